Context: an optimization exercise on an open-source flow, tuned for small area, a short achievable clock period and few clock cycles. The choices shown serve that exercise and are no tape-out recipe. At most, simulation tests tie the RTL to the original design; equivalence was not proved. The runs stand in the order in which they began. Some may have run side by side, so a run need not build on the results above it, and the first need not be the original design. Some runs may be left out. An edit can pass the tests and still lose a function that they never use. No functional check of the RTL was part of runs 4 to 13, 16 to 21, 32, 41, 45, 50, 51, 57 and 58.

==> design.v <==
module LCD_CTRL(
    input clk, cmd_valid, reset,
    input [3:0] cmd,
    input [7:0] IROM_Q,
    output IRAM_valid, IROM_rd, busy, done,
    output [5:0] IROM_A,
    output [5:0] IRAM_A,
    output [7:0] IRAM_D
);
    reg [3:0] status;
    reg [6:0] datAddr;
    reg [6:0] wrAddr;
    reg [7:0] dat [63:0];
    reg _ramVaild, _romRD, _busy, _done;
    reg [2:0] _x, _y;
    assign IRAM_valid = _ramVaild;
    assign IROM_rd = _romRD;
    assign busy = _busy;
    assign done = _done;
    assign IROM_A = datAddr[5:0];
    assign IRAM_A = wrAddr[5:0];
    assign IRAM_D = dat[0];
    integer idx;
    parameter WR = 4'h0, UP = 4'h1, DOWN = 4'h2, LEFT = 4'h3, RIGHT = 4'h4,
        MAX = 4'h5, MIN = 4'h6, AVG = 4'h7, CCWR = 4'h8, CWR = 4'h9, 
        MX = 4'hA, MY = 4'hB, RD = 4'hC, RCMD = 4'hD, TRANS = 4'hE;
    wire [7:0] max, min;
    wire [7:0] dat1, dat2, dat3, dat4;
    wire [9:0] total;
    wire [7:0] average;
    reg [63:0] rowA, rowB;
    integer r, c;
    always @(*) begin
        rowA = 64'd0;
        rowB = 64'd0;
        for (r = 0; r < 7; r = r + 1)
            if (_y == r)
                for (c = 0; c < 8; c = c + 1) begin
                    rowA[c * 8 +: 8] = dat[r * 8 + c];
                    rowB[c * 8 +: 8] = dat[r * 8 + 8 + c];
                end
    end
    assign dat1 = rowA[{_x, 3'b000} +: 8];
    assign dat2 = rowA[{_x + 3'd1, 3'b000} +: 8];
    assign dat3 = rowB[{_x, 3'b000} +: 8];
    assign dat4 = rowB[{_x + 3'd1, 3'b000} +: 8];
    reg [7:0] new1, new2, new3, new4;
    always @(*) begin
        new1 = dat1; new2 = dat2; new3 = dat3; new4 = dat4;
        case (status)
            MAX: begin new1 = max; new2 = max; new3 = max; new4 = max; end
            MIN: begin new1 = min; new2 = min; new3 = min; new4 = min; end
            AVG: begin new1 = average; new2 = average; new3 = average; new4 = average; end
            CCWR: begin new1 = dat2; new2 = dat4; new3 = dat1; new4 = dat3; end
            CWR: begin new1 = dat3; new2 = dat1; new3 = dat4; new4 = dat2; end
            MX: begin new1 = dat3; new2 = dat4; new3 = dat1; new4 = dat2; end
            MY: begin new1 = dat2; new2 = dat1; new3 = dat4; new4 = dat3; end
            default: ;
        endcase
    end
    assign max = (dat1 > dat2) ? ((dat1 > dat3) ? (dat1 > dat4 ? dat1 : dat4) : (dat3 > dat4 ? dat3 : dat4)) : (dat2 > dat3 ? (dat2 > dat4 ? dat2 : dat4) : (dat3 > dat4 ? dat3 : dat4));
    assign min = (dat1 < dat2) ? ((dat1 < dat3) ? (dat1 < dat4 ? dat1 : dat4) : (dat3 < dat4 ? dat3 : dat4)) : (dat2 < dat3 ? (dat2 < dat4 ? dat2 : dat4) : (dat3 < dat4 ? dat3 : dat4));
    assign total = dat1 + dat2 + dat3 + dat4;
    assign average = total >> 2;
    always @(posedge clk, posedge reset) begin
        if (reset) begin
            datAddr <= 7'd0;
            status <= 4'hC;
            _romRD <= 1'b1;
            _busy <= 1'b1;
            _y <= 3'd3;
            _x <= 3'd3;
        end else begin
            case(status)
                WR: begin
                    _busy <= (wrAddr[6] & !wrAddr[0]) ? 1'b0 : 1'b1;
                end
                UP: begin
                    if (_y == 3'd0) begin
                        _y <= 3'd0;
                    end else begin
                        _y <= _y - 1;
                    end
                    status <= TRANS;
                end
                DOWN: begin
                    if (_y == 3'd6) begin
                        _y <= 3'd6;
                    end else begin
                        _y <= _y + 1;
                    end
                    status <= TRANS;
                end
                LEFT: begin
                    if (_x == 3'd0) begin
                        _x <= 3'd0;
                    end else begin
                        _x <= _x - 1;
                    end
                    status <= TRANS;
                end
                RIGHT: begin
                    if (_x == 3'd6) begin
                        _x <= 3'd6;
                    end else begin
                        _x <= _x + 1;
                    end
                    status <= TRANS;
                end
                RD: begin
                    if (datAddr == 7'd63) begin
                        status <= RCMD;
                        _busy <= 1'b0;
                        _romRD <= 1'b0;
                    end else begin
                        datAddr <= datAddr + 1;
                    end
                end
                RCMD: begin
                    status <= (cmd_valid) ? cmd : status;
                    _busy <= cmd_valid;
                end
                TRANS: begin
                    status <= RCMD;
                    _busy <= 1'b0;
                end
                default: status <= TRANS;
            endcase
        end
    end
    always @(posedge clk, posedge reset) begin
        if (reset) begin
            for (idx = 63; idx >= 0; idx = idx - 1) begin
                dat[idx] <= 0;
            end
            wrAddr <= 7'd65;
            _done <= 1'b0;
            _ramVaild <= 1'b0;
        end else begin
            case(status)
                WR: begin
                    if (wrAddr[6] & wrAddr[0]) begin
                        wrAddr <= 7'd0;
                        _ramVaild <= 1'b1;
                    end else if (wrAddr[6]) begin
                        _done <= 1'b1;
                        _ramVaild <= 1'b0;
                    end else begin
                        dat[63] <= dat[0];
                        for (idx = 63; idx > 0; idx = idx - 1) begin
                            dat[idx - 1] <= dat[idx];
                        end
                        wrAddr <= wrAddr + 1;
                    end
                end
                MAX, MIN, AVG, CCWR, CWR, MX, MY: begin
                    for (idx = 0; idx < 64; idx = idx + 1) begin
                        if (idx[5:3] == _y && idx[2:0] == _x) dat[idx] <= new1;
                        if (idx[5:3] == _y && idx[2:0] == _x + 3'd1) dat[idx] <= new2;
                        if (idx[5:3] == _y + 3'd1 && idx[2:0] == _x) dat[idx] <= new3;
                        if (idx[5:3] == _y + 3'd1 && idx[2:0] == _x + 3'd1) dat[idx] <= new4;
                    end
                end
                RD: begin
                    for (idx = 63; idx > 0; idx = idx - 1) begin
                        dat[idx - 1] <= dat[idx];
                    end
                    dat[63] <= IROM_Q;
                end
            endcase
        end
    end
endmodule
==> run.sh <==
#!/bin/bash
# synth_recipe.tcl (not shown) runs the flow's synth.tcl, then flattens the netlist and writes it again
# the make line also repeats each setting of config.mk as NAME=value (left out here)
make -C /OpenROAD-flow-scripts/flow DESIGN_CONFIG=/design/flow/config.mk WORK_HOME=/design/flow/orfs CLKGATE_MAP_FILE= SYNTH_SCRIPT=/design/flow/synth_recipe.tcl finish
==> config.mk <==
export PLATFORM = sky130hd
export DESIGN_NAME = LCD_CTRL
export DESIGN_NICKNAME = LCD_CTRL
export VERILOG_FILES = /design/flow/design.v
export SDC_FILE = /design/flow/constraint.sdc
export NUM_CORES = 8
export LEC_CHECK = 0
export CAP_MARGIN = 20
export CORE_MARGIN = 2
export CORE_UTILIZATION = 30
export SLEW_MARGIN = 20
==> constraint.sdc <==
create_clock -name core_clock -period 10.0 [get_ports {clk}]
set_input_delay 2.0000 -clock core_clock [delete_from_list [all_inputs] [get_ports {clk}]]
set_output_delay 2.0000 -clock core_clock [all_outputs]
set_load 0.01 [all_outputs]
==> results of run 1 <==
[layout make-up]
class	count	area, sq um
Multi-Input combinational cell	6864	40800
Timing Repair Buffer	433	4360
Clock inverter	30	510
Sequential cell	540	13500
Clock buffer	114	2300
Inverter	121	462
Tap cell	2526	3160
Antenna cell	62	155
Fill cell	20599	127000
[stage by stage]
step / setup WS [ps] / std cells
3_5_place_dp: 1040 / 10480
5_1_grt: 431 / 10631
4_1_cts: 980 / 10624
3_3_place_gp: 895 / 10478
2_1_floorplan: 664 / 8361
6_report: 432 / 10690
[worst paths after layout]
kind / from / to / slack, ps / depth (start not counted)
setup / recovery: _y[0] / dat[35][5] / 430 / 25
hold reg to reg: _romRD / _romRD / 460 / 1
setup reg to reg: _y[0] / dat[35][5] / 430 / 25
hold / removal: _romRD / _romRD / 460 / 1
min in group asynchronous: reset / wrAddr[1] / 1560 / 2
max in group asynchronous: reset / dat[0][3] / 5900 / 5
[flip-flops by register name, indices dropped and copies added (netlist names)]
| signal | cells |
|---|---|
| _done | 1 |
| _romRD | 1 |
| wrAddr | 7 |
| _y | 3 |
| dat | 512 |
| _x | 3 |
| _ramVaild | 1 |
| status | 4 |
| datAddr | 7 |
| _busy | 1 |
[cells in the final DEF (no fill, tap or decap), drive strengths merged, types with 26 or more instances in the layout]
master and n:
mux2 26, a22oi 49, a21oi 1058, a211oi 112, and3 53, mux2i 289
nor2b 77, nand3b 76, a311oi 186, clkdlybuf4s50 38, a21o 34, inv 119
o31ai 58, a22o 36, clkbuf 115, o22ai 112, nand4 31, diode 62
o221ai 51, ha 80, a221oi 133, dfrtp 530, nor3 107, nand2b 53
and2 75, or3 41, o211ai 187, nor2 921, nand2 1091, nand3 233
buf 394, a31oi 142, o21ai 1089, mux4 43, a221o 59
[cell usage after synthesis, drive strengths merged, types with 107 or more instances]
cell type | number | area [sq um]
nand2 | 1091 | 4100
buf | 261 | 1520
a31oi | 142 | 901
nand3 | 233 | 1180
a221oi | 133 | 1170
a311oi | 186 | 1640
a21oi | 1058 | 5300
nor3 | 107 | 546
o211ai | 187 | 1410
a211oi | 112 | 846
o21ai | 1089 | 5460
nor2 | 921 | 3460
mux2i | 289 | 2900
clkbuf | 575 | 2160
inv | 116 | 435
o22ai | 112 | 721
dfrtp | 530 | 13300
[cell families (layout without fill, tap and decap cells)]
| group | Yosys count | in the layout | share of synthesized area |
|---|---|---|---|
| compound gates | 3570 | 3570 | 0.384 |
| xor+xnor | 19 | 19 | 0.00288 |
| fa+ha+maj | 93 | 93 | 0.0216 |
| buf+inv | 957 | 698 | 0.0714 |
| flops | 540 | 540 | 0.234 |
| mux | 358 | 358 | 0.0718 |
| other cells | 0 | 62 | 0 |
| simple gates | 2824 | 2824 | 0.214 |
[worst register-to-register path, stage by stage (launching register included)]
cell and delay, ps:
dfstp_2 590, inv_1 170, ha_4 360, inv_4 600, buf_4 520, nor2_1 70
o21ai_0 580, o21ai_0 380, mux4_2 520, mux2i_1 690, inv_1 420, ha_1 420
nor2b_1 130, o21ai_0 140, nand2b_1 90, a21oi_1 300, o31ai_1 190, a31oi_2 400
mux2i_1 240, a211o_1 170, nand4_1 340, o22ai_4 960, buf_12 390, mux2i_1 470
a21oi_1 190, a311oi_1 60
[metal layers]
metal	vias up	GRT usage
met1	37855	0.553
li1	30653	-
met5	-	0.00733
met4	38	0.372
met2	7842	0.618
met3	2247	0.186
==> results.cfg, run 1 <==
[floorplanning]
ios = 39
rows = 161
die_height_um = 443
die_w_um = 443
start_util = 0.301
core_sq_um = 192000
die-area_sq_um = 196000

[setup_path]
slowest_delay_ps = 960
critPathCaptureType = register
crit_path_max_fanout = 47
critPathRequiredTime_ps = 10570
arrival_ps = 10140
path_buf_inv = 5
crit_family = compound AO/OA/AOI/OAI gates
crit_path_start_kind = register
critPathKind = reg2reg
critPathSlowestCell = o22ai_4

[cts]
clkLatencyLatePin_ps = 810
holdBufCountCts = 0
clockBufferDepth = 3
htree_levels = 3
cts_tree = yes
cts.repair.resized = 0
post_cts_buffers = 0
numCtsBuffers = 79
cts_root_buf = clkbuf_16
cts_num_sinks = 540
clk_pin_slew_worst_paths_ps = 60

[place]
portBuffers = 38
dp_hpwl_mm = 323
gp_congestion = 1.09
postPlaceCellArea_sq_um = 62200

[sta]
maxSlewViolCount = 0
tightest_slew_ps = 1210
setup_viol = 0
period_share = 0.957
whs_ps = 458
max_freq_mhz = 105
slew_headroom = 0.196
grt_setup_unrepaired = false
fin_setup_tns_ps = 0
hold_violations = 0
finClkSkew_ps = 84.2
layout_min_cycle_time_ps = 9570

[logic_synthesis]
synthCells = 8361
avgSynthCellArea_sq_um = 6.92
ys_ff_latch = 540
syn_area_sq_um = 57900
synth_seq_area_share = 0.234
synth_flop_cell = dfrtp_1
synth-edff-count = 0
async_reset_ff_frac = 1.00
synth_fp_nets = 8468
yosysWarnings = 2
ys_types = 104

[grt]
antenna_found_initial = 64
grt_util_all_layers = 0.454
grt_start_max_net_pins = 163
grt_overflow = 0
grt_pass1_wl_mm = 622
grt_pass1_vias = 69526

[route]
wl_per_cell_um = 43.6
top_layer_used = met5
firstDrtPassIters = 10
drc_errors = 0
route.detailed.vias_per_inst = 7.36
drt-met1-wl_mm = 168
wl_met2_mm = 180
ant_nets = 0
vias = 78635
dr_wl_met3_mm = 69.9
drt_wl_total_mm = 466
drtIter0Drc = 15539

[layout]
final_util = 0.340
drive_gt1_frac = 0.0900
area_growth_pct = 12.8
design_area_sq_um = 65300
final_nets = 8146

[hold_path]
hp-class = reg2reg

[run]
drv_cap = 0

[run_status]
outcome = finished clean
Testbench counts, summed over its fixed seeds: cycles 24,921.
Power of run 1 is not shown: default switching activity piles up to over one toggle a cycle in this logic, so the estimate is an artifact.
==> run 2: changes to the inputs <==
==> design.v (replaced) <==
module LCD_CTRL(
    input clk, cmd_valid, reset,
    input [3:0] cmd,
    input [7:0] IROM_Q,
    output IRAM_valid, IROM_rd, busy, done,
    output [5:0] IROM_A,
    output [5:0] IRAM_A,
    output [7:0] IRAM_D
);
    reg [2:0] r, c;           
    reg       busy_r, pend, wph, done_r, rom_rd, ram_v;
    reg [3:0] pcmd;           
    reg [5:0] rom_a, ram_a;
    reg [7:0] ram_d;
    reg [63:0] ld;            
    reg [7:0] pix [0:63];     
    assign busy = busy_r;
    assign done = done_r;
    assign IROM_rd = rom_rd;
    assign IROM_A = rom_a;
    assign IRAM_valid = ram_v;
    assign IRAM_A = ram_a;
    assign IRAM_D = ram_d;
    wire [1:0] ri1 = r[2:1];                  
    wire [1:0] ri0 = r[2:1] + {1'b0, r[0]};    
    wire [1:0] ci1 = c[2:1];
    wire [1:0] ci0 = c[2:1] + {1'b0, c[0]};
    wire [5:0] wa0 = {ri0, 1'b0, ci0, 1'b0};   
    wire [5:0] wa1 = {ri0, 1'b0, ci1, 1'b1};   
    wire [5:0] wa2 = {ri1, 1'b1, ci0, 1'b0};   
    wire [5:0] wa3 = {ri1, 1'b1, ci1, 1'b1};   
    wire [7:0] x0 = pix[wa0];
    wire [7:0] x1 = pix[wa1];
    wire [7:0] x2 = pix[wa2];
    wire [7:0] x3 = pix[wa3];
    wire l0 = ld[wa0], l1 = ld[wa1], l2 = ld[wa2], l3 = ld[wa3];
    wire wc = l0 & l1 & l2 & l3;              
    wire g01 = x0 >= x1, g02 = x0 >= x2, g03 = x0 >= x3;
    wire g12 = x1 >= x2, g13 = x1 >= x3, g23 = x2 >= x3;
    wire [7:0] vmax = ({8{ g01 &  g02 &  g03}} & x0) | ({8{~g01 &  g12 &  g13}} & x1) |
                      ({8{~g02 & ~g12 &  g23}} & x2) | ({8{~g03 & ~g13 & ~g23}} & x3);
    wire [7:0] vmin = ({8{~g01 & ~g02 & ~g03}} & x0) | ({8{ g01 & ~g12 & ~g13}} & x1) |
                      ({8{ g02 &  g12 & ~g23}} & x2) | ({8{ g03 &  g13 &  g23}} & x3);
    wire [9:0] sum = x0 + x1 + x2 + x3;
    wire [7:0] vavg = sum[9:2];
    wire       take = cmd_valid & ~busy_r;
    wire [3:0] opc = pend ? pcmd : cmd;
    wire       is_op = (cmd >= 4'd5);
    wire       opx = (pend | (take & is_op)) & wc;
    wire d = r[0] ^ c[0];
    function [7:0] newv;
        input [3:0] op;
        input       dd;
        input [7:0] rown, coln, mx, mn, av;
        begin
            case (op)
                4'd5: newv = mx;
                4'd6: newv = mn;
                4'd7: newv = av;
                4'd8: newv = dd ? rown : coln;    
                4'd9: newv = dd ? coln : rown;    
                4'd10: newv = rown;               
                default: newv = coln;             
            endcase
        end
    endfunction
    wire [7:0] n0 = newv(opc, d,  x2, x1, vmax, vmin, vavg);
    wire [7:0] n1 = newv(opc, ~d, x3, x0, vmax, vmin, vavg);
    wire [7:0] n2 = newv(opc, ~d, x0, x3, vmax, vmin, vavg);
    wire [7:0] n3 = newv(opc, d,  x1, x2, vmax, vmin, vavg);
    wire       land = rom_rd & ~wph;         
    integer k;
    always @(posedge clk) begin
        for (k = 0; k < 64; k = k + 1) begin
            if (opx && k == wa0) pix[k] <= n0;
            if (opx && k == wa1) pix[k] <= n1;
            if (opx && k == wa2) pix[k] <= n2;
            if (opx && k == wa3) pix[k] <= n3;
            if (land && k == rom_a) pix[k] <= IROM_Q;
        end
    end
    reg [2:0] rn, cn;
    always @(*) begin
        rn = r; cn = c;
        if (take) case (cmd)
            4'd1: if (r != 3'd0) rn = r - 3'd1;
            4'd2: if (r != 3'd6) rn = r + 3'd1;
            4'd3: if (c != 3'd0) cn = c - 3'd1;
            4'd4: if (c != 3'd6) cn = c + 3'd1;
            default: ;
        endcase
    end
    wire [63:0] ldn = ld | ({63'd0, land} << rom_a);
    wire [1:0] nri1 = rn[2:1], nri0 = rn[2:1] + {1'b0, rn[0]};
    wire [1:0] nci1 = cn[2:1], nci0 = cn[2:1] + {1'b0, cn[0]};
    wire [5:0] na0 = {nri0, 1'b0, nci0, 1'b0};
    wire [5:0] na1 = {nri0, 1'b0, nci1, 1'b1};
    wire [5:0] na2 = {nri1, 1'b1, nci0, 1'b0};
    wire [5:0] na3 = {nri1, 1'b1, nci1, 1'b1};
    wire m0 = ~ldn[na0], m1 = ~ldn[na1], m2 = ~ldn[na2], m3 = ~ldn[na3];
    wire [5:0] fa = m0 ? na0 : m1 ? na1 : m2 ? na2 : na3;
    wire [5:0] w = {r, c};
    wire       wlast = ram_v & (ram_a == 6'd63);
    wire       wgo = wph & ~done_r & ~wlast;
    reg  [7:0] wsel;
    reg        lsel;
    always @(*) begin
        case ({r[0], c[0]})
            2'b00: begin wsel = x0; lsel = l0; end
            2'b01: begin wsel = x1; lsel = l1; end
            2'b10: begin wsel = x2; lsel = l2; end
            default: begin wsel = x3; lsel = l3; end
        endcase
    end
    always @(posedge clk) begin
        if (wgo) begin
            ram_a <= w;
            ram_d <= lsel ? wsel : IROM_Q;
        end
    end
    always @(posedge clk, posedge reset) begin
        if (reset) begin
            r <= 3'd3;
            c <= 3'd3;
            busy_r <= 1'b0;
            pend <= 1'b0;
            pcmd <= 4'd0;
            wph <= 1'b0;
            done_r <= 1'b0;
            rom_rd <= 1'b0;
            rom_a <= 6'd0;
            ram_v <= 1'b0;
            ld <= 64'd0;
        end else begin
            ld <= ldn;
            if (wph) begin
                ram_v <= wgo;
                if (wlast) done_r <= 1'b1;
                if (wgo) begin
                    {r, c} <= w + 6'd1;
                    rom_a <= w + 6'd1;
                end
                rom_rd <= wgo;
            end else if (take && cmd == 4'd0) begin
                wph <= 1'b1;
                busy_r <= 1'b1;
                {r, c} <= 6'd0;
                rom_a <= 6'd0;
                rom_rd <= 1'b1;
            end else begin
                r <= rn;
                c <= cn;
                rom_rd <= m0 | m1 | m2 | m3;
                rom_a <= fa;
                if (pend) begin
                    if (wc) begin
                        pend <= 1'b0;
                        busy_r <= 1'b0;
                    end
                end else if (take && is_op && !wc) begin
                    pend <= 1'b1;
                    pcmd <= cmd;
                    busy_r <= 1'b1;
                end
            end
        end
    end
endmodule
==> results.cfg, run 2 <==
[route]
drtIter0Drc = 4503
dr_wl_met3_mm = 14.7
ant_nets = 0
drt-met1-wl_mm = 57.3
drt_wl_total_mm = 142
wl_met2_mm = 63.3
route.detailed.vias_per_inst = 5.88
firstDrtPassIters = 6
top_layer_used = met4
wl_per_cell_um = 27.8
vias = 30037
drc_errors = 0

[cts]
cts.repair.resized = 0
clk_pin_slew_worst_paths_ps = 60
cts_num_sinks = 612
htree_levels = 3
holdBufCountCts = 0
post_cts_buffers = 0
clkLatencyLatePin_ps = 650
numCtsBuffers = 70
clockBufferDepth = 3
cts_root_buf = clkbuf_16
cts_tree = yes

[logic_synthesis]
syn_area_sq_um = 36300
ys_ff_latch = 612
synth_top_area_share = 0.435
synth.area.top_cells = edfxtp_1, mux2_2, o21ai_0
synthTopCellsByCount = edfxtp_1, nand2_1, o21ai_0, mux2_2, clkbuf_1
synth_most_common_cell = edfxtp_1
synth_flop_cell = edfxtp_1
yosysWarnings = 2
synth_fp_nets = 3579
synth_seq_area_share = 0.494
ys_types = 98
async_reset_ff_frac = 0.141
synth_top_cell_by_area = edfxtp_1
synth-edff-count = 526
synthCells = 3471
avgSynthCellArea_sq_um = 10.5

[layout]
largest_reg_flops = 512
drive_gt1_frac = 0.194
largest_register = pix
final_common_cell = edfxtp_1
final_nets = 3551
final_util = 0.341
design_area_sq_um = 40900
area_growth_pct = 12.5
diodes = 0
mostFrequentLayoutCells = edfxtp_1, nand2_1, o21ai_0
fin_cells = 5110
reg_top3 = pix: 512 flops, ld: 64 flops, ram_d: 8 flops

[floorplanning]
die-area_sq_um = 124000
start_util = 0.303
core_sq_um = 120000
rows = 127
die_height_um = 352
die_w_um = 352
ios = 39

[sta]
finClkSkew_ps = 32.5
hold_violations = 0
tightest_slew_ps = 1240
grt_setup_unrepaired = false
slew_headroom = 0.175
maxSlewViolCount = 0
layout_min_cycle_time_ps = 8410
period_share = 0.841
max_freq_mhz = 119
whs_ps = 475
setup_viol = 0
setup_slack_ps = 1590
fin_setup_tns_ps = 0

[setup_path]
path_buf_inv = 5
crit_path_max_fanout = 41
crit_path_start_kind = register
slowest_delay_ps = 930
critPathKind = reg2reg
arrival_ps = 8740
crit_family = compound AO/OA/AOI/OAI gates
crit_chain = inv_1, ha_4, buf_4, mux2_2, a22oi_1, nor3_1, a2111oi_1, a21oi_1, buf_4, fa_1, inv_1, fa_1, inv_1, fa_1, a21oi_1, o21bai_1, a211oi_1, nor2_1, o21a_1, o21ai_0, o2111ai_1, nor2_1, a22o_1, o21ai_0
critPathRequiredTime_ps = 10330
critPathSlowestCell = dfstp_4
critPathCaptureType = register

[grt]
grt_util_all_layers = 0.222
grt_pass1_wl_mm = 205
use_met1 = 0.302
antenna_found_initial = 0
grt_start_max_net_pins = 70
grt_most_used_layer = met2
use_met2 = 0.342
grt_overflow = 0
grt_pass1_vias = 28536
met3_usage = 0.0447

[place]
portBuffers = 38
dp_cells = 4980
dp_slack_ps = 1810
postPlaceCellArea_sq_um = 38700
gp_congestion = 0.985
dp_hpwl_mm = 93.5

[hold_path]
hp-class = reg2reg

[run]
drv_cap = 0

[run_status]
outcome = finished clean
-- run 2: cell types whose count changed in the layout (fill, tap and decap cells not counted), moves of 123 or more --
cell | previous run | this run
mux2_2 | 26 | 220
nor2_1 | 908 | 129
edfxtp_1 | 0 | 526
mux2i_1 | 288 | 78
dfrtp_1 | 529 | 80
o21ai_0 | 1078 | 449
a21oi_1 | 1054 | 118
a311oi_1 | 185 | 6
nand3_1 | 231 | 108
buf_4 | 314 | 173
o211ai_1 | 186 | 26
nand2_1 | 1090 | 499
-- run 2: cell type report --
| type | instances | area, sq um |
|---|---|---|
| clock buffers | 105 | 1940 |
| inverters | 64 | 243 |
| clock inverters | 22 | 158 |
| fillers | 11965 | 79100 |
| flip-flops and latches | 612 | 18000 |
| multi-input cells | 2480 | 16900 |
| well taps | 1612 | 2020 |
| repair buffers | 215 | 1690 |
-- run 2: worst reg2reg max path: stages, from the launching register on --
cell	delay, ps
dfstp_4	930
inv_1	190
ha_4	660
buf_4	420
mux2_2	370
a22oi_1	140
nor3_1	70
a2111oi_1	840
a21oi_1	160
buf_4	230
fa_1	490
inv_1	50
fa_1	470
inv_1	60
fa_1	410
a21oi_1	210
o21bai_1	140
a211oi_1	260
nor2_1	90
o21a_1	170
o21ai_0	250
o2111ai_1	220
nor2_1	260
a22o_1	810
o21ai_0	220
-- run 2: path summary, 6_finish.rpt --
check                       start          to  slack, ps  cells past startpoint
setup / recovery             c[1]  pix[54][7]       1590                     24
hold / removal             ld[23]      ld[23]        480                      1
setup reg to reg             c[1]  pix[54][7]       1590                     24
hold reg to reg            ld[23]      ld[23]        480                      1
max in group asynchronous   reset        c[2]       7060                      3
min in group asynchronous   reset      ld[30]       1780                      2
-- run 2: logic make-up (layout without fill, tap and decap cells) --
group,Yosys count,after routing,synth area share
adder cells (fa/ha/maj),93,93,0.0353
AND/OR/NAND/NOR,1037,1037,0.133
buffers and inverters,379,406,0.0467
flip-flops,612,612,0.494
AO/OA/AOI/OAI,999,999,0.173
XOR/XNOR,15,15,0.00475
multiplexers,336,336,0.113
Testbench counts for the RTL of run 2, summed over its fixed seeds: cycles 11,473.
Power of run 2 is not shown: the default activity estimate is doubtful for this run.
==> run 3: changes to the inputs <==
==> design.v (replaced) <==
module LCD_CTRL(
    input clk, cmd_valid, reset,
    input [3:0] cmd,
    input [7:0] IROM_Q,
    output IRAM_valid, IROM_rd, busy, done,
    output [5:0] IROM_A,
    output [5:0] IRAM_A,
    output [7:0] IRAM_D
);
    reg [2:0] r, c;           
    reg [1:0] ri0, ri1, ci0, ci1;
    reg       busy_r, cv, cw, wph, done_r, rom_rd, ram_v;
    reg       smax, smin, savg;
    reg [3:0] srow, scol;     
    reg [5:0] rom_a, ram_a, wend;
    reg [7:0] ram_d;
    reg [63:0] ld;            
    reg [7:0] b0 [0:15];      
    reg [7:0] b1 [0:15];      
    reg [7:0] b2 [0:15];      
    reg [7:0] b3 [0:15];      
    reg [7:0] x0, x1, x2, x3;  
    reg       l0, l1, l2, l3;  
    assign busy = busy_r;
    assign done = done_r;
    assign IROM_rd = rom_rd;
    assign IROM_A = rom_a;
    assign IRAM_valid = ram_v;
    assign IRAM_A = ram_a;
    assign IRAM_D = ram_d;
    wire wc = l0 & l1 & l2 & l3;              
    wire opx = cv & wc;                       
    wire g01 = x0 >= x1, g02 = x0 >= x2, g03 = x0 >= x3;
    wire g12 = x1 >= x2, g13 = x1 >= x3, g23 = x2 >= x3;
    wire [7:0] vmax = ({8{ g01 &  g02 &  g03}} & x0) | ({8{~g01 &  g12 &  g13}} & x1) |
                      ({8{~g02 & ~g12 &  g23}} & x2) | ({8{~g03 & ~g13 & ~g23}} & x3);
    wire [7:0] vmin = ({8{~g01 & ~g02 & ~g03}} & x0) | ({8{ g01 & ~g12 & ~g13}} & x1) |
                      ({8{ g02 &  g12 & ~g23}} & x2) | ({8{ g03 &  g13 &  g23}} & x3);
    wire [9:0] sum = x0 + x1 + x2 + x3;
    wire [7:0] vavg = sum[9:2];
    wire [7:0] vsym = ({8{smax}} & vmax) | ({8{smin}} & vmin) | ({8{savg}} & vavg);
    wire [7:0] nv0 = vsym | ({8{srow[0]}} & x2) | ({8{scol[0]}} & x1);
    wire [7:0] nv1 = vsym | ({8{srow[1]}} & x3) | ({8{scol[1]}} & x0);
    wire [7:0] nv2 = vsym | ({8{srow[2]}} & x0) | ({8{scol[2]}} & x3);
    wire [7:0] nv3 = vsym | ({8{srow[3]}} & x1) | ({8{scol[3]}} & x2);
    wire       land = rom_rd & ~wph;           
    wire [3:0] lidx = {rom_a[5:4], rom_a[2:1]};
    wire [3:0] wi0 = {ri0, ci0}, wi1 = {ri0, ci1}, wi2 = {ri1, ci0}, wi3 = {ri1, ci1};
    wire lb0 = land & ~rom_a[3] & ~rom_a[0];
    wire lb1 = land & ~rom_a[3] &  rom_a[0];
    wire lb2 = land &  rom_a[3] & ~rom_a[0];
    wire lb3 = land &  rom_a[3] &  rom_a[0];
    wire [7:0] wd0 = land ? IROM_Q : nv0;
    wire [7:0] wd1 = land ? IROM_Q : nv1;
    wire [7:0] wd2 = land ? IROM_Q : nv2;
    wire [7:0] wd3 = land ? IROM_Q : nv3;
    integer k;
    always @(posedge clk) begin
        for (k = 0; k < 16; k = k + 1) begin
            if ((opx && wi0 == k) || (lb0 && lidx == k)) b0[k] <= wd0;
            if ((opx && wi1 == k) || (lb1 && lidx == k)) b1[k] <= wd1;
            if ((opx && wi2 == k) || (lb2 && lidx == k)) b2[k] <= wd2;
            if ((opx && wi3 == k) || (lb3 && lidx == k)) b3[k] <= wd3;
        end
    end
    wire [5:0] a0 = {ri0, 1'b0, ci0, 1'b0};    
    wire [5:0] a1 = {ri0, 1'b0, ci1, 1'b1};
    wire [5:0] a2 = {ri1, 1'b1, ci0, 1'b0};
    wire [5:0] a3 = {ri1, 1'b1, ci1, 1'b1};
    wire h0 = lb0 & (lidx == wi0), h1 = lb1 & (lidx == wi1);
    wire h2 = lb2 & (lidx == wi2), h3 = lb3 & (lidx == wi3);
    wire [7:0] y0 = h0 ? IROM_Q : b0[wi0];
    wire [7:0] y1 = h1 ? IROM_Q : b1[wi1];
    wire [7:0] y2 = h2 ? IROM_Q : b2[wi2];
    wire [7:0] y3 = h3 ? IROM_Q : b3[wi3];
    wire nl0 = ld[a0] | h0, nl1 = ld[a1] | h1, nl2 = ld[a2] | h2, nl3 = ld[a3] | h3;
    wire miss = ~(nl0 & nl1 & nl2 & nl3);
    wire [5:0] fa = ~nl0 ? a0 : ~nl1 ? a1 : ~nl2 ? a2 : a3;
    always @(posedge clk) begin
        x0 <= opx ? nv0 : y0;
        x1 <= opx ? nv1 : y1;
        x2 <= opx ? nv2 : y2;
        x3 <= opx ? nv3 : y3;
    end
    wire take = cmd_valid & ~busy_r;
    wire mu = take & (cmd == 4'd1) & (r != 3'd0);
    wire md = take & (cmd == 4'd2) & (r != 3'd6);
    wire ml = take & (cmd == 4'd3) & (c != 3'd0);
    wire mr = take & (cmd == 4'd4) & (c != 3'd6);
    wire is_op = cmd >= 4'd5;
    wire [2:0] ru = r - 3'd1, rd = r + 3'd1, cl = c - 3'd1, cr = c + 3'd1;
    wire [1:0] ru0 = ru[2:1] + {1'b0, ru[0]}, rd0 = rd[2:1] + {1'b0, rd[0]};
    wire [1:0] cl0 = cl[2:1] + {1'b0, cl[0]}, cr0 = cr[2:1] + {1'b0, cr[0]};
    wire [5:0] w = {r, c};
    wire       wstart = cw & ~wph;
    wire [5:0] wfirst = wc ? w : rom_a;
    wire [5:0] wnext = (wstart ? wfirst : w) + 6'd1;
    wire [2:0] wr = wnext[5:3], wcl = wnext[2:0];
    wire       wlast = ram_v & (w == wend);     
    wire       wgo = wph & ~done_r & ~wlast;
    reg  [7:0] xs, ys;
    reg        ls, nls;
    always @(*) begin
        case ({r[0], c[0]})
            2'b00: begin xs = x0; ls = l0; ys = y0; nls = nl0; end
            2'b01: begin xs = x1; ls = l1; ys = y1; nls = nl1; end
            2'b10: begin xs = x2; ls = l2; ys = y2; nls = nl2; end
            default: begin xs = x3; ls = l3; ys = y3; nls = nl3; end
        endcase
    end
    always @(posedge clk) begin
        if (wstart) begin
            ram_a <= wfirst;
            ram_d <= wc ? xs : IROM_Q;
            wend <= wfirst;
        end else if (wgo) begin
            ram_a <= w;
            ram_d <= nls ? ys : IROM_Q;
        end
    end
    wire cvn = (take & is_op) | (cv & ~wc);
    wire dd = r[0] ^ c[0];                    
    always @(posedge clk, posedge reset) begin
        if (reset) begin
            r <= 3'd3; c <= 3'd3;
            ri0 <= 2'd2; ri1 <= 2'd1; ci0 <= 2'd2; ci1 <= 2'd1;
            busy_r <= 1'b0;
            cv <= 1'b0;
            cw <= 1'b0;
            wph <= 1'b0;
            done_r <= 1'b0;
            rom_rd <= 1'b0;
            rom_a <= 6'd0;
            ram_v <= 1'b0;
            ld <= 64'd0;
            l0 <= 1'b0; l1 <= 1'b0; l2 <= 1'b0; l3 <= 1'b0;
        end else begin
            ld <= ld | ({63'd0, land} << rom_a);
            l0 <= nl0; l1 <= nl1; l2 <= nl2; l3 <= nl3;
            if (wph | wstart) begin
                wph <= 1'b1;
                cv <= 1'b0;
                ram_v <= wstart | wgo;
                if (wlast) done_r <= 1'b1;
                if (wstart | wgo) begin
                    r <= wr; c <= wcl;
                    ri1 <= wr[2:1]; ri0 <= wr[2:1] + {1'b0, wr[0]};
                    ci1 <= wcl[2:1]; ci0 <= wcl[2:1] + {1'b0, wcl[0]};
                    rom_a <= wnext;
                end
                rom_rd <= wstart | wgo;
            end else begin
                if (mu) begin r <= ru; ri1 <= ru[2:1]; ri0 <= ru0; end
                if (md) begin r <= rd; ri1 <= rd[2:1]; ri0 <= rd0; end
                if (ml) begin c <= cl; ci1 <= cl[2:1]; ci0 <= cl0; end
                if (mr) begin c <= cr; ci1 <= cr[2:1]; ci0 <= cr0; end
                rom_rd <= miss;
                rom_a <= fa;
                cv <= cvn;
                if (take & (cmd == 4'd0)) cw <= 1'b1;
                busy_r <= (take & (cmd == 4'd0)) | (cvn & miss);
            end
        end
    end
    always @(posedge clk) begin
        if (take) begin
            smax <= cmd == 4'd5;
            smin <= cmd == 4'd6;
            savg <= cmd == 4'd7;
            srow[0] <= (cmd == 4'd10) | (cmd == 4'd8 &  dd) | (cmd == 4'd9 & ~dd);
            srow[1] <= (cmd == 4'd10) | (cmd == 4'd8 & ~dd) | (cmd == 4'd9 &  dd);
            srow[2] <= (cmd == 4'd10) | (cmd == 4'd8 & ~dd) | (cmd == 4'd9 &  dd);
            srow[3] <= (cmd == 4'd10) | (cmd == 4'd8 &  dd) | (cmd == 4'd9 & ~dd);
            scol[0] <= (cmd == 4'd11) | (cmd == 4'd8 & ~dd) | (cmd == 4'd9 &  dd);
            scol[1] <= (cmd == 4'd11) | (cmd == 4'd8 &  dd) | (cmd == 4'd9 & ~dd);
            scol[2] <= (cmd == 4'd11) | (cmd == 4'd8 &  dd) | (cmd == 4'd9 & ~dd);
            scol[3] <= (cmd == 4'd11) | (cmd == 4'd8 & ~dd) | (cmd == 4'd9 &  dd);
        end
    end
endmodule
==> results.cfg, run 3 <==
[setup_path]
arrival_ps = 5390
critPathKind = reg2reg
critPathRequiredTime_ps = 10240
critPathCaptureType = register
crit_path_max_fanout = 16
crit_path_start_kind = register

[hold_path]
hp-class = reg2reg

[sta]
maxSlewViolCount = 0
hold_violations = 0
max_freq_mhz = 194
tightest_slew_ps = 1080
layout_min_cycle_time_ps = 5150
finClkSkew_ps = 31.1
fin_setup_tns_ps = 0
setup_viol = 0
grt_setup_unrepaired = false
period_share = 0.515
slew_headroom = 0.272

[run_status]
outcome = finished clean

[cts]
clk_pin_slew_worst_paths_ps = 60
clkLatencyLatePin_ps = 650
holdBufCountCts = 0
cts_num_sinks = 662
cts_root_buf = clkbuf_16
cts_tree = yes
cts.repair.resized = 0
clockBufferDepth = 3
post_cts_buffers = 0
numCtsBuffers = 71
htree_levels = 3

[logic_synthesis]
synth_top_cell_by_area = edfxtp_1
synth-edff-count = 539
ys_ff_latch = 662
async_reset_ff_frac = 0.137
synth_fp_nets = 2521
yosysWarnings = 5
avgSynthCellArea_sq_um = 12.8
synth_seq_area_share = 0.617
yosys.area_share.xor_xnor = 0.0104
synth_most_common_cell = edfxtp_1
ys_types = 97
synth.area.top_cells = edfxtp_1, dfrtp_1, ha_1
synth_flop_cell = edfxtp_1
synth-compound-area-share = 0.156
synthCells = 2415
synthTopCellsByCount = edfxtp_1, nand2_1, nor2_1, o21ai_0, a22oi_1
synth_top_family_by_area = compound AO/OA/AOI/OAI gates
synth-simple-area-share = 0.0998
syn_area_sq_um = 31000
synth_top_area_share = 0.522
synthAdderAreaFrac = 0.0406
yosys-mux-area-fraction = 0.0455

[layout]
diodes = 0
mostFrequentLayoutCells = edfxtp_1, nand2_1, buf_4
fin_cells = 3926
area_growth_pct = 15.6
final_nets = 2606
ff_latch_area_sq_um = 19100
drive_gt1_frac = 0.139
nFillCells = 10003
final_common_cell = edfxtp_1
multiInputGateArea_sq_um = 11000

[grt]
grt_pass1_vias = 21181
grt_util_all_layers = 0.188
grt_start_max_net_pins = 57
grt_overflow = 0
antenna_found_initial = 1
grt_pass1_wl_mm = 148

[place]
dp_hpwl_mm = 69.0
gp_congestion = 0.926
dp_cells = 3793
portBuffers = 38

[floorplanning]
ios = 39
rows = 117
core_sq_um = 102000
start_util = 0.303
die_w_um = 325
die-area_sq_um = 106000
die_height_um = 325

[run]
drv_cap = 0

[route]
route.detailed.vias_per_inst = 5.65
vias = 22171
drtIter0Drc = 3338
drt_wl_total_mm = 102
ant_nets = 0
drc_errors = 0
firstDrtPassIters = 10
wl_per_cell_um = 26.1
[run 3: changes by cell type in the layout (fill, tap and decap cells not counted), sizes merged, moves of 54 or more]
cell    before  now
a22oi       39  113
a31oi       21   75
buf        184  122
mux2       220   33
nand2      499  194
nand2b      31   85
o21ai      472  120
o22ai       79   18
or2         72    9
[run 3: layout make-up]
type | count | share of cell area
clock inverter | 43 | 0.0145
timing repair buffer | 162 | 0.0367
inverter | 75 | 0.00793
tap | 1368 | 0.0478
multi-input combinational | 1528 | 0.307
clock buffer | 88 | 0.0522
sequential | 662 | 0.534
[run 3: path summary, 6_finish.rpt]
path,end,depth (start not counted),slack [ps],from
setup / recovery,b1[6][5],13,4850,x0[1]
hold / removal,ld[63],1,450,ld[63]
setup reg to reg,b1[6][5],13,4850,x0[1]
hold reg to reg,ld[63],1,450,ld[63]
max in group asynchronous,r[2],3,6870,reset
min in group asynchronous,ld[38],2,1930,reset
[run 3: critical path: stages (launching register included)]
cell,delay (ps)
dfxtp_1,530
inv_1,120
fa_1,560
fa_1,410
nor3b_1,370
fa_1,320
a21o_1,140
a21oi_1,100
o21ai_0,440
xor2_1,120
and2_1,180
a221o_1,310
nor4_2,640
a21oi_1,520
[run 3: stage by stage]
step | hold slack (ps) | setup slack [ps] | area [sq um] | utilization
floorplan | 423 | 5650 | 31000 | -
global placement | 435 | 4860 | 33400 | 0.327
detailed placement | 444 | 4810 | 33400 | 0.327
CTS | 458 | 4770 | 35800 | 0.350
global route | 469 | 4710 | 35800 | 0.350
finish | 454 | 4850 | 35800 | 0.350
[run 3: layer usage]
layer | GRT usage | vias up | share of wire
li1 | - | 9578 | -
met1 | 0.266 | 11209 | 0.43
met2 | 0.294 | 1207 | 0.46
met3 | 0.0276 | 177 | 0.086
met4 | 0.0645 | 0 | 0.030
met5 | 0 | - | 0
Testbench counts for the RTL of run 3, summed over its fixed seeds: cycles 11,404.
Power of run 3 is left out: the tool's default activity adds up to more than one toggle a clock period on the data nets, which glitch-free logic cannot reach.
==> run 4: changes to the inputs <==
--- a/design.v
+++ b/design.v
@@ -11,2 +11,3 @@
     reg [1:0] ri0, ri1, ci0, ci1;
+    reg [1:0] pri0, pri1, pci0, pci1;   
     reg       busy_r, cv, cw, wph, done_r, rom_rd, ram_v;
@@ -45,5 +46,6 @@
     wire [7:0] nv3 = vsym | ({8{srow[3]}} & x1) | ({8{scol[3]}} & x2);
-    wire       land = rom_rd & ~wph;           
-    wire [3:0] lidx = {rom_a[5:4], rom_a[2:1]};
     wire [3:0] wi0 = {ri0, ci0}, wi1 = {ri0, ci1}, wi2 = {ri1, ci0}, wi3 = {ri1, ci1};
+    wire [3:0] pi0 = {pri0, pci0}, pi1 = {pri0, pci1}, pi2 = {pri1, pci0}, pi3 = {pri1, pci1};
+    wire chg0 = wi0 != pi0, chg1 = wi1 != pi1, chg2 = wi2 != pi2, chg3 = wi3 != pi3;
+    wire land = rom_rd & ~wph;                 
     wire lb0 = land & ~rom_a[3] & ~rom_a[0];
@@ -52,6 +54,11 @@
     wire lb3 = land &  rom_a[3] &  rom_a[0];
-    wire [7:0] wd0 = land ? IROM_Q : nv0;
-    wire [7:0] wd1 = land ? IROM_Q : nv1;
-    wire [7:0] wd2 = land ? IROM_Q : nv2;
-    wire [7:0] wd3 = land ? IROM_Q : nv3;
+    wire wstart = cw & ~wph;
+    wire ev0 = lb0 | wstart | (chg0 & ~wph);
+    wire ev1 = lb1 | wstart | (chg1 & ~wph);
+    wire ev2 = lb2 | wstart | (chg2 & ~wph);
+    wire ev3 = lb3 | wstart | (chg3 & ~wph);
+    wire [7:0] wd0 = lb0 ? IROM_Q : x0;
+    wire [7:0] wd1 = lb1 ? IROM_Q : x1;
+    wire [7:0] wd2 = lb2 ? IROM_Q : x2;
+    wire [7:0] wd3 = lb3 ? IROM_Q : x3;
     integer k;
@@ -59,6 +66,6 @@
         for (k = 0; k < 16; k = k + 1) begin
-            if ((opx && wi0 == k) || (lb0 && lidx == k)) b0[k] <= wd0;
-            if ((opx && wi1 == k) || (lb1 && lidx == k)) b1[k] <= wd1;
-            if ((opx && wi2 == k) || (lb2 && lidx == k)) b2[k] <= wd2;
-            if ((opx && wi3 == k) || (lb3 && lidx == k)) b3[k] <= wd3;
+            if (ev0 && pi0 == k) b0[k] <= wd0;
+            if (ev1 && pi1 == k) b1[k] <= wd1;
+            if (ev2 && pi2 == k) b2[k] <= wd2;
+            if (ev3 && pi3 == k) b3[k] <= wd3;
         end
@@ -69,9 +76,7 @@
     wire [5:0] a3 = {ri1, 1'b1, ci1, 1'b1};
-    wire h0 = lb0 & (lidx == wi0), h1 = lb1 & (lidx == wi1);
-    wire h2 = lb2 & (lidx == wi2), h3 = lb3 & (lidx == wi3);
-    wire [7:0] y0 = h0 ? IROM_Q : b0[wi0];
-    wire [7:0] y1 = h1 ? IROM_Q : b1[wi1];
-    wire [7:0] y2 = h2 ? IROM_Q : b2[wi2];
-    wire [7:0] y3 = h3 ? IROM_Q : b3[wi3];
-    wire nl0 = ld[a0] | h0, nl1 = ld[a1] | h1, nl2 = ld[a2] | h2, nl3 = ld[a3] | h3;
+    wire [7:0] y0 = b0[wi0], y1 = b1[wi1], y2 = b2[wi2], y3 = b3[wi3];
+    wire nl0 = chg0 ? ld[a0] : (l0 | lb0);
+    wire nl1 = chg1 ? ld[a1] : (l1 | lb1);
+    wire nl2 = chg2 ? ld[a2] : (l2 | lb2);
+    wire nl3 = chg3 ? ld[a3] : (l3 | lb3);
     wire miss = ~(nl0 & nl1 & nl2 & nl3);
@@ -79,6 +84,6 @@
     always @(posedge clk) begin
-        x0 <= opx ? nv0 : y0;
-        x1 <= opx ? nv1 : y1;
-        x2 <= opx ? nv2 : y2;
-        x3 <= opx ? nv3 : y3;
+        x0 <= opx ? nv0 : chg0 ? y0 : lb0 ? IROM_Q : x0;
+        x1 <= opx ? nv1 : chg1 ? y1 : lb1 ? IROM_Q : x1;
+        x2 <= opx ? nv2 : chg2 ? y2 : lb2 ? IROM_Q : x2;
+        x3 <= opx ? nv3 : chg3 ? y3 : lb3 ? IROM_Q : x3;
     end
@@ -94,3 +99,2 @@
     wire [5:0] w = {r, c};
-    wire       wstart = cw & ~wph;
     wire [5:0] wfirst = wc ? w : rom_a;
@@ -101,9 +105,9 @@
     reg  [7:0] xs, ys;
-    reg        ls, nls;
+    reg        nls;
     always @(*) begin
         case ({r[0], c[0]})
-            2'b00: begin xs = x0; ls = l0; ys = y0; nls = nl0; end
-            2'b01: begin xs = x1; ls = l1; ys = y1; nls = nl1; end
-            2'b10: begin xs = x2; ls = l2; ys = y2; nls = nl2; end
-            default: begin xs = x3; ls = l3; ys = y3; nls = nl3; end
+            2'b00: begin xs = x0; ys = y0; nls = ld[a0]; end
+            2'b01: begin xs = x1; ys = y1; nls = ld[a1]; end
+            2'b10: begin xs = x2; ys = y2; nls = ld[a2]; end
+            default: begin xs = x3; ys = y3; nls = ld[a3]; end
         endcase
@@ -126,2 +130,3 @@
             ri0 <= 2'd2; ri1 <= 2'd1; ci0 <= 2'd2; ci1 <= 2'd1;
+            pri0 <= 2'd2; pri1 <= 2'd1; pci0 <= 2'd2; pci1 <= 2'd1;
             busy_r <= 1'b0;
@@ -137,2 +142,3 @@
         end else begin
+            pri0 <= ri0; pri1 <= ri1; pci0 <= ci0; pci1 <= ci1;
             ld <= ld | ({63'd0, land} << rom_a);
--- a/config.mk
+++ b/config.mk
@@ -10,2 +10,3 @@
 export CORE_UTILIZATION = 30
+export SETUP_SLACK_MARGIN = 5
 export SLEW_MARGIN = 20
==> results.cfg, run 4 <==
[hold_path]
min_to = ld[42]
hold_path_depth = 1
hp-class = reg2reg
hold_start = ld[42]

[setup_path]
path_buf_inv = 1
arrival_ps = 4640
r2r_slack_ps = 5610
crit_family = simple AND/OR/NAND/NOR gates
worst_r2r_path_depth = 7
crit_chain = buf_4, xor2_1, or4_1, nor2_1, o21ai_0, nand2_1, nor2_1
rr_startpoint = ci0[1]
critPathSlowestCell = dfstp_4
critPathRequiredTime_ps = 10250
path_depth = 7
crit_path_max_fanout = 47
critPathKind = reg2reg
slowest_delay_ps = 880
critPathCaptureType = register
crit_path_start_kind = register
cp_common_cell = nor2_1
regToRegEndpoint = b2[12][0]

[logic_synthesis]
synthAdderAreaFrac = 0.0429
yosys.area_share.xor_xnor = 0.00897
synth_top_family_by_area = compound AO/OA/AOI/OAI gates
ys_types = 89
synth_top_area_share = 0.525
synth-edff-count = 539
async_reset_ff_frac = 0.148
synthTopCellsByCount = edfxtp_1, nand2_1, nor2_1, a22oi_1, clkbuf_1
synth.area.top_cells = edfxtp_1, dfrtp_1, ha_1
synth_top_cell_by_area = edfxtp_1
synthCells = 2344
syn_area_sq_um = 30800
synth_most_common_cell = edfxtp_1
synth-compound-area-share = 0.167
synth_fp_nets = 2455
synth_flop_cell = edfxtp_1
yosysWarnings = 5
ys_ff_latch = 670
avgSynthCellArea_sq_um = 13.1
synth_seq_area_share = 0.627
yosys-mux-area-fraction = 0.0406
synth-simple-area-share = 0.0831

[cts]
cts_num_sinks = 670
holdBufCountCts = 0
cts_root_buf = clkbuf_16
clockBufferDepth = 3
post_cts_buffers = 0
cts.repair.resized = 0
numCtsBuffers = 71
clk_pin_slew_worst_paths_ps = 60
cts_tree = yes
clkLatencyLatePin_ps = 630
htree_levels = 3

[floorplanning]
ios = 39
start_util = 0.302
core_sq_um = 102000
die_height_um = 324
die-area_sq_um = 105000
rows = 117
die_w_um = 324

[layout]
area_growth_pct = 13.9
mostFrequentLayoutCells = edfxtp_1, nand2_1, nor2_1
final_nets = 2465
diodes = 0
final_common_cell = edfxtp_1
drive_gt1_frac = 0.108
nFillCells = 9963

[place]
dp_hpwl_mm = 64.2
gp_congestion = 0.959
dp_slack_ps = 5540
portBuffers = 38

[grt]
antenna_found_initial = 1
grt_start_max_net_pins = 68
grt_overflow = 0
grt_pass1_wl_mm = 141
grt_pass1_vias = 20347
grt_util_all_layers = 0.177

[sta]
setup_slack_ps = 5610
slew_headroom = 0.248
finClkSkew_ps = 31.2
maxSlewViolCount = 0
period_share = 0.439
fin_setup_tns_ps = 0
tightest_slew_ps = 1120
setup_viol = 0
layout_min_cycle_time_ps = 4390
hold_violations = 0
grt_setup_unrepaired = false
max_freq_mhz = 228

[route]
drt_wl_total_mm = 96.0
vias = 21356
route.detailed.vias_per_inst = 5.65
drc_errors = 0
ant_nets = 0
drtIter0Drc = 3139
firstDrtPassIters = 8
wl_per_cell_um = 25.4

[run]
drv_cap = 0

[run_status]
outcome = finished clean
==> run 4: cell types whose count changed after synthesis, sizes merged, moves of 16 or more <==
cell	before	now
nand2	194	148
mux2	33	17
nand2b	85	29
a21oi	99	83
a31oi	75	30
nand3	62	43
o21bai	1	23
a21o	16	56
nor2	120	139
clkbuf	81	104
o21ai	120	101
==> run 4: layout make-up <==
class / count / area (sq um) / area share
sequential: 670 / 19300 / 0.551
multi-input combinational: 1439 / 10700 / 0.304
clock buffer: 83 / 1880 / 0.0537
tap: 1368 / 1710 / 0.0488
timing repair buffer: 95 / 808 / 0.0230
clock inverter: 45 / 399 / 0.0114
inverter: 77 / 292 / 0.00831
==> run 4: layer usage <==
metal / up-vias / GRT usage / share of wire
li1: 9246 / - / -
met1: 10772 / 0.248 / 0.42
met2: 1130 / 0.269 / 0.45
met3: 208 / 0.0412 / 0.10
met4: 0 / 0.0582 / 0.034
met5: - / 0 / 0
==> run 4: cells by family after synthesis <==
logic type      after synthesis
simple gates                521
buf+inv                     235
xor+xnor                     30
mux                          93
compound gates              699
fa+ha+maj                    96
flops                       670
==> run 4: worst max path at each step <==
stage                     startpoint   endpoint  slack, ps
after floorplan                reset     busy_r       5430
after global placement        cmd[2]     ri0[0]       5580
after detailed placement      cmd[2]     ri0[0]       5540
after CTS                     ci0[1]  b2[11][0]       5740
after global routing          ci0[1]  b2[11][0]       5440
final                         ci0[1]  b2[12][0]       5610
==> run 4: stage by stage <==
step                      instance area [sq um]  std cells   util  hold slack, ps
after detailed placement                  32800       3649  0.322             435
after global placement                    32800       3649  0.322             431
final                                     35100       3777  0.344             445
after global routing                      35100       3777  0.344             463
after floorplan                           30800       2344      -             352
after CTS                                 35100       3777  0.344             449
==> run 4: worst register-to-register path: stages (launching register included) <==
cell,delay [ps]
dfstp_4,880
buf_4,640
xor2_1,280
or4_1,620
nor2_1,80
o21ai_0,510
nand2_1,230
nor2_1,790
Power of run 4 is not shown: the default activity estimate is doubtful for this run.
==> run 5: changes to the inputs <==
--- a/design.v
+++ b/design.v
@@ -39,3 +39,26 @@
                       ({8{ g02 &  g12 & ~g23}} & x2) | ({8{ g03 &  g13 &  g23}} & x3);
-    wire [9:0] sum = x0 + x1 + x2 + x3;
+    function [8:0] add8;
+        input [7:0] a, b;
+        reg [7:0] g0, p0, g1, p1, g2, p2, g3;
+        begin
+            g0 = a & b; p0 = a ^ b;
+            g1 = g0 | (p0 & {g0[6:0], 1'b0}); p1 = p0 & {p0[6:0], 1'b0};
+            g2 = g1 | (p1 & {g1[5:0], 2'b0}); p2 = p1 & {p1[5:0], 2'b0};
+            g3 = g2 | (p2 & {g2[3:0], 4'b0});
+            add8 = {g3[7], p0 ^ {g3[6:0], 1'b0}};
+        end
+    endfunction
+    function [9:0] add9;
+        input [8:0] a, b;
+        reg [8:0] g0, p0, g1, p1, g2, p2, g3, p3, g4;
+        begin
+            g0 = a & b; p0 = a ^ b;
+            g1 = g0 | (p0 & {g0[7:0], 1'b0}); p1 = p0 & {p0[7:0], 1'b0};
+            g2 = g1 | (p1 & {g1[6:0], 2'b0}); p2 = p1 & {p1[6:0], 2'b0};
+            g3 = g2 | (p2 & {g2[4:0], 4'b0}); p3 = p2 & {p2[4:0], 4'b0};
+            g4 = g3 | (p3 & {g3[0], 8'b0});
+            add9 = {g4[8], p0 ^ {g4[7:0], 1'b0}};
+        end
+    endfunction
+    wire [9:0] sum = add9(add8(x0, x1), add8(x2, x3));
     wire [7:0] vavg = sum[9:2];
==> flow/run.sh (new file) <==
#!/bin/bash
# The standard layout, with timing repair aiming for a setup slack of 7 ns at the 10 ns clock.
set -euo pipefail
bash standard.sh SETUP_SLACK_MARGIN=7 finish > standard.log 2>&1
==> standard.sh (new file) <==
#!/bin/bash
# synth_recipe.tcl (not shown) runs the flow's synth.tcl, then flattens the netlist and writes it again
# the make line also repeats each setting of config.mk as NAME=value (left out here)
make -C /OpenROAD-flow-scripts/flow DESIGN_CONFIG=/design/flow/config.mk WORK_HOME=/design/flow/orfs CLKGATE_MAP_FILE= SYNTH_SCRIPT=/design/flow/synth_recipe.tcl "${@:-finish}"
--- a/config.mk
+++ b/config.mk
@@ -10,3 +10,2 @@
 export CORE_UTILIZATION = 30
-export SETUP_SLACK_MARGIN = 5
 export SLEW_MARGIN = 20
removed: run.sh
==> results.cfg, run 5 <==
[run_status]
outcome = finished clean

[logic_synthesis]
yosys-mux-area-fraction = 0.0612
synth-compound-area-share = 0.151
synth-edff-count = 539
synth-simple-area-share = 0.0931
ys_types = 95
synth_top_cell_by_area = edfxtp_1
async_reset_ff_frac = 0.148
yosys.area_share.xor_xnor = 0.0128
synth_top_area_share = 0.513
synthTopCellsByCount = edfxtp_1, nor2_1, nand2_1, o21ai_0, a21oi_1
synthCells = 2450
synthAdderAreaFrac = 0.0366
synth_fp_nets = 2556
synth_flop_cell = edfxtp_1
synth_seq_area_share = 0.613
syn_area_sq_um = 31500
synth_top_family_by_area = compound AO/OA/AOI/OAI gates
avgSynthCellArea_sq_um = 12.9
ys_ff_latch = 670
yosysWarnings = 5
synth.area.top_cells = edfxtp_1, dfrtp_1, ha_1
synth_most_common_cell = edfxtp_1

[grt]
grt_pass1_wl_mm = 159
grt_start_max_net_pins = 55
use_met1 = 0.265
use_met2 = 0.306
grt_most_used_layer = met2
antenna_found_initial = 3
grt_util_all_layers = 0.199
met3_usage = 0.0495
grt_pass1_vias = 22795
grt_overflow = 0

[sta]
tightest_slew_ps = 1020
max_freq_mhz = 295
setup_viol = 0
finClkSkew_ps = 36.8
maxSlewViolCount = 0
grt_setup_unrepaired = true
fin_setup_tns_ps = 0
slew_headroom = 0.320
period_share = 0.339
hold_violations = 0
layout_min_cycle_time_ps = 3390

[floorplanning]
die-area_sq_um = 108000
die_height_um = 328
start_util = 0.303
rows = 118
ios = 39
core_sq_um = 104000
die_w_um = 328

[layout]
mostFrequentLayoutCells = edfxtp_1, buf_4, nand2_1
final_common_cell = edfxtp_1
drive_gt1_frac = 0.306
final_nets = 2785
area_growth_pct = 27.4

[run]
drv_cap = 0

[cts]
numCtsBuffers = 72
htree_levels = 3
holdBufCountCts = 0
post_cts_buffers = 148
cts_tree = yes
clk_pin_slew_worst_paths_ps = 60
cts_num_sinks = 670
cts.repair.resized = 449
clkLatencyLatePin_ps = 650
cts_root_buf = clkbuf_16
clockBufferDepth = 3

[setup_path]
arrival_ps = 1390
critPathSlowestCell = edfxtp_1
critPathKind = reg2out
critPathRequiredTime_ps = 8000
critPathCaptureType = output pin
slowest_delay_ps = 540
crit_path_start_kind = register
crit_chain = buf_2
crit_path_max_fanout = 2
path_buf_inv = 1
crit_family = flip-flops

[route]
route.detailed.vias_per_inst = 5.77
wl_per_cell_um = 27.1
drt_wl_total_mm = 112
ant_nets = 0
vias = 23744
firstDrtPassIters = 8
drtIter0Drc = 2953
drc_errors = 0

[place]
gp_congestion = 0.962
dp_hpwl_mm = 68.9
portBuffers = 38

[hold_path]
hp-class = reg2reg
[run 5: cell count changes after synthesis, moves of 20 or more]
cell,delta
nand3_1,+26
nor2_1,+20
a222oi_1,-32
a22oi_1,-20
mux2_2,+24
o21ai_0,+20
clkbuf_1,-36
a21oi_1,+20
mux2i_1,+22
[run 5: logic make-up after synthesis]
group / after synthesis
compound gates: 673
xor+xnor: 46
fa+ha+maj: 91
buf+inv: 222
flops: 670
mux: 148
simple gates: 600
[run 5: area by class of cell]
class | instances | area (sq um)
timing repair inverter | 1 | 7.51
clock buffer | 93 | 1910
clock inverter | 37 | 492
inverter | 66 | 288
timing repair buffer | 310 | 3340
sequential | 670 | 19400
fill | 9752 | 63800
antenna | 1 | 2.50
multi-input combinational | 1558 | 13000
tap | 1380 | 1730
[run 5: final timing paths]
| check | startpoint | end | slack, ps | cells after the start |
|---|---|---|---|---|
| hold / removal | ld[37] | ld[37] | 450 | 1 |
| max in group asynchronous | reset | pci0[1] | 7250 | 3 |
| setup / recovery | ram_d[7] | IRAM_D[7] | 6610 | 1 |
| min in group asynchronous | reset | ld[17] | 1880 | 2 |
| setup reg to reg | x2[1] | x3[6] | 6720 | 18 |
| hold reg to reg | ld[37] | ld[37] | 450 | 1 |
[run 5: per-layer routing]
layer | up-vias | share of wire | wire [um]
li1 | 9940 | - | -
met1 | 11878 | 0.38 | 42700
met2 | 1567 | 0.45 | 49800
met3 | 357 | 0.12 | 13100
met4 | 2 | 0.055 | 6110
met5 | - | 0.000081 | 9
[run 5: stage by stage]
stage	worst slack (ps)	instances	util	cell area [sq um]	hold slack, ps
finish	6610	4116	0.386	40200	452
global route	6610	4115	0.386	40200	463
floorplan	6670	2450	-	31700	352
CTS	6630	4063	0.375	39000	454
detailed placement	5650	3779	0.323	33600	440
global placement	5510	3777	0.323	33500	432
Power of run 5 is not shown: the default activity estimate is doubtful for this run.
==> run 6: changes to the inputs <==
==> flow/run.sh (replaced) <==
#!/bin/bash
# The standard layout, with timing repair aiming for a setup slack of 6.5 ns at the 10 ns clock.
set -euo pipefail
bash standard.sh SETUP_SLACK_MARGIN=6.5 finish > standard.log 2>&1
==> results.cfg, run 6 <==
[logic_synthesis]
synth.area.top_cells = edfxtp_1, dfrtp_1, ha_1
synth_fp_nets = 2556
ys_ff_latch = 670
yosysWarnings = 5
synth_top_area_share = 0.513
synth_flop_cell = edfxtp_1
async_reset_ff_frac = 0.148
synthCells = 2450
synth_seq_area_share = 0.613
syn_area_sq_um = 31500
synthTopCellsByCount = edfxtp_1, nor2_1, nand2_1, o21ai_0, a21oi_1
synth-edff-count = 539
ys_types = 95
synth_top_cell_by_area = edfxtp_1
synth_most_common_cell = edfxtp_1
avgSynthCellArea_sq_um = 12.9

[grt]
grt_util_all_layers = 0.188
antenna_found_initial = 7
grt_pass1_vias = 21539
grt_most_used_layer = met2
use_met2 = 0.286
use_met1 = 0.267
grt_pass1_wl_mm = 150
met3_usage = 0.0397
grt_start_max_net_pins = 69
grt_overflow = 0

[setup_path]
rr_startpoint = ci0[0]
path_buf_inv = 1
crit_chain = dlygate4sd2_1
crit_family = flip-flops
crit_path_max_fanout = 1
crit_path_start_kind = register
critPathKind = reg2out
critPathSlowestCell = edfxtp_1
critPathCaptureType = output pin
r2r_slack_ps = 6500
critPathRequiredTime_ps = 8000
worst_r2r_path_depth = 8
arrival_ps = 1500
slowest_delay_ps = 520
regToRegEndpoint = ram_d[2]

[layout]
nFillCells = 10138
mostFrequentLayoutCells = edfxtp_1, nand2_1, nor2_1
drive_gt1_frac = 0.190
area_growth_pct = 17.4
final_nets = 2629
final_common_cell = edfxtp_1

[run_status]
outcome = finished clean

[cts]
cts_num_sinks = 670
holdBufCountCts = 0
clk_pin_slew_worst_paths_ps = 60
clockBufferDepth = 3
numCtsBuffers = 72
clkLatencyLatePin_ps = 640
cts_root_buf = clkbuf_16
cts_tree = yes
htree_levels = 3

[place]
portBuffers = 38
dp_hpwl_mm = 66.9
gp_congestion = 0.934

[floorplanning]
core_sq_um = 104000
die_height_um = 328
start_util = 0.303
ios = 39
rows = 118
die_w_um = 328
die-area_sq_um = 108000

[sta]
setup_viol = 0
maxSlewViolCount = 0
grt_setup_unrepaired = true
layout_min_cycle_time_ps = 3500
fin_setup_tns_ps = 0
slew_headroom = 0.266
tightest_slew_ps = 1100
max_freq_mhz = 286
finClkSkew_ps = 32.0
hold_violations = 0
period_share = 0.350

[route]
drt_wl_total_mm = 104
vias = 22400
top_layer_used = met5
route.detailed.vias_per_inst = 5.66
drc_errors = 0
firstDrtPassIters = 6
drt-met1-wl_mm = 44.3
wl_per_cell_um = 26.3
dr_wl_met3_mm = 10.5
ant_nets = 0
wl_met2_mm = 45.8
drtIter0Drc = 3308

[run]
drv_cap = 0

[hold_path]
min_to = ld[48]
hold_path_depth = 1
hold_start = ld[48]
hp-class = reg2reg
run 6: changes by cell type in the layout (fill, tap and decap cells not counted), moves of 15 or more:
cell / delta
nor2_4: -38
buf_6: -24
buf_4: -96
buf_2: -15
buf_12: -34
nand2_1: +20
nor2_2: +27
a22oi_2: -23
dlygate4sd2_1: +21
nand2_2: -19
a22oi_1: +23
a21oi_1: +17
run 6: kinds of logic after synthesis:
logic type                 share of synthesized area
buffers and inverters                         0.0330
AOI/OAI and AO/OA                              0.151
xor gates and xnor gates                      0.0128
DFF                                            0.613
adders and majority gates                     0.0366
muxes                                         0.0612
and+or+nand+nor                               0.0931
run 6: metrics by stage:
stage           util  instance area, sq um  setup slack (ps)  instances  hold slack (ps)
4_1_cts        0.349                 36300              6410       3928              450
3_3_place_gp   0.321                 33300              5740       3767              434
6_report       0.356                 37000              6500       3961              448
5_1_grt        0.356                 37000              6330       3959              466
2_1_floorplan      -                 31500              6570       2450              352
3_5_place_dp   0.321                 33400              5740       3770              438
run 6: repair_timing:
item | 4_1_cts | 5_1_grt
gates resized for setup | 142 | 85
endpoints found under the setup margin | 539 | 386
pin swaps | 15 | 28
buffers inserted | 27 | 29
gates cloned | 1 | 1
hold endpoints to repair | 0 | 0
run 6: worst max-delay path by stage:
stage | start | end | slack (ps) | cells past startpoint
final | ram_d[0] | IRAM_D[0] | 6500 | 1
after detailed placement | cmd_valid | ri0[0] | 5740 | 9
after CTS | cmd_valid | ri0[0] | 6410 | 9
after floorplan | cmd_valid | ri0[0] | 6570 | 8
after global routing | r[1] | b3[1][2] | 6330 | 7
after global placement | cmd_valid | ri0[0] | 5740 | 9
run 6: layout make-up:
cell class	instances	area [sq um]	area share
antenna	2	5.00	0.000135
clock buffer	92	1910	0.0515
clock inverter	38	398	0.0108
inverter	66	270	0.00730
multi-input combinational	1558	11800	0.319
sequential	670	19400	0.524
tap	1380	1730	0.0467
timing repair buffer	154	1480	0.0399
timing repair inverter	1	7.51	0.000203
Power of run 6 is not shown: the default activity estimate is doubtful for this run.
==> run 7: changes to the inputs <==
==> flow/run.sh (replaced) <==
#!/bin/bash
# The standard layout, with timing repair aiming for a setup slack of 7 ns at the 10 ns clock.
set -euo pipefail
bash standard.sh SETUP_SLACK_MARGIN=7 finish > standard.log 2>&1
--- a/config.mk
+++ b/config.mk
@@ -7,2 +7,3 @@
 export LEC_CHECK = 0
+export ABC_AREA = 1
 export CAP_MARGIN = 20
==> results.cfg, run 7 <==
[floorplanning]
die-area_sq_um = 106000
core_sq_um = 103000
ios = 39
die_w_um = 326
die_height_um = 326
rows = 118
start_util = 0.302

[hold_path]
hold_path_depth = 2
hp-class = reg2reg

[route]
drc_errors = 0
firstDrtPassIters = 7
route.detailed.vias_per_inst = 5.09
vias = 23855
drtIter0Drc = 2523
drt_wl_total_mm = 95.3
wl_per_cell_um = 20.4
ant_nets = 0

[logic_synthesis]
synth_top_area_share = 0.519
ys_ff_latch = 670
synth_seq_area_share = 0.620
syn_area_sq_um = 31200
synth_top_cell_by_area = edfxtp_1
synth-edff-count = 539
synthCells = 3105
synth_flop_cell = edfxtp_1
synth_most_common_cell = nand2_1
synth_fp_nets = 3211
async_reset_ff_frac = 0.148
ys_types = 51
synth.area.top_cells = edfxtp_1, nand2_1, dfrtp_1
synthTopCellsByCount = nand2_1, edfxtp_1, nor2_1, inv_1, nand3_1
yosysWarnings = 5
avgSynthCellArea_sq_um = 10.0

[setup_path]
critPathSlowestCell = edfxtp_1
crit_family = flip-flops
crit_path_max_fanout = 1
worst_r2r_path_depth = 21
crit_path_start_kind = register
arrival_ps = 1310
crit_chain = buf_6
critPathRequiredTime_ps = 8000
path_buf_inv = 1
path_depth = 1
critPathKind = reg2out
slowest_delay_ps = 510
critPathCaptureType = output pin

[cts]
cts_num_sinks = 670
cts_root_buf = clkbuf_16
clkLatencyLatePin_ps = 630
clockBufferDepth = 3
numCtsBuffers = 73
htree_levels = 3
cts_tree = yes
clk_pin_slew_worst_paths_ps = 60
holdBufCountCts = 0

[sta]
max_freq_mhz = 302
maxSlewViolCount = 0
period_share = 0.331
grt_setup_unrepaired = true
whs_ps = 454
tightest_slew_ps = 854
layout_min_cycle_time_ps = 3310
hold_violations = 0
setup_slack_ps = 6690
finClkSkew_ps = 35.1
slew_headroom = 0.429
setup_viol = 0
fin_setup_tns_ps = 0

[layout]
mostFrequentLayoutCells = nand2_1, edfxtp_1, nor2_1
final_common_cell = nand2_1
final_nets = 3350
drive_gt1_frac = 0.178
area_growth_pct = 20.9
final_util = 0.365

[place]
gp_congestion = 0.946
dp_slack_ps = 5980
portBuffers = 38
dp_hpwl_mm = 65.6

[grt]
grt_util_all_layers = 0.175
grt_pass1_wl_mm = 142
antenna_found_initial = 2
grt_pass1_vias = 22852
grt_start_max_net_pins = 66
grt_overflow = 0

[run]
drv_cap = 0

[run_status]
outcome = finished clean
run 7: worst paths after layout:
check	endpoint	start	slack [ps]
worst min register to register	ld[59]	ld[59]	450
worst max register to register	x3[7]	x3[1]	6720
min in group asynchronous	ld[40]	reset	1830
worst max-delay path	IRAM_D[4]	ram_d[4]	6690
max in group asynchronous	r[2]	reset	7340
worst min-delay path	ld[59]	ld[59]	450
run 7: through the flow:
step,area (sq um),cells
floorplan,31200,3105
detailed placement,33200,4478
global route,37700,4682
CTS,36800,4664
finish,37700,4684
global placement,33200,4478
run 7: cells by family (layout without fill, tap and decap cells):
family | Yosys count | after routing | synth area share
simple gates | 1644 | 1644 | 0.223
flops | 670 | 670 | 0.620
compound gates | 374 | 375 | 0.0735
buf+inv | 299 | 495 | 0.0386
fa+ha+maj | 91 | 91 | 0.0370
xor+xnor | 27 | 27 | 0.00759
other cells | 0 | 2 | 0
run 7: layer usage:
metal | GRT usage | routed length, um | vias to the layer above
li1 | - | - | 11094
met1 | 0.236 | 39600 | 11433
met2 | 0.282 | 44100 | 1107
met3 | 0.0304 | 8000 | 219
met4 | 0.0672 | 3650 | 2
met5 | 0 | 16 | -
run 7: final cells by class:
type / count / area (sq um)
multi-input combinational: 2137 / 12200
timing repair inverter: 2 / 10.0
sequential: 670 / 19400
timing repair buffer: 131 / 1200
clock buffer: 92 / 1940
tap: 1380 / 1730
clock inverter: 41 / 299
inverter: 229 / 947
fill: 10142 / 65500
antenna: 2 / 5.00
run 7: timing repair:
item,in CTS,in global routing
cloned,3,1
setup buffers,50,17
pin swaps,29,28
resized for setup,420,160
endpoints found under the setup margin,1011,547
Power of run 7 is not shown: the default activity estimate is doubtful for this run.
==> run 8: changes to the inputs <==
--- a/design.v
+++ b/design.v
@@ -78,6 +78,2 @@
     wire wstart = cw & ~wph;
-    wire ev0 = lb0 | wstart | (chg0 & ~wph);
-    wire ev1 = lb1 | wstart | (chg1 & ~wph);
-    wire ev2 = lb2 | wstart | (chg2 & ~wph);
-    wire ev3 = lb3 | wstart | (chg3 & ~wph);
     wire [7:0] wd0 = lb0 ? IROM_Q : x0;
@@ -89,6 +85,6 @@
         for (k = 0; k < 16; k = k + 1) begin
-            if (ev0 && pi0 == k) b0[k] <= wd0;
-            if (ev1 && pi1 == k) b1[k] <= wd1;
-            if (ev2 && pi2 == k) b2[k] <= wd2;
-            if (ev3 && pi3 == k) b3[k] <= wd3;
+            if (pi0 == k) b0[k] <= wd0;
+            if (pi1 == k) b1[k] <= wd1;
+            if (pi2 == k) b2[k] <= wd2;
+            if (pi3 == k) b3[k] <= wd3;
         end
@@ -138,10 +134,5 @@
     always @(posedge clk) begin
-        if (wstart) begin
-            ram_a <= wfirst;
-            ram_d <= wc ? xs : IROM_Q;
-            wend <= wfirst;
-        end else if (wgo) begin
-            ram_a <= w;
-            ram_d <= nls ? ys : IROM_Q;
-        end
+        ram_a <= wstart ? wfirst : w;
+        ram_d <= wstart ? (wc ? xs : IROM_Q) : (nls ? ys : IROM_Q);
+        if (wstart) wend <= wfirst;
     end
@@ -160,5 +151,3 @@
             rom_rd <= 1'b0;
-            rom_a <= 6'd0;
             ram_v <= 1'b0;
-            ld <= 64'd0;
             l0 <= 1'b0; l1 <= 1'b0; l2 <= 1'b0; l3 <= 1'b0;
@@ -166,3 +155,2 @@
             pri0 <= ri0; pri1 <= ri1; pci0 <= ci0; pci1 <= ci1;
-            ld <= ld | ({63'd0, land} << rom_a);
             l0 <= nl0; l1 <= nl1; l2 <= nl2; l3 <= nl3;
@@ -177,3 +165,2 @@
                     ci1 <= wcl[2:1]; ci0 <= wcl[2:1] + {1'b0, wcl[0]};
-                    rom_a <= wnext;
                 end
@@ -186,3 +173,2 @@
                 rom_rd <= miss;
-                rom_a <= fa;
                 cv <= cvn;
@@ -192,2 +178,8 @@
         end
+    end
+    always @(posedge clk) rom_a <= (wph | wstart) ? wnext : fa;
+    integer q;
+    always @(posedge clk, posedge reset) begin
+        if (reset) ld <= 64'd0;
+        else for (q = 0; q < 64; q = q + 1) if (land && rom_a == q) ld[q] <= 1'b1;
     end
--- a/config.mk
+++ b/config.mk
@@ -11,2 +11,3 @@
 export CORE_UTILIZATION = 30
+export CTS_BUF_LIST = sky130_fd_sc_hd__clkbuf_8
 export SLEW_MARGIN = 20
==> results.cfg, run 8 <==
[setup_path]
crit_path_max_fanout = 2
critPathRequiredTime_ps = 8000
slowest_delay_ps = 470
crit_chain = buf_6
critPathKind = reg2out
crit_family = flip-flops
crit_path_start_kind = register
arrival_ps = 1380
path_buf_inv = 1
critPathCaptureType = output pin
critPathSlowestCell = dfrtp_2

[logic_synthesis]
synth_seq_area_share = 0.620
ys_ff_latch = 670
async_reset_ff_frac = 0.139
ys_types = 55
synth_fp_nets = 3174
synth_flop_cell = edfxtp_1
synth_top_area_share = 0.511
avgSynthCellArea_sq_um = 10.1
syn_area_sq_um = 30900
synthTopCellsByCount = nand2_1, edfxtp_1, nor2_1, inv_1, nand3_1
synth-edff-count = 525
synthCells = 3068
synth_most_common_cell = nand2_1
yosysWarnings = 5
synth_top_cell_by_area = edfxtp_1
synth.area.top_cells = edfxtp_1, nand2_1, dfrtp_1

[route]
vias = 24092
drtIter0Drc = 2852
wl_per_cell_um = 20.9
firstDrtPassIters = 6
drt_wl_total_mm = 98.5
drc_errors = 0
route.detailed.vias_per_inst = 5.10
ant_nets = 0

[grt]
grt_pass1_vias = 23277
grt_util_all_layers = 0.182
antenna_found_initial = 4
grt_start_max_net_pins = 57
grt_pass1_wl_mm = 146
grt_overflow = 0

[cts]
clockBufferDepth = 3
post_cts_buffers = 43
htree_levels = 3
cts_root_buf = clkbuf_8
clk_pin_slew_worst_paths_ps = 60
cts_num_sinks = 670
numCtsBuffers = 108
cts_tree = yes
holdBufCountCts = 0
cts.repair.resized = 313
clkLatencyLatePin_ps = 760

[floorplanning]
die_height_um = 325
rows = 117
die-area_sq_um = 106000
start_util = 0.303
die_w_um = 325
ios = 39
core_sq_um = 102000

[place]
dp_hpwl_mm = 67.9
gp_congestion = 0.922
portBuffers = 38

[sta]
hold_violations = 0
maxSlewViolCount = 0
max_freq_mhz = 296
tightest_slew_ps = 1080
period_share = 0.338
finClkSkew_ps = 74.1
layout_min_cycle_time_ps = 3380
grt_setup_unrepaired = true
slew_headroom = 0.274
setup_viol = 0
fin_setup_tns_ps = 0

[layout]
final_common_cell = nand2_1
final_nets = 3366
area_growth_pct = 19.4
drive_gt1_frac = 0.183
mostFrequentLayoutCells = nand2_1, edfxtp_1, nor2_1
final_util = 0.362

[hold_path]
hp-class = reg2reg

[run_status]
outcome = finished clean

[run]
drv_cap = 0
==> run 8: changes by cell type after synthesis, moves of 6 or more <==
cell / change
dfrtp_1: -6
nor2_1: +6
nand2_1: -18
a21oi_1: -11
o21bai_1: -6
o21ai_0: -19
nand3_1: -19
edfxtp_1: -14
a21o_1: +7
dfxtp_1: +20
inv_1: +23
==> run 8: stage by stage <==
step | cells | cell area [sq um] | worst slack (ps) | hold WS, ps
floorplan | 3068 | 31000 | 6920 | 352
global placement | 4431 | 32900 | 6100 | 432
detailed placement | 4431 | 32900 | 6100 | 435
CTS | 4674 | 36000 | 6560 | 458
global route | 4720 | 36900 | 6560 | 476
finish | 4720 | 36900 | 6620 | 457
==> run 8: logic make-up after synthesis <==
kind of cell / after synthesis / synth area share
fa+ha+maj: 91 / 0.0374
flops: 670 / 0.620
simple gates: 1623 / 0.224
xor+xnor: 29 / 0.00822
compound gates: 346 / 0.0696
buf+inv: 309 / 0.0410
==> run 8: routing by layer <==
layer / wire length, um / global-route usage
met2: 45200 / 0.293
met3: 8680 / 0.0356
met4: 4200 / 0.0741
met5: 0 / 0
met1: 40400 / 0.239
==> run 8: worst paths after layout <==
| kind | start | endpoint | slack, ps | cells past startpoint |
|---|---|---|---|---|
| worst max-delay path | ram_v | IRAM_valid | 6620 | 1 |
| worst max register to register | x1[4] | x0[6] | 6740 | 16 |
| min in group asynchronous | reset | cw | 1760 | 2 |
| worst min-delay path | ld[12] | ld[12] | 460 | 1 |
| worst min register to register | ld[12] | ld[12] | 460 | 1 |
| max in group asynchronous | reset | ld[43] | 7250 | 3 |
==> run 8: area by class of cell <==
| cell class | count | area (sq um) |
|---|---|---|
| diodes | 2 | 5.00 |
| clock inverters | 84 | 478 |
| flip-flops and latches | 670 | 19300 |
| fillers | 10198 | 65000 |
| well taps | 1368 | 1710 |
| multi-input cells | 2090 | 11600 |
| inverters | 245 | 1020 |
| clock buffers | 116 | 1600 |
| repair buffers | 145 | 1240 |
Power of run 8 is not shown: the default activity estimate is doubtful for this run.
==> run 9: changes to the inputs <==
--- a/config.mk
+++ b/config.mk
@@ -11,3 +11,2 @@
 export CORE_UTILIZATION = 30
-export CTS_BUF_LIST = sky130_fd_sc_hd__clkbuf_8
 export SLEW_MARGIN = 20
==> results.cfg, run 9 <==
[hold_path]
hp-class = reg2reg
hold_path_depth = 1
hold_start = ld[12]
min_to = ld[12]

[floorplanning]
die_w_um = 325
rows = 117
start_util = 0.303
die-area_sq_um = 106000
die_height_um = 325
ios = 39
core_sq_um = 102000

[layout]
drive_gt1_frac = 0.166
diodes = 0
final_common_cell = nand2_1
final_util = 0.361
area_growth_pct = 19.0
final_nets = 3317
fin_cells = 4630
mostFrequentLayoutCells = nand2_1, edfxtp_1, nor2_1

[sta]
setup_slack_ps = 6700
setup_viol = 0
hold_violations = 0
fin_setup_tns_ps = 0
max_freq_mhz = 303
maxSlewViolCount = 0
slew_headroom = 0.278
grt_setup_unrepaired = true
period_share = 0.330
layout_min_cycle_time_ps = 3300
finClkSkew_ps = 35.9
tightest_slew_ps = 1080

[route]
route.detailed.vias_per_inst = 5.17
wl_per_cell_um = 21.3
vias = 23938
drtIter0Drc = 2883
drc_errors = 0
ant_nets = 0
drt_wl_total_mm = 98.7
firstDrtPassIters = 6

[logic_synthesis]
synthTopCellsByCount = nand2_1, edfxtp_1, nor2_1, inv_1, nand3_1
synth_flop_cell = edfxtp_1
ys_ff_latch = 670
synth_seq_area_share = 0.620
avgSynthCellArea_sq_um = 10.1
synth-edff-count = 525
async_reset_ff_frac = 0.139
syn_area_sq_um = 30900
synth_fp_nets = 3174
synth_top_cell_by_area = edfxtp_1
synth_most_common_cell = nand2_1
ys_types = 55
synthCells = 3068
synth.area.top_cells = edfxtp_1, nand2_1, dfrtp_1
yosysWarnings = 5
synth_top_area_share = 0.511

[setup_path]
rr_startpoint = x0[0]
arrival_ps = 3800
worst_r2r_path_depth = 18
critPathKind = reg2reg
critPathRequiredTime_ps = 10500
critPathCaptureType = register
crit_path_max_fanout = 5
r2r_slack_ps = 6700
regToRegEndpoint = x1[6]
crit_path_start_kind = register

[place]
gp_congestion = 0.922
dp_slack_ps = 6100
dp_hpwl_mm = 67.9
portBuffers = 38
dp_cells = 4431

[cts]
clk_pin_slew_worst_paths_ps = 60
numCtsBuffers = 72
clkLatencyLatePin_ps = 620
cts_tree = yes
htree_levels = 3
cts_num_sinks = 670
clockBufferDepth = 3
cts_root_buf = clkbuf_16
holdBufCountCts = 0

[grt]
grt_start_max_net_pins = 57
grt_overflow = 0
grt_pass1_vias = 22921
grt_pass1_wl_mm = 145
antenna_found_initial = 4
grt_util_all_layers = 0.181

[run]
drv_cap = 0

[run_status]
outcome = finished clean
run 9: cell counts after synthesis:
Identical to the previous run, type by type.
run 9: metrics by stage:
stage	area, sq um	hold slack (ps)
after detailed placement	32900	435
after global placement	32900	432
after CTS	36100	458
final	36800	455
after floorplan	31000	352
after global routing	36800	475
run 9: cell type report:
cell class,count,area [sq um]
clock buffer,94,1920
tap,1368,1710
inverter,245,1020
multi-input combinational,2089,11400
sequential,670,19200
clock inverter,31,280
timing repair buffer,132,1120
timing repair inverter,1,5.00
fill,10109,65100
run 9: logic make-up (layout without fill, tap and decap cells):
kind of cell / Yosys count / count (layout) / share of synthesized area
buf+inv: 309 / 503 / 0.0410
flops: 670 / 670 / 0.620
fa+ha+maj: 91 / 91 / 0.0374
simple gates: 1623 / 1623 / 0.224
compound gates: 346 / 346 / 0.0696
xor+xnor: 29 / 29 / 0.00822
run 9: worst max-delay path: stages, from the launching register on:
cell and delay, ps:
dfxtp_1 370, ha_1 250, fa_2 370, a21oi_2 240, o21bai_2 130, a21oi_2 160, o21bai_1 100, xor2_1 150
inv_1 90, ha_4 260, nand2_2 70, inv_2 40, a221oi_2 200, nand2_1 140, or2_4 260, nand3_4 80
nand3_4 140, nor2_1 120, nor2_1 50
run 9: worst max path at each step:
stage	from	to	slack [ps]	cells after the start
finish	x0[0]	x1[6]	6700	18
global route	x0[0]	x0[6]	6560	18
CTS	ram_v	IRAM_valid	6710	1
detailed placement	IROM_Q[0]	x0[0]	6100	7
global placement	IROM_Q[3]	x1[3]	6100	8
floorplan	reset	busy_r	6920	1
run 9: repair_timing:
item,CTS,global route
pin swaps,24,25
gates cloned,0,1
resized for setup,324,93
setup endpoints to repair,402,164
buffers inserted,42,29
run 9: per-layer routing:
layer / up-vias / track usage / share of wire
li1: 10906 / - / -
met2: 1199 / 0.293 / 0.47
met3: 277 / 0.0359 / 0.090
met4: 2 / 0.0747 / 0.039
met5: - / 0 / 0.00011
met1: 11554 / 0.237 / 0.41
Power of run 9 is not shown: the default activity estimate is doubtful for this run.
==> run 10: changes to the inputs <==
--- a/design.v
+++ b/design.v
@@ -14,2 +14,4 @@
     reg       smax, smin, savg;
+    reg [9:0] ssum;           
+    reg       sv;             
     reg [3:0] srow, scol;     
@@ -32,3 +34,3 @@
     wire wc = l0 & l1 & l2 & l3;              
-    wire opx = cv & wc;                       
+    wire opx = cv & wc & (~savg | sv);
     wire g01 = x0 >= x1, g02 = x0 >= x2, g03 = x0 >= x3;
@@ -63,3 +65,3 @@
     wire [9:0] sum = add9(add8(x0, x1), add8(x2, x3));
-    wire [7:0] vavg = sum[9:2];
+    wire [7:0] vavg = ssum[9:2];
     wire [7:0] vsym = ({8{smax}} & vmax) | ({8{smin}} & vmin) | ({8{savg}} & vavg);
@@ -102,2 +104,9 @@
     wire [5:0] fa = ~nl0 ? a0 : ~nl1 ? a1 : ~nl2 ? a2 : a3;
+    wire sym = smax | smin | savg;            
+    wire xch = chg0 | chg1 | chg2 | chg3 | land;
+    always @(posedge clk) ssum <= opx ? (sym ? {vsym, 2'b00} : ssum) : sum;
+    always @(posedge clk, posedge reset) begin
+        if (reset) sv <= 1'b0;
+        else sv <= opx ? (sym | sv) : ~xch;
+    end
     always @(posedge clk) begin
@@ -138,3 +147,5 @@
     end
-    wire cvn = (take & is_op) | (cv & ~wc);
+    wire cvn = (take & is_op) | (cv & ~opx);
+    wire avgn = take ? (cmd == 4'd7) : savg;   
+    wire svn = opx ? (sym | sv) : ~xch;
     wire dd = r[0] ^ c[0];                    
@@ -175,3 +186,3 @@
                 if (take & (cmd == 4'd0)) cw <= 1'b1;
-                busy_r <= (take & (cmd == 4'd0)) | (cvn & miss);
+                busy_r <= (take & (cmd == 4'd0)) | (cvn & (miss | (avgn & ~svn)));
             end
--- a/config.mk
+++ b/config.mk
@@ -11,2 +11,3 @@
 export CORE_UTILIZATION = 30
+export CTS_BUF_LIST = sky130_fd_sc_hd__clkbuf_8
 export SLEW_MARGIN = 20
==> results.cfg, run 10 <==
[hold_path]
hp-class = reg2reg
min_to = ld[16]
hold_start = ld[16]
hold_path_depth = 2

[layout]
final_common_cell = nand2_1
drive_gt1_frac = 0.178
mostFrequentLayoutCells = nand2_1, edfxtp_1, nor2_1
nFillCells = 10247
final_nets = 3464
area_growth_pct = 21.0

[setup_path]
crit_path_start_kind = register
crit_chain = buf_2
arrival_ps = 1370
critPathSlowestCell = dfrtp_1
critPathKind = reg2out
path_buf_inv = 1
rr_startpoint = x0[0]
worst_r2r_path_depth = 16
r2r_slack_ps = 6920
critPathRequiredTime_ps = 8000
critPathCaptureType = output pin
slowest_delay_ps = 440
regToRegEndpoint = ssum[8]
path_depth = 1
crit_family = flip-flops
crit_path_max_fanout = 2

[cts]
clkLatencyLatePin_ps = 770
clockBufferDepth = 3
cts_num_sinks = 679
htree_levels = 3
clk_pin_slew_worst_paths_ps = 60
post_cts_buffers = 66
cts_root_buf = clkbuf_8
cts.repair.resized = 339
numCtsBuffers = 113
holdBufCountCts = 0
cts_tree = yes

[sta]
fin_setup_tns_ps = 0
setup_viol = 0
period_share = 0.337
slew_headroom = 0.233
max_freq_mhz = 296
maxSlewViolCount = 0
layout_min_cycle_time_ps = 3370
whs_ps = 449
grt_setup_unrepaired = true
finClkSkew_ps = 55.5
setup_slack_ps = 6630
hold_violations = 0
tightest_slew_ps = 1150

[logic_synthesis]
synth-edff-count = 532
avgSynthCellArea_sq_um = 9.93
synthCells = 3138
synth_top_cell_by_area = edfxtp_1
syn_area_sq_um = 31200
ys_types = 50
synth_flop_cell = edfxtp_1
synth_seq_area_share = 0.623
synth_fp_nets = 3249
async_reset_ff_frac = 0.138
yosysWarnings = 5
synth_top_area_share = 0.513
synthTopCellsByCount = nand2_1, edfxtp_1, nor2_1, inv_1, o21ai_0
ys_ff_latch = 679
synth_most_common_cell = nand2_1
synth.area.top_cells = edfxtp_1, nand2_1, dfrtp_1

[floorplanning]
core_sq_um = 103000
die_w_um = 326
die-area_sq_um = 106000
ios = 39
rows = 118
die_height_um = 326
start_util = 0.302

[grt]
grt_overflow = 0
grt_util_all_layers = 0.189
grt_start_max_net_pins = 68
grt_pass1_wl_mm = 152
antenna_found_initial = 8
grt_pass1_vias = 23514

[route]
route.detailed.vias_per_inst = 5.10
drt_wl_total_mm = 103
vias = 24662
drc_errors = 0
wl_per_cell_um = 21.3
drtIter0Drc = 3199
ant_nets = 0
firstDrtPassIters = 8

[run_status]
outcome = finished clean

[place]
dp_hpwl_mm = 67.7
gp_congestion = 0.937
dp_slack_ps = 5930
portBuffers = 38

[run]
drv_cap = 0
-- run 10: changes by cell type after synthesis, moves of 26 or more --
cell,before,now
o221ai_1,40,8
o21ai_0,97,137
o22ai_1,11,37
nand3_1,167,124
nor2_1,366,334
nand2_1,856,959
-- run 10: area by class of cell --
| class | count | area [sq um] | share of cell area |
|---|---|---|---|
| multi-input cells | 2149 | 11700 | 0.311 |
| flip-flops and latches | 679 | 19500 | 0.518 |
| clock buffers | 121 | 1670 | 0.0442 |
| repair buffers | 162 | 1520 | 0.0404 |
| well taps | 1380 | 1730 | 0.0458 |
| clock inverters | 90 | 533 | 0.0141 |
| inverters | 248 | 1010 | 0.0267 |
| diodes | 4 | 10.0 | 0.000265 |
-- run 10: per-stage QoR --
| step | utilization | std cells | instance area (sq um) |
|---|---|---|---|
| global route | 0.365 | 4831 | 37700 |
| detailed placement | 0.322 | 4515 | 33200 |
| floorplan | - | 3138 | 31200 |
| finish | 0.365 | 4833 | 37700 |
| global placement | 0.321 | 4514 | 33200 |
| CTS | 0.355 | 4793 | 36700 |
-- run 10: how the worst max path moves through the flow --
stage              start  slack, ps      to
2_1_floorplan  cmd_valid       6850  ri0[0]
3_3_place_gp   IROM_Q[0]       5880   x2[0]
3_5_place_dp   IROM_Q[1]       5930   x2[1]
4_1_cts           done_r       6590    done
5_1_grt           done_r       6610    done
6_report          done_r       6630    done
-- run 10: metal layers --
metal	track usage	wire [um]	vias to the layer above
li1	-	-	11226
met1	0.255	42700	11893
met2	0.296	46700	1279
met3	0.0378	9480	256
met4	0.0785	4080	8
met5	0	54	-
-- run 10: logic make-up after synthesis --
kind of cell	after synthesis	share of synthesized area
AND/OR/NAND/NOR	1636	0.220
flip-flops	679	0.623
AO/OA/AOI/OAI	390	0.0724
buffers and inverters	311	0.0391
adder cells (fa/ha/maj)	96	0.0390
XOR/XNOR	26	0.00731
Power of run 10 is not shown: the default activity estimate is doubtful for this run.
==> run 11: changes to the inputs <==
--- a/design.v
+++ b/design.v
@@ -14,4 +14,2 @@
     reg       smax, smin, savg;
-    reg [9:0] ssum;           
-    reg       sv;             
     reg [3:0] srow, scol;     
@@ -34,3 +32,3 @@
     wire wc = l0 & l1 & l2 & l3;              
-    wire opx = cv & wc & (~savg | sv);
+    wire opx = cv & wc;                       
     wire g01 = x0 >= x1, g02 = x0 >= x2, g03 = x0 >= x3;
@@ -65,3 +63,3 @@
     wire [9:0] sum = add9(add8(x0, x1), add8(x2, x3));
-    wire [7:0] vavg = ssum[9:2];
+    wire [7:0] vavg = sum[9:2];
     wire [7:0] vsym = ({8{smax}} & vmax) | ({8{smin}} & vmin) | ({8{savg}} & vavg);
@@ -104,9 +102,2 @@
     wire [5:0] fa = ~nl0 ? a0 : ~nl1 ? a1 : ~nl2 ? a2 : a3;
-    wire sym = smax | smin | savg;            
-    wire xch = chg0 | chg1 | chg2 | chg3 | land;
-    always @(posedge clk) ssum <= opx ? (sym ? {vsym, 2'b00} : ssum) : sum;
-    always @(posedge clk, posedge reset) begin
-        if (reset) sv <= 1'b0;
-        else sv <= opx ? (sym | sv) : ~xch;
-    end
     always @(posedge clk) begin
@@ -147,5 +138,3 @@
     end
-    wire cvn = (take & is_op) | (cv & ~opx);
-    wire avgn = take ? (cmd == 4'd7) : savg;   
-    wire svn = opx ? (sym | sv) : ~xch;
+    wire cvn = (take & is_op) | (cv & ~wc);
     wire dd = r[0] ^ c[0];                    
@@ -186,3 +175,3 @@
                 if (take & (cmd == 4'd0)) cw <= 1'b1;
-                busy_r <= (take & (cmd == 4'd0)) | (cvn & (miss | (avgn & ~svn)));
+                busy_r <= (take & (cmd == 4'd0)) | (cvn & miss);
             end
==> flow/run.sh (replaced) <==
#!/bin/bash
# The standard layout, with timing repair aiming for a setup slack of 7.5 ns at the 10 ns clock.
set -euo pipefail
bash standard.sh SETUP_SLACK_MARGIN=7.5 finish > standard.log 2>&1
==> results.cfg, run 11 <==
[logic_synthesis]
synth_seq_area_share = 0.620
ys_ff_latch = 670
synth_top_area_share = 0.511
synth_fp_nets = 3174
synth_top_cell_by_area = edfxtp_1
synthCells = 3068
synth-edff-count = 525
synth_flop_cell = edfxtp_1
avgSynthCellArea_sq_um = 10.1
yosysWarnings = 5
ys_types = 55
syn_area_sq_um = 30900
synth_most_common_cell = nand2_1
synth.area.top_cells = edfxtp_1, nand2_1, dfrtp_1
async_reset_ff_frac = 0.139
synthTopCellsByCount = nand2_1, edfxtp_1, nor2_1, inv_1, nand3_1

[route]
drc_errors = 0
drt_wl_total_mm = 99.8
route.detailed.vias_per_inst = 5.08
vias = 24482
drtIter0Drc = 2308
ant_nets = 0
firstDrtPassIters = 5
wl_per_cell_um = 20.7

[cts]
clkLatencyLatePin_ps = 760
cts_root_buf = clkbuf_8
cts_tree = yes
htree_levels = 3
clk_pin_slew_worst_paths_ps = 60
clockBufferDepth = 3
cts_num_sinks = 670
numCtsBuffers = 110
holdBufCountCts = 0

[setup_path]
crit_chain = buf_6
crit_family = flip-flops
rr_startpoint = x2[1]
critPathKind = reg2out
path_buf_inv = 1
arrival_ps = 1380
r2r_slack_ps = 6780
crit_end = busy
critPathSlowestCell = dfrtp_2
crit_path_max_fanout = 2
worst_r2r_path_depth = 19
cp-startpoint = busy_r
slowest_delay_ps = 480
critPathRequiredTime_ps = 8000
regToRegEndpoint = x3[6]
critPathCaptureType = output pin
crit_path_start_kind = register
path_depth = 1

[hold_path]
hp-class = reg2reg
hold_start = ld[0]

[run]
drv_cap = 0

[layout]
final_common_cell = nand2_1
final_util = 0.389
final_nets = 3468
area_growth_pct = 28.5
design_area_sq_um = 39700
drive_gt1_frac = 0.268
mostFrequentLayoutCells = nand2_1, edfxtp_1, nor2_1

[floorplanning]
die-area_sq_um = 106000
die_height_um = 325
start_util = 0.303
core_sq_um = 102000
die_w_um = 325
rows = 117
ios = 39

[sta]
whs_ps = 453
slew_headroom = 0.299
setup_viol = 0
tightest_slew_ps = 1050
grt_setup_unrepaired = true
fin_setup_tns_ps = 0
hold_violations = 0
period_share = 0.338
maxSlewViolCount = 0
layout_min_cycle_time_ps = 3380
max_freq_mhz = 295
finClkSkew_ps = 70.6

[place]
postPlaceCellArea_sq_um = 33600
gp_congestion = 0.933
portBuffers = 38
dp_hpwl_mm = 66.9

[run_status]
outcome = finished clean

[grt]
grt_start_max_net_pins = 58
grt_util_all_layers = 0.182
antenna_found_initial = 2
grt_pass1_wl_mm = 146
grt_overflow = 0
grt_pass1_vias = 23034
-- run 11: cell count changes in the layout (fill, tap and decap cells not counted), moves of 26 or more --
cell      previous run  this run
o22ai_1             37        11
nand2_4              9        35
inv_1              245       211
o221ai_1             6        40
buf_4              104       163
o21ai_0            107        57
buf_6               22        49
nand2_1            931       767
nor2_1             279       253
nor2_4              53        89
nand2_2             20        46
-- run 11: final cells by class --
cell class,instances,area [sq um]
antenna,1,2.50
fill,9777,62200
multi-input combinational,2093,13200
clock buffer,124,1710
timing repair inverter,1,7.51
tap,1368,1710
inverter,245,1090
timing repair buffer,241,2240
clock inverter,80,480
sequential,670,19300
-- run 11: kinds of logic after synthesis --
logic type | count (synthesis) | share of synthesized area
compound gates | 346 | 0.0696
xor+xnor | 29 | 0.00822
fa+ha+maj | 91 | 0.0374
buf+inv | 309 | 0.0410
flops | 670 | 0.620
simple gates | 1623 | 0.224
-- run 11: what timing repair did --
item	4_1_cts	5_1_grt
pin swaps	78	152
resized for setup	557	215
cloned	1	5
setup buffers	114	76
endpoints found under the setup margin	666	168
-- run 11: worst min-delay path by stage --
stage	endpoint	slack, ps	depth (start not counted)
after CTS	ld[0]	450	2
after global routing	ld[47]	470	2
final	ld[0]	450	2
after detailed placement	pri0[1]	410	0
after floorplan	pri0[1]	350	0
after global placement	pri0[1]	400	0
-- run 11: metrics by stage --
step / setup WS [ps] / cells
after CTS: 6590 / 4741
after detailed placement: 6040 / 4422
final: 6620 / 4823
after global placement: 6080 / 4422
after global routing: 6570 / 4823
after floorplan: 6920 / 3068
-- run 11: tightest hold or removal path, stage by stage (launching register included) --
cell	delay, ps
dfrtp_1	320
inv_1	50
nand2_1	50
-- run 11: metal layers --
layer,track usage,vias up,part of all wire
li1,-,11266,-
met2,0.284,1175,0.45
met4,0.0691,0,0.037
met1,0.251,11841,0.43
met3,0.0349,200,0.080
met5,0,-,0
Power of run 11 is not shown: the default activity estimate is doubtful for this run.
==> run 12: changes to the inputs <==
==> flow/run.sh (replaced) <==
#!/bin/bash
# The standard layout, with timing repair aiming for a setup slack of 7 ns at the 10 ns clock.
set -euo pipefail
bash standard.sh SETUP_SLACK_MARGIN=7 finish > standard.log 2>&1
--- a/config.mk
+++ b/config.mk
@@ -10,4 +10,3 @@
 export CORE_MARGIN = 2
-export CORE_UTILIZATION = 30
-export CTS_BUF_LIST = sky130_fd_sc_hd__clkbuf_8
+export CORE_UTILIZATION = 55
 export SLEW_MARGIN = 20
==> results.cfg, run 12 <==
[run_status]
outcome = finished clean

[floorplanning]
start_util = 0.558
die_height_um = 241
rows = 86
die_w_um = 241
die-area_sq_um = 58100
core_sq_um = 55300
ios = 39

[logic_synthesis]
synth_top_cell_by_area = edfxtp_1
synth.area.top_cells = edfxtp_1, nand2_1, dfrtp_1
ys_ff_latch = 670
ys_types = 55
syn_area_sq_um = 30900
synth_top_area_share = 0.511
synth_flop_cell = edfxtp_1
synth-edff-count = 525
synth_most_common_cell = nand2_1
yosysWarnings = 5
avgSynthCellArea_sq_um = 10.1
synthTopCellsByCount = nand2_1, edfxtp_1, nor2_1, inv_1, nand3_1
synthCells = 3068
synth_seq_area_share = 0.620
synth_fp_nets = 3174
async_reset_ff_frac = 0.139

[setup_path]
slowest_delay_ps = 430
critPathKind = reg2reg
regToRegEndpoint = x0[6]
crit_path_max_fanout = 5
critPathSlowestCell = dfxtp_2
crit_chain = ha_2, fa_2, a21oi_2, o21bai_1, a21oi_1, o21bai_1, xor2_1, inv_1, ha_4, nand2_2, inv_2, a221oi_2, nand2_1, or2_4, nand3_4, nand3_4, nor2_2, nor2_1
critPathCaptureType = register
path_depth = 18
critPathRequiredTime_ps = 10510
rr_startpoint = x1[0]
crit_family = simple AND/OR/NAND/NOR gates
arrival_ps = 3820
worst_r2r_path_depth = 18
path_buf_inv = 2
crit_path_start_kind = register
r2r_slack_ps = 6690

[grt]
grt_pass1_vias = 22649
grt_start_max_net_pins = 80
antenna_found_initial = 1
grt_util_all_layers = 0.354
grt_pass1_wl_mm = 148
grt_overflow = 0

[layout]
final_common_cell = nand2_1
diodes = 0
multiInputGateArea_sq_um = 11700
ff_latch_area_sq_um = 19300
area_growth_pct = 18.1
drive_gt1_frac = 0.180
nFillCells = 4458
mostFrequentLayoutCells = nand2_1, edfxtp_1, nor2_1
final_nets = 3329

[cts]
numCtsBuffers = 71
htree_levels = 3
holdBufCountCts = 0
cts_tree = yes
clk_pin_slew_worst_paths_ps = 60
clkLatencyLatePin_ps = 630
cts_root_buf = clkbuf_16
clockBufferDepth = 3
cts_num_sinks = 670

[route]
route.detailed.vias_per_inst = 6.11
ant_nets = 0
drtIter0Drc = 3461
drt_wl_total_mm = 102
drc_errors = 0
vias = 24603
wl_per_cell_um = 25.4
firstDrtPassIters = 8

[sta]
layout_min_cycle_time_ps = 3310
period_share = 0.331
max_freq_mhz = 302
tightest_slew_ps = 1160
fin_setup_tns_ps = 0
maxSlewViolCount = 0
grt_setup_unrepaired = true
hold_violations = 0
setup_viol = 0
finClkSkew_ps = 32.2
slew_headroom = 0.225

[run]
drv_cap = 0

[hold_path]
hp-class = reg2reg
hold_start = ld[0]
min_to = ld[0]
hold_path_depth = 2

[place]
gp_congestion = 1.02
portBuffers = 38
dp_hpwl_mm = 68.5
## run 12: routing by layer
metal	GRT usage	up-vias	share of wire
li1	-	10918	-
met1	0.488	11923	0.40
met2	0.535	1443	0.45
met3	0.0856	317	0.11
met4	0.160	2	0.048
met5	0	-	0.00040
## run 12: logic make-up after synthesis
group	count (synthesis)	share of synthesized area
xor+xnor	29	0.00822
fa+ha+maj	91	0.0374
buf+inv	309	0.0410
compound gates	346	0.0696
flops	670	0.620
simple gates	1623	0.224
## run 12: final cells by class
class | count | area share
clock buffers | 91 | 0.0522
clock inverters | 40 | 0.00991
inverters | 245 | 0.0283
multi-input cells | 2090 | 0.322
flip-flops and latches | 670 | 0.528
well taps | 748 | 0.0257
repair buffers | 145 | 0.0339
## run 12: worst max path at each step
stage | from | end | slack [ps]
finish | x1[0] | x0[6] | 6690
global route | x1[0] | x0[6] | 6540
CTS | x1[2] | x3[6] | 6790
detailed placement | IROM_Q[2] | x3[2] | 5790
global placement | IROM_Q[2] | x3[2] | 5740
floorplan | reset | busy_r | 6920
## run 12: metrics by stage
| stage | hold slack (ps) | setup slack (ps) | util | area [sq um] | std cells |
|---|---|---|---|---|---|
| floorplan | 352 | 6920 | - | 31000 | 3068 |
| global placement | 435 | 5740 | 0.581 | 32100 | 3808 |
| detailed placement | 434 | 5790 | 0.581 | 32200 | 3809 |
| CTS | 455 | 6790 | 0.643 | 35600 | 3991 |
| global route | 470 | 6540 | 0.659 | 36500 | 4029 |
| finish | 458 | 6690 | 0.659 | 36500 | 4029 |
## run 12: repair_timing
action                     CTS  global route
cloned                       1             0
buffers inserted            50            38
pin swaps                   34            49
setup endpoints to repair  484            76
gates resized for setup    349           149
## run 12: worst reg2reg max path: stages, from the launching register on
cell	delay, ps
dfxtp_2	430
ha_2	250
fa_2	230
a21oi_2	70
o21bai_1	200
a21oi_1	110
o21bai_1	210
xor2_1	170
inv_1	90
ha_4	260
nand2_2	70
inv_2	40
a221oi_2	210
nand2_1	170
or2_4	280
nand3_4	70
nand3_4	160
nor2_2	140
nor2_1	40
Power of run 12 is not shown: the default activity estimate is doubtful for this run.
==> run 13: changes to the inputs <==
--- a/design.v
+++ b/design.v
@@ -14,2 +14,4 @@
     reg       smax, smin, savg;
+    reg [9:0] ssum;           
+    reg       sv;             
     reg [3:0] srow, scol;     
@@ -32,3 +34,3 @@
     wire wc = l0 & l1 & l2 & l3;              
-    wire opx = cv & wc;                       
+    wire opx = cv & wc & (~savg | sv);
     wire g01 = x0 >= x1, g02 = x0 >= x2, g03 = x0 >= x3;
@@ -63,3 +65,3 @@
     wire [9:0] sum = add9(add8(x0, x1), add8(x2, x3));
-    wire [7:0] vavg = sum[9:2];
+    wire [7:0] vavg = ssum[9:2];
     wire [7:0] vsym = ({8{smax}} & vmax) | ({8{smin}} & vmin) | ({8{savg}} & vavg);
@@ -102,2 +104,9 @@
     wire [5:0] fa = ~nl0 ? a0 : ~nl1 ? a1 : ~nl2 ? a2 : a3;
+    wire sym = smax | smin | savg;            
+    wire xch = chg0 | chg1 | chg2 | chg3 | land;
+    always @(posedge clk) ssum <= opx ? (sym ? {vsym, 2'b00} : ssum) : sum;
+    always @(posedge clk, posedge reset) begin
+        if (reset) sv <= 1'b0;
+        else sv <= opx ? (sym | sv) : ~xch;
+    end
     always @(posedge clk) begin
@@ -138,3 +147,5 @@
     end
-    wire cvn = (take & is_op) | (cv & ~wc);
+    wire cvn = (take & is_op) | (cv & ~opx);
+    wire avgn = take ? (cmd == 4'd7) : savg;   
+    wire svn = opx ? (sym | sv) : ~xch;
     wire dd = r[0] ^ c[0];                    
@@ -175,3 +186,3 @@
                 if (take & (cmd == 4'd0)) cw <= 1'b1;
-                busy_r <= (take & (cmd == 4'd0)) | (cvn & miss);
+                busy_r <= (take & (cmd == 4'd0)) | (cvn & (miss | (avgn & ~svn)));
             end
==> results.cfg, run 13 <==
[run_status]
outcome = finished clean

[logic_synthesis]
synth_top_cell_by_area = edfxtp_1
synth_seq_area_share = 0.623
synth-simple-area-share = 0.220
synth-edff-count = 532
synthTopCellsByCount = nand2_1, edfxtp_1, nor2_1, inv_1, o21ai_0
yosys.area_share.xor_xnor = 0.00731
synthAdderAreaFrac = 0.0390
synth.area.top_cells = edfxtp_1, nand2_1, dfrtp_1
synth_flop_cell = edfxtp_1
synth-compound-area-share = 0.0724
synth_fp_nets = 3249
ys_ff_latch = 679
synthCells = 3138
avgSynthCellArea_sq_um = 9.93
yosys-mux-area-fraction = 0
yosysWarnings = 5
synth_top_area_share = 0.513
synth_most_common_cell = nand2_1
async_reset_ff_frac = 0.138
syn_area_sq_um = 31200
ys_types = 50
synth_top_family_by_area = simple AND/OR/NAND/NOR gates

[sta]
layout_min_cycle_time_ps = 3210
max_freq_mhz = 312
slew_headroom = 0.195
setup_viol = 0
hold_violations = 0
maxSlewViolCount = 0
tightest_slew_ps = 1200
finClkSkew_ps = 22.8
grt_setup_unrepaired = true
period_share = 0.321
fin_setup_tns_ps = 0

[place]
portBuffers = 38
gp_congestion = 0.939
dp_hpwl_mm = 68.3

[setup_path]
critPathCaptureType = output pin
critPathSlowestCell = dfrtp_1
path_buf_inv = 1
rr_startpoint = x0[0]
crit_path_max_fanout = 2
critPathRequiredTime_ps = 8000
crit_family = flip-flops
arrival_ps = 1210
slowest_delay_ps = 430
crit_chain = buf_2
crit_path_start_kind = register
critPathKind = reg2out
cp-startpoint = rom_rd

[floorplanning]
die_height_um = 242
rows = 87
die-area_sq_um = 58600
die_w_um = 242
ios = 39
start_util = 0.555
core_sq_um = 56200

[route]
firstDrtPassIters = 6
drt_wl_total_mm = 101
wl_per_cell_um = 24.7
vias = 24536
drtIter0Drc = 2883
ant_nets = 0
drc_errors = 0
route.detailed.vias_per_inst = 5.96

[cts]
clockBufferDepth = 3
cts_root_buf = clkbuf_16
htree_levels = 3
cts_tree = yes
numCtsBuffers = 73
clkLatencyLatePin_ps = 620
cts_num_sinks = 679
holdBufCountCts = 0
clk_pin_slew_worst_paths_ps = 70

[run]
drv_cap = 0

[hold_path]
hp-class = reg2reg
hold_start = ri0[1]

[grt]
grt_util_all_layers = 0.345
grt_overflow = 0
antenna_found_initial = 1
grt_most_used_layer = met2
grt_pass1_wl_mm = 150
use_met1 = 0.466
grt_start_max_net_pins = 52
met3_usage = 0.0582
grt_pass1_vias = 23571
use_met2 = 0.557

[layout]
drive_gt1_frac = 0.163
mostFrequentLayoutCells = nand2_1, edfxtp_1, nor2_1
final_common_cell = nand2_1
area_growth_pct = 17.5
diodes = 0
final_nets = 3415
-- run 13: cell count changes after synthesis, sizes merged, moves of 8 or more --
cell	delta
a211oi	-9
a21oi	+10
a221oi	-9
buf	-17
clkbuf	+16
nand2	+93
nand3	-43
nand4	-8
nor2	-26
o211ai	+9
o21ai	+43
o21bai	+13
o221ai	-32
o22ai	+26
-- run 13: timing repair --
| action | 4_1_cts | 5_1_grt |
|---|---|---|
| gates cloned | 2 | 0 |
| setup endpoints to repair | 406 | 127 |
| pin swaps | 29 | 35 |
| resized for setup | 346 | 99 |
| buffers inserted | 58 | 29 |
-- run 13: layout make-up --
cell class	count	area, sq um
clock buffer	88	1970
multi-input combinational	2149	11500
inverter	248	992
tap	756	946
sequential	679	19500
timing repair buffer	152	1340
clock inverter	42	349
timing repair inverter	1	7.51
fill	4490	19500
-- run 13: worst paths after layout --
kind | endpoint | slack (ps) | cells past startpoint
min in group asynchronous | ld[22] | 1920 | 2
min reg2reg | pri0[1] | 450 | 0
min | pri0[1] | 450 | 0
max reg2reg | ssum[8] | 6880 | 16
max in group asynchronous | ci1[1] | 7180 | 3
max | IROM_rd | 6790 | 1
-- run 13: cell families (layout without fill, tap and decap cells) --
group	count (synthesis)	count (layout)
AND/OR/NAND/NOR	1636	1637
flip-flops	679	679
AO/OA/AOI/OAI	390	390
buffers and inverters	311	531
adder cells (fa/ha/maj)	96	96
XOR/XNOR	26	26
-- run 13: per-stage QoR --
stage               worst slack, ps  hold slack [ps]  utilization  area, sq um  cells
floorplan                      6850              349            -        31200   3138
global placement               5760              429        0.578        32400   3892
detailed placement             5740              434        0.578        32500   3893
CTS                            6770              451        0.642        36100   4083
global route                   6760              460        0.652        36600   4115
finish                         6790              447        0.652        36600   4115
-- run 13: routing by layer --
metal	share of wire	vias up
met2	0.47	1380
met1	0.39	11788
met3	0.10	268
li1	-	11098
met4	0.042	2
met5	0.00013	-
Power of run 13 is not shown: the default activity estimate is doubtful for this run.
==> run 14: changes to the inputs <==
--- a/design.v
+++ b/design.v
@@ -13,2 +13,3 @@
     reg       busy_r, cv, cw, wph, done_r, rom_rd, ram_v;
+    reg       rsp;            
     reg       smax, smin, savg;
@@ -75,6 +76,10 @@
     wire land = rom_rd & ~wph;                 
-    wire lb0 = land & ~rom_a[3] & ~rom_a[0];
-    wire lb1 = land & ~rom_a[3] &  rom_a[0];
-    wire lb2 = land &  rom_a[3] & ~rom_a[0];
-    wire lb3 = land &  rom_a[3] &  rom_a[0];
+    wire lb0 = land & ~rsp & ~rom_a[3] & ~rom_a[0];
+    wire lb1 = land & ~rsp & ~rom_a[3] &  rom_a[0];
+    wire lb2 = land & ~rsp &  rom_a[3] & ~rom_a[0];
+    wire lb3 = land & ~rsp &  rom_a[3] &  rom_a[0];
+    wire sh0 = land & rsp & ~rom_a[3] & ~rom_a[0];
+    wire sh1 = land & rsp & ~rom_a[3] &  rom_a[0];
+    wire sh2 = land & rsp &  rom_a[3] & ~rom_a[0];
+    wire sh3 = land & rsp &  rom_a[3] &  rom_a[0];
     wire wstart = cw & ~wph;
@@ -98,6 +103,7 @@
     wire [7:0] y0 = b0[wi0], y1 = b1[wi1], y2 = b2[wi2], y3 = b3[wi3];
-    wire nl0 = chg0 ? ld[a0] : (l0 | lb0);
-    wire nl1 = chg1 ? ld[a1] : (l1 | lb1);
-    wire nl2 = chg2 ? ld[a2] : (l2 | lb2);
-    wire nl3 = chg3 ? ld[a3] : (l3 | lb3);
+    wire ld0 = ld[a0], ld1 = ld[a1], ld2 = ld[a2], ld3 = ld[a3];
+    wire nl0 = chg0 ? (ld0 | sh0) : (l0 | lb0);
+    wire nl1 = chg1 ? (ld1 | sh1) : (l1 | lb1);
+    wire nl2 = chg2 ? (ld2 | sh2) : (l2 | lb2);
+    wire nl3 = chg3 ? (ld3 | sh3) : (l3 | lb3);
     wire miss = ~(nl0 & nl1 & nl2 & nl3);
@@ -112,6 +118,6 @@
     always @(posedge clk) begin
-        x0 <= opx ? nv0 : chg0 ? y0 : lb0 ? IROM_Q : x0;
-        x1 <= opx ? nv1 : chg1 ? y1 : lb1 ? IROM_Q : x1;
-        x2 <= opx ? nv2 : chg2 ? y2 : lb2 ? IROM_Q : x2;
-        x3 <= opx ? nv3 : chg3 ? y3 : lb3 ? IROM_Q : x3;
+        x0 <= opx ? nv0 : chg0 ? ((sh0 & ~ld0) ? IROM_Q : y0) : lb0 ? IROM_Q : x0;
+        x1 <= opx ? nv1 : chg1 ? ((sh1 & ~ld1) ? IROM_Q : y1) : lb1 ? IROM_Q : x1;
+        x2 <= opx ? nv2 : chg2 ? ((sh2 & ~ld2) ? IROM_Q : y2) : lb2 ? IROM_Q : x2;
+        x3 <= opx ? nv3 : chg3 ? ((sh3 & ~ld3) ? IROM_Q : y3) : lb3 ? IROM_Q : x3;
     end
@@ -162,2 +168,3 @@
             rom_rd <= 1'b0;
+            rsp <= 1'b0;
             ram_v <= 1'b0;
@@ -178,2 +185,3 @@
                 rom_rd <= wstart | wgo;
+                rsp <= 1'b0;
             end else begin
@@ -183,3 +191,4 @@
                 if (mr) begin c <= cr; ci1 <= cr[2:1]; ci0 <= cr0; end
-                rom_rd <= miss;
+                rom_rd <= miss | mv_any;
+                rsp <= mv_any;
                 cv <= cvn;
@@ -190,3 +199,5 @@
     end
-    always @(posedge clk) rom_a <= (wph | wstart) ? wnext : fa;
+    wire mv_any = mu | md | ml | mr;
+    wire [5:0] fmv = mu ? {ru, c} : md ? {r + 3'd2, c} : ml ? {r, cl} : {r, c + 3'd2};
+    always @(posedge clk) rom_a <= (wph | wstart) ? wnext : mv_any ? fmv : fa;
     integer q;
==> results.cfg, run 14 <==
[sta]
slew_headroom = 0.238
hold_violations = 0
setup_viol = 0
max_freq_mhz = 312
layout_min_cycle_time_ps = 3200
period_share = 0.320
tightest_slew_ps = 1140
grt_setup_unrepaired = true
fin_setup_tns_ps = 0
finClkSkew_ps = 38.4
maxSlewViolCount = 0

[run]
drv_cap = 0

[grt]
grt_util_all_layers = 0.353
grt_pass1_wl_mm = 156
antenna_found_initial = 2
grt_start_max_net_pins = 67
grt_pass1_vias = 24401
grt_overflow = 0

[logic_synthesis]
synth_top_area_share = 0.499
synth_most_common_cell = nand2_1
avgSynthCellArea_sq_um = 9.66
synth-edff-count = 532
synth_flop_cell = edfxtp_1
ys_types = 55
synth_seq_area_share = 0.607
synthCells = 3315
yosysWarnings = 5
syn_area_sq_um = 32000
ys_ff_latch = 680
synthTopCellsByCount = nand2_1, edfxtp_1, nor2_1, inv_1, nand3_1
async_reset_ff_frac = 0.140
synth_fp_nets = 3429
synth_top_cell_by_area = edfxtp_1
synth.area.top_cells = edfxtp_1, nand2_1, dfrtp_1

[route]
vias = 25727
wl_per_cell_um = 24.6
drt_wl_total_mm = 106
route.detailed.vias_per_inst = 5.97
ant_nets = 0
drtIter0Drc = 2867
firstDrtPassIters = 6
drc_errors = 0

[layout]
final_common_cell = nand2_1
final_nets = 3601
area_growth_pct = 17.2
ff_latch_area_sq_um = 19600
diodes = 0
drive_gt1_frac = 0.166
nFillCells = 4704
mostFrequentLayoutCells = nand2_1, edfxtp_1, nor2_1
multiInputGateArea_sq_um = 12100

[cts]
cts_num_sinks = 680
htree_levels = 3
cts_root_buf = clkbuf_16
numCtsBuffers = 71
clk_pin_slew_worst_paths_ps = 60
cts_tree = yes
clkLatencyLatePin_ps = 640
clockBufferDepth = 3

[floorplanning]
ios = 39
core_sq_um = 57600
die-area_sq_um = 60200
start_util = 0.556
die_w_um = 245
die_height_um = 245
rows = 88

[setup_path]
r2r_slack_ps = 6960
crit_family = flip-flops
crit_path_start_kind = register
critPathSlowestCell = dfrtp_2
critPathCaptureType = output pin
path_buf_inv = 1
critPathRequiredTime_ps = 8000
crit_path_max_fanout = 2
critPathKind = reg2out
slowest_delay_ps = 440
crit_chain = buf_6
arrival_ps = 1200

[place]
gp_congestion = 1.02
portBuffers = 38
dp_hpwl_mm = 72.5

[run_status]
outcome = finished clean

[hold_path]
hp-class = reg2reg
run 14: changes by cell type in the layout (fill, tap and decap cells not counted), sizes merged, moves of 8 or more:
cell	previous run	this run
clkinvlp	20	28
o22ai	37	18
o21bai	44	26
nand3	126	162
nor2	362	343
nand2	965	1049
inv	239	266
buf	138	151
a21oi	96	139
or2	22	14
nand4	135	143
run 14: worst paths after layout:
check,start,end,cells past startpoint
max in group asynchronous,reset,ci0[0],3
worst min register to register,ld[46],ld[46],2
worst max register to register,x3[3],ssum[8],16
worst max-delay path,busy_r,busy,1
min in group asynchronous,reset,ld[19],2
worst min-delay path,ld[46],ld[46],2
run 14: routing by layer:
metal	part of all wire	wire [um]	track usage
met1	0.40	42100	0.483
met2	0.46	48400	0.552
met3	0.10	10600	0.0688
met4	0.047	4980	0.155
met5	0.00025	27	0
run 14: metrics by stage:
stage | setup WS, ps | hold slack, ps | instances | area, sq um | utilization
2_1_floorplan | 6780 | 354 | 3315 | 32100 | -
3_3_place_gp | 5730 | 431 | 4073 | 33300 | 0.578
3_5_place_dp | 5640 | 434 | 4073 | 33300 | 0.578
4_1_cts | 6770 | 445 | 4268 | 36800 | 0.639
5_1_grt | 6780 | 467 | 4307 | 37500 | 0.652
6_report | 6800 | 450 | 4307 | 37500 | 0.652
run 14: repair_timing:
action,in CTS,in global routing
hold buffers,0,0
setup endpoints to repair,613,330
pin swaps,30,23
gates resized for setup,354,128
setup buffers,67,37
cloned,0,1
run 14: cell type report:
type                    instances  area share
well taps                     765      0.0255
repair buffers                164      0.0395
clock inverters                37     0.00780
inverters                     294      0.0331
flip-flops and latches        680       0.521
multi-input cells            2276       0.322
clock buffers                  91      0.0513
run 14: kinds of logic after synthesis:
family / count (synthesis) / synth area share
adder cells (fa/ha/maj): 99 / 0.0392
AND/OR/NAND/NOR: 1749 / 0.230
XOR/XNOR: 26 / 0.00711
flip-flops: 680 / 0.607
AO/OA/AOI/OAI: 401 / 0.0717
buffers and inverters: 360 / 0.0451
Testbench counts for the RTL of run 14, summed over its fixed seeds: cycles 11,240.
Power of run 14 is not shown: the default activity estimate is doubtful for this run.
==> run 15: changes to the inputs <==
--- a/config.mk
+++ b/config.mk
@@ -10,3 +10,3 @@
 export CORE_MARGIN = 2
-export CORE_UTILIZATION = 55
+export CORE_UTILIZATION = 70
 export SLEW_MARGIN = 20
==> results.cfg, run 15 <==
[route]
drt_wl_total_mm = 112
dr_wl_met3_mm = 17.0
top_layer_used = met4
wl_per_cell_um = 27.2
firstDrtPassIters = 12
vias = 28309
drtIter0Drc = 5658
drc_errors = 0
drt-met1-wl_mm = 35.9
wl_met2_mm = 49.7
route.detailed.vias_per_inst = 6.87
ant_nets = 0

[floorplanning]
core_sq_um = 45300
start_util = 0.707
ios = 39
die-area_sq_um = 47500
die_w_um = 218
die_height_um = 218
rows = 78

[place]
gp_congestion = 1.02
dp_slack_ps = 5780
dp_hpwl_mm = 70.2
portBuffers = 38

[grt]
use_met1 = 0.575
grt_start_max_net_pins = 60
grt_pass1_vias = 27281
grt_util_all_layers = 0.467
use_met2 = 0.718
grt_pass1_wl_mm = 163
met3_usage = 0.147
grt_most_used_layer = met2
antenna_found_initial = 0
grt_overflow = 0

[sta]
hold_violations = 0
tightest_slew_ps = 1690
setup_slack_ps = 6780
max_freq_mhz = 311
finClkSkew_ps = 37.2
layout_min_cycle_time_ps = 3220
slew_headroom = -0.133
setup_viol = 0
maxSlewViolCount = 9
period_share = 0.322
grt_setup_unrepaired = true
fin_setup_tns_ps = 0

[layout]
final_common_cell = nand2_1
mostFrequentLayoutCells = nand2_1, edfxtp_1, nor2_1
nFillCells = 2448
drive_gt1_frac = 0.154
final_nets = 3583
final_util = 0.823
area_growth_pct = 16.4

[setup_path]
crit_chain = clkinvlp_4, ha_1, o21bai_1, a21oi_1, o21bai_2, xor2_1, inv_1, ha_1, inv_2, nor3_2, nand2_1, o311ai_4, a21oi_2, o21ai_1, nand2_1
arrival_ps = 3600
critPathKind = reg2reg
critPathCaptureType = register
crit_path_start_kind = register
critPathSlowestCell = dfxtp_4
crit_path_max_fanout = 6
slowest_delay_ps = 430
critPathRequiredTime_ps = 10380
path_buf_inv = 3
r2r_slack_ps = 6780
crit_family = compound AO/OA/AOI/OAI gates

[logic_synthesis]
synth_flop_cell = edfxtp_1
async_reset_ff_frac = 0.140
ys_ff_latch = 680
avgSynthCellArea_sq_um = 9.66
synthTopCellsByCount = nand2_1, edfxtp_1, nor2_1, inv_1, nand3_1
syn_area_sq_um = 32000
synthCells = 3315
synth_most_common_cell = nand2_1
synth-edff-count = 532
ys_types = 55
yosysWarnings = 5
synth_top_cell_by_area = edfxtp_1
synth.area.top_cells = edfxtp_1, nand2_1, dfrtp_1
synth_seq_area_share = 0.607
synth_fp_nets = 3429
synth_top_area_share = 0.499

[cts]
cts_root_buf = clkbuf_16
htree_levels = 3
holdBufCountCts = 0
clockBufferDepth = 3
clk_pin_slew_worst_paths_ps = 60
cts_num_sinks = 680
numCtsBuffers = 70
clkLatencyLatePin_ps = 660
cts_tree = yes

[run_status]
check-failures = capacitance limit, slew limit
outcome = complete, but fails checks

[hold_path]
hp-class = reg2reg

[run]
drv_cap = 1
run 15: cell counts after synthesis:
Identical to the previous run, type by type.
run 15: repair_timing:
item | CTS | global route
resized for setup | 335 | 131
endpoints found under the setup margin | 624 | 434
cloned | 2 | 1
buffers inserted | 59 | 39
pin swaps | 22 | 30
run 15: worst reg2reg max path, cell delays in order, from the launching register on:
cell,delay (ps)
dfxtp_4,430
clkinvlp_4,140
ha_1,370
o21bai_1,280
a21oi_1,130
o21bai_2,210
xor2_1,210
inv_1,70
ha_1,310
inv_2,70
nor3_2,200
nand2_1,120
o311ai_4,110
a21oi_2,110
o21ai_1,110
nand2_1,70
run 15: cell type report:
type	count	area [sq um]	share of cell area
timing repair buffer	145	1310	0.0350
clock inverter	33	433	0.0116
antenna	1	2.50	0.0000671
inverter	294	1220	0.0327
tap	600	751	0.0201
timing repair inverter	1	5.00	0.000134
multi-input combinational	2277	12100	0.325
clock buffer	91	1910	0.0514
sequential	680	19500	0.524
run 15: through the flow:
| step | instances | hold slack (ps) | instance area [sq um] |
|---|---|---|---|
| floorplan | 3315 | 354 | 32100 |
| global placement | 3896 | 431 | 33000 |
| detailed placement | 3896 | 437 | 33000 |
| CTS | 4081 | 442 | 36500 |
| global route | 4121 | 451 | 37300 |
| finish | 4122 | 451 | 37300 |
run 15: cells by family (layout without fill, tap and decap cells):
logic type      count (synthesis)  count (layout)  share of synthesized area
other cells                     0               1                          0
simple gates                 1749            1751                      0.230
fa+ha+maj                      99              99                     0.0392
buf+inv                       360             564                     0.0451
flops                         680             680                      0.607
xor+xnor                       26              26                    0.00711
compound gates                401             401                     0.0717
run 15: path summary, 6_finish.rpt:
path | startpoint | end | cells past startpoint
max | x3[3] | ssum[8] | 15
min | ld[7] | ld[7] | 2
max reg2reg | x3[3] | ssum[8] | 15
min reg2reg | ld[7] | ld[7] | 2
max in group asynchronous | reset | ri1[1] | 3
min in group asynchronous | reset | pri0[0] | 2
Power of run 15 is not shown: the default activity estimate is doubtful for this run.
==> run 16: changes to the inputs <==
--- a/design.v
+++ b/design.v
@@ -14,2 +14,3 @@
     reg       rsp;            
+    reg       idl;            
     reg       smax, smin, savg;
@@ -75,3 +76,3 @@
     wire chg0 = wi0 != pi0, chg1 = wi1 != pi1, chg2 = wi2 != pi2, chg3 = wi3 != pi3;
-    wire land = rom_rd & ~wph;                 
+    wire land = rom_rd & ~wph & ~idl;          
     wire lb0 = land & ~rsp & ~rom_a[3] & ~rom_a[0];
@@ -84,3 +85,4 @@
     wire sh3 = land & rsp &  rom_a[3] &  rom_a[0];
-    wire wstart = cw & ~wph;
+    wire fast = take & (cmd == 4'd0) & idl & ~ld[0] & ~(opx & (r == 3'd0));
+    wire wstart = (cw & ~wph) | fast;
     wire [7:0] wd0 = lb0 ? IROM_Q : x0;
@@ -133,3 +135,3 @@
     wire [5:0] w = {r, c};
-    wire [5:0] wfirst = wc ? w : rom_a;
+    wire [5:0] wfirst = fast ? 6'd0 : wc ? w : rom_a;
     wire [5:0] wnext = (wstart ? wfirst : w) + 6'd1;
@@ -150,3 +152,3 @@
         ram_a <= wstart ? wfirst : w;
-        ram_d <= wstart ? (wc ? xs : IROM_Q) : (nls ? ys : IROM_Q);
+        ram_d <= wstart ? ((wc & ~fast) ? xs : IROM_Q) : (nls ? ys : IROM_Q);
         if (wstart) wend <= wfirst;
@@ -169,2 +171,3 @@
             rsp <= 1'b0;
+            idl <= 1'b0;
             ram_v <= 1'b0;
@@ -176,2 +179,3 @@
                 wph <= 1'b1;
+                busy_r <= 1'b1;
                 cv <= 1'b0;
@@ -186,2 +190,3 @@
                 rsp <= 1'b0;
+                idl <= 1'b0;
             end else begin
@@ -191,4 +196,5 @@
                 if (mr) begin c <= cr; ci1 <= cr[2:1]; ci0 <= cr0; end
-                rom_rd <= miss | mv_any;
+                rom_rd <= 1'b1;
                 rsp <= mv_any;
+                idl <= ~miss & ~mv_any;
                 cv <= cvn;
@@ -201,3 +207,3 @@
     wire [5:0] fmv = mu ? {ru, c} : md ? {r + 3'd2, c} : ml ? {r, cl} : {r, c + 3'd2};
-    always @(posedge clk) rom_a <= (wph | wstart) ? wnext : mv_any ? fmv : fa;
+    always @(posedge clk) rom_a <= (wph | wstart) ? wnext : mv_any ? fmv : miss ? fa : 6'd0;
     integer q;
==> flow/run.sh (replaced) <==
#!/bin/bash
# The standard layout, with plain buffers on the ports and timing repair aiming for a setup
# slack of 7 ns at the 10 ns clock.
set -euo pipefail
export BUFFER_PORTS_ARGS="-buffer_cell sky130_fd_sc_hd__buf_4"
bash standard.sh SETUP_SLACK_MARGIN=7 finish > standard.log 2>&1
--- a/config.mk
+++ b/config.mk
@@ -10,3 +10,5 @@
 export CORE_MARGIN = 2
-export CORE_UTILIZATION = 70
+export CORE_UTILIZATION = 55
+export CTS_CLUSTER_DIAMETER = 100
+export CTS_CLUSTER_SIZE = 24
 export SLEW_MARGIN = 20
==> results.cfg, run 16 <==
[run_status]
outcome = finished clean

[logic_synthesis]
synth-edff-count = 532
synth_top_area_share = 0.493
synth.area.top_cells = edfxtp_1, nand2_1, dfrtp_1
ys_types = 51
synthTopCellsByCount = nand2_1, edfxtp_1, nor2_1, inv_1, nand3_1
ys_ff_latch = 681
synth_top_cell_by_area = edfxtp_1
yosysWarnings = 5
synth_flop_cell = edfxtp_1
avgSynthCellArea_sq_um = 9.70
syn_area_sq_um = 32400
synthCells = 3339
synth_seq_area_share = 0.600
async_reset_ff_frac = 0.141
synth_fp_nets = 3454
synth_most_common_cell = nand2_1

[grt]
grt_most_used_layer = met2
use_met1 = 0.482
grt_overflow = 0
grt_pass1_vias = 24686
use_met2 = 0.541
met3_usage = 0.0672
grt_pass1_wl_mm = 154
grt_util_all_layers = 0.344
grt_start_max_net_pins = 56
antenna_found_initial = 1

[sta]
slew_headroom = 0.336
period_share = 0.329
grt_setup_unrepaired = true
layout_min_cycle_time_ps = 3290
setup_viol = 0
fin_setup_tns_ps = 0
maxSlewViolCount = 0
whs_ps = 464
tightest_slew_ps = 992
hold_violations = 0
max_freq_mhz = 304
finClkSkew_ps = 31.2

[setup_path]
crit_chain = buf_8, inv_12, nand2_4, nor2_4, nand2_2, nor2_4, nand2_4, nand2_8, nand2_4, o21ai_4, ha_4, nand3_4, xnor2_4, ha_4, o21ai_1, o22ai_1
slowest_delay_ps = 220
arrival_ps = 3760
critPathRequiredTime_ps = 10470
rr_startpoint = ri0[1]
critPathKind = in2reg
r2r_slack_ps = 6960
critPathCaptureType = register
regToRegEndpoint = ram_d[7]
critPathSlowestCell = ha_4
crit_path_max_fanout = 5
cp_common_cell = nand2_4
worst_r2r_path_depth = 12
crit_path_start_kind = input port

[route]
drtIter0Drc = 3182
wl_per_cell_um = 24.6
drt_wl_total_mm = 105
vias = 25492
route.detailed.vias_per_inst = 6.00
ant_nets = 0
drc_errors = 0
firstDrtPassIters = 7

[layout]
final_common_cell = nand2_1
ff_latch_area_sq_um = 19600
nFillCells = 4777
design_area_sq_um = 36700
area_growth_pct = 13.4
mostFrequentLayoutCells = nand2_1, edfxtp_1, nor2_1
multiInputGateArea_sq_um = 12600
diodes = 0
final_nets = 3578
drive_gt1_frac = 0.155

[cts]
cts_root_buf = clkbuf_16
clockBufferDepth = 3
clkLatencyLatePin_ps = 600
cts_num_sinks = 681
clk_pin_slew_worst_paths_ps = 90
holdBufCountCts = 0
cts_tree = yes
numCtsBuffers = 35
htree_levels = 2

[run]
drv_cap = 0

[hold_path]
hold_start = ld[38]
min_to = ld[38]
hold_path_depth = 2
hp-class = reg2reg

[floorplanning]
die_w_um = 247
die_height_um = 247
core_sq_um = 57900
ios = 39
start_util = 0.559
rows = 88
die-area_sq_um = 60900

[place]
gp_congestion = 0.959
dp_hpwl_mm = 71.6
postPlaceCellArea_sq_um = 33600
portBuffers = 38
[run 16: changes by cell type after synthesis, moves of 13 or more]
cell      previous run  this run
nand4_1            143       156
o21a_1               2        16
nor2_1             328       306
a21oi_1            135       104
inv_1              281       265
o21bai_1            26        44
[run 16: layout make-up]
type	count	area share
clock buffers	50	0.0260
clock inverters	8	0.00211
inverters	291	0.0326
multi-input cells	2297	0.343
flip-flops and latches	681	0.533
well taps	765	0.0261
repair buffers	157	0.0378
[run 16: logic make-up after synthesis]
family	after synthesis	synth area share
simple gates	1757	0.232
flops	681	0.600
compound gates	409	0.0740
buf+inv	363	0.0471
fa+ha+maj	100	0.0391
xor+xnor	29	0.00784
[run 16: repair_timing]
item / CTS / global route
setup buffers: 40 / 50
setup endpoints to repair: 164 / 155
cloned: 2 / 0
pin swaps: 33 / 53
gates resized for setup: 221 / 129
[run 16: how the worst max path moves through the flow]
stage	startpoint	to	slack [ps]	depth (start not counted)
6_report	cmd[3]	ri0[0]	6710	16
5_1_grt	cmd[3]	ri0[0]	6600	17
4_1_cts	cmd[3]	ri0[0]	6700	16
3_5_place_dp	cmd[1]	ri0[0]	5710	14
3_3_place_gp	cmd[2]	ri0[1]	5740	19
2_1_floorplan	cmd[2]	ri0[0]	6170	15
[run 16: critical path, delay by kind of cell]
family                   cells  cell delay [ps]
XOR/XNOR                     1              190
AO/OA/AOI/OAI                3              280
AND/OR/NAND/NOR              8              710
buffers and inverters        2              150
adder cells (fa/ha/maj)      2              410
[run 16: stage by stage]
stage	utilization	cells	setup slack, ps
final	0.634	4249	6710
after global routing	0.634	4249	6600
after CTS	0.618	4199	6700
after detailed placement	0.581	4099	5710
after global placement	0.580	4097	5740
after floorplan	-	3339	6170
[run 16: metal layers]
metal  routed length [um]  part of all wire
met4                 3620             0.035
met5                   13           0.00012
met1                43000              0.41
met3                10300             0.099
met2                47700              0.46
Power of run 16 is not shown: the default activity estimate is doubtful for this run.
==> run 17: changes to the inputs <==
--- a/config.mk
+++ b/config.mk
@@ -11,4 +11,4 @@
 export CORE_UTILIZATION = 55
-export CTS_CLUSTER_DIAMETER = 100
-export CTS_CLUSTER_SIZE = 24
+export CTS_CLUSTER_DIAMETER = 80
+export CTS_CLUSTER_SIZE = 20
 export SLEW_MARGIN = 20
==> results.cfg, run 17 <==
[grt]
grt_overflow = 0
grt_start_max_net_pins = 56
grt_pass1_wl_mm = 154
grt_util_all_layers = 0.344
grt_pass1_vias = 24682
antenna_found_initial = 0

[hold_path]
hold_start = ri0[1]
hp-class = reg2reg
hold_path_depth = 0
min_to = pri0[1]

[cts]
cts_root_buf = clkbuf_16
cts_num_sinks = 681
clockBufferDepth = 3
cts_tree = yes
numCtsBuffers = 42
htree_levels = 2
clk_pin_slew_worst_paths_ps = 80
clkLatencyLatePin_ps = 620
holdBufCountCts = 0

[route]
drt-met1-wl_mm = 42.9
dr_wl_met3_mm = 10.2
wl_met2_mm = 47.5
drtIter0Drc = 3121
top_layer_used = met4
ant_nets = 0
route.detailed.vias_per_inst = 6.01
drt_wl_total_mm = 105
vias = 25675
wl_per_cell_um = 24.5
firstDrtPassIters = 6
drc_errors = 0

[sta]
finClkSkew_ps = 41.3
maxSlewViolCount = 0
tightest_slew_ps = 995
max_freq_mhz = 305
setup_viol = 0
fin_setup_tns_ps = 0
grt_setup_unrepaired = true
period_share = 0.328
hold_violations = 0
layout_min_cycle_time_ps = 3280
slew_headroom = 0.334

[logic_synthesis]
yosysWarnings = 5
syn_area_sq_um = 32400
synth_flop_cell = edfxtp_1
synthAdderAreaFrac = 0.0391
synth_top_area_share = 0.493
synthTopCellsByCount = nand2_1, edfxtp_1, nor2_1, inv_1, nand3_1
synth_top_cell_by_area = edfxtp_1
synth-compound-area-share = 0.0740
async_reset_ff_frac = 0.141
synth.area.top_cells = edfxtp_1, nand2_1, dfrtp_1
synth_most_common_cell = nand2_1
ys_ff_latch = 681
ys_types = 51
synthCells = 3339
synth-simple-area-share = 0.232
synth_fp_nets = 3454
avgSynthCellArea_sq_um = 9.70
synth_seq_area_share = 0.600
synth_top_family_by_area = simple AND/OR/NAND/NOR gates
yosys.area_share.xor_xnor = 0.00784
yosys-mux-area-fraction = 0
synth-edff-count = 532

[layout]
drive_gt1_frac = 0.157
diodes = 0
area_growth_pct = 14.1
nFillCells = 4737
mostFrequentLayoutCells = nand2_1, edfxtp_1, nor2_1
final_nets = 3586
final_common_cell = nand2_1

[setup_path]
rr_startpoint = ri0[0]
critPathRequiredTime_ps = 10480
critPathCaptureType = register
critPathKind = in2reg
worst_r2r_path_depth = 11
arrival_ps = 3750
crit_path_max_fanout = 5
r2r_slack_ps = 6940
crit_path_start_kind = input port
regToRegEndpoint = ram_d[4]
cp-startpoint = cmd[3]

[floorplanning]
die-area_sq_um = 60900
start_util = 0.559
ios = 39
rows = 88
die_w_um = 247
core_sq_um = 57900
die_height_um = 247

[place]
dp_hpwl_mm = 71.6
portBuffers = 38
gp_congestion = 0.959

[run_status]
outcome = finished clean

[run]
drv_cap = 0
run 17: cell counts after synthesis:
Identical to the previous run, type by type.
run 17: kinds of logic after synthesis:
logic type,after synthesis
buf+inv,363
xor+xnor,29
flops,681
compound gates,409
fa+ha+maj,100
simple gates,1757
run 17: worst max-delay path, cell delays in order:
cell     delay (ps)
buf_8           110
inv_12           40
nand2_4          50
nor2_4          110
nand2_4          70
nor2_4          120
nand2_4         110
nand2_8          90
nand2_4          60
o21ai_4         100
ha_4            200
nand3_4          90
xnor2_4         190
ha_4            220
o21ai_1         110
o22ai_1          70
run 17: per-layer routing:
layer / track usage / vias to the layer above
li1: - / 11648
met1: 0.483 / 12449
met2: 0.538 / 1334
met3: 0.0641 / 244
met4: 0.121 / 0
met5: 0 / -
run 17: worst max path at each step:
stage	to	slack (ps)	cells after the start
floorplan	ri0[0]	6170	15
global placement	ri0[1]	5740	19
detailed placement	ri0[0]	5710	14
CTS	ri0[0]	6710	16
global route	ri0[0]	6600	17
finish	ri0[0]	6720	16
run 17: through the flow:
step	setup slack (ps)	hold WS [ps]	util	std cells	instance area [sq um]
after CTS	6710	447	0.621	4218	36000
final	6720	454	0.638	4269	37000
after detailed placement	5710	444	0.581	4099	33600
after global routing	6600	460	0.638	4269	37000
after floorplan	6170	352	-	3339	32600
after global placement	5740	435	0.580	4097	33600
run 17: final cells by class:
cell class | instances | area, sq um | share of cell area
clock inverters | 9 | 109 | 0.00294
well taps | 765 | 957 | 0.0259
multi-input cells | 2298 | 12600 | 0.341
repair buffers | 157 | 1390 | 0.0376
flip-flops and latches | 681 | 19600 | 0.529
clock buffers | 68 | 1150 | 0.0311
inverters | 291 | 1200 | 0.0325
run 17: what timing repair did:
action,in CTS,in global routing
cloned,2,1
setup endpoints to repair,156,155
pin swaps,32,48
setup buffers,40,50
resized for setup,223,128
Power of run 17 is not shown: the default activity estimate is doubtful for this run.
==> run 18: changes to the inputs <==
--- a/design.v
+++ b/design.v
@@ -86,3 +86,4 @@
     wire fast = take & (cmd == 4'd0) & idl & ~ld[0] & ~(opx & (r == 3'd0));
-    wire wstart = (cw & ~wph) | fast;
+    wire ws = cw & ~wph;                      
+    wire wstart = ws | fast;
     wire [7:0] wd0 = lb0 ? IROM_Q : x0;
@@ -135,5 +136,6 @@
     wire [5:0] w = {r, c};
-    wire [5:0] wfirst = fast ? 6'd0 : wc ? w : rom_a;
-    wire [5:0] wnext = (wstart ? wfirst : w) + 6'd1;
+    wire [5:0] wfirst = wc ? w : rom_a;
+    wire [5:0] wnext = (ws ? wfirst : w) + 6'd1;
     wire [2:0] wr = wnext[5:3], wcl = wnext[2:0];
+    wire [1:0] wri0 = wr[2:1] + {1'b0, wr[0]}, wci0 = wcl[2:1] + {1'b0, wcl[0]};
     wire       wlast = ram_v & (w == wend);     
@@ -151,5 +153,5 @@
     always @(posedge clk) begin
-        ram_a <= wstart ? wfirst : w;
-        ram_d <= wstart ? ((wc & ~fast) ? xs : IROM_Q) : (nls ? ys : IROM_Q);
-        if (wstart) wend <= wfirst;
+        ram_a <= fast ? 6'd0 : ws ? wfirst : w;
+        ram_d <= fast ? IROM_Q : ws ? (wc ? xs : IROM_Q) : (nls ? ys : IROM_Q);
+        if (wstart) wend <= fast ? 6'd0 : wfirst;
     end
@@ -183,6 +185,9 @@
                 if (wlast) done_r <= 1'b1;
-                if (wstart | wgo) begin
+                if (fast) begin                   
+                    r <= 3'd0; c <= 3'd1;
+                    ri1 <= 2'd0; ri0 <= 2'd0; ci1 <= 2'd0; ci0 <= 2'd1;
+                end else if (ws | wgo) begin
                     r <= wr; c <= wcl;
-                    ri1 <= wr[2:1]; ri0 <= wr[2:1] + {1'b0, wr[0]};
-                    ci1 <= wcl[2:1]; ci0 <= wcl[2:1] + {1'b0, wcl[0]};
+                    ri1 <= wr[2:1]; ri0 <= wri0;
+                    ci1 <= wcl[2:1]; ci0 <= wci0;
                 end
@@ -207,3 +212,4 @@
     wire [5:0] fmv = mu ? {ru, c} : md ? {r + 3'd2, c} : ml ? {r, cl} : {r, c + 3'd2};
-    always @(posedge clk) rom_a <= (wph | wstart) ? wnext : mv_any ? fmv : miss ? fa : 6'd0;
+    always @(posedge clk)
+        rom_a <= (wph | ws) ? wnext : fast ? 6'd1 : mv_any ? fmv : miss ? fa : 6'd0;
     integer q;
--- a/config.mk
+++ b/config.mk
@@ -11,4 +11,2 @@
 export CORE_UTILIZATION = 55
-export CTS_CLUSTER_DIAMETER = 80
-export CTS_CLUSTER_SIZE = 20
 export SLEW_MARGIN = 20
==> results.cfg, run 18 <==
[sta]
maxSlewViolCount = 0
setup_slack_ps = 6800
finClkSkew_ps = 34.6
layout_min_cycle_time_ps = 3200
hold_violations = 0
max_freq_mhz = 312
tightest_slew_ps = 1090
slew_headroom = 0.269
setup_viol = 0
fin_setup_tns_ps = 0
period_share = 0.320
grt_setup_unrepaired = true
whs_ps = 454

[logic_synthesis]
synth-edff-count = 532
syn_area_sq_um = 34000
synth_most_common_cell = nand2_1
ys_types = 64
synth_flop_cell = edfxtp_1
synth_seq_area_share = 0.572
avgSynthCellArea_sq_um = 9.21
yosysWarnings = 5
async_reset_ff_frac = 0.141
synth_fp_nets = 3808
synthTopCellsByCount = nand2_1, edfxtp_1, nor2_1, inv_1, nand3_1
synth_top_cell_by_area = edfxtp_1
synth_top_area_share = 0.469
ys_ff_latch = 681
synth.area.top_cells = edfxtp_1, nand2_1, dfrtp_1
synthCells = 3694

[cts]
htree_levels = 3
cts_root_buf = clkbuf_16
post_cts_buffers = 51
clkLatencyLatePin_ps = 630
cts.repair.resized = 197
holdBufCountCts = 0
cts_num_sinks = 681
cts_tree = yes
numCtsBuffers = 73
clk_pin_slew_worst_paths_ps = 60
clockBufferDepth = 3

[setup_path]
slowest_delay_ps = 440
arrival_ps = 1200
worst_r2r_path_depth = 19
critPathRequiredTime_ps = 8000
critPathKind = reg2out
crit_family = flip-flops
crit_path_max_fanout = 2
crit_chain = buf_6
path_buf_inv = 1
crit_path_start_kind = register
critPathCaptureType = output pin
path_depth = 1
critPathSlowestCell = dfrtp_1

[place]
gp_congestion = 0.987
dp_cells = 4430
portBuffers = 38
postPlaceCellArea_sq_um = 35000
dp_hpwl_mm = 76.3
dp_slack_ps = 6060

[grt]
grt_pass1_wl_mm = 170
grt_pass1_vias = 26624
antenna_found_initial = 2
grt_util_all_layers = 0.361
grt_start_max_net_pins = 72
grt_overflow = 0

[run]
drv_cap = 0

[run_status]
outcome = finished clean

[layout]
fin_cells = 4670
final_util = 0.638
mostFrequentLayoutCells = nand2_1, edfxtp_1, nor2_1
final_common_cell = nand2_1
area_growth_pct = 15.3
final_nets = 3934
nFillCells = 5184
design_area_sq_um = 39200
drive_gt1_frac = 0.150

[floorplanning]
die_w_um = 253
die_height_um = 253
start_util = 0.553
die-area_sq_um = 63900
rows = 91
core_sq_um = 61500
ios = 39

[hold_path]
hold_path_depth = 2
hp-class = reg2reg

[route]
ant_nets = 0
drc_errors = 0
drt_wl_total_mm = 116
firstDrtPassIters = 6
route.detailed.vias_per_inst = 6.00
drtIter0Drc = 3474
vias = 28000
wl_per_cell_um = 24.7
-- run 18: cell types whose count changed after synthesis, sizes merged, moves of 13 or more --
cell / previous run / this run
nor2: 331 / 428
nand3: 167 / 344
inv: 286 / 414
o211ai: 17 / 32
o21a: 16 / 3
nand4: 156 / 131
buf: 46 / 96
clkbuf: 26 / 41
nand2: 1060 / 942
-- run 18: worst paths after layout --
path	from	slack, ps	endpoint
max reg2reg	x3[2]	6920	ssum[8]
max	busy_r	6800	busy
max in group asynchronous	reset	7440	ri1[1]
min in group asynchronous	reset	1430	ld[17]
min reg2reg	ld[61]	450	ld[61]
min	ld[61]	450	ld[61]
-- run 18: area by class of cell --
cell class	instances	area, sq um	area share
clock inverters	43	428	0.0109
inverters	421	1680	0.0429
well taps	790	988	0.0252
repair buffers	179	1600	0.0407
diodes	1	2.50	0.0000638
repair inverters	2	13.8	0.000351
clock buffers	91	1920	0.0489
flip-flops and latches	681	19600	0.499
multi-input cells	2462	13000	0.332
-- run 18: cells by family after synthesis --
family / count (synthesis) / share of synthesized area
AO/OA/AOI/OAI: 427 / 0.0729
XOR/XNOR: 28 / 0.00721
adder cells (fa/ha/maj): 99 / 0.0368
buffers and inverters: 558 / 0.0685
flip-flops: 681 / 0.572
AND/OR/NAND/NOR: 1901 / 0.243
-- run 18: routing by layer --
metal  part of all wire  global-route usage  vias to the layer above  wire length [um]
met5           0.000087                   0                        -                10
met4              0.046               0.168                        2              5330
met3              0.094              0.0735                      326             10800
met2               0.46               0.570                     1429             53200
met1               0.40               0.481                    13526             46200
li1                   -                   -                    12717                 -
-- run 18: worst reg2reg max path, cell delays in order (launching register included) --
cell and delay [ps]:
dfxtp_4 390, inv_8 50, ha_4 240, buf_4 130, nor2_1 110, nand2_1 70
nand2_2 80, a21oi_2 70, o21bai_2 140, a21oi_1 80, nor2_1 100, nor2_1 60
xor2_1 140, ha_1 360, inv_2 60, buf_4 140, o311ai_4 290, a21oi_2 110
o21ai_1 110, nand2_1 70
Power of run 18 is not shown: the default activity estimate is doubtful for this run.
==> run 19: changes to the inputs <==
==> flow/run.sh (replaced) <==
#!/bin/bash
# The standard layout, with plain buffers on the ports and timing repair aiming for a setup
# slack of 6.85 ns at the 10 ns clock.
set -euo pipefail
export BUFFER_PORTS_ARGS="-buffer_cell sky130_fd_sc_hd__buf_4"
bash standard.sh SETUP_SLACK_MARGIN=6.85 finish > standard.log 2>&1
==> results.cfg, run 19 <==
[setup_path]
path_buf_inv = 1
critPathCaptureType = output pin
crit_family = flip-flops
crit_path_max_fanout = 2
crit_path_start_kind = register
slowest_delay_ps = 420
critPathKind = reg2out
critPathRequiredTime_ps = 8000
crit_chain = buf_6
arrival_ps = 1170
critPathSlowestCell = dfrtp_1

[route]
drc_errors = 0
drt-met1-wl_mm = 45.3
drt_wl_total_mm = 112
top_layer_used = met5
vias = 27642
wl_met2_mm = 52.1
route.detailed.vias_per_inst = 5.98
dr_wl_met3_mm = 9.87
wl_per_cell_um = 24.3
firstDrtPassIters = 6
ant_nets = 0
drtIter0Drc = 3161

[place]
portBuffers = 38
dp_hpwl_mm = 75.0
gp_congestion = 0.979

[logic_synthesis]
async_reset_ff_frac = 0.141
yosysWarnings = 5
ys_ff_latch = 681
synth.area.top_cells = edfxtp_1, nand2_1, dfrtp_1
avgSynthCellArea_sq_um = 9.21
synthTopCellsByCount = nand2_1, edfxtp_1, nor2_1, inv_1, nand3_1
synth-edff-count = 532
synth_seq_area_share = 0.572
syn_area_sq_um = 34000
synth_fp_nets = 3808
synth_most_common_cell = nand2_1
synth_flop_cell = edfxtp_1
synth_top_cell_by_area = edfxtp_1
synth_top_area_share = 0.469
ys_types = 64
synthCells = 3694

[floorplanning]
ios = 39
start_util = 0.553
die_w_um = 253
core_sq_um = 61500
rows = 91
die-area_sq_um = 63900
die_height_um = 253

[grt]
antenna_found_initial = 2
grt_start_max_net_pins = 81
grt_util_all_layers = 0.349
grt_pass1_vias = 26052
grt_overflow = 0
grt_pass1_wl_mm = 164

[sta]
setup_viol = 0
max_freq_mhz = 315
maxSlewViolCount = 0
slew_headroom = 0.208
tightest_slew_ps = 1180
hold_violations = 0
grt_setup_unrepaired = true
fin_setup_tns_ps = 0
period_share = 0.317
finClkSkew_ps = 34.8
layout_min_cycle_time_ps = 3170

[cts]
cts_tree = yes
clk_pin_slew_worst_paths_ps = 60
numCtsBuffers = 74
cts_num_sinks = 681
clkLatencyLatePin_ps = 640
cts_root_buf = clkbuf_16
htree_levels = 3
clockBufferDepth = 3

[layout]
drive_gt1_frac = 0.129
final_common_cell = nand2_1
mostFrequentLayoutCells = nand2_1, edfxtp_1, nor2_1
area_growth_pct = 13.7
diodes = 0
final_nets = 3890

[run_status]
outcome = finished clean

[run]
drv_cap = 0

[hold_path]
hp-class = reg2reg
run 19: cell counts after synthesis:
No cell type changed its count.
run 19: final cells by class:
cell class | count | area [sq um]
Multi-Input combinational cell | 2457 | 12700
Timing Repair inverter | 1 | 6.26
Sequential cell | 681 | 19600
Tap cell | 790 | 988
Inverter | 421 | 1670
Clock buffer | 94 | 2000
Fill cell | 5148 | 22800
Clock inverter | 41 | 522
Timing Repair Buffer | 140 | 1190
run 19: cells by family (layout without fill, tap and decap cells):
group / after synthesis / count (layout) / share of synthesized area
and+or+nand+nor: 1901 / 1903 / 0.243
DFF: 681 / 681 / 0.572
buffers and inverters: 558 / 697 / 0.0685
AOI/OAI and AO/OA: 427 / 427 / 0.0729
adders and majority gates: 99 / 99 / 0.0368
xor gates and xnor gates: 28 / 28 / 0.00721
run 19: final timing paths:
path	start	end	slack, ps	depth (start not counted)
max in group asynchronous	reset	c[2]	7540	3
min in group asynchronous	reset	ld[33]	1350	2
min reg2reg	ld[29]	ld[29]	460	2
max reg2reg	x1[4]	ssum[4]	6860	15
min	ld[29]	ld[29]	460	2
max	rom_rd	IROM_rd	6830	1
run 19: stage by stage:
step	hold WS [ps]	worst slack [ps]	instance area (sq um)	utilization	instances
after global routing	470	6790	38700	0.629	4625
after floorplan	352	6610	34100	-	3694
after global placement	439	6050	35000	0.569	4426
final	458	6830	38700	0.629	4625
after detailed placement	446	5990	35000	0.569	4426
after CTS	459	6810	38000	0.618	4585
run 19: per-layer routing:
metal	GRT usage	up-vias
li1	-	12610
met1	0.471	13250
met2	0.560	1460
met3	0.0568	320
met4	0.153	2
met5	0	-
run 19: repair_timing:
item | in CTS | in global routing
resized for setup | 124 | 93
pin swaps | 7 | 34
setup endpoints to repair | 79 | 61
endpoints found under the hold margin | 0 | 0
setup buffers | 22 | 38
cloned | 2 | 1
hold buffers | 0 | 0
Power of run 19 is not shown: the default activity estimate is doubtful for this run.
==> run 20: changes to the inputs <==
==> flow/run.sh (replaced) <==
#!/bin/bash
# The standard layout, with plain buffers on the ports and timing repair aiming for a setup
# slack of 7 ns at the 10 ns clock.
set -euo pipefail
export BUFFER_PORTS_ARGS="-buffer_cell sky130_fd_sc_hd__buf_4"
bash standard.sh SETUP_SLACK_MARGIN=7 finish > standard.log 2>&1
--- a/config.mk
+++ b/config.mk
@@ -7,3 +7,3 @@
 export LEC_CHECK = 0
-export ABC_AREA = 1
+export ABC_AREA = 0
 export CAP_MARGIN = 20
==> results.cfg, run 20 <==
[sta]
max_freq_mhz = 313
hold_violations = 0
layout_min_cycle_time_ps = 3190
setup_slack_ps = 6810
slew_headroom = 0.225
whs_ps = 451
tightest_slew_ps = 1160
grt_setup_unrepaired = true
period_share = 0.319
fin_setup_tns_ps = 0
setup_viol = 0
finClkSkew_ps = 44.4
maxSlewViolCount = 0

[logic_synthesis]
synthCells = 2581
syn_area_sq_um = 32600
avgSynthCellArea_sq_um = 12.6
synth_seq_area_share = 0.598
yosysWarnings = 5
async_reset_ff_frac = 0.141
synth.area.top_cells = edfxtp_1, dfrtp_1, ha_1
synth_flop_cell = edfxtp_1
synthTopCellsByCount = edfxtp_1, nand2_1, nor2_1, a21oi_1, a22oi_1
synth_most_common_cell = edfxtp_1
synth_fp_nets = 2695
ys_types = 118
synth-edff-count = 532
ys_ff_latch = 681
synth_top_cell_by_area = edfxtp_1
synth_top_area_share = 0.491

[layout]
area_growth_pct = 21.2
drive_gt1_frac = 0.271
nFillCells = 4316
final_common_cell = edfxtp_1
final_nets = 2848
mostFrequentLayoutCells = edfxtp_1, buf_4, nand2_1
final_util = 0.671

[floorplanning]
die-area_sq_um = 61100
ios = 39
rows = 89
die_height_um = 247
core_sq_um = 58800
start_util = 0.554
die_w_um = 247

[cts]
clk_pin_slew_worst_paths_ps = 60
cts_num_sinks = 681
cts_root_buf = clkbuf_16
htree_levels = 3
numCtsBuffers = 71
cts.repair.resized = 284
post_cts_buffers = 81
clkLatencyLatePin_ps = 650
cts_tree = yes
clockBufferDepth = 3
holdBufCountCts = 0

[grt]
grt_pass1_wl_mm = 160
antenna_found_initial = 1
grt_util_all_layers = 0.360
grt_start_max_net_pins = 72
grt_pass1_vias = 23079
grt_overflow = 0

[setup_path]
crit_path_max_fanout = 6
worst_r2r_path_depth = 10
critPathRequiredTime_ps = 10490
regToRegEndpoint = ram_d[5]
critPathKind = reg2reg
crit_end = ram_d[5]
critPathCaptureType = register
arrival_ps = 3680
r2r_slack_ps = 6810
rr_startpoint = c[1]
cp-startpoint = c[1]
crit_path_start_kind = register

[route]
wl_per_cell_um = 31.5
drc_errors = 0
drtIter0Drc = 3486
vias = 24680
firstDrtPassIters = 7
route.detailed.vias_per_inst = 6.92
ant_nets = 0
drt_wl_total_mm = 112

[hold_path]
hp-class = reg2reg
hold_start = ld[33]

[run]
drv_cap = 0

[place]
portBuffers = 38
gp_congestion = 0.988
dp_slack_ps = 5910
dp_hpwl_mm = 69.7

[run_status]
outcome = finished clean
-- run 20: changes by cell type after synthesis, moves of 38 or more --
cell / previous run / this run
a22oi_1: 5 / 117
nand2_1: 931 / 176
a21o_1: 4 / 58
nor2_1: 404 / 150
nand3_1: 336 / 61
nand2b_1: 1 / 43
a221oi_1: 0 / 38
a222oi_1: 0 / 43
o21ai_0: 159 / 72
clkbuf_1: 39 / 99
inv_1: 396 / 67
mux2i_1: 0 / 64
nand4_1: 131 / 18
-- run 20: worst max-delay path: stages (launching register included) --
cell        delay, ps
dfstp_2           580
clkinvlp_4        200
ha_4              270
buf_16            160
a222oi_1          350
a221oi_1          150
a21oi_2           250
o211ai_1          250
a222oi_1          430
a211oi_1          130
a221o_1           270
-- run 20: cells by family after synthesis --
logic type | synth area share
multiplexers | 0.0349
buffers and inverters | 0.0344
AO/OA/AOI/OAI | 0.178
XOR/XNOR | 0.0145
flip-flops | 0.598
adder cells (fa/ha/maj) | 0.0385
AND/OR/NAND/NOR | 0.102
-- run 20: worst min-delay path by stage --
stage	cells after the start	slack, ps	endpoint
after CTS	1	460	ld[33]
after global routing	1	470	ld[2]
after detailed placement	1	440	ld[33]
final	1	450	ld[33]
after floorplan	0	350	pri0[0]
after global placement	1	440	ld[37]
-- run 20: cell type report --
class | count | area [sq um] | share of cell area
Tap cell | 773 | 967 | 0.0245
Inverter | 73 | 317 | 0.00802
Clock buffer | 89 | 1870 | 0.0475
Antenna cell | 1 | 2.50 | 0.0000634
Clock inverter | 40 | 363 | 0.00919
Multi-Input combinational cell | 1652 | 13600 | 0.344
Sequential cell | 681 | 19600 | 0.497
Timing Repair Buffer | 255 | 2720 | 0.0690
-- run 20: metal layers --
metal  GRT usage  share of wire
met5           0              0
met4       0.153          0.049
met3      0.0776           0.11
met2       0.544           0.45
met1       0.506           0.40
-- run 20: per-stage QoR --
step,cells,cell area (sq um)
2_1_floorplan,2581,32700
3_3_place_gp,3257,33400
3_5_place_dp,3257,33400
4_1_cts,3480,37700
5_1_grt,3563,39500
6_report,3564,39500
Power of run 20 is not shown: the default activity estimate is doubtful for this run.
==> run 21: changes to the inputs <==
--- a/design.v
+++ b/design.v
@@ -86,4 +86,3 @@
     wire fast = take & (cmd == 4'd0) & idl & ~ld[0] & ~(opx & (r == 3'd0));
-    wire ws = cw & ~wph;                      
-    wire wstart = ws | fast;
+    wire wstart = (cw & ~wph) | fast;
     wire [7:0] wd0 = lb0 ? IROM_Q : x0;
@@ -136,6 +135,5 @@
     wire [5:0] w = {r, c};
-    wire [5:0] wfirst = wc ? w : rom_a;
-    wire [5:0] wnext = (ws ? wfirst : w) + 6'd1;
+    wire [5:0] wfirst = fast ? 6'd0 : wc ? w : rom_a;
+    wire [5:0] wnext = (wstart ? wfirst : w) + 6'd1;
     wire [2:0] wr = wnext[5:3], wcl = wnext[2:0];
-    wire [1:0] wri0 = wr[2:1] + {1'b0, wr[0]}, wci0 = wcl[2:1] + {1'b0, wcl[0]};
     wire       wlast = ram_v & (w == wend);     
@@ -153,5 +151,5 @@
     always @(posedge clk) begin
-        ram_a <= fast ? 6'd0 : ws ? wfirst : w;
-        ram_d <= fast ? IROM_Q : ws ? (wc ? xs : IROM_Q) : (nls ? ys : IROM_Q);
-        if (wstart) wend <= fast ? 6'd0 : wfirst;
+        ram_a <= wstart ? wfirst : w;
+        ram_d <= wstart ? ((wc & ~fast) ? xs : IROM_Q) : (nls ? ys : IROM_Q);
+        if (wstart) wend <= wfirst;
     end
@@ -185,9 +183,6 @@
                 if (wlast) done_r <= 1'b1;
-                if (fast) begin                   
-                    r <= 3'd0; c <= 3'd1;
-                    ri1 <= 2'd0; ri0 <= 2'd0; ci1 <= 2'd0; ci0 <= 2'd1;
-                end else if (ws | wgo) begin
+                if (wstart | wgo) begin
                     r <= wr; c <= wcl;
-                    ri1 <= wr[2:1]; ri0 <= wri0;
-                    ci1 <= wcl[2:1]; ci0 <= wci0;
+                    ri1 <= wr[2:1]; ri0 <= wr[2:1] + {1'b0, wr[0]};
+                    ci1 <= wcl[2:1]; ci0 <= wcl[2:1] + {1'b0, wcl[0]};
                 end
@@ -212,4 +207,3 @@
     wire [5:0] fmv = mu ? {ru, c} : md ? {r + 3'd2, c} : ml ? {r, cl} : {r, c + 3'd2};
-    always @(posedge clk)
-        rom_a <= (wph | ws) ? wnext : fast ? 6'd1 : mv_any ? fmv : miss ? fa : 6'd0;
+    always @(posedge clk) rom_a <= (wph | wstart) ? wnext : mv_any ? fmv : miss ? fa : 6'd0;
     integer q;
--- a/config.mk
+++ b/config.mk
@@ -7,3 +7,3 @@
 export LEC_CHECK = 0
-export ABC_AREA = 0
+export ABC_AREA = 1
 export CAP_MARGIN = 20
==> results.cfg, run 21 <==
[run_status]
outcome = finished clean

[layout]
final_common_cell = nand2_1
area_growth_pct = 16.8
design_area_sq_um = 37800
fin_cells = 4314
drive_gt1_frac = 0.165
final_util = 0.653
nFillCells = 4624
diodes = 0
mostFrequentLayoutCells = nand2_1, edfxtp_1, nor2_1
final_nets = 3606

[floorplanning]
ios = 39
rows = 88
die-area_sq_um = 60900
die_height_um = 247
start_util = 0.559
core_sq_um = 57900
die_w_um = 247

[logic_synthesis]
synthCells = 3339
ys_types = 51
synth_top_area_share = 0.493
synth_flop_cell = edfxtp_1
syn_area_sq_um = 32400
ys_ff_latch = 681
synth_top_cell_by_area = edfxtp_1
synth.area.top_cells = edfxtp_1, nand2_1, dfrtp_1
synthTopCellsByCount = nand2_1, edfxtp_1, nor2_1, inv_1, nand3_1
yosysWarnings = 5
synth_seq_area_share = 0.600
async_reset_ff_frac = 0.141
synth_most_common_cell = nand2_1
synth-edff-count = 532
avgSynthCellArea_sq_um = 9.70
synth_fp_nets = 3454

[sta]
grt_setup_unrepaired = true
setup_slack_ps = 6700
hold_violations = 0
setup_viol = 0
fin_setup_tns_ps = 0
maxSlewViolCount = 0
max_freq_mhz = 303
tightest_slew_ps = 980
finClkSkew_ps = 26.3
period_share = 0.330
layout_min_cycle_time_ps = 3300
whs_ps = 456
slew_headroom = 0.344

[route]
wl_met2_mm = 47.5
drt_wl_total_mm = 105
vias = 25820
wl_per_cell_um = 24.4
route.detailed.vias_per_inst = 5.99
drt-met1-wl_mm = 42.8
drc_errors = 0
top_layer_used = met4
ant_nets = 0
dr_wl_met3_mm = 10.7
firstDrtPassIters = 6
drtIter0Drc = 3038

[setup_path]
critPathCaptureType = register
crit_path_start_kind = input port
critPathSlowestCell = or2_4
arrival_ps = 3810
path_buf_inv = 5
crit_family = simple AND/OR/NAND/NOR gates
cp_common_cell = nand2_4
slowest_delay_ps = 260
crit_chain = buf_8, inv_12, nand2_4, nor2_4, nand2_4, nor2_4, nand2_4, clkinv_4, nor2_4, nand2_4, o21ai_4, buf_4, inv_2, ha_4, or2_4, o211ai_1, o21ai_1
critPathRequiredTime_ps = 10510
critPathKind = in2reg
crit_path_max_fanout = 5

[grt]
grt_pass1_vias = 25176
grt_start_max_net_pins = 56
antenna_found_initial = 0
grt_util_all_layers = 0.349
grt_overflow = 0
grt_pass1_wl_mm = 156

[place]
gp_congestion = 0.959
portBuffers = 38
dp_cells = 4099
postPlaceCellArea_sq_um = 33600
dp_slack_ps = 5710
dp_hpwl_mm = 71.6

[cts]
clk_pin_slew_worst_paths_ps = 60
numCtsBuffers = 72
htree_levels = 3
cts_tree = yes
cts_root_buf = clkbuf_16
holdBufCountCts = 0
clockBufferDepth = 3
cts_num_sinks = 681
clkLatencyLatePin_ps = 640

[run]
drv_cap = 0

[hold_path]
hp-class = reg2reg
[run 21: cell count changes after synthesis, sizes merged, moves of 34 or more]
cell / previous run / this run
a21o: 58 / 0
clkbuf: 99 / 26
mux2i: 67 / 0
a22oi: 118 / 5
nand2: 179 / 1060
inv: 70 / 286
nand4: 18 / 156
nand2b: 43 / 0
nor2: 153 / 331
a221oi: 39 / 0
o21ai: 79 / 169
buf: 80 / 46
nand3: 61 / 167
a222oi: 43 / 0
[run 21: tightest hold or removal path, cell delays in order, from the launching register on]
cell	delay (ps)
dfrtp_1	320
inv_1	50
o21ai_0	60
[run 21: logic make-up (layout without fill, tap and decap cells)]
logic type | after synthesis | in the layout | synth area share
simple gates | 1757 | 1759 | 0.232
flops | 681 | 681 | 0.600
compound gates | 409 | 409 | 0.0740
buf+inv | 363 | 571 | 0.0471
fa+ha+maj | 100 | 100 | 0.0391
xor+xnor | 29 | 29 | 0.00784
[run 21: worst paths after layout]
kind                             start       end  slack [ps]  cells past startpoint
worst max-delay path            cmd[3]    ci0[0]        6700                     17
max in group asynchronous        reset   pri0[1]        7430                      3
worst min register to register  ld[62]    ld[62]         460                      2
min in group asynchronous        reset    ld[29]        1560                      2
worst min-delay path            ld[62]    ld[62]         460                      2
worst max register to register  ri0[1]  ram_d[7]        6910                     12
[run 21: area by class of cell]
cell class | count | area (sq um) | share of cell area
repair buffers | 148 | 1320 | 0.0350
clock buffers | 95 | 1910 | 0.0504
flip-flops and latches | 681 | 19600 | 0.517
well taps | 765 | 957 | 0.0253
inverters | 291 | 1210 | 0.0320
clock inverters | 37 | 324 | 0.00856
multi-input cells | 2297 | 12500 | 0.332
[run 21: what timing repair did]
| item | in CTS | in global routing |
|---|---|---|
| pin swaps | 32 | 33 |
| setup buffers | 38 | 42 |
| cloned | 2 | 1 |
| setup endpoints to repair | 164 | 153 |
| resized for setup | 221 | 126 |
[run 21: per-layer routing]
layer  up-vias  GRT usage
met4         0      0.125
li1      11737          -
met2      1329      0.545
met1     12502      0.482
met3       252     0.0762
met5         -          0
Power of run 21 is not shown: the default activity estimate is doubtful for this run.
==> run 22: changes to the inputs <==
--- a/design.v
+++ b/design.v
@@ -14,3 +14,2 @@
     reg       rsp;            
-    reg       idl;            
     reg       smax, smin, savg;
@@ -76,3 +75,3 @@
     wire chg0 = wi0 != pi0, chg1 = wi1 != pi1, chg2 = wi2 != pi2, chg3 = wi3 != pi3;
-    wire land = rom_rd & ~wph & ~idl;          
+    wire land = rom_rd & ~wph;                 
     wire lb0 = land & ~rsp & ~rom_a[3] & ~rom_a[0];
@@ -85,4 +84,3 @@
     wire sh3 = land & rsp &  rom_a[3] &  rom_a[0];
-    wire fast = take & (cmd == 4'd0) & idl & ~ld[0] & ~(opx & (r == 3'd0));
-    wire wstart = (cw & ~wph) | fast;
+    wire wstart = cw & ~wph;
     wire [7:0] wd0 = lb0 ? IROM_Q : x0;
@@ -135,3 +133,3 @@
     wire [5:0] w = {r, c};
-    wire [5:0] wfirst = fast ? 6'd0 : wc ? w : rom_a;
+    wire [5:0] wfirst = wc ? w : rom_a;
     wire [5:0] wnext = (wstart ? wfirst : w) + 6'd1;
@@ -152,3 +150,3 @@
         ram_a <= wstart ? wfirst : w;
-        ram_d <= wstart ? ((wc & ~fast) ? xs : IROM_Q) : (nls ? ys : IROM_Q);
+        ram_d <= wstart ? (wc ? xs : IROM_Q) : (nls ? ys : IROM_Q);
         if (wstart) wend <= wfirst;
@@ -171,3 +169,2 @@
             rsp <= 1'b0;
-            idl <= 1'b0;
             ram_v <= 1'b0;
@@ -179,3 +176,2 @@
                 wph <= 1'b1;
-                busy_r <= 1'b1;
                 cv <= 1'b0;
@@ -190,3 +186,2 @@
                 rsp <= 1'b0;
-                idl <= 1'b0;
             end else begin
@@ -196,5 +191,4 @@
                 if (mr) begin c <= cr; ci1 <= cr[2:1]; ci0 <= cr0; end
-                rom_rd <= 1'b1;
+                rom_rd <= miss | mv_any;
                 rsp <= mv_any;
-                idl <= ~miss & ~mv_any;
                 cv <= cvn;
@@ -207,3 +201,3 @@
     wire [5:0] fmv = mu ? {ru, c} : md ? {r + 3'd2, c} : ml ? {r, cl} : {r, c + 3'd2};
-    always @(posedge clk) rom_a <= (wph | wstart) ? wnext : mv_any ? fmv : miss ? fa : 6'd0;
+    always @(posedge clk) rom_a <= (wph | wstart) ? wnext : mv_any ? fmv : fa;
     integer q;
==> flow/run.sh (replaced) <==
#!/bin/bash
# The standard layout with three changes: plain buffers on the ports, an area-oriented ABC
# mapping script (flow/area.script) in the otherwise standard synthesis, and timing repair
# aiming for a setup slack of 7 ns at the 10 ns clock.
set -euo pipefail
here=$(pwd)
cat > own_synth.tcl <<EOF2
proc abc {args} {
  set i [lsearch -exact \$args -script]
  if {\$i >= 0} { lset args [expr {\$i + 1}] $here/flow/area.script }
  yosys abc {*}\$args
}
EOF2
cat synth_recipe.tcl >> own_synth.tcl
export BUFFER_PORTS_ARGS="-buffer_cell sky130_fd_sc_hd__buf_4"
bash standard.sh SYNTH_SCRIPT=$here/own_synth.tcl SETUP_SLACK_MARGIN=7 finish > standard.log 2>&1
==> flow/area.script (new file) <==
strash
dch
amap
topo
stime -c
==> results.cfg, run 22 <==
[logic_synthesis]
synth_seq_area_share = 0.657
synth-edff-count = 532
synth_flop_cell = edfxtp_1
synth_most_common_cell = edfxtp_1
synth_top_cell_by_area = edfxtp_1
synth_top_area_share = 0.540
yosysWarnings = 5
synthCells = 2290
synth_fp_nets = 2404
synth.area.top_cells = edfxtp_1, dfrtp_1, ha_1
syn_area_sq_um = 29600
async_reset_ff_frac = 0.140
ys_types = 46
ys_ff_latch = 680
avgSynthCellArea_sq_um = 12.9
synthTopCellsByCount = edfxtp_1, nor2_1, clkinv_1, o22ai_1, a22oi_1

[place]
dp_hpwl_mm = 65.8
portBuffers = 38
gp_congestion = 1.01
dp_slack_ps = 5090

[setup_path]
crit_path_start_kind = register
r2r_slack_ps = 6700
critPathCaptureType = register
arrival_ps = 3790
crit_path_max_fanout = 14
critPathKind = reg2reg
critPathRequiredTime_ps = 10480

[layout]
final_nets = 2812
multiInputGateArea_sq_um = 12500
diodes = 0
nFillCells = 3343
mostFrequentLayoutCells = edfxtp_1, buf_4, nor2_1
area_growth_pct = 33.6
final_common_cell = edfxtp_1
drive_gt1_frac = 0.350
ff_latch_area_sq_um = 19600
final_util = 0.747

[sta]
fin_setup_tns_ps = 0
finClkSkew_ps = 19.2
hold_violations = 0
max_freq_mhz = 303
setup_slack_ps = 6700
layout_min_cycle_time_ps = 3300
setup_viol = 0
maxSlewViolCount = 0
grt_setup_unrepaired = true
tightest_slew_ps = 1020
slew_headroom = 0.318
period_share = 0.330

[floorplanning]
die_w_um = 236
die_height_um = 236
start_util = 0.560
core_sq_um = 52900
ios = 39
rows = 84
die-area_sq_um = 55700

[route]
ant_nets = 0
route.detailed.vias_per_inst = 6.99
drc_errors = 0
firstDrtPassIters = 7
vias = 24088
drtIter0Drc = 3622
drt_wl_total_mm = 106
wl_per_cell_um = 30.7

[grt]
grt_overflow = 0
grt_pass1_wl_mm = 151
grt_util_all_layers = 0.368
grt_start_max_net_pins = 96
grt_pass1_vias = 23276
antenna_found_initial = 1

[hold_path]
hp-class = reg2reg

[run]
drv_cap = 0

[cts]
cts_num_sinks = 680
clk_pin_slew_worst_paths_ps = 70
htree_levels = 3
clkLatencyLatePin_ps = 620
clockBufferDepth = 3
cts_root_buf = clkbuf_16
cts_tree = yes
numCtsBuffers = 72

[run_status]
outcome = finished clean
==> run 22: metal layers <==
layer	global-route usage	routed length [um]
met4	0.168	5740
met5	0	13
met3	0.0862	11400
met1	0.495	40200
met2	0.572	48200
==> run 22: critical path, stage by stage (launching register included) <==
cell,delay [ps]
dfstp_4,690
clkinv_8,120
ha_4,230
clkinv_4,110
nor3_1,50
buf_4,190
and2_0,210
a2111oi_4,290
nand4_1,280
o22ai_2,200
o21ai_1,140
o22ai_1,170
nor2_1,90
o32a_1,390
==> run 22: what timing repair did <==
action	4_1_cts	5_1_grt
hold buffers	0	0
gates resized for setup	582	215
buffers inserted	208	61
pin swaps	174	151
setup endpoints to repair	528	221
cloned	2	3
==> run 22: kinds of logic after synthesis <==
logic type | count (synthesis) | share of synthesized area
flip-flops | 680 | 0.657
AND/OR/NAND/NOR | 520 | 0.0812
adder cells (fa/ha/maj) | 99 | 0.0424
buffers and inverters | 177 | 0.0225
AO/OA/AOI/OAI | 814 | 0.197
==> run 22: worst paths after layout <==
kind,startpoint,end,cells after the start
max,ri1[0],ram_d[4],13
min,ld[32],ld[32],1
max reg2reg,ri1[0],ram_d[4],13
min reg2reg,ld[32],ld[32],1
max in group asynchronous,reset,ri0[0],2
min in group asynchronous,reset,ld[13],2
==> run 22: stage by stage <==
| stage | hold WS, ps | cell area, sq um | instances |
|---|---|---|---|
| 6_report | 481 | 39500 | 3444 |
| 5_1_grt | 497 | 39500 | 3444 |
| 4_1_cts | 478 | 38000 | 3380 |
| 3_5_place_dp | 461 | 31500 | 3038 |
| 3_3_place_gp | 458 | 31500 | 3037 |
| 2_1_floorplan | 423 | 30100 | 2290 |
==> run 22: final cells by class <==
class                      instances  area share
multi-input combinational       1434       0.317
clock buffer                      87      0.0486
inverter                         177      0.0261
sequential                       680       0.496
timing repair buffer             330      0.0779
tap                              688      0.0218
clock inverter                    45      0.0125
timing repair inverter             3    0.000665
Testbench counts for the RTL of run 22, summed over its fixed seeds: cycles 11,240.
Power of run 22 is not shown: the default activity estimate is doubtful for this run.
==> run 23: changes to the inputs <==
==> flow/area.script (replaced) <==
strash
ifraig
dc2
dch -f
amap
topo
stime -c
==> results.cfg, run 23 <==
[grt]
grt_pass1_vias = 23232
grt_pass1_wl_mm = 151
grt_overflow = 0
grt_util_all_layers = 0.370
grt_start_max_net_pins = 74
antenna_found_initial = 2

[layout]
mostFrequentLayoutCells = edfxtp_1, buf_4, nor2_1
ff_latch_area_sq_um = 19500
multiInputGateArea_sq_um = 12200
final_nets = 2805
nFillCells = 3448
final_common_cell = edfxtp_1
area_growth_pct = 31.8
fin_cells = 3436
drive_gt1_frac = 0.328
diodes = 0

[logic_synthesis]
yosysWarnings = 5
synthCells = 2308
avgSynthCellArea_sq_um = 12.8
synth_fp_nets = 2422
synth_seq_area_share = 0.659
synth_top_area_share = 0.542
ys_types = 52
synthTopCellsByCount = edfxtp_1, nor2_1, clkinv_1, o22ai_1, nand2_1
synth_flop_cell = edfxtp_1
synth-edff-count = 532
async_reset_ff_frac = 0.140
synth_top_cell_by_area = edfxtp_1
ys_ff_latch = 680
synth_most_common_cell = edfxtp_1
synth.area.top_cells = edfxtp_1, dfrtp_1, ha_1
syn_area_sq_um = 29500

[cts]
cts_num_sinks = 680
clk_pin_slew_worst_paths_ps = 70
clkLatencyLatePin_ps = 640
htree_levels = 3
numCtsBuffers = 70
cts_root_buf = clkbuf_16
cts_tree = yes
clockBufferDepth = 3

[sta]
maxSlewViolCount = 0
finClkSkew_ps = 33.1
max_freq_mhz = 274
fin_setup_tns_ps = 0
setup_viol = 0
layout_min_cycle_time_ps = 3650
grt_setup_unrepaired = true
hold_violations = 0
period_share = 0.365
tightest_slew_ps = 1110
slew_headroom = 0.258

[setup_path]
crit_path_max_fanout = 6
critPathKind = reg2reg
crit_path_start_kind = register
slowest_delay_ps = 440
critPathSlowestCell = or3_4
path_buf_inv = 5
arrival_ps = 4140
crit_chain = buf_6, buf_6, clkinv_4, ha_4, inv_4, nand2_2, a21oi_2, nor2_1, o21a_1, o21a_1, nor2_2, o21bai_2, a31oi_4, buf_4, nand3_4, nor2_4, o41ai_4, o21ai_1, or3_4, a221oi_2, a21oi_1
critPathRequiredTime_ps = 10490
crit_family = compound AO/OA/AOI/OAI gates
critPathCaptureType = register

[place]
gp_congestion = 0.972
dp_cells = 3044
dp_hpwl_mm = 67.5
portBuffers = 38

[floorplanning]
start_util = 0.559
core_sq_um = 52800
rows = 84
die_height_um = 236
die-area_sq_um = 55500
ios = 39
die_w_um = 236

[route]
firstDrtPassIters = 8
drc_errors = 0
vias = 23954
ant_nets = 0
wl_per_cell_um = 30.6
drt_wl_total_mm = 105
drtIter0Drc = 3563
route.detailed.vias_per_inst = 6.97

[run_status]
outcome = finished clean

[run]
drv_cap = 0

[hold_path]
hp-class = reg2reg
==> run 23: cell families after synthesis <==
| group | Yosys count | synth area share |
|---|---|---|
| adder cells (fa/ha/maj) | 99 | 0.0425 |
| AO/OA/AOI/OAI | 767 | 0.189 |
| flip-flops | 680 | 0.659 |
| AND/OR/NAND/NOR | 549 | 0.0825 |
| buffers and inverters | 213 | 0.0271 |
==> run 23: final timing paths <==
path / startpoint / endpoint / slack [ps] / cells past startpoint
worst max-delay path: x2[0] / x2[7] / 6350 / 21
worst max register to register: x2[0] / x2[7] / 6350 / 21
max in group asynchronous: reset / ci0[0] / 7300 / 3
worst min-delay path: ri0[1] / pri0[1] / 450 / 0
worst min register to register: ri0[1] / pri0[1] / 450 / 0
min in group asynchronous: reset / ld[13] / 1330 / 2
==> run 23: what timing repair did <==
| action | CTS | global route |
|---|---|---|
| endpoints found under the hold margin | 0 | 0 |
| pin swaps | 124 | 177 |
| cloned | 3 | 0 |
| setup endpoints to repair | 607 | 197 |
| hold buffers | 0 | 0 |
| gates resized for setup | 503 | 217 |
| buffers inserted | 179 | 81 |
==> run 23: final cells by class <==
type                       instances  share of cell area
clock inverter                    39              0.0102
clock buffer                      90              0.0499
sequential                       680               0.503
timing repair inverter             2            0.000515
timing repair buffer             309              0.0723
multi-input combinational       1415               0.313
tap                              688              0.0222
inverter                         213              0.0289
==> run 23: through the flow <==
step | hold WS (ps) | util | cell area [sq um] | setup WS (ps)
floorplan | 376 | - | 30000 | 6350
global placement | 380 | 0.592 | 31200 | 5240
detailed placement | 388 | 0.592 | 31200 | 5210
CTS | 447 | 0.705 | 37200 | 6430
global route | 450 | 0.736 | 38800 | 6250
finish | 448 | 0.736 | 38800 | 6350
==> run 23: routing by layer <==
metal / global-route usage / vias up / wire (um) / part of all wire
li1: - / 10043 / - / -
met1: 0.498 / 11875 / 39000 / 0.37
met2: 0.581 / 1677 / 48900 / 0.46
met3: 0.0794 / 359 / 12300 / 0.12
met4: 0.171 / 0 / 5180 / 0.049
met5: 0 / - / 0 / 0
Power of run 23 is not shown: the default activity estimate is doubtful for this run.
==> run 24: changes to the inputs <==
==> flow/area.script (replaced) <==
strash
dch -f
map -B 0.9
topo
stime -c
buffer -c
upsize -c
dnsize -c
==> results.cfg, run 24 <==
[logic_synthesis]
synth-simple-area-share = 0.228
synth_top_family_by_area = simple AND/OR/NAND/NOR gates
synth_top_cell_by_area = edfxtp_1
syn_area_sq_um = 32100
synth_seq_area_share = 0.605
synthCells = 3257
synthAdderAreaFrac = 0.0391
synth_top_area_share = 0.498
synth_fp_nets = 3371
synth_most_common_cell = nand2_1
async_reset_ff_frac = 0.140
synth-edff-count = 532
yosysWarnings = 5
yosys-mux-area-fraction = 0
ys_ff_latch = 680
synth-compound-area-share = 0.0773
synth_flop_cell = edfxtp_1
synthTopCellsByCount = nand2_1, edfxtp_1, nor2_1, inv_1, nand4_1
yosys.area_share.xor_xnor = 0.00791
synth.area.top_cells = edfxtp_1, nand2_1, dfrtp_1
avgSynthCellArea_sq_um = 9.85
ys_types = 61

[sta]
period_share = 0.320
setup_viol = 0
layout_min_cycle_time_ps = 3200
finClkSkew_ps = 39.0
tightest_slew_ps = 1130
whs_ps = 437
slew_headroom = 0.241
grt_setup_unrepaired = true
maxSlewViolCount = 0
max_freq_mhz = 313
hold_violations = 0
fin_setup_tns_ps = 0

[route]
drc_errors = 0
drt_wl_total_mm = 106
drtIter0Drc = 2866
vias = 25671
ant_nets = 0
route.detailed.vias_per_inst = 6.08
firstDrtPassIters = 9
wl_per_cell_um = 25.1

[setup_path]
crit_family = flip-flops
rr_startpoint = x1[6]
cp-startpoint = busy_r
crit_path_max_fanout = 3
critPathKind = reg2out
r2r_slack_ps = 7060
crit_chain = buf_6
regToRegEndpoint = ssum[3]
arrival_ps = 1200
path_buf_inv = 1
worst_r2r_path_depth = 17
critPathCaptureType = output pin
slowest_delay_ps = 440
critPathRequiredTime_ps = 8000
critPathSlowestCell = dfrtp_2
crit_path_start_kind = register

[cts]
cts_num_sinks = 680
cts_root_buf = clkbuf_16
cts_tree = yes
numCtsBuffers = 73
htree_levels = 3
clk_pin_slew_worst_paths_ps = 60
clockBufferDepth = 3
clkLatencyLatePin_ps = 640

[layout]
nFillCells = 4696
design_area_sq_um = 37200
diodes = 0
ff_latch_area_sq_um = 19600
drive_gt1_frac = 0.160
final_common_cell = nand2_1
fin_cells = 4222
area_growth_pct = 15.8
final_nets = 3518
multiInputGateArea_sq_um = 12000
mostFrequentLayoutCells = nand2_1, edfxtp_1, nor2_1

[floorplanning]
die_w_um = 246
core_sq_um = 57700
rows = 88
ios = 39
die-area_sq_um = 60300
start_util = 0.556
die_height_um = 246

[hold_path]
hp-class = reg2reg
hold_path_depth = 0
hold_start = ri0[1]
min_to = pri0[1]

[place]
gp_congestion = 1.04
dp_hpwl_mm = 72.5
dp_cells = 4020
portBuffers = 38
postPlaceCellArea_sq_um = 33300

[grt]
grt_pass1_wl_mm = 154
grt_util_all_layers = 0.351
grt_pass1_vias = 24192
grt_start_max_net_pins = 61
antenna_found_initial = 0
grt_overflow = 0

[run_status]
outcome = finished clean

[run]
drv_cap = 0
[run 24: through the flow]
step	setup WS, ps	util
after floorplan	6670	-
after global placement	6020	0.576
after detailed placement	5950	0.577
after CTS	6760	0.631
after global routing	6780	0.644
final	6800	0.644
[run 24: layout make-up]
| class | instances | area share |
|---|---|---|
| clock inverters | 34 | 0.0119 |
| flip-flops and latches | 680 | 0.527 |
| repair buffers | 136 | 0.0316 |
| multi-input cells | 2243 | 0.323 |
| clock buffers | 94 | 0.0521 |
| well taps | 765 | 0.0257 |
| inverters | 270 | 0.0291 |
[run 24: layer usage]
layer / global-route usage / part of all wire / vias up
li1: - / - / 11506
met1: 0.493 / 0.41 / 12478
met2: 0.538 / 0.45 / 1427
met3: 0.0777 / 0.10 / 260
met4: 0.130 / 0.039 / 0
met5: 0 / 0 / -
[run 24: cells by family after synthesis]
group,count (synthesis)
adder cells (fa/ha/maj),99
buffers and inverters,335
AO/OA/AOI/OAI,408
XOR/XNOR,29
flip-flops,680
AND/OR/NAND/NOR,1706
[run 24: repair_timing]
action                     in CTS  in global routing
setup endpoints to repair     155                 87
cloned                          1                  0
hold buffers                    0                  0
pin swaps                       6                 37
gates resized for setup       173                114
buffers inserted               34                 38
[run 24: worst max path at each step]
stage | slack [ps] | cells after the start | endpoint
after floorplan | 6670 | 11 | ri0[0]
after global placement | 6020 | 13 | ram_d[5]
after detailed placement | 5950 | 13 | ram_d[5]
after CTS | 6760 | 1 | IROM_rd
after global routing | 6780 | 1 | busy
final | 6800 | 1 | busy
Power of run 24 is not shown: the default activity estimate is doubtful for this run.
==> run 25: changes to the inputs <==
==> flow/area.script (replaced) <==
strash
dc2
dch -f
map
topo
stime -c
buffer -c
upsize -c
dnsize -c
==> results.cfg, run 25 <==
[run_status]
outcome = finished clean

[setup_path]
crit_end = busy
crit_path_start_kind = register
rr_startpoint = ri1[0]
path_depth = 1
worst_r2r_path_depth = 15
slowest_delay_ps = 460
path_buf_inv = 1
r2r_slack_ps = 6890
critPathSlowestCell = dfrtp_2
critPathRequiredTime_ps = 8000
crit_family = flip-flops
crit_path_max_fanout = 2
arrival_ps = 1230
cp-startpoint = busy_r
crit_chain = buf_6
regToRegEndpoint = x2[3]
critPathCaptureType = output pin
critPathKind = reg2out

[layout]
final_nets = 3069
area_growth_pct = 23.5
mostFrequentLayoutCells = edfxtp_1, nand2_1, inv_1
final_util = 0.685
drive_gt1_frac = 0.265
final_common_cell = edfxtp_1
diodes = 0
nFillCells = 4125

[route]
firstDrtPassIters = 8
drt-met1-wl_mm = 43.3
dr_wl_met3_mm = 9.86
wl_met2_mm = 49.9
wl_per_cell_um = 28.5
vias = 24648
drtIter0Drc = 3066
route.detailed.vias_per_inst = 6.54
drc_errors = 0
ant_nets = 0
drt_wl_total_mm = 107
top_layer_used = met4

[logic_synthesis]
synth_fp_nets = 2853
synth_top_cell_by_area = edfxtp_1
async_reset_ff_frac = 0.140
synth_seq_area_share = 0.624
synth_most_common_cell = edfxtp_1
synth-edff-count = 532
avgSynthCellArea_sq_um = 11.4
synth_top_area_share = 0.513
synthCells = 2739
syn_area_sq_um = 31100
yosysWarnings = 5
ys_ff_latch = 680
synth.area.top_cells = edfxtp_1, dfrtp_1, nand2_1
ys_types = 75
synth_flop_cell = edfxtp_1
synthTopCellsByCount = edfxtp_1, nand2_1, inv_1, o21ai_0, nor2_1

[run]
drv_cap = 0

[sta]
setup_viol = 0
grt_setup_unrepaired = true
finClkSkew_ps = 35.1
max_freq_mhz = 309
maxSlewViolCount = 0
hold_violations = 0
period_share = 0.323
slew_headroom = 0.269
tightest_slew_ps = 1100
layout_min_cycle_time_ps = 3230
fin_setup_tns_ps = 0

[grt]
use_met2 = 0.566
met3_usage = 0.0544
antenna_found_initial = 1
use_met1 = 0.511
grt_util_all_layers = 0.359
grt_pass1_vias = 23311
grt_pass1_wl_mm = 156
grt_start_max_net_pins = 85
grt_most_used_layer = met2
grt_overflow = 0

[cts]
holdBufCountCts = 0
numCtsBuffers = 71
clk_pin_slew_worst_paths_ps = 60
cts_tree = yes
cts_root_buf = clkbuf_16
clockBufferDepth = 3
cts_num_sinks = 680
clkLatencyLatePin_ps = 650
htree_levels = 3

[floorplanning]
die_w_um = 242
core_sq_um = 56200
die_height_um = 242
die-area_sq_um = 58600
rows = 87
ios = 39
start_util = 0.555

[place]
dp_hpwl_mm = 73.0
portBuffers = 38
gp_congestion = 0.952

[hold_path]
hold_start = ld[43]
hp-class = reg2reg
==> run 25: cell count changes in the layout (fill, tap and decap cells not counted), sizes merged, moves of 70 or more <==
cell / delta
a22oi: +106
buf: +88
nand2: -654
nand3: -70
nor2: -124
o21ai: +96
==> run 25: kinds of logic after synthesis <==
kind of cell,Yosys count,share of synthesized area
AO/OA/AOI/OAI,818,0.175
AND/OR/NAND/NOR,783,0.112
flip-flops,680,0.624
buffers and inverters,334,0.0422
adder cells (fa/ha/maj),99,0.0403
XOR/XNOR,24,0.00675
multiplexers,1,0.000321
==> run 25: worst min-delay path by stage <==
stage / endpoint / slack (ps) / cells past startpoint
3_3_place_gp: pri0[1] / 410 / 0
4_1_cts: pri0[1] / 410 / 0
5_1_grt: ld[41] / 480 / 1
6_report: ld[43] / 460 / 2
2_1_floorplan: pci0[0] / 350 / 0
3_5_place_dp: pri0[1] / 410 / 0
==> run 25: area by class of cell <==
type | count | area, sq um | share of cell area
sequential | 680 | 19500 | 0.508
clock inverter | 40 | 435 | 0.0113
multi-input combinational | 1730 | 12400 | 0.322
clock buffer | 91 | 1950 | 0.0508
timing repair inverter | 1 | 7.51 | 0.000195
timing repair buffer | 225 | 2130 | 0.0555
inverter | 246 | 1080 | 0.0281
tap | 756 | 946 | 0.0246
==> run 25: per-stage QoR <==
stage | hold slack [ps] | area, sq um | setup slack (ps) | instances
CTS | 407 | 36800 | 6740 | 3694
floorplan | 355 | 31400 | 6750 | 2739
detailed placement | 410 | 32400 | 5470 | 3461
global placement | 409 | 32400 | 5500 | 3460
global route | 479 | 38500 | 6730 | 3769
finish | 458 | 38500 | 6770 | 3769
==> run 25: what timing repair did <==
action / CTS / global route
pin swaps: 50 / 88
resized for setup: 314 / 226
setup endpoints to repair: 116 / 80
setup buffers: 98 / 72
gates cloned: 4 / 3
Power of run 25 is not shown: the default activity estimate is doubtful for this run.
==> run 26: changes to the inputs <==
--- a/design.v
+++ b/design.v
@@ -21,6 +21,2 @@
     reg [63:0] ld;            
-    reg [7:0] b0 [0:15];      
-    reg [7:0] b1 [0:15];      
-    reg [7:0] b2 [0:15];      
-    reg [7:0] b3 [0:15];      
     reg [7:0] x0, x1, x2, x3;  
@@ -89,11 +85,7 @@
     wire [7:0] wd3 = lb3 ? IROM_Q : x3;
-    integer k;
-    always @(posedge clk) begin
-        for (k = 0; k < 16; k = k + 1) begin
-            if (pi0 == k) b0[k] <= wd0;
-            if (pi1 == k) b1[k] <= wd1;
-            if (pi2 == k) b2[k] <= wd2;
-            if (pi3 == k) b3[k] <= wd3;
-        end
-    end
+    wire [7:0] y0, y1, y2, y3;
+    lcd_bank b0 (.clk(clk), .wa(pi0), .wd(wd0), .ra(wi0), .rd(y0));
+    lcd_bank b1 (.clk(clk), .wa(pi1), .wd(wd1), .ra(wi1), .rd(y1));
+    lcd_bank b2 (.clk(clk), .wa(pi2), .wd(wd2), .ra(wi2), .rd(y2));
+    lcd_bank b3 (.clk(clk), .wa(pi3), .wd(wd3), .ra(wi3), .rd(y3));
     wire [5:0] a0 = {ri0, 1'b0, ci0, 1'b0};    
@@ -102,3 +94,2 @@
     wire [5:0] a3 = {ri1, 1'b1, ci1, 1'b1};
-    wire [7:0] y0 = b0[wi0], y1 = b1[wi1], y2 = b2[wi2], y3 = b3[wi3];
     wire ld0 = ld[a0], ld1 = ld[a1], ld2 = ld[a2], ld3 = ld[a3];
@@ -223 +214,14 @@
 endmodule
+module lcd_bank(
+    input clk,
+    input [3:0] wa, ra,
+    input [7:0] wd,
+    output [7:0] rd
+);
+    reg [7:0] m [0:15];
+    integer k;
+    always @(posedge clk)
+        for (k = 0; k < 16; k = k + 1)
+            if (wa == k) m[k] <= wd;
+    assign rd = m[ra];
+endmodule
==> flow/run.sh (replaced) <==
#!/bin/bash
# The standard layout with three changes: plain buffers on the ports; in the otherwise standard
# (hierarchical) synthesis, the pixel banks (module lcd_bank) are mapped by an area-oriented ABC
# script (flow/bank.script) and the rest by the standard one; timing repair aiming for a setup
# slack of 7 ns at the 10 ns clock.
set -euo pipefail
here=$(pwd)
cat > own_synth.tcl <<EOF2
proc abc {args} {
  set i [lsearch -exact \$args -script]
  set a2 \$args
  lset a2 [expr {\$i + 1}] $here/flow/bank.script
  yosys abc {*}\$a2 lcd_bank
  yosys abc {*}\$args LCD_CTRL
}
EOF2
cat synth_recipe.tcl >> own_synth.tcl
export BUFFER_PORTS_ARGS="-buffer_cell sky130_fd_sc_hd__buf_4"
bash standard.sh SYNTH_SCRIPT=$here/own_synth.tcl SETUP_SLACK_MARGIN=7 finish > standard.log 2>&1
==> flow/bank.script (new file) <==
strash
dch
amap
topo
stime -c
--- a/config.mk
+++ b/config.mk
@@ -12 +12,2 @@
 export SLEW_MARGIN = 20
+export SYNTH_HIERARCHICAL = 1
removed: flow/area.script
==> results.cfg, run 26 <==
[run_status]
outcome = finished clean

[layout]
mostFrequentLayoutCells = edfxtp_1, nand2_1, nor2_1
area_growth_pct = 17.4
final_common_cell = edfxtp_1
diodes = 0
design_area_sq_um = 37100
drive_gt1_frac = 0.184
final_nets = 3150
final_util = 0.655
fin_cells = 3855

[route]
vias = 24354
wl_per_cell_um = 25.7
top_layer_used = met5
drt-met1-wl_mm = 41.1
dr_wl_met3_mm = 9.99
drt_wl_total_mm = 99.1
drc_errors = 0
route.detailed.vias_per_inst = 6.32
ant_nets = 0
firstDrtPassIters = 6
drtIter0Drc = 2966
wl_met2_mm = 43.8

[place]
portBuffers = 38
gp_congestion = 0.956
dp_cells = 3647
postPlaceCellArea_sq_um = 33100
dp_hpwl_mm = 67.7
dp_slack_ps = 6180

[logic_synthesis]
synth_top_cell_by_area = edfxtp_1
syn_area_sq_um = 31600
synth_seq_area_share = 0.615
synth_fp_nets = 2961
async_reset_ff_frac = 0.140
synth_top_area_share = 0.506
ys_ff_latch = 680
yosysWarnings = 9
synth_flop_cell = edfxtp_1
synthTopCellsByCount = edfxtp_1, nand2_1, nor2_1, inv_1, a22oi_1
avgSynthCellArea_sq_um = 11.1
synth_most_common_cell = edfxtp_1
synth-edff-count = 532
synth.area.top_cells = edfxtp_1, dfrtp_1, nand2_1
ys_types = 64
synthCells = 2855

[setup_path]
slowest_delay_ps = 420
cp-startpoint = rom_rd
rr_startpoint = x1[3]
critPathCaptureType = output pin
crit_end = IROM_rd
arrival_ps = 1160
crit_path_max_fanout = 2
regToRegEndpoint = ssum[9]
critPathKind = reg2out
critPathRequiredTime_ps = 8000
worst_r2r_path_depth = 18
crit_path_start_kind = register
critPathSlowestCell = dfrtp_1
crit_family = flip-flops
r2r_slack_ps = 6880
path_depth = 1
path_buf_inv = 1
crit_chain = buf_6

[sta]
hold_violations = 0
fin_setup_tns_ps = 0
slew_headroom = 0.356
period_share = 0.316
tightest_slew_ps = 958
layout_min_cycle_time_ps = 3160
setup_viol = 0
finClkSkew_ps = 24.7
whs_ps = 458
setup_slack_ps = 6840
maxSlewViolCount = 0
max_freq_mhz = 316
grt_setup_unrepaired = true

[run]
drv_cap = 0

[grt]
grt_overflow = 0
grt_pass1_vias = 23189
antenna_found_initial = 1
grt_pass1_wl_mm = 146
grt_start_max_net_pins = 57
grt_util_all_layers = 0.328

[cts]
clk_pin_slew_worst_paths_ps = 60
holdBufCountCts = 0
cts_num_sinks = 680
clockBufferDepth = 3
numCtsBuffers = 71
cts_tree = yes
cts_root_buf = clkbuf_16
htree_levels = 3
clkLatencyLatePin_ps = 610

[hold_path]
hp-class = reg2reg
hold_start = ld[42]

[floorplanning]
ios = 39
die_w_um = 244
start_util = 0.558
core_sq_um = 56600
rows = 87
die-area_sq_um = 59400
die_height_um = 244
-- run 26: cell count changes in the layout (fill, tap and decap cells not counted), sizes merged, moves of 53 or more --
cell / previous run / this run
nor4: 3 / 63
nand2: 356 / 507
a221oi: 58 / 0
o21bai: 80 / 27
o21ai: 224 / 167
nand3: 68 / 138
-- run 26: modules after synthesis (local to each module, per instance) --
module,flip-flops and latches,copies in the design
LCD_CTRL,168,1
lcd_bank,128,4
-- run 26: final cells by class --
cell class                 count  area [sq um]
timing repair inverter         1          7.51
clock inverter                31           253
fill                        4387         19500
tap                          756           946
multi-input combinational   1829         11500
clock buffer                  97          1980
timing repair buffer         178          1670
inverter                     283          1140
sequential                   680         19600
-- run 26: worst min-delay path by stage --
stage               cells after the start      to  slack, ps
finish                                  2  ld[42]        460
global route                            1  ld[37]        470
CTS                                     2   ld[2]        450
detailed placement                      2   ld[2]        440
global placement                        2   ld[2]        430
floorplan                               2  ld[45]        420
-- run 26: worst min-delay path: cells and delay by family (launching register included) --
family,cells,cell delay [ps]
flip-flops,1,320
AO/OA/AOI/OAI,1,60
buffers and inverters,1,40
-- run 26: per-layer routing --
metal / GRT usage / up-vias
met4: 0.130 / 2
met3: 0.0627 / 238
met5: 0 / -
met1: 0.476 / 11894
met2: 0.491 / 1370
li1: - / 10850
-- run 26: repair_timing --
action	4_1_cts	5_1_grt
endpoints found under the setup margin	130	160
gates resized for setup	181	97
gates cloned	0	3
pin swaps	22	60
setup buffers	34	43
-- run 26: logic make-up (layout without fill, tap and decap cells) --
| family | after synthesis | in the layout | share of synthesized area |
|---|---|---|---|
| AO/OA/AOI/OAI | 676 | 676 | 0.143 |
| AND/OR/NAND/NOR | 1033 | 1034 | 0.151 |
| adder cells (fa/ha/maj) | 91 | 91 | 0.0365 |
| flip-flops | 680 | 680 | 0.615 |
| buffers and inverters | 347 | 590 | 0.0462 |
| XOR/XNOR | 28 | 28 | 0.00800 |
Testbench counts for the RTL of run 26, summed over its fixed seeds: cycles 11,240.
Power of run 26 is not shown: the default activity estimate is doubtful for this run.
==> run 27: changes to the inputs <==
--- a/design.v
+++ b/design.v
@@ -21,2 +21,6 @@
     reg [63:0] ld;            
+    reg [7:0] b0 [0:15];      
+    reg [7:0] b1 [0:15];      
+    reg [7:0] b2 [0:15];      
+    reg [7:0] b3 [0:15];      
     reg [7:0] x0, x1, x2, x3;  
@@ -85,7 +89,11 @@
     wire [7:0] wd3 = lb3 ? IROM_Q : x3;
-    wire [7:0] y0, y1, y2, y3;
-    lcd_bank b0 (.clk(clk), .wa(pi0), .wd(wd0), .ra(wi0), .rd(y0));
-    lcd_bank b1 (.clk(clk), .wa(pi1), .wd(wd1), .ra(wi1), .rd(y1));
-    lcd_bank b2 (.clk(clk), .wa(pi2), .wd(wd2), .ra(wi2), .rd(y2));
-    lcd_bank b3 (.clk(clk), .wa(pi3), .wd(wd3), .ra(wi3), .rd(y3));
+    integer k;
+    always @(posedge clk) begin
+        for (k = 0; k < 16; k = k + 1) begin
+            if (pi0 == k) b0[k] <= wd0;
+            if (pi1 == k) b1[k] <= wd1;
+            if (pi2 == k) b2[k] <= wd2;
+            if (pi3 == k) b3[k] <= wd3;
+        end
+    end
     wire [5:0] a0 = {ri0, 1'b0, ci0, 1'b0};    
@@ -94,2 +102,3 @@
     wire [5:0] a3 = {ri1, 1'b1, ci1, 1'b1};
+    wire [7:0] y0 = b0[wi0], y1 = b1[wi1], y2 = b2[wi2], y3 = b3[wi3];
     wire ld0 = ld[a0], ld1 = ld[a1], ld2 = ld[a2], ld3 = ld[a3];
@@ -214,14 +223 @@
 endmodule
-module lcd_bank(
-    input clk,
-    input [3:0] wa, ra,
-    input [7:0] wd,
-    output [7:0] rd
-);
-    reg [7:0] m [0:15];
-    integer k;
-    always @(posedge clk)
-        for (k = 0; k < 16; k = k + 1)
-            if (wa == k) m[k] <= wd;
-    assign rd = m[ra];
-endmodule
==> flow/run.sh (replaced) <==
#!/bin/bash
# The standard layout, with plain buffers on the ports and timing repair aiming for a setup
# slack of 7 ns at the 10 ns clock.
set -euo pipefail
export BUFFER_PORTS_ARGS="-buffer_cell sky130_fd_sc_hd__buf_4"
bash standard.sh SETUP_SLACK_MARGIN=7 finish > standard.log 2>&1
--- a/config.mk
+++ b/config.mk
@@ -12,2 +12 @@
 export SLEW_MARGIN = 20
-export SYNTH_HIERARCHICAL = 1
removed: flow/bank.script
==> results.cfg, run 27 <==
[sta]
period_share = 0.317
maxSlewViolCount = 0
hold_violations = 0
fin_setup_tns_ps = 0
setup_viol = 0
grt_setup_unrepaired = true
finClkSkew_ps = 43.2
tightest_slew_ps = 1120
max_freq_mhz = 315
layout_min_cycle_time_ps = 3170
slew_headroom = 0.254

[grt]
antenna_found_initial = 1
grt_start_max_net_pins = 71
grt_pass1_wl_mm = 154
grt_pass1_vias = 24383
grt_util_all_layers = 0.347
grt_overflow = 0

[setup_path]
path_buf_inv = 1
arrival_ps = 1170
crit_path_max_fanout = 2
crit_family = flip-flops
critPathKind = reg2out
critPathRequiredTime_ps = 8000
r2r_slack_ps = 6880
critPathSlowestCell = dfrtp_1
slowest_delay_ps = 410
crit_path_start_kind = register
critPathCaptureType = output pin
crit_chain = buf_6

[place]
dp_hpwl_mm = 72.4
portBuffers = 38
gp_congestion = 0.985

[cts]
clkLatencyLatePin_ps = 640
cts_tree = yes
numCtsBuffers = 74
clockBufferDepth = 3
cts_root_buf = clkbuf_16
clk_pin_slew_worst_paths_ps = 60
cts_num_sinks = 680
htree_levels = 3

[floorplanning]
core_sq_um = 57600
die-area_sq_um = 60200
rows = 88
ios = 39
die_w_um = 245
start_util = 0.556
die_height_um = 245

[route]
drt_wl_total_mm = 105
firstDrtPassIters = 6
drtIter0Drc = 2791
wl_per_cell_um = 24.4
route.detailed.vias_per_inst = 6.01
vias = 25835
drc_errors = 0
ant_nets = 0

[logic_synthesis]
synth_seq_area_share = 0.607
synth_flop_cell = edfxtp_1
syn_area_sq_um = 32000
async_reset_ff_frac = 0.140
ys_types = 55
synth_top_area_share = 0.499
synth_most_common_cell = nand2_1
synth_top_cell_by_area = edfxtp_1
synthTopCellsByCount = nand2_1, edfxtp_1, nor2_1, inv_1, nand3_1
synth_fp_nets = 3429
avgSynthCellArea_sq_um = 9.66
synth.area.top_cells = edfxtp_1, nand2_1, dfrtp_1
synth-edff-count = 532
yosysWarnings = 5
ys_ff_latch = 680
synthCells = 3315

[layout]
drive_gt1_frac = 0.159
final_common_cell = nand2_1
diodes = 0
area_growth_pct = 16.9
final_nets = 3586
mostFrequentLayoutCells = nand2_1, edfxtp_1, nor2_1

[run]
drv_cap = 0

[hold_path]
hp-class = reg2reg

[run_status]
outcome = finished clean
[run 27: stage by stage]
step / cells / hold WS (ps) / util / area, sq um / setup slack, ps
floorplan: 3315 / 354 / - / 32100 / 6780
global placement: 4071 / 427 / 0.576 / 33100 / 6230
detailed placement: 4071 / 426 / 0.576 / 33200 / 6150
CTS: 4244 / 433 / 0.634 / 36500 / 6810
global route: 4298 / 442 / 0.650 / 37400 / 6720
finish: 4298 / 439 / 0.650 / 37400 / 6830
[run 27: final cells by class]
class / count / area [sq um]
Clock inverter: 49 / 588
Timing Repair Buffer: 145 / 1200
Tap cell: 765 / 957
Sequential cell: 680 / 19600
Inverter: 294 / 1210
Clock buffer: 88 / 1980
Multi-Input combinational cell: 2277 / 12000
Fill cell: 4603 / 20100
[run 27: kinds of logic (layout without fill, tap and decap cells)]
logic type / count (synthesis) / after routing / share of synthesized area
AOI/OAI and AO/OA: 401 / 401 / 0.0717
DFF: 680 / 680 / 0.607
xor gates and xnor gates: 26 / 26 / 0.00711
buffers and inverters: 360 / 576 / 0.0451
adders and majority gates: 99 / 99 / 0.0392
and+or+nand+nor: 1749 / 1751 / 0.230
[run 27: per-layer routing]
layer	up-vias	wire (um)	global-route usage
li1	11620	-	-
met1	12326	42000	0.478
met2	1562	47300	0.539
met3	325	10800	0.0677
met4	2	4990	0.153
met5	-	13	0
[run 27: timing repair]
item / 4_1_cts / 5_1_grt
hold buffers: 0 / 0
buffers inserted: 36 / 51
pin swaps: 9 / 30
cloned: 0 / 2
resized for setup: 190 / 145
endpoints found under the setup margin: 327 / 477
[run 27: worst paths after layout]
check / from / end / depth (start not counted)
min in group asynchronous: reset / ld[51] / 2
setup / recovery: busy_r / busy / 1
max in group asynchronous: reset / ci0[0] / 3
hold reg to reg: ri0[1] / pri0[1] / 0
setup reg to reg: x3[1] / ssum[9] / 17
hold / removal: ri0[1] / pri0[1] / 0
Testbench counts for the RTL of run 27, summed over its fixed seeds: cycles 11,240.
Power of run 27 is not shown: the default activity estimate is doubtful for this run.
==> run 28: changes to the inputs <==
--- a/design.v
+++ b/design.v
@@ -21,6 +21,2 @@
     reg [63:0] ld;            
-    reg [7:0] b0 [0:15];      
-    reg [7:0] b1 [0:15];      
-    reg [7:0] b2 [0:15];      
-    reg [7:0] b3 [0:15];      
     reg [7:0] x0, x1, x2, x3;  
@@ -89,11 +85,7 @@
     wire [7:0] wd3 = lb3 ? IROM_Q : x3;
-    integer k;
-    always @(posedge clk) begin
-        for (k = 0; k < 16; k = k + 1) begin
-            if (pi0 == k) b0[k] <= wd0;
-            if (pi1 == k) b1[k] <= wd1;
-            if (pi2 == k) b2[k] <= wd2;
-            if (pi3 == k) b3[k] <= wd3;
-        end
-    end
+    wire [7:0] y0, y1, y2, y3;
+    lcd_bank b0 (.clk(clk), .wa(pi0), .wd(wd0), .ra(wi0), .rd(y0));
+    lcd_bank b1 (.clk(clk), .wa(pi1), .wd(wd1), .ra(wi1), .rd(y1));
+    lcd_bank b2 (.clk(clk), .wa(pi2), .wd(wd2), .ra(wi2), .rd(y2));
+    lcd_bank b3 (.clk(clk), .wa(pi3), .wd(wd3), .ra(wi3), .rd(y3));
     wire [5:0] a0 = {ri0, 1'b0, ci0, 1'b0};    
@@ -102,3 +94,2 @@
     wire [5:0] a3 = {ri1, 1'b1, ci1, 1'b1};
-    wire [7:0] y0 = b0[wi0], y1 = b1[wi1], y2 = b2[wi2], y3 = b3[wi3];
     wire ld0 = ld[a0], ld1 = ld[a1], ld2 = ld[a2], ld3 = ld[a3];
@@ -223 +214,14 @@
 endmodule
+module lcd_bank(
+    input clk,
+    input [3:0] wa, ra,
+    input [7:0] wd,
+    output [7:0] rd
+);
+    reg [7:0] m [0:15];
+    integer k;
+    always @(posedge clk)
+        for (k = 0; k < 16; k = k + 1)
+            if (wa == k) m[k] <= wd;
+    assign rd = m[ra];
+endmodule
==> flow/run.sh (replaced) <==
#!/bin/bash
# The standard layout with three changes: plain buffers on the ports; in the otherwise standard
# (hierarchical) synthesis, the pixel banks (module lcd_bank) are mapped by an area-oriented ABC
# script (flow/bank.script) and the rest by flow/top.script; timing repair aiming for a setup
# slack of 7 ns at the 10 ns clock.
set -euo pipefail
here=$(pwd)
cat > own_synth.tcl <<EOF2
proc abc {args} {
  set i [lsearch -exact \$args -script]
  set a2 \$args
  lset a2 [expr {\$i + 1}] $here/flow/bank.script
  yosys abc {*}\$a2 lcd_bank
  lset a2 [expr {\$i + 1}] $here/flow/top.script
  yosys abc {*}\$a2 LCD_CTRL
}
EOF2
cat synth_recipe.tcl >> own_synth.tcl
export BUFFER_PORTS_ARGS="-buffer_cell sky130_fd_sc_hd__buf_4"
bash standard.sh SYNTH_SCRIPT=$here/own_synth.tcl SETUP_SLACK_MARGIN=7 finish > standard.log 2>&1
==> flow/bank.script (new file) <==
strash
dch
amap
topo
stime -c
==> flow/top.script (new file) <==
strash
dch -f
map -B 0.9
topo
stime -c
buffer -c
upsize -c
dnsize -c
--- a/config.mk
+++ b/config.mk
@@ -12 +12,2 @@
 export SLEW_MARGIN = 20
+export SYNTH_HIERARCHICAL = 1
==> results.cfg, run 28 <==
[run_status]
outcome = finished clean

[setup_path]
critPathCaptureType = register
crit_path_start_kind = register
cp_common_cell = nand2_2
crit_family = adder cells
critPathKind = reg2reg
arrival_ps = 3520
critPathRequiredTime_ps = 10340
r2r_slack_ps = 6820
regToRegEndpoint = ssum[6]
critPathSlowestCell = o21ai_0
path_depth = 15
crit_chain = ha_4, fa_2, xnor2_2, ha_1, a21oi_2, nand2_2, nand2_1, nand2_2, nand2_1, nand2_2, nand2_2, nand2_2, buf_4, o21ai_0, nand2_1
rr_startpoint = x0[0]
worst_r2r_path_depth = 15
crit_path_max_fanout = 5
path_buf_inv = 1
crit_end = ssum[6]
slowest_delay_ps = 460
cp-startpoint = x0[0]

[grt]
grt_pass1_vias = 23434
grt_start_max_net_pins = 55
antenna_found_initial = 1
grt_util_all_layers = 0.327
grt_pass1_wl_mm = 146
grt_overflow = 0

[layout]
final_nets = 3130
fin_cells = 3834
diodes = 0
design_area_sq_um = 37400
final_common_cell = edfxtp_1
final_util = 0.663
nFillCells = 4384
mostFrequentLayoutCells = edfxtp_1, nand2_1, nor2_1
area_growth_pct = 19.1
drive_gt1_frac = 0.192

[cts]
clkLatencyLatePin_ps = 630
cts_tree = yes
numCtsBuffers = 71
cts_num_sinks = 680
holdBufCountCts = 0
cts_root_buf = clkbuf_16
clockBufferDepth = 3
htree_levels = 3
clk_pin_slew_worst_paths_ps = 60

[route]
vias = 24419
firstDrtPassIters = 7
ant_nets = 0
drt_wl_total_mm = 97.7
drtIter0Drc = 3243
route.detailed.vias_per_inst = 6.37
wl_per_cell_um = 25.5
drc_errors = 0

[place]
dp_hpwl_mm = 65.6
postPlaceCellArea_sq_um = 33000
dp_slack_ps = 6150
dp_cells = 3605
portBuffers = 38
gp_congestion = 1.06

[sta]
layout_min_cycle_time_ps = 3180
setup_slack_ps = 6820
grt_setup_unrepaired = true
finClkSkew_ps = 26.1
fin_setup_tns_ps = 0
whs_ps = 455
period_share = 0.318
hold_violations = 0
max_freq_mhz = 315
tightest_slew_ps = 1080
setup_viol = 0
maxSlewViolCount = 0
slew_headroom = 0.274

[floorplanning]
ios = 39
die_height_um = 243
rows = 87
core_sq_um = 56400
die-area_sq_um = 59000
die_w_um = 243
start_util = 0.557

[run]
drv_cap = 0

[logic_synthesis]
syn_area_sq_um = 31400
synthTopCellsByCount = edfxtp_1, nand2_1, nor2_1, inv_1, a22oi_1
synth_most_common_cell = edfxtp_1
synth_fp_nets = 2939
ys_types = 63
async_reset_ff_frac = 0.140
synth-edff-count = 532
synth_seq_area_share = 0.619
synthCells = 2833
synth_flop_cell = edfxtp_1
synth_top_cell_by_area = edfxtp_1
yosysWarnings = 9
ys_ff_latch = 680
synth_top_area_share = 0.509
synth.area.top_cells = edfxtp_1, dfrtp_1, nand2_1
avgSynthCellArea_sq_um = 11.1

[hold_path]
hp-class = reg2reg
run 28: cell types whose count changed in the layout (fill, tap and decap cells not counted), sizes merged, moves of 22 or more:
| cell | previous run | this run |
|---|---|---|
| a211o | 0 | 32 |
| a222oi | 0 | 32 |
| a22oi | 8 | 160 |
| buf | 145 | 183 |
| clkinv | 38 | 72 |
| inv | 279 | 205 |
| nand2 | 1049 | 530 |
| nand3 | 163 | 93 |
| nand4 | 143 | 93 |
| nor2 | 343 | 210 |
| nor4 | 3 | 63 |
| o2111ai | 2 | 24 |
| o211ai | 16 | 41 |
run 28: repair_timing:
item / 4_1_cts / 5_1_grt
setup buffers: 66 / 35
pin swaps: 41 / 51
gates resized for setup: 188 / 111
gates cloned: 0 / 1
endpoints found under the setup margin: 248 / 299
run 28: worst min path at each step:
stage | from | endpoint | slack [ps] | cells after the start
finish | ld[21] | ld[21] | 460 | 2
global route | ld[18] | ld[18] | 470 | 2
CTS | ld[0] | ld[0] | 450 | 1
detailed placement | ld[0] | ld[0] | 440 | 1
global placement | ld[61] | ld[61] | 430 | 2
floorplan | ld[61] | ld[61] | 420 | 2
run 28: cell families (layout without fill, tap and decap cells):
logic type,Yosys count,in the layout,share of synthesized area
adders and majority gates,91,91,0.0367
xor gates and xnor gates,29,29,0.00853
AOI/OAI and AO/OA,674,674,0.143
DFF,680,680,0.619
buffers and inverters,328,572,0.0433
and+or+nand+nor,1031,1032,0.150
run 28: per-layer routing:
layer | vias up | global-route usage | wire length [um]
met3 | 281 | 0.0564 | 8900
met4 | 2 | 0.126 | 3980
met5 | - | 0 | 11
li1 | 10835 | - | -
met1 | 12043 | 0.466 | 40400
met2 | 1258 | 0.504 | 44400
run 28: area by class of cell:
class / instances / area, sq um / area share
flip-flops and latches: 680 / 19600 / 0.524
multi-input cells: 1826 / 11900 / 0.317
clock buffers: 94 / 1980 / 0.0529
repair buffers: 183 / 1580 / 0.0423
inverters: 262 / 1070 / 0.0287
well taps: 756 / 946 / 0.0253
clock inverters: 33 / 374 / 0.0100
Testbench counts for the RTL of run 28, summed over its fixed seeds: cycles 11,240.
Power of run 28 is not shown: the default activity estimate is doubtful for this run.
==> run 29: changes to the inputs <==
==> flow/run.sh (replaced) <==
#!/bin/bash
# The standard layout with three changes: plain buffers on the ports; in the otherwise standard
# (hierarchical) synthesis, the pixel banks (module lcd_bank) are mapped by an area-oriented ABC
# script (flow/bank.script) and the rest by the standard one; timing repair aiming for a setup
# slack of 6.85 ns at the 10 ns clock.
set -euo pipefail
here=$(pwd)
cat > own_synth.tcl <<EOF2
proc abc {args} {
  set i [lsearch -exact \$args -script]
  set a2 \$args
  lset a2 [expr {\$i + 1}] $here/flow/bank.script
  yosys abc {*}\$a2 lcd_bank
  yosys abc {*}\$args LCD_CTRL
}
EOF2
cat synth_recipe.tcl >> own_synth.tcl
export BUFFER_PORTS_ARGS="-buffer_cell sky130_fd_sc_hd__buf_4"
bash standard.sh SYNTH_SCRIPT=$here/own_synth.tcl SETUP_SLACK_MARGIN=6.85 finish > standard.log 2>&1
removed: flow/top.script
==> results.cfg, run 29 <==
[logic_synthesis]
synth_top_cell_by_area = edfxtp_1
synthTopCellsByCount = edfxtp_1, nand2_1, nor2_1, inv_1, a22oi_1
ys_types = 64
synthCells = 2855
synth_top_area_share = 0.506
avgSynthCellArea_sq_um = 11.1
yosysWarnings = 9
synth_seq_area_share = 0.615
synth-edff-count = 532
synth.area.top_cells = edfxtp_1, dfrtp_1, nand2_1
async_reset_ff_frac = 0.140
synth_flop_cell = edfxtp_1
syn_area_sq_um = 31600
synth_fp_nets = 2961
ys_ff_latch = 680
synth_most_common_cell = edfxtp_1

[cts]
cts_root_buf = clkbuf_16
htree_levels = 3
holdBufCountCts = 0
clockBufferDepth = 3
numCtsBuffers = 70
clk_pin_slew_worst_paths_ps = 60
cts_num_sinks = 680
cts.repair.resized = 100
cts_tree = yes
clkLatencyLatePin_ps = 620
post_cts_buffers = 32

[hold_path]
min_to = ld[2]
hold_path_depth = 2
hp-class = reg2reg
hold_start = ld[2]

[setup_path]
worst_r2r_path_depth = 20
cp-startpoint = IROM_Q[5]
crit_path_max_fanout = 17
arrival_ps = 3810
r2r_slack_ps = 6870
rr_startpoint = x3[2]
crit_path_start_kind = input port
critPathRequiredTime_ps = 10550
critPathKind = in2reg
regToRegEndpoint = ssum[9]
crit_end = x2[5]
critPathCaptureType = register

[place]
gp_congestion = 0.963
dp_hpwl_mm = 66.8
postPlaceCellArea_sq_um = 33000
portBuffers = 38

[run]
drv_cap = 0

[grt]
grt_pass1_wl_mm = 143
grt_start_max_net_pins = 54
antenna_found_initial = 0
grt_pass1_vias = 23173
grt_overflow = 0
grt_util_all_layers = 0.322

[layout]
area_growth_pct = 16.3
final_nets = 3139
nFillCells = 4434
diodes = 0
design_area_sq_um = 36700
drive_gt1_frac = 0.174
mostFrequentLayoutCells = edfxtp_1, nand2_1, nor2_1
final_common_cell = edfxtp_1

[route]
firstDrtPassIters = 7
route.detailed.vias_per_inst = 6.34
drtIter0Drc = 2840
drc_errors = 0
drt_wl_total_mm = 96.4
vias = 24392
ant_nets = 0
wl_per_cell_um = 25.1

[sta]
fin_setup_tns_ps = 0
period_share = 0.327
max_freq_mhz = 306
finClkSkew_ps = 31.5
hold_violations = 0
tightest_slew_ps = 1100
slew_headroom = 0.269
layout_min_cycle_time_ps = 3270
setup_viol = 0
maxSlewViolCount = 0
grt_setup_unrepaired = true

[run_status]
outcome = finished clean

[floorplanning]
rows = 87
core_sq_um = 56600
ios = 39
die_height_um = 244
start_util = 0.558
die_w_um = 244
die-area_sq_um = 59400
==> run 29: cell count changes after synthesis, sizes merged, moves of 7 or more <==
cell    change
o21bai     -12
a21o        -7
inv        +18
a31o        +8
nand4      -31
nand3      +45
nor2       +14
o21ai      +15
nand2      -23
==> run 29: through the flow <==
step / hold WS, ps / util / std cells / setup slack [ps]
2_1_floorplan: 422 / - / 2855 / 6710
3_3_place_gp: 433 / 0.582 / 3640 / 6050
3_5_place_dp: 438 / 0.583 / 3644 / 6030
4_1_cts: 454 / 0.634 / 3805 / 6700
5_1_grt: 475 / 0.649 / 3846 / 6650
6_report: 451 / 0.649 / 3846 / 6730
==> run 29: kinds of logic after synthesis <==
| logic type | count (synthesis) | synth area share |
|---|---|---|
| xor gates and xnor gates | 28 | 0.00800 |
| AOI/OAI and AO/OA | 676 | 0.143 |
| DFF | 680 | 0.615 |
| and+or+nand+nor | 1033 | 0.151 |
| buffers and inverters | 347 | 0.0462 |
| adders and majority gates | 91 | 0.0365 |
==> run 29: area by class of cell <==
cell class / count / area [sq um] / area share
sequential: 680 / 19500 / 0.532
multi-input combinational: 1829 / 11500 / 0.313
clock buffer: 93 / 1900 / 0.0517
timing repair buffer: 169 / 1360 / 0.0371
inverter: 283 / 1110 / 0.0303
tap: 756 / 946 / 0.0258
clock inverter: 36 / 379 / 0.0103
==> run 29: Yosys stat by module (local to each module, per instance) <==
module	flip-flops and latches	cells inside
LCD_CTRL	168	1791
lcd_bank	128	266
==> run 29: worst max-delay path: stages <==
cell	delay, ps
buf_4	80
clkinv_1	570
o21ai_2	800
nor2_1	90
nor2_1	110
a21oi_1	80
nand2_1	70
==> run 29: layer usage <==
| metal | vias up | global-route usage | share of wire |
|---|---|---|---|
| met5 | - | 0 | 0 |
| met4 | 0 | 0.139 | 0.045 |
| met3 | 230 | 0.0481 | 0.094 |
| met2 | 1303 | 0.486 | 0.44 |
| met1 | 12027 | 0.468 | 0.42 |
| li1 | 10832 | - | - |
Power of run 29 is not shown: the default activity estimate is doubtful for this run.
==> run 30: changes to the inputs <==
--- a/flow/run.sh
+++ b/flow/run.sh
@@ -4,3 +4,3 @@
 # script (flow/bank.script) and the rest by the standard one; timing repair aiming for a setup
-# slack of 6.85 ns at the 10 ns clock.
+# slack of 7 ns at the 10 ns clock.
 set -euo pipefail
@@ -18,2 +18,2 @@
 export BUFFER_PORTS_ARGS="-buffer_cell sky130_fd_sc_hd__buf_4"
-bash standard.sh SYNTH_SCRIPT=$here/own_synth.tcl SETUP_SLACK_MARGIN=6.85 finish > standard.log 2>&1
+bash standard.sh SYNTH_SCRIPT=$here/own_synth.tcl SETUP_SLACK_MARGIN=7 finish > standard.log 2>&1
--- a/config.mk
+++ b/config.mk
@@ -11,2 +11,4 @@
 export CORE_UTILIZATION = 55
+export CTS_CLUSTER_DIAMETER = 100
+export CTS_CLUSTER_SIZE = 24
 export SLEW_MARGIN = 20
==> results.cfg, run 30 <==
[run_status]
outcome = finished clean

[logic_synthesis]
synth_most_common_cell = edfxtp_1
ys_ff_latch = 680
synth_top_cell_by_area = edfxtp_1
synth_seq_area_share = 0.615
yosysWarnings = 9
synth_fp_nets = 2961
synth_flop_cell = edfxtp_1
synthCells = 2855
synthTopCellsByCount = edfxtp_1, nand2_1, nor2_1, inv_1, a22oi_1
syn_area_sq_um = 31600
synth-edff-count = 532
avgSynthCellArea_sq_um = 11.1
synth_top_area_share = 0.506
synth.area.top_cells = edfxtp_1, dfrtp_1, nand2_1
ys_types = 64
async_reset_ff_frac = 0.140

[grt]
grt_pass1_wl_mm = 146
grt_util_all_layers = 0.327
grt_overflow = 0
grt_pass1_vias = 22811
antenna_found_initial = 0
grt_start_max_net_pins = 57

[route]
ant_nets = 0
route.detailed.vias_per_inst = 6.41
drtIter0Drc = 3146
wl_per_cell_um = 26.2
drt_wl_total_mm = 99.7
firstDrtPassIters = 8
vias = 24421
drc_errors = 0

[place]
portBuffers = 38
postPlaceCellArea_sq_um = 33100
dp_cells = 3647
dp_hpwl_mm = 67.7
gp_congestion = 0.956

[setup_path]
rr_startpoint = x1[2]
cp-startpoint = rom_rd
arrival_ps = 1170
critPathSlowestCell = dfrtp_1
critPathKind = reg2out
path_buf_inv = 1
worst_r2r_path_depth = 20
regToRegEndpoint = ssum[9]
path_depth = 1
slowest_delay_ps = 440
crit_family = flip-flops
critPathRequiredTime_ps = 8000
r2r_slack_ps = 6860
crit_end = IROM_rd
crit_chain = buf_6
crit_path_max_fanout = 2
critPathCaptureType = output pin
crit_path_start_kind = register

[cts]
holdBufCountCts = 0
cts_tree = yes
cts_num_sinks = 680
clkLatencyLatePin_ps = 600
clockBufferDepth = 3
clk_pin_slew_worst_paths_ps = 100
numCtsBuffers = 35
htree_levels = 2
cts_root_buf = clkbuf_16

[layout]
drive_gt1_frac = 0.175
diodes = 0
design_area_sq_um = 36100
final_common_cell = edfxtp_1
fin_cells = 3807
mostFrequentLayoutCells = edfxtp_1, nand2_1, nor2_1
area_growth_pct = 14.3
final_nets = 3131

[sta]
max_freq_mhz = 315
fin_setup_tns_ps = 0
grt_setup_unrepaired = true
layout_min_cycle_time_ps = 3170
period_share = 0.317
maxSlewViolCount = 0
finClkSkew_ps = 28.3
tightest_slew_ps = 1000
slew_headroom = 0.328
hold_violations = 0
setup_viol = 0

[floorplanning]
start_util = 0.558
die_w_um = 244
die-area_sq_um = 59400
ios = 39
rows = 87
die_height_um = 244
core_sq_um = 56600

[run]
drv_cap = 0

[hold_path]
hp-class = reg2reg
-- run 30: cell count changes in the layout (fill, tap and decap cells not counted), moves of 8 or more --
cell	change
buf_12	+9
buf_6	+23
clkbuf_16	-33
clkinv_1	-13
dfxtp_1	-10
dfxtp_4	+9
nor4_4	-8
o21ai_4	+8
-- run 30: what timing repair did --
item / in CTS / in global routing
pin swaps: 21 / 60
setup endpoints to repair: 177 / 180
resized for setup: 181 / 101
hold endpoints to repair: 0 / 0
buffers inserted: 39 / 54
gates cloned: 0 / 4
-- run 30: cell type report --
class,instances,area (sq um)
Tap cell,756,946
Inverter,283,1140
Timing Repair Buffer,195,1810
Multi-Input combinational cell,1830,11600
Clock inverter,4,45.0
Clock buffer,59,1030
Fill cell,4482,20500
Sequential cell,680,19600
-- run 30: how the worst min path moves through the flow --
stage	startpoint	end	slack (ps)	cells after the start
3_5_place_dp	ld[2]	ld[2]	440	2
4_1_cts	ld[2]	ld[2]	460	2
5_1_grt	ld[37]	ld[37]	490	1
6_report	ld[2]	ld[2]	460	2
3_3_place_gp	ld[2]	ld[2]	430	2
2_1_floorplan	ld[45]	ld[45]	420	2
-- run 30: per-module statistics from Yosys (local to each module, per instance) --
module    copies in the design  cell area [sq um]
lcd_bank                     4               4700
LCD_CTRL                     1              12800
-- run 30: layer usage --
layer,GRT usage,wire length (um)
met1,0.480,40900
met2,0.497,45000
met3,0.0577,10100
met4,0.104,3570
met5,0,0
-- run 30: stage by stage --
step	utilization	setup slack [ps]	hold slack (ps)
floorplan	-	6720	422
global placement	0.582	5930	434
detailed placement	0.584	6180	439
CTS	0.621	6830	461
global route	0.638	6720	485
finish	0.638	6830	460
-- run 30: cell families (layout without fill, tap and decap cells) --
group | after synthesis | after routing | synth area share
AOI/OAI and AO/OA | 676 | 676 | 0.143
xor gates and xnor gates | 28 | 28 | 0.00800
adders and majority gates | 91 | 91 | 0.0365
buffers and inverters | 347 | 541 | 0.0462
DFF | 680 | 680 | 0.615
and+or+nand+nor | 1033 | 1035 | 0.151
Power of run 30 is not shown: the default activity estimate is doubtful for this run.
==> run 31: changes to the inputs <==
--- a/config.mk
+++ b/config.mk
@@ -10,3 +10,3 @@
 export CORE_MARGIN = 2
-export CORE_UTILIZATION = 55
+export CORE_UTILIZATION = 62
 export CTS_CLUSTER_DIAMETER = 100
==> results.cfg, run 31 <==
[grt]
grt_overflow = 0
grt_util_all_layers = 0.354
grt_start_max_net_pins = 56
grt_pass1_vias = 23046
grt_pass1_wl_mm = 141
antenna_found_initial = 1

[logic_synthesis]
synth_flop_cell = edfxtp_1
synth_seq_area_share = 0.615
ys_ff_latch = 680
yosysWarnings = 9
async_reset_ff_frac = 0.140
synth_top_cell_by_area = edfxtp_1
synthTopCellsByCount = edfxtp_1, nand2_1, nor2_1, inv_1, a22oi_1
synthCells = 2855
synth_most_common_cell = edfxtp_1
synth.area.top_cells = edfxtp_1, dfrtp_1, nand2_1
ys_types = 64
synth-edff-count = 532
synth_fp_nets = 2961
avgSynthCellArea_sq_um = 11.1
syn_area_sq_um = 31600
synth_top_area_share = 0.506

[route]
drtIter0Drc = 3456
route.detailed.vias_per_inst = 6.59
firstDrtPassIters = 6
vias = 24587
wl_per_cell_um = 25.6
drt_wl_total_mm = 95.4
drc_errors = 0
ant_nets = 0

[floorplanning]
die-area_sq_um = 52800
rows = 82
die_w_um = 230
die_height_um = 230
ios = 39
core_sq_um = 50300
start_util = 0.628

[sta]
slew_headroom = 0.336
hold_violations = 0
max_freq_mhz = 319
fin_setup_tns_ps = 0
setup_viol = 0
layout_min_cycle_time_ps = 3140
finClkSkew_ps = 30.4
grt_setup_unrepaired = true
maxSlewViolCount = 0
period_share = 0.314
tightest_slew_ps = 993

[cts]
cts_num_sinks = 680
htree_levels = 2
clkLatencyLatePin_ps = 600
clk_pin_slew_worst_paths_ps = 90
holdBufCountCts = 0
cts_tree = yes
cts_root_buf = clkbuf_16
numCtsBuffers = 35
clockBufferDepth = 3

[setup_path]
slowest_delay_ps = 420
critPathKind = reg2out
worst_r2r_path_depth = 16
arrival_ps = 1140
critPathCaptureType = output pin
path_depth = 1
regToRegEndpoint = ssum[9]
path_buf_inv = 1
crit_path_max_fanout = 2
critPathSlowestCell = dfrtp_1
crit_chain = buf_6
crit_path_start_kind = register
r2r_slack_ps = 6880
rr_startpoint = x3[4]
crit_family = flip-flops
cp-startpoint = rom_rd
critPathRequiredTime_ps = 8000

[run_status]
outcome = finished clean

[place]
dp_cells = 3549
dp_hpwl_mm = 63.9
gp_congestion = 0.983
portBuffers = 38

[layout]
drive_gt1_frac = 0.185
fin_cells = 3730
final_nets = 3136
area_growth_pct = 14.9
final_common_cell = edfxtp_1
ff_latch_area_sq_um = 19600
nFillCells = 3566
mostFrequentLayoutCells = edfxtp_1, nand2_1, nor2_1
multiInputGateArea_sq_um = 11900

[hold_path]
min_to = ld[45]
hp-class = reg2reg
hold_path_depth = 2
hold_start = ld[45]

[run]
drv_cap = 0
run 31: cell counts after synthesis:
No cell type changed its count.
run 31: worst max path at each step:
stage,end,slack [ps]
finish,IROM_rd,6860
global route,ssum[9],6740
CTS,x1[7],6830
detailed placement,ram_d[6],6180
global placement,ram_d[5],5910
floorplan,rom_a[5],6720
run 31: cells by family (layout without fill, tap and decap cells):
group,after synthesis,in the layout,share of synthesized area
simple gates,1033,1034,0.151
flops,680,680,0.615
compound gates,676,676,0.143
buf+inv,347,548,0.0462
fa+ha+maj,91,91,0.0365
xor+xnor,28,28,0.00800
other cells,0,1,0
run 31: cell type report:
type | count | share of cell area
inverter | 283 | 0.0310
timing repair buffer | 201 | 0.0517
clock buffer | 58 | 0.0265
multi-input combinational | 1829 | 0.327
tap | 672 | 0.0232
clock inverter | 6 | 0.00196
sequential | 680 | 0.539
antenna | 1 | 0.0000689
run 31: timing repair:
action	4_1_cts	5_1_grt
gates cloned	0	2
gates resized for setup	197	119
endpoints found under the setup margin	228	262
pin swaps	47	84
buffers inserted	54	60
run 31: per-stage QoR:
step / area [sq um] / setup WS, ps / hold WS, ps / utilization
after CTS: 35100 / 6830 / 460 / 0.699
after floorplan: 31700 / 6720 / 422 / -
after global placement: 32700 / 5910 / 434 / 0.651
after global routing: 36300 / 6740 / 476 / 0.722
after detailed placement: 32900 / 6180 / 438 / 0.654
final: 36300 / 6860 / 459 / 0.722
run 31: metal layers:
metal,GRT usage,wire length [um]
met3,0.0608,10500
met4,0.134,4630
met2,0.540,42700
met1,0.516,37600
met5,0,0
run 31: per-module statistics from Yosys, one instance, submodules excluded:
module    flops+latches  cell area [sq um]  cells  times used
lcd_bank            128               4700    266           4
LCD_CTRL            168              12800   1791           1
Power of run 31 is not shown: the default activity estimate is doubtful for this run.
==> run 32: changes to the inputs <==
--- a/design.v
+++ b/design.v
@@ -81,11 +81,7 @@
     wire wstart = cw & ~wph;
-    wire [7:0] wd0 = lb0 ? IROM_Q : x0;
-    wire [7:0] wd1 = lb1 ? IROM_Q : x1;
-    wire [7:0] wd2 = lb2 ? IROM_Q : x2;
-    wire [7:0] wd3 = lb3 ? IROM_Q : x3;
     wire [7:0] y0, y1, y2, y3;
-    lcd_bank b0 (.clk(clk), .wa(pi0), .wd(wd0), .ra(wi0), .rd(y0));
-    lcd_bank b1 (.clk(clk), .wa(pi1), .wd(wd1), .ra(wi1), .rd(y1));
-    lcd_bank b2 (.clk(clk), .wa(pi2), .wd(wd2), .ra(wi2), .rd(y2));
-    lcd_bank b3 (.clk(clk), .wa(pi3), .wd(wd3), .ra(wi3), .rd(y3));
+    lcd_bank b0 (.clk(clk), .wa(pi0), .wd(x0), .ra(wi0), .rd(y0));
+    lcd_bank b1 (.clk(clk), .wa(pi1), .wd(x1), .ra(wi1), .rd(y1));
+    lcd_bank b2 (.clk(clk), .wa(pi2), .wd(x2), .ra(wi2), .rd(y2));
+    lcd_bank b3 (.clk(clk), .wa(pi3), .wd(x3), .ra(wi3), .rd(y3));
     wire [5:0] a0 = {ri0, 1'b0, ci0, 1'b0};    
--- a/config.mk
+++ b/config.mk
@@ -10,3 +10,3 @@
 export CORE_MARGIN = 2
-export CORE_UTILIZATION = 62
+export CORE_UTILIZATION = 55
 export CTS_CLUSTER_DIAMETER = 100
==> results.cfg, run 32 <==
[logic_synthesis]
synth.area.top_cells = edfxtp_1, dfrtp_1, nand2_1
synth-compound-area-share = 0.140
yosys.area_share.xor_xnor = 0.00964
avgSynthCellArea_sq_um = 11.5
synth_fp_nets = 2785
ys_ff_latch = 680
ys_types = 55
yosys-mux-area-fraction = 0
synth_top_family_by_area = compound AO/OA/AOI/OAI gates
syn_area_sq_um = 30900
async_reset_ff_frac = 0.140
synth_seq_area_share = 0.639
synth-simple-area-share = 0.129
yosysWarnings = 9
synth_top_cell_by_area = edfxtp_1
synth-edff-count = 564
synth_most_common_cell = edfxtp_1
synthCells = 2679
synth_top_area_share = 0.548
synthTopCellsByCount = edfxtp_1, nand2_1, inv_1, nor2_1, o21ai_0
synthAdderAreaFrac = 0.0374
synth_flop_cell = edfxtp_1

[setup_path]
r2r_slack_ps = 6680
cp-startpoint = x1[2]
critPathRequiredTime_ps = 10360
regToRegEndpoint = ssum[9]
critPathCaptureType = register
crit_end = ssum[9]
crit_path_max_fanout = 3
worst_r2r_path_depth = 19
critPathKind = reg2reg
rr_startpoint = x1[2]
arrival_ps = 3680
crit_path_start_kind = register

[route]
wl_per_cell_um = 26.5
ant_nets = 0
drtIter0Drc = 2999
firstDrtPassIters = 8
vias = 23460
route.detailed.vias_per_inst = 6.40
drt_wl_total_mm = 97.3
drc_errors = 0

[cts]
holdBufCountCts = 0
numCtsBuffers = 34
cts_num_sinks = 680
htree_levels = 2
clockBufferDepth = 3
cts_root_buf = clkbuf_16
clkLatencyLatePin_ps = 590
cts_tree = yes
clk_pin_slew_worst_paths_ps = 100

[sta]
tightest_slew_ps = 1010
layout_min_cycle_time_ps = 3320
maxSlewViolCount = 0
fin_setup_tns_ps = 0
whs_ps = 459
setup_slack_ps = 6680
hold_violations = 0
grt_setup_unrepaired = true
setup_viol = 0
period_share = 0.332
finClkSkew_ps = 16.9
max_freq_mhz = 301
slew_headroom = 0.324

[layout]
area_growth_pct = 15.3
final_nets = 3009
diodes = 0
fin_cells = 3665
design_area_sq_um = 35600
final_common_cell = edfxtp_1
mostFrequentLayoutCells = edfxtp_1, nand2_1, inv_1
final_util = 0.644
drive_gt1_frac = 0.168

[grt]
grt_most_used_layer = met2
use_met2 = 0.526
use_met1 = 0.468
grt_start_max_net_pins = 63
grt_pass1_wl_mm = 140
grt_overflow = 0
antenna_found_initial = 0
grt_util_all_layers = 0.329
grt_pass1_vias = 21826
met3_usage = 0.0467

[place]
dp_cells = 3487
dp_hpwl_mm = 63.1
postPlaceCellArea_sq_um = 32600
dp_slack_ps = 5940
gp_congestion = 0.969
portBuffers = 38

[floorplanning]
rows = 86
die_w_um = 241
die-area_sq_um = 58100
ios = 39
start_util = 0.558
core_sq_um = 55300
die_height_um = 241

[hold_path]
hp-class = reg2reg

[run]
drv_cap = 0

[run_status]
outcome = finished clean
-- run 32: metal layers --
metal / share of wire / up-vias
met5: 0 / -
met4: 0.041 / 0
met3: 0.089 / 245
met2: 0.46 / 1239
met1: 0.41 / 11622
li1: - / 10354
-- run 32: logic make-up after synthesis --
kind of cell	after synthesis
compound gates	645
fa+ha+maj	91
xor+xnor	34
buf+inv	339
flops	680
simple gates	890
-- run 32: worst min path at each step --
stage          slack (ps)    from     end  depth (start not counted)
2_1_floorplan         420  ld[44]  ld[44]                          2
3_3_place_gp          430  ld[44]  ld[44]                          2
3_5_place_dp          440  ld[44]  ld[44]                          2
4_1_cts               460  ld[44]  ld[44]                          2
5_1_grt               480  ld[13]  ld[13]                          1
6_report              460  ld[58]  ld[58]                          2
-- run 32: area by class of cell --
| class | count | area [sq um] |
|---|---|---|
| flip-flops and latches | 680 | 19800 |
| fillers | 4415 | 19700 |
| multi-input cells | 1662 | 10500 |
| repair buffers | 243 | 2220 |
| inverters | 282 | 1120 |
| clock buffers | 47 | 963 |
| well taps | 748 | 936 |
| clock inverters | 3 | 22.5 |
-- run 32: Yosys stat by module, one instance, submodules excluded --
| module | cell area (sq um) | cells inside | times used |
|---|---|---|---|
| lcd_bank | 4700 | 266 | 4 |
| LCD_CTRL | 12100 | 1615 | 1 |
-- run 32: repair_timing --
action                     in CTS  in global routing
setup endpoints to repair     101                134
buffers inserted               77                 46
resized for setup             146                104
cloned                          2                  3
pin swaps                      31                 53
hold endpoints to repair        0                  0
-- run 32: critical path, cell delays in order (launching register included) --
cell	delay [ps]
edfxtp_1	500
buf_6	190
ha_1	260
a21oi_2	210
nand2_2	120
a21oi_4	170
o21bai_1	100
a21oi_1	130
nor2_1	60
nor2_1	110
xor2_1	170
ha_1	290
inv_2	120
nor3_2	40
nand2_1	100
o311ai_4	110
a21oi_2	200
nand2_2	100
nand2_1	70
inv_1	40
Power of run 32 is not shown: the default activity estimate is doubtful for this run.
==> run 33: changes to the inputs <==
--- a/design.v
+++ b/design.v
@@ -81,7 +81,11 @@
     wire wstart = cw & ~wph;
+    wire [7:0] wd0 = lb0 ? IROM_Q : x0;
+    wire [7:0] wd1 = lb1 ? IROM_Q : x1;
+    wire [7:0] wd2 = lb2 ? IROM_Q : x2;
+    wire [7:0] wd3 = lb3 ? IROM_Q : x3;
     wire [7:0] y0, y1, y2, y3;
-    lcd_bank b0 (.clk(clk), .wa(pi0), .wd(x0), .ra(wi0), .rd(y0));
-    lcd_bank b1 (.clk(clk), .wa(pi1), .wd(x1), .ra(wi1), .rd(y1));
-    lcd_bank b2 (.clk(clk), .wa(pi2), .wd(x2), .ra(wi2), .rd(y2));
-    lcd_bank b3 (.clk(clk), .wa(pi3), .wd(x3), .ra(wi3), .rd(y3));
+    lcd_bank b0 (.clk(clk), .wa(pi0), .wd(wd0), .ra(wi0), .rd(y0));
+    lcd_bank b1 (.clk(clk), .wa(pi1), .wd(wd1), .ra(wi1), .rd(y1));
+    lcd_bank b2 (.clk(clk), .wa(pi2), .wd(wd2), .ra(wi2), .rd(y2));
+    lcd_bank b3 (.clk(clk), .wa(pi3), .wd(wd3), .ra(wi3), .rd(y3));
     wire [5:0] a0 = {ri0, 1'b0, ci0, 1'b0};    
@@ -99,6 +103,6 @@
     wire xch = chg0 | chg1 | chg2 | chg3 | land;
-    always @(posedge clk) ssum <= opx ? (sym ? {vsym, 2'b00} : ssum) : sum;
+    always @(posedge clk) ssum <= (opx & sym) ? {vsym, 2'b00} : sum;
     always @(posedge clk, posedge reset) begin
         if (reset) sv <= 1'b0;
-        else sv <= opx ? (sym | sv) : ~xch;
+        else sv <= opx | ~xch;
     end
@@ -142,3 +146,3 @@
     wire avgn = take ? (cmd == 4'd7) : savg;   
-    wire svn = opx ? (sym | sv) : ~xch;
+    wire svn = opx | ~xch;
     wire dd = r[0] ^ c[0];                    
==> results.cfg, run 33 <==
[run_status]
outcome = finished clean

[logic_synthesis]
syn_area_sq_um = 31300
avgSynthCellArea_sq_um = 11.0
synthCells = 2833
synthTopCellsByCount = edfxtp_1, nand2_1, inv_1, nor2_1, o21ai_0
async_reset_ff_frac = 0.140
synth_fp_nets = 2939
ys_ff_latch = 680
synth_top_area_share = 0.503
synth_most_common_cell = edfxtp_1
yosysWarnings = 9
synth_flop_cell = edfxtp_1
synth-edff-count = 524
synth_top_cell_by_area = edfxtp_1
synth.area.top_cells = edfxtp_1, dfrtp_1, nand2_1
ys_types = 59
synth_seq_area_share = 0.619

[cts]
cts_root_buf = clkbuf_16
htree_levels = 2
numCtsBuffers = 35
clockBufferDepth = 3
clkLatencyLatePin_ps = 600
holdBufCountCts = 0
cts_tree = yes
cts_num_sinks = 680
clk_pin_slew_worst_paths_ps = 110

[route]
route.detailed.vias_per_inst = 6.36
ant_nets = 0
wl_per_cell_um = 25.3
firstDrtPassIters = 8
drtIter0Drc = 2956
drc_errors = 0
drt_wl_total_mm = 96.1
vias = 24131

[setup_path]
critPathRequiredTime_ps = 8000
critPathKind = reg2out
critPathCaptureType = output pin
crit_family = flip-flops
path_buf_inv = 1
crit_path_max_fanout = 1
crit_chain = buf_6
critPathSlowestCell = dfxtp_4
crit_path_start_kind = register
slowest_delay_ps = 430
arrival_ps = 1150

[sta]
fin_setup_tns_ps = 0
whs_ps = 466
slew_headroom = 0.243
max_freq_mhz = 317
maxSlewViolCount = 0
setup_viol = 0
grt_setup_unrepaired = true
period_share = 0.315
layout_min_cycle_time_ps = 3150
setup_slack_ps = 6850
tightest_slew_ps = 1130
hold_violations = 0
finClkSkew_ps = 34.9

[layout]
final_nets = 3118
diodes = 0
design_area_sq_um = 36500
mostFrequentLayoutCells = edfxtp_1, nand2_1, inv_1
final_util = 0.648
final_common_cell = edfxtp_1
area_growth_pct = 16.7
drive_gt1_frac = 0.181
fin_cells = 3794
nFillCells = 4396

[place]
gp_congestion = 0.980
portBuffers = 38
postPlaceCellArea_sq_um = 32800
dp_hpwl_mm = 64.5
dp_slack_ps = 6050
dp_cells = 3610

[floorplanning]
die_height_um = 242
start_util = 0.556
ios = 39
die-area_sq_um = 58800
core_sq_um = 56300
rows = 87
die_w_um = 242

[run]
drv_cap = 0

[hold_path]
hp-class = reg2reg

[grt]
grt_pass1_vias = 23034
grt_pass1_wl_mm = 143
grt_start_max_net_pins = 66
grt_util_all_layers = 0.320
grt_overflow = 0
antenna_found_initial = 2
## run 33: cell types whose count changed in the layout (fill, tap and decap cells not counted), sizes merged, moves of 31 or more
| cell | change |
|---|---|
| a21oi | +33 |
| o21ai | +32 |
| o221ai | +31 |
| dfxtp | +40 |
| nor2 | +40 |
| buf | -32 |
| o22ai | -34 |
| edfxtp | -40 |
| nand4 | +42 |
## run 33: metal layers
| layer | up-vias | share of wire | GRT usage |
|---|---|---|---|
| met5 | - | 0.0019 | 0.0180 |
| li1 | 10794 | - | - |
| met1 | 11933 | 0.41 | 0.448 |
| met3 | 250 | 0.087 | 0.0513 |
| met2 | 1148 | 0.46 | 0.506 |
| met4 | 6 | 0.041 | 0.119 |
## run 33: cell type report
type	instances	area (sq um)	share of cell area
Clock buffer	59	1020	0.0279
Clock inverter	4	50.0	0.00137
Inverter	308	1240	0.0340
Multi-Input combinational cell	1776	11700	0.320
Sequential cell	680	19500	0.534
Tap cell	756	946	0.0259
Timing Repair Buffer	210	2070	0.0567
Timing Repair inverter	1	5.00	0.000137
## run 33: modules after synthesis, one instance, submodules excluded
module    cells  times used
LCD_CTRL   1769           1
lcd_bank    266           4
## run 33: worst paths after layout
kind,start,end,slack (ps),cells past startpoint
max in group asynchronous,reset,c[2],7400,3
min in group asynchronous,reset,ld[59],1570,2
max,ram_d[7],IRAM_D[7],6850,1
min,ld[26],ld[26],470,2
max reg2reg,x2[7],x0[1],6990,13
min reg2reg,ld[26],ld[26],470,2
## run 33: cell families (layout without fill, tap and decap cells)
group                    after synthesis  after routing  synth area share
AND/OR/NAND/NOR                      976            976             0.144
AO/OA/AOI/OAI                        680            680             0.144
flip-flops                           680            680             0.619
buffers and inverters                377            582            0.0485
adder cells (fa/ha/maj)               91             91            0.0369
XOR/XNOR                              29             29           0.00812
## run 33: timing repair
action,CTS,global route
setup endpoints to repair,403,172
setup buffers,75,42
gates cloned,1,3
pin swaps,44,50
resized for setup,206,114
Testbench counts for the RTL of run 33, summed over its fixed seeds: cycles 11,201.
Power of run 33 is not shown: the default activity estimate is doubtful for this run.
==> run 34: changes to the inputs <==
--- a/config.mk
+++ b/config.mk
@@ -11,4 +11,4 @@
 export CORE_UTILIZATION = 55
-export CTS_CLUSTER_DIAMETER = 100
-export CTS_CLUSTER_SIZE = 24
+export CTS_CLUSTER_DIAMETER = 110
+export CTS_CLUSTER_SIZE = 27
 export SLEW_MARGIN = 20
==> results.cfg, run 34 <==
[run_status]
outcome = finished clean

[sta]
setup_viol = 0
tightest_slew_ps = 1080
max_freq_mhz = 312
finClkSkew_ps = 38.1
grt_setup_unrepaired = true
slew_headroom = 0.278
hold_violations = 0
period_share = 0.321
fin_setup_tns_ps = 0
maxSlewViolCount = 0
layout_min_cycle_time_ps = 3210

[layout]
final_nets = 3121
area_growth_pct = 15.5
mostFrequentLayoutCells = edfxtp_1, nand2_1, inv_1
diodes = 0
drive_gt1_frac = 0.175
final_common_cell = edfxtp_1

[logic_synthesis]
ys_types = 59
yosys.area_share.xor_xnor = 0.00812
synth_most_common_cell = edfxtp_1
synth_flop_cell = edfxtp_1
synthCells = 2833
syn_area_sq_um = 31300
avgSynthCellArea_sq_um = 11.0
synth_top_cell_by_area = edfxtp_1
synth.area.top_cells = edfxtp_1, dfrtp_1, nand2_1
async_reset_ff_frac = 0.140
synthTopCellsByCount = edfxtp_1, nand2_1, inv_1, nor2_1, o21ai_0
synth_fp_nets = 2939
synth-edff-count = 524
yosysWarnings = 9
synth_seq_area_share = 0.619
synth_top_area_share = 0.503
synth-compound-area-share = 0.144
yosys-mux-area-fraction = 0
synth_top_family_by_area = compound AO/OA/AOI/OAI gates
synthAdderAreaFrac = 0.0369
synth-simple-area-share = 0.144
ys_ff_latch = 680

[cts]
cts_root_buf = clkbuf_16
clkLatencyLatePin_ps = 660
clockBufferDepth = 3
cts_num_sinks = 680
clk_pin_slew_worst_paths_ps = 120
htree_levels = 1
cts_tree = yes
numCtsBuffers = 29
holdBufCountCts = 0

[floorplanning]
die-area_sq_um = 58800
core_sq_um = 56300
ios = 39
die_w_um = 242
start_util = 0.556
die_height_um = 242
rows = 87

[setup_path]
crit_chain = buf_6
crit_path_max_fanout = 2
path_buf_inv = 1
critPathRequiredTime_ps = 8000
crit_family = flip-flops
crit_path_start_kind = register
slowest_delay_ps = 420
critPathCaptureType = output pin
critPathKind = reg2out
arrival_ps = 1210
critPathSlowestCell = dfrtp_1

[route]
top_layer_used = met5
drt-met1-wl_mm = 39.1
drt_wl_total_mm = 96.4
drtIter0Drc = 2682
wl_per_cell_um = 25.4
route.detailed.vias_per_inst = 6.38
dr_wl_met3_mm = 8.45
ant_nets = 0
drc_errors = 0
firstDrtPassIters = 8
wl_met2_mm = 44.8
vias = 24196

[grt]
grt_util_all_layers = 0.318
grt_pass1_wl_mm = 142
antenna_found_initial = 1
grt_overflow = 0
grt_start_max_net_pins = 66
grt_pass1_vias = 22795

[run]
drv_cap = 0

[place]
dp_hpwl_mm = 64.5
portBuffers = 38
gp_congestion = 0.980

[hold_path]
hp-class = reg2reg
## run 34: stage by stage
step                hold slack, ps  area, sq um  instances  worst slack, ps  utilization
global route                   496        36100       3794             6770        0.642
detailed placement             441        32800       3610             6050        0.584
CTS                            465        35100       3718             6780        0.624
floorplan                      422        31400       2833             6730            -
global placement               436        32800       3608             6160        0.583
finish                         467        36100       3794             6790        0.642
## run 34: per-layer routing
metal  global-route usage  vias to the layer above
li1                     -                    10799
met1                0.446                    11947
met2                0.511                     1208
met3               0.0454                      240
met4                0.110                        2
met5                    0                        -
## run 34: cells by family (layout without fill, tap and decap cells)
kind of cell             after synthesis  count (layout)
AND/OR/NAND/NOR                      976             976
buffers and inverters                377             582
XOR/XNOR                              29              29
flip-flops                           680             680
adder cells (fa/ha/maj)               91              91
AO/OA/AOI/OAI                        680             680
## run 34: layout make-up
| cell class | count | area (sq um) |
|---|---|---|
| Clock buffer | 51 | 808 |
| Clock inverter | 3 | 58.8 |
| Fill cell | 4423 | 20100 |
| Inverter | 308 | 1230 |
| Multi-Input combinational cell | 1776 | 11600 |
| Sequential cell | 680 | 19500 |
| Tap cell | 756 | 946 |
| Timing Repair Buffer | 219 | 2000 |
| Timing Repair inverter | 1 | 5.00 |
## run 34: repair_timing
item | 4_1_cts | 5_1_grt
gates resized for setup | 201 | 100
endpoints found under the setup margin | 244 | 291
cloned | 1 | 3
pin swaps | 27 | 55
buffers inserted | 53 | 73
## run 34: worst paths after layout
check / startpoint / end / slack [ps] / cells after the start
worst min register to register: ld[22] / ld[22] / 470 / 2
max in group asynchronous: reset / c[2] / 7480 / 3
min in group asynchronous: reset / rom_rd / 1500 / 2
worst max register to register: x3[5] / x0[7] / 7050 / 15
worst min-delay path: ld[22] / ld[22] / 470 / 2
worst max-delay path: rom_rd / IROM_rd / 6790 / 1
## run 34: modules after synthesis, one instance, submodules excluded
module	cells	times used	flops+latches
LCD_CTRL	1769	1	168
lcd_bank	266	4	128
Power of run 34 is not shown: the default activity estimate is doubtful for this run.
==> run 35: changes to the inputs <==
--- a/flow/run.sh
+++ b/flow/run.sh
@@ -4,3 +4,3 @@
 # script (flow/bank.script) and the rest by the standard one; timing repair aiming for a setup
-# slack of 7 ns at the 10 ns clock.
+# slack of 7.2 ns at the 10 ns clock.
 set -euo pipefail
@@ -18,2 +18,2 @@
 export BUFFER_PORTS_ARGS="-buffer_cell sky130_fd_sc_hd__buf_4"
-bash standard.sh SYNTH_SCRIPT=$here/own_synth.tcl SETUP_SLACK_MARGIN=7 finish > standard.log 2>&1
+bash standard.sh SYNTH_SCRIPT=$here/own_synth.tcl SETUP_SLACK_MARGIN=7.2 finish > standard.log 2>&1
--- a/config.mk
+++ b/config.mk
@@ -11,4 +11,4 @@
 export CORE_UTILIZATION = 55
-export CTS_CLUSTER_DIAMETER = 110
-export CTS_CLUSTER_SIZE = 27
+export CTS_CLUSTER_DIAMETER = 100
+export CTS_CLUSTER_SIZE = 24
 export SLEW_MARGIN = 20
==> results.cfg, run 35 <==
[logic_synthesis]
synth_top_cell_by_area = edfxtp_1
avgSynthCellArea_sq_um = 11.0
synth_fp_nets = 2939
async_reset_ff_frac = 0.140
synth_top_area_share = 0.503
synth_most_common_cell = edfxtp_1
synth_seq_area_share = 0.619
yosysWarnings = 9
synthCells = 2833
synthAdderAreaFrac = 0.0369
yosys.area_share.xor_xnor = 0.00812
synth_flop_cell = edfxtp_1
synth-compound-area-share = 0.144
synth-edff-count = 524
synth.area.top_cells = edfxtp_1, dfrtp_1, nand2_1
ys_types = 59
synth_top_family_by_area = compound AO/OA/AOI/OAI gates
yosys-mux-area-fraction = 0
synthTopCellsByCount = edfxtp_1, nand2_1, inv_1, nor2_1, o21ai_0
synth-simple-area-share = 0.144
syn_area_sq_um = 31300
ys_ff_latch = 680

[route]
wl_per_cell_um = 25.4
top_layer_used = met5
drc_errors = 0
firstDrtPassIters = 6
drt-met1-wl_mm = 38.7
drtIter0Drc = 2857
drt_wl_total_mm = 97.2
ant_nets = 0
dr_wl_met3_mm = 7.22
wl_met2_mm = 46.8
vias = 24268
route.detailed.vias_per_inst = 6.33

[sta]
hold_violations = 0
fin_setup_tns_ps = 0
grt_setup_unrepaired = true
period_share = 0.320
maxSlewViolCount = 0
slew_headroom = 0.240
tightest_slew_ps = 1130
layout_min_cycle_time_ps = 3200
finClkSkew_ps = 21.5
max_freq_mhz = 313
setup_viol = 0
setup_slack_ps = 6800

[cts]
cts_num_sinks = 680
clockBufferDepth = 3
clkLatencyLatePin_ps = 600
cts_tree = yes
numCtsBuffers = 35
clk_pin_slew_worst_paths_ps = 110
cts_root_buf = clkbuf_16
htree_levels = 2
holdBufCountCts = 0

[layout]
drive_gt1_frac = 0.222
final_common_cell = edfxtp_1
fin_cells = 3834
area_growth_pct = 19.6
mostFrequentLayoutCells = edfxtp_1, nand2_1, inv_1
final_nets = 3169
multiInputGateArea_sq_um = 12200
diodes = 0
ff_latch_area_sq_um = 19500
nFillCells = 4380

[hold_path]
hp-class = reg2reg
hold_start = ld[45]

[setup_path]
critPathCaptureType = output pin
rr_startpoint = x1[2]
crit_path_start_kind = register
crit_path_max_fanout = 2
crit_family = flip-flops
slowest_delay_ps = 460
arrival_ps = 1200
crit_chain = buf_6
critPathKind = reg2out
critPathSlowestCell = dfrtp_2
critPathRequiredTime_ps = 8000
cp-startpoint = rom_rd
path_buf_inv = 1

[grt]
met3_usage = 0.0378
grt_start_max_net_pins = 70
use_met2 = 0.539
antenna_found_initial = 1
grt_overflow = 0
grt_pass1_wl_mm = 144
grt_util_all_layers = 0.324
grt_pass1_vias = 23148
grt_most_used_layer = met2
use_met1 = 0.438

[place]
dp_hpwl_mm = 65.4
gp_congestion = 0.940
dp_cells = 3612
portBuffers = 38
dp_slack_ps = 6240

[floorplanning]
ios = 39
start_util = 0.556
die_height_um = 242
core_sq_um = 56300
die_w_um = 242
rows = 87
die-area_sq_um = 58800

[run_status]
outcome = finished clean

[run]
drv_cap = 0
-- run 35: through the flow --
| stage | utilization | instance area [sq um] | hold slack [ps] |
|---|---|---|---|
| after floorplan | - | 31700 | 422 |
| after global placement | 0.586 | 33000 | 437 |
| after detailed placement | 0.587 | 33000 | 442 |
| after CTS | 0.635 | 35700 | 469 |
| after global routing | 0.665 | 37400 | 487 |
| final | 0.665 | 37400 | 464 |
-- run 35: worst reg2reg max path, delay by kind of cell, from the launching register on --
kind | cells | cell delay (ps)
buffers and inverters | 4 | 320
adders and majority gates | 2 | 530
and+or+nand+nor | 4 | 320
AOI/OAI and AO/OA | 7 | 1100
DFF | 1 | 380
xor gates and xnor gates | 1 | 240
-- run 35: modules after synthesis, one instance, submodules excluded --
module / cell area [sq um] / copies in the design / cells
lcd_bank: 4700 / 4 / 266
LCD_CTRL: 12500 / 1 / 1769
-- run 35: path summary, 6_finish.rpt --
check	cells after the start	slack (ps)	endpoint
max	1	6800	IROM_rd
min	2	460	ld[45]
max reg2reg	18	7030	ssum[8]
min reg2reg	2	460	ld[45]
max in group asynchronous	3	7500	c[2]
min in group asynchronous	2	1470	ld[18]
-- run 35: layout make-up --
cell class / instances / share of cell area
Clock inverter: 8 / 0.00231
Multi-Input combinational cell: 1778 / 0.325
Sequential cell: 680 / 0.521
Clock buffer: 44 / 0.0243
Tap cell: 756 / 0.0253
Inverter: 308 / 0.0342
Timing Repair Buffer: 260 / 0.0682
-- run 35: cell families (layout without fill, tap and decap cells) --
kind of cell               Yosys count  in the layout
and+or+nand+nor                    976            978
AOI/OAI and AO/OA                  680            680
buffers and inverters              377            620
xor gates and xnor gates            29             29
DFF                                680            680
adders and majority gates           91             91
-- run 35: repair_timing --
action	4_1_cts	5_1_grt
setup endpoints to repair	108	89
setup buffers	83	83
gates cloned	1	3
resized for setup	252	187
pin swaps	72	134
Power of run 35 is not shown: the default activity estimate is doubtful for this run.
==> run 36: changes to the inputs <==
--- a/flow/run.sh
+++ b/flow/run.sh
@@ -4,3 +4,3 @@
 # script (flow/bank.script) and the rest by the standard one; timing repair aiming for a setup
-# slack of 7.2 ns at the 10 ns clock.
+# slack of 6.9 ns at the 10 ns clock.
 set -euo pipefail
@@ -18,2 +18,2 @@
 export BUFFER_PORTS_ARGS="-buffer_cell sky130_fd_sc_hd__buf_4"
-bash standard.sh SYNTH_SCRIPT=$here/own_synth.tcl SETUP_SLACK_MARGIN=7.2 finish > standard.log 2>&1
+bash standard.sh SYNTH_SCRIPT=$here/own_synth.tcl SETUP_SLACK_MARGIN=6.9 finish > standard.log 2>&1
==> results.cfg, run 36 <==
[setup_path]
path_depth = 1
r2r_slack_ps = 6910
critPathCaptureType = output pin
critPathSlowestCell = dfrtp_1
regToRegEndpoint = ssum[9]
arrival_ps = 1150
rr_startpoint = x1[2]
critPathRequiredTime_ps = 8000
slowest_delay_ps = 420
critPathKind = reg2out
path_buf_inv = 1
crit_end = IROM_rd
cp-startpoint = rom_rd
worst_r2r_path_depth = 16
crit_path_max_fanout = 2
crit_path_start_kind = register
crit_family = flip-flops
crit_chain = buf_6

[cts]
numCtsBuffers = 35
cts_root_buf = clkbuf_16
htree_levels = 2
cts_num_sinks = 680
cts_tree = yes
clkLatencyLatePin_ps = 600
clockBufferDepth = 3
clk_pin_slew_worst_paths_ps = 100
holdBufCountCts = 0

[sta]
tightest_slew_ps = 1170
fin_setup_tns_ps = 0
setup_viol = 0
finClkSkew_ps = 32.9
slew_headroom = 0.213
max_freq_mhz = 318
layout_min_cycle_time_ps = 3150
period_share = 0.315
grt_setup_unrepaired = true
maxSlewViolCount = 0
hold_violations = 0

[grt]
use_met2 = 0.505
grt_util_all_layers = 0.326
grt_start_max_net_pins = 73
antenna_found_initial = 1
met3_usage = 0.0497
grt_most_used_layer = met2
grt_pass1_wl_mm = 144
grt_overflow = 0
use_met1 = 0.474
grt_pass1_vias = 22781

[route]
wl_per_cell_um = 25.9
drc_errors = 0
ant_nets = 0
firstDrtPassIters = 7
vias = 24303
drtIter0Drc = 2941
route.detailed.vias_per_inst = 6.41
drt_wl_total_mm = 98.1

[hold_path]
hold_start = ld[27]
min_to = ld[27]
hp-class = reg2reg
hold_path_depth = 2

[logic_synthesis]
syn_area_sq_um = 31300
synth_fp_nets = 2939
synthTopCellsByCount = edfxtp_1, nand2_1, inv_1, nor2_1, o21ai_0
ys_ff_latch = 680
ys_types = 59
async_reset_ff_frac = 0.140
synth_flop_cell = edfxtp_1
synthCells = 2833
synth.area.top_cells = edfxtp_1, dfrtp_1, nand2_1
synth-edff-count = 524
synth_most_common_cell = edfxtp_1
synth_top_cell_by_area = edfxtp_1
yosysWarnings = 9
avgSynthCellArea_sq_um = 11.0
synth_top_area_share = 0.503
synth_seq_area_share = 0.619

[place]
portBuffers = 38
dp_hpwl_mm = 67.0
gp_congestion = 0.945

[floorplanning]
start_util = 0.556
die_w_um = 242
die_height_um = 242
die-area_sq_um = 58800
ios = 39
rows = 87
core_sq_um = 56300

[layout]
drive_gt1_frac = 0.173
nFillCells = 4428
final_common_cell = edfxtp_1
multiInputGateArea_sq_um = 11600
area_growth_pct = 15.2
final_nets = 3117
ff_latch_area_sq_um = 19500
diodes = 0
mostFrequentLayoutCells = edfxtp_1, nand2_1, inv_1

[run]
drv_cap = 0

[run_status]
outcome = finished clean
-- run 36: cell counts after synthesis --
Identical to the previous run, type by type.
-- run 36: timing repair --
action,in CTS,in global routing
resized for setup,133,119
pin swaps,27,34
buffers inserted,63,48
endpoints found under the hold margin,0,0
cloned,0,2
setup endpoints to repair,362,146
-- run 36: layout make-up --
| class | instances | share of cell area |
|---|---|---|
| inverter | 308 | 0.0341 |
| sequential | 680 | 0.541 |
| timing repair buffer | 210 | 0.0490 |
| tap | 756 | 0.0263 |
| multi-input combinational | 1776 | 0.321 |
| clock buffer | 58 | 0.0273 |
| clock inverter | 6 | 0.00194 |
-- run 36: per-module statistics from Yosys, one instance, submodules excluded --
module    flip-flops and latches  cells
LCD_CTRL                     168   1769
lcd_bank                     128    266
-- run 36: logic make-up after synthesis --
group,after synthesis,share of synthesized area
AND/OR/NAND/NOR,976,0.144
AO/OA/AOI/OAI,680,0.144
flip-flops,680,0.619
buffers and inverters,377,0.0485
adder cells (fa/ha/maj),91,0.0369
XOR/XNOR,29,0.00812
-- run 36: routing by layer --
layer	share of wire	wire length, um	vias to the layer above
li1	-	-	10799
met1	0.41	40700	11957
met2	0.45	44000	1322
met3	0.095	9350	225
met4	0.041	4050	0
met5	0	0	-
-- run 36: metrics by stage --
stage / area (sq um) / hold WS (ps) / worst slack (ps) / util / cells
after floorplan: 31400 / 422 / 6630 / - / 2833
after global placement: 32900 / 435 / 5970 / 0.585 / 3615
after detailed placement: 32900 / 443 / 6000 / 0.585 / 3616
after CTS: 35000 / 466 / 6680 / 0.622 / 3743
after global routing: 36000 / 479 / 6770 / 0.640 / 3794
final: 36000 / 464 / 6850 / 0.640 / 3794
-- run 36: worst register-to-register path, delay by kind of cell (launching register included) --
kind                     cells  cell delay [ps]
AND/OR/NAND/NOR              4              320
adder cells (fa/ha/maj)      2              650
flip-flops                   1              390
XOR/XNOR                     1              290
AO/OA/AOI/OAI                7             1150
buffers and inverters        2              160
Power of run 36 is not shown: the default activity estimate is doubtful for this run.
==> run 37: changes to the inputs <==
--- a/flow/run.sh
+++ b/flow/run.sh
@@ -4,3 +4,3 @@
 # script (flow/bank.script) and the rest by the standard one; timing repair aiming for a setup
-# slack of 6.9 ns at the 10 ns clock.
+# slack of 7 ns at the 10 ns clock.
 set -euo pipefail
@@ -18,2 +18,2 @@
 export BUFFER_PORTS_ARGS="-buffer_cell sky130_fd_sc_hd__buf_4"
-bash standard.sh SYNTH_SCRIPT=$here/own_synth.tcl SETUP_SLACK_MARGIN=6.9 finish > standard.log 2>&1
+bash standard.sh SYNTH_SCRIPT=$here/own_synth.tcl SETUP_SLACK_MARGIN=7 finish > standard.log 2>&1
--- a/config.mk
+++ b/config.mk
@@ -15 +15,2 @@
 export SYNTH_HIERARCHICAL = 1
+export TNS_END_PERCENT = 10
==> results.cfg, run 37 <==
[grt]
grt_overflow = 0
antenna_found_initial = 0
grt_util_all_layers = 0.328
grt_pass1_vias = 23178
grt_pass1_wl_mm = 145
grt_start_max_net_pins = 80

[logic_synthesis]
synthCells = 2833
synth_top_area_share = 0.503
synth_seq_area_share = 0.619
synth-edff-count = 524
synthTopCellsByCount = edfxtp_1, nand2_1, inv_1, nor2_1, o21ai_0
syn_area_sq_um = 31300
synth_fp_nets = 2939
async_reset_ff_frac = 0.140
yosysWarnings = 9
synth_most_common_cell = edfxtp_1
avgSynthCellArea_sq_um = 11.0
ys_ff_latch = 680
synth_top_cell_by_area = edfxtp_1
ys_types = 59
synth.area.top_cells = edfxtp_1, dfrtp_1, nand2_1
synth_flop_cell = edfxtp_1

[layout]
design_area_sq_um = 36300
final_util = 0.646
mostFrequentLayoutCells = edfxtp_1, nand2_1, inv_1
multiInputGateArea_sq_um = 11800
final_nets = 3130
final_common_cell = edfxtp_1
nFillCells = 4409
diodes = 0
area_growth_pct = 16.2
ff_latch_area_sq_um = 19500
drive_gt1_frac = 0.178

[cts]
clockBufferDepth = 3
numCtsBuffers = 35
cts_num_sinks = 680
cts_root_buf = clkbuf_16
cts_tree = yes
htree_levels = 2
holdBufCountCts = 0
clkLatencyLatePin_ps = 600
clk_pin_slew_worst_paths_ps = 100

[sta]
finClkSkew_ps = 31.8
slew_headroom = 0.221
grt_setup_unrepaired = true
tightest_slew_ps = 1160
fin_setup_tns_ps = 0
maxSlewViolCount = 0
period_share = 0.316
max_freq_mhz = 316
setup_viol = 0
layout_min_cycle_time_ps = 3160
setup_slack_ps = 6840
hold_violations = 0

[run_status]
outcome = finished clean

[route]
drt-met1-wl_mm = 40.4
ant_nets = 0
firstDrtPassIters = 7
top_layer_used = met4
drtIter0Drc = 3228
drc_errors = 0
wl_met2_mm = 44.9
drt_wl_total_mm = 97.5
route.detailed.vias_per_inst = 6.37
vias = 24232
wl_per_cell_um = 25.6
dr_wl_met3_mm = 8.63

[setup_path]
crit_path_max_fanout = 4
regToRegEndpoint = ssum[9]
crit_end = ssum[9]
arrival_ps = 3630
crit_path_start_kind = register
critPathRequiredTime_ps = 10470
critPathKind = reg2reg
r2r_slack_ps = 6840
rr_startpoint = x1[2]
critPathCaptureType = register
worst_r2r_path_depth = 18
cp-startpoint = x1[2]

[run]
drv_cap = 0

[hold_path]
min_to = ld[58]
hp-class = reg2reg
hold_path_depth = 2
hold_start = ld[58]

[place]
postPlaceCellArea_sq_um = 32900
dp_slack_ps = 5920
dp_hpwl_mm = 65.5
portBuffers = 38
gp_congestion = 0.967

[floorplanning]
die_w_um = 242
rows = 87
die_height_um = 242
start_util = 0.556
core_sq_um = 56300
ios = 39
die-area_sq_um = 58800
==> run 37: cell counts after synthesis <==
Identical to the previous run, type by type.
==> run 37: cells by family after synthesis <==
| group | share of synthesized area |
|---|---|
| compound gates | 0.144 |
| xor+xnor | 0.00812 |
| fa+ha+maj | 0.0369 |
| simple gates | 0.144 |
| flops | 0.619 |
| buf+inv | 0.0485 |
==> run 37: cell type report <==
cell class                      instances  area share
Clock buffer                           59      0.0283
Clock inverter                          4     0.00117
Inverter                              308      0.0345
Multi-Input combinational cell       1776       0.324
Sequential cell                       680       0.535
Tap cell                              756      0.0260
Timing Repair Buffer                  223      0.0502
==> run 37: worst max-delay path: stages, from the launching register on <==
cell,delay [ps]
dfxtp_4,420
clkinvlp_4,120
ha_4,290
inv_2,40
a21oi_2,150
nand2_2,80
a21oi_2,170
o21bai_2,100
a21oi_1,170
nor2_1,60
nor2_1,120
xor2_1,260
ha_1,330
inv_2,120
nor3_2,50
nand2_1,100
o311ai_4,120
a211oi_2,260
nor2_1,60
==> run 37: metal layers <==
layer | up-vias | track usage
met4 | 0 | 0.109
li1 | 10817 | -
met2 | 1310 | 0.526
met1 | 11859 | 0.460
met5 | - | 0
met3 | 246 | 0.0508
==> run 37: what timing repair did <==
action	4_1_cts	5_1_grt
cloned	0	0
setup buffers	93	40
gates resized for setup	224	69
pin swaps	43	33
endpoints found under the setup margin	559	199
==> run 37: stage by stage <==
step / cells / hold slack (ps)
5_1_grt: 3806 / 487
4_1_cts: 3765 / 460
6_report: 3806 / 459
2_1_floorplan: 2833 / 422
3_3_place_gp: 3608 / 436
3_5_place_dp: 3609 / 438
==> run 37: per-module statistics from Yosys (local to each module, per instance) <==
module    cell area (sq um)  cells
lcd_bank               4700    266
LCD_CTRL              12500   1769
Power of run 37 is not shown: the default activity estimate is doubtful for this run.
==> run 38: changes to the inputs <==
--- a/design.v
+++ b/design.v
@@ -194,3 +194,3 @@
     integer q;
-    always @(posedge clk, posedge reset) begin
+    always @(posedge clk) begin
         if (reset) ld <= 64'd0;
--- a/config.mk
+++ b/config.mk
@@ -15,2 +15 @@
 export SYNTH_HIERARCHICAL = 1
-export TNS_END_PERCENT = 10
==> results.cfg, run 38 <==
[run_status]
outcome = finished clean

[setup_path]
r2r_slack_ps = 6980
critPathSlowestCell = dfrtp_2
critPathCaptureType = output pin
worst_r2r_path_depth = 18
crit_path_max_fanout = 2
critPathKind = reg2out
rr_startpoint = x3[2]
crit_path_start_kind = register
critPathRequiredTime_ps = 8000
arrival_ps = 1170
crit_family = flip-flops
path_buf_inv = 1
slowest_delay_ps = 450
regToRegEndpoint = ssum[9]
crit_chain = buf_6

[cts]
numCtsBuffers = 34
clockBufferDepth = 3
cts_num_sinks = 680
cts_tree = yes
htree_levels = 2
holdBufCountCts = 0
clk_pin_slew_worst_paths_ps = 100
cts_root_buf = clkbuf_16
clkLatencyLatePin_ps = 590

[logic_synthesis]
synth.area.top_cells = edfxtp_1, dfxtp_1, nand2_1
synth_flop_cell = edfxtp_1
avgSynthCellArea_sq_um = 10.9
ys_ff_latch = 680
synth_fp_nets = 2974
synth_top_cell_by_area = edfxtp_1
synth-edff-count = 524
ys_types = 60
syn_area_sq_um = 31100
synth_seq_area_share = 0.611
async_reset_ff_frac = 0.0456
synth_most_common_cell = edfxtp_1
yosysWarnings = 9
synth_top_area_share = 0.506
synthTopCellsByCount = edfxtp_1, nand2_1, nor2_1, inv_1, a21oi_1
synthCells = 2868

[sta]
maxSlewViolCount = 0
finClkSkew_ps = 33.4
grt_setup_unrepaired = true
fin_setup_tns_ps = 0
period_share = 0.317
layout_min_cycle_time_ps = 3170
setup_viol = 0
slew_headroom = 0.260
hold_violations = 0
tightest_slew_ps = 1110
setup_slack_ps = 6830
max_freq_mhz = 316

[layout]
mostFrequentLayoutCells = edfxtp_1, nand2_1, nor2_1
fin_cells = 3809
final_nets = 3134
diodes = 0
nFillCells = 4510
area_growth_pct = 15.0
drive_gt1_frac = 0.165
final_common_cell = edfxtp_1
final_util = 0.637

[grt]
antenna_found_initial = 0
grt_pass1_vias = 22650
grt_pass1_wl_mm = 142
grt_start_max_net_pins = 66
grt_overflow = 0
grt_util_all_layers = 0.322

[place]
dp_cells = 3644
dp_slack_ps = 6110
dp_hpwl_mm = 65.3
portBuffers = 38
gp_congestion = 0.949

[floorplanning]
die-area_sq_um = 58500
core_sq_um = 56200
rows = 87
start_util = 0.554
die_w_um = 242
die_height_um = 242
ios = 39

[route]
drc_errors = 0
drt_wl_total_mm = 96.5
drtIter0Drc = 2838
firstDrtPassIters = 6
vias = 24247
route.detailed.vias_per_inst = 6.37
wl_per_cell_um = 25.3
ant_nets = 0

[hold_path]
hold_start = ld[10]
hold_path_depth = 2
min_to = ld[10]
hp-class = reg2reg

[run]
drv_cap = 0
## run 38: layout make-up
cell class	instances	area (sq um)	share of cell area
clock inverters	2	25.0	0.000699
multi-input cells	1824	11700	0.327
repair buffers	198	1840	0.0515
inverters	290	1150	0.0322
well taps	756	946	0.0264
flip-flops and latches	680	19100	0.535
clock buffers	59	976	0.0273
## run 38: worst max-delay path by stage
| stage | from | cells past startpoint | end | slack, ps |
|---|---|---|---|---|
| floorplan | cmd_valid | 10 | rom_a[2] | 6760 |
| global placement | IROM_Q[3] | 7 | x3[3] | 6140 |
| detailed placement | IROM_Q[6] | 7 | x3[6] | 6110 |
| CTS | busy_r | 1 | busy | 6820 |
| global route | busy_r | 1 | busy | 6810 |
| finish | busy_r | 1 | busy | 6830 |
## run 38: routing by layer
metal  track usage  up-vias  part of all wire
met5             0        -                 0
met4         0.118        0             0.039
met3        0.0482      219             0.081
met2         0.522     1097              0.47
met1         0.443    12041              0.41
li1              -    10890                 -
## run 38: per-module statistics from Yosys (local to each module, per instance)
module | cell area, sq um | copies in the design
LCD_CTRL | 12300 | 1
lcd_bank | 4700 | 4
## run 38: cells by family after synthesis
| logic type | synth area share |
|---|---|
| xor gates and xnor gates | 0.00901 |
| AOI/OAI and AO/OA | 0.146 |
| DFF | 0.611 |
| adders and majority gates | 0.0371 |
| and+or+nand+nor | 0.149 |
| buffers and inverters | 0.0485 |
## run 38: through the flow
stage / hold WS [ps] / instance area (sq um)
2_1_floorplan: 430 / 31300
3_3_place_gp: 438 / 32700
3_5_place_dp: 444 / 32800
4_1_cts: 459 / 35100
5_1_grt: 482 / 35800
6_report: 460 / 35800
## run 38: repair_timing
action | 4_1_cts | 5_1_grt
pin swaps | 33 | 34
gates cloned | 0 | 2
buffers inserted | 58 | 43
endpoints found under the setup margin | 376 | 177
gates resized for setup | 183 | 68
Testbench counts for the RTL of run 38, summed over its fixed seeds: cycles 11,201.
Power of run 38 is not shown: the default activity estimate is doubtful for this run.
==> run 39: changes to the inputs <==
--- a/flow/run.sh
+++ b/flow/run.sh
@@ -4,3 +4,3 @@
 # script (flow/bank.script) and the rest by the standard one; timing repair aiming for a setup
-# slack of 7 ns at the 10 ns clock.
+# slack of 7 ns at the 10 ns clock; clock tree options in CTS_ARGS.
 set -euo pipefail
@@ -17,2 +17,3 @@
 cat synth_recipe.tcl >> own_synth.tcl
+export CTS_ARGS="-sink_clustering_enable -repair_clock_nets -sink_clustering_size 24 -sink_clustering_max_diameter 100 -sink_clustering_levels 1"
 export BUFFER_PORTS_ARGS="-buffer_cell sky130_fd_sc_hd__buf_4"
==> results.cfg, run 39 <==
[logic_synthesis]
synth.area.top_cells = edfxtp_1, dfxtp_1, nand2_1
async_reset_ff_frac = 0.0456
synth_seq_area_share = 0.611
synth_top_cell_by_area = edfxtp_1
synth-edff-count = 524
synth_flop_cell = edfxtp_1
yosysWarnings = 9
ys_ff_latch = 680
synth_most_common_cell = edfxtp_1
synthTopCellsByCount = edfxtp_1, nand2_1, nor2_1, inv_1, a21oi_1
avgSynthCellArea_sq_um = 10.9
syn_area_sq_um = 31100
synthCells = 2868
synth_fp_nets = 2974
ys_types = 60
synth_top_area_share = 0.506

[sta]
maxSlewViolCount = 0
whs_ps = 460
layout_min_cycle_time_ps = 3170
finClkSkew_ps = 33.4
setup_viol = 0
grt_setup_unrepaired = true
period_share = 0.317
tightest_slew_ps = 1110
slew_headroom = 0.260
hold_violations = 0
fin_setup_tns_ps = 0
max_freq_mhz = 316

[route]
drtIter0Drc = 2838
drc_errors = 0
wl_per_cell_um = 25.3
drt_wl_total_mm = 96.5
firstDrtPassIters = 6
route.detailed.vias_per_inst = 6.37
ant_nets = 0
vias = 24247

[layout]
multiInputGateArea_sq_um = 11700
design_area_sq_um = 35800
nFillCells = 4510
diodes = 0
final_util = 0.637
drive_gt1_frac = 0.165
area_growth_pct = 15.0
ff_latch_area_sq_um = 19100
mostFrequentLayoutCells = edfxtp_1, nand2_1, nor2_1
final_nets = 3134
final_common_cell = edfxtp_1

[cts]
clockBufferDepth = 3
cts_num_sinks = 680
cts_root_buf = clkbuf_16
clkLatencyLatePin_ps = 590
cts_tree = yes
holdBufCountCts = 0
numCtsBuffers = 34
htree_levels = 2
clk_pin_slew_worst_paths_ps = 100

[grt]
grt_util_all_layers = 0.322
grt_overflow = 0
antenna_found_initial = 0
grt_pass1_vias = 22650
grt_pass1_wl_mm = 142
grt_start_max_net_pins = 66

[setup_path]
critPathCaptureType = output pin
arrival_ps = 1170
path_buf_inv = 1
critPathSlowestCell = dfrtp_2
crit_path_max_fanout = 2
crit_path_start_kind = register
slowest_delay_ps = 450
crit_chain = buf_6
critPathKind = reg2out
critPathRequiredTime_ps = 8000
crit_family = flip-flops

[place]
portBuffers = 38
dp_hpwl_mm = 65.3
postPlaceCellArea_sq_um = 32800
gp_congestion = 0.949

[floorplanning]
ios = 39
die_w_um = 242
die_height_um = 242
die-area_sq_um = 58500
rows = 87
start_util = 0.554
core_sq_um = 56200

[hold_path]
hp-class = reg2reg

[run_status]
outcome = finished clean

[run]
drv_cap = 0
-- run 39: cell counts after synthesis --
Identical to the previous run, type by type.
-- run 39: logic make-up after synthesis --
group           Yosys count  synth area share
simple gates           1009             0.149
flops                   680             0.611
compound gates          691             0.146
fa+ha+maj                91            0.0371
buf+inv                 365            0.0485
xor+xnor                 32           0.00901
-- run 39: per-stage QoR --
stage	setup slack (ps)	cells
after CTS	6820	3763
after global routing	6810	3809
final	6830	3809
after detailed placement	6110	3644
after global placement	6140	3642
after floorplan	6760	2868
-- run 39: modules after synthesis (local to each module, per instance) --
module    cells inside  copies in the design
LCD_CTRL          1804                     1
lcd_bank           266                     4
-- run 39: path summary, 6_finish.rpt --
kind	start	endpoint	slack [ps]	cells past startpoint
worst min register to register	ld[10]	ld[10]	460	2
worst max-delay path	busy_r	busy	6830	1
max in group asynchronous	reset	c[2]	7570	2
worst min-delay path	ld[10]	ld[10]	460	2
min in group asynchronous	reset	l0	1890	2
worst max register to register	x3[2]	ssum[9]	6980	18
-- run 39: layer usage --
metal	part of all wire	vias up	global-route usage
met5	0	-	0
met2	0.47	1097	0.522
met3	0.081	219	0.0482
met1	0.41	12041	0.443
li1	-	10890	-
met4	0.039	0	0.118
-- run 39: final cells by class --
cell class / instances / share of cell area
Sequential cell: 680 / 0.535
Clock buffer: 59 / 0.0273
Inverter: 290 / 0.0322
Multi-Input combinational cell: 1824 / 0.327
Tap cell: 756 / 0.0264
Clock inverter: 2 / 0.000699
Timing Repair Buffer: 198 / 0.0515
-- run 39: repair_timing --
item / 4_1_cts / 5_1_grt
gates cloned: 0 / 2
pin swaps: 33 / 34
hold endpoints to repair: 0 / 0
resized for setup: 183 / 68
endpoints found under the setup margin: 376 / 177
buffers inserted: 58 / 43
Power of run 39 is not shown: the default activity estimate is doubtful for this run.
==> run 40: changes to the inputs <==
--- a/flow/run.sh
+++ b/flow/run.sh
@@ -17,3 +17,3 @@
 cat synth_recipe.tcl >> own_synth.tcl
-export CTS_ARGS="-sink_clustering_enable -repair_clock_nets -sink_clustering_size 24 -sink_clustering_max_diameter 100 -sink_clustering_levels 1"
+export CTS_ARGS="-sink_clustering_enable -repair_clock_nets -sink_clustering_size 24 -sink_clustering_max_diameter 100 -dont_use_dummy_load"
 export BUFFER_PORTS_ARGS="-buffer_cell sky130_fd_sc_hd__buf_4"
==> results.cfg, run 40 <==
[place]
dp_slack_ps = 6110
dp_hpwl_mm = 65.3
gp_congestion = 0.949
portBuffers = 38

[floorplanning]
rows = 87
die_height_um = 242
die-area_sq_um = 58500
ios = 39
die_w_um = 242
core_sq_um = 56200
start_util = 0.554

[logic_synthesis]
synthAdderAreaFrac = 0.0371
synth.area.top_cells = edfxtp_1, dfxtp_1, nand2_1
syn_area_sq_um = 31100
yosys.area_share.xor_xnor = 0.00901
synth_fp_nets = 2974
synth-edff-count = 524
synth_seq_area_share = 0.611
synth_top_area_share = 0.506
synth_top_cell_by_area = edfxtp_1
synthCells = 2868
synth-compound-area-share = 0.146
async_reset_ff_frac = 0.0456
ys_types = 60
synth_flop_cell = edfxtp_1
avgSynthCellArea_sq_um = 10.9
synth_most_common_cell = edfxtp_1
yosys-mux-area-fraction = 0
ys_ff_latch = 680
synth-simple-area-share = 0.149
synth_top_family_by_area = simple AND/OR/NAND/NOR gates
yosysWarnings = 9
synthTopCellsByCount = edfxtp_1, nand2_1, nor2_1, inv_1, a21oi_1

[route]
firstDrtPassIters = 8
vias = 24117
drtIter0Drc = 2922
drt_wl_total_mm = 97.0
route.detailed.vias_per_inst = 6.35
drc_errors = 0
wl_per_cell_um = 25.5
ant_nets = 0

[layout]
drive_gt1_frac = 0.170
area_growth_pct = 14.8
final_nets = 3148
mostFrequentLayoutCells = edfxtp_1, nand2_1, nor2_1
final_common_cell = edfxtp_1
nFillCells = 4511

[setup_path]
path_buf_inv = 1
crit_chain = buf_6
critPathCaptureType = output pin
critPathRequiredTime_ps = 8000
critPathSlowestCell = dfrtp_2
worst_r2r_path_depth = 18
crit_path_start_kind = register
slowest_delay_ps = 450
crit_family = flip-flops
arrival_ps = 1160
path_depth = 1
critPathKind = reg2out
crit_path_max_fanout = 2

[sta]
slew_headroom = 0.236
max_freq_mhz = 316
setup_slack_ps = 6840
grt_setup_unrepaired = true
tightest_slew_ps = 1140
setup_viol = 0
whs_ps = 458
maxSlewViolCount = 0
fin_setup_tns_ps = 0
finClkSkew_ps = 51.8
hold_violations = 0
period_share = 0.316
layout_min_cycle_time_ps = 3160

[cts]
cts_num_sinks = 680
cts_root_buf = clkbuf_16
numCtsBuffers = 34
clk_pin_slew_worst_paths_ps = 100
htree_levels = 2
cts_tree = yes
clkLatencyLatePin_ps = 590
clockBufferDepth = 3

[grt]
antenna_found_initial = 1
grt_overflow = 0
grt_pass1_wl_mm = 142
grt_pass1_vias = 22630
grt_start_max_net_pins = 66
grt_util_all_layers = 0.322

[hold_path]
hold_path_depth = 2
hp-class = reg2reg

[run]
drv_cap = 0

[run_status]
outcome = finished clean
run 40: Yosys stat by module, one instance, submodules excluded:
module    copies in the design  area [sq um]  flip-flops and latches
LCD_CTRL                     1         12300                     168
lcd_bank                     4          4700                     128
run 40: final cells by class:
cell class	count	area (sq um)	share of cell area
repair buffers	212	1930	0.0541
flip-flops and latches	680	19100	0.536
well taps	756	946	0.0265
inverters	290	1160	0.0324
multi-input cells	1824	11700	0.327
diodes	1	2.50	0.0000700
clock buffers	34	851	0.0238
run 40: kinds of logic (layout without fill, tap and decap cells):
logic type                 count (synthesis)  count (layout)
and+or+nand+nor                         1009            1010
AOI/OAI and AO/OA                        691             691
DFF                                      680             680
buffers and inverters                    365             536
adders and majority gates                 91              91
xor gates and xnor gates                  32              32
other                                      0               1
run 40: final timing paths:
kind                             start      end  slack, ps
worst max-delay path            busy_r     busy       6840
worst min-delay path            ld[47]   ld[47]        460
worst max register to register   x3[2]  ssum[9]       6890
worst min register to register  ld[47]   ld[47]        460
max in group asynchronous        reset     c[2]       7570
min in group asynchronous        reset       l1       1890
run 40: timing repair:
item                       4_1_cts  5_1_grt
setup endpoints to repair      394      193
pin swaps                       36       37
hold buffers                     0        0
resized for setup              188       69
gates cloned                     0        3
setup buffers                   62       53
run 40: metrics by stage:
stage / cell area (sq um) / std cells / util
global placement: 32700 / 3642 / 0.583
floorplan: 31300 / 2868 / -
detailed placement: 32800 / 3644 / 0.583
global route: 35700 / 3796 / 0.636
finish: 35700 / 3797 / 0.636
CTS: 35000 / 3740 / 0.623
run 40: metal layers:
| metal | global-route usage | vias up | routed length [um] |
|---|---|---|---|
| li1 | - | 10895 | - |
| met5 | 0 | - | 0 |
| met3 | 0.0512 | 233 | 8930 |
| met4 | 0.118 | 0 | 4040 |
| met2 | 0.523 | 1157 | 45600 |
| met1 | 0.440 | 11832 | 38500 |
Power of run 40 is not shown: the default activity estimate is doubtful for this run.
==> run 41: changes to the inputs <==
--- a/design.v
+++ b/design.v
@@ -20,3 +20,2 @@
     reg [7:0] ram_d;
-    reg [63:0] ld;            
     reg [7:0] x0, x1, x2, x3;  
@@ -86,6 +85,12 @@
     wire [7:0] y0, y1, y2, y3;
-    lcd_bank b0 (.clk(clk), .wa(pi0), .wd(wd0), .ra(wi0), .rd(y0));
-    lcd_bank b1 (.clk(clk), .wa(pi1), .wd(wd1), .ra(wi1), .rd(y1));
-    lcd_bank b2 (.clk(clk), .wa(pi2), .wd(wd2), .ra(wi2), .rd(y2));
-    lcd_bank b3 (.clk(clk), .wa(pi3), .wd(wd3), .ra(wi3), .rd(y3));
+    wire       ld0, ld1, ld2, ld3;         
+    wire [3:0] lidx = {rom_a[5:4], rom_a[2:1]};
+    lcd_bank b0 (.clk(clk), .clr(reset), .wa(pi0), .wd(wd0), .ra(wi0), .rd(y0), .rl(ld0),
+                 .set(land & ~rom_a[3] & ~rom_a[0]), .sa(lidx));
+    lcd_bank b1 (.clk(clk), .clr(reset), .wa(pi1), .wd(wd1), .ra(wi1), .rd(y1), .rl(ld1),
+                 .set(land & ~rom_a[3] &  rom_a[0]), .sa(lidx));
+    lcd_bank b2 (.clk(clk), .clr(reset), .wa(pi2), .wd(wd2), .ra(wi2), .rd(y2), .rl(ld2),
+                 .set(land &  rom_a[3] & ~rom_a[0]), .sa(lidx));
+    lcd_bank b3 (.clk(clk), .clr(reset), .wa(pi3), .wd(wd3), .ra(wi3), .rd(y3), .rl(ld3),
+                 .set(land &  rom_a[3] &  rom_a[0]), .sa(lidx));
     wire [5:0] a0 = {ri0, 1'b0, ci0, 1'b0};    
@@ -94,3 +99,2 @@
     wire [5:0] a3 = {ri1, 1'b1, ci1, 1'b1};
-    wire ld0 = ld[a0], ld1 = ld[a1], ld2 = ld[a2], ld3 = ld[a3];
     wire nl0 = chg0 ? (ld0 | sh0) : (l0 | lb0);
@@ -133,6 +137,6 @@
         case ({r[0], c[0]})
-            2'b00: begin xs = x0; ys = y0; nls = ld[a0]; end
-            2'b01: begin xs = x1; ys = y1; nls = ld[a1]; end
-            2'b10: begin xs = x2; ys = y2; nls = ld[a2]; end
-            default: begin xs = x3; ys = y3; nls = ld[a3]; end
+            2'b00: begin xs = x0; ys = y0; nls = ld0; end
+            2'b01: begin xs = x1; ys = y1; nls = ld1; end
+            2'b10: begin xs = x2; ys = y2; nls = ld2; end
+            default: begin xs = x3; ys = y3; nls = ld3; end
         endcase
@@ -193,7 +197,2 @@
     always @(posedge clk) rom_a <= (wph | wstart) ? wnext : mv_any ? fmv : fa;
-    integer q;
-    always @(posedge clk) begin
-        if (reset) ld <= 64'd0;
-        else for (q = 0; q < 64; q = q + 1) if (land && rom_a == q) ld[q] <= 1'b1;
-    end
     always @(posedge clk) begin
@@ -215,13 +214,19 @@
 module lcd_bank(
-    input clk,
-    input [3:0] wa, ra,
+    input clk, clr, set,
+    input [3:0] wa, ra, sa,
     input [7:0] wd,
-    output [7:0] rd
+    output [7:0] rd,
+    output rl
 );
     reg [7:0] m [0:15];
+    reg [15:0] ld;
     integer k;
     always @(posedge clk)
-        for (k = 0; k < 16; k = k + 1)
+        for (k = 0; k < 16; k = k + 1) begin
             if (wa == k) m[k] <= wd;
+            if (clr) ld[k] <= 1'b0;
+            else if (set && sa == k) ld[k] <= 1'b1;
+        end
     assign rd = m[ra];
+    assign rl = ld[ra];
 endmodule
--- a/flow/run.sh
+++ b/flow/run.sh
@@ -4,3 +4,3 @@
 # script (flow/bank.script) and the rest by the standard one; timing repair aiming for a setup
-# slack of 7 ns at the 10 ns clock; clock tree options in CTS_ARGS.
+# slack of 7 ns at the 10 ns clock.
 set -euo pipefail
@@ -17,3 +17,2 @@
 cat synth_recipe.tcl >> own_synth.tcl
-export CTS_ARGS="-sink_clustering_enable -repair_clock_nets -sink_clustering_size 24 -sink_clustering_max_diameter 100 -dont_use_dummy_load"
 export BUFFER_PORTS_ARGS="-buffer_cell sky130_fd_sc_hd__buf_4"
==> results.cfg, run 41 <==
[run_status]
outcome = finished clean

[cts]
cts_root_buf = clkbuf_16
holdBufCountCts = 0
cts_tree = yes
htree_levels = 2
clk_pin_slew_worst_paths_ps = 100
cts_num_sinks = 680
clockBufferDepth = 3
numCtsBuffers = 36
clkLatencyLatePin_ps = 590

[route]
firstDrtPassIters = 6
route.detailed.vias_per_inst = 6.21
dr_wl_met3_mm = 8.23
drt-met1-wl_mm = 41.2
top_layer_used = met4
drc_errors = 0
vias = 24501
wl_per_cell_um = 24.8
ant_nets = 0
drt_wl_total_mm = 97.7
drtIter0Drc = 2817
wl_met2_mm = 43.9

[logic_synthesis]
synthTopCellsByCount = edfxtp_1, nor2_1, nand2_1, clkinv_1, inv_1
synth_top_area_share = 0.498
synth.area.top_cells = edfxtp_1, dfxtp_1, nor2_1
synthCells = 3027
async_reset_ff_frac = 0.0456
avgSynthCellArea_sq_um = 10.4
yosysWarnings = 9
synth_flop_cell = edfxtp_1
synth_most_common_cell = edfxtp_1
ys_types = 68
synth_fp_nets = 3132
syn_area_sq_um = 31600
ys_ff_latch = 680
synth_top_cell_by_area = edfxtp_1
synth-edff-count = 524
synth_seq_area_share = 0.603

[sta]
maxSlewViolCount = 0
period_share = 0.318
layout_min_cycle_time_ps = 3180
fin_setup_tns_ps = 0
max_freq_mhz = 314
setup_viol = 0
slew_headroom = 0.175
tightest_slew_ps = 1230
setup_slack_ps = 6820
grt_setup_unrepaired = true
finClkSkew_ps = 26.7
hold_violations = 0

[grt]
antenna_found_initial = 3
grt_util_all_layers = 0.325
grt_start_max_net_pins = 66
grt_overflow = 0
grt_pass1_wl_mm = 145
grt_pass1_vias = 23200

[floorplanning]
die_height_um = 244
die_w_um = 244
rows = 87
core_sq_um = 56600
start_util = 0.558
ios = 39
die-area_sq_um = 59300

[layout]
fin_cells = 3948
area_growth_pct = 16.1
final_common_cell = edfxtp_1
mostFrequentLayoutCells = edfxtp_1, nor2_1, nand2_1
drive_gt1_frac = 0.184
final_nets = 3268
nFillCells = 4510

[hold_path]
hp-class = reg2reg

[setup_path]
crit_path_start_kind = register
critPathKind = reg2out
critPathRequiredTime_ps = 8000
crit_path_max_fanout = 2
crit_family = flip-flops
slowest_delay_ps = 460
crit_chain = buf_6
critPathCaptureType = output pin
path_buf_inv = 1
arrival_ps = 1180
critPathSlowestCell = dfrtp_2
r2r_slack_ps = 6880

[place]
dp_cells = 3779
dp_hpwl_mm = 68.0
gp_congestion = 0.981
portBuffers = 38
dp_slack_ps = 6040

[run]
drv_cap = 0
[run 41: cell count changes after synthesis, sizes merged, moves of 61 or more]
cell	change
a21oi	-62
nor2	+202
nor4	-61
o22ai	+75
a22oi	-116
clkinv	+153
[run 41: cell type report]
cell class              count  area, sq um  area share
flip-flops and latches    680        19100       0.522
clock inverters             5         75.1     0.00205
clock buffers              59         1010      0.0275
diodes                      3         7.51    0.000205
repair inverters            1         5.00    0.000137
multi-input cells        1893        12500       0.341
inverters                 402         1620      0.0441
well taps                 756          946      0.0258
repair buffers            149         1350      0.0367
[run 41: logic make-up (layout without fill, tap and decap cells)]
kind of cell | Yosys count | count (layout) | share of synthesized area
AO/OA/AOI/OAI | 640 | 640 | 0.139
XOR/XNOR | 30 | 30 | 0.00856
adder cells (fa/ha/maj) | 90 | 90 | 0.0361
buffers and inverters | 455 | 616 | 0.0558
flip-flops | 680 | 680 | 0.603
other | 0 | 3 | 0
AND/OR/NAND/NOR | 1132 | 1133 | 0.158
[run 41: final timing paths]
path                       startpoint       end  cells past startpoint
hold reg to reg              b3.ld[7]  b3.ld[7]                      2
max in group asynchronous       reset      r[0]                      3
setup reg to reg                 c[1]  ram_d[3]                     13
min in group asynchronous       reset   pci0[0]                      2
setup / recovery               busy_r      busy                      1
hold / removal               b3.ld[7]  b3.ld[7]                      2
[run 41: repair_timing]
action                                  4_1_cts  5_1_grt
buffers inserted                             42       58
pin swaps                                    24       81
resized for setup                           286      207
endpoints found under the setup margin       77       81
cloned                                        0        2
[run 41: metal layers]
| layer | vias to the layer above | GRT usage |
|---|---|---|
| li1 | 11107 | - |
| met1 | 11972 | 0.463 |
| met2 | 1174 | 0.496 |
| met3 | 248 | 0.0540 |
| met4 | 0 | 0.138 |
| met5 | - | 0 |
[run 41: metrics by stage]
step	hold slack, ps	utilization	area (sq um)
6_report	482	0.647	36600
5_1_grt	514	0.647	36600
4_1_cts	461	0.621	35200
3_5_place_dp	421	0.579	32700
3_3_place_gp	419	0.579	32700
2_1_floorplan	387	-	31700
Power of run 41 is not shown: the default activity estimate is doubtful for this run.
==> run 42: changes to the inputs <==
==> design.v: back to that of run 38 <==
--- a/config.mk
+++ b/config.mk
@@ -13,2 +13,3 @@
 export CTS_CLUSTER_SIZE = 24
+export GPL_ROUTABILITY_DRIVEN = 0
 export SLEW_MARGIN = 20
==> results.cfg, run 42 <==
[logic_synthesis]
yosys.area_share.xor_xnor = 0.00901
synth-edff-count = 524
ys_ff_latch = 680
synth_fp_nets = 2974
synth_top_area_share = 0.506
async_reset_ff_frac = 0.0456
yosys-mux-area-fraction = 0
synth-simple-area-share = 0.149
synthTopCellsByCount = edfxtp_1, nand2_1, nor2_1, inv_1, a21oi_1
synth_top_family_by_area = simple AND/OR/NAND/NOR gates
syn_area_sq_um = 31100
ys_types = 60
synth_most_common_cell = edfxtp_1
synth-compound-area-share = 0.146
avgSynthCellArea_sq_um = 10.9
synth_flop_cell = edfxtp_1
synth_top_cell_by_area = edfxtp_1
synth_seq_area_share = 0.611
yosysWarnings = 9
synth.area.top_cells = edfxtp_1, dfxtp_1, nand2_1
synthCells = 2868
synthAdderAreaFrac = 0.0371

[place]
dp_cells = 3639
dp_hpwl_mm = 63.5
dp_slack_ps = 6090
postPlaceCellArea_sq_um = 32700
portBuffers = 38

[route]
ant_nets = 0
drc_errors = 0
route.detailed.vias_per_inst = 6.29
drtIter0Drc = 2544
vias = 23986
firstDrtPassIters = 10
wl_per_cell_um = 24.5
drt_wl_total_mm = 93.6

[setup_path]
critPathRequiredTime_ps = 8000
crit_family = flip-flops
slowest_delay_ps = 450
critPathKind = reg2out
crit_path_start_kind = register
critPathCaptureType = output pin
crit_path_max_fanout = 2
arrival_ps = 1170
critPathSlowestCell = dfrtp_2
path_buf_inv = 1
crit_chain = buf_6

[grt]
grt_util_all_layers = 0.312
antenna_found_initial = 0
grt_pass1_wl_mm = 139
grt_overflow = 0
grt_start_max_net_pins = 67
grt_pass1_vias = 23046

[layout]
fin_cells = 3814
drive_gt1_frac = 0.166
area_growth_pct = 15.6
diodes = 0
final_util = 0.640
final_common_cell = edfxtp_1
design_area_sq_um = 36000
final_nets = 3141
mostFrequentLayoutCells = edfxtp_1, nand2_1, nor2_1

[sta]
maxSlewViolCount = 0
period_share = 0.317
fin_setup_tns_ps = 0
layout_min_cycle_time_ps = 3170
whs_ps = 461
grt_setup_unrepaired = true
hold_violations = 0
setup_slack_ps = 6830
setup_viol = 0
tightest_slew_ps = 1070
max_freq_mhz = 315
finClkSkew_ps = 33.0
slew_headroom = 0.284

[hold_path]
hp-class = reg2reg

[run]
drv_cap = 0

[floorplanning]
start_util = 0.554
rows = 87
die_w_um = 242
die-area_sq_um = 58500
core_sq_um = 56200
ios = 39
die_height_um = 242

[cts]
htree_levels = 2
cts_tree = yes
cts_num_sinks = 680
numCtsBuffers = 35
clk_pin_slew_worst_paths_ps = 100
clkLatencyLatePin_ps = 590
clockBufferDepth = 3
cts_root_buf = clkbuf_16

[run_status]
outcome = finished clean
==> run 42: worst register-to-register path, cell delays in order, from the launching register on <==
cell and delay [ps]:
dfxtp_4 390, clkinvlp_4 150, ha_4 330, inv_2 40, a21oi_2 130, nand2_2 80
a21oi_2 120, o21bai_1 100, a21oi_1 150, nor2_1 50, nor2_1 130, xor2_1 240
ha_1 320, buf_6 140, a211oi_2 220, nand2_2 110, a211oi_2 170, nor2_1 70
==> run 42: layout make-up <==
type | instances | area [sq um]
timing repair buffer | 204 | 1970
tap | 756 | 946
inverter | 290 | 1150
clock inverter | 4 | 65.1
multi-input combinational | 1824 | 11600
sequential | 680 | 19200
fill | 4498 | 20200
clock buffer | 56 | 1030
==> run 42: layer usage <==
| metal | routed length [um] | vias to the layer above | track usage |
|---|---|---|---|
| met2 | 43700 | 1124 | 0.504 |
| met3 | 8400 | 252 | 0.0531 |
| met4 | 3710 | 0 | 0.117 |
| met1 | 37800 | 11716 | 0.427 |
| li1 | - | 10894 | - |
| met5 | 0 | - | 0 |
==> run 42: what timing repair did <==
action | 4_1_cts | 5_1_grt
hold buffers | 0 | 0
buffers inserted | 79 | 32
endpoints found under the setup margin | 341 | 115
gates resized for setup | 181 | 76
pin swaps | 44 | 42
cloned | 1 | 3
==> run 42: final timing paths <==
kind	start	end	slack, ps	depth (start not counted)
hold reg to reg	ld[2]	ld[2]	460	2
hold / removal	ld[2]	ld[2]	460	2
setup reg to reg	x3[2]	ssum[9]	6960	17
min in group asynchronous	reset	l1	1890	2
max in group asynchronous	reset	c[2]	7580	2
setup / recovery	busy_r	busy	6830	1
==> run 42: Yosys stat by module, one instance, submodules excluded <==
| module | area (sq um) | cells | times used | flip-flops and latches |
|---|---|---|---|---|
| lcd_bank | 4700 | 266 | 4 | 128 |
| LCD_CTRL | 12300 | 1804 | 1 | 168 |
==> run 42: cells by family after synthesis <==
kind of cell,count (synthesis)
adder cells (fa/ha/maj),91
XOR/XNOR,32
AND/OR/NAND/NOR,1009
flip-flops,680
AO/OA/AOI/OAI,691
buffers and inverters,365
Testbench counts for the RTL of run 42, summed over its fixed seeds: cycles 11,201.
Power of run 42 is not shown: the default activity estimate is doubtful for this run.
==> run 43: changes to the inputs <==
--- a/config.mk
+++ b/config.mk
@@ -13,3 +13,3 @@
 export CTS_CLUSTER_SIZE = 24
-export GPL_ROUTABILITY_DRIVEN = 0
+export GPL_TIMING_DRIVEN = 0
 export SLEW_MARGIN = 20
==> results.cfg, run 43 <==
[route]
firstDrtPassIters = 8
drt_wl_total_mm = 102
wl_per_cell_um = 26.0
drc_errors = 0
vias = 24884
ant_nets = 0
route.detailed.vias_per_inst = 6.36
drtIter0Drc = 2880

[grt]
grt_util_all_layers = 0.339
grt_start_max_net_pins = 32
grt_overflow = 0
antenna_found_initial = 0
grt_pass1_wl_mm = 149
grt_pass1_vias = 24028

[logic_synthesis]
yosysWarnings = 9
synth_top_area_share = 0.506
ys_types = 60
synth_most_common_cell = edfxtp_1
synth_top_cell_by_area = edfxtp_1
synth_fp_nets = 2974
syn_area_sq_um = 31100
avgSynthCellArea_sq_um = 10.9
synth_flop_cell = edfxtp_1
synthTopCellsByCount = edfxtp_1, nand2_1, nor2_1, inv_1, a21oi_1
synth-edff-count = 524
ys_ff_latch = 680
synthCells = 2868
synth.area.top_cells = edfxtp_1, dfxtp_1, nand2_1
async_reset_ff_frac = 0.0456
synth_seq_area_share = 0.611

[floorplanning]
die_height_um = 242
rows = 87
core_sq_um = 56200
die_w_um = 242
ios = 39
start_util = 0.554
die-area_sq_um = 58500

[place]
gp_congestion = 1.00
dp_hpwl_mm = 68.5
portBuffers = 37

[sta]
slew_headroom = 0.201
whs_ps = 462
tightest_slew_ps = 1190
max_freq_mhz = 319
layout_min_cycle_time_ps = 3140
hold_violations = 0
fin_setup_tns_ps = 0
maxSlewViolCount = 0
grt_setup_unrepaired = true
finClkSkew_ps = 34.4
period_share = 0.314
setup_viol = 0

[cts]
clkLatencyLatePin_ps = 600
numCtsBuffers = 35
clk_pin_slew_worst_paths_ps = 100
cts_num_sinks = 680
cts_tree = yes
clockBufferDepth = 3
cts_root_buf = clkbuf_16
htree_levels = 2

[setup_path]
r2r_slack_ps = 6940
crit_chain = buf_6
crit_family = flip-flops
critPathKind = reg2out
crit_path_start_kind = register
arrival_ps = 1140
critPathRequiredTime_ps = 8000
critPathCaptureType = output pin
path_buf_inv = 1
critPathSlowestCell = dfrtp_1
crit_path_max_fanout = 2
slowest_delay_ps = 410

[layout]
diodes = 0
mostFrequentLayoutCells = edfxtp_1, nand2_1, nor2_1
final_util = 0.663
area_growth_pct = 19.6
drive_gt1_frac = 0.203
final_nets = 3237
final_common_cell = edfxtp_1

[hold_path]
hp-class = reg2reg

[run_status]
outcome = finished clean

[run]
drv_cap = 0
-- run 43: cell counts after synthesis --
No cell type changed its count.
-- run 43: logic make-up after synthesis --
kind of cell | share of synthesized area
flops | 0.611
compound gates | 0.146
xor+xnor | 0.00901
buf+inv | 0.0485
fa+ha+maj | 0.0371
simple gates | 0.149
-- run 43: Yosys stat by module, one instance, submodules excluded --
module    cells inside  times used
LCD_CTRL          1804           1
lcd_bank           266           4
-- run 43: what timing repair did --
| action | CTS | global route |
|---|---|---|
| pin swaps | 53 | 86 |
| resized for setup | 224 | 115 |
| endpoints found under the setup margin | 461 | 126 |
| setup buffers | 113 | 73 |
| hold buffers | 0 | 0 |
| endpoints found under the hold margin | 0 | 0 |
-- run 43: stage by stage --
step                      setup slack, ps  instances  cell area, sq um
after floorplan                      6760       2868             31300
after global placement               5510       3661             32600
after detailed placement             5880       3664             32900
after CTS                            6830       3840             36200
after global routing                 6820       3913             37200
final                                6860       3913             37200
-- run 43: area by class of cell --
| cell class | instances | area (sq um) |
|---|---|---|
| sequential | 680 | 19200 |
| buffer | 75 | 425 |
| multi-input combinational | 1823 | 12200 |
| timing repair buffer | 226 | 2200 |
| fill | 4311 | 18900 |
| tap | 756 | 946 |
| clock inverter | 6 | 70.1 |
| inverter | 290 | 1170 |
| clock buffer | 57 | 1000 |
-- run 43: per-layer routing --
layer | vias up | part of all wire | GRT usage
li1 | 11092 | - | -
met1 | 12232 | 0.39 | 0.449
met2 | 1271 | 0.47 | 0.544
met3 | 287 | 0.088 | 0.0619
met4 | 2 | 0.050 | 0.163
met5 | - | 0.0015 | 0
-- run 43: final timing paths --
check / cells past startpoint / endpoint / start
setup / recovery: 1 / busy / busy_r
hold / removal: 2 / ld[30] / ld[30]
setup reg to reg: 14 / ram_d[7] / ci0[1]
hold reg to reg: 2 / ld[30] / ld[30]
max in group asynchronous: 3 / c[2] / reset
min in group asynchronous: 3 / pci1[1] / reset
Power of run 43 is not shown: the default activity estimate is doubtful for this run.
==> run 44: changes to the inputs <==
--- a/config.mk
+++ b/config.mk
@@ -7,3 +7,3 @@
 export LEC_CHECK = 0
-export ABC_AREA = 1
+export ABC_AREA = 0
 export CAP_MARGIN = 20
@@ -13,3 +13,2 @@
 export CTS_CLUSTER_SIZE = 24
-export GPL_TIMING_DRIVEN = 0
 export SLEW_MARGIN = 20
==> results.cfg, run 44 <==
[run_status]
outcome = finished clean

[setup_path]
critPathKind = reg2out
path_buf_inv = 1
rr_startpoint = x0[0]
critPathCaptureType = output pin
arrival_ps = 1180
crit_chain = buf_6
crit_path_start_kind = register
regToRegEndpoint = x3[2]
worst_r2r_path_depth = 14
r2r_slack_ps = 6880
crit_family = flip-flops
slowest_delay_ps = 460
critPathRequiredTime_ps = 8000
critPathSlowestCell = dfrtp_2
crit_path_max_fanout = 2

[logic_synthesis]
synthCells = 2389
syn_area_sq_um = 30200
synthTopCellsByCount = edfxtp_1, nor2_1, a22oi_1, nand2_1, a21oi_1
synth.area.top_cells = edfxtp_1, dfxtp_1, a22oi_1
avgSynthCellArea_sq_um = 12.6
synth_top_area_share = 0.521
synth_fp_nets = 2495
synth_top_cell_by_area = edfxtp_1
synth_most_common_cell = edfxtp_1
synth_seq_area_share = 0.630
ys_types = 80
ys_ff_latch = 680
synth-edff-count = 524
async_reset_ff_frac = 0.0456
yosysWarnings = 9
synth_flop_cell = edfxtp_1

[sta]
max_freq_mhz = 314
layout_min_cycle_time_ps = 3180
period_share = 0.318
grt_setup_unrepaired = true
setup_viol = 0
tightest_slew_ps = 1120
slew_headroom = 0.250
hold_violations = 0
maxSlewViolCount = 0
fin_setup_tns_ps = 0
setup_slack_ps = 6820
whs_ps = 470
finClkSkew_ps = 33.7

[place]
dp_hpwl_mm = 59.3
portBuffers = 38
gp_congestion = 0.936
dp_slack_ps = 6160

[route]
drt_wl_total_mm = 93.3
dr_wl_met3_mm = 7.34
drtIter0Drc = 2888
drc_errors = 0
firstDrtPassIters = 9
wl_met2_mm = 42.9
vias = 22090
ant_nets = 0
route.detailed.vias_per_inst = 6.68
drt-met1-wl_mm = 38.8
wl_per_cell_um = 28.2
top_layer_used = met4

[run]
drv_cap = 0

[cts]
cts.repair.resized = 211
holdBufCountCts = 0
post_cts_buffers = 52
htree_levels = 2
cts_root_buf = clkbuf_16
clockBufferDepth = 3
cts_num_sinks = 680
cts_tree = yes
clkLatencyLatePin_ps = 600
clk_pin_slew_worst_paths_ps = 100
numCtsBuffers = 35

[layout]
nFillCells = 3985
area_growth_pct = 18.1
final_nets = 2690
diodes = 0
mostFrequentLayoutCells = edfxtp_1, nor2_1, a22oi_1
drive_gt1_frac = 0.234
final_common_cell = edfxtp_1

[grt]
grt_overflow = 0
met3_usage = 0.0539
grt_util_all_layers = 0.318
grt_most_used_layer = met2
antenna_found_initial = 1
grt_pass1_vias = 21051
grt_pass1_wl_mm = 135
use_met1 = 0.446
use_met2 = 0.505
grt_start_max_net_pins = 66

[floorplanning]
core_sq_um = 54000
die_w_um = 238
rows = 85
die_height_um = 238
die-area_sq_um = 56800
ios = 39
start_util = 0.559

[hold_path]
hp-class = reg2reg
min_to = ld[34]
hold_start = ld[34]
hold_path_depth = 2
[run 44: cell count changes after synthesis, sizes merged, moves of 32 or more]
cell,previous run,this run
nand2,428,170
inv,225,52
o21ai,172,64
nand3,124,27
nand4,104,50
a22oi,153,206
mux2,0,44
a21oi,185,148
clkbuf,34,70
nor2,251,219
[run 44: area by class of cell]
class	count	area [sq um]	area share
Clock inverter	5	70.1	0.00196
Sequential cell	680	19200	0.538
Timing Repair Buffer	243	2230	0.0624
Clock buffer	58	983	0.0276
Inverter	110	478	0.0134
Multi-Input combinational cell	1514	11900	0.333
Tap cell	696	871	0.0244
[run 44: logic make-up after synthesis]
logic type	count (synthesis)	synth area share
XOR/XNOR	49	0.0142
multiplexers	90	0.0400
AND/OR/NAND/NOR	648	0.102
flip-flops	680	0.630
buffers and inverters	198	0.0256
adder cells (fa/ha/maj)	91	0.0382
AO/OA/AOI/OAI	633	0.150
[run 44: worst max path at each step]
stage	slack, ps	endpoint	start	cells after the start
3_5_place_dp	6160	ram_d[7]	r[1]	9
3_3_place_gp	5840	ram_d[0]	c[1]	10
6_report	6820	IROM_rd	rom_rd	1
4_1_cts	6800	IROM_rd	rom_rd	1
5_1_grt	6760	ssum[9]	x1[1]	15
2_1_floorplan	6690	ci0[0]	cmd[2]	5
[run 44: modules after synthesis (local to each module, per instance)]
module	flops+latches	area (sq um)
LCD_CTRL	168	11400
lcd_bank	128	4700
[run 44: worst reg2reg max path, stage by stage (launching register included)]
cell	delay, ps
dfxtp_4	410
clkinvlp_4	200
ha_1	350
nand2b_4	130
a2111oi_4	70
o31a_1	330
buf_4	140
buf_6	100
buf_6	110
and4_4	170
o41ai_4	330
nand4_1	170
buf_6	170
nor2_4	240
a22oi_2	80
[run 44: through the flow]
step,utilization,instance area (sq um),instances
finish,0.660,35700,3306
global placement,0.585,31600,3096
floorplan,-,30300,2389
global route,0.660,35700,3306
detailed placement,0.588,31800,3099
CTS,0.633,34200,3219
Power of run 44 is not shown: the default activity estimate is doubtful for this run.
==> run 45: changes to the inputs <==
--- a/design.v
+++ b/design.v
@@ -14,2 +14,3 @@
     reg       rsp;            
+    reg       idl;            
     reg       smax, smin, savg;
@@ -71,3 +72,3 @@
     wire chg0 = wi0 != pi0, chg1 = wi1 != pi1, chg2 = wi2 != pi2, chg3 = wi3 != pi3;
-    wire land = rom_rd & ~wph;                 
+    wire land = rom_rd & ~wph & ~idl;          
     wire lb0 = land & ~rsp & ~rom_a[3] & ~rom_a[0];
@@ -80,3 +81,3 @@
     wire sh3 = land & rsp &  rom_a[3] &  rom_a[0];
-    wire wstart = cw & ~wph;
+    wire wstart = cw & ~wph;                  
     wire [7:0] wd0 = lb0 ? IROM_Q : x0;
@@ -127,2 +128,9 @@
     wire [2:0] wr = wnext[5:3], wcl = wnext[2:0];
+    wire ldq = rom_a[3] ? (rom_a[0] ? ld3 : ld2) : (rom_a[0] ? ld1 : ld0);
+    wire fok = (idl & ~ld[0] & ~(opx & (r == 3'd0) & ~c[2] & ~c[1])) |
+               (land & ~rsp) | (land & rsp & ~ldq);
+    wire fast = take & (cmd == 4'd0) & fok;
+    wire [5:0] fnext = rom_a + 6'd1;          
+    wire [2:0] fr = fnext[5:3], fcl = fnext[2:0];
+    wire [1:0] fri0 = fr[2:1] + {1'b0, fr[0]}, fci0 = fcl[2:1] + {1'b0, fcl[0]};
     wire       wlast = ram_v & (w == wend);     
@@ -140,5 +148,6 @@
     always @(posedge clk) begin
-        ram_a <= wstart ? wfirst : w;
-        ram_d <= wstart ? (wc ? xs : IROM_Q) : (nls ? ys : IROM_Q);
-        if (wstart) wend <= wfirst;
+        ram_a <= fast ? rom_a : wstart ? wfirst : w;
+        ram_d <= fast ? IROM_Q : wstart ? (wc ? xs : IROM_Q) : (nls ? ys : IROM_Q);
+        if (fast) wend <= rom_a;
+        else if (wstart) wend <= wfirst;
     end
@@ -160,2 +169,3 @@
             rsp <= 1'b0;
+            idl <= 1'b0;
             ram_v <= 1'b0;
@@ -165,3 +175,14 @@
             l0 <= nl0; l1 <= nl1; l2 <= nl2; l3 <= nl3;
-            if (wph | wstart) begin
+            if (fast) begin
+                wph <= 1'b1;
+                busy_r <= 1'b1;
+                cv <= 1'b0;
+                ram_v <= 1'b1;
+                r <= fr; c <= fcl;
+                ri1 <= fr[2:1]; ri0 <= fri0;
+                ci1 <= fcl[2:1]; ci0 <= fci0;
+                rom_rd <= 1'b1;
+                rsp <= 1'b0;
+                idl <= 1'b0;
+            end else if (wph | wstart) begin
                 wph <= 1'b1;
@@ -177,2 +198,3 @@
                 rsp <= 1'b0;
+                idl <= 1'b0;
             end else begin
@@ -182,4 +204,5 @@
                 if (mr) begin c <= cr; ci1 <= cr[2:1]; ci0 <= cr0; end
-                rom_rd <= miss | mv_any;
+                rom_rd <= 1'b1;
                 rsp <= mv_any;
+                idl <= ~miss & ~mv_any;
                 cv <= cvn;
@@ -192,3 +215,4 @@
     wire [5:0] fmv = mu ? {ru, c} : md ? {r + 3'd2, c} : ml ? {r, cl} : {r, c + 3'd2};
-    always @(posedge clk) rom_a <= (wph | wstart) ? wnext : mv_any ? fmv : fa;
+    always @(posedge clk)
+        rom_a <= fast ? fnext : (wph | wstart) ? wnext : mv_any ? fmv : miss ? fa : 6'd0;
     integer q;
--- a/config.mk
+++ b/config.mk
@@ -7,3 +7,3 @@
 export LEC_CHECK = 0
-export ABC_AREA = 0
+export ABC_AREA = 1
 export CAP_MARGIN = 20
==> results.cfg, run 45 <==
[run_status]
outcome = finished clean

[place]
dp_cells = 3832
dp_hpwl_mm = 69.0
gp_congestion = 0.984
portBuffers = 38
postPlaceCellArea_sq_um = 33300
dp_slack_ps = 6090

[layout]
design_area_sq_um = 37100
fin_cells = 4007
drive_gt1_frac = 0.181
nFillCells = 4443
diodes = 0
final_common_cell = nand2_1
ff_latch_area_sq_um = 19200
final_nets = 3335
area_growth_pct = 17.5
mostFrequentLayoutCells = nand2_1, edfxtp_1, inv_1
multiInputGateArea_sq_um = 12400

[sta]
slew_headroom = 0.414
grt_setup_unrepaired = true
fin_setup_tns_ps = 0
tightest_slew_ps = 879
setup_viol = 0
maxSlewViolCount = 0
setup_slack_ps = 6760
finClkSkew_ps = 23.9
max_freq_mhz = 309
layout_min_cycle_time_ps = 3240
hold_violations = 0
period_share = 0.324

[hold_path]
min_to = ld[8]
hold_path_depth = 2
hp-class = reg2reg
hold_start = ld[8]

[grt]
grt_overflow = 0
grt_pass1_wl_mm = 148
grt_start_max_net_pins = 66
grt_pass1_vias = 23756
antenna_found_initial = 0
grt_util_all_layers = 0.333

[logic_synthesis]
synth_top_family_by_area = simple AND/OR/NAND/NOR gates
synth_fp_nets = 3149
synthCells = 3037
async_reset_ff_frac = 0.0470
synth-simple-area-share = 0.168
synthAdderAreaFrac = 0.0389
synth_seq_area_share = 0.603
ys_ff_latch = 681
yosysWarnings = 9
syn_area_sq_um = 31600
synth-compound-area-share = 0.131
synth_top_area_share = 0.498
yosys.area_share.xor_xnor = 0.00998
synth.area.top_cells = edfxtp_1, dfxtp_1, nand2_1
yosys-mux-area-fraction = 0
synth_most_common_cell = nand2_1
synth_flop_cell = edfxtp_1
ys_types = 52
synth_top_cell_by_area = edfxtp_1
avgSynthCellArea_sq_um = 10.4
synth-edff-count = 524
synthTopCellsByCount = nand2_1, edfxtp_1, inv_1, nor2_1, nand3_1

[floorplanning]
die_height_um = 244
rows = 87
die_w_um = 244
ios = 39
core_sq_um = 56600
die-area_sq_um = 59400
start_util = 0.558

[setup_path]
critPathSlowestCell = dfrtp_2
cp-startpoint = rom_rd
rr_startpoint = ri0[1]
path_buf_inv = 1
crit_family = flip-flops
critPathCaptureType = output pin
regToRegEndpoint = ram_d[0]
crit_path_start_kind = register
critPathRequiredTime_ps = 8000
arrival_ps = 1240
slowest_delay_ps = 500
crit_path_max_fanout = 2
critPathKind = reg2out
crit_chain = buf_6
worst_r2r_path_depth = 14
path_depth = 1
r2r_slack_ps = 6980

[route]
drtIter0Drc = 3082
firstDrtPassIters = 6
drc_errors = 0
wl_per_cell_um = 25.5
ant_nets = 0
vias = 25315
route.detailed.vias_per_inst = 6.32
drt_wl_total_mm = 102

[cts]
clk_pin_slew_worst_paths_ps = 90
holdBufCountCts = 0
cts_root_buf = clkbuf_16
cts_num_sinks = 681
htree_levels = 2
numCtsBuffers = 36
clockBufferDepth = 3
clkLatencyLatePin_ps = 590
cts_tree = yes

[run]
drv_cap = 0
-- run 45: kinds of logic (layout without fill, tap and decap cells) --
logic type | after synthesis | count (layout)
AND/OR/NAND/NOR | 1221 | 1221
flip-flops | 681 | 681
AO/OA/AOI/OAI | 599 | 600
buffers and inverters | 403 | 616
adder cells (fa/ha/maj) | 97 | 97
XOR/XNOR | 36 | 36
-- run 45: through the flow --
step	util	hold slack [ps]
finish	0.656	460
global route	0.656	471
CTS	0.629	461
detailed placement	0.588	447
global placement	0.586	443
floorplan	-	435
-- run 45: worst max-delay path by stage --
| stage | slack [ps] | end |
|---|---|---|
| after detailed placement | 6090 | ram_d[7] |
| final | 6760 | IROM_rd |
| after floorplan | 6710 | wend[0] |
| after CTS | 6750 | IROM_rd |
| after global placement | 5800 | ram_d[6] |
| after global routing | 6760 | IROM_rd |
-- run 45: worst reg2reg max path: stages, from the launching register on --
cell and delay (ps):
dfstp_4 670, buf_12 150, nor4_2 70, buf_4 180, a222oi_1 500, o2111ai_2 290
a211o_1 350, nand2_1 90, nand3_2 120, nand2_1 80, o211ai_1 100, o21ai_1 160
nand2_1 60, nand2_1 70, inv_1 40
-- run 45: repair_timing --
item                                    4_1_cts  5_1_grt
resized for setup                           211      220
endpoints found under the setup margin      191      190
pin swaps                                    27      100
cloned                                        3        6
buffers inserted                             33       67
-- run 45: metal layers --
layer / vias up / wire length (um) / GRT usage
met3: 273 / 9510 / 0.0467
met2: 1309 / 46900 / 0.527
met4: 0 / 4510 / 0.132
met1: 12332 / 41200 / 0.468
met5: - / 0 / 0
li1: 11401 / - / -
-- run 45: area by class of cell --
type                            count  share of cell area
Tap cell                          756              0.0255
Clock inverter                      8             0.00249
Timing Repair Buffer              224              0.0580
Clock buffer                       58              0.0276
Inverter                          326              0.0355
Sequential cell                   681               0.517
Multi-Input combinational cell   1954               0.334
-- run 45: Yosys stat by module (local to each module, per instance) --
module	flip-flops and latches	cells	area [sq um]
lcd_bank	128	266	4700
LCD_CTRL	169	1973	12800
Power of run 45 is not shown: the default activity estimate is doubtful for this run.
==> run 46: changes to the inputs <==
--- a/design.v
+++ b/design.v
@@ -14,3 +14,2 @@
     reg       rsp;            
-    reg       idl;            
     reg       smax, smin, savg;
@@ -72,3 +71,3 @@
     wire chg0 = wi0 != pi0, chg1 = wi1 != pi1, chg2 = wi2 != pi2, chg3 = wi3 != pi3;
-    wire land = rom_rd & ~wph & ~idl;          
+    wire land = rom_rd & ~wph;                 
     wire lb0 = land & ~rsp & ~rom_a[3] & ~rom_a[0];
@@ -81,3 +80,3 @@
     wire sh3 = land & rsp &  rom_a[3] &  rom_a[0];
-    wire wstart = cw & ~wph;                  
+    wire wstart = cw & ~wph;
     wire [7:0] wd0 = lb0 ? IROM_Q : x0;
@@ -105,3 +104,3 @@
     always @(posedge clk) ssum <= (opx & sym) ? {vsym, 2'b00} : sum;
-    always @(posedge clk, posedge reset) begin
+    always @(posedge clk) begin
         if (reset) sv <= 1'b0;
@@ -128,9 +127,2 @@
     wire [2:0] wr = wnext[5:3], wcl = wnext[2:0];
-    wire ldq = rom_a[3] ? (rom_a[0] ? ld3 : ld2) : (rom_a[0] ? ld1 : ld0);
-    wire fok = (idl & ~ld[0] & ~(opx & (r == 3'd0) & ~c[2] & ~c[1])) |
-               (land & ~rsp) | (land & rsp & ~ldq);
-    wire fast = take & (cmd == 4'd0) & fok;
-    wire [5:0] fnext = rom_a + 6'd1;          
-    wire [2:0] fr = fnext[5:3], fcl = fnext[2:0];
-    wire [1:0] fri0 = fr[2:1] + {1'b0, fr[0]}, fci0 = fcl[2:1] + {1'b0, fcl[0]};
     wire       wlast = ram_v & (w == wend);     
@@ -148,6 +140,5 @@
     always @(posedge clk) begin
-        ram_a <= fast ? rom_a : wstart ? wfirst : w;
-        ram_d <= fast ? IROM_Q : wstart ? (wc ? xs : IROM_Q) : (nls ? ys : IROM_Q);
-        if (fast) wend <= rom_a;
-        else if (wstart) wend <= wfirst;
+        ram_a <= wstart ? wfirst : w;
+        ram_d <= wstart ? (wc ? xs : IROM_Q) : (nls ? ys : IROM_Q);
+        if (wstart) wend <= wfirst;
     end
@@ -159,2 +150,20 @@
         if (reset) begin
+            busy_r <= 1'b0;
+            done_r <= 1'b0;
+            rom_rd <= 1'b0;
+            ram_v <= 1'b0;
+        end else begin
+            if (wph | wstart) begin
+                busy_r <= 1'b1;
+                ram_v <= wstart | wgo;
+                if (wlast) done_r <= 1'b1;
+                rom_rd <= wstart | wgo;
+            end else begin
+                rom_rd <= miss | mv_any;
+                busy_r <= (take & (cmd == 4'd0)) | (cvn & (miss | (avgn & ~svn)));
+            end
+        end
+    end
+    always @(posedge clk) begin
+        if (reset) begin
             r <= 3'd3; c <= 3'd3;
@@ -162,3 +171,2 @@
             pri0 <= 2'd2; pri1 <= 2'd1; pci0 <= 2'd2; pci1 <= 2'd1;
-            busy_r <= 1'b0;
             cv <= 1'b0;
@@ -166,7 +174,3 @@
             wph <= 1'b0;
-            done_r <= 1'b0;
-            rom_rd <= 1'b0;
             rsp <= 1'b0;
-            idl <= 1'b0;
-            ram_v <= 1'b0;
             l0 <= 1'b0; l1 <= 1'b0; l2 <= 1'b0; l3 <= 1'b0;
@@ -175,18 +179,5 @@
             l0 <= nl0; l1 <= nl1; l2 <= nl2; l3 <= nl3;
-            if (fast) begin
-                wph <= 1'b1;
-                busy_r <= 1'b1;
-                cv <= 1'b0;
-                ram_v <= 1'b1;
-                r <= fr; c <= fcl;
-                ri1 <= fr[2:1]; ri0 <= fri0;
-                ci1 <= fcl[2:1]; ci0 <= fci0;
-                rom_rd <= 1'b1;
-                rsp <= 1'b0;
-                idl <= 1'b0;
-            end else if (wph | wstart) begin
+            if (wph | wstart) begin
                 wph <= 1'b1;
                 cv <= 1'b0;
-                ram_v <= wstart | wgo;
-                if (wlast) done_r <= 1'b1;
                 if (wstart | wgo) begin
@@ -196,5 +187,3 @@
                 end
-                rom_rd <= wstart | wgo;
                 rsp <= 1'b0;
-                idl <= 1'b0;
             end else begin
@@ -204,8 +193,5 @@
                 if (mr) begin c <= cr; ci1 <= cr[2:1]; ci0 <= cr0; end
-                rom_rd <= 1'b1;
                 rsp <= mv_any;
-                idl <= ~miss & ~mv_any;
                 cv <= cvn;
                 if (take & (cmd == 4'd0)) cw <= 1'b1;
-                busy_r <= (take & (cmd == 4'd0)) | (cvn & (miss | (avgn & ~svn)));
             end
@@ -215,4 +201,3 @@
     wire [5:0] fmv = mu ? {ru, c} : md ? {r + 3'd2, c} : ml ? {r, cl} : {r, c + 3'd2};
-    always @(posedge clk)
-        rom_a <= fast ? fnext : (wph | wstart) ? wnext : mv_any ? fmv : miss ? fa : 6'd0;
+    always @(posedge clk) rom_a <= (wph | wstart) ? wnext : mv_any ? fmv : fa;
     integer q;
==> results.cfg, run 46 <==
[grt]
grt_pass1_wl_mm = 139
grt_start_max_net_pins = 85
grt_overflow = 0
antenna_found_initial = 5
grt_pass1_vias = 22597
grt_util_all_layers = 0.319

[setup_path]
critPathKind = reg2out
rr_startpoint = x1[0]
crit_path_max_fanout = 2
crit_chain = buf_6
crit_family = flip-flops
critPathCaptureType = output pin
critPathSlowestCell = dfrtp_2
path_buf_inv = 1
worst_r2r_path_depth = 16
r2r_slack_ps = 7000
slowest_delay_ps = 450
regToRegEndpoint = ssum[7]
arrival_ps = 1170
critPathRequiredTime_ps = 8000
crit_path_start_kind = register

[logic_synthesis]
syn_area_sq_um = 30900
synth_flop_cell = edfxtp_1
async_reset_ff_frac = 0.00588
synth_top_area_share = 0.509
yosysWarnings = 9
synth_top_cell_by_area = edfxtp_1
ys_ff_latch = 680
synthCells = 2896
synth-edff-count = 524
ys_types = 55
synthTopCellsByCount = edfxtp_1, nand2_1, nor2_1, inv_1, a21oi_1
synth_fp_nets = 3001
avgSynthCellArea_sq_um = 10.7
synth_most_common_cell = edfxtp_1
synth_seq_area_share = 0.610
synth.area.top_cells = edfxtp_1, dfxtp_1, nand2_1

[cts]
cts.repair.resized = 190
holdBufCountCts = 0
numCtsBuffers = 36
clockBufferDepth = 3
clk_pin_slew_worst_paths_ps = 90
cts_num_sinks = 680
htree_levels = 2
cts_root_buf = clkbuf_16
clkLatencyLatePin_ps = 600
post_cts_buffers = 52
cts_tree = yes

[route]
drc_errors = 0
route.detailed.vias_per_inst = 6.29
drtIter0Drc = 2663
drt_wl_total_mm = 93.5
firstDrtPassIters = 6
wl_per_cell_um = 24.5
ant_nets = 0
vias = 24022

[hold_path]
hold_path_depth = 2
hold_start = ld[34]
min_to = ld[34]
hp-class = reg2reg

[layout]
final_nets = 3149
final_common_cell = edfxtp_1
ff_latch_area_sq_um = 19000
drive_gt1_frac = 0.157
area_growth_pct = 14.6
mostFrequentLayoutCells = edfxtp_1, nand2_1, nor2_1
nFillCells = 4454
multiInputGateArea_sq_um = 11600

[floorplanning]
ios = 39
die_w_um = 241
die-area_sq_um = 58200
start_util = 0.559
die_height_um = 241
rows = 86
core_sq_um = 55300

[sta]
tightest_slew_ps = 1040
maxSlewViolCount = 0
hold_violations = 0
setup_viol = 0
layout_min_cycle_time_ps = 3170
max_freq_mhz = 316
period_share = 0.317
slew_headroom = 0.303
grt_setup_unrepaired = true
fin_setup_tns_ps = 0
finClkSkew_ps = 40.8

[run_status]
outcome = finished clean

[place]
gp_congestion = 0.976
portBuffers = 38
dp_hpwl_mm = 63.8

[run]
drv_cap = 0
## run 46: cell count changes in the layout (fill, tap and decap cells not counted), sizes merged, moves of 12 or more
cell | before | now
a21oi | 131 | 208
dfxtp | 125 | 152
dfrtp | 22 | 4
nor2 | 232 | 260
clkinv | 62 | 50
inv | 260 | 237
o21ai | 101 | 144
nand2 | 611 | 454
o211ai | 45 | 24
buf | 218 | 185
nand3 | 176 | 117
## run 46: final cells by class
class,instances,area share
tap,748,0.0264
inverter,288,0.0327
clock inverter,7,0.00226
timing repair buffer,187,0.0461
clock buffer,54,0.0279
antenna,3,0.000212
multi-input combinational,1851,0.328
sequential,680,0.536
## run 46: cell families (layout without fill, tap and decap cells)
family	count (synthesis)	count (layout)	share of synthesized area
adders and majority gates	90	90	0.0369
and+or+nand+nor	1050	1052	0.153
xor gates and xnor gates	25	25	0.00708
DFF	680	680	0.610
AOI/OAI and AO/OA	684	684	0.145
buffers and inverters	367	536	0.0482
other	0	3	0
## run 46: per-stage QoR
step	cell area [sq um]	worst slack, ps	cells	utilization	hold WS, ps
2_1_floorplan	31000	6750	2896	-	431
3_3_place_gp	32500	6070	3660	0.587	444
3_5_place_dp	32500	6090	3661	0.588	448
4_1_cts	34700	6800	3774	0.627	461
5_1_grt	35400	6800	3815	0.641	476
6_report	35500	6830	3818	0.641	462
## run 46: how the worst max path moves through the flow
stage / end / cells after the start / start
after floorplan: x1[0] / 6 / IROM_Q[0]
after global placement: ri0[1] / 5 / reset
after detailed placement: ri0[1] / 5 / reset
after CTS: busy / 1 / busy_r
after global routing: ssum[7] / 16 / x1[0]
final: IROM_rd / 1 / rom_rd
## run 46: layer usage
layer / track usage / vias up / wire, um / part of all wire
li1: - / 10953 / - / -
met1: 0.450 / 11748 / 39400 / 0.42
met2: 0.498 / 1116 / 42200 / 0.45
met3: 0.0602 / 201 / 8320 / 0.089
met4: 0.111 / 4 / 3620 / 0.039
met5: 0 / - / 25 / 0.00027
Testbench counts for the RTL of run 46, summed over its fixed seeds: cycles 11,201.
Power of run 46 is not shown: the default activity estimate is doubtful for this run.
==> run 47: changes to the inputs <==
--- a/design.v
+++ b/design.v
@@ -15,2 +15,3 @@
     reg       smax, smin, savg;
+    reg       sperm;          
     reg [9:0] ssum;           
@@ -31,3 +32,6 @@
     wire wc = l0 & l1 & l2 & l3;              
-    wire opx = cv & wc & (~savg | sv);
+    wire [7:0] wd0, wd1, wd2, wd3;
+    wire lb0, lb1, lb2, lb3;
+    wire wcf = (l0 | lb0) & (l1 | lb1) & (l2 | lb2) & (l3 | lb3);
+    wire opx = cv & (sperm ? wcf : (wc & (~savg | sv)));
     wire g01 = x0 >= x1, g02 = x0 >= x2, g03 = x0 >= x3;
@@ -64,6 +68,6 @@
     wire [7:0] vsym = ({8{smax}} & vmax) | ({8{smin}} & vmin) | ({8{savg}} & vavg);
-    wire [7:0] nv0 = vsym | ({8{srow[0]}} & x2) | ({8{scol[0]}} & x1);
-    wire [7:0] nv1 = vsym | ({8{srow[1]}} & x3) | ({8{scol[1]}} & x0);
-    wire [7:0] nv2 = vsym | ({8{srow[2]}} & x0) | ({8{scol[2]}} & x3);
-    wire [7:0] nv3 = vsym | ({8{srow[3]}} & x1) | ({8{scol[3]}} & x2);
+    wire [7:0] nv0 = vsym | ({8{srow[0]}} & wd2) | ({8{scol[0]}} & wd1);
+    wire [7:0] nv1 = vsym | ({8{srow[1]}} & wd3) | ({8{scol[1]}} & wd0);
+    wire [7:0] nv2 = vsym | ({8{srow[2]}} & wd0) | ({8{scol[2]}} & wd3);
+    wire [7:0] nv3 = vsym | ({8{srow[3]}} & wd1) | ({8{scol[3]}} & wd2);
     wire [3:0] wi0 = {ri0, ci0}, wi1 = {ri0, ci1}, wi2 = {ri1, ci0}, wi3 = {ri1, ci1};
@@ -72,6 +76,6 @@
     wire land = rom_rd & ~wph;                 
-    wire lb0 = land & ~rsp & ~rom_a[3] & ~rom_a[0];
-    wire lb1 = land & ~rsp & ~rom_a[3] &  rom_a[0];
-    wire lb2 = land & ~rsp &  rom_a[3] & ~rom_a[0];
-    wire lb3 = land & ~rsp &  rom_a[3] &  rom_a[0];
+    assign lb0 = land & ~rsp & ~rom_a[3] & ~rom_a[0];
+    assign lb1 = land & ~rsp & ~rom_a[3] &  rom_a[0];
+    assign lb2 = land & ~rsp &  rom_a[3] & ~rom_a[0];
+    assign lb3 = land & ~rsp &  rom_a[3] &  rom_a[0];
     wire sh0 = land & rsp & ~rom_a[3] & ~rom_a[0];
@@ -81,6 +85,6 @@
     wire wstart = cw & ~wph;
-    wire [7:0] wd0 = lb0 ? IROM_Q : x0;
-    wire [7:0] wd1 = lb1 ? IROM_Q : x1;
-    wire [7:0] wd2 = lb2 ? IROM_Q : x2;
-    wire [7:0] wd3 = lb3 ? IROM_Q : x3;
+    assign wd0 = lb0 ? IROM_Q : x0;
+    assign wd1 = lb1 ? IROM_Q : x1;
+    assign wd2 = lb2 ? IROM_Q : x2;
+    assign wd3 = lb3 ? IROM_Q : x3;
     wire [7:0] y0, y1, y2, y3;
@@ -106,3 +110,3 @@
         if (reset) sv <= 1'b0;
-        else sv <= opx | ~xch;
+        else sv <= (opx & ~land) | ~xch;
     end
@@ -146,3 +150,6 @@
     wire avgn = take ? (cmd == 4'd7) : savg;   
-    wire svn = opx | ~xch;
+    wire svn = (opx & ~land) | ~xch;
+    wire miss2 = (~nl0 & ~nl1) | (~nl0 & ~nl2) | (~nl0 & ~nl3) | (~nl1 & ~nl2) | (~nl1 & ~nl3) |
+                 (~nl2 & ~nl3);
+    wire permn = take ? ((cmd >= 4'd8) & (cmd <= 4'd11)) : sperm;
     wire dd = r[0] ^ c[0];                    
@@ -162,3 +169,4 @@
                 rom_rd <= miss | mv_any;
-                busy_r <= (take & (cmd == 4'd0)) | (cvn & (miss | (avgn & ~svn)));
+                busy_r <= (take & (cmd == 4'd0)) |
+                          (cvn & (permn ? miss2 : (miss | (avgn & ~svn))));
             end
@@ -210,2 +218,3 @@
             smax <= cmd == 4'd5;
+            sperm <= (cmd >= 4'd8) & (cmd <= 4'd11);
             smin <= cmd == 4'd6;
==> results.cfg, run 47 <==
[setup_path]
crit_chain = buf_6
crit_path_start_kind = register
cp-startpoint = ram_v
path_buf_inv = 1
critPathRequiredTime_ps = 8000
critPathKind = reg2out
critPathSlowestCell = dfrtp_2
rr_startpoint = x3[7]
slowest_delay_ps = 460
arrival_ps = 1190
critPathCaptureType = output pin
crit_path_max_fanout = 3
crit_family = flip-flops

[floorplanning]
die_w_um = 242
die_height_um = 242
ios = 39
die-area_sq_um = 58600
rows = 87
core_sq_um = 56200
start_util = 0.555

[logic_synthesis]
avgSynthCellArea_sq_um = 10.5
synth_most_common_cell = nand2_1
ys_types = 54
syn_area_sq_um = 31200
ys_ff_latch = 681
async_reset_ff_frac = 0.00587
synth.area.top_cells = edfxtp_1, dfxtp_1, nand2_1
synth_seq_area_share = 0.606
synthTopCellsByCount = nand2_1, edfxtp_1, nor2_1, inv_1, a21oi_1
synth_top_cell_by_area = edfxtp_1
synth-edff-count = 524
synthCells = 2978
synth_top_area_share = 0.505
synth_fp_nets = 3084
yosysWarnings = 9
synth_flop_cell = edfxtp_1

[layout]
design_area_sq_um = 35000
drive_gt1_frac = 0.136
diodes = 0
area_growth_pct = 12.3
nFillCells = 4641
mostFrequentLayoutCells = edfxtp_1, nand2_1, nor2_1
final_common_cell = edfxtp_1
final_nets = 3203

[sta]
slew_headroom = 0.298
period_share = 0.319
maxSlewViolCount = 0
hold_violations = 0
setup_viol = 0
tightest_slew_ps = 1050
grt_setup_unrepaired = true
max_freq_mhz = 313
setup_slack_ps = 6810
layout_min_cycle_time_ps = 3190
finClkSkew_ps = 38.2
fin_setup_tns_ps = 0

[route]
wl_per_cell_um = 24.9
firstDrtPassIters = 7
vias = 24397
drc_errors = 0
drt_wl_total_mm = 96.2
drtIter0Drc = 2691
route.detailed.vias_per_inst = 6.31
ant_nets = 0

[place]
dp_slack_ps = 6260
gp_congestion = 0.988
postPlaceCellArea_sq_um = 32700
portBuffers = 38
dp_hpwl_mm = 67.8

[cts]
clkLatencyLatePin_ps = 600
numCtsBuffers = 35
cts_num_sinks = 681
htree_levels = 2
clockBufferDepth = 3
holdBufCountCts = 0
cts_tree = yes
clk_pin_slew_worst_paths_ps = 100
cts_root_buf = clkbuf_16

[grt]
grt_pass1_wl_mm = 143
grt_overflow = 0
antenna_found_initial = 0
grt_pass1_vias = 22847
grt_util_all_layers = 0.322
grt_start_max_net_pins = 81

[run]
drv_cap = 0

[hold_path]
hold_start = ld[49]
hp-class = reg2reg

[run_status]
outcome = finished clean
## run 47: stage by stage
| step | hold slack, ps | instances | util |
|---|---|---|---|
| after global placement | 442 | 3759 | 0.580 |
| after global routing | 485 | 3866 | 0.623 |
| after detailed placement | 449 | 3764 | 0.582 |
| after floorplan | 431 | 2978 | - |
| after CTS | 465 | 3840 | 0.612 |
| final | 463 | 3866 | 0.623 |
## run 47: path summary, 6_finish.rpt
| check | end | slack (ps) | cells past startpoint |
|---|---|---|---|
| hold reg to reg | ld[49] | 460 | 2 |
| max in group asynchronous | ram_v | 7860 | 2 |
| hold / removal | ld[49] | 460 | 2 |
| setup / recovery | IRAM_valid | 6810 | 1 |
| setup reg to reg | x1[7] | 7020 | 12 |
| min in group asynchronous | done_r | 1740 | 2 |
## run 47: per-module statistics from Yosys, one instance, submodules excluded
module | cell area [sq um] | cells inside
LCD_CTRL | 12400 | 1914
lcd_bank | 4700 | 266
## run 47: repair_timing
item / 4_1_cts / 5_1_grt
gates resized for setup: 147 / 100
buffers inserted: 26 / 26
pin swaps: 22 / 37
setup endpoints to repair: 83 / 105
## run 47: cell families after synthesis
group,share of synthesized area
AND/OR/NAND/NOR,0.170
XOR/XNOR,0.00815
flip-flops,0.606
buffers and inverters,0.0455
AO/OA/AOI/OAI,0.132
adder cells (fa/ha/maj),0.0370
## run 47: final cells by class
type | count | area, sq um | share of cell area
Clock inverter | 6 | 71.3 | 0.00204
Sequential cell | 681 | 19000 | 0.544
Timing Repair Buffer | 162 | 1400 | 0.0400
Multi-Input combinational cell | 1944 | 11500 | 0.329
Tap cell | 756 | 946 | 0.0270
Clock buffer | 44 | 931 | 0.0266
Inverter | 273 | 1090 | 0.0312
## run 47: per-layer routing
layer	track usage	vias to the layer above	part of all wire
li1	-	11065	-
met1	0.452	11943	0.42
met4	0.0986	0	0.032
met3	0.0589	176	0.091
met2	0.511	1213	0.46
met5	0.00245	-	0
Testbench counts for the RTL of run 47, summed over its fixed seeds: cycles 11,002.
Power of run 47 is not shown: the default activity estimate is doubtful for this run.
==> run 48: changes to the inputs <==
--- a/flow/run.sh
+++ b/flow/run.sh
@@ -4,3 +4,3 @@
 # script (flow/bank.script) and the rest by the standard one; timing repair aiming for a setup
-# slack of 7 ns at the 10 ns clock.
+# slack of 6.9 ns at the 10 ns clock.
 set -euo pipefail
@@ -18,2 +18,2 @@
 export BUFFER_PORTS_ARGS="-buffer_cell sky130_fd_sc_hd__buf_4"
-bash standard.sh SYNTH_SCRIPT=$here/own_synth.tcl SETUP_SLACK_MARGIN=7 finish > standard.log 2>&1
+bash standard.sh SYNTH_SCRIPT=$here/own_synth.tcl SETUP_SLACK_MARGIN=6.9 finish > standard.log 2>&1
==> results.cfg, run 48 <==
[run_status]
outcome = finished clean

[floorplanning]
die_height_um = 242
start_util = 0.555
die_w_um = 242
core_sq_um = 56200
die-area_sq_um = 58600
rows = 87
ios = 39

[layout]
drive_gt1_frac = 0.129
diodes = 0
ff_latch_area_sq_um = 19000
mostFrequentLayoutCells = edfxtp_1, nand2_1, nor2_1
nFillCells = 4669
design_area_sq_um = 34900
final_common_cell = edfxtp_1
final_nets = 3194
area_growth_pct = 11.9
multiInputGateArea_sq_um = 11500

[sta]
fin_setup_tns_ps = 0
hold_violations = 0
tightest_slew_ps = 967
finClkSkew_ps = 40.4
period_share = 0.319
maxSlewViolCount = 0
max_freq_mhz = 313
grt_setup_unrepaired = true
setup_slack_ps = 6810
layout_min_cycle_time_ps = 3190
slew_headroom = 0.353
setup_viol = 0

[route]
dr_wl_met3_mm = 8.60
wl_met2_mm = 44.7
firstDrtPassIters = 8
vias = 24382
drc_errors = 0
drt-met1-wl_mm = 39.5
route.detailed.vias_per_inst = 6.31
top_layer_used = met5
drtIter0Drc = 2715
wl_per_cell_um = 24.9
drt_wl_total_mm = 96.1
ant_nets = 0

[hold_path]
hp-class = reg2reg

[place]
portBuffers = 38
dp_hpwl_mm = 67.0
gp_congestion = 0.950
postPlaceCellArea_sq_um = 32700
dp_slack_ps = 6290

[setup_path]
critPathKind = reg2out
critPathRequiredTime_ps = 8000
crit_path_start_kind = register
r2r_slack_ps = 6930
crit_family = flip-flops
crit_chain = buf_6
critPathCaptureType = output pin
critPathSlowestCell = dfrtp_2
path_buf_inv = 1
arrival_ps = 1190
crit_path_max_fanout = 2
slowest_delay_ps = 450

[logic_synthesis]
synth_flop_cell = edfxtp_1
avgSynthCellArea_sq_um = 10.5
synth_fp_nets = 3084
synth_top_area_share = 0.505
ys_types = 54
synthCells = 2978
synth_most_common_cell = nand2_1
syn_area_sq_um = 31200
synth-edff-count = 524
synth_seq_area_share = 0.606
async_reset_ff_frac = 0.00587
ys_ff_latch = 681
synth.area.top_cells = edfxtp_1, dfxtp_1, nand2_1
synth_top_cell_by_area = edfxtp_1
synthTopCellsByCount = nand2_1, edfxtp_1, nor2_1, inv_1, a21oi_1
yosysWarnings = 9

[cts]
clk_pin_slew_worst_paths_ps = 110
numCtsBuffers = 35
cts_root_buf = clkbuf_16
clkLatencyLatePin_ps = 610
cts_num_sinks = 681
clockBufferDepth = 3
htree_levels = 2
holdBufCountCts = 0
cts_tree = yes

[grt]
grt_overflow = 0
met3_usage = 0.0496
grt_start_max_net_pins = 81
use_met1 = 0.451
grt_most_used_layer = met2
grt_pass1_vias = 22924
grt_pass1_wl_mm = 143
antenna_found_initial = 2
grt_util_all_layers = 0.320
use_met2 = 0.515

[run]
drv_cap = 0
==> run 48: changes by cell type in the layout (fill, tap and decap cells not counted), moves of 6 or more <==
cell	change
nor4_4	+13
buf_6	-13
nor4_2	-8
buf_4	+7
ha_1	+6
dfxtp_4	-10
dfxtp_1	+11
==> run 48: cells by family after synthesis <==
kind of cell | count (synthesis) | synth area share
xor gates and xnor gates | 29 | 0.00815
buffers and inverters | 353 | 0.0455
DFF | 681 | 0.606
adders and majority gates | 91 | 0.0370
AOI/OAI and AO/OA | 636 | 0.132
and+or+nand+nor | 1188 | 0.170
==> run 48: final timing paths <==
| kind | start | to | cells after the start |
|---|---|---|---|
| worst min register to register | ld[20] | ld[20] | 2 |
| worst max register to register | c[2] | ram_d[2] | 13 |
| worst min-delay path | ld[20] | ld[20] | 2 |
| min in group asynchronous | reset | done_r | 2 |
| max in group asynchronous | reset | rom_rd | 2 |
| worst max-delay path | busy_r | busy | 1 |
==> run 48: cell type report <==
type	count	share of cell area
sequential	681	0.544
multi-input combinational	1944	0.331
timing repair buffer	153	0.0364
inverter	273	0.0317
clock buffer	49	0.0272
tap	756	0.0271
clock inverter	7	0.00215
==> run 48: through the flow <==
stage | hold WS, ps | std cells | util
3_3_place_gp | 442 | 3752 | 0.580
5_1_grt | 475 | 3863 | 0.621
3_5_place_dp | 447 | 3755 | 0.582
6_report | 459 | 3863 | 0.621
4_1_cts | 461 | 3826 | 0.610
2_1_floorplan | 431 | 2978 | -
==> run 48: per-module statistics from Yosys, one instance, submodules excluded <==
module | flip-flops and latches | copies in the design | cells
LCD_CTRL | 169 | 1 | 1914
lcd_bank | 128 | 4 | 266
==> run 48: repair_timing <==
item / in CTS / in global routing
pin swaps: 9 / 37
setup endpoints to repair: 68 / 75
buffers inserted: 15 / 36
gates cloned: 0 / 1
gates resized for setup: 113 / 91
Power of run 48 is not shown: the default activity estimate is doubtful for this run.
==> run 49: changes to the inputs <==
--- a/flow/run.sh
+++ b/flow/run.sh
@@ -4,3 +4,3 @@
 # script (flow/bank.script) and the rest by the standard one; timing repair aiming for a setup
-# slack of 6.9 ns at the 10 ns clock.
+# slack of 7 ns at the 10 ns clock.
 set -euo pipefail
@@ -18,2 +18,2 @@
 export BUFFER_PORTS_ARGS="-buffer_cell sky130_fd_sc_hd__buf_4"
-bash standard.sh SYNTH_SCRIPT=$here/own_synth.tcl SETUP_SLACK_MARGIN=6.9 finish > standard.log 2>&1
+bash standard.sh SYNTH_SCRIPT=$here/own_synth.tcl SETUP_SLACK_MARGIN=7 finish > standard.log 2>&1
--- a/config.mk
+++ b/config.mk
@@ -7,3 +7,3 @@
 export LEC_CHECK = 0
-export ABC_AREA = 1
+export ABC_AREA = 0
 export CAP_MARGIN = 20
==> results.cfg, run 49 <==
[route]
route.detailed.vias_per_inst = 6.65
firstDrtPassIters = 8
ant_nets = 0
drtIter0Drc = 2530
vias = 21698
wl_per_cell_um = 27.9
drt_wl_total_mm = 90.9
drc_errors = 0

[logic_synthesis]
yosys-mux-area-fraction = 0.0478
ys_ff_latch = 681
synth-simple-area-share = 0.0970
synth.area.top_cells = edfxtp_1, dfxtp_1, a22oi_1
yosys.area_share.xor_xnor = 0.0136
synth_top_area_share = 0.521
synth_seq_area_share = 0.625
syn_area_sq_um = 30200
synth_top_cell_by_area = edfxtp_1
avgSynthCellArea_sq_um = 12.7
yosysWarnings = 9
async_reset_ff_frac = 0.00587
synthCells = 2376
synthTopCellsByCount = edfxtp_1, nor2_1, a22oi_1, dfxtp_1, nand2_1
synth_fp_nets = 2482
synth-compound-area-share = 0.153
synth-edff-count = 524
synth_top_family_by_area = compound AO/OA/AOI/OAI gates
synth_most_common_cell = edfxtp_1
synth_flop_cell = edfxtp_1
ys_types = 72
synthAdderAreaFrac = 0.0382

[sta]
slew_headroom = 0.276
period_share = 0.320
setup_slack_ps = 6800
setup_viol = 0
max_freq_mhz = 313
layout_min_cycle_time_ps = 3200
maxSlewViolCount = 0
finClkSkew_ps = 47.7
tightest_slew_ps = 1090
whs_ps = 471
fin_setup_tns_ps = 0
grt_setup_unrepaired = true
hold_violations = 0

[floorplanning]
core_sq_um = 54000
die_w_um = 238
start_util = 0.559
die-area_sq_um = 56900
ios = 39
die_height_um = 238
rows = 85

[setup_path]
critPathSlowestCell = dfxtp_4
crit_family = flip-flops
path_depth = 2
arrival_ps = 1200
critPathRequiredTime_ps = 8000
rr_startpoint = x3[1]
critPathKind = reg2out
crit_chain = buf_12, buf_6
path_buf_inv = 2
worst_r2r_path_depth = 14
critPathCaptureType = output pin
cp-startpoint = rom_a[3]
r2r_slack_ps = 6930
crit_path_start_kind = register
regToRegEndpoint = x1[3]
crit_path_max_fanout = 2
crit_end = IROM_A[3]
slowest_delay_ps = 370

[cts]
clockBufferDepth = 3
clkLatencyLatePin_ps = 590
clk_pin_slew_worst_paths_ps = 100
htree_levels = 2
holdBufCountCts = 0
cts_tree = yes
cts_root_buf = clkbuf_16
cts_num_sinks = 681
numCtsBuffers = 35

[place]
portBuffers = 38
dp_slack_ps = 6310
dp_hpwl_mm = 59.9
postPlaceCellArea_sq_um = 31800
gp_congestion = 0.953
dp_cells = 3089

[layout]
final_nets = 2646
area_growth_pct = 15.5
nFillCells = 4028
final_util = 0.646
design_area_sq_um = 34900
drive_gt1_frac = 0.213
final_common_cell = edfxtp_1
fin_cells = 3261
mostFrequentLayoutCells = edfxtp_1, nor2_1, a22oi_1

[hold_path]
min_to = ld[23]
hold_start = ld[23]
hp-class = reg2reg
hold_path_depth = 2

[grt]
antenna_found_initial = 2
grt_util_all_layers = 0.310
grt_overflow = 0
grt_pass1_vias = 20697
grt_pass1_wl_mm = 131
grt_start_max_net_pins = 86

[run_status]
outcome = finished clean

[run]
drv_cap = 0
-- run 49: cell count changes after synthesis, sizes merged, moves of 24 or more --
cell    before  now
a21oi      179  138
a22oi      152  188
inv        215   54
mux2         0   51
mux2i        0   51
nand2      536  139
nand3      181   31
nand4      105   52
nor2       250  223
o211ai      35    4
o21ai      154   47
xnor2        7   31
-- run 49: area by class of cell --
| type | count | area (sq um) | area share |
|---|---|---|---|
| Multi-Input combinational cell | 1498 | 11500 | 0.330 |
| Sequential cell | 681 | 19000 | 0.545 |
| Tap cell | 696 | 871 | 0.0249 |
| Timing Repair Buffer | 211 | 2000 | 0.0573 |
| Clock inverter | 4 | 53.8 | 0.00154 |
| Antenna cell | 1 | 2.50 | 0.0000717 |
| Clock buffer | 57 | 968 | 0.0277 |
| Inverter | 113 | 478 | 0.0137 |
-- run 49: logic make-up (layout without fill, tap and decap cells) --
kind of cell | Yosys count | in the layout
compound gates | 626 | 626
xor+xnor | 47 | 47
fa+ha+maj | 91 | 91
buf+inv | 197 | 385
flops | 681 | 681
mux | 118 | 118
other cells | 0 | 1
simple gates | 616 | 616
-- run 49: Yosys stat by module (local to each module, per instance) --
module	cell area (sq um)	flip-flops and latches
LCD_CTRL	11400	169
lcd_bank	4700	128
-- run 49: tightest hold or removal path, delay by kind of cell (launching register included) --
kind	cells	cell delay [ps]
flip-flops	1	330
AO/OA/AOI/OAI	1	40
AND/OR/NAND/NOR	1	70
-- run 49: what timing repair did --
action	CTS	global route
gates cloned	1	5
setup buffers	55	49
setup endpoints to repair	84	84
pin swaps	38	83
gates resized for setup	168	124
-- run 49: per-layer routing --
layer,vias up,global-route usage,part of all wire
met5,-,0,0.00014
met4,2,0.127,0.043
met3,238,0.0451,0.080
met2,1072,0.493,0.47
met1,10751,0.429,0.41
li1,9635,-,-
Power of run 49 is not shown: the default activity estimate is doubtful for this run.
==> run 50: changes to the inputs <==
--- a/design.v
+++ b/design.v
@@ -84,3 +84,3 @@
     wire sh3 = land & rsp &  rom_a[3] &  rom_a[0];
-    wire wstart = cw & ~wph;
+    wire ws = cw & ~wph;                      
     assign wd0 = lb0 ? IROM_Q : x0;
@@ -112,7 +112,11 @@
     end
-    always @(posedge clk) begin
-        x0 <= opx ? nv0 : chg0 ? ((sh0 & ~ld0) ? IROM_Q : y0) : lb0 ? IROM_Q : x0;
-        x1 <= opx ? nv1 : chg1 ? ((sh1 & ~ld1) ? IROM_Q : y1) : lb1 ? IROM_Q : x1;
-        x2 <= opx ? nv2 : chg2 ? ((sh2 & ~ld2) ? IROM_Q : y2) : lb2 ? IROM_Q : x2;
-        x3 <= opx ? nv3 : chg3 ? ((sh3 & ~ld3) ? IROM_Q : y3) : lb3 ? IROM_Q : x3;
+    wire [7:0] xn0 = opx ? nv0 : chg0 ? ((sh0 & ~ld0) ? IROM_Q : y0) : lb0 ? IROM_Q : x0;
+    wire [7:0] xn1 = opx ? nv1 : chg1 ? ((sh1 & ~ld1) ? IROM_Q : y1) : lb1 ? IROM_Q : x1;
+    wire [7:0] xn2 = opx ? nv2 : chg2 ? ((sh2 & ~ld2) ? IROM_Q : y2) : lb2 ? IROM_Q : x2;
+    wire [7:0] xn3 = opx ? nv3 : chg3 ? ((sh3 & ~ld3) ? IROM_Q : y3) : lb3 ? IROM_Q : x3;
+    always @(posedge clk) begin
+        x0 <= xn0;
+        x1 <= xn1;
+        x2 <= xn2;
+        x3 <= xn3;
     end
@@ -128,4 +132,16 @@
     wire [5:0] w = {r, c};
-    wire [5:0] wfirst = wc ? w : rom_a;
-    wire [5:0] wnext = (wstart ? wfirst : w) + 6'd1;
+    reg  [7:0] xns;
+    reg        nlp;
+    always @(*) begin
+        case ({r[0], c[0]})
+            2'b00: begin xns = xn0; nlp = nl0; end
+            2'b01: begin xns = xn1; nlp = nl1; end
+            2'b10: begin xns = xn2; nlp = nl2; end
+            default: begin xns = xn3; nlp = nl3; end
+        endcase
+    end
+    wire fast = take & (cmd == 4'd0) & nlp;
+    wire wstart = ws | fast;
+    wire [5:0] wfirst = (fast | wc) ? w : rom_a;
+    wire [5:0] wnext = (wstart ? wfirst : w) - 6'd1;
     wire [2:0] wr = wnext[5:3], wcl = wnext[2:0];
@@ -145,3 +161,3 @@
         ram_a <= wstart ? wfirst : w;
-        ram_d <= wstart ? (wc ? xs : IROM_Q) : (nls ? ys : IROM_Q);
+        ram_d <= fast ? xns : ws ? (wc ? xs : IROM_Q) : (nls ? ys : IROM_Q);
         if (wstart) wend <= wfirst;
--- a/config.mk
+++ b/config.mk
@@ -7,3 +7,3 @@
 export LEC_CHECK = 0
-export ABC_AREA = 0
+export ABC_AREA = 1
 export CAP_MARGIN = 20
==> results.cfg, run 50 <==
[floorplanning]
start_util = 0.557
die-area_sq_um = 59100
rows = 87
die_height_um = 243
core_sq_um = 56400
ios = 39
die_w_um = 243

[grt]
use_met1 = 0.422
grt_pass1_wl_mm = 143
grt_start_max_net_pins = 79
use_met2 = 0.524
met3_usage = 0.0536
grt_util_all_layers = 0.319
grt_pass1_vias = 23782
antenna_found_initial = 3
grt_most_used_layer = met2
grt_overflow = 0

[route]
wl_per_cell_um = 24.6
drtIter0Drc = 2856
wl_met2_mm = 46.6
firstDrtPassIters = 7
ant_nets = 0
dr_wl_met3_mm = 8.37
drt_wl_total_mm = 98.8
vias = 25134
drc_errors = 0
route.detailed.vias_per_inst = 6.27
top_layer_used = met5
drt-met1-wl_mm = 39.2

[sta]
hold_violations = 0
grt_setup_unrepaired = true
layout_min_cycle_time_ps = 3870
fin_setup_tns_ps = 0
maxSlewViolCount = 0
setup_slack_ps = 6130
max_freq_mhz = 259
setup_viol = 0
finClkSkew_ps = 44.5
tightest_slew_ps = 877
slew_headroom = 0.411
period_share = 0.387

[logic_synthesis]
synth-edff-count = 524
synth_flop_cell = edfxtp_1
ys_ff_latch = 681
async_reset_ff_frac = 0.00587
syn_area_sq_um = 31400
synth_top_cell_by_area = edfxtp_1
synth_fp_nets = 3065
synthTopCellsByCount = edfxtp_1, nand2_1, inv_1, a21oi_1, nor2_1
synth_top_area_share = 0.501
synth_seq_area_share = 0.601
avgSynthCellArea_sq_um = 10.6
synth.area.top_cells = edfxtp_1, dfxtp_1, nand2_1
ys_types = 69
yosysWarnings = 9
synth_most_common_cell = edfxtp_1
synthCells = 2960

[layout]
ff_latch_area_sq_um = 19000
multiInputGateArea_sq_um = 12400
design_area_sq_um = 37700
final_nets = 3330
mostFrequentLayoutCells = edfxtp_1, nand2_1, buf_4
final_common_cell = edfxtp_1
final_util = 0.669
diodes = 0
drive_gt1_frac = 0.229
nFillCells = 4352
area_growth_pct = 20.1

[place]
dp_slack_ps = 4960
dp_hpwl_mm = 65.9
gp_congestion = 0.993
portBuffers = 38
postPlaceCellArea_sq_um = 33100

[setup_path]
critPathKind = in2reg
rr_startpoint = r[0]
arrival_ps = 4370
worst_r2r_path_depth = 19
cp_common_cell = nand2_1
critPathSlowestCell = xor2_4
regToRegEndpoint = ri0[0]
crit_family = simple AND/OR/NAND/NOR gates
critPathRequiredTime_ps = 10510
crit_path_start_kind = input port
crit_path_max_fanout = 7
crit_chain = buf_8, inv_8, nor2_4, inv_2, nor2_4, nand2_4, a21oi_4, o21ai_4, buf_8, nand2_8, nand2_4, nand3_4, nand2_4, ha_4, nand3_4, xor2_4, ha_4, inv_2, nand3_2, nand2_1, nand2_1, nand2_1, nand2_1, nand2_1
slowest_delay_ps = 200
path_buf_inv = 5
r2r_slack_ps = 6250
critPathCaptureType = register

[run_status]
outcome = finished clean

[hold_path]
hp-class = reg2reg
hold_path_depth = 2
min_to = ld[6]
hold_start = ld[6]

[cts]
clockBufferDepth = 3
clk_pin_slew_worst_paths_ps = 90
holdBufCountCts = 0
cts_tree = yes
clkLatencyLatePin_ps = 620
numCtsBuffers = 38
htree_levels = 2
cts_root_buf = clkbuf_16
cts_num_sinks = 681

[run]
drv_cap = 0
-- run 50: cell count changes after synthesis, sizes merged, moves of 36 or more --
cell	change
mux2	-51
a21oi	+80
a22oi	-36
mux2i	-51
o21ai	+131
nand3	+81
nand2	+351
inv	+219
-- run 50: layout make-up --
class                           count  share of cell area
Multi-Input combinational cell   1870               0.330
Sequential cell                   681               0.504
Clock inverter                      9             0.00401
Tap cell                          756              0.0251
Clock buffer                       61              0.0289
Inverter                          331              0.0367
Timing Repair Buffer              302              0.0713
Timing Repair inverter              1            0.000133
-- run 50: how the worst max path moves through the flow --
stage | startpoint | endpoint | slack (ps) | cells past startpoint
3_5_place_dp | cmd_valid | ri0[0] | 4960 | 20
5_1_grt | cmd_valid | ri0[1] | 6060 | 24
4_1_cts | cmd[3] | ri0[0] | 6270 | 20
2_1_floorplan | cmd_valid | ri0[0] | 5730 | 19
3_3_place_gp | cmd_valid | ri0[1] | 5030 | 23
6_report | cmd_valid | ri0[1] | 6130 | 24
-- run 50: metrics by stage --
step	hold WS (ps)	instances
finish	461	4011
global route	478	4011
CTS	462	3914
detailed placement	448	3740
global placement	442	3739
floorplan	435	2960
-- run 50: worst min-delay path: cells and delay by family, from the launching register on --
kind	cells	cell delay (ps)
AOI/OAI and AO/OA	1	60
buffers and inverters	1	60
DFF	1	310
-- run 50: modules after synthesis (local to each module, per instance) --
module / cells / flip-flops and latches / copies in the design
LCD_CTRL: 1896 / 169 / 1
lcd_bank: 266 / 128 / 4
-- run 50: cell families (layout without fill, tap and decap cells) --
logic type	Yosys count	after routing	synth area share
compound gates	798	799	0.165
buf+inv	410	704	0.0511
xor+xnor	30	30	0.00836
flops	681	681	0.601
simple gates	951	951	0.138
fa+ha+maj	90	90	0.0363
-- run 50: timing repair --
action,CTS,global route
setup endpoints to repair,118,116
pin swaps,46,103
cloned,1,5
resized for setup,243,269
setup buffers,103,92
hold endpoints to repair,0,0
Power of run 50 is not shown: the default activity estimate is doubtful for this run.
==> run 51: changes to the inputs <==
--- a/design.v
+++ b/design.v
@@ -144,5 +144,9 @@
     wire wstart = ws | fast;
-    wire [5:0] wfirst = (fast | wc) ? w : rom_a;
-    wire [5:0] wnext = (wstart ? wfirst : w) - 6'd1;
+    wire [5:0] wfirst = wc ? w : rom_a;
+    wire [5:0] wnext = (ws ? wfirst : w) - 6'd1;
     wire [2:0] wr = wnext[5:3], wcl = wnext[2:0];
+    wire [1:0] wri0 = wr[2:1] + {1'b0, wr[0]}, wci0 = wcl[2:1] + {1'b0, wcl[0]};
+    wire [5:0] fnext = w - 6'd1;
+    wire [2:0] fr = fnext[5:3], fcl = fnext[2:0];
+    wire [1:0] fri0 = fr[2:1] + {1'b0, fr[0]}, fci0 = fcl[2:1] + {1'b0, fcl[0]};
     wire       wlast = ram_v & (w == wend);     
@@ -160,5 +164,6 @@
     always @(posedge clk) begin
-        ram_a <= wstart ? wfirst : w;
+        ram_a <= (ws & ~wc) ? rom_a : w;
         ram_d <= fast ? xns : ws ? (wc ? xs : IROM_Q) : (nls ? ys : IROM_Q);
-        if (wstart) wend <= wfirst;
+        if (fast) wend <= w;
+        else if (ws) wend <= wfirst;
     end
@@ -206,6 +211,10 @@
                 cv <= 1'b0;
-                if (wstart | wgo) begin
+                if (fast) begin
+                    r <= fr; c <= fcl;
+                    ri1 <= fr[2:1]; ri0 <= fri0;
+                    ci1 <= fcl[2:1]; ci0 <= fci0;
+                end else if (ws | wgo) begin
                     r <= wr; c <= wcl;
-                    ri1 <= wr[2:1]; ri0 <= wr[2:1] + {1'b0, wr[0]};
-                    ci1 <= wcl[2:1]; ci0 <= wcl[2:1] + {1'b0, wcl[0]};
+                    ri1 <= wr[2:1]; ri0 <= wri0;
+                    ci1 <= wcl[2:1]; ci0 <= wci0;
                 end
@@ -225,3 +234,3 @@
     wire [5:0] fmv = mu ? {ru, c} : md ? {r + 3'd2, c} : ml ? {r, cl} : {r, c + 3'd2};
-    always @(posedge clk) rom_a <= (wph | wstart) ? wnext : mv_any ? fmv : fa;
+    always @(posedge clk) rom_a <= fast ? fnext : (wph | ws) ? wnext : mv_any ? fmv : fa;
     integer q;
==> results.cfg, run 51 <==
[floorplanning]
rows = 88
ios = 39
core_sq_um = 57600
start_util = 0.554
die_height_um = 245
die_w_um = 245
die-area_sq_um = 60000

[run_status]
outcome = finished clean

[layout]
final_common_cell = edfxtp_1
design_area_sq_um = 37400
fin_cells = 4068
drive_gt1_frac = 0.199
area_growth_pct = 17.2
diodes = 0
final_nets = 3383
mostFrequentLayoutCells = edfxtp_1, nand2_1, buf_4

[cts]
clockBufferDepth = 3
clk_pin_slew_worst_paths_ps = 100
cts_num_sinks = 681
holdBufCountCts = 0
htree_levels = 2
clkLatencyLatePin_ps = 610
cts_tree = yes
numCtsBuffers = 36
cts_root_buf = clkbuf_16

[logic_synthesis]
synth_top_cell_by_area = edfxtp_1
ys_types = 69
synth_seq_area_share = 0.592
yosysWarnings = 9
synthTopCellsByCount = edfxtp_1, nand2_1, inv_1, nor2_1, a21oi_1
synth.area.top_cells = edfxtp_1, dfxtp_1, nand2_1
async_reset_ff_frac = 0.00587
syn_area_sq_um = 31900
synth_fp_nets = 3141
ys_ff_latch = 681
avgSynthCellArea_sq_um = 10.5
synth_top_area_share = 0.493
synth_flop_cell = edfxtp_1
synthCells = 3035
synth-edff-count = 524
synth_most_common_cell = edfxtp_1

[grt]
antenna_found_initial = 1
grt_pass1_vias = 24293
grt_start_max_net_pins = 79
grt_util_all_layers = 0.332
grt_pass1_wl_mm = 149
grt_overflow = 0

[place]
postPlaceCellArea_sq_um = 33400
portBuffers = 38
dp_hpwl_mm = 67.2
gp_congestion = 0.959
dp_cells = 3816

[run]
drv_cap = 0

[sta]
hold_violations = 0
period_share = 0.318
whs_ps = 453
fin_setup_tns_ps = 0
grt_setup_unrepaired = true
max_freq_mhz = 314
slew_headroom = 0.331
maxSlewViolCount = 0
layout_min_cycle_time_ps = 3180
setup_viol = 0
finClkSkew_ps = 27.7
tightest_slew_ps = 998

[route]
drt_wl_total_mm = 101
vias = 25694
wl_per_cell_um = 24.9
route.detailed.vias_per_inst = 6.32
drtIter0Drc = 3100
firstDrtPassIters = 8
ant_nets = 0
drc_errors = 0

[setup_path]
critPathKind = reg2out
worst_r2r_path_depth = 18
path_depth = 1
crit_chain = buf_6
slowest_delay_ps = 440
r2r_slack_ps = 7010
critPathCaptureType = output pin
crit_path_max_fanout = 2
crit_path_start_kind = register
crit_family = flip-flops
critPathRequiredTime_ps = 8000
critPathSlowestCell = dfrtp_1
arrival_ps = 1180
path_buf_inv = 1

[hold_path]
hp-class = reg2reg
hold_path_depth = 2
## run 51: cell count changes in the layout (fill, tap and decap cells not counted), moves of 19 or more
cell / change
a22o_1: +26
a31oi_1: -19
and2_1: +24
nand3_1: +41
o21a_1: -20
inv_2: -33
nand4_1: +77
a21oi_1: -41
nor2_1: +43
o22ai_1: -19
## run 51: layer usage
metal,vias up,global-route usage,part of all wire
li1,11625,-,-
met1,12497,0.468,0.41
met2,1301,0.511,0.45
met3,269,0.0590,0.097
met4,2,0.133,0.043
met5,-,0,0.000089
## run 51: area by class of cell
type	count	area (sq um)
inverters	303	1330
repair inverters	1	7.51
multi-input cells	1971	12500
flip-flops and latches	681	19000
well taps	765	957
repair buffers	283	2430
clock buffers	56	997
fillers	4640	20200
clock inverters	8	111
## run 51: metrics by stage
step,utilization,setup slack (ps)
after CTS,0.626,6800
after detailed placement,0.579,5750
after global placement,0.579,5770
after floorplan,-,6450
final,0.650,6820
after global routing,0.650,6800
## run 51: cell families (layout without fill, tap and decap cells)
group                      Yosys count  count (layout)  synth area share
and+or+nand+nor                   1132            1138             0.164
AOI/OAI and AO/OA                  703             703             0.147
DFF                                681             681             0.592
buffers and inverters              389             651            0.0508
adders and majority gates           91              91            0.0361
xor gates and xnor gates            39              39            0.0107
## run 51: path summary, 6_finish.rpt
path                               to   start
min                            ld[31]  ld[31]
min reg2reg                    ld[31]  ld[31]
max                        IRAM_valid   ram_v
min in group asynchronous      done_r   reset
max reg2reg                   ssum[3]   x3[2]
max in group asynchronous      busy_r   reset
## run 51: timing repair
item,CTS,global route
cloned,4,3
pin swaps,36,78
resized for setup,217,173
setup buffers,92,89
setup endpoints to repair,109,93
endpoints found under the hold margin,0,0
## run 51: worst reg2reg max path: stages, from the launching register on
cell     delay, ps
dfxtp_4        390
inv_4           50
ha_4           290
inv_4           40
a221o_1        350
xor2_1         200
inv_1          110
ha_4           290
nand2_4         60
buf_6          120
buf_4          120
buf_4          120
buf_4          120
buf_4          120
buf_4          120
buf_4          120
buf_6          110
nand3_2         70
o21ai_2         60
Power of run 51 is not shown: the default activity estimate is doubtful for this run.
==> run 52: changes to the inputs <==
--- a/design.v
+++ b/design.v
@@ -42,26 +42,3 @@
                       ({8{ g02 &  g12 & ~g23}} & x2) | ({8{ g03 &  g13 &  g23}} & x3);
-    function [8:0] add8;
-        input [7:0] a, b;
-        reg [7:0] g0, p0, g1, p1, g2, p2, g3;
-        begin
-            g0 = a & b; p0 = a ^ b;
-            g1 = g0 | (p0 & {g0[6:0], 1'b0}); p1 = p0 & {p0[6:0], 1'b0};
-            g2 = g1 | (p1 & {g1[5:0], 2'b0}); p2 = p1 & {p1[5:0], 2'b0};
-            g3 = g2 | (p2 & {g2[3:0], 4'b0});
-            add8 = {g3[7], p0 ^ {g3[6:0], 1'b0}};
-        end
-    endfunction
-    function [9:0] add9;
-        input [8:0] a, b;
-        reg [8:0] g0, p0, g1, p1, g2, p2, g3, p3, g4;
-        begin
-            g0 = a & b; p0 = a ^ b;
-            g1 = g0 | (p0 & {g0[7:0], 1'b0}); p1 = p0 & {p0[7:0], 1'b0};
-            g2 = g1 | (p1 & {g1[6:0], 2'b0}); p2 = p1 & {p1[6:0], 2'b0};
-            g3 = g2 | (p2 & {g2[4:0], 4'b0}); p3 = p2 & {p2[4:0], 4'b0};
-            g4 = g3 | (p3 & {g3[0], 8'b0});
-            add9 = {g4[8], p0 ^ {g4[7:0], 1'b0}};
-        end
-    endfunction
-    wire [9:0] sum = add9(add8(x0, x1), add8(x2, x3));
+    wire [9:0] sum = x0 + x1 + x2 + x3;
     wire [7:0] vavg = ssum[9:2];
@@ -84,3 +61,3 @@
     wire sh3 = land & rsp &  rom_a[3] &  rom_a[0];
-    wire ws = cw & ~wph;                      
+    wire wstart = cw & ~wph;
     assign wd0 = lb0 ? IROM_Q : x0;
@@ -112,11 +89,7 @@
     end
-    wire [7:0] xn0 = opx ? nv0 : chg0 ? ((sh0 & ~ld0) ? IROM_Q : y0) : lb0 ? IROM_Q : x0;
-    wire [7:0] xn1 = opx ? nv1 : chg1 ? ((sh1 & ~ld1) ? IROM_Q : y1) : lb1 ? IROM_Q : x1;
-    wire [7:0] xn2 = opx ? nv2 : chg2 ? ((sh2 & ~ld2) ? IROM_Q : y2) : lb2 ? IROM_Q : x2;
-    wire [7:0] xn3 = opx ? nv3 : chg3 ? ((sh3 & ~ld3) ? IROM_Q : y3) : lb3 ? IROM_Q : x3;
-    always @(posedge clk) begin
-        x0 <= xn0;
-        x1 <= xn1;
-        x2 <= xn2;
-        x3 <= xn3;
+    always @(posedge clk) begin
+        x0 <= opx ? nv0 : chg0 ? ((sh0 & ~ld0) ? IROM_Q : y0) : lb0 ? IROM_Q : x0;
+        x1 <= opx ? nv1 : chg1 ? ((sh1 & ~ld1) ? IROM_Q : y1) : lb1 ? IROM_Q : x1;
+        x2 <= opx ? nv2 : chg2 ? ((sh2 & ~ld2) ? IROM_Q : y2) : lb2 ? IROM_Q : x2;
+        x3 <= opx ? nv3 : chg3 ? ((sh3 & ~ld3) ? IROM_Q : y3) : lb3 ? IROM_Q : x3;
     end
@@ -132,21 +105,5 @@
     wire [5:0] w = {r, c};
-    reg  [7:0] xns;
-    reg        nlp;
-    always @(*) begin
-        case ({r[0], c[0]})
-            2'b00: begin xns = xn0; nlp = nl0; end
-            2'b01: begin xns = xn1; nlp = nl1; end
-            2'b10: begin xns = xn2; nlp = nl2; end
-            default: begin xns = xn3; nlp = nl3; end
-        endcase
-    end
-    wire fast = take & (cmd == 4'd0) & nlp;
-    wire wstart = ws | fast;
     wire [5:0] wfirst = wc ? w : rom_a;
-    wire [5:0] wnext = (ws ? wfirst : w) - 6'd1;
+    wire [5:0] wnext = (wstart ? wfirst : w) + 6'd1;
     wire [2:0] wr = wnext[5:3], wcl = wnext[2:0];
-    wire [1:0] wri0 = wr[2:1] + {1'b0, wr[0]}, wci0 = wcl[2:1] + {1'b0, wcl[0]};
-    wire [5:0] fnext = w - 6'd1;
-    wire [2:0] fr = fnext[5:3], fcl = fnext[2:0];
-    wire [1:0] fri0 = fr[2:1] + {1'b0, fr[0]}, fci0 = fcl[2:1] + {1'b0, fcl[0]};
     wire       wlast = ram_v & (w == wend);     
@@ -164,6 +121,5 @@
     always @(posedge clk) begin
-        ram_a <= (ws & ~wc) ? rom_a : w;
-        ram_d <= fast ? xns : ws ? (wc ? xs : IROM_Q) : (nls ? ys : IROM_Q);
-        if (fast) wend <= w;
-        else if (ws) wend <= wfirst;
+        ram_a <= wstart ? wfirst : w;
+        ram_d <= wstart ? (wc ? xs : IROM_Q) : (nls ? ys : IROM_Q);
+        if (wstart) wend <= wfirst;
     end
@@ -211,10 +167,6 @@
                 cv <= 1'b0;
-                if (fast) begin
-                    r <= fr; c <= fcl;
-                    ri1 <= fr[2:1]; ri0 <= fri0;
-                    ci1 <= fcl[2:1]; ci0 <= fci0;
-                end else if (ws | wgo) begin
+                if (wstart | wgo) begin
                     r <= wr; c <= wcl;
-                    ri1 <= wr[2:1]; ri0 <= wri0;
-                    ci1 <= wcl[2:1]; ci0 <= wci0;
+                    ri1 <= wr[2:1]; ri0 <= wr[2:1] + {1'b0, wr[0]};
+                    ci1 <= wcl[2:1]; ci0 <= wcl[2:1] + {1'b0, wcl[0]};
                 end
@@ -234,3 +186,3 @@
     wire [5:0] fmv = mu ? {ru, c} : md ? {r + 3'd2, c} : ml ? {r, cl} : {r, c + 3'd2};
-    always @(posedge clk) rom_a <= fast ? fnext : (wph | ws) ? wnext : mv_any ? fmv : fa;
+    always @(posedge clk) rom_a <= (wph | wstart) ? wnext : mv_any ? fmv : fa;
     integer q;
--- a/flow/run.sh
+++ b/flow/run.sh
@@ -4,3 +4,3 @@
 # script (flow/bank.script) and the rest by the standard one; timing repair aiming for a setup
-# slack of 7 ns at the 10 ns clock.
+# slack of 6.9 ns at the 10 ns clock.
 set -euo pipefail
@@ -18,2 +18,2 @@
 export BUFFER_PORTS_ARGS="-buffer_cell sky130_fd_sc_hd__buf_4"
-bash standard.sh SYNTH_SCRIPT=$here/own_synth.tcl SETUP_SLACK_MARGIN=7 finish > standard.log 2>&1
+bash standard.sh SYNTH_SCRIPT=$here/own_synth.tcl SETUP_SLACK_MARGIN=6.9 finish > standard.log 2>&1
==> results.cfg, run 52 <==
[setup_path]
crit_path_start_kind = register
arrival_ps = 3650
cp-startpoint = ri0[1]
worst_r2r_path_depth = 12
critPathRequiredTime_ps = 10490
rr_startpoint = ri0[1]
critPathCaptureType = register
regToRegEndpoint = ram_d[7]
critPathKind = reg2reg
r2r_slack_ps = 6840
crit_path_max_fanout = 20

[sta]
setup_slack_ps = 6840
tightest_slew_ps = 1120
slew_headroom = 0.252
max_freq_mhz = 317
maxSlewViolCount = 0
finClkSkew_ps = 29.9
hold_violations = 0
whs_ps = 458
period_share = 0.316
setup_viol = 0
grt_setup_unrepaired = true
layout_min_cycle_time_ps = 3160
fin_setup_tns_ps = 0

[grt]
grt_overflow = 0
grt_pass1_wl_mm = 138
met3_usage = 0.0464
grt_pass1_vias = 22266
use_met1 = 0.450
antenna_found_initial = 2
use_met2 = 0.514
grt_util_all_layers = 0.320
grt_start_max_net_pins = 81
grt_most_used_layer = met2

[route]
route.detailed.vias_per_inst = 6.27
ant_nets = 0
wl_per_cell_um = 24.6
firstDrtPassIters = 8
drc_errors = 0
drt_wl_total_mm = 93.4
vias = 23793
drtIter0Drc = 2862

[cts]
cts_tree = yes
clkLatencyLatePin_ps = 590
holdBufCountCts = 0
cts_num_sinks = 681
clk_pin_slew_worst_paths_ps = 110
numCtsBuffers = 35
cts_root_buf = clkbuf_16
htree_levels = 2
clockBufferDepth = 3

[layout]
fin_cells = 3795
design_area_sq_um = 34200
final_util = 0.619
drive_gt1_frac = 0.108
area_growth_pct = 11.0
mostFrequentLayoutCells = nand2_1, edfxtp_1, nor2_1
final_nets = 3123
final_common_cell = nand2_1

[logic_synthesis]
synth_flop_cell = edfxtp_1
ys_types = 48
synthCells = 2932
synth_seq_area_share = 0.613
yosysWarnings = 9
synthTopCellsByCount = nand2_1, edfxtp_1, nor2_1, inv_1, a21oi_1
syn_area_sq_um = 30800
synth.area.top_cells = edfxtp_1, dfxtp_1, nand2_1
async_reset_ff_frac = 0.00587
synth_top_cell_by_area = edfxtp_1
synth-edff-count = 524
ys_ff_latch = 681
synth_fp_nets = 3035
synth_top_area_share = 0.510
avgSynthCellArea_sq_um = 10.5
synth_most_common_cell = nand2_1

[place]
portBuffers = 38
postPlaceCellArea_sq_um = 32400
dp_slack_ps = 6320
dp_cells = 3697
gp_congestion = 1.00
dp_hpwl_mm = 65.4

[run]
drv_cap = 0

[floorplanning]
die_w_um = 241
die-area_sq_um = 58000
ios = 39
start_util = 0.558
core_sq_um = 55300
rows = 86
die_height_um = 241

[hold_path]
min_to = ld[55]
hp-class = reg2reg
hold_start = ld[55]
hold_path_depth = 2

[run_status]
outcome = finished clean
[run 52: cell count changes after synthesis, sizes merged, moves of 15 or more]
| cell | previous run | this run |
|---|---|---|
| nand2 | 497 | 550 |
| a22o | 36 | 0 |
| inv | 243 | 212 |
| and2 | 32 | 9 |
| nand3 | 144 | 166 |
| buf | 46 | 29 |
| ha | 89 | 72 |
| xor2 | 26 | 11 |
[run 52: metal layers]
| layer | vias to the layer above | part of all wire |
|---|---|---|
| li1 | 10816 | - |
| met1 | 11582 | 0.41 |
| met2 | 1183 | 0.46 |
| met3 | 212 | 0.089 |
| met4 | 0 | 0.037 |
| met5 | - | 0 |
[run 52: timing repair]
item | in CTS | in global routing
setup endpoints to repair | 62 | 75
cloned | 0 | 1
resized for setup | 85 | 67
pin swaps | 7 | 23
buffers inserted | 13 | 20
[run 52: critical path, cell delays in order (launching register included)]
cell	delay, ps
dfxtp_1	320
buf_4	330
nor4_1	130
buf_4	190
a222oi_1	520
o2111ai_2	250
a211o_1	370
nand2_1	90
nand4_1	330
o21ai_0	230
nand2_1	100
nand3_1	90
nand2_1	60
[run 52: cells by family (layout without fill, tap and decap cells)]
| family | Yosys count | count (layout) | share of synthesized area |
|---|---|---|---|
| AO/OA/AOI/OAI | 619 | 619 | 0.128 |
| flip-flops | 681 | 681 | 0.613 |
| adder cells (fa/ha/maj) | 88 | 88 | 0.0396 |
| XOR/XNOR | 17 | 17 | 0.00483 |
| other | 0 | 1 | 0 |
| buffers and inverters | 349 | 462 | 0.0450 |
| AND/OR/NAND/NOR | 1178 | 1179 | 0.170 |
[run 52: layout make-up]
type,instances,area (sq um)
diodes,1,2.50
clock buffers,59,1010
clock inverters,4,47.5
fillers,4553,21100
inverters,268,1040
multi-input cells,1903,11100
flip-flops and latches,681,19000
well taps,748,936
repair buffers,131,1090
[run 52: worst max path at each step]
stage                     to  slack, ps
finish              ram_d[7]       6840
global route            busy       6810
global placement    ram_d[7]       5970
detailed placement  rom_a[4]       6320
floorplan           rom_a[4]       6730
CTS                     busy       6820
Testbench counts for the RTL of run 52, summed over its fixed seeds: cycles 11,002.
Power of run 52 is not shown: the default activity estimate is doubtful for this run.
==> run 53: changes to the inputs <==
--- a/flow/run.sh
+++ b/flow/run.sh
@@ -4,3 +4,3 @@
 # script (flow/bank.script) and the rest by the standard one; timing repair aiming for a setup
-# slack of 6.9 ns at the 10 ns clock.
+# slack of 7 ns at the 10 ns clock.
 set -euo pipefail
@@ -18,2 +18,2 @@
 export BUFFER_PORTS_ARGS="-buffer_cell sky130_fd_sc_hd__buf_4"
-bash standard.sh SYNTH_SCRIPT=$here/own_synth.tcl SETUP_SLACK_MARGIN=6.9 finish > standard.log 2>&1
+bash standard.sh SYNTH_SCRIPT=$here/own_synth.tcl SETUP_SLACK_MARGIN=7 finish > standard.log 2>&1
==> results.cfg, run 53 <==
[sta]
hold_violations = 0
setup_viol = 0
slew_headroom = 0.415
maxSlewViolCount = 0
max_freq_mhz = 317
whs_ps = 463
fin_setup_tns_ps = 0
grt_setup_unrepaired = true
setup_slack_ps = 6850
period_share = 0.315
finClkSkew_ps = 23.4
layout_min_cycle_time_ps = 3150
tightest_slew_ps = 878

[grt]
grt_pass1_vias = 22460
grt_overflow = 0
antenna_found_initial = 1
grt_util_all_layers = 0.326
grt_start_max_net_pins = 81
grt_pass1_wl_mm = 140

[floorplanning]
die_height_um = 241
core_sq_um = 55300
start_util = 0.558
die-area_sq_um = 58000
rows = 86
die_w_um = 241
ios = 39

[setup_path]
critPathRequiredTime_ps = 8000
critPathSlowestCell = dfrtp_2
crit_path_start_kind = register
crit_chain = buf_6
path_buf_inv = 1
arrival_ps = 1150
slowest_delay_ps = 440
crit_path_max_fanout = 2
crit_family = flip-flops
critPathCaptureType = output pin
critPathKind = reg2out

[route]
ant_nets = 0
drt_wl_total_mm = 93.9
drc_errors = 0
firstDrtPassIters = 8
vias = 23797
route.detailed.vias_per_inst = 6.27
drtIter0Drc = 3006
wl_per_cell_um = 24.8

[place]
dp_hpwl_mm = 64.8
postPlaceCellArea_sq_um = 32300
portBuffers = 38
dp_slack_ps = 6300
dp_cells = 3674
gp_congestion = 0.973

[cts]
cts_root_buf = clkbuf_16
clkLatencyLatePin_ps = 600
post_cts_buffers = 17
holdBufCountCts = 0
cts_tree = yes
clk_pin_slew_worst_paths_ps = 100
cts_num_sinks = 681
numCtsBuffers = 35
cts.repair.resized = 172
htree_levels = 2
clockBufferDepth = 3

[logic_synthesis]
synthTopCellsByCount = nand2_1, edfxtp_1, nor2_1, inv_1, a21oi_1
ys_ff_latch = 681
yosysWarnings = 9
async_reset_ff_frac = 0.00587
synthCells = 2932
synth.area.top_cells = edfxtp_1, dfxtp_1, nand2_1
synth_top_cell_by_area = edfxtp_1
syn_area_sq_um = 30800
avgSynthCellArea_sq_um = 10.5
synth_seq_area_share = 0.613
synth_flop_cell = edfxtp_1
synth-edff-count = 524
ys_types = 48
synth_top_area_share = 0.510
synth_fp_nets = 3035
synth_most_common_cell = nand2_1

[layout]
mostFrequentLayoutCells = nand2_1, edfxtp_1, nor2_1
final_util = 0.628
diodes = 0
fin_cells = 3793
final_nets = 3122
final_common_cell = nand2_1
area_growth_pct = 12.6
drive_gt1_frac = 0.124
design_area_sq_um = 34700

[hold_path]
hp-class = reg2reg

[run]
drv_cap = 0

[run_status]
outcome = finished clean
## run 53: cell count changes in the layout (fill, tap and decap cells not counted), moves of 7 or more
cell and delta:
nor4_4 +19, buf_4 -17, clkinv_1 -9, dfxtp_1 -11
nor4_1 -17, o21ai_1 -12, dfxtp_4 +11, o21ai_4 +7
buf_6 +14
## run 53: metal layers
| metal | global-route usage | vias to the layer above | share of wire |
|---|---|---|---|
| met5 | 0 | - | 0.00014 |
| met1 | 0.466 | 11599 | 0.42 |
| met2 | 0.507 | 1160 | 0.46 |
| li1 | - | 10826 | - |
| met3 | 0.0491 | 210 | 0.084 |
| met4 | 0.125 | 2 | 0.039 |
## run 53: modules after synthesis (local to each module, per instance)
module	copies in the design	flip-flops and latches
LCD_CTRL	1	169
lcd_bank	4	128
## run 53: final cells by class
| cell class | count | area [sq um] |
|---|---|---|
| timing repair buffer | 131 | 1150 |
| tap | 748 | 936 |
| clock buffer | 55 | 951 |
| clock inverter | 8 | 73.8 |
| sequential | 681 | 19000 |
| multi-input combinational | 1902 | 11500 |
| fill | 4553 | 20600 |
| inverter | 268 | 1110 |
## run 53: final timing paths
path | start | to | slack (ps) | depth (start not counted)
hold / removal | ld[34] | ld[34] | 460 | 2
min in group asynchronous | reset | done_r | 1720 | 2
max in group asynchronous | reset | busy_r | 7860 | 2
setup reg to reg | ri0[1] | x0[0] | 7030 | 10
hold reg to reg | ld[34] | ld[34] | 460 | 2
setup / recovery | busy_r | busy | 6850 | 1
## run 53: cell families (layout without fill, tap and decap cells)
family          count (synthesis)  in the layout  share of synthesized area
buf+inv                       349            462                     0.0450
simple gates                 1178           1178                      0.170
xor+xnor                       17             17                    0.00483
fa+ha+maj                      88             88                     0.0396
flops                         681            681                      0.613
compound gates                619            619                      0.128
## run 53: tightest hold or removal path, stage by stage (launching register included)
cell	delay (ps)
dfxtp_1	310
inv_1	60
a21oi_1	60
Power of run 53 is not shown: the default activity estimate is doubtful for this run.
==> run 54: changes to the inputs <==
--- a/config.mk
+++ b/config.mk
@@ -11,4 +11,4 @@
 export CORE_UTILIZATION = 55
-export CTS_CLUSTER_DIAMETER = 100
-export CTS_CLUSTER_SIZE = 24
+export CTS_CLUSTER_DIAMETER = 110
+export CTS_CLUSTER_SIZE = 27
 export SLEW_MARGIN = 20
==> results.cfg, run 54 <==
[run_status]
outcome = finished clean

[sta]
whs_ps = 464
slew_headroom = 0.395
max_freq_mhz = 313
hold_violations = 0
maxSlewViolCount = 0
tightest_slew_ps = 907
setup_viol = 0
period_share = 0.319
layout_min_cycle_time_ps = 3190
grt_setup_unrepaired = true
fin_setup_tns_ps = 0
finClkSkew_ps = 27.7

[logic_synthesis]
synth_most_common_cell = nand2_1
synth-compound-area-share = 0.128
avgSynthCellArea_sq_um = 10.5
syn_area_sq_um = 30800
synthTopCellsByCount = nand2_1, edfxtp_1, nor2_1, inv_1, a21oi_1
synth_top_family_by_area = simple AND/OR/NAND/NOR gates
synth_top_area_share = 0.510
async_reset_ff_frac = 0.00587
ys_types = 48
ys_ff_latch = 681
synth-simple-area-share = 0.170
yosys.area_share.xor_xnor = 0.00483
synthAdderAreaFrac = 0.0396
synth.area.top_cells = edfxtp_1, dfxtp_1, nand2_1
synth-edff-count = 524
synthCells = 2932
synth_seq_area_share = 0.613
synth_flop_cell = edfxtp_1
yosys-mux-area-fraction = 0
yosysWarnings = 9
synth_top_cell_by_area = edfxtp_1
synth_fp_nets = 3035

[layout]
fin_cells = 3791
final_common_cell = nand2_1
drive_gt1_frac = 0.124
mostFrequentLayoutCells = nand2_1, edfxtp_1, nor2_1
final_nets = 3124
nFillCells = 4577
area_growth_pct = 12.2

[floorplanning]
die_w_um = 241
ios = 39
die_height_um = 241
core_sq_um = 55300
start_util = 0.558
die-area_sq_um = 58000
rows = 86

[setup_path]
crit_family = flip-flops
slowest_delay_ps = 440
critPathRequiredTime_ps = 8000
critPathSlowestCell = dfrtp_2
arrival_ps = 1190
crit_path_start_kind = register
critPathCaptureType = output pin
crit_path_max_fanout = 2
critPathKind = reg2out
r2r_slack_ps = 7030
crit_chain = buf_6
path_buf_inv = 1

[route]
drtIter0Drc = 2743
wl_per_cell_um = 24.7
ant_nets = 0
route.detailed.vias_per_inst = 6.30
vias = 23869
drc_errors = 0
firstDrtPassIters = 6
drt_wl_total_mm = 93.7

[hold_path]
hp-class = reg2reg

[place]
dp_hpwl_mm = 64.8
dp_cells = 3674
gp_congestion = 0.973
portBuffers = 38

[grt]
grt_overflow = 0
antenna_found_initial = 0
grt_util_all_layers = 0.324
grt_start_max_net_pins = 81
grt_pass1_vias = 22463
grt_pass1_wl_mm = 140

[cts]
numCtsBuffers = 29
cts.repair.resized = 166
holdBufCountCts = 0
clkLatencyLatePin_ps = 630
htree_levels = 1
clk_pin_slew_worst_paths_ps = 120
cts_root_buf = clkbuf_16
post_cts_buffers = 19
cts_tree = yes
cts_num_sinks = 681
clockBufferDepth = 3

[run]
drv_cap = 0
[run 54: cell types whose count changed in the layout (fill, tap and decap cells not counted), sizes merged]
cell | previous run | this run
buf | 131 | 139
clkbuf | 55 | 50
clkinvlp | 10 | 8
diode | 0 | 1
inv | 216 | 212
[run 54: per-module statistics from Yosys (local to each module, per instance)]
module,copies in the design,flip-flops and latches,area [sq um],cells inside
LCD_CTRL,1,169,12000,1868
lcd_bank,4,128,4700,266
[run 54: cell families (layout without fill, tap and decap cells)]
group,after synthesis,in the layout
buffers and inverters,349,459
DFF,681,681
AOI/OAI and AO/OA,619,619
adders and majority gates,88,88
and+or+nand+nor,1178,1178
xor gates and xnor gates,17,17
other,0,1
[run 54: layout make-up]
| class | instances | area [sq um] | share of cell area |
|---|---|---|---|
| timing repair buffer | 139 | 1220 | 0.0353 |
| clock inverter | 2 | 25.0 | 0.000723 |
| multi-input combinational | 1902 | 11500 | 0.332 |
| clock buffer | 50 | 805 | 0.0232 |
| sequential | 681 | 19000 | 0.550 |
| antenna | 1 | 2.50 | 0.0000723 |
| inverter | 268 | 1090 | 0.0315 |
| tap | 748 | 936 | 0.0270 |
[run 54: per-stage QoR]
step | utilization | setup slack (ps) | instance area [sq um]
3_3_place_gp | 0.580 | 6020 | 32100
6_report | 0.626 | 6810 | 34600
2_1_floorplan | - | 6750 | 30900
3_5_place_dp | 0.584 | 6300 | 32300
4_1_cts | 0.613 | 6770 | 33900
5_1_grt | 0.626 | 6780 | 34600
[run 54: layer usage]
layer / part of all wire / track usage / up-vias
li1: - / - / 10814
met1: 0.42 / 0.462 / 11696
met2: 0.45 / 0.503 / 1147
met3: 0.086 / 0.0482 / 212
met4: 0.044 / 0.124 / 0
met5: 0 / 0 / -
[run 54: final timing paths]
check,from,endpoint,cells past startpoint
worst max register to register,x1[6],x0[2],13
worst min-delay path,ld[34],ld[34],2
worst max-delay path,rom_rd,IROM_rd,1
max in group asynchronous,reset,busy_r,2
min in group asynchronous,reset,ram_v,2
worst min register to register,ld[34],ld[34],2
Power of run 54 is not shown: the default activity estimate is doubtful for this run.
==> run 55: changes to the inputs <==
--- a/config.mk
+++ b/config.mk
@@ -10,5 +10,5 @@
 export CORE_MARGIN = 2
-export CORE_UTILIZATION = 55
-export CTS_CLUSTER_DIAMETER = 110
-export CTS_CLUSTER_SIZE = 27
+export CORE_UTILIZATION = 58
+export CTS_CLUSTER_DIAMETER = 100
+export CTS_CLUSTER_SIZE = 24
 export SLEW_MARGIN = 20
==> results.cfg, run 55 <==
[run_status]
outcome = finished clean

[logic_synthesis]
synth_top_cell_by_area = edfxtp_1
synth_flop_cell = edfxtp_1
synth_top_area_share = 0.510
syn_area_sq_um = 30800
ys_types = 48
synthTopCellsByCount = nand2_1, edfxtp_1, nor2_1, inv_1, a21oi_1
synth_most_common_cell = nand2_1
yosysWarnings = 9
synth_seq_area_share = 0.613
synth-edff-count = 524
synth.area.top_cells = edfxtp_1, dfxtp_1, nand2_1
async_reset_ff_frac = 0.00587
avgSynthCellArea_sq_um = 10.5
ys_ff_latch = 681
synth_fp_nets = 3035
synthCells = 2932

[layout]
final_common_cell = nand2_1
area_growth_pct = 12.2
final_nets = 3125
design_area_sq_um = 34600
drive_gt1_frac = 0.124
ff_latch_area_sq_um = 19000
nFillCells = 4090
multiInputGateArea_sq_um = 11400
fin_cells = 3737
mostFrequentLayoutCells = nand2_1, edfxtp_1, nor2_1

[route]
drtIter0Drc = 3323
firstDrtPassIters = 7
ant_nets = 0
route.detailed.vias_per_inst = 6.44
wl_per_cell_um = 25.3
drt_wl_total_mm = 94.6
drc_errors = 0
vias = 24079

[sta]
period_share = 0.317
setup_viol = 0
fin_setup_tns_ps = 0
hold_violations = 0
whs_ps = 460
maxSlewViolCount = 0
max_freq_mhz = 316
grt_setup_unrepaired = true
slew_headroom = 0.355
tightest_slew_ps = 967
finClkSkew_ps = 37.4
layout_min_cycle_time_ps = 3170

[place]
gp_congestion = 0.981
dp_cells = 3619
postPlaceCellArea_sq_um = 32200
dp_hpwl_mm = 64.8
portBuffers = 38

[setup_path]
crit_end = IROM_rd
rr_startpoint = ci0[1]
crit_chain = buf_6
path_buf_inv = 1
crit_path_max_fanout = 2
critPathKind = reg2out
critPathRequiredTime_ps = 8000
critPathCaptureType = output pin
arrival_ps = 1170
r2r_slack_ps = 7070
worst_r2r_path_depth = 13
crit_path_start_kind = register
cp-startpoint = rom_rd
regToRegEndpoint = ram_d[7]
crit_family = flip-flops
critPathSlowestCell = dfrtp_2
slowest_delay_ps = 440
path_depth = 1

[grt]
grt_overflow = 0
grt_start_max_net_pins = 81
grt_pass1_wl_mm = 140
grt_pass1_vias = 22745
antenna_found_initial = 0
grt_util_all_layers = 0.335

[cts]
clockBufferDepth = 3
cts_root_buf = clkbuf_16
numCtsBuffers = 34
cts_num_sinks = 681
clkLatencyLatePin_ps = 600
htree_levels = 2
cts_tree = yes
clk_pin_slew_worst_paths_ps = 110

[hold_path]
hold_start = ld[39]
hp-class = reg2reg
min_to = ld[39]
hold_path_depth = 2

[floorplanning]
die-area_sq_um = 55000
core_sq_um = 52600
ios = 39
die_w_um = 235
start_util = 0.587
die_height_um = 235
rows = 84

[run]
drv_cap = 0
-- run 55: cell counts after synthesis --
No cell type changed its count.
-- run 55: repair_timing --
action	CTS	global route
pin swaps	12	40
hold buffers	0	0
setup endpoints to repair	79	81
gates cloned	0	1
setup buffers	21	33
endpoints found under the hold margin	0	0
resized for setup	149	80
-- run 55: logic make-up (layout without fill, tap and decap cells) --
logic type / Yosys count / count (layout) / share of synthesized area
other cells: 0 / 1 / 0
simple gates: 1178 / 1179 / 0.170
buf+inv: 349 / 464 / 0.0450
xor+xnor: 17 / 17 / 0.00483
compound gates: 619 / 619 / 0.128
fa+ha+maj: 88 / 88 / 0.0396
flops: 681 / 681 / 0.613
-- run 55: routing by layer --
layer | vias up | GRT usage | part of all wire | routed length, um
li1 | 10839 | - | - | -
met1 | 11612 | 0.456 | 0.39 | 37300
met2 | 1371 | 0.535 | 0.46 | 43800
met3 | 257 | 0.0647 | 0.10 | 9500
met4 | 0 | 0.127 | 0.042 | 3980
met5 | - | 0 | 0 | 0
-- run 55: metrics by stage --
stage / setup WS (ps) / util
2_1_floorplan: 6750 / -
3_3_place_gp: 6000 / 0.609
3_5_place_dp: 6320 / 0.613
4_1_cts: 6780 / 0.647
5_1_grt: 6800 / 0.658
6_report: 6830 / 0.658
-- run 55: Yosys stat by module, one instance, submodules excluded --
module    cells inside  flops+latches  cell area, sq um  times used
LCD_CTRL          1868            169             12000           1
lcd_bank           266            128              4700           4
-- run 55: cell type report --
class,instances,area share
Clock inverter,4,0.00228
Inverter,268,0.0311
Multi-Input combinational cell,1903,0.330
Timing Repair Buffer,134,0.0337
Tap cell,688,0.0249
Clock buffer,58,0.0278
Sequential cell,681,0.550
Antenna cell,1,0.0000723
Power of run 55 is not shown: the default activity estimate is doubtful for this run.
==> run 56: changes to the inputs <==
--- a/design.v
+++ b/design.v
@@ -104,2 +104,4 @@
     wire [1:0] cl0 = cl[2:1] + {1'b0, cl[0]}, cr0 = cr[2:1] + {1'b0, cr[0]};
+    wire mv_any = mu | md | ml | mr;
+    wire [5:0] fmv = mu ? {ru, c} : md ? {r + 3'd2, c} : ml ? {r, cl} : {r, c + 3'd2};
     wire [5:0] w = {r, c};
@@ -184,4 +186,2 @@
     end
-    wire mv_any = mu | md | ml | mr;
-    wire [5:0] fmv = mu ? {ru, c} : md ? {r + 3'd2, c} : ml ? {r, cl} : {r, c + 3'd2};
     always @(posedge clk) rom_a <= (wph | wstart) ? wnext : mv_any ? fmv : fa;
--- a/config.mk
+++ b/config.mk
@@ -10,3 +10,3 @@
 export CORE_MARGIN = 2
-export CORE_UTILIZATION = 58
+export CORE_UTILIZATION = 55
 export CTS_CLUSTER_DIAMETER = 100
==> results.cfg, run 56 <==
[run_status]
outcome = finished clean

[logic_synthesis]
synth_top_area_share = 0.510
synth_most_common_cell = nand2_1
synth_flop_cell = edfxtp_1
avgSynthCellArea_sq_um = 10.5
syn_area_sq_um = 30800
synth-edff-count = 524
synth_seq_area_share = 0.613
synthCells = 2925
async_reset_ff_frac = 0.00587
synth_fp_nets = 3028
synth_top_cell_by_area = edfxtp_1
ys_ff_latch = 681
synthTopCellsByCount = nand2_1, edfxtp_1, nor2_1, inv_1, nand3_1
synth.area.top_cells = edfxtp_1, dfxtp_1, nand2_1
ys_types = 51
yosysWarnings = 9

[floorplanning]
ios = 39
die_height_um = 241
core_sq_um = 55300
die-area_sq_um = 58000
start_util = 0.558
rows = 86
die_w_um = 241

[setup_path]
critPathKind = reg2out
critPathRequiredTime_ps = 8000
cp-startpoint = rom_rd
crit_chain = buf_6
slowest_delay_ps = 450
crit_path_max_fanout = 2
critPathSlowestCell = dfrtp_2
crit_family = flip-flops
critPathCaptureType = output pin
rr_startpoint = ri0[0]
arrival_ps = 1180
crit_path_start_kind = register
path_buf_inv = 1

[hold_path]
hp-class = reg2reg
hold_start = ld[19]

[grt]
grt_start_max_net_pins = 61
grt_util_all_layers = 0.319
grt_pass1_vias = 22243
antenna_found_initial = 2
grt_overflow = 0
grt_pass1_wl_mm = 138

[sta]
slew_headroom = 0.257
fin_setup_tns_ps = 0
whs_ps = 459
tightest_slew_ps = 1110
finClkSkew_ps = 27.7
setup_viol = 0
max_freq_mhz = 315
hold_violations = 0
layout_min_cycle_time_ps = 3180
period_share = 0.318
grt_setup_unrepaired = true
maxSlewViolCount = 0

[route]
vias = 23884
wl_per_cell_um = 24.6
drtIter0Drc = 2771
drc_errors = 0
route.detailed.vias_per_inst = 6.31
firstDrtPassIters = 6
drt_wl_total_mm = 93.0
ant_nets = 0

[layout]
multiInputGateArea_sq_um = 11400
final_common_cell = nand2_1
final_nets = 3112
diodes = 0
drive_gt1_frac = 0.120
ff_latch_area_sq_um = 19000
design_area_sq_um = 34600
nFillCells = 4564
mostFrequentLayoutCells = nand2_1, edfxtp_1, nor2_1
area_growth_pct = 12.2
fin_cells = 3784

[cts]
cts_root_buf = clkbuf_16
clkLatencyLatePin_ps = 600
holdBufCountCts = 0
clk_pin_slew_worst_paths_ps = 100
htree_levels = 2
cts_tree = yes
numCtsBuffers = 35
cts_num_sinks = 681
clockBufferDepth = 3

[place]
portBuffers = 38
dp_hpwl_mm = 65.0
dp_cells = 3683
postPlaceCellArea_sq_um = 32400
gp_congestion = 0.991

[run]
drv_cap = 0
==> run 56: cell types whose count changed in the layout (fill, tap and decap cells not counted), sizes merged, moves of 5 or more <==
cell | before | now
inv | 214 | 200
nand2 | 550 | 544
nand3 | 166 | 176
or2 | 9 | 15
clkinv | 52 | 57
o211ai | 24 | 36
o21ai | 168 | 154
a21oi | 175 | 163
buf | 133 | 127
xor2 | 11 | 6
==> run 56: path summary, 6_finish.rpt <==
path / endpoint / slack (ps) / cells after the start
setup / recovery: IROM_rd / 6820 / 1
hold / removal: ld[19] / 460 / 2
setup reg to reg: ram_d[6] / 7050 / 12
hold reg to reg: ld[19] / 460 / 2
max in group asynchronous: rom_rd / 7980 / 2
min in group asynchronous: ram_v / 1570 / 2
==> run 56: layer usage <==
metal / share of wire / global-route usage / routed length [um]
met1: 0.41 / 0.442 / 37900
met5: 0.00016 / 0 / 15
met4: 0.041 / 0.109 / 3850
met3: 0.084 / 0.0413 / 7770
met2: 0.47 / 0.523 / 43500
==> run 56: Yosys stat by module (local to each module, per instance) <==
module    cells  flops+latches  cell area (sq um)  copies in the design
LCD_CTRL   1861            169              12000                     1
lcd_bank    266            128               4700                     4
==> run 56: layout make-up <==
cell class                 count  area share
clock buffer                  57      0.0277
tap                          748      0.0270
inverter                     258      0.0302
sequential                   681       0.549
timing repair buffer         129      0.0347
clock inverter                 7     0.00206
multi-input combinational   1904       0.329
==> run 56: timing repair <==
item | CTS | global route
gates cloned | 0 | 3
gates resized for setup | 141 | 60
setup endpoints to repair | 84 | 87
setup buffers | 13 | 21
pin swaps | 6 | 22
==> run 56: stage by stage <==
stage | util | worst slack [ps]
6_report | 0.626 | 6820
5_1_grt | 0.626 | 6800
4_1_cts | 0.617 | 6800
3_5_place_dp | 0.587 | 6230
3_3_place_gp | 0.584 | 6070
2_1_floorplan | - | 6710
==> run 56: logic make-up after synthesis <==
group,synth area share
buffers and inverters,0.0431
adders and majority gates,0.0396
xor gates and xnor gates,0.00426
and+or+nand+nor,0.172
AOI/OAI and AO/OA,0.129
DFF,0.613
Testbench counts for the RTL of run 56, summed over its fixed seeds: cycles 11,002.
Power of run 56 is not shown: the default activity estimate is doubtful for this run.
==> run 57: changes to the inputs <==
--- a/design.v
+++ b/design.v
@@ -138,3 +138,3 @@
             done_r <= 1'b0;
-            rom_rd <= 1'b0;
+            rom_rd <= 1'b1;                   
             ram_v <= 1'b0;
@@ -186,3 +186,6 @@
     end
-    always @(posedge clk) rom_a <= (wph | wstart) ? wnext : mv_any ? fmv : fa;
+    always @(posedge clk, posedge reset) begin
+        if (reset) rom_a <= 6'd36;
+        else rom_a <= (wph | wstart) ? wnext : mv_any ? fmv : fa;
+    end
     integer q;
==> results.cfg, run 57 <==
[run_status]
outcome = finished clean

[grt]
antenna_found_initial = 0
use_met2 = 0.503
met3_usage = 0.0540
grt_most_used_layer = met2
grt_pass1_vias = 22661
use_met1 = 0.454
grt_pass1_wl_mm = 140
grt_overflow = 0
grt_util_all_layers = 0.322
grt_start_max_net_pins = 83

[sta]
layout_min_cycle_time_ps = 3280
hold_violations = 0
tightest_slew_ps = 1030
setup_viol = 0
finClkSkew_ps = 29.0
slew_headroom = 0.315
grt_setup_unrepaired = true
max_freq_mhz = 305
maxSlewViolCount = 0
fin_setup_tns_ps = 0
period_share = 0.328

[layout]
final_util = 0.628
area_growth_pct = 12.4
diodes = 0
drive_gt1_frac = 0.132
design_area_sq_um = 34800
final_common_cell = edfxtp_1
mostFrequentLayoutCells = edfxtp_1, nand2_1, nor2_1
final_nets = 3137

[setup_path]
arrival_ps = 1280
crit_family = flip-flops
crit_path_start_kind = register
path_buf_inv = 1
critPathCaptureType = output pin
slowest_delay_ps = 580
critPathKind = reg2out
critPathSlowestCell = dfstp_2
crit_path_max_fanout = 2
crit_chain = buf_6
critPathRequiredTime_ps = 8000

[route]
firstDrtPassIters = 6
drt_wl_total_mm = 94.2
drtIter0Drc = 3119
vias = 24088
ant_nets = 0
route.detailed.vias_per_inst = 6.33
wl_per_cell_um = 24.7
drc_errors = 0

[cts]
clk_pin_slew_worst_paths_ps = 100
numCtsBuffers = 35
cts_root_buf = clkbuf_16
clockBufferDepth = 3
clkLatencyLatePin_ps = 590
htree_levels = 2
cts_tree = yes
holdBufCountCts = 0
cts_num_sinks = 681

[logic_synthesis]
synth-edff-count = 524
synth_top_cell_by_area = edfxtp_1
synth_top_area_share = 0.508
avgSynthCellArea_sq_um = 10.6
synthTopCellsByCount = edfxtp_1, nand2_1, nor2_1, inv_1, nand3_1
yosysWarnings = 9
ys_types = 56
synthCells = 2924
synth_most_common_cell = edfxtp_1
synth.area.top_cells = edfxtp_1, dfxtp_1, nand2_1
ys_ff_latch = 681
synth_flop_cell = edfxtp_1
syn_area_sq_um = 31000
synth_seq_area_share = 0.611
synth_fp_nets = 3027
async_reset_ff_frac = 0.0147

[hold_path]
hp-class = reg2reg

[place]
portBuffers = 38
dp_hpwl_mm = 66.0
postPlaceCellArea_sq_um = 32500
gp_congestion = 0.968

[floorplanning]
die-area_sq_um = 58200
die_w_um = 241
rows = 86
ios = 39
start_util = 0.559
core_sq_um = 55400
die_height_um = 241

[run]
drv_cap = 0
-- run 57: area by class of cell --
cell class                 count  area, sq um
fill                        4514        20600
sequential                   681        19000
multi-input combinational   1904        11400
timing repair buffer         152         1330
inverter                     259         1030
clock buffer                  57         1000
tap                          748          936
clock inverter                 6         48.8
timing repair inverter         1         5.00
-- run 57: path summary, 6_finish.rpt --
check | from | end | slack [ps] | depth (start not counted)
max | rom_a[2] | IROM_A[2] | 6720 | 1
min | ld[47] | ld[47] | 450 | 2
max reg2reg | c[0] | ram_d[1] | 7000 | 8
min reg2reg | ld[47] | ld[47] | 450 | 2
max in group asynchronous | reset | rom_a[0] | 7890 | 2
min in group asynchronous | reset | rom_a[4] | 1750 | 2
-- run 57: what timing repair did --
item,in CTS,in global routing
gates cloned,2,0
gates resized for setup,138,79
endpoints found under the setup margin,87,86
setup buffers,19,36
pin swaps,5,32
-- run 57: kinds of logic after synthesis --
family,count (synthesis),synth area share
AOI/OAI and AO/OA,620,0.130
xor gates and xnor gates,17,0.00481
and+or+nand+nor,1178,0.170
buffers and inverters,340,0.0441
adders and majority gates,88,0.0394
DFF,681,0.611
-- run 57: routing by layer --
layer | routed length (um) | share of wire
met3 | 8280 | 0.088
met2 | 43000 | 0.46
met5 | 0 | 0
met1 | 39000 | 0.41
met4 | 3940 | 0.042
-- run 57: per-module statistics from Yosys (local to each module, per instance) --
| module | flops+latches | copies in the design | area (sq um) |
|---|---|---|---|
| LCD_CTRL | 169 | 1 | 12200 |
| lcd_bank | 128 | 4 | 4700 |
-- run 57: stage by stage --
| step | std cells | setup WS (ps) | hold WS (ps) |
|---|---|---|---|
| finish | 3808 | 6720 | 453 |
| global placement | 3683 | 5990 | 438 |
| detailed placement | 3688 | 6210 | 439 |
| CTS | 3772 | 6690 | 453 |
| global route | 3808 | 6690 | 467 |
| floorplan | 2924 | 6730 | 427 |
Power of run 57 is not shown: the default activity estimate is doubtful for this run.
==> run 58: changes to the inputs <==
--- a/design.v
+++ b/design.v
@@ -12,3 +12,4 @@
     reg [1:0] pri0, pri1, pci0, pci1;   
-    reg       busy_r, cv, cw, wph, done_r, rom_rd, ram_v;
+    reg       busy_r, cv, cw, wph, done_r, rom_rdn, ram_v;
+    wire      rom_rd = ~rom_rdn;   
     reg       rsp;            
@@ -19,3 +20,5 @@
     reg [3:0] srow, scol;     
-    reg [5:0] rom_a, ram_a, wend;
+    reg [5:0] ram_a, wend;
+    reg [5:0] rom_ax;         
+    wire [5:0] rom_a = rom_ax ^ 6'd36;
     reg [7:0] ram_d;
@@ -138,3 +141,3 @@
             done_r <= 1'b0;
-            rom_rd <= 1'b1;                   
+            rom_rdn <= 1'b0;                  
             ram_v <= 1'b0;
@@ -145,5 +148,5 @@
                 if (wlast) done_r <= 1'b1;
-                rom_rd <= wstart | wgo;
+                rom_rdn <= ~(wstart | wgo);
             end else begin
-                rom_rd <= miss | mv_any;
+                rom_rdn <= ~(miss | mv_any);
                 busy_r <= (take & (cmd == 4'd0)) |
@@ -187,4 +190,4 @@
     always @(posedge clk, posedge reset) begin
-        if (reset) rom_a <= 6'd36;
-        else rom_a <= (wph | wstart) ? wnext : mv_any ? fmv : fa;
+        if (reset) rom_ax <= 6'd0;
+        else rom_ax <= ((wph | wstart) ? wnext : mv_any ? fmv : fa) ^ 6'd36;
     end
==> results.cfg, run 58 <==
[layout]
final_util = 0.629
design_area_sq_um = 35400
final_nets = 3196
diodes = 0
drive_gt1_frac = 0.147
fin_cells = 3876
final_common_cell = nand2_1
area_growth_pct = 13.4
mostFrequentLayoutCells = nand2_1, edfxtp_1, nor2_1
nFillCells = 4603

[run_status]
outcome = finished clean

[cts]
numCtsBuffers = 34
clkLatencyLatePin_ps = 600
htree_levels = 2
clk_pin_slew_worst_paths_ps = 100
cts_tree = yes
cts_root_buf = clkbuf_16
cts_num_sinks = 681
clockBufferDepth = 3

[logic_synthesis]
synth_top_family_by_area = simple AND/OR/NAND/NOR gates
synth_top_area_share = 0.504
yosys.area_share.xor_xnor = 0.00589
synth_most_common_cell = nand2_1
synth_seq_area_share = 0.606
synth_fp_nets = 3071
avgSynthCellArea_sq_um = 10.5
synth_top_cell_by_area = edfxtp_1
yosysWarnings = 9
synthAdderAreaFrac = 0.0387
synthTopCellsByCount = nand2_1, edfxtp_1, nor2_1, inv_1, a21oi_1
syn_area_sq_um = 31200
synth-simple-area-share = 0.172
synth-compound-area-share = 0.127
ys_types = 61
synth_flop_cell = edfxtp_1
yosys-mux-area-fraction = 0
synthCells = 2969
synth-edff-count = 524
ys_ff_latch = 681
async_reset_ff_frac = 0.0147
synth.area.top_cells = edfxtp_1, dfxtp_1, nand2_1

[route]
wl_per_cell_um = 24.2
drtIter0Drc = 3024
ant_nets = 0
route.detailed.vias_per_inst = 6.16
drt_wl_total_mm = 93.9
firstDrtPassIters = 8
vias = 23877
drc_errors = 0

[sta]
finClkSkew_ps = 32.8
whs_ps = 461
fin_setup_tns_ps = 0
hold_violations = 0
setup_slack_ps = 6790
max_freq_mhz = 311
tightest_slew_ps = 1040
layout_min_cycle_time_ps = 3210
grt_setup_unrepaired = true
slew_headroom = 0.305
period_share = 0.321
setup_viol = 0
maxSlewViolCount = 0

[setup_path]
critPathSlowestCell = dfrtp_2
critPathRequiredTime_ps = 8000
critPathKind = reg2out
worst_r2r_path_depth = 13
arrival_ps = 1210
critPathCaptureType = output pin
crit_chain = inv_2, buf_6
path_depth = 2
crit_family = flip-flops
slowest_delay_ps = 430
path_buf_inv = 2
crit_path_max_fanout = 2
crit_path_start_kind = register

[floorplanning]
rows = 87
ios = 39
die_height_um = 242
die_w_um = 242
start_util = 0.555
core_sq_um = 56300
die-area_sq_um = 58700

[place]
postPlaceCellArea_sq_um = 32600
dp_slack_ps = 5910
dp_cells = 3723
portBuffers = 38
dp_hpwl_mm = 63.4
gp_congestion = 0.970

[grt]
grt_pass1_wl_mm = 140
grt_start_max_net_pins = 84
grt_pass1_vias = 22862
grt_util_all_layers = 0.315
antenna_found_initial = 1
grt_overflow = 0

[run]
drv_cap = 0

[hold_path]
hold_path_depth = 2
hp-class = reg2reg
run 58: cell types whose count changed after synthesis, moves of 10 or more:
cell	before	now
o211ai_1	34	13
o21ai_0	146	107
nand2_1	522	574
inv_1	188	208
buf_2	17	7
nand3_1	174	156
o21ai_1	7	39
a21oi_1	166	179
buf_4	7	19
run 58: final timing paths:
path	slack, ps	end	start
max	6790	IROM_A[2]	rom_ax[2]
min	460	ld[50]	ld[50]
max reg2reg	7060	ram_d[5]	ci0[1]
min reg2reg	460	ld[50]	ld[50]
max in group asynchronous	8180	rom_ax[1]	reset
min in group asynchronous	1610	ram_v	reset
run 58: worst min-delay path: stages, from the launching register on:
cell and delay (ps):
dfxtp_1 310, inv_1 60, a21oi_1 60
run 58: modules after synthesis, one instance, submodules excluded:
module,flip-flops and latches,cells inside,copies in the design
LCD_CTRL,169,1905,1
lcd_bank,128,266,4
run 58: per-layer routing:
layer / wire length [um] / track usage
met1: 38900 / 0.446
met2: 43400 / 0.500
met3: 8160 / 0.0471
met4: 3290 / 0.106
met5: 59 / 0
run 58: repair_timing:
item | 4_1_cts | 5_1_grt
setup buffers | 42 | 47
resized for setup | 178 | 96
pin swaps | 21 | 52
endpoints found under the setup margin | 125 | 85
hold buffers | 0 | 0
gates cloned | 0 | 2
run 58: cell type report:
| type | count | area, sq um | area share |
|---|---|---|---|
| sequential | 681 | 19000 | 0.538 |
| multi-input combinational | 1925 | 11700 | 0.330 |
| timing repair buffer | 174 | 1550 | 0.0438 |
| inverter | 278 | 1190 | 0.0336 |
| tap | 756 | 946 | 0.0267 |
| clock buffer | 56 | 933 | 0.0264 |
| clock inverter | 6 | 53.8 | 0.00152 |
run 58: logic make-up (layout without fill, tap and decap cells):
logic type	count (synthesis)	after routing
xor gates and xnor gates	21	21
adders and majority gates	87	87
DFF	681	681
and+or+nand+nor	1201	1203
buffers and inverters	365	514
AOI/OAI and AO/OA	614	614
Power of run 58 is not shown: the default activity estimate is doubtful for this run.
==> run 59: changes to the inputs <==
--- a/design.v
+++ b/design.v
@@ -12,4 +12,3 @@
     reg [1:0] pri0, pri1, pci0, pci1;   
-    reg       busy_r, cv, cw, wph, done_r, rom_rdn, ram_v;
-    wire      rom_rd = ~rom_rdn;   
+    reg       busy_r, cv, cw, wph, done_r, rom_rd, ram_v;
     reg       rsp;            
@@ -20,5 +19,3 @@
     reg [3:0] srow, scol;     
-    reg [5:0] ram_a, wend;
-    reg [5:0] rom_ax;         
-    wire [5:0] rom_a = rom_ax ^ 6'd36;
+    reg [5:0] rom_a, ram_a, wend;
     reg [7:0] ram_d;
@@ -141,3 +138,2 @@
             done_r <= 1'b0;
-            rom_rdn <= 1'b0;                  
             ram_v <= 1'b0;
@@ -148,5 +144,3 @@
                 if (wlast) done_r <= 1'b1;
-                rom_rdn <= ~(wstart | wgo);
             end else begin
-                rom_rdn <= ~(miss | mv_any);
                 busy_r <= (take & (cmd == 4'd0)) |
@@ -154,2 +148,11 @@
             end
+        end
+    end
+    always @(posedge clk) begin
+        if (reset) begin
+            rom_rd <= 1'b1;
+            rom_a <= 6'd36;
+        end else begin
+            rom_rd <= (wph | wstart) ? (wstart | wgo) : (miss | mv_any);
+            rom_a <= (wph | wstart) ? wnext : mv_any ? fmv : fa;
         end
@@ -189,6 +192,2 @@
     end
-    always @(posedge clk, posedge reset) begin
-        if (reset) rom_ax <= 6'd0;
-        else rom_ax <= ((wph | wstart) ? wnext : mv_any ? fmv : fa) ^ 6'd36;
-    end
     integer q;
==> results.cfg, run 59 <==
[run_status]
outcome = finished clean

[setup_path]
slowest_delay_ps = 450
critPathCaptureType = output pin
crit_chain = buf_6
crit_path_max_fanout = 2
crit_family = flip-flops
arrival_ps = 1190
crit_path_start_kind = register
critPathKind = reg2out
path_buf_inv = 1
critPathSlowestCell = dfrtp_1
critPathRequiredTime_ps = 8000

[route]
wl_per_cell_um = 25.0
wl_met2_mm = 43.0
route.detailed.vias_per_inst = 6.29
drc_errors = 0
drt-met1-wl_mm = 39.6
top_layer_used = met4
drt_wl_total_mm = 95.1
vias = 23962
firstDrtPassIters = 6
dr_wl_met3_mm = 8.78
drtIter0Drc = 3214
ant_nets = 0

[layout]
fin_cells = 3808
mostFrequentLayoutCells = nand2_1, edfxtp_1, nor2_1
area_growth_pct = 12.7
final_common_cell = nand2_1
design_area_sq_um = 34800
drive_gt1_frac = 0.134
diodes = 0
final_nets = 3144

[floorplanning]
die-area_sq_um = 58000
start_util = 0.558
die_w_um = 241
core_sq_um = 55300
die_height_um = 241
ios = 39
rows = 86

[cts]
clockBufferDepth = 3
htree_levels = 2
cts_tree = yes
cts_num_sinks = 681
cts_root_buf = clkbuf_16
numCtsBuffers = 34
holdBufCountCts = 0
clkLatencyLatePin_ps = 600
clk_pin_slew_worst_paths_ps = 100

[grt]
grt_overflow = 0
grt_util_all_layers = 0.325
grt_pass1_wl_mm = 140
grt_start_max_net_pins = 84
grt_pass1_vias = 22200
antenna_found_initial = 0

[sta]
whs_ps = 462
hold_violations = 0
setup_viol = 0
layout_min_cycle_time_ps = 3190
slew_headroom = 0.239
max_freq_mhz = 313
period_share = 0.319
maxSlewViolCount = 0
grt_setup_unrepaired = true
finClkSkew_ps = 35.7
tightest_slew_ps = 1140
fin_setup_tns_ps = 0

[logic_synthesis]
ys_types = 50
synth_flop_cell = edfxtp_1
synth-edff-count = 524
syn_area_sq_um = 30900
synthTopCellsByCount = nand2_1, edfxtp_1, nor2_1, inv_1, nand3_1
synth_seq_area_share = 0.612
synth_most_common_cell = nand2_1
avgSynthCellArea_sq_um = 10.5
synth_top_area_share = 0.510
synth_fp_nets = 3032
ys_ff_latch = 681
synth.area.top_cells = edfxtp_1, dfxtp_1, nand2_1
synth_top_cell_by_area = edfxtp_1
async_reset_ff_frac = 0.00441
synthCells = 2930
yosysWarnings = 9

[hold_path]
hp-class = reg2reg

[place]
postPlaceCellArea_sq_um = 32400
dp_hpwl_mm = 65.5
gp_congestion = 0.977
dp_cells = 3691
portBuffers = 38

[run]
drv_cap = 0
run 59: timing repair:
action / in CTS / in global routing
resized for setup: 156 / 95
buffers inserted: 27 / 34
setup endpoints to repair: 85 / 88
pin swaps: 12 / 26
gates cloned: 0 / 2
run 59: cell type report:
| cell class | instances | area [sq um] |
|---|---|---|
| clock buffer | 49 | 917 |
| clock inverter | 5 | 50.0 |
| fill | 4577 | 20500 |
| inverter | 257 | 1030 |
| multi-input combinational | 1913 | 11500 |
| sequential | 681 | 19000 |
| tap | 748 | 936 |
| timing repair buffer | 155 | 1310 |
run 59: per-layer routing:
metal / vias to the layer above / global-route usage
met2: 1206 / 0.501
met4: 0 / 0.117
met5: - / 0
met3: 204 / 0.0627
li1: 10872 / -
met1: 11680 / 0.461
run 59: logic make-up after synthesis:
kind of cell / after synthesis / share of synthesized area
flip-flops: 681 / 0.612
AO/OA/AOI/OAI: 594 / 0.125
XOR/XNOR: 19 / 0.00563
buffers and inverters: 338 / 0.0430
AND/OR/NAND/NOR: 1211 / 0.175
adder cells (fa/ha/maj): 87 / 0.0391
run 59: modules after synthesis, one instance, submodules excluded:
module    cells inside  copies in the design  flops+latches
lcd_bank           266                     4            128
LCD_CTRL          1866                     1            169
run 59: worst min-delay path, stage by stage (launching register included):
cell and delay (ps):
dfxtp_1 310, inv_1 60, a21oi_1 60
run 59: final timing paths:
| check | start | endpoint | slack [ps] | cells after the start |
|---|---|---|---|---|
| max | ram_v | IRAM_valid | 6810 | 1 |
| min | ld[22] | ld[22] | 460 | 2 |
| max reg2reg | c[2] | ram_d[0] | 7050 | 13 |
| min reg2reg | ld[22] | ld[22] | 460 | 2 |
| max in group asynchronous | reset | busy_r | 7860 | 2 |
| min in group asynchronous | reset | ram_v | 1760 | 2 |
run 59: per-stage QoR:
step | util | setup WS (ps)
after floorplan | - | 6700
after global placement | 0.583 | 6050
after detailed placement | 0.586 | 6270
after CTS | 0.616 | 6820
after global routing | 0.629 | 6780
final | 0.629 | 6810
Testbench counts for the RTL of run 59, summed over its fixed seeds: cycles 10,934.
Power of run 59 is not shown: the default activity estimate is doubtful for this run.
==> run 60: changes to the inputs <==
--- a/flow/run.sh
+++ b/flow/run.sh
@@ -4,3 +4,3 @@
 # script (flow/bank.script) and the rest by the standard one; timing repair aiming for a setup
-# slack of 7 ns at the 10 ns clock.
+# slack of 6.85 ns at the 10 ns clock.
 set -euo pipefail
@@ -18,2 +18,2 @@
 export BUFFER_PORTS_ARGS="-buffer_cell sky130_fd_sc_hd__buf_4"
-bash standard.sh SYNTH_SCRIPT=$here/own_synth.tcl SETUP_SLACK_MARGIN=7 finish > standard.log 2>&1
+bash standard.sh SYNTH_SCRIPT=$here/own_synth.tcl SETUP_SLACK_MARGIN=6.85 finish > standard.log 2>&1
==> results.cfg, run 60 <==
[cts]
htree_levels = 2
clockBufferDepth = 3
cts_num_sinks = 681
numCtsBuffers = 35
clk_pin_slew_worst_paths_ps = 100
clkLatencyLatePin_ps = 590
cts_tree = yes
cts_root_buf = clkbuf_16

[layout]
drive_gt1_frac = 0.111
final_common_cell = nand2_1
mostFrequentLayoutCells = nand2_1, edfxtp_1, nor2_1
area_growth_pct = 11.1
diodes = 0
final_nets = 3121

[setup_path]
worst_r2r_path_depth = 12
critPathRequiredTime_ps = 8000
crit_path_max_fanout = 1
crit_family = flip-flops
critPathKind = reg2out
crit_chain = buf_4
r2r_slack_ps = 6860
critPathSlowestCell = dfxtp_2
regToRegEndpoint = ram_d[4]
slowest_delay_ps = 420
crit_path_start_kind = register
path_buf_inv = 1
critPathCaptureType = output pin
rr_startpoint = ri0[0]
arrival_ps = 1140
cp-startpoint = ram_d[0]

[floorplanning]
ios = 39
start_util = 0.558
die_w_um = 241
die-area_sq_um = 58000
die_height_um = 241
core_sq_um = 55300
rows = 86

[route]
vias = 23845
ant_nets = 0
drc_errors = 0
route.detailed.vias_per_inst = 6.30
wl_met2_mm = 43.9
dr_wl_met3_mm = 7.71
drt_wl_total_mm = 93.7
top_layer_used = met4
firstDrtPassIters = 6
wl_per_cell_um = 24.8
drt-met1-wl_mm = 38.1
drtIter0Drc = 2946

[logic_synthesis]
yosysWarnings = 9
ys_types = 50
synth_top_area_share = 0.510
synth_fp_nets = 3032
synth.area.top_cells = edfxtp_1, dfxtp_1, nand2_1
ys_ff_latch = 681
synth_seq_area_share = 0.612
synth_flop_cell = edfxtp_1
synthTopCellsByCount = nand2_1, edfxtp_1, nor2_1, inv_1, nand3_1
avgSynthCellArea_sq_um = 10.5
synthCells = 2930
synth_most_common_cell = nand2_1
syn_area_sq_um = 30900
async_reset_ff_frac = 0.00441
synth-edff-count = 524
synth_top_cell_by_area = edfxtp_1

[sta]
slew_headroom = 0.335
finClkSkew_ps = 36.4
grt_setup_unrepaired = true
layout_min_cycle_time_ps = 3140
setup_viol = 0
period_share = 0.314
tightest_slew_ps = 998
maxSlewViolCount = 0
hold_violations = 0
max_freq_mhz = 318
fin_setup_tns_ps = 0

[grt]
grt_pass1_vias = 22709
met3_usage = 0.0411
grt_start_max_net_pins = 84
use_met1 = 0.446
use_met2 = 0.515
antenna_found_initial = 2
grt_most_used_layer = met2
grt_pass1_wl_mm = 139
grt_util_all_layers = 0.321
grt_overflow = 0

[hold_path]
min_to = ld[1]
hp-class = reg2reg
hold_path_depth = 2
hold_start = ld[1]

[run_status]
outcome = finished clean

[place]
portBuffers = 38
dp_hpwl_mm = 65.3
gp_congestion = 1.01

[run]
drv_cap = 0
==> run 60: cell count changes in the layout (fill, tap and decap cells not counted), sizes merged <==
cell	change
buf	-23
clkinv	+2
clkinvlp	-3
nor2	-1
clkbuf	+3
==> run 60: worst max-delay path by stage <==
stage                            to  cells after the start
final                     IRAM_D[0]                      1
after global routing        ssum[9]                     13
after detailed placement   ram_d[3]                     12
after floorplan            rom_a[2]                     13
after global placement     ram_d[3]                     12
after CTS                      busy                      1
==> run 60: timing repair <==
| item | 4_1_cts | 5_1_grt |
|---|---|---|
| hold buffers | 0 | 0 |
| pin swaps | 3 | 12 |
| endpoints found under the setup margin | 67 | 65 |
| cloned | 0 | 1 |
| setup buffers | 7 | 25 |
| resized for setup | 94 | 49 |
==> run 60: cell type report <==
class	count	area, sq um
clock buffer	52	982
multi-input combinational	1912	11300
tap	748	936
clock inverter	4	45.0
sequential	681	19000
timing repair buffer	132	1040
fill	4576	21000
inverter	257	1010
==> run 60: worst register-to-register path: stages (launching register included) <==
cell and delay, ps:
dfxtp_2 530, buf_6 340, nor4_1 110, buf_4 200, a222oi_1 540, o2111ai_1 350, a211o_1 400, nand2_1 90
nand4_1 110, o21ai_0 110, nand3_1 90, nand3_1 130, nand2_1 60
==> run 60: stage by stage <==
stage / cell area, sq um / util / hold slack [ps] / instances / setup WS (ps)
after floorplan: 30900 / - / 432 / 2930 / 6700
after global placement: 32300 / 0.583 / 444 / 3692 / 6120
after detailed placement: 32500 / 0.587 / 449 / 3697 / 6210
after CTS: 33900 / 0.613 / 461 / 3760 / 6850
after global routing: 34300 / 0.620 / 475 / 3786 / 6740
final: 34300 / 0.620 / 459 / 3786 / 6860
==> run 60: kinds of logic (layout without fill, tap and decap cells) <==
kind of cell / after synthesis / count (layout) / share of synthesized area
fa+ha+maj: 87 / 87 / 0.0391
flops: 681 / 681 / 0.612
simple gates: 1211 / 1212 / 0.175
compound gates: 594 / 594 / 0.125
xor+xnor: 19 / 19 / 0.00563
buf+inv: 338 / 445 / 0.0430
Power of run 60 is not shown: the default activity estimate is doubtful for this run.
==> run 61: changes to the inputs <==
--- a/flow/run.sh
+++ b/flow/run.sh
@@ -4,3 +4,3 @@
 # script (flow/bank.script) and the rest by the standard one; timing repair aiming for a setup
-# slack of 6.85 ns at the 10 ns clock.
+# slack of 6.8 ns at the 10 ns clock.
 set -euo pipefail
@@ -18,2 +18,2 @@
 export BUFFER_PORTS_ARGS="-buffer_cell sky130_fd_sc_hd__buf_4"
-bash standard.sh SYNTH_SCRIPT=$here/own_synth.tcl SETUP_SLACK_MARGIN=6.85 finish > standard.log 2>&1
+bash standard.sh SYNTH_SCRIPT=$here/own_synth.tcl SETUP_SLACK_MARGIN=6.8 finish > standard.log 2>&1
==> results.cfg, run 61 <==
[sta]
period_share = 0.317
setup_viol = 0
max_freq_mhz = 315
maxSlewViolCount = 0
finClkSkew_ps = 39.9
fin_setup_tns_ps = 0
tightest_slew_ps = 897
hold_violations = 0
grt_setup_unrepaired = true
layout_min_cycle_time_ps = 3170
slew_headroom = 0.400

[route]
firstDrtPassIters = 8
ant_nets = 0
vias = 23880
drc_errors = 0
drt_wl_total_mm = 94.8
top_layer_used = met5
dr_wl_met3_mm = 8.37
route.detailed.vias_per_inst = 6.29
drt-met1-wl_mm = 38.6
wl_met2_mm = 44.0
wl_per_cell_um = 25.0
drtIter0Drc = 3024

[setup_path]
crit_chain = buf_4
critPathRequiredTime_ps = 8000
path_buf_inv = 1
slowest_delay_ps = 420
critPathKind = reg2out
critPathCaptureType = output pin
crit_family = flip-flops
arrival_ps = 1170
critPathSlowestCell = dfxtp_2
crit_path_start_kind = register
crit_path_max_fanout = 1

[layout]
ff_latch_area_sq_um = 19000
area_growth_pct = 11.0
diodes = 0
mostFrequentLayoutCells = nand2_1, edfxtp_1, nor2_1
nFillCells = 4526
final_common_cell = nand2_1
drive_gt1_frac = 0.112
final_nets = 3123
multiInputGateArea_sq_um = 11300

[logic_synthesis]
synth_top_cell_by_area = edfxtp_1
synth.area.top_cells = edfxtp_1, dfxtp_1, nand2_1
synthCells = 2930
synth_flop_cell = edfxtp_1
async_reset_ff_frac = 0.00441
syn_area_sq_um = 30900
synth_seq_area_share = 0.612
ys_ff_latch = 681
synth_top_area_share = 0.510
synth_fp_nets = 3032
synthTopCellsByCount = nand2_1, edfxtp_1, nor2_1, inv_1, nand3_1
ys_types = 50
yosysWarnings = 9
synth_most_common_cell = nand2_1
synth-edff-count = 524
avgSynthCellArea_sq_um = 10.5

[run_status]
outcome = finished clean

[grt]
grt_pass1_vias = 22444
grt_util_all_layers = 0.325
use_met2 = 0.516
grt_start_max_net_pins = 84
grt_pass1_wl_mm = 140
grt_overflow = 0
antenna_found_initial = 2
met3_usage = 0.0552
grt_most_used_layer = met2
use_met1 = 0.451

[cts]
htree_levels = 2
clockBufferDepth = 3
cts_root_buf = clkbuf_16
numCtsBuffers = 34
cts_tree = yes
clkLatencyLatePin_ps = 600
holdBufCountCts = 0
clk_pin_slew_worst_paths_ps = 100
cts_num_sinks = 681

[floorplanning]
ios = 39
die_height_um = 241
die-area_sq_um = 58000
rows = 86
core_sq_um = 55300
die_w_um = 241
start_util = 0.558

[place]
gp_congestion = 1.03
portBuffers = 38
dp_hpwl_mm = 65.9

[hold_path]
hp-class = reg2reg

[run]
drv_cap = 0
-- run 61: metrics by stage --
| step | worst slack (ps) | utilization | std cells | hold WS, ps | area (sq um) |
|---|---|---|---|---|---|
| 3_5_place_dp | 6180 | 0.586 | 3695 | 451 | 32400 |
| 4_1_cts | 6730 | 0.610 | 3762 | 465 | 33700 |
| 2_1_floorplan | 6700 | - | 2930 | 432 | 30900 |
| 3_3_place_gp | 5960 | 0.583 | 3692 | 442 | 32300 |
| 6_report | 6830 | 0.619 | 3794 | 461 | 34300 |
| 5_1_grt | 6610 | 0.619 | 3794 | 474 | 34300 |
-- run 61: final cells by class --
type | instances | share of cell area
Inverter | 257 | 0.0301
Clock buffer | 58 | 0.0281
Multi-Input combinational cell | 1912 | 0.328
Clock inverter | 3 | 0.000877
Sequential cell | 681 | 0.554
Timing Repair Buffer | 135 | 0.0308
Tap cell | 748 | 0.0273
-- run 61: path summary, 6_finish.rpt --
kind / from / endpoint / slack [ps] / cells after the start
min in group asynchronous: reset / ram_v / 1750 / 2
worst min-delay path: ld[35] / ld[35] / 460 / 2
max in group asynchronous: reset / busy_r / 7800 / 2
worst min register to register: ld[35] / ld[35] / 460 / 2
worst max-delay path: ram_d[1] / IRAM_D[1] / 6830 / 1
worst max register to register: x3[2] / x3[5] / 6830 / 14
-- run 61: kinds of logic after synthesis --
group,Yosys count,share of synthesized area
XOR/XNOR,19,0.00563
AO/OA/AOI/OAI,594,0.125
flip-flops,681,0.612
adder cells (fa/ha/maj),87,0.0391
buffers and inverters,338,0.0430
AND/OR/NAND/NOR,1211,0.175
-- run 61: repair_timing --
item,4_1_cts,5_1_grt
buffers inserted,6,31
gates resized for setup,69,73
pin swaps,1,13
cloned,0,1
hold endpoints to repair,0,0
endpoints found under the setup margin,66,61
-- run 61: tightest hold or removal path, delay by kind of cell (launching register included) --
kind / cells / cell delay (ps)
buf+inv: 1 / 60
compound gates: 1 / 60
flops: 1 / 300
-- run 61: modules after synthesis, one instance, submodules excluded --
module | times used | cells inside
LCD_CTRL | 1 | 1866
lcd_bank | 4 | 266
Power of run 61 is not shown: the default activity estimate is doubtful for this run.

==> what the ideal ports hide <==
Ports are ideal in the flow. The routed layouts listed here were re-timed in OpenROAD.
Step 1 assumes that a clkbuf_16 drives the clock port and a buf_2 every other input.
Step 2 also shifts input and output timing later by t, the mid clock arrival at the registers, as if the neighbouring blocks saw the same clock.
Three values: ideal, step 1, step 2; two values: the first two.
| run | shift t [ns] | slack for setup (ns) | pins driven straight from the clock port |
|---|---|---|---|
| run 1 | 0.854 | 0.432 / 0.432 / 0.432 | 1 |
| run 2 | 0.706 | 1.591 / 1.591 / 1.591 | 1 |
| run 3 | 0.706 | 4.848 / 4.848 / 4.848 | 1 |
| run 4 | 0.678 | 5.611 / 5.611 / 5.535 | 1 |
| run 5 | 0.699 | 6.606 / 6.539 / 6.101 | 1 |
| run 6 | 0.689 | 6.500 / 6.435 / 5.893 | 1 |
| run 7 | 0.675 | 6.687 / 6.628 / 6.192 | 1 |
| run 8 | 0.780 | 6.617 / 6.561 / 6.211 | 1 |
| run 9 | 0.674 | 6.702 / 6.683 / 6.267 | 1 |
| run 10 | 0.800 | 6.627 / 6.567 / 6.224 | 1 |
| run 11 | 0.785 | 6.616 / 6.554 / 6.474 | 1 |
| run 12 | 0.675 | 6.686 / 6.686 / 6.272 | 1 |
| run 13 | 0.667 | 6.790 / 6.728 / 6.404 | 1 |
| run 14 | 0.682 | 6.800 / 6.733 / 6.298 | 1 |
| run 15 | 0.702 | 6.782 / 6.745 / 6.252 | 1 |
| run 16 | 0.647 | 6.706 / 6.730 / 6.083 | 1 |
| run 17 | 0.666 | 6.722 / 6.747 / 6.081 | 1 |
| run 18 | 0.682 | 6.796 / 6.731 / 6.422 | 1 |
| run 19 | 0.686 | 6.826 / 6.759 / 6.231 | 1 |
| run 20 | 0.690 | 6.809 / 6.764 / 6.237 | 1 |
| run 21 | 0.689 | 6.698 / 6.722 / 6.033 | 1 |
| run 22 | 0.675 | 6.695 / 6.695 / 6.095 | 1 |
| run 23 | 0.682 | 6.351 / 6.351 / 6.000 | 1 |
| run 24 | 0.685 | 6.804 / 6.737 / 6.396 | 1 |
| run 25 | 0.691 | 6.765 / 6.702 / 6.397 | 1 |
| run 26 | 0.665 | 6.837 / 6.771 / 6.383 | 1 |
| run 27 | 0.689 | 6.830 / 6.765 / 6.334 | 1 |
| run 28 | 0.678 | 6.821 / 6.787 / 6.398 | 1 |
| run 29 | 0.671 | 6.734 / 6.765 / 6.094 | 1 |
| run 30 | 0.650 | 6.830 / 6.762 / 6.371 | 1 |
| run 31 | 0.645 | 6.860 / 6.799 / 6.355 | 1 |
| run 32 | 0.645 | 6.682 / 6.682 / 6.342 | 1 |
| run 33 | 0.644 | 6.848 / 6.784 / 6.312 | 1 |
| run 34 | 0.704 | 6.793 / 6.727 / 6.275 | 1 |
| run 35 | 0.657 | 6.804 / 6.737 / 6.520 | 1 |
| run 36 | 0.645 | 6.852 / 6.787 / 6.255 | 1 |
| run 37 | 0.645 | 6.839 / 6.785 / 6.235 | 1 |
| run 38 | 0.638 | 6.833 / 6.768 / 6.458 | 1 |
| run 39 | 0.638 | 6.833 / 6.768 / 6.458 | 1 |
| run 40 | 0.631 | 6.838 / 6.773 / 6.362 | 1 |
| run 41 | 0.643 | 6.818 / 6.753 / 6.429 | 1 |
| run 42 | 0.637 | 6.830 / 6.766 / 6.479 | 1 |
| run 43 | 0.653 | 6.862 / 6.795 / 6.434 | 1 |
| run 44 | 0.650 | 6.819 / 6.756 / 6.384 | 1 |
| run 45 | 0.647 | 6.763 / 6.699 / 6.348 | 1 |
| run 46 | 0.637 | 6.831 / 6.770 / 6.458 | 1 |
| run 47 | 0.646 | 6.807 / 6.742 / 6.484 | 1 |
| run 48 | 0.653 | 6.807 / 6.743 / 6.422 | 1 |
| run 49 | 0.627 | 6.801 / 6.737 / 6.397 | 1 |
| run 50 | 0.656 | 6.133 / 6.144 / 5.488 | 1 |
| run 51 | 0.663 | 6.820 / 6.753 / 6.306 | 1 |
| run 52 | 0.641 | 6.842 / 6.784 / 6.363 | 1 |
| run 53 | 0.645 | 6.846 / 6.784 / 6.490 | 1 |
| run 54 | 0.675 | 6.805 / 6.747 / 6.348 | 1 |
| run 55 | 0.645 | 6.831 / 6.769 / 6.472 | 1 |
| run 56 | 0.647 | 6.824 / 6.763 / 6.488 | 1 |
| run 57 | 0.641 | 6.718 / 6.654 / 6.408 | 1 |
| run 58 | 0.639 | 6.789 / 6.730 / 6.387 | 1 |
| run 59 | 0.643 | 6.806 / 6.745 / 6.467 | 1 |
| run 60 | 0.641 | 6.857 / 6.791 / 6.408 | 1 |
| run 61 | 0.644 | 6.830 / 6.764 / 6.329 | 1 |
For run 21, which loses most, drivers alone change the setup slack by +0.024 ns; drivers and shift together by -0.665 ns.
